Context: an optimization exercise on an open-source flow, tuned for small area and a short achievable clock period. The choices shown serve that exercise and are no tape-out recipe.
Where RTL was checked, it was by simulation tests only, not by an equivalence proof against the original.
Runs are listed by start time; runs that overlapped did not see each other's results, and the first one shown may already differ from the original design.
Some runs may be left out. An edit can pass the tests and still lose a function that they never use.
No functional check of the RTL was part of runs 2 to 6, 15, 16, 18, 20, 21, 27, 28, 30, 35, 36 and 38 to 43.

===== constraint.sdc =====
create_clock -name core_clock -period 36.0 [get_ports {clk}]
set_input_delay 7.2000 -clock core_clock [delete_from_list [all_inputs] [get_ports {clk}]]
set_output_delay 7.2000 -clock core_clock [all_outputs]
set_load 0.01 [all_outputs]

===== config.mk =====
export PLATFORM = sky130hd
export DESIGN_NAME = Pipeline_1
export DESIGN_NICKNAME = Pipeline_1
export VERILOG_FILES = /design/flow/design.v
export SDC_FILE = /design/flow/constraint.sdc
export NUM_CORES = 4
export LEC_CHECK = 0
export CAP_MARGIN = 20
export CORE_MARGIN = 2
export CORE_UTILIZATION = 40
export SLEW_MARGIN = 20

===== design.v =====
`timescale 1ns / 1ps
module Pipeline_1(
input clk,rst,
input [7:0]a,b,c,d,
output [7:0]out
    );
    reg [7:0]L12_x1, L12_x2, L12_d1;
    reg [15:0]L23_x3;
    reg  [7:0]L23_d2;
    reg [15:0]L3_result;
    always@(posedge clk)begin
      if(rst)begin 
        L12_x1 <= 0;
        L12_x2 <= 0;
        L12_d1 <= 0;
      end else begin
        L12_x1 <= a + b;
        L12_x2 <= c-d;
        L12_d1 <= d;  
      end    
    end
    always@(posedge clk)begin
      if(rst)begin
        L23_x3 <= 0;
      end else begin
        L23_x3 <= L12_x1 * L12_x2;
        L23_d2 <= L12_d1;
      end
    end 
    always@(posedge clk)begin
      if(rst)begin
        L3_result <= 0;
      end else begin
      if(L23_d2 != 0)
        L3_result <= L23_x3 / L23_d2;
      else 
        L3_result <= 0;
      end   
    end
    assign out = L3_result;
endmodule

===== run.sh =====
#!/bin/bash
# synth_recipe.tcl (not shown) runs the flow's synth.tcl, then flattens the netlist and writes it again
# the make line also repeats each setting of config.mk as NAME=value (left out here)
make -C /OpenROAD-flow-scripts/flow DESIGN_CONFIG=/design/flow/config.mk WORK_HOME=/design/flow/orfs CLKGATE_MAP_FILE= SYNTH_SCRIPT=/design/flow/synth_recipe.tcl finish

==> metrics.md, run 1 <==
| Metric | Value |
|---|---|
| Result of the run | `complete, no violations` |
| Synthesis-stage register bit count | `56` |
| Hold buffers post-CTS | `0` |
| Final net count | `1380` |
| MaxCap Viol Count | `0` |
| Maximum net fanout on the critical path | `17` |
| Required time at the worst-slack endpoint | `36210 ps` |
| Synth Instances | `1131` |
| Worst r2r src | `L23_d2[7]` |
| Overall via count from detail_route | `8075` |
| Area growth syn-to-layout | `9.58%` |
| Mean instance size in the synthesized netlist | `8.12 sq um` |
| Setup Buffers After CTS | `0` |
| Async set-or-reset flop fraction in the synthesized netlist | `0` |
| XOR/XNOR share of the synthesized area | `0.0563` |
| Dominant combinational cell family by area after synthesis | `adder cells` |
| Largest stage delay on the critical path | `760 ps` |
| Adder and majority cell fraction of the synthesized area | `0.289` |
| Share of synthesized area occupied by flip-flops and latches | `0.131` |
| Starting density of the core | `0.407` |
| Chip Width | `155 um` |
| Clock root buffer master | `sky130_fd_sc_hd__clkbuf_16` |
| Insertion delay of the later-clocked pin in the worst-skew pair | `310 ps` |
| Yosys warning count | `1` |
| Final min period | `32910 ps` |
| Clock sink count | `56` |
| Multi-input gate area in the final layout | `7540 sq um` |
| Most frequent cells in the layout | `151 x sky130_fd_sc_hd__ha_1, 95 x sky130_fd_sc_hd__nand2_1, 94 x sky130_fd_sc_hd__nor2_1` |
| Critical Path Source Type | `flip-flop` |
| Most used DFF post-synth | `sky130_fd_sc_hd__dfxtp_1` |
| Length of the first detailed-routing pass in iterations | `4` |
| Cts bufs inserted | `5` |
| Average vias per placed instance | `5.60` |
| Total die area | `24200 sq um` |
| Uppermost layer routed | `met4` |
| Min-Delay Path Class | `reg2reg` |
| Max-slew headroom | `0.415` |
| Detailed-routing wirelength on met1 | `10600 um` |
| Number of antenna cells inserted | `0` |
| Buffering stage count on the worst path with inverters included | `2` |
| Number of gates given a new drive strength after cts | `0` |
| Max clock buf depth | `2` |
| Crit path max-delay family | `compound AO/OA/AOI/OAI gates` |
| Overall die height | `155 um` |
| Commonest non-fill, non-tap cell in the layout | `sky130_fd_sc_hd__ha_1` |
| Remaining Overflow, GRT | `0` |
| Met2 Wirelength | `10700 um` |
| Placed wire-length estimate after detailed placement | `18200 um` |
| Number of filler instances in the final layout | `2266` |
| Placer's final routability congestion estimate | `0.868` |
| Proportion of synthesized area in mux cells | `0.0369` |
| Most frequent cell on the critical path | `sky130_fd_sc_hd__o21a_1` |
| Post-detailed-route count of antenna-violating nets | `0` |
| Via count of the first global-routing pass | `7870` |
| Top Ports | `42` |
| Max Clk Rate | `30.4 MHz` |
| Crit Path Class | `reg2reg` |
| Final count of negative-setup-slack endpoints | `0` |
| Number of enable flip-flop cells after synthesis | `8` |
| Port Buf Inserts | `41` |
| Total detailed-routing wirelength | `22500 um` |
| TritonCTS clock tree | `yes` |
| Average wire per cell in the routed design | `15.6 um` |
| Worst setup EP type | `flip-flop` |
| Final TNS setup | `0 ps` |
| Post-synth cell types | `86` |
| Antenna violations before repair | `0` |
| Compound-Gate Fraction of Synth Area | `0.223` |
| Post-Synth Simple-Gate Area | `0.216` |
| Hold Path Origin | `L12_d1[1]` |
| Synth Cell Area | `9180 sq um` |
| Num rows | `55` |
| Data arrival time of the critical path | `33120 ps` |
| Met3 WL | `761 um` |
| Clock Skew | `11.9 ps` |
| Final Cycle Share | `0.914` |
| Clock transition at the registers of the reported paths | `90 ps` |
| Master of the slowest instance on the critical path | `sky130_fd_sc_hd__nor4b_4` |
| Number of DRC violations after detailed-routing iteration 0 | `312` |
| Global-route wire length before repair | `38000 um` |
| Fraction of final layout cells with drive strength greater than 1 | `0.0492` |
| Largest net degree at the start of global routing | `42` |
| Least-Margin Pin Slew | `874 ps` |
| H-tree levels | `2` |
| RSZ-0062 raised after global routing | `no` |
| Final Slew Violations | `0` |
| Core Area | `22600 sq um` |
| Crit path from | `L23_d2[7]` |
| Post-Syn Nets | `1354` |
| FF+latch area | `1200 sq um` |
| GRT Util Overall | `0.193` |
| Endpoints failing hold | `0` |
| DRC violations left | `0` |
==> path summary, 6_finish.rpt <==
check	cells after the start	endpoint	slack, ps
max	132	L3_result[0]	3090
min reg2reg	0	L23_d2[1]	400
min	0	L23_d2[1]	400
max reg2reg	132	L3_result[0]	3090
==> cell usage after synthesis, types with 22 or more instances <==
cell type | n | area (sq um)
sky130_fd_sc_hd__ha_1 | 151 | 1890
sky130_fd_sc_hd__a21o_1 | 29 | 218
sky130_fd_sc_hd__nor3_1 | 59 | 295
sky130_fd_sc_hd__o21ai_0 | 42 | 210
sky130_fd_sc_hd__dfxtp_1 | 48 | 961
sky130_fd_sc_hd__and2_1 | 41 | 257
sky130_fd_sc_hd__xnor2_1 | 43 | 377
sky130_fd_sc_hd__inv_1 | 89 | 334
sky130_fd_sc_hd__nor2_1 | 94 | 353
sky130_fd_sc_hd__a21oi_1 | 59 | 295
sky130_fd_sc_hd__nand2_1 | 95 | 357
sky130_fd_sc_hd__o21a_1 | 47 | 353
sky130_fd_sc_hd__o31ai_1 | 22 | 165
sky130_fd_sc_hd__fa_1 | 38 | 761
sky130_fd_sc_hd__clkbuf_1 | 23 | 86.3
==> flip-flops by register name (all words and copies together), names as in the netlist <==
signal and flops:
L23_d2 8, L3_result 8, L12_x2 8, L12_d1 8
L12_x1 8, L23_x3 16
==> cells by family (layout without fill, tap and decap cells) <==
logic type | after synthesis | count (layout)
AOI/OAI and AO/OA | 288 | 288
xor gates and xnor gates | 59 | 59
adders and majority gates | 189 | 189
and+or+nand+nor | 392 | 392
buffers and inverters | 116 | 143
DFF | 56 | 56
muxes | 31 | 31
==> worst register-to-register path: cells and delay by family (launching register included) <==
family / cells / cell delay [ps]
adders and majority gates: 15 / 4640
and+or+nand+nor: 37 / 9260
muxes: 6 / 2190
DFF: 1 / 500
AOI/OAI and AO/OA: 72 / 15950
buffers and inverters: 2 / 300
==> stage by stage <==
step | area [sq um] | std cells | utilization | worst slack [ps] | hold slack, ps
finish | 10100 | 1443 | 0.446 | 3090 | 401
global route | 10100 | 1443 | 0.446 | 681 | 411
CTS | 10100 | 1443 | 0.446 | 3400 | 407
detailed placement | 9880 | 1435 | 0.438 | 3570 | 389
global placement | 9880 | 1435 | 0.438 | 4210 | 390
floorplan | 9180 | 1131 | - | 6730 | 386
==> cell type report <==
type	instances	share of cell area
Clock buffer	7	0.0152
Clock inverter	1	0.00299
Inverter	89	0.0332
Multi-Input combinational cell	959	0.749
Sequential cell	56	0.119
Tap cell	285	0.0354
Timing Repair Buffer	46	0.0445
==> routing by layer <==
| metal | global-route usage | up-vias |
|---|---|---|
| met5 | 0 | - |
| met4 | 0.0594 | 0 |
| met3 | 0.0209 | 35 |
| met2 | 0.337 | 178 |
| met1 | 0.249 | 3744 |
| li1 | - | 4118 |
Power of run 1 is not shown: default switching activity piles up to over one toggle a cycle in this logic, so the estimate is an artifact.
==> inputs of run 2 (changes only) <==
==> design.v (replaced) <==
`timescale 1ns / 1ps
module Pipeline_1(
input clk,rst,
input [7:0]a,b,c,d,
output [7:0]out
    );
  wire s1 = a[0] ^ b[0];
  wire c2 = a[0] & b[0];
  wire s3 = a[1] ^ b[1] ^ c2;
  wire c4 = (a[1] & b[1]) | (c2 & (a[1] ^ b[1]));
  wire s5 = a[2] ^ b[2] ^ c4;
  wire c6 = (a[2] & b[2]) | (c4 & (a[2] ^ b[2]));
  wire s7 = a[3] ^ b[3] ^ c6;
  wire c8 = (a[3] & b[3]) | (c6 & (a[3] ^ b[3]));
  wire s9 = a[4] ^ b[4] ^ c8;
  wire c10 = (a[4] & b[4]) | (c8 & (a[4] ^ b[4]));
  wire s11 = a[5] ^ b[5] ^ c10;
  wire c12 = (a[5] & b[5]) | (c10 & (a[5] ^ b[5]));
  wire s13 = a[6] ^ b[6] ^ c12;
  wire c14 = (a[6] & b[6]) | (c12 & (a[6] ^ b[6]));
  wire s15 = a[7] ^ b[7] ^ c14;
  wire s16 = c[0] ^ d[0];
  wire c17 = c[0] | ~d[0];
  wire nd18 = ~d[1];
  wire s19 = c[1] ^ nd18 ^ c17;
  wire c20 = (c[1] & nd18) | (c17 & (c[1] ^ nd18));
  wire nd21 = ~d[2];
  wire s22 = c[2] ^ nd21 ^ c20;
  wire c23 = (c[2] & nd21) | (c20 & (c[2] ^ nd21));
  wire nd24 = ~d[3];
  wire s25 = c[3] ^ nd24 ^ c23;
  wire c26 = (c[3] & nd24) | (c23 & (c[3] ^ nd24));
  wire nd27 = ~d[4];
  wire s28 = c[4] ^ nd27 ^ c26;
  wire c29 = (c[4] & nd27) | (c26 & (c[4] ^ nd27));
  wire nd30 = ~d[5];
  wire s31 = c[5] ^ nd30 ^ c29;
  wire c32 = (c[5] & nd30) | (c29 & (c[5] ^ nd30));
  wire nd33 = ~d[6];
  wire s34 = c[6] ^ nd33 ^ c32;
  wire c35 = (c[6] & nd33) | (c32 & (c[6] ^ nd33));
  wire s36 = ~(c[7] ^ d[7] ^ c35);
  reg [7:0] R1_s, R1_t, R1_d;
  reg R1_v;
  always @(posedge clk) begin
    R1_s <= {s15, s13, s11, s9, s7, s5, s3, s1};
    R1_t <= {s36, s34, s31, s28, s25, s22, s19, s16};
    R1_d <= d;
    R1_v <= ~rst & (|d);
  end
  wire pp37 = R1_s[0] & R1_t[0];
  wire pp38 = R1_s[1] & R1_t[0];
  wire pp39 = R1_s[2] & R1_t[0];
  wire pp40 = R1_s[3] & R1_t[0];
  wire pp41 = R1_s[4] & R1_t[0];
  wire pp42 = R1_s[5] & R1_t[0];
  wire pp43 = R1_s[6] & R1_t[0];
  wire pp44 = R1_s[7] & R1_t[0];
  wire pp45 = R1_s[0] & R1_t[1];
  wire pp46 = R1_s[1] & R1_t[1];
  wire pp47 = R1_s[2] & R1_t[1];
  wire pp48 = R1_s[3] & R1_t[1];
  wire pp49 = R1_s[4] & R1_t[1];
  wire pp50 = R1_s[5] & R1_t[1];
  wire pp51 = R1_s[6] & R1_t[1];
  wire pp52 = R1_s[7] & R1_t[1];
  wire pp53 = R1_s[0] & R1_t[2];
  wire pp54 = R1_s[1] & R1_t[2];
  wire pp55 = R1_s[2] & R1_t[2];
  wire pp56 = R1_s[3] & R1_t[2];
  wire pp57 = R1_s[4] & R1_t[2];
  wire pp58 = R1_s[5] & R1_t[2];
  wire pp59 = R1_s[6] & R1_t[2];
  wire pp60 = R1_s[7] & R1_t[2];
  wire pp61 = R1_s[0] & R1_t[3];
  wire pp62 = R1_s[1] & R1_t[3];
  wire pp63 = R1_s[2] & R1_t[3];
  wire pp64 = R1_s[3] & R1_t[3];
  wire pp65 = R1_s[4] & R1_t[3];
  wire pp66 = R1_s[5] & R1_t[3];
  wire pp67 = R1_s[6] & R1_t[3];
  wire pp68 = R1_s[7] & R1_t[3];
  wire pp69 = R1_s[0] & R1_t[4];
  wire pp70 = R1_s[1] & R1_t[4];
  wire pp71 = R1_s[2] & R1_t[4];
  wire pp72 = R1_s[3] & R1_t[4];
  wire pp73 = R1_s[4] & R1_t[4];
  wire pp74 = R1_s[5] & R1_t[4];
  wire pp75 = R1_s[6] & R1_t[4];
  wire pp76 = R1_s[7] & R1_t[4];
  wire pp77 = R1_s[0] & R1_t[5];
  wire pp78 = R1_s[1] & R1_t[5];
  wire pp79 = R1_s[2] & R1_t[5];
  wire pp80 = R1_s[3] & R1_t[5];
  wire pp81 = R1_s[4] & R1_t[5];
  wire pp82 = R1_s[5] & R1_t[5];
  wire pp83 = R1_s[6] & R1_t[5];
  wire pp84 = R1_s[7] & R1_t[5];
  wire pp85 = R1_s[0] & R1_t[6];
  wire pp86 = R1_s[1] & R1_t[6];
  wire pp87 = R1_s[2] & R1_t[6];
  wire pp88 = R1_s[3] & R1_t[6];
  wire pp89 = R1_s[4] & R1_t[6];
  wire pp90 = R1_s[5] & R1_t[6];
  wire pp91 = R1_s[6] & R1_t[6];
  wire pp92 = R1_s[7] & R1_t[6];
  wire pp93 = R1_s[0] & R1_t[7];
  wire pp94 = R1_s[1] & R1_t[7];
  wire pp95 = R1_s[2] & R1_t[7];
  wire pp96 = R1_s[3] & R1_t[7];
  wire pp97 = R1_s[4] & R1_t[7];
  wire pp98 = R1_s[5] & R1_t[7];
  wire pp99 = R1_s[6] & R1_t[7];
  wire pp100 = R1_s[7] & R1_t[7];
  wire s101 = pp45 ^ pp38;
  wire c102 = pp45 & pp38;
  wire s103 = pp46 ^ pp39;
  wire c104 = pp46 & pp39;
  wire s105 = pp47 ^ pp40;
  wire c106 = pp47 & pp40;
  wire s107 = pp48 ^ pp41;
  wire c108 = pp48 & pp41;
  wire s109 = pp49 ^ pp42;
  wire c110 = pp49 & pp42;
  wire s111 = pp50 ^ pp43;
  wire c112 = pp50 & pp43;
  wire s113 = pp51 ^ pp44;
  wire c114 = pp51 & pp44;
  wire s115 = pp53 ^ s103 ^ c102;
  wire c116 = (pp53 & s103) | (c102 & (pp53 ^ s103));
  wire s117 = pp54 ^ s105 ^ c104;
  wire c118 = (pp54 & s105) | (c104 & (pp54 ^ s105));
  wire s119 = pp55 ^ s107 ^ c106;
  wire c120 = (pp55 & s107) | (c106 & (pp55 ^ s107));
  wire s121 = pp56 ^ s109 ^ c108;
  wire c122 = (pp56 & s109) | (c108 & (pp56 ^ s109));
  wire s123 = pp57 ^ s111 ^ c110;
  wire c124 = (pp57 & s111) | (c110 & (pp57 ^ s111));
  wire s125 = pp58 ^ s113 ^ c112;
  wire c126 = (pp58 & s113) | (c112 & (pp58 ^ s113));
  wire s127 = pp59 ^ pp52 ^ c114;
  wire c128 = (pp59 & pp52) | (c114 & (pp59 ^ pp52));
  wire s129 = pp61 ^ s117 ^ c116;
  wire c130 = (pp61 & s117) | (c116 & (pp61 ^ s117));
  wire s131 = pp62 ^ s119 ^ c118;
  wire c132 = (pp62 & s119) | (c118 & (pp62 ^ s119));
  wire s133 = pp63 ^ s121 ^ c120;
  wire c134 = (pp63 & s121) | (c120 & (pp63 ^ s121));
  wire s135 = pp64 ^ s123 ^ c122;
  wire c136 = (pp64 & s123) | (c122 & (pp64 ^ s123));
  wire s137 = pp65 ^ s125 ^ c124;
  wire c138 = (pp65 & s125) | (c124 & (pp65 ^ s125));
  wire s139 = pp66 ^ s127 ^ c126;
  wire c140 = (pp66 & s127) | (c126 & (pp66 ^ s127));
  wire s141 = pp67 ^ pp60 ^ c128;
  wire c142 = (pp67 & pp60) | (c128 & (pp67 ^ pp60));
  wire s143 = pp69 ^ s131 ^ c130;
  wire c144 = (pp69 & s131) | (c130 & (pp69 ^ s131));
  wire s145 = pp70 ^ s133 ^ c132;
  wire c146 = (pp70 & s133) | (c132 & (pp70 ^ s133));
  wire s147 = pp71 ^ s135 ^ c134;
  wire c148 = (pp71 & s135) | (c134 & (pp71 ^ s135));
  wire s149 = pp72 ^ s137 ^ c136;
  wire c150 = (pp72 & s137) | (c136 & (pp72 ^ s137));
  wire s151 = pp73 ^ s139 ^ c138;
  wire c152 = (pp73 & s139) | (c138 & (pp73 ^ s139));
  wire s153 = pp74 ^ s141 ^ c140;
  wire c154 = (pp74 & s141) | (c140 & (pp74 ^ s141));
  wire s155 = pp75 ^ pp68 ^ c142;
  wire c156 = (pp75 & pp68) | (c142 & (pp75 ^ pp68));
  wire s157 = pp77 ^ s145 ^ c144;
  wire c158 = (pp77 & s145) | (c144 & (pp77 ^ s145));
  wire s159 = pp78 ^ s147 ^ c146;
  wire c160 = (pp78 & s147) | (c146 & (pp78 ^ s147));
  wire s161 = pp79 ^ s149 ^ c148;
  wire c162 = (pp79 & s149) | (c148 & (pp79 ^ s149));
  wire s163 = pp80 ^ s151 ^ c150;
  wire c164 = (pp80 & s151) | (c150 & (pp80 ^ s151));
  wire s165 = pp81 ^ s153 ^ c152;
  wire c166 = (pp81 & s153) | (c152 & (pp81 ^ s153));
  wire s167 = pp82 ^ s155 ^ c154;
  wire c168 = (pp82 & s155) | (c154 & (pp82 ^ s155));
  wire s169 = pp83 ^ pp76 ^ c156;
  wire c170 = (pp83 & pp76) | (c156 & (pp83 ^ pp76));
  wire s171 = pp85 ^ s159 ^ c158;
  wire c172 = (pp85 & s159) | (c158 & (pp85 ^ s159));
  wire s173 = pp86 ^ s161 ^ c160;
  wire c174 = (pp86 & s161) | (c160 & (pp86 ^ s161));
  wire s175 = pp87 ^ s163 ^ c162;
  wire c176 = (pp87 & s163) | (c162 & (pp87 ^ s163));
  wire s177 = pp88 ^ s165 ^ c164;
  wire c178 = (pp88 & s165) | (c164 & (pp88 ^ s165));
  wire s179 = pp89 ^ s167 ^ c166;
  wire c180 = (pp89 & s167) | (c166 & (pp89 ^ s167));
  wire s181 = pp90 ^ s169 ^ c168;
  wire c182 = (pp90 & s169) | (c168 & (pp90 ^ s169));
  wire s183 = pp91 ^ pp84 ^ c170;
  wire c184 = (pp91 & pp84) | (c170 & (pp91 ^ pp84));
  wire s185 = pp93 ^ s173 ^ c172;
  wire c186 = (pp93 & s173) | (c172 & (pp93 ^ s173));
  wire s187 = pp94 ^ s175 ^ c174;
  wire c188 = (pp94 & s175) | (c174 & (pp94 ^ s175));
  wire s189 = pp95 ^ s177 ^ c176;
  wire c190 = (pp95 & s177) | (c176 & (pp95 ^ s177));
  wire s191 = pp96 ^ s179 ^ c178;
  wire c192 = (pp96 & s179) | (c178 & (pp96 ^ s179));
  wire s193 = pp97 ^ s181 ^ c180;
  wire c194 = (pp97 & s181) | (c180 & (pp97 ^ s181));
  wire s195 = pp98 ^ s183 ^ c182;
  wire c196 = (pp98 & s183) | (c182 & (pp98 ^ s183));
  wire s197 = pp99 ^ pp92 ^ c184;
  wire c198 = (pp99 & pp92) | (c184 & (pp99 ^ pp92));
  wire s199 = s187 ^ c186;
  wire c200 = s187 & c186;
  wire s201 = s189 ^ c188 ^ c200;
  wire c202 = (s189 & c188) | (c200 & (s189 ^ c188));
  wire s203 = s191 ^ c190 ^ c202;
  wire c204 = (s191 & c190) | (c202 & (s191 ^ c190));
  wire s205 = s193 ^ c192 ^ c204;
  wire c206 = (s193 & c192) | (c204 & (s193 ^ c192));
  wire s207 = s195 ^ c194 ^ c206;
  wire c208 = (s195 & c194) | (c206 & (s195 ^ c194));
  wire s209 = s197 ^ c196 ^ c208;
  wire c210 = (s197 & c196) | (c208 & (s197 ^ c196));
  wire s211 = pp100 ^ c198 ^ c210;
  wire c212 = (pp100 & c198) | (c210 & (pp100 ^ c198));
  wire nd213 = ~R1_d[0];
  wire nd214 = ~R1_d[1];
  wire nd215 = ~R1_d[2];
  wire nd216 = ~R1_d[3];
  wire nd217 = ~R1_d[4];
  wire nd218 = ~R1_d[5];
  wire nd219 = ~R1_d[6];
  wire nd220 = ~R1_d[7];
  wire hz221 = ~R1_d[7];
  wire hz222 = hz221 & ~R1_d[6];
  wire hz223 = hz222 & ~R1_d[5];
  wire hz224 = hz223 & ~R1_d[4];
  wire hz225 = hz224 & ~R1_d[3];
  wire hz226 = hz225 & ~R1_d[2];
  wire hz227 = hz226 & ~R1_d[1];
  wire b228 = ~c212 & R1_d[0];
  wire ge229 = ~b228 & hz227;
  wire r230 = c212 ^ (ge229 & R1_d[0]);
  wire b231 = ~s211 & R1_d[0];
  wire b232 = (~r230 & R1_d[1]) | (~(r230 ^ R1_d[1]) & b231);
  wire ge233 = ~b232 & hz226;
  wire r234 = s211 ^ (ge233 & R1_d[0]);
  wire r235 = r230 ^ (ge233 & (R1_d[1] ^ b231));
  wire b236 = ~s209 & R1_d[0];
  wire b237 = (~r234 & R1_d[1]) | (~(r234 ^ R1_d[1]) & b236);
  wire b238 = (~r235 & R1_d[2]) | (~(r235 ^ R1_d[2]) & b237);
  wire ge239 = ~b238 & hz225;
  wire r240 = s209 ^ (ge239 & R1_d[0]);
  wire r241 = r234 ^ (ge239 & (R1_d[1] ^ b236));
  wire r242 = r235 ^ (ge239 & (R1_d[2] ^ b237));
  wire b243 = ~s207 & R1_d[0];
  wire b244 = (~r240 & R1_d[1]) | (~(r240 ^ R1_d[1]) & b243);
  wire b245 = (~r241 & R1_d[2]) | (~(r241 ^ R1_d[2]) & b244);
  wire b246 = (~r242 & R1_d[3]) | (~(r242 ^ R1_d[3]) & b245);
  wire ge247 = ~b246 & hz224;
  wire r248 = s207 ^ (ge247 & R1_d[0]);
  wire r249 = r240 ^ (ge247 & (R1_d[1] ^ b243));
  wire r250 = r241 ^ (ge247 & (R1_d[2] ^ b244));
  wire r251 = r242 ^ (ge247 & (R1_d[3] ^ b245));
  wire b252 = ~s205 & R1_d[0];
  wire b253 = (~r248 & R1_d[1]) | (~(r248 ^ R1_d[1]) & b252);
  wire b254 = (~r249 & R1_d[2]) | (~(r249 ^ R1_d[2]) & b253);
  wire b255 = (~r250 & R1_d[3]) | (~(r250 ^ R1_d[3]) & b254);
  wire b256 = (~r251 & R1_d[4]) | (~(r251 ^ R1_d[4]) & b255);
  wire ge257 = ~b256 & hz223;
  wire r258 = s205 ^ (ge257 & R1_d[0]);
  wire r259 = r248 ^ (ge257 & (R1_d[1] ^ b252));
  wire r260 = r249 ^ (ge257 & (R1_d[2] ^ b253));
  wire r261 = r250 ^ (ge257 & (R1_d[3] ^ b254));
  wire r262 = r251 ^ (ge257 & (R1_d[4] ^ b255));
  reg [10:0] R2_p;
  reg [4:0] R2_r;
  reg [7:0] R2_d;
  reg R2_v;
  always @(posedge clk) begin
    R2_p <= {s203, s201, s199, s185, s171, s157, s143, s129, s115, s101, pp37};
    R2_r <= {r262, r261, r260, r259, r258};
    R2_d <= R1_d;
    R2_v <= ~rst & R1_v;
  end
  wire nd263 = ~R2_d[0];
  wire nd264 = ~R2_d[1];
  wire nd265 = ~R2_d[2];
  wire nd266 = ~R2_d[3];
  wire nd267 = ~R2_d[4];
  wire nd268 = ~R2_d[5];
  wire nd269 = ~R2_d[6];
  wire nd270 = ~R2_d[7];
  wire hz271 = ~R2_d[7];
  wire hz272 = hz271 & ~R2_d[6];
  wire hz273 = hz272 & ~R2_d[5];
  wire hz274 = hz273 & ~R2_d[4];
  wire hz275 = hz274 & ~R2_d[3];
  wire hz276 = hz275 & ~R2_d[2];
  wire hz277 = hz276 & ~R2_d[1];
  wire b278 = ~R2_p[10] & R2_d[0];
  wire b279 = (~R2_r[0] & R2_d[1]) | (~(R2_r[0] ^ R2_d[1]) & b278);
  wire b280 = (~R2_r[1] & R2_d[2]) | (~(R2_r[1] ^ R2_d[2]) & b279);
  wire b281 = (~R2_r[2] & R2_d[3]) | (~(R2_r[2] ^ R2_d[3]) & b280);
  wire b282 = (~R2_r[3] & R2_d[4]) | (~(R2_r[3] ^ R2_d[4]) & b281);
  wire b283 = (~R2_r[4] & R2_d[5]) | (~(R2_r[4] ^ R2_d[5]) & b282);
  wire ge284 = ~b283 & hz272;
  wire r285 = R2_p[10] ^ (ge284 & R2_d[0]);
  wire r286 = R2_r[0] ^ (ge284 & (R2_d[1] ^ b278));
  wire r287 = R2_r[1] ^ (ge284 & (R2_d[2] ^ b279));
  wire r288 = R2_r[2] ^ (ge284 & (R2_d[3] ^ b280));
  wire r289 = R2_r[3] ^ (ge284 & (R2_d[4] ^ b281));
  wire r290 = R2_r[4] ^ (ge284 & (R2_d[5] ^ b282));
  wire b291 = ~R2_p[9] & R2_d[0];
  wire b292 = (~r285 & R2_d[1]) | (~(r285 ^ R2_d[1]) & b291);
  wire b293 = (~r286 & R2_d[2]) | (~(r286 ^ R2_d[2]) & b292);
  wire b294 = (~r287 & R2_d[3]) | (~(r287 ^ R2_d[3]) & b293);
  wire b295 = (~r288 & R2_d[4]) | (~(r288 ^ R2_d[4]) & b294);
  wire b296 = (~r289 & R2_d[5]) | (~(r289 ^ R2_d[5]) & b295);
  wire b297 = (~r290 & R2_d[6]) | (~(r290 ^ R2_d[6]) & b296);
  wire ge298 = ~b297 & hz271;
  wire r299 = R2_p[9] ^ (ge298 & R2_d[0]);
  wire r300 = r285 ^ (ge298 & (R2_d[1] ^ b291));
  wire r301 = r286 ^ (ge298 & (R2_d[2] ^ b292));
  wire r302 = r287 ^ (ge298 & (R2_d[3] ^ b293));
  wire r303 = r288 ^ (ge298 & (R2_d[4] ^ b294));
  wire r304 = r289 ^ (ge298 & (R2_d[5] ^ b295));
  wire r305 = r290 ^ (ge298 & (R2_d[6] ^ b296));
  wire b306 = ~R2_p[8] & R2_d[0];
  wire b307 = (~r299 & R2_d[1]) | (~(r299 ^ R2_d[1]) & b306);
  wire b308 = (~r300 & R2_d[2]) | (~(r300 ^ R2_d[2]) & b307);
  wire b309 = (~r301 & R2_d[3]) | (~(r301 ^ R2_d[3]) & b308);
  wire b310 = (~r302 & R2_d[4]) | (~(r302 ^ R2_d[4]) & b309);
  wire b311 = (~r303 & R2_d[5]) | (~(r303 ^ R2_d[5]) & b310);
  wire b312 = (~r304 & R2_d[6]) | (~(r304 ^ R2_d[6]) & b311);
  wire b313 = (~r305 & R2_d[7]) | (~(r305 ^ R2_d[7]) & b312);
  wire ge314 = ~b313;
  wire r315 = R2_p[8] ^ (ge314 & R2_d[0]);
  wire r316 = r299 ^ (ge314 & (R2_d[1] ^ b306));
  wire r317 = r300 ^ (ge314 & (R2_d[2] ^ b307));
  wire r318 = r301 ^ (ge314 & (R2_d[3] ^ b308));
  wire r319 = r302 ^ (ge314 & (R2_d[4] ^ b309));
  wire r320 = r303 ^ (ge314 & (R2_d[5] ^ b310));
  wire r321 = r304 ^ (ge314 & (R2_d[6] ^ b311));
  wire r322 = r305 ^ (ge314 & (R2_d[7] ^ b312));
  wire b323 = ~R2_p[7] & R2_d[0];
  wire b324 = (~r315 & R2_d[1]) | (~(r315 ^ R2_d[1]) & b323);
  wire b325 = (~r316 & R2_d[2]) | (~(r316 ^ R2_d[2]) & b324);
  wire b326 = (~r317 & R2_d[3]) | (~(r317 ^ R2_d[3]) & b325);
  wire b327 = (~r318 & R2_d[4]) | (~(r318 ^ R2_d[4]) & b326);
  wire b328 = (~r319 & R2_d[5]) | (~(r319 ^ R2_d[5]) & b327);
  wire b329 = (~r320 & R2_d[6]) | (~(r320 ^ R2_d[6]) & b328);
  wire b330 = (~r321 & R2_d[7]) | (~(r321 ^ R2_d[7]) & b329);
  wire ge331 = r322 | ~b330;
  wire r332 = R2_p[7] ^ (ge331 & R2_d[0]);
  wire r333 = r315 ^ (ge331 & (R2_d[1] ^ b323));
  wire r334 = r316 ^ (ge331 & (R2_d[2] ^ b324));
  wire r335 = r317 ^ (ge331 & (R2_d[3] ^ b325));
  wire r336 = r318 ^ (ge331 & (R2_d[4] ^ b326));
  wire r337 = r319 ^ (ge331 & (R2_d[5] ^ b327));
  wire r338 = r320 ^ (ge331 & (R2_d[6] ^ b328));
  wire r339 = r321 ^ (ge331 & (R2_d[7] ^ b329));
  wire b340 = ~R2_p[6] & R2_d[0];
  wire b341 = (~r332 & R2_d[1]) | (~(r332 ^ R2_d[1]) & b340);
  wire b342 = (~r333 & R2_d[2]) | (~(r333 ^ R2_d[2]) & b341);
  wire b343 = (~r334 & R2_d[3]) | (~(r334 ^ R2_d[3]) & b342);
  wire b344 = (~r335 & R2_d[4]) | (~(r335 ^ R2_d[4]) & b343);
  wire b345 = (~r336 & R2_d[5]) | (~(r336 ^ R2_d[5]) & b344);
  wire b346 = (~r337 & R2_d[6]) | (~(r337 ^ R2_d[6]) & b345);
  wire b347 = (~r338 & R2_d[7]) | (~(r338 ^ R2_d[7]) & b346);
  wire ge348 = r339 | ~b347;
  wire r349 = R2_p[6] ^ (ge348 & R2_d[0]);
  wire r350 = r332 ^ (ge348 & (R2_d[1] ^ b340));
  wire r351 = r333 ^ (ge348 & (R2_d[2] ^ b341));
  wire r352 = r334 ^ (ge348 & (R2_d[3] ^ b342));
  wire r353 = r335 ^ (ge348 & (R2_d[4] ^ b343));
  wire r354 = r336 ^ (ge348 & (R2_d[5] ^ b344));
  wire r355 = r337 ^ (ge348 & (R2_d[6] ^ b345));
  wire r356 = r338 ^ (ge348 & (R2_d[7] ^ b346));
  wire b357 = ~R2_p[5] & R2_d[0];
  wire b358 = (~r349 & R2_d[1]) | (~(r349 ^ R2_d[1]) & b357);
  wire b359 = (~r350 & R2_d[2]) | (~(r350 ^ R2_d[2]) & b358);
  wire b360 = (~r351 & R2_d[3]) | (~(r351 ^ R2_d[3]) & b359);
  wire b361 = (~r352 & R2_d[4]) | (~(r352 ^ R2_d[4]) & b360);
  wire b362 = (~r353 & R2_d[5]) | (~(r353 ^ R2_d[5]) & b361);
  wire b363 = (~r354 & R2_d[6]) | (~(r354 ^ R2_d[6]) & b362);
  wire b364 = (~r355 & R2_d[7]) | (~(r355 ^ R2_d[7]) & b363);
  wire ge365 = r356 | ~b364;
  wire r366 = R2_p[5] ^ (ge365 & R2_d[0]);
  wire r367 = r349 ^ (ge365 & (R2_d[1] ^ b357));
  wire r368 = r350 ^ (ge365 & (R2_d[2] ^ b358));
  wire r369 = r351 ^ (ge365 & (R2_d[3] ^ b359));
  wire r370 = r352 ^ (ge365 & (R2_d[4] ^ b360));
  wire r371 = r353 ^ (ge365 & (R2_d[5] ^ b361));
  wire r372 = r354 ^ (ge365 & (R2_d[6] ^ b362));
  wire r373 = r355 ^ (ge365 & (R2_d[7] ^ b363));
  wire b374 = ~R2_p[4] & R2_d[0];
  wire b375 = (~r366 & R2_d[1]) | (~(r366 ^ R2_d[1]) & b374);
  wire b376 = (~r367 & R2_d[2]) | (~(r367 ^ R2_d[2]) & b375);
  wire b377 = (~r368 & R2_d[3]) | (~(r368 ^ R2_d[3]) & b376);
  wire b378 = (~r369 & R2_d[4]) | (~(r369 ^ R2_d[4]) & b377);
  wire b379 = (~r370 & R2_d[5]) | (~(r370 ^ R2_d[5]) & b378);
  wire b380 = (~r371 & R2_d[6]) | (~(r371 ^ R2_d[6]) & b379);
  wire b381 = (~r372 & R2_d[7]) | (~(r372 ^ R2_d[7]) & b380);
  wire ge382 = r373 | ~b381;
  wire r383 = R2_p[4] ^ (ge382 & R2_d[0]);
  wire r384 = r366 ^ (ge382 & (R2_d[1] ^ b374));
  wire r385 = r367 ^ (ge382 & (R2_d[2] ^ b375));
  wire r386 = r368 ^ (ge382 & (R2_d[3] ^ b376));
  wire r387 = r369 ^ (ge382 & (R2_d[4] ^ b377));
  wire r388 = r370 ^ (ge382 & (R2_d[5] ^ b378));
  wire r389 = r371 ^ (ge382 & (R2_d[6] ^ b379));
  wire r390 = r372 ^ (ge382 & (R2_d[7] ^ b380));
  reg [3:0] R3_p;
  reg [7:0] R3_r;
  reg [3:0] R3_q;
  reg [7:0] R3_d;
  reg R3_v;
  always @(posedge clk) begin
    R3_p <= {R2_p[3], R2_p[2], R2_p[1], R2_p[0]};
    R3_r <= {r390, r389, r388, r387, r386, r385, r384, r383};
    R3_q <= {ge331, ge348, ge365, ge382};
    R3_d <= R2_d;
    R3_v <= ~rst & R2_v;
  end
  wire nd391 = ~R3_d[0];
  wire nd392 = ~R3_d[1];
  wire nd393 = ~R3_d[2];
  wire nd394 = ~R3_d[3];
  wire nd395 = ~R3_d[4];
  wire nd396 = ~R3_d[5];
  wire nd397 = ~R3_d[6];
  wire nd398 = ~R3_d[7];
  wire hz399 = ~R3_d[7];
  wire hz400 = hz399 & ~R3_d[6];
  wire hz401 = hz400 & ~R3_d[5];
  wire hz402 = hz401 & ~R3_d[4];
  wire hz403 = hz402 & ~R3_d[3];
  wire hz404 = hz403 & ~R3_d[2];
  wire hz405 = hz404 & ~R3_d[1];
  wire b406 = ~R3_p[3] & R3_d[0];
  wire b407 = (~R3_r[0] & R3_d[1]) | (~(R3_r[0] ^ R3_d[1]) & b406);
  wire b408 = (~R3_r[1] & R3_d[2]) | (~(R3_r[1] ^ R3_d[2]) & b407);
  wire b409 = (~R3_r[2] & R3_d[3]) | (~(R3_r[2] ^ R3_d[3]) & b408);
  wire b410 = (~R3_r[3] & R3_d[4]) | (~(R3_r[3] ^ R3_d[4]) & b409);
  wire b411 = (~R3_r[4] & R3_d[5]) | (~(R3_r[4] ^ R3_d[5]) & b410);
  wire b412 = (~R3_r[5] & R3_d[6]) | (~(R3_r[5] ^ R3_d[6]) & b411);
  wire b413 = (~R3_r[6] & R3_d[7]) | (~(R3_r[6] ^ R3_d[7]) & b412);
  wire ge414 = R3_r[7] | ~b413;
  wire r415 = R3_p[3] ^ (ge414 & R3_d[0]);
  wire r416 = R3_r[0] ^ (ge414 & (R3_d[1] ^ b406));
  wire r417 = R3_r[1] ^ (ge414 & (R3_d[2] ^ b407));
  wire r418 = R3_r[2] ^ (ge414 & (R3_d[3] ^ b408));
  wire r419 = R3_r[3] ^ (ge414 & (R3_d[4] ^ b409));
  wire r420 = R3_r[4] ^ (ge414 & (R3_d[5] ^ b410));
  wire r421 = R3_r[5] ^ (ge414 & (R3_d[6] ^ b411));
  wire r422 = R3_r[6] ^ (ge414 & (R3_d[7] ^ b412));
  wire b423 = ~R3_p[2] & R3_d[0];
  wire b424 = (~r415 & R3_d[1]) | (~(r415 ^ R3_d[1]) & b423);
  wire b425 = (~r416 & R3_d[2]) | (~(r416 ^ R3_d[2]) & b424);
  wire b426 = (~r417 & R3_d[3]) | (~(r417 ^ R3_d[3]) & b425);
  wire b427 = (~r418 & R3_d[4]) | (~(r418 ^ R3_d[4]) & b426);
  wire b428 = (~r419 & R3_d[5]) | (~(r419 ^ R3_d[5]) & b427);
  wire b429 = (~r420 & R3_d[6]) | (~(r420 ^ R3_d[6]) & b428);
  wire b430 = (~r421 & R3_d[7]) | (~(r421 ^ R3_d[7]) & b429);
  wire ge431 = r422 | ~b430;
  wire r432 = R3_p[2] ^ (ge431 & R3_d[0]);
  wire r433 = r415 ^ (ge431 & (R3_d[1] ^ b423));
  wire r434 = r416 ^ (ge431 & (R3_d[2] ^ b424));
  wire r435 = r417 ^ (ge431 & (R3_d[3] ^ b425));
  wire r436 = r418 ^ (ge431 & (R3_d[4] ^ b426));
  wire r437 = r419 ^ (ge431 & (R3_d[5] ^ b427));
  wire r438 = r420 ^ (ge431 & (R3_d[6] ^ b428));
  wire r439 = r421 ^ (ge431 & (R3_d[7] ^ b429));
  wire b440 = ~R3_p[1] & R3_d[0];
  wire b441 = (~r432 & R3_d[1]) | (~(r432 ^ R3_d[1]) & b440);
  wire b442 = (~r433 & R3_d[2]) | (~(r433 ^ R3_d[2]) & b441);
  wire b443 = (~r434 & R3_d[3]) | (~(r434 ^ R3_d[3]) & b442);
  wire b444 = (~r435 & R3_d[4]) | (~(r435 ^ R3_d[4]) & b443);
  wire b445 = (~r436 & R3_d[5]) | (~(r436 ^ R3_d[5]) & b444);
  wire b446 = (~r437 & R3_d[6]) | (~(r437 ^ R3_d[6]) & b445);
  wire b447 = (~r438 & R3_d[7]) | (~(r438 ^ R3_d[7]) & b446);
  wire ge448 = r439 | ~b447;
  wire r449 = R3_p[1] ^ (ge448 & R3_d[0]);
  wire r450 = r432 ^ (ge448 & (R3_d[1] ^ b440));
  wire r451 = r433 ^ (ge448 & (R3_d[2] ^ b441));
  wire r452 = r434 ^ (ge448 & (R3_d[3] ^ b442));
  wire r453 = r435 ^ (ge448 & (R3_d[4] ^ b443));
  wire r454 = r436 ^ (ge448 & (R3_d[5] ^ b444));
  wire r455 = r437 ^ (ge448 & (R3_d[6] ^ b445));
  wire r456 = r438 ^ (ge448 & (R3_d[7] ^ b446));
  wire b457 = ~R3_p[0] & R3_d[0];
  wire b458 = (~r449 & R3_d[1]) | (~(r449 ^ R3_d[1]) & b457);
  wire b459 = (~r450 & R3_d[2]) | (~(r450 ^ R3_d[2]) & b458);
  wire b460 = (~r451 & R3_d[3]) | (~(r451 ^ R3_d[3]) & b459);
  wire b461 = (~r452 & R3_d[4]) | (~(r452 ^ R3_d[4]) & b460);
  wire b462 = (~r453 & R3_d[5]) | (~(r453 ^ R3_d[5]) & b461);
  wire b463 = (~r454 & R3_d[6]) | (~(r454 ^ R3_d[6]) & b462);
  wire b464 = (~r455 & R3_d[7]) | (~(r455 ^ R3_d[7]) & b463);
  wire ge465 = r456 | ~b464;
  assign out = {R3_q[3], R3_q[2], R3_q[1], R3_q[0], ge414, ge431, ge448, ge465} & {8{R3_v}};
endmodule
==> run 2 against run 1 <==
  * Still clean on timing, DRC and antenna
  * Worst setup slack improved by 16000 ps
  * Flip-flop and latch count rose by 19
  * Register-to-register slack improved by 17000 ps
  * Synthesized cell count fell by 17%
  * Clock skew fell by 3.2 ps
  * Synthesized area fell by 11%
  * Clock-buffer cell count rose by 2
  * Routed wire length fell by 23%
  * Cell count fell by 14%
  * Via count fell by 24%
  * Critical endpoint is now out[0]
==> metrics.md, run 2 <==
| Metric | Value |
|---|---|
| H-tree levels | `3 (+1)` |
| Core utilization of the finished layout | `0.457 (+0.0111)` |
| Hold Path Origin | `R2_p[2]` |
| Commonest non-fill, non-tap cell in the layout | `sky130_fd_sc_hd__nand2_1` |
| Post-detailed-route count of antenna-violating nets | `0 (unchanged)` |
| Total die area | `21700 sq um (-10%)` |
| Async set-or-reset flop fraction in the synthesized netlist | `0 (unchanged)` |
| Crit Path Class | `reg2out` |
| Number of enable flip-flop cells after synthesis | `0 (-8)` |
| Insertion delay of the later-clocked pin in the worst-skew pair | `340 ps (+30 ps)` |
| Global-route wire length before repair | `29700 um (-22%)` |
| Placer's final routability congestion estimate | `0.833 (-4.0%)` |
| GR Layer Usage met1 | `0.207 (-0.0424)` |
| Endpoints failing hold | `0 (unchanged)` |
| Final net count | `1147 (-17%)` |
| Worst setup EP type | `output port` |
| Multi-input gate area in the final layout | `6220 sq um (-17%)` |
| Standard cell area after detailed placement | `8840 sq um (-11%)` |
| Area growth syn-to-layout | `12.3%` |
| Largest stage delay on the critical path | `530 ps (-230 ps)` |
| Hold buffers post-CTS | `0 (unchanged)` |
| Num rows | `52 (-5.5%)` |
| Most frequent cell on the critical path | `sky130_fd_sc_hd__a21o_1` |
| Required time at the worst-slack endpoint | `28800 ps (-7410 ps)` |
| Cts bufs inserted | `9 (+4)` |
| Length of the first detailed-routing pass in iterations | `4 (unchanged)` |
| Leading area contributor after synthesis | `sky130_fd_sc_hd__dfxtp_1` |
| Data arrival time of the critical path | `9460 ps (-23660 ps)` |
| Final count of negative-setup-slack endpoints | `0 (unchanged)` |
| MaxCap Viol Count | `0 (unchanged)` |
| Count of cells along the worst hold path | `0 (unchanged)` |
| Largest register FFs | `11 (-5)` |
| Largest net degree at the start of global routing | `23 (-45%)` |
| Synth Instances | `939 (-17%)` |
| Chip Width | `147 um (-5.3%)` |
| Number of filler instances in the final layout | `2000 (-12%)` |
| Top Ports | `42 (unchanged)` |
| DRC violations left | `0 (unchanged)` |
| Largest Register | `R2_p` |
| Number of DRC violations after detailed-routing iteration 0 | `173 (-45%)` |
| Depth of the worst register-to-register path | `80 (-39%)` |
| Via count of the first global-routing pass | `6195 (-21%)` |
| Number of antenna cells inserted | `0 (unchanged)` |
| Average wire per cell in the routed design | `14.0 um (-10%)` |
| Yosys warning count | `1 (unchanged)` |
| Starting density of the core | `0.407 (about the same)` |
| Final Slew Violations | `0 (unchanged)` |
| Top area cells in the synthesized netlist | `sky130_fd_sc_hd__dfxtp_1 18%, sky130_fd_sc_hd__fa_1 15%, sky130_fd_sc_hd__ha_1 14%` |
| Area share of the leading cell type in the synthesized netlist | `0.183 (-0.0228)` |
| Mean instance size in the synthesized netlist | `8.74 sq um (+7.6%)` |
| Clock sink count | `75 (+34%)` |
| Busiest layer in global routing | `met2` |
| Fraction of final layout cells with drive strength greater than 1 | `0.0454 (-0.00382)` |
| Most used DFF post-synth | `sky130_fd_sc_hd__dfxtp_1` |
| Port Buf Inserts | `41 (unchanged)` |
| Post-Syn Nets | `1122 (-17%)` |
| Number of gates given a new drive strength after cts | `0 (unchanged)` |
| Placed wire-length estimate after detailed placement | `13600 um (-26%)` |
| TritonCTS clock tree | `yes` |
| Cell area after layout | `9210 sq um (-8.4%)` |
| Master of the slowest instance on the critical path | `sky130_fd_sc_hd__clkdlybuf4s50_1` |
| GRT Util Overall | `0.167 (-0.0254)` |
| Max clock buf depth | `2 (unchanged)` |
| Average vias per placed instance | `4.98 (-11%)` |
| Antenna violations before repair | `0 (unchanged)` |
| Max Clk Rate | `60.0 MHz (+98%)` |
| Worst r2r src | `R2_d[2]` |
| Final instance count without filler cells | `1239 (-14%)` |
| Result of the run | `complete, no violations` |
| Least-Margin Pin Slew | `974 ps (+100 ps)` |
| Min-Delay Path Class | `reg2reg` |
| FF+latch area | `1500 sq um (+25%)` |
| Final Cycle Share | `0.463 (-0.451)` |
| Overall via count from detail_route | `6165 (-24%)` |
| Overall die height | `147 um (-5.3%)` |
| Setup Buffers After CTS | `0 (unchanged)` |
| Worst flop-to-flop path endpoint | `R3_r[1]` |
| Synthesis-stage register bit count | `75 (+34%)` |
| Setup slack of the most critical reg-to-reg path | `19740 ps (+16650 ps)` |
| Total placed cells including tap cells | `1223 (-15%)` |
| Maximum net fanout on the critical path | `10 (-7)` |
| Synth Cell Area | `8200 sq um (-11%)` |
| RSZ-0062 raised after global routing | `no` |
| Commonest cells in the netlist | `141 x sky130_fd_sc_hd__nand2_1, 89 x sky130_fd_sc_hd__ha_1, 88 x sky130_fd_sc_hd__inv_1` |
| Sink of the worst hold path | `R3_p[2]` |
| Clock root buffer master | `sky130_fd_sc_hd__clkbuf_16` |
| Final TNS setup | `0 ps (unchanged)` |
| Most frequent cells in the layout | `141 x sky130_fd_sc_hd__nand2_1, 89 x sky130_fd_sc_hd__ha_1, 88 x sky130_fd_sc_hd__inv_1` |
| Remaining Overflow, GRT | `0 (unchanged)` |
| Clock transition at the registers of the reported paths | `60 ps (-30 ps)` |
| Max-slew headroom | `0.350 (-0.0653)` |
| Met2 usage in global routing | `0.303 (-0.0334)` |
| Post-synth cell types | `74 (-14%)` |
| Final min period | `16660 ps (-16250 ps)` |
| Met3 layer usage reported by global route | `0.0230 (+0.00209)` |
| Library cell with the highest instance count after synthesis | `sky130_fd_sc_hd__nand2_1` |
| Critical Path Source Type | `flip-flop` |
| Clock Skew | `8.70 ps (-3.21 ps)` |
| Core Area | `20200 sq um (-11%)` |
| Share of synthesized area occupied by flip-flops and latches | `0.183 (+0.0522)` |
| Total detailed-routing wirelength | `17300 um (-23%)` |
-- run 2: cell types whose count changed after synthesis, moves of 22 or more --
| cell | before | now |
|---|---|---|
| sky130_fd_sc_hd__xor2_1 | 16 | 65 |
| sky130_fd_sc_hd__o21a_1 | 47 | 6 |
| sky130_fd_sc_hd__ha_1 | 151 | 89 |
| sky130_fd_sc_hd__nand2_1 | 95 | 141 |
| sky130_fd_sc_hd__dfxtp_1 | 48 | 75 |
| sky130_fd_sc_hd__fa_1 | 38 | 60 |
| sky130_fd_sc_hd__a21oi_1 | 59 | 31 |
| sky130_fd_sc_hd__o21ai_0 | 42 | 14 |
| sky130_fd_sc_hd__nor3_1 | 59 | 13 |
| sky130_fd_sc_hd__nor2_1 | 94 | 22 |
| sky130_fd_sc_hd__xnor2_1 | 43 | 84 |
-- run 2: area by class of cell --
class,count,share of cell area
multi-input cells,744,0.675
well taps,270,0.0367
clock buffers,9,0.0244
repair buffers,45,0.0478
flip-flops and latches,75,0.163
inverters,89,0.0368
clock inverters,7,0.0162
-- run 2: how the worst max path moves through the flow --
stage,startpoint,end,slack [ps],cells past startpoint
after floorplan,R3_d[1],out[0],20770,47
after global placement,R3_d[1],out[0],19630,46
after detailed placement,R3_d[1],out[0],19660,46
after CTS,R3_d[1],out[0],19200,46
after global routing,R2_d[2],R3_r[1],18230,80
final,R3_d[1],out[0],19340,46
-- run 2: per-layer routing --
metal,vias up,share of wire,routed length [um]
li1,3165,-,-
met1,2878,0.45,7830
met2,100,0.50,8720
met3,22,0.031,532
met4,0,0.015,259
met5,-,0,0
-- run 2: stage by stage --
step / setup WS (ps) / hold slack [ps]
floorplan: 20770 / 310
global placement: 19630 / 311
detailed placement: 19660 / 316
CTS: 19200 / 329
global route: 18230 / 331
finish: 19340 / 326
-- run 2: logic make-up after synthesis --
logic type | after synthesis | share of synthesized area
muxes | 8 | 0.0102
adders and majority gates | 150 | 0.284
and+or+nand+nor | 279 | 0.163
DFF | 75 | 0.183
xor gates and xnor gates | 149 | 0.159
AOI/OAI and AO/OA | 158 | 0.142
buffers and inverters | 120 | 0.0586
-- run 2: critical path, delay by kind of cell, from the launching register on --
kind	cells	cell delay (ps)
AOI/OAI and AO/OA	27	5000
xor gates and xnor gates	3	600
adders and majority gates	4	1110
buffers and inverters	1	530
DFF	1	510
and+or+nand+nor	11	1400
Power of run 2 is left out for the same reason.
==> inputs of run 3 (changes only) <==
--- a/design.v
+++ b/design.v
@@ -275,57 +275,57 @@
   wire r261 = r250 ^ (ge257 & (R1_d[3] ^ b254));
   wire r262 = r251 ^ (ge257 & (R1_d[4] ^ b255));
-  reg [10:0] R2_p;
-  reg [4:0] R2_r;
+  wire b263 = ~s203 & R1_d[0];
+  wire b264 = (~r258 & R1_d[1]) | (~(r258 ^ R1_d[1]) & b263);
+  wire b265 = (~r259 & R1_d[2]) | (~(r259 ^ R1_d[2]) & b264);
+  wire b266 = (~r260 & R1_d[3]) | (~(r260 ^ R1_d[3]) & b265);
+  wire b267 = (~r261 & R1_d[4]) | (~(r261 ^ R1_d[4]) & b266);
+  wire b268 = (~r262 & R1_d[5]) | (~(r262 ^ R1_d[5]) & b267);
+  wire ge269 = ~b268 & hz222;
+  wire r270 = s203 ^ (ge269 & R1_d[0]);
+  wire r271 = r258 ^ (ge269 & (R1_d[1] ^ b263));
+  wire r272 = r259 ^ (ge269 & (R1_d[2] ^ b264));
+  wire r273 = r260 ^ (ge269 & (R1_d[3] ^ b265));
+  wire r274 = r261 ^ (ge269 & (R1_d[4] ^ b266));
+  wire r275 = r262 ^ (ge269 & (R1_d[5] ^ b267));
+  reg [9:0] R2_p;
+  reg [5:0] R2_r;
   reg [7:0] R2_d;
   reg R2_v;
   always @(posedge clk) begin
-    R2_p <= {s203, s201, s199, s185, s171, s157, s143, s129, s115, s101, pp37};
-    R2_r <= {r262, r261, r260, r259, r258};
+    R2_p <= {s201, s199, s185, s171, s157, s143, s129, s115, s101, pp37};
+    R2_r <= {r275, r274, r273, r272, r271, r270};
     R2_d <= R1_d;
     R2_v <= ~rst & R1_v;
   end
-  wire nd263 = ~R2_d[0];
-  wire nd264 = ~R2_d[1];
-  wire nd265 = ~R2_d[2];
-  wire nd266 = ~R2_d[3];
-  wire nd267 = ~R2_d[4];
-  wire nd268 = ~R2_d[5];
-  wire nd269 = ~R2_d[6];
-  wire nd270 = ~R2_d[7];
-  wire hz271 = ~R2_d[7];
-  wire hz272 = hz271 & ~R2_d[6];
-  wire hz273 = hz272 & ~R2_d[5];
-  wire hz274 = hz273 & ~R2_d[4];
-  wire hz275 = hz274 & ~R2_d[3];
-  wire hz276 = hz275 & ~R2_d[2];
-  wire hz277 = hz276 & ~R2_d[1];
-  wire b278 = ~R2_p[10] & R2_d[0];
-  wire b279 = (~R2_r[0] & R2_d[1]) | (~(R2_r[0] ^ R2_d[1]) & b278);
-  wire b280 = (~R2_r[1] & R2_d[2]) | (~(R2_r[1] ^ R2_d[2]) & b279);
-  wire b281 = (~R2_r[2] & R2_d[3]) | (~(R2_r[2] ^ R2_d[3]) & b280);
-  wire b282 = (~R2_r[3] & R2_d[4]) | (~(R2_r[3] ^ R2_d[4]) & b281);
-  wire b283 = (~R2_r[4] & R2_d[5]) | (~(R2_r[4] ^ R2_d[5]) & b282);
-  wire ge284 = ~b283 & hz272;
-  wire r285 = R2_p[10] ^ (ge284 & R2_d[0]);
-  wire r286 = R2_r[0] ^ (ge284 & (R2_d[1] ^ b278));
-  wire r287 = R2_r[1] ^ (ge284 & (R2_d[2] ^ b279));
-  wire r288 = R2_r[2] ^ (ge284 & (R2_d[3] ^ b280));
-  wire r289 = R2_r[3] ^ (ge284 & (R2_d[4] ^ b281));
-  wire r290 = R2_r[4] ^ (ge284 & (R2_d[5] ^ b282));
+  wire nd276 = ~R2_d[0];
+  wire nd277 = ~R2_d[1];
+  wire nd278 = ~R2_d[2];
+  wire nd279 = ~R2_d[3];
+  wire nd280 = ~R2_d[4];
+  wire nd281 = ~R2_d[5];
+  wire nd282 = ~R2_d[6];
+  wire nd283 = ~R2_d[7];
+  wire hz284 = ~R2_d[7];
+  wire hz285 = hz284 & ~R2_d[6];
+  wire hz286 = hz285 & ~R2_d[5];
+  wire hz287 = hz286 & ~R2_d[4];
+  wire hz288 = hz287 & ~R2_d[3];
+  wire hz289 = hz288 & ~R2_d[2];
+  wire hz290 = hz289 & ~R2_d[1];
   wire b291 = ~R2_p[9] & R2_d[0];
-  wire b292 = (~r285 & R2_d[1]) | (~(r285 ^ R2_d[1]) & b291);
-  wire b293 = (~r286 & R2_d[2]) | (~(r286 ^ R2_d[2]) & b292);
-  wire b294 = (~r287 & R2_d[3]) | (~(r287 ^ R2_d[3]) & b293);
-  wire b295 = (~r288 & R2_d[4]) | (~(r288 ^ R2_d[4]) & b294);
-  wire b296 = (~r289 & R2_d[5]) | (~(r289 ^ R2_d[5]) & b295);
-  wire b297 = (~r290 & R2_d[6]) | (~(r290 ^ R2_d[6]) & b296);
-  wire ge298 = ~b297 & hz271;
+  wire b292 = (~R2_r[0] & R2_d[1]) | (~(R2_r[0] ^ R2_d[1]) & b291);
+  wire b293 = (~R2_r[1] & R2_d[2]) | (~(R2_r[1] ^ R2_d[2]) & b292);
+  wire b294 = (~R2_r[2] & R2_d[3]) | (~(R2_r[2] ^ R2_d[3]) & b293);
+  wire b295 = (~R2_r[3] & R2_d[4]) | (~(R2_r[3] ^ R2_d[4]) & b294);
+  wire b296 = (~R2_r[4] & R2_d[5]) | (~(R2_r[4] ^ R2_d[5]) & b295);
+  wire b297 = (~R2_r[5] & R2_d[6]) | (~(R2_r[5] ^ R2_d[6]) & b296);
+  wire ge298 = ~b297 & hz284;
   wire r299 = R2_p[9] ^ (ge298 & R2_d[0]);
-  wire r300 = r285 ^ (ge298 & (R2_d[1] ^ b291));
-  wire r301 = r286 ^ (ge298 & (R2_d[2] ^ b292));
-  wire r302 = r287 ^ (ge298 & (R2_d[3] ^ b293));
-  wire r303 = r288 ^ (ge298 & (R2_d[4] ^ b294));
-  wire r304 = r289 ^ (ge298 & (R2_d[5] ^ b295));
-  wire r305 = r290 ^ (ge298 & (R2_d[6] ^ b296));
+  wire r300 = R2_r[0] ^ (ge298 & (R2_d[1] ^ b291));
+  wire r301 = R2_r[1] ^ (ge298 & (R2_d[2] ^ b292));
+  wire r302 = R2_r[2] ^ (ge298 & (R2_d[3] ^ b293));
+  wire r303 = R2_r[3] ^ (ge298 & (R2_d[4] ^ b294));
+  wire r304 = R2_r[4] ^ (ge298 & (R2_d[5] ^ b295));
+  wire r305 = R2_r[5] ^ (ge298 & (R2_d[6] ^ b296));
   wire b306 = ~R2_p[8] & R2_d[0];
   wire b307 = (~r299 & R2_d[1]) | (~(r299 ^ R2_d[1]) & b306);
==> run 3 against run 2 <==
  * Critical path type unchanged
  * Flip-flop and latch count unchanged
  * Hold slack is essentially flat
  * Global-route usage fell by 0.68 points
  * Clock skew is 2.2 ps lower
  * Synthesized area about the same
  * Utilization shrank 0.062 points
  * Design area shrank 0.14%
  * Die area about the same
  * Cell count decreased by 0.65%
  * Still clean on timing, DRC and antenna
==> metrics.md, run 3 <==
| Metric | Value |
|---|---|
| Placed wire-length estimate after detailed placement | `12900 um (-5.1%)` |
| Final TNS setup | `0 ps (unchanged)` |
| Largest stage delay on the critical path | `660 ps (+130 ps)` |
| Placer's final routability congestion estimate | `0.787 (-5.5%)` |
| Clock sink count | `75 (unchanged)` |
| Port Buf Inserts | `41 (unchanged)` |
| Standard cell area after detailed placement | `8870 sq um (+0.38%)` |
| Synth Instances | `924 (-1.6%)` |
| Synth Cell Area | `8200 sq um (about the same)` |
| Remaining Overflow, GRT | `0 (unchanged)` |
| Top area cells in the synthesized netlist | `sky130_fd_sc_hd__dfxtp_1 18%, sky130_fd_sc_hd__fa_1 15%, sky130_fd_sc_hd__ha_1 14%` |
| Final net count | `1140 (-0.61%)` |
| Average vias per placed instance | `4.96 (-0.35%)` |
| Most used DFF post-synth | `sky130_fd_sc_hd__dfxtp_1` |
| MaxCap Viol Count | `0 (unchanged)` |
| Sink of the worst hold path | `R3_p[1]` |
| Largest register FFs | `10 (-1)` |
| RSZ-0062 raised after global routing | `no` |
| Number of antenna cells inserted | `0 (unchanged)` |
| Min-Delay Path Class | `reg2reg` |
| H-tree levels | `3 (unchanged)` |
| Antenna violations before repair | `0 (unchanged)` |
| Cell area after layout | `9200 sq um (-0.14%)` |
| Final min period | `16530 ps (-135 ps)` |
| Fraction of final layout cells with drive strength greater than 1 | `0.0552 (+0.00974)` |
| Max-slew headroom | `0.382 (+0.0327)` |
| Data arrival time of the critical path | `9330 ps (-130 ps)` |
| Largest net degree at the start of global routing | `24 (+4.3%)` |
| Library cell with the highest instance count after synthesis | `sky130_fd_sc_hd__nand2_1` |
| Chip Width | `147 um (about the same)` |
| Worst r2r src | `R2_d[4]` |
| Most frequent cells in the layout | `113 x sky130_fd_sc_hd__nand2_1, 91 x sky130_fd_sc_hd__inv_1, 90 x sky130_fd_sc_hd__ha_1` |
| Most frequent cell on the critical path | `sky130_fd_sc_hd__a21o_1` |
| Area growth syn-to-layout | `12.2% (about the same)` |
| Async set-or-reset flop fraction in the synthesized netlist | `0 (unchanged)` |
| Crit Path Class | `reg2out` |
| Buffering stage count on the worst path with inverters included | `1 (unchanged)` |
| Master of the slowest instance on the critical path | `sky130_fd_sc_hd__nor3_1` |
| Least-Margin Pin Slew | `925 ps (-49.0 ps)` |
| Top Ports | `42 (unchanged)` |
| Cts bufs inserted | `9 (unchanged)` |
| Area share of the leading cell type in the synthesized netlist | `0.183 (about the same)` |
| Commonest non-fill, non-tap cell in the layout | `sky130_fd_sc_hd__nand2_1` |
| Max Clk Rate | `60.5 MHz (+0.81%)` |
| Clock root buffer master | `sky130_fd_sc_hd__clkbuf_16` |
| Core Area | `20200 sq um (unchanged)` |
| Worst flop-to-flop path endpoint | `R3_r[4]` |
| Hold buffers post-CTS | `0 (unchanged)` |
| Final count of negative-setup-slack endpoints | `0 (unchanged)` |
| Overall die height | `147 um (about the same)` |
| Number of DRC violations after detailed-routing iteration 0 | `172 (-0.58%)` |
| Number of enable flip-flop cells after synthesis | `0 (unchanged)` |
| Num rows | `52 (unchanged)` |
| GRT Util Overall | `0.160 (-0.00682)` |
| Global-route wire length before repair | `28900 um (-2.8%)` |
| Maximum net fanout on the critical path | `10 (unchanged)` |
| Number of gates given a new drive strength after cts | `0 (unchanged)` |
| Post-synth cell types | `66 (-11%)` |
| Worst setup EP type | `output port` |
| Max clock buf depth | `2 (unchanged)` |
| Commonest cells in the netlist | `113 x sky130_fd_sc_hd__nand2_1, 91 x sky130_fd_sc_hd__inv_1, 90 x sky130_fd_sc_hd__ha_1` |
| Share of synthesized area occupied by flip-flops and latches | `0.183 (about the same)` |
| Result of the run | `complete, no violations` |
| TritonCTS clock tree | `yes` |
| Clock Skew | `6.45 ps (-2.25 ps)` |
| Via count of the first global-routing pass | `6364 (+2.7%)` |
| Yosys warning count | `1 (unchanged)` |
| Critical Path Source Type | `flip-flop` |
| Final Cycle Share | `0.459 (-0.00374)` |
| Insertion delay of the later-clocked pin in the worst-skew pair | `340 ps (about the same)` |
| Leading area contributor after synthesis | `sky130_fd_sc_hd__dfxtp_1` |
| Total die area | `21700 sq um (about the same)` |
| Count of cells along the worst hold path | `0 (unchanged)` |
| Clock transition at the registers of the reported paths | `60 ps (about the same)` |
| Hold Path Origin | `R2_p[1]` |
| Endpoints failing hold | `0 (unchanged)` |
| Depth of the worst register-to-register path | `63 (-21%)` |
| Largest Register | `R2_p` |
| Post-detailed-route count of antenna-violating nets | `0 (unchanged)` |
| Overall via count from detail_route | `6104 (-0.99%)` |
| Synthesis-stage register bit count | `75 (unchanged)` |
| Setup slack of the most critical reg-to-reg path | `20420 ps (+680 ps)` |
| Mean instance size in the synthesized netlist | `8.87 sq um (+1.6%)` |
| Length of the first detailed-routing pass in iterations | `4 (unchanged)` |
| Total detailed-routing wirelength | `15700 um (-9.6%)` |
| Average wire per cell in the routed design | `12.7 um (-9.0%)` |
| Setup Buffers After CTS | `0 (unchanged)` |
| Required time at the worst-slack endpoint | `28800 ps (about the same)` |
| Final Slew Violations | `0 (unchanged)` |
| DRC violations left | `0 (unchanged)` |
| Starting density of the core | `0.407 (about the same)` |
| Post-Syn Nets | `1108 (-1.2%)` |
| Crit path max-delay family | `compound AO/OA/AOI/OAI gates` |
run 3: changes by cell type after synthesis, sizes merged, moves of 4 or more:
cell    before  now
and2        42   38
a21o        45   39
o21a         6   11
a21oi       34   29
mux2i        8    3
nor2b        9   13
buf         11    6
nand2      141  113
inv         88   93
nor2        22   36
or2          3    8
o21bai       0    5
run 3: cells by family after synthesis:
group / share of synthesized area
xor+xnor: 0.171
buf+inv: 0.0543
flops: 0.183
fa+ha+maj: 0.286
mux: 0.00549
compound gates: 0.132
simple gates: 0.167
run 3: how the worst max path moves through the flow:
stage	to	slack (ps)	depth (start not counted)	from
after CTS	out[0]	19310	46	R3_d[1]
after detailed placement	out[0]	19700	46	R3_d[1]
after global placement	out[0]	19880	46	R3_d[1]
after floorplan	out[0]	20860	47	R3_d[1]
final	out[0]	19470	46	R3_d[1]
after global routing	out[0]	18550	46	R3_d[1]
run 3: through the flow:
| stage | hold WS (ps) | setup WS (ps) | utilization | instances |
|---|---|---|---|---|
| after CTS | 326 | 19310 | 0.456 | 1231 |
| after detailed placement | 312 | 19700 | 0.440 | 1215 |
| final | 326 | 19470 | 0.456 | 1231 |
| after floorplan | 310 | 20860 | - | 924 |
| after global placement | 313 | 19880 | 0.440 | 1215 |
| after global routing | 336 | 18550 | 0.456 | 1231 |
run 3: area by class of cell:
class | instances | area, sq um
clock inverter | 6 | 87.6
clock buffer | 10 | 239
fill | 1970 | 11000
tap | 270 | 338
inverter | 93 | 349
timing repair buffer | 44 | 433
sequential | 75 | 1500
multi-input combinational | 733 | 6250
run 3: metal layers:
metal | GRT usage | vias up | share of wire
met5 | 0 | - | 0
met4 | 0.0505 | 0 | 0.017
met3 | 0.0258 | 18 | 0.028
met2 | 0.285 | 70 | 0.49
met1 | 0.199 | 2897 | 0.47
li1 | - | 3119 | -
Power of run 3 is left out for the same reason.
## Run 4: large edit since run 3, in outline
design.v: 503 -> 473 lines; modules unchanged: 0
  Pipeline_1: edited, 502 -> 472 lines, not shown
--- a/config.mk
+++ b/config.mk
@@ -6,4 +6,5 @@
 export NUM_CORES = 4
 export LEC_CHECK = 0
+export ABC_AREA = 1
 export CAP_MARGIN = 20
 export CORE_MARGIN = 2
==> run 4 against run 3 <==
  * Via count shrank 2.2%
  * Highest routed layer unchanged
  * Register-to-register slack gained 2200 ps
  * Clock skew shrank 2.1 ps
  * Global-route usage shrank 2.2 points
  * Critical endpoint unchanged
==> metrics.md, run 4 <==
| Metric | Value |
|---|---|
| Result of the run | `complete, no violations` |
| DRC violations left | `0 (unchanged)` |
| Synth Instances | `1042 (+13%)` |
| Worst r2r src | `R1_t[1]` |
| Area growth syn-to-layout | `11.4%` |
| Total detailed-routing wirelength | `14000 um (-11%)` |
| Data arrival time of the critical path | `6970 ps (-2360 ps)` |
| Synthesis-stage register bit count | `75 (unchanged)` |
| Antenna violations before repair | `0 (unchanged)` |
| Post-detailed-route count of antenna-violating nets | `0 (unchanged)` |
| Leading area contributor after synthesis | `sky130_fd_sc_hd__dfxtp_1` |
| Required time at the worst-slack endpoint | `28800 ps (about the same)` |
| Placer's final routability congestion estimate | `0.794 (+0.80%)` |
| Library cell with the highest instance count after synthesis | `sky130_fd_sc_hd__inv_1` |
| Largest net degree at the start of global routing | `22 (-8.3%)` |
| Largest stage delay on the critical path | `560 ps (-100 ps)` |
| Endpoints failing hold | `0 (unchanged)` |
| Length of the first detailed-routing pass in iterations | `4 (unchanged)` |
| Clock sink count | `75 (unchanged)` |
| Final net count | `1251 (+9.7%)` |
| Least-Margin Pin Slew | `728 ps (-198 ps)` |
| Fraction of final layout cells with drive strength greater than 1 | `0.0792 (+0.0241)` |
| Top area cells in the synthesized netlist | `sky130_fd_sc_hd__dfxtp_1 19%, sky130_fd_sc_hd__fa_1 15%, sky130_fd_sc_hd__ha_1 14%` |
| Commonest non-fill, non-tap cell in the layout | `sky130_fd_sc_hd__inv_1` |
| Max clock buf depth | `2 (unchanged)` |
| Mean instance size in the synthesized netlist | `7.63 sq um (-14%)` |
| Master of the slowest instance on the critical path | `sky130_fd_sc_hd__clkdlybuf4s50_1` |
| Final Slew Violations | `0 (unchanged)` |
| Async set-or-reset flop fraction in the synthesized netlist | `0 (unchanged)` |
| Compound-Gate Fraction of Synth Area | `0.0495 (-0.0828)` |
| Critical Path Source Type | `flip-flop` |
| Post-synth cell types | `32 (-52%)` |
| Synth Cell Area | `7960 sq um (-3.0%)` |
| Insertion delay of the later-clocked pin in the worst-skew pair | `340 ps (about the same)` |
| Final min period | `14170 ps (-2350 ps)` |
| Average wire per cell in the routed design | `10.5 um (-18%)` |
| Most used DFF post-synth | `sky130_fd_sc_hd__dfxtp_1` |
| H-tree levels | `3 (unchanged)` |
| Final Cycle Share | `0.394 (-0.0654)` |
| Global-route wire length before repair | `24700 um (-15%)` |
| Num rows | `51 (-1.9%)` |
| Overall die height | `145 um (-1.5%)` |
| Min-Delay Path Class | `reg2reg` |
| Clock transition at the registers of the reported paths | `50 ps (about the same)` |
| Post-Syn Nets | `1225 (+11%)` |
| Largest Register | `R2_p` |
| Overall via count from detail_route | `5972 (-2.2%)` |
| Area share of the leading cell type in the synthesized netlist | `0.189 (+0.00562)` |
| Number of DRC violations after detailed-routing iteration 0 | `130 (-24%)` |
| Chip Width | `145 um (-1.5%)` |
| Starting density of the core | `0.409 (+0.00223)` |
| Max Clk Rate | `70.6 MHz (+17%)` |
| Hold buffers post-CTS | `0 (unchanged)` |
| Crit Path Class | `reg2out` |
| Cts bufs inserted | `9 (unchanged)` |
| Post-Synth Simple-Gate Area | `0.215 (+0.0478)` |
| Via count of the first global-routing pass | `5674 (-11%)` |
| Yosys warning count | `1 (unchanged)` |
| Dominant combinational cell family by area after synthesis | `adder cells` |
| Final TNS setup | `0 ps (unchanged)` |
| Adder and majority cell fraction of the synthesized area | `0.291 (+0.00469)` |
| Maximum net fanout on the critical path | `7 (-3)` |
| MaxCap Viol Count | `0 (unchanged)` |
| Remaining Overflow, GRT | `0 (unchanged)` |
| RSZ-0062 raised after global routing | `no` |
| Commonest cells in the netlist | `227 x sky130_fd_sc_hd__inv_1, 207 x sky130_fd_sc_hd__nand2_1, 89 x sky130_fd_sc_hd__ha_1` |
| Proportion of synthesized area in mux cells | `0 (-0.00549)` |
| Core Area | `19500 sq um (-3.5%)` |
| Most frequent cell on the critical path | `sky130_fd_sc_hd__a21oi_1` |
| Average vias per placed instance | `4.46 (-10%)` |
| Setup Buffers After CTS | `0 (unchanged)` |
| Largest register FFs | `10 (unchanged)` |
| Number of antenna cells inserted | `0 (unchanged)` |
| Total die area | `21000 sq um (-2.9%)` |
| Final count of negative-setup-slack endpoints | `0 (unchanged)` |
| TritonCTS clock tree | `yes` |
| XOR/XNOR share of the synthesized area | `0.129 (-0.0423)` |
| Number of enable flip-flop cells after synthesis | `0 (unchanged)` |
| Hold Path Origin | `R2_p[0]` |
| Max-slew headroom | `0.514 (+0.132)` |
| Crit path from | `R3_r[0]` |
| Worst setup EP type | `output port` |
| Number of gates given a new drive strength after cts | `0 (unchanged)` |
| Most frequent cells in the layout | `227 x sky130_fd_sc_hd__inv_1, 207 x sky130_fd_sc_hd__nand2_1, 89 x sky130_fd_sc_hd__ha_1` |
| Top Ports | `42 (unchanged)` |
| Clock Skew | `4.38 ps (-2.07 ps)` |
| Port Buf Inserts | `41 (unchanged)` |
| Share of synthesized area occupied by flip-flops and latches | `0.189 (+0.00562)` |
| Placed wire-length estimate after detailed placement | `11900 um (-7.4%)` |
| GRT Util Overall | `0.139 (-0.0218)` |
| Clock root buffer master | `sky130_fd_sc_hd__clkbuf_16` |
==> run 4: cell types whose count changed in the layout (fill, tap and decap cells not counted), sizes merged, moves of 35 or more <==
| cell | previous run | this run |
|---|---|---|
| a21o | 39 | 4 |
| inv | 94 | 228 |
| nand3 | 10 | 67 |
| xnor2 | 87 | 39 |
| nand2 | 113 | 265 |
| and2 | 38 | 0 |
==> run 4: critical path: cells and delay by family, from the launching register on <==
family                     cells  cell delay [ps]
and+or+nand+nor                4              430
adders and majority gates      3              840
buffers and inverters         15             1590
AOI/OAI and AO/OA             21             3060
xor gates and xnor gates       2              330
DFF                            1              340
==> run 4: worst paths after layout <==
kind	endpoint	slack (ps)	cells past startpoint
min	R3_p[0]	320	0
min reg2reg	R3_p[0]	320	0
max reg2reg	R2_r[4]	22640	66
max	out[0]	21830	45
==> run 4: cells by family (layout without fill, tap and decap cells) <==
family / after synthesis / count (layout)
simple gates: 376 / 376
buf+inv: 256 / 287
fa+ha+maj: 149 / 149
xor+xnor: 117 / 117
flops: 75 / 75
compound gates: 69 / 69
==> run 4: final cells by class <==
class,count,area [sq um]
repair buffers,41,410
well taps,265,332
flip-flops and latches,75,1500
inverters,230,863
multi-input cells,711,5450
clock inverters,5,60.1
fillers,1963,10600
clock buffers,11,253
==> run 4: per-stage QoR <==
step | utilization | cells | area, sq um | setup slack (ps) | hold slack, ps
after CTS | 0.455 | 1338 | 8860 | 21850 | 325
final | 0.455 | 1338 | 8860 | 21830 | 325
after detailed placement | 0.439 | 1322 | 8550 | 22250 | 312
after global placement | 0.439 | 1322 | 8550 | 22320 | 318
after global routing | 0.455 | 1338 | 8860 | 21140 | 338
after floorplan | - | 1042 | 7960 | 23390 | 310
==> run 4: routing by layer <==
layer	vias up	track usage	wire [um]
li1	3181	-	-
met1	2720	0.167	6530
met2	55	0.253	6990
met3	16	0.0236	290
met4	0	0.0396	190
met5	-	0	0
Power of run 4 is left out for the same reason.
==> inputs of run 5 (changes only) <==
--- a/config.mk
+++ b/config.mk
@@ -9,4 +9,5 @@
 export CAP_MARGIN = 20
 export CORE_MARGIN = 2
-export CORE_UTILIZATION = 40
+export CORE_UTILIZATION = 60
+export CTS_BUF_LIST = sky130_fd_sc_hd__clkbuf_8
 export SLEW_MARGIN = 20
==> run 5 against run 4 <==
  * First-iteration DRC count rose by 28%
  * Non-clock buffer count increased by 1
  * Synthesized area unchanged
  * Register-to-register slack worse by 220 ps
  * Critical path depth fell by 1
  * Clock skew is 6.8 ps higher
  * Hold slack improved by 5.6 ps
  * Routed wire length is 5.3% lower
  * Flip-flop and latch count unchanged
  * Synthesized cell count stayed put
  * Cell count decreased by 6.6%
  * Critical endpoint unchanged
  * Highest routed layer unchanged
==> metrics.md, run 5 <==
| Metric | Value |
|---|---|
| Clock root buffer master | `sky130_fd_sc_hd__clkbuf_8` |
| Master of the slowest instance on the critical path | `sky130_fd_sc_hd__clkdlybuf4s50_1` |
| Final min period | `14120 ps (-47.9 ps)` |
| Num rows | `42 (-18%)` |
| Placed wire-length estimate after detailed placement | `11300 um (-4.9%)` |
| Async set-or-reset flop fraction in the synthesized netlist | `0 (unchanged)` |
| Detailed-routing wirelength on met1 | `6160 um (-5.6%)` |
| Antenna violations before repair | `0 (unchanged)` |
| Port Buf Inserts | `41 (unchanged)` |
| Setup Buffers After CTS | `0 (unchanged)` |
| Worst r2r src | `R1_s[6]` |
| Synth Instances | `1042 (unchanged)` |
| Critical Path Source Type | `flip-flop` |
| Share of synthesized area occupied by flip-flops and latches | `0.189 (unchanged)` |
| Yosys warning count | `1 (unchanged)` |
| Required time at the worst-slack endpoint | `28800 ps (about the same)` |
| H-tree levels | `3 (unchanged)` |
| Average wire per cell in the routed design | `10.6 um (+1.4%)` |
| Library cell with the highest instance count after synthesis | `sky130_fd_sc_hd__inv_1` |
| Length of the first detailed-routing pass in iterations | `4 (unchanged)` |
| Count of cells along the worst hold path | `0 (unchanged)` |
| Largest stage delay on the critical path | `540 ps (-20 ps)` |
| Clock transition at the registers of the reported paths | `80 ps (+30 ps)` |
| Number of antenna cells inserted | `0 (unchanged)` |
| Leading area contributor after synthesis | `sky130_fd_sc_hd__dfxtp_1` |
| Final TNS setup | `0 ps (unchanged)` |
| Largest net degree at the start of global routing | `22 (unchanged)` |
| Synthesis-stage register bit count | `75 (unchanged)` |
| Depth of the worst register-to-register path | `64 (-3.0%)` |
| Commonest non-fill, non-tap cell in the layout | `sky130_fd_sc_hd__inv_1` |
| Sink of the worst hold path | `R3_p[2]` |
| Remaining Overflow, GRT | `0 (unchanged)` |
| Min-Delay Path Class | `reg2reg` |
| Clock Skew | `11.2 ps (+6.81 ps)` |
| Via count of the first global-routing pass | `5860 (+3.3%)` |
| Top Ports | `42 (unchanged)` |
| Max Clk Rate | `70.8 MHz (+0.34%)` |
| Result of the run | `complete, no violations` |
| Final net count | `1252 (+0.080%)` |
| Uppermost layer routed | `met4` |
| Number of gates given a new drive strength after cts | `0 (unchanged)` |
| Final count of negative-setup-slack endpoints | `0 (unchanged)` |
| Largest Register | `R2_p` |
| Met3 WL | `244 um (-16%)` |
| Final Cycle Share | `0.392 (-0.00133)` |
| Fraction of final layout cells with drive strength greater than 1 | `0.0801 (+0.000857)` |
| Data arrival time of the critical path | `6920 ps (-50 ps)` |
| Setup slack of the most critical reg-to-reg path | `22420 ps (-220 ps)` |
| Area share of the leading cell type in the synthesized netlist | `0.189 (unchanged)` |
| Post-Syn Nets | `1225 (unchanged)` |
| Total detailed-routing wirelength | `13300 um (-5.3%)` |
| Insertion delay of the later-clocked pin in the worst-skew pair | `370 ps (+30 ps)` |
| Core Area | `13100 sq um (-33%)` |
| Endpoints failing hold | `0 (unchanged)` |
| Maximum net fanout on the critical path | `4 (-3)` |
| Average vias per placed instance | `4.71 (+5.6%)` |
| Least-Margin Pin Slew | `718 ps (-9.68 ps)` |
| Synth Cell Area | `7960 sq um (unchanged)` |
| RSZ-0062 raised after global routing | `no` |
| Largest register FFs | `10 (unchanged)` |
| Mean instance size in the synthesized netlist | `7.63 sq um (unchanged)` |
| TritonCTS clock tree | `yes` |
| Commonest cells in the netlist | `227 x sky130_fd_sc_hd__inv_1, 207 x sky130_fd_sc_hd__nand2_1, 89 x sky130_fd_sc_hd__ha_1` |
| Crit Path Class | `reg2out` |
| Met2 Wirelength | `6700 um (-4.1%)` |
| Max-slew headroom | `0.521 (+0.00646)` |
| Area growth syn-to-layout | `8.43%` |
| Number of enable flip-flop cells after synthesis | `0 (unchanged)` |
| Placer's final routability congestion estimate | `0.786 (-1.0%)` |
| Most used DFF post-synth | `sky130_fd_sc_hd__dfxtp_1` |
| GRT Util Overall | `0.210 (+0.0717)` |
| Overall via count from detail_route | `5891 (-1.4%)` |
| DRC violations left | `0 (unchanged)` |
| Global-route wire length before repair | `24800 um (+0.47%)` |
| MaxCap Viol Count | `0 (unchanged)` |
| Number of filler instances in the final layout | `1213 (-38%)` |
| Clock sink count | `75 (unchanged)` |
| Hold buffers post-CTS | `0 (unchanged)` |
| Starting density of the core | `0.608 (+0.199)` |
| Cts bufs inserted | `9 (unchanged)` |
| Top area cells in the synthesized netlist | `sky130_fd_sc_hd__dfxtp_1 19%, sky130_fd_sc_hd__fa_1 15%, sky130_fd_sc_hd__ha_1 14%` |
| Max clock buf depth | `2 (unchanged)` |
| Worst setup EP type | `output port` |
| Worst flop-to-flop path endpoint | `R2_r[4]` |
| Chip Width | `119 um (-18%)` |
| Overall die height | `119 um (-18%)` |
| Total die area | `14200 sq um (-33%)` |
| Most frequent cell on the critical path | `sky130_fd_sc_hd__a21oi_1` |
| Hold Path Origin | `R2_p[2]` |
| Post-synth cell types | `32 (unchanged)` |
| Post-detailed-route count of antenna-violating nets | `0 (unchanged)` |
| Final Slew Violations | `0 (unchanged)` |
| Most frequent cells in the layout | `227 x sky130_fd_sc_hd__inv_1, 207 x sky130_fd_sc_hd__nand2_1, 89 x sky130_fd_sc_hd__ha_1` |
| Number of DRC violations after detailed-routing iteration 0 | `167 (+28%)` |
==> run 5: worst max path at each step <==
stage          endpoint  slack (ps)     from  cells after the start
2_1_floorplan    out[0]       23390  R3_r[0]                     43
3_3_place_gp     out[0]       22330  R3_d[1]                     44
3_5_place_dp     out[0]       22300  R3_r[0]                     45
4_1_cts          out[0]       21850  R3_d[1]                     44
5_1_grt          out[0]       21060  R3_d[1]                     44
6_report         out[0]       21880  R3_d[1]                     44
==> run 5: worst max-delay path: cells and delay by family, from the launching register on <==
family                   cells  cell delay (ps)
AO/OA/AOI/OAI               22             3150
XOR/XNOR                     2              340
adder cells (fa/ha/maj)      3              800
buffers and inverters       13             1310
flip-flops                   1              410
AND/OR/NAND/NOR              4              500
==> run 5: layer usage <==
metal	vias to the layer above	GRT usage
met2	43	0.387
met3	14	0.0354
li1	3179	-
met5	-	0
met4	0	0.0543
met1	2655	0.253
==> run 5: cell families after synthesis <==
group	count (synthesis)	synth area share
AOI/OAI and AO/OA	69	0.0495
xor gates and xnor gates	117	0.129
adders and majority gates	149	0.291
buffers and inverters	256	0.127
DFF	75	0.189
and+or+nand+nor	376	0.215
==> run 5: layout make-up <==
cell class / count / area [sq um] / share of cell area
multi-input combinational: 711 / 5450 / 0.631
tap: 176 / 220 / 0.0255
clock inverter: 6 / 40.0 / 0.00464
timing repair buffer: 42 / 418 / 0.0484
inverter: 230 / 863 / 0.100
sequential: 75 / 1500 / 0.174
clock buffer: 10 / 138 / 0.0160
==> run 5: through the flow <==
stage                     utilization  area (sq um)  cells  hold slack [ps]  setup WS (ps)
after global routing            0.659          8630   1250              338          21060
after detailed placement        0.646          8450   1234              312          22300
after global placement          0.646          8450   1234              312          22330
final                           0.659          8630   1250              330          21880
after CTS                       0.659          8630   1250              332          21850
after floorplan                     -          7960   1042              310          23390
Power of run 5 is left out for the same reason.
## Run 6: large edit since run 5, in outline
design.v: 473 -> 500 lines; modules unchanged: 0
  Pipeline_1: edited, 472 -> 447 lines, not shown
  Pipeline_1_seg3: new, 52 lines, not shown
--- a/config.mk
+++ b/config.mk
@@ -12,2 +12,4 @@
 export CTS_BUF_LIST = sky130_fd_sc_hd__clkbuf_8
 export SLEW_MARGIN = 20
+export SYNTH_HIERARCHICAL = 1
+export SYNTH_MINIMUM_KEEP_SIZE = 0
==> run 6 against run 5 <==
  * Maximum frequency rose by 29%
  * Routed wire length grew 30%
  * Highest routed layer unchanged
  * Critical path type is now reg2reg
  * Critical endpoint is now R3_r[3]
  * Still clean
  * Hold slack better by 1.2 ps
==> metrics.md, run 6 <==
| Metric | Value |
|---|---|
| Result of the run | `complete, no violations` |
| Clock root buffer master | `sky130_fd_sc_hd__clkbuf_8` |
| Placer's final routability congestion estimate | `0.914 (+16%)` |
| Post-detailed-route count of antenna-violating nets | `0 (unchanged)` |
| Global-route wire length before repair | `30200 um (+22%)` |
| Cell area after layout | `9000 sq um (+4.3%)` |
| Largest Register | `R2_p` |
| Final worst setup slack | `25020 ps (+3140 ps)` |
| Chip Width | `123 um (+3.5%)` |
| Yosys warning count | `7 (+6)` |
| Hold buffers post-CTS | `0 (unchanged)` |
| Master of the slowest instance on the critical path | `sky130_fd_sc_hd__dfxtp_1` |
| Clock Skew | `9.14 ps (-2.05 ps)` |
| Final count of negative-setup-slack endpoints | `0 (unchanged)` |
| Synthesis-stage register bit count | `75 (unchanged)` |
| FF+latch area | `1500 sq um (unchanged)` |
| Share of synthesized area occupied by flip-flops and latches | `0.176 (-0.0131)` |
| Maximum net fanout on the critical path | `24 (+20)` |
| Most frequent cells in the layout | `351 x sky130_fd_sc_hd__nand2_1, 235 x sky130_fd_sc_hd__inv_1, 113 x sky130_fd_sc_hd__nand3_1` |
| Mean instance size in the synthesized netlist | `7.07 sq um (-7.4%)` |
| Most used DFF post-synth | `sky130_fd_sc_hd__dfxtp_1` |
| Via count of the first global-routing pass | `6631 (+13%)` |
| Area growth syn-to-layout | `5.24%` |
| Crit Path Class | `reg2reg` |
| Number of DRC violations after detailed-routing iteration 0 | `316 (+89%)` |
| Area share of the leading cell type in the synthesized netlist | `0.176 (-0.0131)` |
| Final min period | `10980 ps (-3140 ps)` |
| Num rows | `43 (+2.4%)` |
| Post-synth cell types | `49 (+53%)` |
| Number of enable flip-flop cells after synthesis | `0 (unchanged)` |
| Antenna violations before repair | `0 (unchanged)` |
| DRC violations left | `0 (unchanged)` |
| Least-Margin Pin Slew | `975 ps (+257 ps)` |
| Final TNS setup | `0 ps (unchanged)` |
| Most frequent cell on the critical path | `sky130_fd_sc_hd__nand2_2` |
| Final Cycle Share | `0.305 (-0.0872)` |
| H-tree levels | `3 (unchanged)` |
| Standard cell area after detailed placement | `8790 sq um (+4.1%)` |
| Max Clk Rate | `91.0 MHz (+29%)` |
| GRT Util Overall | `0.250 (+0.0401)` |
| Critical Path Source Type | `flip-flop` |
| Average vias per placed instance | `4.90 (+3.9%)` |
| Number of antenna cells inserted | `0 (unchanged)` |
| Library cell with the highest instance count after synthesis | `sky130_fd_sc_hd__nand2_1` |
| Clock transition at the registers of the reported paths | `80 ps (about the same)` |
| Post-Syn Nets | `1313 (+7.2%)` |
| Remaining Overflow, GRT | `0 (unchanged)` |
| Largest register FFs | `11 (+1)` |
| Number of gates given a new drive strength after cts | `0 (unchanged)` |
| Synth Instances | `1209 (+16%)` |
| Commonest cells in the netlist | `351 x sky130_fd_sc_hd__nand2_1, 234 x sky130_fd_sc_hd__inv_1, 113 x sky130_fd_sc_hd__nand3_1` |
| Commonest non-fill, non-tap cell in the layout | `sky130_fd_sc_hd__nand2_1` |
| Clock sink count | `75 (unchanged)` |
| Overall via count from detail_route | `6862 (+16%)` |
| Data arrival time of the critical path | `11230 ps (+4310 ps)` |
| Synth Cell Area | `8550 sq um (+7.5%)` |
| Required time at the worst-slack endpoint | `36250 ps (+7450 ps)` |
| Final net count | `1321 (+5.5%)` |
| Leading area contributor after synthesis | `sky130_fd_sc_hd__dfxtp_1` |
| Top area cells in the synthesized netlist | `sky130_fd_sc_hd__dfxtp_1 18%, sky130_fd_sc_hd__nand2_1 15%, sky130_fd_sc_hd__fa_1 14%` |
| Setup slack at placement | `25060 ps (+2760 ps)` |
| Core Area | `13900 sq um (+6.1%)` |
| Final Slew Violations | `0 (unchanged)` |
| Insertion delay of the later-clocked pin in the worst-skew pair | `360 ps (about the same)` |
| Max-slew headroom | `0.349 (-0.171)` |
| Top Ports | `42 (unchanged)` |
| RSZ-0062 raised after global routing | `no` |
| Async set-or-reset flop fraction in the synthesized netlist | `0 (unchanged)` |
| Fraction of final layout cells with drive strength greater than 1 | `0.137 (+0.0567)` |
| Length of the first detailed-routing pass in iterations | `5 (+1)` |
| TritonCTS clock tree | `yes` |
| Max clock buf depth | `2 (unchanged)` |
| Largest stage delay on the critical path | `960 ps (+420 ps)` |
| Setup Buffers After CTS | `0 (unchanged)` |
| Endpoints failing hold | `0 (unchanged)` |
| Min-Delay Path Class | `reg2reg` |
| Multi-input gate area in the final layout | `5680 sq um (+4.3%)` |
| Cts bufs inserted | `9 (unchanged)` |
| Total detailed-routing wirelength | `17300 um (+30%)` |
| Overall die height | `123 um (+3.5%)` |
| Number of filler instances in the final layout | `1359 (+12%)` |
| Largest net degree at the start of global routing | `25 (+14%)` |
| Worst setup EP type | `flip-flop` |
| Placed wire-length estimate after detailed placement | `14000 um (+23%)` |
| Average wire per cell in the routed design | `12.3 um (+16%)` |
| Total die area | `15200 sq um (+7.2%)` |
| Port Buf Inserts | `41 (unchanged)` |
| Starting density of the core | `0.616 (+0.00796)` |
| MaxCap Viol Count | `0 (unchanged)` |
-- run 6: changes by cell type after synthesis, moves of 9 or more --
cell                       before  now
sky130_fd_sc_hd__xor2_1        78   62
sky130_fd_sc_hd__nand3_1       63  113
sky130_fd_sc_hd__xnor2_1       39   15
sky130_fd_sc_hd__a21oi_1       38   11
sky130_fd_sc_hd__o21bai_1      12    0
sky130_fd_sc_hd__xor2_2         0   10
sky130_fd_sc_hd__nand3_2        3   44
sky130_fd_sc_hd__nand2_4        2   11
sky130_fd_sc_hd__ha_1          89   10
sky130_fd_sc_hd__nand2_1      207  351
sky130_fd_sc_hd__clkbuf_8       2   11
-- run 6: per-module statistics from Yosys (local to each module, per instance) --
module	flops+latches	cell area, sq um
Pipeline_1	75	7840
Pipeline_1_seg3	0	708
-- run 6: path summary, 6_finish.rpt --
path / from / to / slack, ps / cells after the start
worst max-delay path: R2_d[0] / R3_r[3] / 25020 / 110
worst min-delay path: R2_p[1] / R3_p[1] / 330 / 0
worst max register to register: R2_d[0] / R3_r[3] / 25020 / 110
worst min register to register: R2_p[1] / R3_p[1] / 330 / 0
-- run 6: area by class of cell --
cell class	instances	area share
inverter	244	0.105
tap	180	0.0250
multi-input combinational	842	0.631
clock inverter	6	0.00918
timing repair buffer	45	0.0490
clock buffer	9	0.0138
sequential	75	0.167
-- run 6: worst max-delay path: cells and delay by family, from the launching register on --
family / cells / cell delay (ps)
AND/OR/NAND/NOR: 107 / 9460
buffers and inverters: 2 / 220
XOR/XNOR: 1 / 190
flip-flops: 1 / 960
-- run 6: cells by family (layout without fill, tap and decap cells) --
kind of cell	after synthesis	in the layout	synth area share
flops	75	75	0.176
fa+ha+maj	70	70	0.155
buf+inv	292	304	0.160
xor+xnor	91	91	0.109
compound gates	43	43	0.0304
simple gates	638	638	0.370
-- run 6: stage by stage --
| step | utilization | std cells | hold slack (ps) |
|---|---|---|---|
| after global routing | 0.648 | 1401 | 338 |
| after global placement | 0.633 | 1386 | 313 |
| after CTS | 0.648 | 1401 | 334 |
| final | 0.648 | 1401 | 331 |
| after detailed placement | 0.633 | 1386 | 315 |
| after floorplan | - | 1209 | 310 |
-- run 6: metal layers --
metal | part of all wire | wire, um | vias up | global-route usage
met5 | 0 | 0 | - | 0
li1 | - | - | 3605 | -
met1 | 0.43 | 7510 | 3140 | 0.304
met2 | 0.52 | 9050 | 96 | 0.466
met4 | 0.013 | 231 | 0 | 0.0611
met3 | 0.028 | 486 | 21 | 0.0318
Power of run 6 is left out for the same reason.
==> inputs of run 7 (changes only) <==
--- a/design.v
+++ b/design.v
@@ -265,44 +265,44 @@
   wire r251 = r239 ^ (ge247 & (R1_d[3] ^ b244));
   wire r252 = r240 ^ (ge247 & (R1_d[4] ^ b245));
-  reg [10:0] R2_p;
-  reg [4:0] R2_r;
+  wire hz253 = ~(R1_d[6] | R1_d[7]);
+  wire b254 = ~s203 & R1_d[0];
+  wire b255 = (r248 ^ R1_d[1]) ? ~r248 : b254;
+  wire b256 = (r249 ^ R1_d[2]) ? ~r249 : b255;
+  wire b257 = (r250 ^ R1_d[3]) ? ~r250 : b256;
+  wire b258 = (r251 ^ R1_d[4]) ? ~r251 : b257;
+  wire b259 = (r252 ^ R1_d[5]) ? ~r252 : b258;
+  wire ge260 = ~b259 & hz253;
+  wire r261 = s203 ^ (ge260 & R1_d[0]);
+  wire r262 = r248 ^ (ge260 & (R1_d[1] ^ b254));
+  wire r263 = r249 ^ (ge260 & (R1_d[2] ^ b255));
+  wire r264 = r250 ^ (ge260 & (R1_d[3] ^ b256));
+  wire r265 = r251 ^ (ge260 & (R1_d[4] ^ b257));
+  wire r266 = r252 ^ (ge260 & (R1_d[5] ^ b258));
+  reg [9:0] R2_p;
+  reg [5:0] R2_r;
   reg [7:0] R2_d;
   reg R2_v;
   always @(posedge clk) begin
-    R2_p <= {s203, s201, s199, s197, s195, s193, s191, s189, s187, s185, pp37};
-    R2_r <= {r252, r251, r250, r249, r248};
+    R2_p <= {s201, s199, s197, s195, s193, s191, s189, s187, s185, pp37};
+    R2_r <= {r266, r265, r264, r263, r262, r261};
     R2_d <= {R1_d[7], R1_d[6], R1_d[5], R1_d[4], R1_d[3], R1_d[2], R1_d[1], R1_d[0]};
     R2_v <= ~rst & R1_v;
   end
-  wire hz253 = ~(R2_d[6] | R2_d[7]);
-  wire b254 = ~R2_p[10] & R2_d[0];
-  wire b255 = (R2_r[0] ^ R2_d[1]) ? ~R2_r[0] : b254;
-  wire b256 = (R2_r[1] ^ R2_d[2]) ? ~R2_r[1] : b255;
-  wire b257 = (R2_r[2] ^ R2_d[3]) ? ~R2_r[2] : b256;
-  wire b258 = (R2_r[3] ^ R2_d[4]) ? ~R2_r[3] : b257;
-  wire b259 = (R2_r[4] ^ R2_d[5]) ? ~R2_r[4] : b258;
-  wire ge260 = ~b259 & hz253;
-  wire r261 = R2_p[10] ^ (ge260 & R2_d[0]);
-  wire r262 = R2_r[0] ^ (ge260 & (R2_d[1] ^ b254));
-  wire r263 = R2_r[1] ^ (ge260 & (R2_d[2] ^ b255));
-  wire r264 = R2_r[2] ^ (ge260 & (R2_d[3] ^ b256));
-  wire r265 = R2_r[3] ^ (ge260 & (R2_d[4] ^ b257));
-  wire r266 = R2_r[4] ^ (ge260 & (R2_d[5] ^ b258));
   wire hz267 = ~(R2_d[7]);
   wire b268 = ~R2_p[9] & R2_d[0];
-  wire b269 = (r261 ^ R2_d[1]) ? ~r261 : b268;
-  wire b270 = (r262 ^ R2_d[2]) ? ~r262 : b269;
-  wire b271 = (r263 ^ R2_d[3]) ? ~r263 : b270;
-  wire b272 = (r264 ^ R2_d[4]) ? ~r264 : b271;
-  wire b273 = (r265 ^ R2_d[5]) ? ~r265 : b272;
-  wire b274 = (r266 ^ R2_d[6]) ? ~r266 : b273;
+  wire b269 = (R2_r[0] ^ R2_d[1]) ? ~R2_r[0] : b268;
+  wire b270 = (R2_r[1] ^ R2_d[2]) ? ~R2_r[1] : b269;
+  wire b271 = (R2_r[2] ^ R2_d[3]) ? ~R2_r[2] : b270;
+  wire b272 = (R2_r[3] ^ R2_d[4]) ? ~R2_r[3] : b271;
+  wire b273 = (R2_r[4] ^ R2_d[5]) ? ~R2_r[4] : b272;
+  wire b274 = (R2_r[5] ^ R2_d[6]) ? ~R2_r[5] : b273;
   wire ge275 = ~b274 & hz267;
   wire r276 = R2_p[9] ^ (ge275 & R2_d[0]);
-  wire r277 = r261 ^ (ge275 & (R2_d[1] ^ b268));
-  wire r278 = r262 ^ (ge275 & (R2_d[2] ^ b269));
-  wire r279 = r263 ^ (ge275 & (R2_d[3] ^ b270));
-  wire r280 = r264 ^ (ge275 & (R2_d[4] ^ b271));
-  wire r281 = r265 ^ (ge275 & (R2_d[5] ^ b272));
-  wire r282 = r266 ^ (ge275 & (R2_d[6] ^ b273));
+  wire r277 = R2_r[0] ^ (ge275 & (R2_d[1] ^ b268));
+  wire r278 = R2_r[1] ^ (ge275 & (R2_d[2] ^ b269));
+  wire r279 = R2_r[2] ^ (ge275 & (R2_d[3] ^ b270));
+  wire r280 = R2_r[3] ^ (ge275 & (R2_d[4] ^ b271));
+  wire r281 = R2_r[4] ^ (ge275 & (R2_d[5] ^ b272));
+  wire r282 = R2_r[5] ^ (ge275 & (R2_d[6] ^ b273));
   wire b283 = ~R2_p[8] & R2_d[0];
   wire b284 = (r276 ^ R2_d[1]) ? ~r276 : b283;
@@ -407,30 +407,13 @@
   wire r383 = r365 ^ (ge376 & (R2_d[6] ^ b373));
   wire r384 = r366 ^ (ge376 & (R2_d[7] ^ b374));
-  wire b385 = ~R2_p[2] & R2_d[0];
-  wire b386 = (r377 ^ R2_d[1]) ? ~r377 : b385;
-  wire b387 = (r378 ^ R2_d[2]) ? ~r378 : b386;
-  wire b388 = (r379 ^ R2_d[3]) ? ~r379 : b387;
-  wire b389 = (r380 ^ R2_d[4]) ? ~r380 : b388;
-  wire b390 = (r381 ^ R2_d[5]) ? ~r381 : b389;
-  wire b391 = (r382 ^ R2_d[6]) ? ~r382 : b390;
-  wire b392 = (r383 ^ R2_d[7]) ? ~r383 : b391;
-  wire ge393 = r384 | ~b392;
-  wire r394 = R2_p[2] ^ (ge393 & R2_d[0]);
-  wire r395 = r377 ^ (ge393 & (R2_d[1] ^ b385));
-  wire r396 = r378 ^ (ge393 & (R2_d[2] ^ b386));
-  wire r397 = r379 ^ (ge393 & (R2_d[3] ^ b387));
-  wire r398 = r380 ^ (ge393 & (R2_d[4] ^ b388));
-  wire r399 = r381 ^ (ge393 & (R2_d[5] ^ b389));
-  wire r400 = r382 ^ (ge393 & (R2_d[6] ^ b390));
-  wire r401 = r383 ^ (ge393 & (R2_d[7] ^ b391));
-  reg [1:0] R3_p;
+  reg [2:0] R3_p;
   reg [7:0] R3_r;
-  reg [5:0] R3_q;
+  reg [4:0] R3_q;
   reg [7:0] R3_d;
   reg R3_v;
   always @(posedge clk) begin
-    R3_p <= {R2_p[1], R2_p[0]};
-    R3_r <= {r401, r400, r399, r398, r397, r396, r395, r394};
-    R3_q <= {ge308, ge325, ge342, ge359, ge376, ge393};
+    R3_p <= {R2_p[2], R2_p[1], R2_p[0]};
+    R3_r <= {r384, r383, r382, r381, r380, r379, r378, r377};
+    R3_q <= {ge308, ge325, ge342, ge359, ge376};
     R3_d <= {R2_d[7], R2_d[6], R2_d[5], R2_d[4], R2_d[3], R2_d[2], R2_d[1], R2_d[0]};
     R3_v <= ~rst & R2_v;
@@ -438,7 +421,7 @@
   wire [7:0] seg3_out;
   Pipeline_1_seg3 u_seg3 (
-    .p({R3_p[1], R3_p[0]}),
+    .p({R3_p[2], R3_p[1], R3_p[0]}),
     .r({R3_r[7], R3_r[6], R3_r[5], R3_r[4], R3_r[3], R3_r[2], R3_r[1], R3_r[0]}),
-    .q({R3_q[5], R3_q[4], R3_q[3], R3_q[2], R3_q[1], R3_q[0]}),
+    .q({R3_q[4], R3_q[3], R3_q[2], R3_q[1], R3_q[0]}),
     .d({R3_d[7], R3_d[6], R3_d[5], R3_d[4], R3_d[3], R3_d[2], R3_d[1], R3_d[0]}),
     .v({R3_v}),
@@ -448,12 +431,12 @@
 endmodule
 module Pipeline_1_seg3(
-  input [1:0] p,
+  input [2:0] p,
   input [7:0] r,
-  input [5:0] q,
+  input [4:0] q,
   input [7:0] d,
   input [0:0] v,
   output [7:0] o_out
 );
-  wire b1 = ~p[1] & d[0];
+  wire b1 = ~p[2] & d[0];
   wire b2 = (r[0] ^ d[1]) ? ~r[0] : b1;
   wire b3 = (r[1] ^ d[2]) ? ~r[1] : b2;
@@ -464,5 +447,5 @@
   wire b8 = (r[6] ^ d[7]) ? ~r[6] : b7;
   wire ge9 = r[7] | ~b8;
-  wire r10 = p[1] ^ (ge9 & d[0]);
+  wire r10 = p[2] ^ (ge9 & d[0]);
   wire r11 = r[0] ^ (ge9 & (d[1] ^ b1));
   wire r12 = r[1] ^ (ge9 & (d[2] ^ b2));
@@ -472,5 +455,5 @@
   wire r16 = r[5] ^ (ge9 & (d[6] ^ b6));
   wire r17 = r[6] ^ (ge9 & (d[7] ^ b7));
-  wire b18 = ~p[0] & d[0];
+  wire b18 = ~p[1] & d[0];
   wire b19 = (r10 ^ d[1]) ? ~r10 : b18;
   wire b20 = (r11 ^ d[2]) ? ~r11 : b19;
@@ -481,5 +464,5 @@
   wire b25 = (r16 ^ d[7]) ? ~r16 : b24;
   wire ge26 = r17 | ~b25;
-  wire r27 = p[0] ^ (ge26 & d[0]);
+  wire r27 = p[1] ^ (ge26 & d[0]);
   wire r28 = r10 ^ (ge26 & (d[1] ^ b18));
   wire r29 = r11 ^ (ge26 & (d[2] ^ b19));
@@ -489,12 +472,29 @@
   wire r33 = r15 ^ (ge26 & (d[6] ^ b23));
   wire r34 = r16 ^ (ge26 & (d[7] ^ b24));
-  wire o35 = ge26 & v[0];
-  wire o36 = ge9 & v[0];
-  wire o37 = q[0] & v[0];
-  wire o38 = q[1] & v[0];
-  wire o39 = q[2] & v[0];
-  wire o40 = q[3] & v[0];
-  wire o41 = q[4] & v[0];
-  wire o42 = q[5] & v[0];
-  assign o_out = {o42, o41, o40, o39, o38, o37, o36, o35};
+  wire b35 = ~p[0] & d[0];
+  wire b36 = (r27 ^ d[1]) ? ~r27 : b35;
+  wire b37 = (r28 ^ d[2]) ? ~r28 : b36;
+  wire b38 = (r29 ^ d[3]) ? ~r29 : b37;
+  wire b39 = (r30 ^ d[4]) ? ~r30 : b38;
+  wire b40 = (r31 ^ d[5]) ? ~r31 : b39;
+  wire b41 = (r32 ^ d[6]) ? ~r32 : b40;
+  wire b42 = (r33 ^ d[7]) ? ~r33 : b41;
+  wire ge43 = r34 | ~b42;
+  wire r44 = p[0] ^ (ge43 & d[0]);
+  wire r45 = r27 ^ (ge43 & (d[1] ^ b35));
+  wire r46 = r28 ^ (ge43 & (d[2] ^ b36));
+  wire r47 = r29 ^ (ge43 & (d[3] ^ b37));
+  wire r48 = r30 ^ (ge43 & (d[4] ^ b38));
+  wire r49 = r31 ^ (ge43 & (d[5] ^ b39));
+  wire r50 = r32 ^ (ge43 & (d[6] ^ b40));
+  wire r51 = r33 ^ (ge43 & (d[7] ^ b41));
+  wire o52 = ge43 & v[0];
+  wire o53 = ge26 & v[0];
+  wire o54 = ge9 & v[0];
+  wire o55 = q[0] & v[0];
+  wire o56 = q[1] & v[0];
+  wire o57 = q[2] & v[0];
+  wire o58 = q[3] & v[0];
+  wire o59 = q[4] & v[0];
+  assign o_out = {o59, o58, o57, o56, o55, o54, o53, o52};
 endmodule
==> run 7 against run 6 <==
  * Synthesized area shrank 4.8%
  * Global-route usage shrank 2.6 points
  * Clock skew shrank 2.1 ps
  * Via count shrank 3.6%
  * Hold slack lost 2.4 ps
==> metrics.md, run 7 <==
| Metric | Value |
|---|---|
| Required time at the worst-slack endpoint | `28800 ps (-7450 ps)` |
| Post-detailed-route count of antenna-violating nets | `0 (unchanged)` |
| Insertion delay of the later-clocked pin in the worst-skew pair | `370 ps (about the same)` |
| Clock Skew | `7.00 ps (-2.14 ps)` |
| Number of antenna cells inserted | `0 (unchanged)` |
| Num rows | `42 (-2.3%)` |
| Post-Syn Nets | `1293 (-1.5%)` |
| Overall die height | `120 um (-2.3%)` |
| Max Clk Rate | `89.8 MHz (-1.3%)` |
| Largest Register | `R2_p` |
| Endpoints failing hold | `0 (unchanged)` |
| Average vias per placed instance | `4.80 (-2.0%)` |
| Average wire per cell in the routed design | `10.8 um (-12%)` |
| Global-route wire length before repair | `26800 um (-11%)` |
| Total detailed-routing wirelength | `14900 um (-14%)` |
| MaxCap Viol Count | `0 (unchanged)` |
| Master of the slowest instance on the critical path | `sky130_fd_sc_hd__clkdlybuf4s50_1` |
| Mean instance size in the synthesized netlist | `6.85 sq um (-3.2%)` |
| Number of enable flip-flop cells after synthesis | `0 (unchanged)` |
| Largest register FFs | `10 (-1)` |
| Worst setup EP type | `output port` |
| Total die area | `14500 sq um (-4.6%)` |
| Post-synth cell types | `45 (-8.2%)` |
| Synthesis-stage register bit count | `75 (unchanged)` |
| Maximum net fanout on the critical path | `10 (-58%)` |
| Placer's final routability congestion estimate | `0.851 (-6.8%)` |
| Least-Margin Pin Slew | `812 ps (-163 ps)` |
| Core Area | `13200 sq um (-4.6%)` |
| Top Ports | `42 (unchanged)` |
| Length of the first detailed-routing pass in iterations | `5 (unchanged)` |
| Async set-or-reset flop fraction in the synthesized netlist | `0 (unchanged)` |
| Fraction of final layout cells with drive strength greater than 1 | `0.109 (-0.0278)` |
| Data arrival time of the critical path | `3930 ps (-7300 ps)` |
| Antenna violations before repair | `0 (unchanged)` |
| Most used DFF post-synth | `sky130_fd_sc_hd__dfxtp_1` |
| Number of DRC violations after detailed-routing iteration 0 | `236 (-25%)` |
| Area growth syn-to-layout | `6.56%` |
| Synth Cell Area | `8140 sq um (-4.8%)` |
| Final min period | `11130 ps (+146 ps)` |
| Hold buffers post-CTS | `0 (unchanged)` |
| Port Buf Inserts | `41 (unchanged)` |
| Final net count | `1301 (-1.5%)` |
| Crit path max-delay family | `simple AND/OR/NAND/NOR gates` |
| Cts bufs inserted | `9 (unchanged)` |
| Largest net degree at the start of global routing | `23 (-8.0%)` |
| Clock transition at the registers of the reported paths | `70 ps (about the same)` |
| Final Cycle Share | `0.309 (+0.00406)` |
| Starting density of the core | `0.615 (-0.00122)` |
| Final TNS setup | `0 ps (unchanged)` |
| Placed wire-length estimate after detailed placement | `12500 um (-10%)` |
| Overall via count from detail_route | `6614 (-3.6%)` |
| Synth Instances | `1189 (-1.7%)` |
| Crit Path Class | `reg2out` |
| Library cell with the highest instance count after synthesis | `sky130_fd_sc_hd__nand2_1` |
| Most frequent cell on the critical path | `sky130_fd_sc_hd__nand3_2` |
| Max-slew headroom | `0.458 (+0.109)` |
| GRT Util Overall | `0.225 (-0.0256)` |
| Clock root buffer master | `sky130_fd_sc_hd__clkbuf_8` |
| Remaining Overflow, GRT | `0 (unchanged)` |
| TritonCTS clock tree | `yes` |
| Min-Delay Path Class | `reg2reg` |
| Result of the run | `complete, no violations` |
| DRC violations left | `0 (unchanged)` |
| Via count of the first global-routing pass | `6291 (-5.1%)` |
| Setup Buffers After CTS | `0 (unchanged)` |
| Yosys warning count | `7 (unchanged)` |
| Number of gates given a new drive strength after cts | `0 (unchanged)` |
| Max clock buf depth | `2 (unchanged)` |
| H-tree levels | `3 (unchanged)` |
| Largest stage delay on the critical path | `540 ps (-420 ps)` |
| Commonest cells in the netlist | `355 x sky130_fd_sc_hd__nand2_1, 235 x sky130_fd_sc_hd__inv_1, 106 x sky130_fd_sc_hd__nand3_1` |
| Buffering stage count on the worst path with inverters included | `4 (+2)` |
| Most frequent cells in the layout | `355 x sky130_fd_sc_hd__nand2_1, 236 x sky130_fd_sc_hd__inv_1, 106 x sky130_fd_sc_hd__nand3_1` |
| Clock sink count | `75 (unchanged)` |
| Final Slew Violations | `0 (unchanged)` |
| Area share of the leading cell type in the synthesized netlist | `0.184 (+0.00883)` |
| Leading area contributor after synthesis | `sky130_fd_sc_hd__dfxtp_1` |
| Critical Path Source Type | `flip-flop` |
| Commonest non-fill, non-tap cell in the layout | `sky130_fd_sc_hd__nand2_1` |
| Chip Width | `120 um (-2.3%)` |
| Share of synthesized area occupied by flip-flops and latches | `0.184 (+0.00883)` |
| Top area cells in the synthesized netlist | `sky130_fd_sc_hd__dfxtp_1 18%, sky130_fd_sc_hd__nand2_1 16%, sky130_fd_sc_hd__fa_1 15%` |
| Final count of negative-setup-slack endpoints | `0 (unchanged)` |
| RSZ-0062 raised after global routing | `no` |
[run 7: cell types whose count changed after synthesis, moves of 4 or more]
cell,change
sky130_fd_sc_hd__xor2_1,+6
sky130_fd_sc_hd__nand2_2,-11
sky130_fd_sc_hd__xor2_2,-7
sky130_fd_sc_hd__nand3_1,-7
sky130_fd_sc_hd__nand3_4,-4
sky130_fd_sc_hd__nand2_1,+4
sky130_fd_sc_hd__buf_2,+4
sky130_fd_sc_hd__nand3_2,-6
sky130_fd_sc_hd__clkbuf_1,+8
sky130_fd_sc_hd__clkbuf_8,-11
sky130_fd_sc_hd__buf_6,-5
sky130_fd_sc_hd__nand3b_1,+6
sky130_fd_sc_hd__o21ai_0,+4
sky130_fd_sc_hd__a21oi_1,+8
[run 7: per-module statistics from Yosys (local to each module, per instance)]
module | cell area (sq um) | cells | times used | flip-flops and latches
Pipeline_1 | 7060 | 981 | 1 | 75
Pipeline_1_seg3 | 1080 | 208 | 1 | 0
[run 7: kinds of logic after synthesis]
family	Yosys count	synth area share
compound gates	55	0.0389
xor+xnor	89	0.104
fa+ha+maj	71	0.164
buf+inv	287	0.146
flops	75	0.184
simple gates	612	0.362
[run 7: metal layers]
metal	vias to the layer above	track usage	share of wire
li1	3550	-	-
met1	2957	0.267	0.45
met2	86	0.419	0.51
met3	21	0.0354	0.026
met4	0	0.0596	0.017
met5	-	0	0
[run 7: metrics by stage]
step	instances	util	cell area, sq um	setup WS [ps]	hold WS, ps
2_1_floorplan	1189	-	8140	25770	310
3_3_place_gp	1362	0.642	8500	25250	311
3_5_place_dp	1362	0.642	8500	25070	312
4_1_cts	1378	0.655	8670	24830	330
5_1_grt	1378	0.655	8670	23880	346
6_report	1378	0.655	8670	24870	329
[run 7: cell type report]
| cell class | count | area, sq um |
|---|---|---|
| Multi-Input combinational cell | 827 | 5450 |
| Tap cell | 176 | 220 |
| Fill cell | 1212 | 4570 |
| Inverter | 242 | 913 |
| Clock buffer | 10 | 138 |
| Sequential cell | 75 | 1500 |
| Timing Repair Buffer | 42 | 418 |
| Clock inverter | 6 | 32.5 |
[run 7: worst paths after layout]
path | startpoint | endpoint | slack [ps] | depth (start not counted)
setup / recovery | R3_d[1] | out[0] | 24870 | 31
hold / removal | R2_p[1] | R3_p[1] | 330 | 0
setup reg to reg | R1_s[4] | R2_r[3] | 25020 | 59
hold reg to reg | R2_p[1] | R3_p[1] | 330 | 0
[run 7: worst reg2reg max path, delay by kind of cell (launching register included)]
| kind | cells | cell delay, ps |
|---|---|---|
| XOR/XNOR | 4 | 690 |
| buffers and inverters | 11 | 720 |
| AND/OR/NAND/NOR | 18 | 1740 |
| flip-flops | 1 | 480 |
| AO/OA/AOI/OAI | 12 | 2100 |
| adder cells (fa/ha/maj) | 14 | 5140 |
Power of run 7 is left out for the same reason.
--- run 8: outline of the changes from run 7 ---
design.v: 500 -> 647 lines; modules unchanged: 0
  Pipeline_1: edited, 430 -> 594 lines, not shown
  Pipeline_1_seg3: edited, 69 -> 52 lines, not shown
==> run 8 against run 7 <==
  * Synthesized area rose by 2.7%
  * Via count rose by 7.3%
  * Design area rose by 3.3%
  * Clock skew rose by 8.5 ps
  * Utilization fell by 0.42 points
  * Non-clock buffer count rose by 4
  * Cell count rose by 4.9%
  * Die area rose by 2.6%
  * Global-route usage rose by 0.66 points
  * Largest cell class unchanged
==> metrics.md, run 8 <==
| Metric | Value |
|---|---|
| Mean instance size in the synthesized netlist | `6.68 sq um (-2.4%)` |
| Largest net degree at the start of global routing | `25 (+8.7%)` |
| Clock Skew | `15.5 ps (+8.48 ps)` |
| Leading area contributor after synthesis | `sky130_fd_sc_hd__dfxtp_1` |
| Antenna violations before repair | `0 (unchanged)` |
| Endpoints failing hold | `0 (unchanged)` |
| Area growth syn-to-layout | `7.18%` |
| Most used DFF post-synth | `sky130_fd_sc_hd__dfxtp_1` |
| Overall die height | `122 um (+1.3%)` |
| Final Slew Violations | `0 (unchanged)` |
| Result of the run | `complete, no violations` |
| Top area cells in the synthesized netlist | `sky130_fd_sc_hd__dfxtp_1 18%, sky130_fd_sc_hd__nand2_1 16%, sky130_fd_sc_hd__inv_1 11%` |
| Data arrival time of the critical path | `10780 ps (+6850 ps)` |
| Most frequent cells in the layout | `357 x sky130_fd_sc_hd__nand2_1, 245 x sky130_fd_sc_hd__inv_1, 120 x sky130_fd_sc_hd__nand3_1` |
| Remaining Overflow, GRT | `0 (unchanged)` |
| Overall via count from detail_route | `7098 (+7.3%)` |
| Average vias per placed instance | `4.91 (+2.3%)` |
| Least-Margin Pin Slew | `831 ps (+19.0 ps)` |
| Average wire per cell in the routed design | `11.1 um (+2.2%)` |
| Synth Cell Area | `8360 sq um (+2.7%)` |
| Hold buffers post-CTS | `0 (unchanged)` |
| Chip Width | `122 um (+1.3%)` |
| Most frequent cell on the critical path | `sky130_fd_sc_hd__nand2_2` |
| Synth Instances | `1252 (+5.3%)` |
| Share of synthesized area occupied by flip-flops and latches | `0.180 (-0.00491)` |
| Final count of negative-setup-slack endpoints | `0 (unchanged)` |
| Placer's final routability congestion estimate | `0.874 (+2.6%)` |
| Length of the first detailed-routing pass in iterations | `5 (unchanged)` |
| Area share of the leading cell type in the synthesized netlist | `0.180 (-0.00491)` |
| Clock sink count | `75 (unchanged)` |
| Fraction of final layout cells with drive strength greater than 1 | `0.111 (+0.00239)` |
| Worst setup EP type | `flip-flop` |
| Number of DRC violations after detailed-routing iteration 0 | `262 (+11%)` |
| Post-detailed-route count of antenna-violating nets | `0 (unchanged)` |
| Final Cycle Share | `0.292 (-0.0171)` |
| Critical Path Source Type | `flip-flop` |
| Max-slew headroom | `0.445 (-0.0127)` |
| Max Clk Rate | `95.1 MHz (+5.8%)` |
| Top Ports | `42 (unchanged)` |
| Number of filler instances in the final layout | `1313 (+8.3%)` |
| Number of enable flip-flop cells after synthesis | `0 (unchanged)` |
| Final TNS setup | `0 ps (unchanged)` |
| Clock transition at the registers of the reported paths | `90 ps (+20 ps)` |
| RSZ-0062 raised after global routing | `no` |
| Num rows | `43 (+2.4%)` |
| Placed wire-length estimate after detailed placement | `13200 um (+5.6%)` |
| Global-route wire length before repair | `28000 um (+4.6%)` |
| Cts bufs inserted | `9 (unchanged)` |
| Number of gates given a new drive strength after cts | `0 (unchanged)` |
| Crit Path Class | `reg2reg` |
| Async set-or-reset flop fraction in the synthesized netlist | `0 (unchanged)` |
| Min-Delay Path Class | `reg2reg` |
| Clock root buffer master | `sky130_fd_sc_hd__clkbuf_8` |
| GRT Util Overall | `0.231 (+0.00662)` |
| Multi-input gate area in the final layout | `5640 sq um (+3.5%)` |
| Yosys warning count | `7 (unchanged)` |
| Synthesis-stage register bit count | `75 (unchanged)` |
| Commonest cells in the netlist | `357 x sky130_fd_sc_hd__nand2_1, 245 x sky130_fd_sc_hd__inv_1, 120 x sky130_fd_sc_hd__nand3_1` |
| Library cell with the highest instance count after synthesis | `sky130_fd_sc_hd__nand2_1` |
| FF+latch area | `1500 sq um (unchanged)` |
| Via count of the first global-routing pass | `6490 (+3.2%)` |
| Master of the slowest instance on the critical path | `sky130_fd_sc_hd__dfxtp_1` |
| Maximum net fanout on the critical path | `20 (+10)` |
| Largest register FFs | `10 (unchanged)` |
| Largest stage delay on the critical path | `690 ps (+150 ps)` |
| DRC violations left | `0 (unchanged)` |
| Number of antenna cells inserted | `0 (unchanged)` |
| Final net count | `1372 (+5.5%)` |
| Final min period | `10520 ps (-614 ps)` |
| Starting density of the core | `0.607 (-0.00751)` |
| H-tree levels | `3 (unchanged)` |
| Setup Buffers After CTS | `0 (unchanged)` |
| Post-synth cell types | `41 (-8.9%)` |
| Max clock buf depth | `2 (unchanged)` |
| MaxCap Viol Count | `0 (unchanged)` |
| Commonest non-fill, non-tap cell in the layout | `sky130_fd_sc_hd__nand2_1` |
| Post-Syn Nets | `1363 (+5.4%)` |
| TritonCTS clock tree | `yes` |
| Insertion delay of the later-clocked pin in the worst-skew pair | `380 ps (about the same)` |
| Largest Register | `R2_p` |
| Total die area | `14900 sq um (+2.6%)` |
| Core Area | `13800 sq um (+4.0%)` |
| Port Buf Inserts | `41 (unchanged)` |
| Total detailed-routing wirelength | `16000 um (+7.2%)` |
| Required time at the worst-slack endpoint | `36270 ps (+7470 ps)` |
-- run 8: cell count changes after synthesis, moves of 4 or more --
cell / previous run / this run
sky130_fd_sc_hd__fa_1: 60 / 44
sky130_fd_sc_hd__nand3_2: 38 / 34
sky130_fd_sc_hd__inv_1: 235 / 245
sky130_fd_sc_hd__or2_2: 3 / 7
sky130_fd_sc_hd__xor2_1: 68 / 86
sky130_fd_sc_hd__nand3b_1: 9 / 5
sky130_fd_sc_hd__a21oi_1: 19 / 23
sky130_fd_sc_hd__nand2_2: 45 / 62
sky130_fd_sc_hd__nand3_1: 106 / 120
sky130_fd_sc_hd__ha_1: 10 / 33
sky130_fd_sc_hd__nand2_4: 10 / 4
sky130_fd_sc_hd__buf_2: 7 / 12
-- run 8: cell type report --
type,count,area share
inverters,249,0.104
clock buffers,11,0.0169
repair buffers,46,0.0500
well taps,180,0.0251
clock inverters,5,0.00670
multi-input cells,880,0.630
flip-flops and latches,75,0.168
-- run 8: metal layers --
metal  up-vias  global-route usage  share of wire
met2        76               0.439           0.51
li1       3768                   -              -
met4         0              0.0510         0.0093
met3        11              0.0393          0.024
met5         -                   0              0
met1      3243               0.270           0.45
-- run 8: worst paths after layout --
check               start      end  slack (ps)  cells after the start
setup / recovery  R2_d[3]  R3_r[0]       25480                    102
hold / removal    R2_p[0]  R3_p[0]         330                      0
setup reg to reg  R2_d[3]  R3_r[0]       25480                    102
hold reg to reg   R2_p[0]  R3_p[0]         330                      0
-- run 8: per-module statistics from Yosys (local to each module, per instance) --
module	cell area, sq um	times used
Pipeline_1	7650	1
Pipeline_1_seg3	708	1
-- run 8: critical path: cells and delay by family (launching register included) --
family	cells	cell delay, ps
xor gates and xnor gates	3	740
buffers and inverters	2	540
and+or+nand+nor	97	8410
DFF	1	690
-- run 8: through the flow --
step                area [sq um]  instances   util  setup WS [ps]  hold slack [ps]
finish                      8960       1446  0.651          25480              332
global route                8960       1446  0.651          24100              340
CTS                         8960       1446  0.651          25460              335
detailed placement          8750       1430  0.635          25480              315
global placement            8750       1430  0.635          25740              314
floorplan                   8360       1252      -          26890              310
-- run 8: cells by family (layout without fill, tap and decap cells) --
logic type / after synthesis / after routing / synth area share
and+or+nand+nor: 632 / 632 / 0.356
AOI/OAI and AO/OA: 62 / 62 / 0.0414
adders and majority gates: 78 / 78 / 0.156
DFF: 75 / 75 / 0.180
buffers and inverters: 297 / 311 / 0.146
xor gates and xnor gates: 108 / 108 / 0.122
Power of run 8 is left out for the same reason.
==> inputs of run 9 (changes only) <==
==> flow/run.sh (new file) <==
#!/bin/bash
# Own flow: the standard layout (standard.sh, unchanged synthesis, floorplan,
# power grid, placement, CTS and routing), except that the port buffers that
# global placement inserts are plain sky130_fd_sc_hd__buf_2 cells instead of the
# default delay-cell buffers. make's full output goes to standard.log here; ORFS
# also keeps each step's own log under orfs/logs/.
set -euo pipefail
export BUFFER_PORTS_ARGS="-buffer_cell sky130_fd_sc_hd__buf_2"
bash standard.sh > standard.log 2>&1
==> standard.sh (new file) <==
#!/bin/bash
# synth_recipe.tcl (not shown) runs the flow's synth.tcl, then flattens the netlist and writes it again
# the make line also repeats each setting of config.mk as NAME=value (left out here)
make -C /OpenROAD-flow-scripts/flow DESIGN_CONFIG=/design/flow/config.mk WORK_HOME=/design/flow/orfs CLKGATE_MAP_FILE= SYNTH_SCRIPT=/design/flow/synth_recipe.tcl "${@:-finish}"
removed: run.sh
==> run 9 against run 8 <==
  * Register-to-register slack better by 30 ps
  * Global-route usage hardly changed
  * Design area is 2.8% lower
  * Critical path depth is 2 higher
  * Cell count stayed put
  * Die area stayed put
  * Hold slack worse by 2.2 ps
  * Clock-buffer cell count is 2 lower
  * Sequential share of layout area is 0.49 points higher
  * Critical path type unchanged
  * First-iteration DRC count is 5.0% lower
  * Routed wire length is 0.68% lower
  * Synthesized cell count stayed put
==> metrics.md, run 9 <==
| Metric | Value |
|---|---|
| Result of the run | `complete, no violations` |
| Largest Register | `R2_p` |
| Final Cycle Share | `0.291 (-0.000800)` |
| Yosys warning count | `7 (unchanged)` |
| Share of synthesized area occupied by flip-flops and latches | `0.180 (unchanged)` |
| Crit Path Class | `reg2reg` |
| Dominant combinational cell family by area after synthesis | `simple AND/OR/NAND/NOR gates` |
| Placer's final routability congestion estimate | `0.834 (-4.6%)` |
| MaxCap Viol Count | `0 (unchanged)` |
| Placed wire-length estimate after detailed placement | `13200 um (-0.58%)` |
| Chip Width | `122 um (unchanged)` |
| Largest register FFs | `10 (unchanged)` |
| Critical Path Source Type | `flip-flop` |
| Synth Cell Area | `8360 sq um (unchanged)` |
| Final count of negative-setup-slack endpoints | `0 (unchanged)` |
| Synth Instances | `1252 (unchanged)` |
| Count of cells along the worst hold path | `0 (unchanged)` |
| Total die area | `14900 sq um (unchanged)` |
| Final Slew Violations | `0 (unchanged)` |
| Least-Margin Pin Slew | `836 ps (+5.38 ps)` |
| GRT Util Overall | `0.231 (-0.000335)` |
| Max Clk Rate | `95.3 MHz (+0.28%)` |
| Remaining Overflow, GRT | `0 (unchanged)` |
| Overall via count from detail_route | `6979 (-1.7%)` |
| Antenna violations before repair | `0 (unchanged)` |
| DRC violations left | `0 (unchanged)` |
| Leading area contributor after synthesis | `sky130_fd_sc_hd__dfxtp_1` |
| Clock sink count | `75 (unchanged)` |
| Top Ports | `42 (unchanged)` |
| Max-slew headroom | `0.442 (-0.00359)` |
| Depth of the worst register-to-register path | `104 (+2.0%)` |
| Number of DRC violations after detailed-routing iteration 0 | `249 (-5.0%)` |
| Starting density of the core | `0.607 (unchanged)` |
| Largest net degree at the start of global routing | `25 (unchanged)` |
| Fraction of final layout cells with drive strength greater than 1 | `0.141 (+0.0300)` |
| Via count of the first global-routing pass | `6498 (+0.12%)` |
| Endpoints failing hold | `0 (unchanged)` |
| H-tree levels | `3 (unchanged)` |
| Num rows | `43 (unchanged)` |
| Total detailed-routing wirelength | `15900 um (-0.68%)` |
| Final TNS setup | `0 ps (unchanged)` |
| Commonest non-fill, non-tap cell in the layout | `sky130_fd_sc_hd__nand2_1` |
| Synthesis-stage register bit count | `75 (unchanged)` |
| Number of gates given a new drive strength after cts | `0 (unchanged)` |
| Clock root buffer master | `sky130_fd_sc_hd__clkbuf_8` |
| Library cell with the highest instance count after synthesis | `sky130_fd_sc_hd__nand2_1` |
| Post-synth cell types | `41 (unchanged)` |
| Maximum net fanout on the critical path | `20 (unchanged)` |
| Data arrival time of the critical path | `10760 ps (-20 ps)` |
| Min-Delay Path Class | `reg2reg` |
| Most frequent cell on the critical path | `sky130_fd_sc_hd__nand2_2` |
| Adder and majority cell fraction of the synthesized area | `0.156 (unchanged)` |
| Required time at the worst-slack endpoint | `36270 ps (about the same)` |
| Most used DFF post-synth | `sky130_fd_sc_hd__dfxtp_1` |
| Compound-Gate Fraction of Synth Area | `0.0414 (unchanged)` |
| Length of the first detailed-routing pass in iterations | `4 (-1)` |
| Final net count | `1372 (unchanged)` |
| Core Area | `13800 sq um (unchanged)` |
| Largest stage delay on the critical path | `700 ps (about the same)` |
| Overall die height | `122 um (unchanged)` |
| Most frequent cells in the layout | `357 x sky130_fd_sc_hd__nand2_1, 248 x sky130_fd_sc_hd__inv_1, 120 x sky130_fd_sc_hd__nand3_1` |
| Global-route wire length before repair | `28000 um (+0.17%)` |
| Post-Syn Nets | `1363 (unchanged)` |
| XOR/XNOR share of the synthesized area | `0.122 (unchanged)` |
| Post-Synth Simple-Gate Area | `0.356 (unchanged)` |
| Area share of the leading cell type in the synthesized netlist | `0.180 (unchanged)` |
| Post-detailed-route count of antenna-violating nets | `0 (unchanged)` |
| TritonCTS clock tree | `yes` |
| Proportion of synthesized area in mux cells | `0 (unchanged)` |
| Worst Hold Slack | `330 ps (-2.24 ps)` |
| Top area cells in the synthesized netlist | `sky130_fd_sc_hd__dfxtp_1 18%, sky130_fd_sc_hd__nand2_1 16%, sky130_fd_sc_hd__inv_1 11%` |
| Number of filler instances in the final layout | `1343 (+2.3%)` |
| Final min period | `10490 ps (-28.8 ps)` |
| Hold buffers post-CTS | `0 (unchanged)` |
| Number of antenna cells inserted | `0 (unchanged)` |
| Max clock buf depth | `2 (unchanged)` |
| RSZ-0062 raised after global routing | `no` |
| Port Buf Inserts | `41 (unchanged)` |
| Area growth syn-to-layout | `4.14%` |
| Average wire per cell in the routed design | `11.0 um (-0.68%)` |
| Insertion delay of the later-clocked pin in the worst-skew pair | `370 ps (about the same)` |
| Cts bufs inserted | `9 (unchanged)` |
| Number of enable flip-flop cells after synthesis | `0 (unchanged)` |
| Commonest cells in the netlist | `357 x sky130_fd_sc_hd__nand2_1, 245 x sky130_fd_sc_hd__inv_1, 120 x sky130_fd_sc_hd__nand3_1` |
| Worst setup EP type | `flip-flop` |
| Average vias per placed instance | `4.83 (-1.7%)` |
| Clock Skew | `16.9 ps (+1.41 ps)` |
| Clock transition at the registers of the reported paths | `90 ps (about the same)` |
| Setup Buffers After CTS | `0 (unchanged)` |
| Master of the slowest instance on the critical path | `sky130_fd_sc_hd__dfxtp_1` |
| Async set-or-reset flop fraction in the synthesized netlist | `0 (unchanged)` |
| Mean instance size in the synthesized netlist | `6.68 sq um (unchanged)` |
run 9: cell counts after synthesis:
No cell type changed its count.
run 9: layer usage:
layer	global-route usage	vias up	part of all wire
li1	-	3766	-
met1	0.283	3126	0.46
met2	0.422	75	0.51
met3	0.0365	12	0.022
met4	0.0575	0	0.011
met5	0	-	0
run 9: final cells by class:
type | count | area [sq um] | share of cell area
flip-flops and latches | 75 | 1500 | 0.172
inverters | 249 | 935 | 0.107
well taps | 180 | 225 | 0.0259
repair buffers | 46 | 243 | 0.0279
clock buffers | 9 | 124 | 0.0142
clock inverters | 7 | 38.8 | 0.00445
multi-input cells | 880 | 5640 | 0.648
run 9: final timing paths:
kind | startpoint | end | slack (ps)
worst max-delay path | R2_d[3] | R3_r[4] | 25510
worst min-delay path | R2_p[0] | R3_p[0] | 330
worst max register to register | R2_d[3] | R3_r[4] | 25510
worst min register to register | R2_p[0] | R3_p[0] | 330
run 9: critical path: cells and delay by family (launching register included):
kind | cells | cell delay (ps)
buffers and inverters | 1 | 440
and+or+nand+nor | 101 | 8780
DFF | 1 | 700
xor gates and xnor gates | 2 | 480
run 9: per-stage QoR:
stage	area, sq um	std cells	setup WS, ps	util
after CTS	8710	1446	25450	0.632
after global routing	8710	1446	24040	0.632
after global placement	8550	1430	25720	0.621
after detailed placement	8550	1430	25500	0.621
final	8710	1446	25510	0.632
after floorplan	8360	1252	26890	-
run 9: per-module statistics from Yosys (local to each module, per instance):
| module | cell area [sq um] | flip-flops and latches | times used |
|---|---|---|---|
| Pipeline_1 | 7650 | 75 | 1 |
| Pipeline_1_seg3 | 708 | 0 | 1 |
run 9: logic make-up (layout without fill, tap and decap cells):
kind of cell,count (synthesis),count (layout)
adders and majority gates,78,78
buffers and inverters,297,311
and+or+nand+nor,632,632
xor gates and xnor gates,108,108
AOI/OAI and AO/OA,62,62
DFF,75,75
Power of run 9 is left out for the same reason.
==> inputs of run 10 (changes only) <==
--- a/flow/run.sh
+++ b/flow/run.sh
@@ -7,3 +7,4 @@
 set -euo pipefail
 export BUFFER_PORTS_ARGS="-buffer_cell sky130_fd_sc_hd__buf_2"
+export SETUP_SLACK_MARGIN=26.5
 bash standard.sh > standard.log 2>&1
==> run 10 against run 9 <==
  * Clock-buffer cell count is the same
  * Cell count grew 6.4%
  * Global-route usage grew 1.3 points
  * Die area is the same
  * Design area grew 19%
  * Routed wire length grew 28%
  * Register-to-register slack gained 690 ps
  * Hold slack is essentially flat
  * Synthesized area is the same
  * Critical path depth shrank 2
  * Highest routed layer unchanged
==> metrics.md, run 10 <==
| Metric | Value |
|---|---|
| Result of the run | `complete, no violations` |
| Port Buf Inserts | `41 (unchanged)` |
| Yosys warning count | `7 (unchanged)` |
| Top area cells in the synthesized netlist | `sky130_fd_sc_hd__dfxtp_1 18%, sky130_fd_sc_hd__nand2_1 16%, sky130_fd_sc_hd__inv_1 11%` |
| Average vias per placed instance | `5.09 (+5.5%)` |
| Library cell with the highest instance count after synthesis | `sky130_fd_sc_hd__nand2_1` |
| Min-Delay Path Class | `reg2reg` |
| Synthesis-stage register bit count | `75 (unchanged)` |
| Num rows | `43 (unchanged)` |
| Commonest cells in the netlist | `357 x sky130_fd_sc_hd__nand2_1, 245 x sky130_fd_sc_hd__inv_1, 120 x sky130_fd_sc_hd__nand3_1` |
| Maximum net fanout on the critical path | `9 (-55%)` |
| Average wire per cell in the routed design | `13.3 um (+21%)` |
| Post-detailed-route count of antenna-violating nets | `0 (unchanged)` |
| Most frequent cell on the critical path | `sky130_fd_sc_hd__nand2_2` |
| Fraction of final layout cells with drive strength greater than 1 | `0.319 (+0.177)` |
| Count of cells along the worst hold path | `0 (unchanged)` |
| Overall die height | `122 um (unchanged)` |
| Most frequent cells in the layout | `286 x sky130_fd_sc_hd__nand2_1, 235 x sky130_fd_sc_hd__inv_1, 108 x sky130_fd_sc_hd__nand2_2` |
| Buffering stage count on the worst path with inverters included | `2 (+1)` |
| Critical Path Source Type | `flip-flop` |
| Number of enable flip-flop cells after synthesis | `0 (unchanged)` |
| Number of DRC violations after detailed-routing iteration 0 | `360 (+45%)` |
| Final net count | `1465 (+6.8%)` |
| Depth of the worst register-to-register path | `102 (-1.9%)` |
| Top Ports | `42 (unchanged)` |
| TritonCTS clock tree | `yes` |
| Overall via count from detail_route | `7838 (+12%)` |
| Clock Skew | `22.8 ps (+5.92 ps)` |
| Async set-or-reset flop fraction in the synthesized netlist | `0 (unchanged)` |
| Most used DFF post-synth | `sky130_fd_sc_hd__dfxtp_1` |
| Area growth syn-to-layout | `24.1%` |
| Synth Instances | `1252 (unchanged)` |
| Number of antenna cells inserted | `0 (unchanged)` |
| Worst r2r src | `R2_d[3]` |
| Largest register FFs | `10 (unchanged)` |
| Sink of the worst hold path | `R3_p[0]` |
| Total detailed-routing wirelength | `20400 um (+28%)` |
| Leading area contributor after synthesis | `sky130_fd_sc_hd__dfxtp_1` |
| Max clock buf depth | `2 (unchanged)` |
| Hold Path Origin | `R2_p[0]` |
| Max-slew headroom | `0.410 (-0.0320)` |
| Master of the slowest instance on the critical path | `sky130_fd_sc_hd__dfxtp_4` |
| Setup slack of the most critical reg-to-reg path | `26200 ps (+690 ps)` |
| Core Area | `13800 sq um (unchanged)` |
| Largest net degree at the start of global routing | `25 (unchanged)` |
| Least-Margin Pin Slew | `884 ps (+47.9 ps)` |
| Final count of negative-setup-slack endpoints | `0 (unchanged)` |
| Commonest non-fill, non-tap cell in the layout | `sky130_fd_sc_hd__nand2_1` |
| Worst setup EP type | `flip-flop` |
| Clock transition at the registers of the reported paths | `90 ps (about the same)` |
| Final min period | `9800 ps (-689 ps)` |
| H-tree levels | `3 (unchanged)` |
| MaxCap Viol Count | `0 (unchanged)` |
| GRT Util Overall | `0.244 (+0.0130)` |
| Synth Cell Area | `8360 sq um (unchanged)` |
| Antenna violations before repair | `0 (unchanged)` |
| Remaining Overflow, GRT | `0 (unchanged)` |
| Final worst setup slack | `26200 ps (+689 ps)` |
| Worst flop-to-flop path endpoint | `R3_r[1]` |
| DRC violations left | `0 (unchanged)` |
| Global-route wire length before repair | `29500 um (+5.1%)` |
| Mean instance size in the synthesized netlist | `6.68 sq um (unchanged)` |
| Endpoints failing hold | `0 (unchanged)` |
| Clock sink count | `75 (unchanged)` |
| FF+latch area | `1560 sq um (+3.6%)` |
| Placed wire-length estimate after detailed placement | `13200 um (unchanged)` |
| Setup slack at placement | `25500 ps (unchanged)` |
| Final Cycle Share | `0.272 (-0.0192)` |
| Largest stage delay on the critical path | `440 ps (-260 ps)` |
| Length of the first detailed-routing pass in iterations | `5 (+1)` |
| Insertion delay of the later-clocked pin in the worst-skew pair | `380 ps (about the same)` |
| Crit path max-delay family | `simple AND/OR/NAND/NOR gates` |
| Total die area | `14900 sq um (unchanged)` |
| Clock root buffer master | `sky130_fd_sc_hd__clkbuf_8` |
| Number of filler instances in the final layout | `1071 (-20%)` |
| Area share of the leading cell type in the synthesized netlist | `0.180 (unchanged)` |
| RSZ-0062 raised after global routing | `yes` |
| Post-Syn Nets | `1363 (unchanged)` |
| Chip Width | `122 um (unchanged)` |
| Share of synthesized area occupied by flip-flops and latches | `0.180 (unchanged)` |
| Multi-input gate area in the final layout | `6520 sq um (+16%)` |
| Final Slew Violations | `0 (unchanged)` |
| Final TNS setup | `0 ps (unchanged)` |
| Starting density of the core | `0.607 (unchanged)` |
| Post-synth cell types | `41 (unchanged)` |
| Placer's final routability congestion estimate | `0.834 (unchanged)` |
| Largest Register | `R2_p` |
| Cts bufs inserted | `9 (unchanged)` |
| Max Clk Rate | `102 MHz (+7.0%)` |
| Required time at the worst-slack endpoint | `36280 ps (about the same)` |
| Crit Path Class | `reg2reg` |
| Via count of the first global-routing pass | `6732 (+3.6%)` |
| Data arrival time of the critical path | `10080 ps (-680 ps)` |
[run 10: worst max path at each step]
stage / cells past startpoint / slack (ps) / to / startpoint
floorplan: 18 / 26890 / out[0] / R3_d[1]
global placement: 97 / 25720 / R3_r[0] / R2_d[3]
detailed placement: 102 / 25500 / R3_r[5] / R2_d[3]
CTS: 20 / 26320 / out[0] / R3_d[1]
global route: 104 / 25500 / R3_r[1] / R2_d[3]
finish: 102 / 26200 / R3_r[1] / R2_d[3]
[run 10: kinds of logic (layout without fill, tap and decap cells)]
logic type	after synthesis	in the layout	synth area share
fa+ha+maj	78	78	0.156
compound gates	62	62	0.0414
xor+xnor	108	108	0.122
simple gates	632	638	0.356
buf+inv	297	398	0.146
flops	75	75	0.180
[run 10: modules after synthesis, one instance, submodules excluded]
| module | copies in the design | cell area (sq um) | flip-flops and latches | cells inside |
|---|---|---|---|---|
| Pipeline_1 | 1 | 7650 | 75 | 1111 |
| Pipeline_1_seg3 | 1 | 708 | 0 | 141 |
[run 10: metrics by stage]
step,util,hold slack [ps],cell area (sq um),cells
after floorplan,-,310,8360,1252
final,0.753,330,10400,1539
after detailed placement,0.621,316,8550,1430
after global placement,0.621,312,8550,1430
after global routing,0.753,340,10400,1539
after CTS,0.655,333,9020,1467
[run 10: per-layer routing]
| layer | part of all wire | wire length (um) | GRT usage |
|---|---|---|---|
| met5 | 0 | 0 | 0 |
| met1 | 0.41 | 8330 | 0.298 |
| met3 | 0.037 | 751 | 0.0370 |
| met2 | 0.53 | 10800 | 0.445 |
| met4 | 0.024 | 484 | 0.0654 |
[run 10: repair_timing]
action / 4_1_cts / 5_1_grt
gates cloned: 4 / 4
pin swaps: 11 / 79
gates resized for setup: 37 / 211
setup buffers: 17 / 68
hold buffers: 0 / 0
endpoints found under the setup margin: 14 / 16
[run 10: final cells by class]
cell class | instances | area share
multi-input cells | 886 | 0.629
flip-flops and latches | 75 | 0.150
repair buffers | 132 | 0.0919
inverters | 249 | 0.0917
well taps | 180 | 0.0217
clock buffers | 9 | 0.0119
clock inverters | 7 | 0.00374
repair inverters | 1 | 0.000482
Power of run 10 is left out for the same reason.
==> inputs of run 11 (changes only) <==
--- a/flow/run.sh
+++ b/flow/run.sh
@@ -7,4 +7,4 @@
 set -euo pipefail
 export BUFFER_PORTS_ARGS="-buffer_cell sky130_fd_sc_hd__buf_2"
-export SETUP_SLACK_MARGIN=26.5
+export SETUP_SLACK_MARGIN=25.5
 bash standard.sh > standard.log 2>&1
--- a/config.mk
+++ b/config.mk
@@ -9,6 +9,7 @@
 export CAP_MARGIN = 20
 export CORE_MARGIN = 2
-export CORE_UTILIZATION = 60
+export CORE_UTILIZATION = 75
 export CTS_BUF_LIST = sky130_fd_sc_hd__clkbuf_8
+export PLACE_DENSITY = 0.85
 export SLEW_MARGIN = 20
 export SYNTH_HIERARCHICAL = 1
==> run 11 against run 10 <==
  * Cell count down 5.7%
  * Critical path type unchanged
  * Synthesized cell count unchanged
  * First-iteration DRC count rose by 46%
  * Design area fell by 10%
  * Critical path depth up 8
  * Non-clock buffer count shrank 46
==> metrics.md, run 11 <==
| Metric | Value |
|---|---|
| Worst flop-to-flop path endpoint | `R3_r[2]` |
| Mean instance size in the synthesized netlist | `6.68 sq um (unchanged)` |
| Crit path from | `R2_d[0]` |
| GRT Util Overall | `0.296 (+0.0515)` |
| Number of filler instances in the final layout | `657 (-39%)` |
| Length of the first detailed-routing pass in iterations | `8 (+3)` |
| Clock sink count | `75 (unchanged)` |
| Via count of the first global-routing pass | `6911 (+2.7%)` |
| Share of synthesized area occupied by flip-flops and latches | `0.180 (unchanged)` |
| Final count of negative-setup-slack endpoints | `0 (unchanged)` |
| Min-Delay Path Class | `reg2reg` |
| Final TNS setup | `0 ps (unchanged)` |
| Clock transition at the registers of the reported paths | `90 ps (about the same)` |
| RSZ-0062 raised after global routing | `no` |
| Starting density of the core | `0.771 (+0.164)` |
| Overall via count from detail_route | `7826 (-0.15%)` |
| Max Clk Rate | `97.1 MHz (-4.9%)` |
| Worst r2r src | `R2_d[0]` |
| Average vias per placed instance | `5.39 (+5.9%)` |
| GR Layer Usage met1 | `0.318 (+0.0193)` |
| Largest Register | `R2_p` |
| Most frequent cell on the critical path | `sky130_fd_sc_hd__nand2_2` |
| Total placed cells including tap cells | `1391 (-2.7%)` |
| DRC violations left | `0 (unchanged)` |
| Port Buf Inserts | `41 (unchanged)` |
| Antenna violations before repair | `0 (unchanged)` |
| Overall die height | `110 um (-10%)` |
| Clock root buffer master | `sky130_fd_sc_hd__clkbuf_8` |
| Number of antenna cells inserted | `0 (unchanged)` |
| Num rows | `38 (-12%)` |
| Met2 usage in global routing | `0.568 (+0.123)` |
| Required time at the worst-slack endpoint | `36280 ps (about the same)` |
| Maximum net fanout on the critical path | `12 (+3)` |
| Top Ports | `42 (unchanged)` |
| Setup slack of the most critical reg-to-reg path | `25700 ps (-500 ps)` |
| Core Area | `10800 sq um (-21%)` |
| Leading area contributor after synthesis | `sky130_fd_sc_hd__dfxtp_1` |
| Result of the run | `complete, no violations` |
| H-tree levels | `3 (unchanged)` |
| Average wire per cell in the routed design | `13.7 um (+3.7%)` |
| Final min period | `10300 ps (+500 ps)` |
| Critical Path Source Type | `flip-flop` |
| Max clock buf depth | `2 (unchanged)` |
| Insertion delay of the later-clocked pin in the worst-skew pair | `380 ps (about the same)` |
| Yosys warning count | `7 (unchanged)` |
| Number of enable flip-flop cells after synthesis | `0 (unchanged)` |
| Largest stage delay on the critical path | `360 ps (-80 ps)` |
| Worst Hold Slack | `331 ps (+1.41 ps)` |
| Largest net degree at the start of global routing | `25 (unchanged)` |
| Final Cycle Share | `0.286 (+0.0139)` |
| End of the critical path | `R3_r[2]` |
| Commonest non-fill, non-tap cell in the layout | `sky130_fd_sc_hd__nand2_1` |
| Busiest layer in global routing | `met2` |
| Post-synth cell types | `41 (unchanged)` |
| TritonCTS clock tree | `yes` |
| Least-Margin Pin Slew | `847 ps (-36.9 ps)` |
| Post-detailed-route count of antenna-violating nets | `0 (unchanged)` |
| Post-Syn Nets | `1363 (unchanged)` |
| Synth Cell Area | `8360 sq um (unchanged)` |
| Top area cells in the synthesized netlist | `sky130_fd_sc_hd__dfxtp_1 18%, sky130_fd_sc_hd__nand2_1 16%, sky130_fd_sc_hd__inv_1 11%` |
| Cts bufs inserted | `9 (unchanged)` |
| Total detailed-routing wirelength | `19900 um (-2.2%)` |
| Data arrival time of the critical path | `10570 ps (+490 ps)` |
| Master of the slowest instance on the critical path | `sky130_fd_sc_hd__dfxtp_4` |
| Placer's final routability congestion estimate | `0.874 (+4.9%)` |
| Synth Instances | `1252 (unchanged)` |
| Total die area | `12000 sq um (-19%)` |
| Most used DFF post-synth | `sky130_fd_sc_hd__dfxtp_1` |
| Fraction of final layout cells with drive strength greater than 1 | `0.197 (-0.122)` |
| Final net count | `1417 (-3.3%)` |
| Number of DRC violations after detailed-routing iteration 0 | `524 (+46%)` |
| Chip Width | `110 um (-10%)` |
| Global-route wire length before repair | `28200 um (-4.4%)` |
| Max-slew headroom | `0.434 (+0.0247)` |
| Final instance count without filler cells | `1451 (-5.7%)` |
| Placed wire-length estimate after detailed placement | `13200 um (+0.16%)` |
| Commonest cells in the netlist | `357 x sky130_fd_sc_hd__nand2_1, 245 x sky130_fd_sc_hd__inv_1, 120 x sky130_fd_sc_hd__nand3_1` |
| Synthesis-stage register bit count | `75 (unchanged)` |
| Async set-or-reset flop fraction in the synthesized netlist | `0 (unchanged)` |
| Endpoints failing hold | `0 (unchanged)` |
| Final Slew Violations | `0 (unchanged)` |
| Remaining Overflow, GRT | `0 (unchanged)` |
| Clock Skew | `12.6 ps (-10.2 ps)` |
| Met3 layer usage reported by global route | `0.0462 (+0.00925)` |
| Area growth syn-to-layout | `11.2%` |
| Library cell with the highest instance count after synthesis | `sky130_fd_sc_hd__nand2_1` |
| Area share of the leading cell type in the synthesized netlist | `0.180 (unchanged)` |
| Crit Path Class | `reg2reg` |
| Depth of the worst register-to-register path | `110 (+7.8%)` |
| Worst setup EP type | `flip-flop` |
| Most frequent cells in the layout | `345 x sky130_fd_sc_hd__nand2_1, 243 x sky130_fd_sc_hd__inv_1, 117 x sky130_fd_sc_hd__nand3_1` |
| MaxCap Viol Count | `0 (unchanged)` |
| Largest register FFs | `10 (unchanged)` |
[run 11: cell counts after synthesis]
No cell type changed its count.
[run 11: modules after synthesis (local to each module, per instance)]
module | flops+latches | area [sq um]
Pipeline_1 | 75 | 7650
Pipeline_1_seg3 | 0 | 708
[run 11: kinds of logic after synthesis]
kind of cell             Yosys count  synth area share
AO/OA/AOI/OAI                     62            0.0414
XOR/XNOR                         108             0.122
adder cells (fa/ha/maj)           78             0.156
buffers and inverters            297             0.146
flip-flops                        75             0.180
AND/OR/NAND/NOR                  632             0.356
[run 11: cell type report]
cell class / instances / area, sq um / share of cell area
multi-input cells: 883 / 5840 / 0.628
clock inverters: 5 / 60.1 / 0.00646
flip-flops and latches: 75 / 1520 / 0.164
clock buffers: 11 / 151 / 0.0163
inverters: 249 / 942 / 0.101
repair buffers: 86 / 602 / 0.0647
well taps: 140 / 175 / 0.0188
repair inverters: 2 / 10.0 / 0.00108
[run 11: stage by stage]
stage          area [sq um]   util  setup slack, ps
2_1_floorplan          8360      -            26890
3_3_place_gp           8500  0.785            25880
3_5_place_dp           8500  0.785            25390
4_1_cts                8730  0.805            25760
5_1_grt                9300  0.858            24810
6_report               9300  0.858            25700
[run 11: per-layer routing]
metal	up-vias	part of all wire	wire, um
li1	3858	-	-
met3	74	0.053	1060
met1	3592	0.37	7460
met2	302	0.53	10600
met5	-	0	0
met4	0	0.039	783
[run 11: repair_timing]
action / in CTS / in global routing
gates cloned: 1 / 5
hold buffers: 0 / 0
setup buffers: 0 / 38
endpoints found under the setup margin: 7 / 15
resized for setup: 2 / 58
pin swaps: 0 / 14
[run 11: how the worst min path moves through the flow]
| stage | from | endpoint | depth (start not counted) |
|---|---|---|---|
| after detailed placement | R2_p[0] | R3_p[0] | 0 |
| after global routing | R2_p[0] | R3_p[0] | 0 |
| after floorplan | R2_p[0] | R3_p[0] | 0 |
| after CTS | R2_p[0] | R3_p[0] | 0 |
| final | R2_p[0] | R3_p[0] | 0 |
| after global placement | R2_p[1] | R3_p[1] | 0 |
[run 11: worst max-delay path: cells and delay by family (launching register included)]
kind | cells | cell delay [ps]
AND/OR/NAND/NOR | 105 | 8920
XOR/XNOR | 2 | 510
flip-flops | 1 | 360
buffers and inverters | 2 | 200
AO/OA/AOI/OAI | 1 | 170
Power of run 11 is left out for the same reason.
==> inputs of run 12 (changes only) <==
--- a/flow/run.sh
+++ b/flow/run.sh
@@ -7,4 +7,4 @@
 set -euo pipefail
 export BUFFER_PORTS_ARGS="-buffer_cell sky130_fd_sc_hd__buf_2"
-export SETUP_SLACK_MARGIN=25.5
+export SETUP_SLACK_MARGIN=26
 bash standard.sh > standard.log 2>&1
--- a/config.mk
+++ b/config.mk
@@ -9,7 +9,6 @@
 export CAP_MARGIN = 20
 export CORE_MARGIN = 2
-export CORE_UTILIZATION = 75
+export CORE_UTILIZATION = 60
 export CTS_BUF_LIST = sky130_fd_sc_hd__clkbuf_8
-export PLACE_DENSITY = 0.85
 export SLEW_MARGIN = 20
 export SYNTH_HIERARCHICAL = 1
==> run 12 against run 11 <==
  * Via count fell by 3.9%
  * Still clean
  * Hold slack got worse by 1.2 ps
  * First-iteration DRC count fell by 35%
  * Design area rose by 6.4%
  * Die area rose by 24%
  * Clock skew rose by 7.3 ps
  * Sequential share of layout area fell by 0.88 points
  * Clock-buffer cell count fell by 2
==> metrics.md, run 12 <==
| Metric | Value |
|---|---|
| Hold buffers post-CTS | `0 (unchanged)` |
| Core utilization of the finished layout | `0.718 (-0.140)` |
| Area growth syn-to-layout | `18.3%` |
| Least-Margin Pin Slew | `858 ps (+10.6 ps)` |
| Master of the slowest instance on the critical path | `sky130_fd_sc_hd__dfxtp_2` |
| Buffering stage count on the worst path with inverters included | `3 (+1)` |
| Final worst setup slack | `26250 ps (+549 ps)` |
| Antenna violations before repair | `0 (unchanged)` |
| Area share of the leading cell type in the synthesized netlist | `0.180 (unchanged)` |
| Most frequent cell on the critical path | `sky130_fd_sc_hd__nand3_2` |
| Placed wire-length estimate after detailed placement | `13200 um (-0.15%)` |
| Min-Delay Path Class | `reg2reg` |
| Setup slack at placement | `25500 ps (+103 ps)` |
| Final count of negative-setup-slack endpoints | `0 (unchanged)` |
| Port Buf Inserts | `41 (unchanged)` |
| Required time at the worst-slack endpoint | `28800 ps (-7480 ps)` |
| Average vias per placed instance | `5.00 (-7.3%)` |
| Post-Syn Nets | `1363 (unchanged)` |
| Critical Path Source Type | `flip-flop` |
| Top area cells in the synthesized netlist | `sky130_fd_sc_hd__dfxtp_1 18%, sky130_fd_sc_hd__nand2_1 16%, sky130_fd_sc_hd__inv_1 11%` |
| Most used DFF post-synth | `sky130_fd_sc_hd__dfxtp_1` |
| Chip Width | `122 um (+11%)` |
| Worst setup EP type | `output port` |
| Via count of the first global-routing pass | `6539 (-5.4%)` |
| Length of the first detailed-routing pass in iterations | `5 (-3)` |
| Max Clk Rate | `103 MHz (+5.6%)` |
| Worst Hold Slack | `330 ps (-1.23 ps)` |
| Clock root buffer master | `sky130_fd_sc_hd__clkbuf_8` |
| Post-synth cell types | `41 (unchanged)` |
| Result of the run | `complete, no violations` |
| Number of antenna cells inserted | `0 (unchanged)` |
| Final min period | `9750 ps (-549 ps)` |
| Overall die height | `122 um (+11%)` |
| Yosys warning count | `7 (unchanged)` |
| H-tree levels | `3 (unchanged)` |
| Endpoints failing hold | `0 (unchanged)` |
| Starting density of the core | `0.607 (-0.164)` |
| RSZ-0062 raised after global routing | `yes` |
| Synth Cell Area | `8360 sq um (unchanged)` |
| GRT Util Overall | `0.232 (-0.0633)` |
| Crit path max-delay family | `simple AND/OR/NAND/NOR gates` |
| Commonest cells in the netlist | `357 x sky130_fd_sc_hd__nand2_1, 245 x sky130_fd_sc_hd__inv_1, 120 x sky130_fd_sc_hd__nand3_1` |
| Async set-or-reset flop fraction in the synthesized netlist | `0 (unchanged)` |
| Depth of the worst register-to-register path | `103 (-6.4%)` |
| Synth Instances | `1252 (unchanged)` |
| Final Cycle Share | `0.271 (-0.0152)` |
| Total detailed-routing wirelength | `18800 um (-6.0%)` |
| Top Ports | `42 (unchanged)` |
| Mean instance size in the synthesized netlist | `6.68 sq um (unchanged)` |
| Library cell with the highest instance count after synthesis | `sky130_fd_sc_hd__nand2_1` |
| Clock transition at the registers of the reported paths | `70 ps (-20 ps)` |
| CP Cell Sequence | `inv_1 > nand2_2 > nand3_2 > nand3_2 > nand3_2 > nand3_2 > nand3_2 > nand3_2 > nand3_2 > nand2_4 > nand2_1 > xor2_2 > nand2_1 > o21ai_0 > inv_1 > nand2_1 > nand2_1 > nand2_1 > a21oi_2 > buf_2` |
| Remaining Overflow, GRT | `0 (unchanged)` |
| Count of cells along the worst hold path | `0 (unchanged)` |
| Final TNS setup | `0 ps (unchanged)` |
| Clock Skew | `20.0 ps (+7.33 ps)` |
| Overall via count from detail_route | `7524 (-3.9%)` |
| Largest net degree at the start of global routing | `25 (unchanged)` |
| Total die area | `14900 sq um (+24%)` |
| Max clock buf depth | `2 (unchanged)` |
| Max-slew headroom | `0.427 (-0.00709)` |
| Num rows | `43 (+13%)` |
| Stages on the worst setup path | `20 (-82%)` |
| Clock sink count | `75 (unchanged)` |
| Placer's final routability congestion estimate | `0.834 (-4.7%)` |
| Final Slew Violations | `0 (unchanged)` |
| Number of enable flip-flop cells after synthesis | `0 (unchanged)` |
| Largest register FFs | `10 (unchanged)` |
| Core Area | `13800 sq um (+27%)` |
| Share of synthesized area occupied by flip-flops and latches | `0.180 (unchanged)` |
| Final net count | `1431 (+0.99%)` |
| Commonest non-fill, non-tap cell in the layout | `sky130_fd_sc_hd__nand2_1` |
| Most frequent cells in the layout | `314 x sky130_fd_sc_hd__nand2_1, 239 x sky130_fd_sc_hd__inv_1, 101 x sky130_fd_sc_hd__nand3_1` |
| DRC violations left | `0 (unchanged)` |
| Cts bufs inserted | `9 (unchanged)` |
| MaxCap Viol Count | `0 (unchanged)` |
| TritonCTS clock tree | `yes` |
| Fraction of final layout cells with drive strength greater than 1 | `0.263 (+0.0666)` |
| Maximum net fanout on the critical path | `6 (-6)` |
| Insertion delay of the later-clocked pin in the worst-skew pair | `370 ps (about the same)` |
| Synthesis-stage register bit count | `75 (unchanged)` |
| Crit Path Class | `reg2out` |
| Global-route wire length before repair | `28100 um (about the same)` |
| Largest stage delay on the critical path | `360 ps (about the same)` |
| Number of DRC violations after detailed-routing iteration 0 | `342 (-35%)` |
| Data arrival time of the critical path | `2550 ps (-8020 ps)` |
| Post-detailed-route count of antenna-violating nets | `0 (unchanged)` |
| Average wire per cell in the routed design | `12.5 um (-9.4%)` |
| Largest Register | `R2_p` |
| Leading area contributor after synthesis | `sky130_fd_sc_hd__dfxtp_1` |
[run 12: cell count changes in the layout (fill, tap and decap cells not counted), sizes merged]
| cell | previous run | this run |
|---|---|---|
| inv | 246 | 248 |
| bufinv | 1 | 0 |
| buf | 85 | 96 |
| clkbuf | 12 | 10 |
| clkinvlp | 5 | 4 |
| clkinv | 4 | 5 |
| nand2 | 426 | 430 |
[run 12: worst register-to-register path: cells and delay by family, from the launching register on]
family | cells | cell delay, ps
AND/OR/NAND/NOR | 94 | 7770
XOR/XNOR | 5 | 970
buffers and inverters | 4 | 370
flip-flops | 1 | 420
[run 12: timing repair]
action	CTS	global route
pin swaps	0	61
setup endpoints to repair	9	16
gates cloned	1	8
buffers inserted	0	50
gates resized for setup	4	171
[run 12: cells by family (layout without fill, tap and decap cells)]
group                    after synthesis  in the layout  share of synthesized area
XOR/XNOR                             108            108                      0.122
adder cells (fa/ha/maj)               78             78                      0.156
buffers and inverters                297            363                      0.146
AO/OA/AOI/OAI                         62             62                     0.0414
AND/OR/NAND/NOR                      632            639                      0.356
flip-flops                            75             75                      0.180
[run 12: cell type report]
type	instances	area (sq um)
Multi-Input combinational cell	887	6350
Inverter	249	948
Timing Repair Buffer	97	672
Clock inverter	7	38.8
Fill cell	1177	3880
Clock buffer	9	124
Tap cell	180	225
Timing Repair inverter	1	5.00
Sequential cell	75	1530
[run 12: final timing paths]
check             startpoint      end  slack [ps]
setup reg to reg     R2_d[3]  R3_r[4]       26450
hold / removal       R2_p[0]  R3_p[0]         330
setup / recovery     R3_d[1]   out[0]       26250
hold reg to reg      R2_p[0]  R3_p[0]         330
[run 12: per-layer routing]
metal	track usage	up-vias	share of wire
met1	0.282	3446	0.43
met2	0.423	154	0.52
li1	-	3891	-
met3	0.0375	33	0.031
met5	0	-	0
met4	0.0654	0	0.020
[run 12: Yosys stat by module (local to each module, per instance)]
module / cells / cell area [sq um]
Pipeline_1_seg3: 141 / 708
Pipeline_1: 1111 / 7650
[run 12: stage by stage]
stage               area, sq um  cells
CTS                        8730   1447
detailed placement         8550   1430
floorplan                  8360   1252
finish                     9890   1505
global route               9890   1505
global placement           8550   1430
Power of run 12 is left out for the same reason.
==> inputs of run 13 (changes only) <==
--- a/flow/run.sh
+++ b/flow/run.sh
@@ -7,4 +7,4 @@
 set -euo pipefail
 export BUFFER_PORTS_ARGS="-buffer_cell sky130_fd_sc_hd__buf_2"
-export SETUP_SLACK_MARGIN=26
+export SETUP_SLACK_MARGIN=25.5
 bash standard.sh > standard.log 2>&1
==> run 13 against run 12 <==
  * Die area unchanged
  * Still clean on timing, DRC and antenna
  * First-iteration DRC count down 27%
  * Largest cell class unchanged
  * Global-route usage down 0.12 points
  * Critical endpoint unchanged
  * Flip-flop and latch count unchanged
  * Synthesized cell count unchanged
==> metrics.md, run 13 <==
| Metric | Value |
|---|---|
| Antenna violations before repair | `0 (unchanged)` |
| Max clock buf depth | `2 (unchanged)` |
| Required time at the worst-slack endpoint | `28800 ps (about the same)` |
| Clock sink count | `75 (unchanged)` |
| Synth Instances | `1252 (unchanged)` |
| Most frequent cells in the layout | `351 x sky130_fd_sc_hd__nand2_1, 245 x sky130_fd_sc_hd__inv_1, 118 x sky130_fd_sc_hd__nand3_1` |
| Multi-input gate area in the final layout | `5790 sq um (-8.7%)` |
| Mean instance size in the synthesized netlist | `6.68 sq um (unchanged)` |
| Clock transition at the registers of the reported paths | `70 ps (about the same)` |
| DRC violations left | `0 (unchanged)` |
| Number of DRC violations after detailed-routing iteration 0 | `249 (-27%)` |
| Async set-or-reset flop fraction in the synthesized netlist | `0 (unchanged)` |
| Final net count | `1401 (-2.1%)` |
| Leading area contributor after synthesis | `sky130_fd_sc_hd__dfxtp_1` |
| Top Ports | `42 (unchanged)` |
| Commonest cells in the netlist | `357 x sky130_fd_sc_hd__nand2_1, 245 x sky130_fd_sc_hd__inv_1, 120 x sky130_fd_sc_hd__nand3_1` |
| Max Clk Rate | `102 MHz (-0.84%)` |
| Length of the first detailed-routing pass in iterations | `4 (-1)` |
| Worst setup EP type | `output port` |
| FF+latch area | `1520 sq um (-0.82%)` |
| Yosys warning count | `7 (unchanged)` |
| Final count of negative-setup-slack endpoints | `0 (unchanged)` |
| Endpoints failing hold | `0 (unchanged)` |
| Largest net degree at the start of global routing | `25 (unchanged)` |
| Num rows | `43 (unchanged)` |
| Remaining Overflow, GRT | `0 (unchanged)` |
| Final TNS setup | `0 ps (unchanged)` |
| Top area cells in the synthesized netlist | `sky130_fd_sc_hd__dfxtp_1 18%, sky130_fd_sc_hd__nand2_1 16%, sky130_fd_sc_hd__inv_1 11%` |
| Chip Width | `122 um (unchanged)` |
| Commonest non-fill, non-tap cell in the layout | `sky130_fd_sc_hd__nand2_1` |
| Largest register FFs | `10 (unchanged)` |
| Cts bufs inserted | `9 (unchanged)` |
| Number of filler instances in the final layout | `1308 (+11%)` |
| Placer's final routability congestion estimate | `0.834 (unchanged)` |
| Most used DFF post-synth | `sky130_fd_sc_hd__dfxtp_1` |
| Clock Skew | `15.8 ps (-4.19 ps)` |
| Placed wire-length estimate after detailed placement | `13200 um (unchanged)` |
| Post-detailed-route count of antenna-violating nets | `0 (unchanged)` |
| RSZ-0062 raised after global routing | `yes` |
| Synth Cell Area | `8360 sq um (unchanged)` |
| Global-route wire length before repair | `28000 um (-0.37%)` |
| Overall die height | `122 um (unchanged)` |
| Least-Margin Pin Slew | `866 ps (+7.55 ps)` |
| Final Slew Violations | `0 (unchanged)` |
| Standard cell area after detailed placement | `8550 sq um (unchanged)` |
| Area share of the leading cell type in the synthesized netlist | `0.180 (unchanged)` |
| Area growth syn-to-layout | `8.80%` |
| TritonCTS clock tree | `yes` |
| Maximum net fanout on the critical path | `12 (+6)` |
| Setup slack of the most critical reg-to-reg path | `26490 ps (+40 ps)` |
| Number of enable flip-flop cells after synthesis | `0 (unchanged)` |
| Critical Path Source Type | `flip-flop` |
| Fraction of final layout cells with drive strength greater than 1 | `0.178 (-0.0858)` |
| Average wire per cell in the routed design | `11.4 um (-8.3%)` |
| Final min period | `9830 ps (+83.1 ps)` |
| Via count of the first global-routing pass | `6498 (-0.63%)` |
| Share of synthesized area occupied by flip-flops and latches | `0.180 (unchanged)` |
| Data arrival time of the critical path | `2630 ps (+80 ps)` |
| MaxCap Viol Count | `0 (unchanged)` |
| Insertion delay of the later-clocked pin in the worst-skew pair | `370 ps (about the same)` |
| Total die area | `14900 sq um (unchanged)` |
| Clock root buffer master | `sky130_fd_sc_hd__clkbuf_8` |
| Max-slew headroom | `0.422 (-0.00504)` |
| Total detailed-routing wirelength | `16800 um (-10%)` |
| Synthesis-stage register bit count | `75 (unchanged)` |
| Starting density of the core | `0.607 (unchanged)` |
| Final Cycle Share | `0.273 (+0.00231)` |
| Hold buffers post-CTS | `0 (unchanged)` |
| Overall via count from detail_route | `7216 (-4.1%)` |
| Post-synth cell types | `41 (unchanged)` |
| GRT Util Overall | `0.231 (-0.00119)` |
| Average vias per placed instance | `4.89 (-2.1%)` |
| Core Area | `13800 sq um (unchanged)` |
| Port Buf Inserts | `41 (unchanged)` |
| Crit Path Class | `reg2out` |
| Cell area after layout | `9100 sq um (-8.0%)` |
| Largest Register | `R2_p` |
| Library cell with the highest instance count after synthesis | `sky130_fd_sc_hd__nand2_1` |
| Min-Delay Path Class | `reg2reg` |
| Post-Syn Nets | `1363 (unchanged)` |
| Result of the run | `complete, no violations` |
| H-tree levels | `3 (unchanged)` |
| Number of antenna cells inserted | `0 (unchanged)` |
==> run 13: changes by cell type in the layout (fill, tap and decap cells not counted), sizes merged <==
cell,delta
inv,-1
buf,-29
clkinv,+1
nand2,-1
==> run 13: per-module statistics from Yosys (local to each module, per instance) <==
module,area [sq um],cells,flops+latches
Pipeline_1,7650,1111,75
Pipeline_1_seg3,708,141,0
==> run 13: repair_timing <==
action	in CTS	in global routing
endpoints found under the setup margin	7	15
hold endpoints to repair	0	0
gates cloned	0	8
gates resized for setup	1	40
pin swaps	0	10
buffers inserted	0	21
==> run 13: worst paths after layout <==
path              cells after the start     from  endpoint
setup / recovery                     20  R3_d[1]    out[0]
hold / removal                        0  R2_p[0]   R3_p[0]
setup reg to reg                    105  R2_d[2]   R3_r[4]
hold reg to reg                       0  R2_p[0]   R3_p[0]
==> run 13: area by class of cell <==
cell class	instances	share of cell area
Sequential cell	75	0.167
Inverter	249	0.104
Clock buffer	9	0.0136
Clock inverter	7	0.00426
Timing Repair Buffer	68	0.0495
Tap cell	180	0.0248
Timing Repair inverter	1	0.000550
Multi-Input combinational cell	886	0.637
==> run 13: logic make-up (layout without fill, tap and decap cells) <==
family | Yosys count | after routing | synth area share
simple gates | 632 | 638 | 0.356
buf+inv | 297 | 334 | 0.146
xor+xnor | 108 | 108 | 0.122
fa+ha+maj | 78 | 78 | 0.156
flops | 75 | 75 | 0.180
compound gates | 62 | 62 | 0.0414
==> run 13: routing by layer <==
layer / share of wire / up-vias / track usage
met4: 0.015 / 0 / 0.0575
met5: 0 / - / 0
met2: 0.51 / 94 / 0.422
li1: - / 3828 / -
met1: 0.45 / 3275 / 0.283
met3: 0.027 / 19 / 0.0365
==> run 13: per-stage QoR <==
stage | std cells | setup WS (ps) | hold WS [ps] | utilization
CTS | 1446 | 25790 | 333 | 0.632
global route | 1475 | 25430 | 339 | 0.661
finish | 1475 | 26170 | 330 | 0.661
floorplan | 1252 | 26890 | 310 | -
global placement | 1430 | 25720 | 312 | 0.621
detailed placement | 1430 | 25500 | 316 | 0.621
==> run 13: worst max-delay path, stage by stage, from the launching register on <==
cell                      delay (ps)
sky130_fd_sc_hd__dfxtp_1         390
sky130_fd_sc_hd__inv_1            80
sky130_fd_sc_hd__nand2_2         100
sky130_fd_sc_hd__nand3_2         110
sky130_fd_sc_hd__nand3_2          90
sky130_fd_sc_hd__nand3_2          80
sky130_fd_sc_hd__nand3_2          90
sky130_fd_sc_hd__nand3_2          80
sky130_fd_sc_hd__nand3_2          80
sky130_fd_sc_hd__nand3_2          60
sky130_fd_sc_hd__nand2_2         230
sky130_fd_sc_hd__nand2_1         110
sky130_fd_sc_hd__xor2_1          190
sky130_fd_sc_hd__nand2_1          80
sky130_fd_sc_hd__o21ai_0          70
sky130_fd_sc_hd__inv_1            50
sky130_fd_sc_hd__nand2_1          80
sky130_fd_sc_hd__nand2_1          50
sky130_fd_sc_hd__nand2_1          70
sky130_fd_sc_hd__a21oi_2          50
sky130_fd_sc_hd__buf_2           130
Power of run 13 is left out for the same reason.
==> inputs of run 14 (changes only) <==
--- a/flow/run.sh
+++ b/flow/run.sh
@@ -7,4 +7,4 @@
 set -euo pipefail
 export BUFFER_PORTS_ARGS="-buffer_cell sky130_fd_sc_hd__buf_2"
-export SETUP_SLACK_MARGIN=25.5
+export SETUP_SLACK_MARGIN=24.5
 bash standard.sh > standard.log 2>&1
==> run 14 against run 13 <==
  * First-iteration DRC count increased by 12%
  * Synthesized cell count unchanged
  * Sequential share of layout area increased by 0.57 points
  * Cell count decreased by 1.9%
  * Design area decreased by 4.1%
  * Global-route usage unchanged
  * Critical path depth increased by 88
  * Die area unchanged
  * Synthesized area unchanged
  * Non-clock buffer count decreased by 22
  * Via count decreased by 3.2%
  * Largest cell class unchanged
  * Highest routed layer unchanged
==> metrics.md, run 14 <==
| Metric | Value |
|---|---|
| Worst setup EP type | `flip-flop` |
| Top Ports | `42 (unchanged)` |
| Leading area contributor after synthesis | `sky130_fd_sc_hd__dfxtp_1` |
| Commonest non-fill, non-tap cell in the layout | `sky130_fd_sc_hd__nand2_1` |
| Largest Register | `R2_p` |
| Largest net degree at the start of global routing | `25 (unchanged)` |
| Clock root buffer master | `sky130_fd_sc_hd__clkbuf_8` |
| Maximum net fanout on the critical path | `15 (+3)` |
| Total die area | `14900 sq um (unchanged)` |
| Num rows | `43 (unchanged)` |
| Overall via count from detail_route | `6988 (-3.2%)` |
| Clock Skew | `15.5 ps (-0.272 ps)` |
| Post-Syn Nets | `1363 (unchanged)` |
| Setup Buffers After CTS | `0 (unchanged)` |
| Max Clk Rate | `100 MHz (-1.6%)` |
| Async set-or-reset flop fraction in the synthesized netlist | `0 (unchanged)` |
| MaxCap Viol Count | `0 (unchanged)` |
| Final TNS setup | `0 ps (unchanged)` |
| Final net count | `1373 (-2.0%)` |
| Via count of the first global-routing pass | `6498 (unchanged)` |
| Placed wire-length estimate after detailed placement | `13200 um (unchanged)` |
| Largest stage delay on the critical path | `310 ps (-80 ps)` |
| Most used DFF post-synth | `sky130_fd_sc_hd__dfxtp_1` |
| Commonest cells in the netlist | `357 x sky130_fd_sc_hd__nand2_1, 245 x sky130_fd_sc_hd__inv_1, 120 x sky130_fd_sc_hd__nand3_1` |
| Mean instance size in the synthesized netlist | `6.68 sq um (unchanged)` |
| Number of gates given a new drive strength after cts | `0 (-1)` |
| Overall die height | `122 um (unchanged)` |
| Master of the slowest instance on the critical path | `sky130_fd_sc_hd__dfxtp_1` |
| Number of antenna cells inserted | `0 (unchanged)` |
| Remaining Overflow, GRT | `0 (unchanged)` |
| Clock sink count | `75 (unchanged)` |
| Port Buf Inserts | `41 (unchanged)` |
| H-tree levels | `3 (unchanged)` |
| Required time at the worst-slack endpoint | `36270 ps (+7470 ps)` |
| Placer's final routability congestion estimate | `0.834 (unchanged)` |
| Final count of negative-setup-slack endpoints | `0 (unchanged)` |
| Yosys warning count | `7 (unchanged)` |
| Final min period | `10000 ps (+164 ps)` |
| RSZ-0062 raised after global routing | `no` |
| Length of the first detailed-routing pass in iterations | `4 (unchanged)` |
| GRT Util Overall | `0.231 (unchanged)` |
| Core Area | `13800 sq um (unchanged)` |
| Area share of the leading cell type in the synthesized netlist | `0.180 (unchanged)` |
| Critical Path Source Type | `flip-flop` |
| Synthesis-stage register bit count | `75 (unchanged)` |
| Area growth syn-to-layout | `4.34%` |
| Min-Delay Path Class | `reg2reg` |
| Most frequent cell on the critical path | `sky130_fd_sc_hd__nand2_2` |
| DRC violations left | `0 (unchanged)` |
| Post-detailed-route count of antenna-violating nets | `0 (unchanged)` |
| Insertion delay of the later-clocked pin in the worst-skew pair | `370 ps (about the same)` |
| Library cell with the highest instance count after synthesis | `sky130_fd_sc_hd__nand2_1` |
| Total detailed-routing wirelength | `16000 um (-5.3%)` |
| Max-slew headroom | `0.436 (+0.0137)` |
| Number of DRC violations after detailed-routing iteration 0 | `280 (+12%)` |
| Least-Margin Pin Slew | `845 ps (-20.5 ps)` |
| Average vias per placed instance | `4.83 (-1.3%)` |
| Average wire per cell in the routed design | `11.0 um (-3.4%)` |
| Number of enable flip-flop cells after synthesis | `0 (unchanged)` |
| Most frequent cells in the layout | `357 x sky130_fd_sc_hd__nand2_1, 246 x sky130_fd_sc_hd__inv_1, 120 x sky130_fd_sc_hd__nand3_1` |
| Clock transition at the registers of the reported paths | `80 ps (about the same)` |
| Largest register FFs | `10 (unchanged)` |
| TritonCTS clock tree | `yes` |
| Starting density of the core | `0.607 (unchanged)` |
| Synth Cell Area | `8360 sq um (unchanged)` |
| Final Cycle Share | `0.278 (+0.00456)` |
| Fraction of final layout cells with drive strength greater than 1 | `0.144 (-0.0332)` |
| Crit Path Class | `reg2reg` |
| Chip Width | `122 um (unchanged)` |
| Final Slew Violations | `0 (unchanged)` |
| Hold buffers post-CTS | `0 (unchanged)` |
| Antenna violations before repair | `0 (unchanged)` |
| Synth Instances | `1252 (unchanged)` |
| Top area cells in the synthesized netlist | `sky130_fd_sc_hd__dfxtp_1 18%, sky130_fd_sc_hd__nand2_1 16%, sky130_fd_sc_hd__inv_1 11%` |
| Post-synth cell types | `41 (unchanged)` |
| Cts bufs inserted | `9 (unchanged)` |
| Share of synthesized area occupied by flip-flops and latches | `0.180 (unchanged)` |
| Data arrival time of the critical path | `10270 ps (+7640 ps)` |
| Result of the run | `complete, no violations` |
| Global-route wire length before repair | `28000 um (unchanged)` |
| Endpoints failing hold | `0 (unchanged)` |
| Max clock buf depth | `2 (unchanged)` |
[run 14: cell counts after synthesis]
No cell type changed its count.
[run 14: area by class of cell]
class	count	area, sq um
multi-input combinational	880	5640
fill	1337	5050
sequential	75	1510
inverter	249	942
timing repair buffer	46	243
tap	180	225
clock buffer	9	124
clock inverter	7	38.8
timing repair inverter	1	5.00
[run 14: modules after synthesis (local to each module, per instance)]
module           flops+latches  cells  area, sq um  copies in the design
Pipeline_1                  75   1111         7650                     1
Pipeline_1_seg3              0    141          708                     1
[run 14: critical path, delay by kind of cell, from the launching register on]
kind	cells	cell delay (ps)
flops	1	310
buf+inv	2	530
xor+xnor	3	720
simple gates	103	8360
[run 14: logic make-up after synthesis]
group                    synth area share
XOR/XNOR                            0.122
flip-flops                          0.180
AO/OA/AOI/OAI                      0.0414
adder cells (fa/ha/maj)             0.156
buffers and inverters               0.146
AND/OR/NAND/NOR                     0.356
[run 14: layer usage]
layer / wire, um / global-route usage / vias to the layer above
met5: 0 / 0 / -
met3: 444 / 0.0365 / 14
met4: 170 / 0.0575 / 0
li1: - / - / 3767
met1: 7240 / 0.283 / 3121
met2: 8110 / 0.422 / 86
[run 14: per-stage QoR]
stage                util  hold slack (ps)  std cells  cell area [sq um]  setup slack (ps)
finish              0.634              330       1447               8730             26000
global placement    0.621              312       1430               8550             25720
CTS                 0.632              333       1446               8710             25450
global route        0.634              339       1447               8730             24580
floorplan               -              310       1252               8360             26890
detailed placement  0.621              316       1430               8550             25500
[run 14: path summary, 6_finish.rpt]
path                               from      end  slack (ps)  cells past startpoint
worst max register to register  R2_d[2]  R3_r[4]       26000                    108
worst max-delay path            R2_d[2]  R3_r[4]       26000                    108
worst min-delay path            R2_p[0]  R3_p[0]         330                      0
worst min register to register  R2_p[0]  R3_p[0]         330                      0
Power of run 14 is left out for the same reason.
==> inputs of run 15 (changes only) <==
--- a/design.v
+++ b/design.v
@@ -571,13 +571,30 @@
   wire r547 = r529 ^ (ge540 & (R2_d[6] ^ b537));
   wire r548 = r530 ^ (ge540 & (R2_d[7] ^ b538));
-  reg [1:0] R3_p;
+  wire b549 = ~R2_p[1] & R2_d[0];
+  wire b550 = (r541 ^ R2_d[1]) ? ~r541 : b549;
+  wire b551 = (r542 ^ R2_d[2]) ? ~r542 : b550;
+  wire b552 = (r543 ^ R2_d[3]) ? ~r543 : b551;
+  wire b553 = (r544 ^ R2_d[4]) ? ~r544 : b552;
+  wire b554 = (r545 ^ R2_d[5]) ? ~r545 : b553;
+  wire b555 = (r546 ^ R2_d[6]) ? ~r546 : b554;
+  wire b556 = (r547 ^ R2_d[7]) ? ~r547 : b555;
+  wire ge557 = r548 | ~b556;
+  wire r558 = R2_p[1] ^ (ge557 & R2_d[0]);
+  wire r559 = r541 ^ (ge557 & (R2_d[1] ^ b549));
+  wire r560 = r542 ^ (ge557 & (R2_d[2] ^ b550));
+  wire r561 = r543 ^ (ge557 & (R2_d[3] ^ b551));
+  wire r562 = r544 ^ (ge557 & (R2_d[4] ^ b552));
+  wire r563 = r545 ^ (ge557 & (R2_d[5] ^ b553));
+  wire r564 = r546 ^ (ge557 & (R2_d[6] ^ b554));
+  wire r565 = r547 ^ (ge557 & (R2_d[7] ^ b555));
+  reg [0:0] R3_p;
   reg [7:0] R3_r;
-  reg [5:0] R3_q;
+  reg [6:0] R3_q;
   reg [7:0] R3_d;
   reg R3_v;
   always @(posedge clk) begin
-    R3_p <= {R2_p[1], R2_p[0]};
-    R3_r <= {r548, r547, r546, r545, r544, r543, r542, r541};
-    R3_q <= {ge455, ge472, ge489, ge506, ge523, ge540};
+    R3_p <= {R2_p[0]};
+    R3_r <= {r565, r564, r563, r562, r561, r560, r559, r558};
+    R3_q <= {ge455, ge472, ge489, ge506, ge523, ge540, ge557};
     R3_d <= {R2_d[7], R2_d[6], R2_d[5], R2_d[4], R2_d[3], R2_d[2], R2_d[1], R2_d[0]};
     R3_v <= ~rst & R2_v;
@@ -585,7 +602,7 @@
   wire [7:0] seg3_out;
   Pipeline_1_seg3 u_seg3 (
-    .p({R3_p[1], R3_p[0]}),
+    .p({R3_p[0]}),
     .r({R3_r[7], R3_r[6], R3_r[5], R3_r[4], R3_r[3], R3_r[2], R3_r[1], R3_r[0]}),
-    .q({R3_q[5], R3_q[4], R3_q[3], R3_q[2], R3_q[1], R3_q[0]}),
+    .q({R3_q[6], R3_q[5], R3_q[4], R3_q[3], R3_q[2], R3_q[1], R3_q[0]}),
     .d({R3_d[7], R3_d[6], R3_d[5], R3_d[4], R3_d[3], R3_d[2], R3_d[1], R3_d[0]}),
     .v({R3_v}),
@@ -595,12 +612,12 @@
 endmodule
 module Pipeline_1_seg3(
-  input [1:0] p,
+  input [0:0] p,
   input [7:0] r,
-  input [5:0] q,
+  input [6:0] q,
   input [7:0] d,
   input [0:0] v,
   output [7:0] o_out
 );
-  wire b1 = ~p[1] & d[0];
+  wire b1 = ~p[0] & d[0];
   wire b2 = (r[0] ^ d[1]) ? ~r[0] : b1;
   wire b3 = (r[1] ^ d[2]) ? ~r[1] : b2;
@@ -611,5 +628,5 @@
   wire b8 = (r[6] ^ d[7]) ? ~r[6] : b7;
   wire ge9 = r[7] | ~b8;
-  wire r10 = p[1] ^ (ge9 & d[0]);
+  wire r10 = p[0] ^ (ge9 & d[0]);
   wire r11 = r[0] ^ (ge9 & (d[1] ^ b1));
   wire r12 = r[1] ^ (ge9 & (d[2] ^ b2));
@@ -619,29 +636,12 @@
   wire r16 = r[5] ^ (ge9 & (d[6] ^ b6));
   wire r17 = r[6] ^ (ge9 & (d[7] ^ b7));
-  wire b18 = ~p[0] & d[0];
-  wire b19 = (r10 ^ d[1]) ? ~r10 : b18;
-  wire b20 = (r11 ^ d[2]) ? ~r11 : b19;
-  wire b21 = (r12 ^ d[3]) ? ~r12 : b20;
-  wire b22 = (r13 ^ d[4]) ? ~r13 : b21;
-  wire b23 = (r14 ^ d[5]) ? ~r14 : b22;
-  wire b24 = (r15 ^ d[6]) ? ~r15 : b23;
-  wire b25 = (r16 ^ d[7]) ? ~r16 : b24;
-  wire ge26 = r17 | ~b25;
-  wire r27 = p[0] ^ (ge26 & d[0]);
-  wire r28 = r10 ^ (ge26 & (d[1] ^ b18));
-  wire r29 = r11 ^ (ge26 & (d[2] ^ b19));
-  wire r30 = r12 ^ (ge26 & (d[3] ^ b20));
-  wire r31 = r13 ^ (ge26 & (d[4] ^ b21));
-  wire r32 = r14 ^ (ge26 & (d[5] ^ b22));
-  wire r33 = r15 ^ (ge26 & (d[6] ^ b23));
-  wire r34 = r16 ^ (ge26 & (d[7] ^ b24));
-  wire o35 = ge26 & v[0];
-  wire o36 = ge9 & v[0];
-  wire o37 = q[0] & v[0];
-  wire o38 = q[1] & v[0];
-  wire o39 = q[2] & v[0];
-  wire o40 = q[3] & v[0];
-  wire o41 = q[4] & v[0];
-  wire o42 = q[5] & v[0];
-  assign o_out = {o42, o41, o40, o39, o38, o37, o36, o35};
+  wire o18 = ge9 & v[0];
+  wire o19 = q[0] & v[0];
+  wire o20 = q[1] & v[0];
+  wire o21 = q[2] & v[0];
+  wire o22 = q[3] & v[0];
+  wire o23 = q[4] & v[0];
+  wire o24 = q[5] & v[0];
+  wire o25 = q[6] & v[0];
+  assign o_out = {o25, o24, o23, o22, o21, o20, o19, o18};
 endmodule
--- a/flow/run.sh
+++ b/flow/run.sh
@@ -7,4 +7,4 @@
 set -euo pipefail
 export BUFFER_PORTS_ARGS="-buffer_cell sky130_fd_sc_hd__buf_2"
-export SETUP_SLACK_MARGIN=24.5
+export SETUP_SLACK_MARGIN=25
 bash standard.sh > standard.log 2>&1
==> run 15 against run 14 <==
  * Flip-flop and latch count did not move
  * Cell count rose by 0.62%
  * Die area is 1.1% lower
  * Design area up 5.3%
  * Global-route usage grew 0.60 points
  * Register-to-register slack got worse by 70 ps
  * Clock-buffer cell count is the same
  * Utilization up 5.5 points
  * Synthesized cell count is 1.5% lower
  * Highest routed layer unchanged
==> metrics.md, run 15 <==
| Metric | Value |
|---|---|
| Largest register FFs | `10 (unchanged)` |
| Max Clk Rate | `99.3 MHz (-0.73%)` |
| Final Cycle Share | `0.280 (+0.00204)` |
| Average wire per cell in the routed design | `11.8 um (+7.3%)` |
| Standard cell area after detailed placement | `8460 sq um (-1.0%)` |
| Post-Syn Nets | `1344 (-1.4%)` |
| Insertion delay of the later-clocked pin in the worst-skew pair | `380 ps (about the same)` |
| Num rows | `42 (-2.3%)` |
| Commonest cells in the netlist | `355 x sky130_fd_sc_hd__nand2_1, 235 x sky130_fd_sc_hd__inv_1, 109 x sky130_fd_sc_hd__nand3_1` |
| Final count of negative-setup-slack endpoints | `0 (unchanged)` |
| Core Area | `13300 sq um (-3.1%)` |
| Max-slew headroom | `0.670 (+0.234)` |
| Most frequent cell on the critical path | `sky130_fd_sc_hd__nand2_2` |
| Proportion of synthesized area in mux cells | `0 (unchanged)` |
| Worst flop-to-flop path endpoint | `R3_r[5]` |
| Post-Synth Simple-Gate Area | `0.346 (-0.00953)` |
| Worst setup EP type | `flip-flop` |
| Number of enable flip-flop cells after synthesis | `0 (unchanged)` |
| Share of synthesized area occupied by flip-flops and latches | `0.182 (+0.00206)` |
| Max clock buf depth | `2 (unchanged)` |
| Clock Skew | `13.3 ps (-2.23 ps)` |
| GRT Util Overall | `0.237 (+0.00595)` |
| RSZ-0062 raised after global routing | `no` |
| Adder and majority cell fraction of the synthesized area | `0.159 (+0.00300)` |
| Antenna violations before repair | `0 (unchanged)` |
| MaxCap Viol Count | `0 (unchanged)` |
| Largest net degree at the start of global routing | `28 (+12%)` |
| Cts bufs inserted | `9 (unchanged)` |
| Overall via count from detail_route | `7164 (+2.5%)` |
| Largest stage delay on the critical path | `340 ps (+30 ps)` |
| Port Buf Inserts | `41 (unchanged)` |
| Clock transition at the registers of the reported paths | `80 ps (about the same)` |
| Global-route wire length before repair | `28200 um (+0.52%)` |
| Chip Width | `121 um (-0.55%)` |
| Maximum net fanout on the critical path | `9 (-6)` |
| Overall die height | `121 um (-0.55%)` |
| Async set-or-reset flop fraction in the synthesized netlist | `0 (unchanged)` |
| Total detailed-routing wirelength | `17200 um (+7.9%)` |
| Worst r2r src | `R2_d[2]` |
| Number of antenna cells inserted | `0 (unchanged)` |
| Area growth syn-to-layout | `11.1%` |
| Via count of the first global-routing pass | `6411 (-1.3%)` |
| Endpoints failing hold | `0 (unchanged)` |
| Data arrival time of the critical path | `10340 ps (+70 ps)` |
| Mean instance size in the synthesized netlist | `6.71 sq um (+0.39%)` |
| Fraction of final layout cells with drive strength greater than 1 | `0.191 (+0.0462)` |
| Length of the first detailed-routing pass in iterations | `5 (+1)` |
| Result of the run | `complete, no violations` |
| Final min period | `10070 ps (+73.6 ps)` |
| Synth Instances | `1233 (-1.5%)` |
| Remaining Overflow, GRT | `0 (unchanged)` |
| Library cell with the highest instance count after synthesis | `sky130_fd_sc_hd__nand2_1` |
| DRC violations left | `0 (unchanged)` |
| Least-Margin Pin Slew | `495 ps (-350 ps)` |
| Master of the slowest instance on the critical path | `sky130_fd_sc_hd__dfxtp_2` |
| Dominant combinational cell family by area after synthesis | `simple AND/OR/NAND/NOR gates` |
| Clock root buffer master | `sky130_fd_sc_hd__clkbuf_8` |
| Average vias per placed instance | `4.92 (+1.9%)` |
| Cell area after layout | `9190 sq um (+5.3%)` |
| Final TNS setup | `0 ps (unchanged)` |
| Area share of the leading cell type in the synthesized netlist | `0.182 (+0.00206)` |
| End of the critical path | `R3_r[5]` |
| Most frequent cells in the layout | `343 x sky130_fd_sc_hd__nand2_1, 232 x sky130_fd_sc_hd__inv_1, 98 x sky130_fd_sc_hd__nand3_1` |
| Top area cells in the synthesized netlist | `sky130_fd_sc_hd__dfxtp_1 18%, sky130_fd_sc_hd__nand2_1 16%, sky130_fd_sc_hd__inv_1 11%` |
| Yosys warning count | `7 (unchanged)` |
| Final net count | `1386 (+0.95%)` |
| Post-detailed-route count of antenna-violating nets | `0 (unchanged)` |
| Hold buffers post-CTS | `0 (unchanged)` |
| Min-Delay Path Class | `reg2reg` |
| XOR/XNOR share of the synthesized area | `0.125 (+0.00337)` |
| Crit path from | `R2_d[2]` |
| Placed wire-length estimate after detailed placement | `13300 um (+1.0%)` |
| Crit Path Class | `reg2reg` |
| Clock sink count | `75 (unchanged)` |
| TritonCTS clock tree | `yes` |
| Largest Register | `R2_p` |
| H-tree levels | `3 (unchanged)` |
| Final Slew Violations | `0 (unchanged)` |
| Placer's final routability congestion estimate | `0.832 (-0.14%)` |
| Number of DRC violations after detailed-routing iteration 0 | `291 (+3.9%)` |
| Total die area | `14700 sq um (-1.1%)` |
| Starting density of the core | `0.619 (+0.0122)` |
| Compound-Gate Fraction of Synth Area | `0.0468 (+0.00532)` |
| Setup slack of the most critical reg-to-reg path | `25930 ps (-70 ps)` |
| Post-synth cell types | `45 (+9.8%)` |
| Critical Path Source Type | `flip-flop` |
| Most used DFF post-synth | `sky130_fd_sc_hd__dfxtp_1` |
| Leading area contributor after synthesis | `sky130_fd_sc_hd__dfxtp_1` |
| Synthesis-stage register bit count | `75 (unchanged)` |
| Required time at the worst-slack endpoint | `36270 ps (about the same)` |
| Synth Cell Area | `8270 sq um (-1.1%)` |
| Top Ports | `42 (unchanged)` |
| Commonest non-fill, non-tap cell in the layout | `sky130_fd_sc_hd__nand2_1` |
| Depth of the worst register-to-register path | `104 (-3.7%)` |
==> run 15: changes by cell type after synthesis, moves of 5 or more <==
| cell | change |
|---|---|
| sky130_fd_sc_hd__inv_1 | -10 |
| sky130_fd_sc_hd__xor2_1 | +8 |
| sky130_fd_sc_hd__buf_2 | -5 |
| sky130_fd_sc_hd__xnor2_1 | -5 |
| sky130_fd_sc_hd__nand3_1 | -11 |
| sky130_fd_sc_hd__clkbuf_1 | +6 |
| sky130_fd_sc_hd__inv_2 | +7 |
| sky130_fd_sc_hd__nand2_2 | -25 |
==> run 15: final cells by class <==
cell class	count	area, sq um
clock buffers	9	124
clock inverters	7	70.1
fillers	1236	4160
inverters	245	937
multi-input cells	869	5840
flip-flops and latches	75	1520
well taps	176	220
repair buffers	74	462
repair inverters	1	5.00
==> run 15: cells by family (layout without fill, tap and decap cells) <==
logic type / count (synthesis) / in the layout
adder cells (fa/ha/maj): 79 / 79
AO/OA/AOI/OAI: 69 / 69
buffers and inverters: 293 / 336
XOR/XNOR: 110 / 110
AND/OR/NAND/NOR: 607 / 611
flip-flops: 75 / 75
==> run 15: worst max-delay path: cells and delay by family (launching register included) <==
kind                      cells  cell delay, ps
xor gates and xnor gates      5             880
and+or+nand+nor              92            7990
DFF                           1             340
buffers and inverters         7             680
==> run 15: what timing repair did <==
action / 4_1_cts / 5_1_grt
pin swaps: 0 / 16
hold endpoints to repair: 0 / 0
buffers inserted: 0 / 31
endpoints found under the setup margin: 9 / 9
cloned: 1 / 4
resized for setup: 5 / 58
==> run 15: worst min-delay path by stage <==
stage / start / to / cells past startpoint
global placement: R2_p[0] / R3_p / 0
global route: R2_p[0] / R3_p / 0
CTS: R2_p[0] / R3_p / 0
floorplan: R2_p[0] / R3_p / 0
detailed placement: R2_p[0] / R3_p / 0
finish: R2_p[0] / R3_p / 0
==> run 15: Yosys stat by module, one instance, submodules excluded <==
module           times used  cell area (sq um)
Pipeline_1_seg3           1                278
Pipeline_1                1               7990
==> run 15: metrics by stage <==
| stage | instances | setup slack, ps | utilization | hold slack (ps) |
|---|---|---|---|---|
| floorplan | 1233 | 27060 | - | 310 |
| global placement | 1404 | 25040 | 0.634 | 310 |
| detailed placement | 1404 | 24790 | 0.634 | 315 |
| CTS | 1421 | 25410 | 0.649 | 334 |
| global route | 1456 | 24880 | 0.688 | 337 |
| finish | 1456 | 25930 | 0.688 | 331 |
==> run 15: metal layers <==
layer	GRT usage	vias up	wire length (um)
met2	0.434	102	8600
met4	0.0718	0	241
met5	0	-	0
met1	0.287	3258	7900
li1	-	3787	-
met3	0.0329	17	487
Power of run 15 is left out for the same reason.
==> inputs of run 16 (changes only) <==
--- a/design.v
+++ b/design.v
@@ -426,47 +426,47 @@
   wire r412 = r398 ^ (ge407 & (R1_d[4] ^ b404));
   wire r413 = r399 ^ (ge407 & (R1_d[5] ^ b405));
-  reg [9:0] R2_p;
-  reg [5:0] R2_r;
+  wire hz414 = ~(R1_d[7]);
+  wire b415 = ~ps353 & R1_d[0];
+  wire b416 = (r408 ^ R1_d[1]) ? ~r408 : b415;
+  wire b417 = (r409 ^ R1_d[2]) ? ~r409 : b416;
+  wire b418 = (r410 ^ R1_d[3]) ? ~r410 : b417;
+  wire b419 = (r411 ^ R1_d[4]) ? ~r411 : b418;
+  wire b420 = (r412 ^ R1_d[5]) ? ~r412 : b419;
+  wire b421 = (r413 ^ R1_d[6]) ? ~r413 : b420;
+  wire ge422 = ~b421 & hz414;
+  wire r423 = ps353 ^ (ge422 & R1_d[0]);
+  wire r424 = r408 ^ (ge422 & (R1_d[1] ^ b415));
+  wire r425 = r409 ^ (ge422 & (R1_d[2] ^ b416));
+  wire r426 = r410 ^ (ge422 & (R1_d[3] ^ b417));
+  wire r427 = r411 ^ (ge422 & (R1_d[4] ^ b418));
+  wire r428 = r412 ^ (ge422 & (R1_d[5] ^ b419));
+  wire r429 = r413 ^ (ge422 & (R1_d[6] ^ b420));
+  reg [8:0] R2_p;
+  reg [6:0] R2_r;
   reg [7:0] R2_d;
   reg R2_v;
   always @(posedge clk) begin
-    R2_p <= {ps353, ps352, ps351, ps350, ps349, ps348, ps347, ps346, ps345, pp105};
-    R2_r <= {r413, r412, r411, r410, r409, r408};
+    R2_p <= {ps352, ps351, ps350, ps349, ps348, ps347, ps346, ps345, pp105};
+    R2_r <= {r429, r428, r427, r426, r425, r424, r423};
     R2_d <= {R1_d[7], R1_d[6], R1_d[5], R1_d[4], R1_d[3], R1_d[2], R1_d[1], R1_d[0]};
     R2_v <= ~rst & R1_v;
   end
-  wire hz414 = ~(R2_d[7]);
-  wire b415 = ~R2_p[9] & R2_d[0];
-  wire b416 = (R2_r[0] ^ R2_d[1]) ? ~R2_r[0] : b415;
-  wire b417 = (R2_r[1] ^ R2_d[2]) ? ~R2_r[1] : b416;
-  wire b418 = (R2_r[2] ^ R2_d[3]) ? ~R2_r[2] : b417;
-  wire b419 = (R2_r[3] ^ R2_d[4]) ? ~R2_r[3] : b418;
-  wire b420 = (R2_r[4] ^ R2_d[5]) ? ~R2_r[4] : b419;
-  wire b421 = (R2_r[5] ^ R2_d[6]) ? ~R2_r[5] : b420;
-  wire ge422 = ~b421 & hz414;
-  wire r423 = R2_p[9] ^ (ge422 & R2_d[0]);
-  wire r424 = R2_r[0] ^ (ge422 & (R2_d[1] ^ b415));
-  wire r425 = R2_r[1] ^ (ge422 & (R2_d[2] ^ b416));
-  wire r426 = R2_r[2] ^ (ge422 & (R2_d[3] ^ b417));
-  wire r427 = R2_r[3] ^ (ge422 & (R2_d[4] ^ b418));
-  wire r428 = R2_r[4] ^ (ge422 & (R2_d[5] ^ b419));
-  wire r429 = R2_r[5] ^ (ge422 & (R2_d[6] ^ b420));
   wire b430 = ~R2_p[8] & R2_d[0];
-  wire b431 = (r423 ^ R2_d[1]) ? ~r423 : b430;
-  wire b432 = (r424 ^ R2_d[2]) ? ~r424 : b431;
-  wire b433 = (r425 ^ R2_d[3]) ? ~r425 : b432;
-  wire b434 = (r426 ^ R2_d[4]) ? ~r426 : b433;
-  wire b435 = (r427 ^ R2_d[5]) ? ~r427 : b434;
-  wire b436 = (r428 ^ R2_d[6]) ? ~r428 : b435;
-  wire b437 = (r429 ^ R2_d[7]) ? ~r429 : b436;
+  wire b431 = (R2_r[0] ^ R2_d[1]) ? ~R2_r[0] : b430;
+  wire b432 = (R2_r[1] ^ R2_d[2]) ? ~R2_r[1] : b431;
+  wire b433 = (R2_r[2] ^ R2_d[3]) ? ~R2_r[2] : b432;
+  wire b434 = (R2_r[3] ^ R2_d[4]) ? ~R2_r[3] : b433;
+  wire b435 = (R2_r[4] ^ R2_d[5]) ? ~R2_r[4] : b434;
+  wire b436 = (R2_r[5] ^ R2_d[6]) ? ~R2_r[5] : b435;
+  wire b437 = (R2_r[6] ^ R2_d[7]) ? ~R2_r[6] : b436;
   wire ge438 = ~b437;
   wire r439 = R2_p[8] ^ (ge438 & R2_d[0]);
-  wire r440 = r423 ^ (ge438 & (R2_d[1] ^ b430));
-  wire r441 = r424 ^ (ge438 & (R2_d[2] ^ b431));
-  wire r442 = r425 ^ (ge438 & (R2_d[3] ^ b432));
-  wire r443 = r426 ^ (ge438 & (R2_d[4] ^ b433));
-  wire r444 = r427 ^ (ge438 & (R2_d[5] ^ b434));
-  wire r445 = r428 ^ (ge438 & (R2_d[6] ^ b435));
-  wire r446 = r429 ^ (ge438 & (R2_d[7] ^ b436));
+  wire r440 = R2_r[0] ^ (ge438 & (R2_d[1] ^ b430));
+  wire r441 = R2_r[1] ^ (ge438 & (R2_d[2] ^ b431));
+  wire r442 = R2_r[2] ^ (ge438 & (R2_d[3] ^ b432));
+  wire r443 = R2_r[3] ^ (ge438 & (R2_d[4] ^ b433));
+  wire r444 = R2_r[4] ^ (ge438 & (R2_d[5] ^ b434));
+  wire r445 = R2_r[5] ^ (ge438 & (R2_d[6] ^ b435));
+  wire r446 = R2_r[6] ^ (ge438 & (R2_d[7] ^ b436));
   wire b447 = ~R2_p[7] & R2_d[0];
   wire b448 = (r439 ^ R2_d[1]) ? ~r439 : b447;
@@ -571,30 +571,13 @@
   wire r547 = r529 ^ (ge540 & (R2_d[6] ^ b537));
   wire r548 = r530 ^ (ge540 & (R2_d[7] ^ b538));
-  wire b549 = ~R2_p[1] & R2_d[0];
-  wire b550 = (r541 ^ R2_d[1]) ? ~r541 : b549;
-  wire b551 = (r542 ^ R2_d[2]) ? ~r542 : b550;
-  wire b552 = (r543 ^ R2_d[3]) ? ~r543 : b551;
-  wire b553 = (r544 ^ R2_d[4]) ? ~r544 : b552;
-  wire b554 = (r545 ^ R2_d[5]) ? ~r545 : b553;
-  wire b555 = (r546 ^ R2_d[6]) ? ~r546 : b554;
-  wire b556 = (r547 ^ R2_d[7]) ? ~r547 : b555;
-  wire ge557 = r548 | ~b556;
-  wire r558 = R2_p[1] ^ (ge557 & R2_d[0]);
-  wire r559 = r541 ^ (ge557 & (R2_d[1] ^ b549));
-  wire r560 = r542 ^ (ge557 & (R2_d[2] ^ b550));
-  wire r561 = r543 ^ (ge557 & (R2_d[3] ^ b551));
-  wire r562 = r544 ^ (ge557 & (R2_d[4] ^ b552));
-  wire r563 = r545 ^ (ge557 & (R2_d[5] ^ b553));
-  wire r564 = r546 ^ (ge557 & (R2_d[6] ^ b554));
-  wire r565 = r547 ^ (ge557 & (R2_d[7] ^ b555));
-  reg [0:0] R3_p;
+  reg [1:0] R3_p;
   reg [7:0] R3_r;
-  reg [6:0] R3_q;
+  reg [5:0] R3_q;
   reg [7:0] R3_d;
   reg R3_v;
   always @(posedge clk) begin
-    R3_p <= {R2_p[0]};
-    R3_r <= {r565, r564, r563, r562, r561, r560, r559, r558};
-    R3_q <= {ge455, ge472, ge489, ge506, ge523, ge540, ge557};
+    R3_p <= {R2_p[1], R2_p[0]};
+    R3_r <= {r548, r547, r546, r545, r544, r543, r542, r541};
+    R3_q <= {ge455, ge472, ge489, ge506, ge523, ge540};
     R3_d <= {R2_d[7], R2_d[6], R2_d[5], R2_d[4], R2_d[3], R2_d[2], R2_d[1], R2_d[0]};
     R3_v <= ~rst & R2_v;
@@ -602,7 +585,7 @@
   wire [7:0] seg3_out;
   Pipeline_1_seg3 u_seg3 (
-    .p({R3_p[0]}),
+    .p({R3_p[1], R3_p[0]}),
     .r({R3_r[7], R3_r[6], R3_r[5], R3_r[4], R3_r[3], R3_r[2], R3_r[1], R3_r[0]}),
-    .q({R3_q[6], R3_q[5], R3_q[4], R3_q[3], R3_q[2], R3_q[1], R3_q[0]}),
+    .q({R3_q[5], R3_q[4], R3_q[3], R3_q[2], R3_q[1], R3_q[0]}),
     .d({R3_d[7], R3_d[6], R3_d[5], R3_d[4], R3_d[3], R3_d[2], R3_d[1], R3_d[0]}),
     .v({R3_v}),
@@ -612,12 +595,12 @@
 endmodule
 module Pipeline_1_seg3(
-  input [0:0] p,
+  input [1:0] p,
   input [7:0] r,
-  input [6:0] q,
+  input [5:0] q,
   input [7:0] d,
   input [0:0] v,
   output [7:0] o_out
 );
-  wire b1 = ~p[0] & d[0];
+  wire b1 = ~p[1] & d[0];
   wire b2 = (r[0] ^ d[1]) ? ~r[0] : b1;
   wire b3 = (r[1] ^ d[2]) ? ~r[1] : b2;
@@ -628,5 +611,5 @@
   wire b8 = (r[6] ^ d[7]) ? ~r[6] : b7;
   wire ge9 = r[7] | ~b8;
-  wire r10 = p[0] ^ (ge9 & d[0]);
+  wire r10 = p[1] ^ (ge9 & d[0]);
   wire r11 = r[0] ^ (ge9 & (d[1] ^ b1));
   wire r12 = r[1] ^ (ge9 & (d[2] ^ b2));
@@ -636,12 +619,29 @@
   wire r16 = r[5] ^ (ge9 & (d[6] ^ b6));
   wire r17 = r[6] ^ (ge9 & (d[7] ^ b7));
-  wire o18 = ge9 & v[0];
-  wire o19 = q[0] & v[0];
-  wire o20 = q[1] & v[0];
-  wire o21 = q[2] & v[0];
-  wire o22 = q[3] & v[0];
-  wire o23 = q[4] & v[0];
-  wire o24 = q[5] & v[0];
-  wire o25 = q[6] & v[0];
-  assign o_out = {o25, o24, o23, o22, o21, o20, o19, o18};
+  wire b18 = ~p[0] & d[0];
+  wire b19 = (r10 ^ d[1]) ? ~r10 : b18;
+  wire b20 = (r11 ^ d[2]) ? ~r11 : b19;
+  wire b21 = (r12 ^ d[3]) ? ~r12 : b20;
+  wire b22 = (r13 ^ d[4]) ? ~r13 : b21;
+  wire b23 = (r14 ^ d[5]) ? ~r14 : b22;
+  wire b24 = (r15 ^ d[6]) ? ~r15 : b23;
+  wire b25 = (r16 ^ d[7]) ? ~r16 : b24;
+  wire ge26 = r17 | ~b25;
+  wire r27 = p[0] ^ (ge26 & d[0]);
+  wire r28 = r10 ^ (ge26 & (d[1] ^ b18));
+  wire r29 = r11 ^ (ge26 & (d[2] ^ b19));
+  wire r30 = r12 ^ (ge26 & (d[3] ^ b20));
+  wire r31 = r13 ^ (ge26 & (d[4] ^ b21));
+  wire r32 = r14 ^ (ge26 & (d[5] ^ b22));
+  wire r33 = r15 ^ (ge26 & (d[6] ^ b23));
+  wire r34 = r16 ^ (ge26 & (d[7] ^ b24));
+  wire o35 = ge26 & v[0];
+  wire o36 = ge9 & v[0];
+  wire o37 = q[0] & v[0];
+  wire o38 = q[1] & v[0];
+  wire o39 = q[2] & v[0];
+  wire o40 = q[3] & v[0];
+  wire o41 = q[4] & v[0];
+  wire o42 = q[5] & v[0];
+  assign o_out = {o42, o41, o40, o39, o38, o37, o36, o35};
 endmodule
==> run 16 against run 15 <==
  * Still clean on timing, DRC and antenna
  * Routed wire length fell by 8.8%
  * Via count down 2.7%
  * Die area up 1.7%
  * Synthesized cell count up 1.9%
  * Flip-flop and latch count did not move
  * Clock skew down 2.2 ps
  * First-iteration DRC count decreased by 4.5%
  * Clock-buffer cell count is 1 higher
  * Synthesized area grew 1.8%
  * Non-clock buffer count decreased by 30
  * Utilization fell by 4.1 points
  * Worst setup slack better by 140 ps
  * Largest cell class unchanged
==> metrics.md, run 16 <==
| Metric | Value |
|---|---|
| Crit path max-delay family | `simple AND/OR/NAND/NOR gates` |
| Required time at the worst-slack endpoint | `36260 ps (about the same)` |
| Worst setup EP type | `flip-flop` |
| Worst Hold Slack | `331 ps (+0.139 ps)` |
| Endpoints failing hold | `0 (unchanged)` |
| Via count of the first global-routing pass | `6446 (+0.55%)` |
| TritonCTS clock tree | `yes` |
| Yosys warning count | `7 (unchanged)` |
| DRC violations left | `0 (unchanged)` |
| Worst flop-to-flop path endpoint | `R2_r[4]` |
| Crit Path Class | `reg2reg` |
| Length of the first detailed-routing pass in iterations | `4 (-1)` |
| Average vias per placed instance | `4.81 (-2.3%)` |
| Max-slew headroom | `0.547 (-0.123)` |
| Largest net degree at the start of global routing | `23 (-18%)` |
| Final instance count without filler cells | `1451 (-0.34%)` |
| Largest Register | `R2_p` |
| Antenna violations before repair | `0 (unchanged)` |
| Clock transition at the registers of the reported paths | `80 ps (about the same)` |
| Post-detailed-route count of antenna-violating nets | `0 (unchanged)` |
| Most used DFF post-synth | `sky130_fd_sc_hd__dfxtp_1` |
| Final net count | `1377 (-0.65%)` |
| Total die area | `15000 sq um (+1.7%)` |
| Hold buffers post-CTS | `0 (unchanged)` |
| Result of the run | `complete, no violations` |
| Area share of the leading cell type in the synthesized netlist | `0.178 (-0.00319)` |
| Most frequent cells in the layout | `364 x sky130_fd_sc_hd__nand2_1, 242 x sky130_fd_sc_hd__inv_1, 110 x sky130_fd_sc_hd__nand3_1` |
| RSZ-0062 raised after global routing | `no` |
| Final count of negative-setup-slack endpoints | `0 (unchanged)` |
| FF+latch area | `1520 sq um (-0.16%)` |
| Top Ports | `42 (unchanged)` |
| Overall via count from detail_route | `6974 (-2.7%)` |
| Total detailed-routing wirelength | `15700 um (-8.8%)` |
| Critical Path Source Type | `flip-flop` |
| Worst r2r src | `R1_s[7]` |
| Placer's final routability congestion estimate | `0.830 (-0.29%)` |
| Clock Skew | `11.1 ps (-2.19 ps)` |
| Fraction of final layout cells with drive strength greater than 1 | `0.151 (-0.0396)` |
| Count of cells along the worst hold path | `0 (unchanged)` |
| Maximum net fanout on the critical path | `8 (-1)` |
| Placed wire-length estimate after detailed placement | `13100 um (-1.8%)` |
| Hold Path Origin | `R2_p[1]` |
| Overall die height | `122 um (+0.86%)` |
| Global-route wire length before repair | `27700 um (-1.5%)` |
| Final Cycle Share | `0.276 (-0.00394)` |
| Mean instance size in the synthesized netlist | `6.69 sq um (-0.16%)` |
| Post-synth cell types | `44 (-2.2%)` |
| Most frequent cell on the critical path | `sky130_fd_sc_hd__nand2_1` |
| Max Clk Rate | `101 MHz (+1.4%)` |
| Core utilization of the finished layout | `0.647 (-0.0411)` |
| Top area cells in the synthesized netlist | `sky130_fd_sc_hd__dfxtp_1 18%, sky130_fd_sc_hd__nand2_1 16%, sky130_fd_sc_hd__inv_1 11%` |
| Remaining Overflow, GRT | `0 (unchanged)` |
| Final Slew Violations | `0 (unchanged)` |
| Share of synthesized area occupied by flip-flops and latches | `0.178 (-0.00319)` |
| Starting density of the core | `0.611 (-0.00841)` |
| Buffering stage count on the worst path with inverters included | `7 (unchanged)` |
| Min-Delay Path Class | `reg2reg` |
| Library cell with the highest instance count after synthesis | `sky130_fd_sc_hd__nand2_1` |
| Insertion delay of the later-clocked pin in the worst-skew pair | `380 ps (about the same)` |
| Num rows | `43 (+2.4%)` |
| Max clock buf depth | `2 (unchanged)` |
| Master of the slowest instance on the critical path | `sky130_fd_sc_hd__fa_1` |
| Depth of the worst register-to-register path | `75 (-28%)` |
| Area growth syn-to-layout | `5.89%` |
| Synth Cell Area | `8420 sq um (+1.8%)` |
| Clock root buffer master | `sky130_fd_sc_hd__clkbuf_8` |
| Largest stage delay on the critical path | `500 ps (+160 ps)` |
| Sink of the worst hold path | `R3_p[1]` |
| Synthesis-stage register bit count | `75 (unchanged)` |
| Number of antenna cells inserted | `0 (unchanged)` |
| Data arrival time of the critical path | `10190 ps (-150 ps)` |
| Commonest non-fill, non-tap cell in the layout | `sky130_fd_sc_hd__nand2_1` |
| Clock sink count | `75 (unchanged)` |
| Setup slack of the most critical reg-to-reg path | `26070 ps (+140 ps)` |
| Leading area contributor after synthesis | `sky130_fd_sc_hd__dfxtp_1` |
| Port Buf Inserts | `41 (unchanged)` |
| Number of filler instances in the final layout | `1352 (+9.4%)` |
| Core Area | `13800 sq um (+3.2%)` |
| Multi-input gate area in the final layout | `5750 sq um (-1.6%)` |
| Cts bufs inserted | `9 (unchanged)` |
| Total placed cells including tap cells | `1431 (+1.9%)` |
| GRT Util Overall | `0.227 (-0.0103)` |
| Chip Width | `122 um (+0.86%)` |
| MaxCap Viol Count | `0 (unchanged)` |
| Post-Syn Nets | `1368 (+1.8%)` |
| Average wire per cell in the routed design | `10.8 um (-8.5%)` |
| H-tree levels | `3 (unchanged)` |
| Final TNS setup | `0 ps (unchanged)` |
| Largest register FFs | `9 (-1)` |
| Synth Instances | `1257 (+1.9%)` |
| Least-Margin Pin Slew | `679 ps (+184 ps)` |
| Final min period | `9930 ps (-142 ps)` |
| Commonest cells in the netlist | `366 x sky130_fd_sc_hd__nand2_1, 241 x sky130_fd_sc_hd__inv_1, 111 x sky130_fd_sc_hd__nand3_1` |
| Async set-or-reset flop fraction in the synthesized netlist | `0 (unchanged)` |
| Number of enable flip-flop cells after synthesis | `0 (unchanged)` |
| Number of DRC violations after detailed-routing iteration 0 | `278 (-4.5%)` |
run 16: changes by cell type after synthesis, sizes merged, moves of 3 or more:
cell,delta
buf,+8
clkbuf,-10
clkinv,+4
inv,+13
nand2,+6
nand4,+6
nor2,+3
xnor2,+15
xor2,-17
run 16: per-layer routing:
metal,vias up,GRT usage,routed length (um),part of all wire
li1,3791,-,-,-
met1,3114,0.285,7460,0.47
met2,56,0.406,7770,0.49
met3,13,0.0321,281,0.018
met4,0,0.0596,195,0.012
met5,-,0,0,0
run 16: final cells by class:
| type | count | share of cell area |
|---|---|---|
| well taps | 180 | 0.0253 |
| clock inverters | 6 | 0.00730 |
| inverters | 262 | 0.111 |
| multi-input cells | 874 | 0.645 |
| flip-flops and latches | 75 | 0.171 |
| clock buffers | 10 | 0.0154 |
| repair buffers | 44 | 0.0256 |
run 16: worst max-delay path by stage:
| stage | cells past startpoint | endpoint | startpoint |
|---|---|---|---|
| finish | 75 | R2_r[4] | R1_s[7] |
| global placement | 73 | R2_r[1] | R1_s[6] |
| floorplan | 75 | R2_r[0] | R1_s[6] |
| CTS | 73 | R2_r[4] | R1_t[2] |
| global route | 79 | R2_r[0] | R1_s[5] |
| detailed placement | 73 | R2_r[4] | R1_t[2] |
run 16: stage by stage:
step	area (sq um)	worst slack [ps]
floorplan	8420	26710
global placement	8560	26060
detailed placement	8560	25800
CTS	8760	25750
global route	8910	24960
finish	8910	26070
run 16: worst register-to-register path, delay by kind of cell (launching register included):
family / cells / cell delay [ps]
compound gates: 17 / 2550
xor+xnor: 3 / 440
fa+ha+maj: 6 / 2470
buf+inv: 7 / 430
flops: 1 / 370
simple gates: 42 / 3500
run 16: timing repair:
item / CTS / global route
resized for setup: 0 / 30
setup buffers: 0 / 3
endpoints found under the setup margin: 0 / 7
run 16: cell families (layout without fill, tap and decap cells):
logic type / after synthesis / in the layout / share of synthesized area
compound gates: 67 / 68 / 0.0461
xor+xnor: 110 / 110 / 0.126
fa+ha+maj: 78 / 78 / 0.155
buf+inv: 309 / 322 / 0.151
flops: 75 / 75 / 0.178
mux: 1 / 1 / 0.00119
simple gates: 617 / 617 / 0.342
run 16: Yosys stat by module, one instance, submodules excluded:
module / times used / flip-flops and latches / cells
Pipeline_1: 1 / 75 / 1116
Pipeline_1_seg3: 1 / 0 / 141
Power of run 16 is left out for the same reason.
==> inputs of run 17 (changes only) <==
==> design.v: back to that of run 8 <==
==> run 17 against run 16 <==
  * Still clean
  * Utilization decreased by 0.84 points
  * Clock skew rose by 5.4 ps
  * Sequential share of layout area up 0.069 points
  * Critical path depth shrank 55
  * Clock-buffer cell count down 1
  * Non-clock buffer count up 8
  * Cell count up 0.14%
==> metrics.md, run 17 <==
| Metric | Value |
|---|---|
| Num rows | `43 (unchanged)` |
| Library cell with the highest instance count after synthesis | `sky130_fd_sc_hd__nand2_1` |
| Max-slew headroom | `0.422 (-0.125)` |
| Length of the first detailed-routing pass in iterations | `5 (+1)` |
| Final min period | `9830 ps (-99.4 ps)` |
| Placed wire-length estimate after detailed placement | `13200 um (+0.80%)` |
| Worst r2r src | `R2_d[0]` |
| Total die area | `14900 sq um (-0.60%)` |
| Synth Instances | `1252 (-0.40%)` |
| Number of enable flip-flop cells after synthesis | `0 (unchanged)` |
| Core Area | `13800 sq um (unchanged)` |
| Synthesis-stage register bit count | `75 (unchanged)` |
| TritonCTS clock tree | `yes` |
| Cts bufs inserted | `9 (unchanged)` |
| Commonest cells in the netlist | `357 x sky130_fd_sc_hd__nand2_1, 245 x sky130_fd_sc_hd__inv_1, 120 x sky130_fd_sc_hd__nand3_1` |
| Max Clk Rate | `102 MHz (+1.0%)` |
| Global-route wire length before repair | `28000 um (+1.0%)` |
| RSZ-0062 raised after global routing | `no` |
| Number of DRC violations after detailed-routing iteration 0 | `275 (-1.1%)` |
| Least-Margin Pin Slew | `865 ps (+187 ps)` |
| Port Buf Inserts | `41 (unchanged)` |
| Clock Skew | `16.5 ps (+5.36 ps)` |
| Hold Path Origin | `R2_p[0]` |
| Most used DFF post-synth | `sky130_fd_sc_hd__dfxtp_1` |
| Overall via count from detail_route | `7024 (+0.72%)` |
| Data arrival time of the critical path | `2630 ps (-7560 ps)` |
| Largest net degree at the start of global routing | `25 (+8.7%)` |
| Required time at the worst-slack endpoint | `28800 ps (-7460 ps)` |
| Critical Path Source Type | `flip-flop` |
| Commonest non-fill, non-tap cell in the layout | `sky130_fd_sc_hd__nand2_1` |
| Max clock buf depth | `2 (unchanged)` |
| Maximum net fanout on the critical path | `12 (+4)` |
| Number of filler instances in the final layout | `1325 (-2.0%)` |
| Endpoints failing hold | `0 (unchanged)` |
| Starting density of the core | `0.607 (-0.00382)` |
| Top Ports | `42 (unchanged)` |
| Final Slew Violations | `0 (unchanged)` |
| Yosys warning count | `7 (unchanged)` |
| Depth of the worst register-to-register path | `102 (+36%)` |
| Overall die height | `122 um (-0.30%)` |
| Via count of the first global-routing pass | `6498 (+0.81%)` |
| Met3 WL | `347 um (+23%)` |
| Sink of the worst hold path | `R3_p[0]` |
| Final Cycle Share | `0.273 (-0.00276)` |
| Standard cell area after detailed placement | `8550 sq um (-0.15%)` |
| Hold buffers post-CTS | `0 (unchanged)` |
| Crit Path Class | `reg2out` |
| H-tree levels | `3 (unchanged)` |
| Chip Width | `122 um (-0.30%)` |
| Average vias per placed instance | `4.83 (+0.58%)` |
| Placer's final routability congestion estimate | `0.834 (+0.43%)` |
| Largest stage delay on the critical path | `390 ps (-110 ps)` |
| Mean instance size in the synthesized netlist | `6.68 sq um (-0.23%)` |
| Fraction of final layout cells with drive strength greater than 1 | `0.150 (-0.00102)` |
| Remaining Overflow, GRT | `0 (unchanged)` |
| Worst flop-to-flop path endpoint | `R3_r[4]` |
| Most frequent cells in the layout | `357 x sky130_fd_sc_hd__nand2_1, 245 x sky130_fd_sc_hd__inv_1, 120 x sky130_fd_sc_hd__nand3_1` |
| Leading area contributor after synthesis | `sky130_fd_sc_hd__dfxtp_1` |
| Result of the run | `complete, no violations` |
| Cell area after layout | `8790 sq um (-1.3%)` |
| Crit path max-delay family | `simple AND/OR/NAND/NOR gates` |
| Synth Cell Area | `8360 sq um (-0.62%)` |
| Post-detailed-route count of antenna-violating nets | `0 (unchanged)` |
| Average wire per cell in the routed design | `11.0 um (+2.0%)` |
| Min-Delay Path Class | `reg2reg` |
| MaxCap Viol Count | `0 (unchanged)` |
| Total detailed-routing wirelength | `16000 um (+2.2%)` |
| Final net count | `1379 (+0.15%)` |
| Post-synth cell types | `41 (-6.8%)` |
| Antenna violations before repair | `0 (unchanged)` |
| Worst setup EP type | `output port` |
| Uppermost layer routed | `met4` |
| Insertion delay of the later-clocked pin in the worst-skew pair | `370 ps (about the same)` |
| Largest Register | `R2_p` |
| Final TNS setup | `0 ps (unchanged)` |
| Clock transition at the registers of the reported paths | `70 ps (about the same)` |
| DRC violations left | `0 (unchanged)` |
| Post-Syn Nets | `1363 (-0.37%)` |
| Area share of the leading cell type in the synthesized netlist | `0.180 (+0.00112)` |
| Setup slack of the most critical reg-to-reg path | `26350 ps (+280 ps)` |
| Area growth syn-to-layout | `5.16%` |
| Async set-or-reset flop fraction in the synthesized netlist | `0 (unchanged)` |
| Clock sink count | `75 (unchanged)` |
| Count of cells along the worst hold path | `0 (unchanged)` |
| Clock root buffer master | `sky130_fd_sc_hd__clkbuf_8` |
| Share of synthesized area occupied by flip-flops and latches | `0.180 (+0.00112)` |
| Master of the slowest instance on the critical path | `sky130_fd_sc_hd__dfxtp_1` |
| CP Cell Sequence | `inv_1 > nand2_2 > nand3_2 > nand3_2 > nand3_2 > nand3_2 > nand3_2 > nand3_2 > nand3_2 > nand2_2 > nand2_1 > xor2_1 > nand2_1 > o21ai_0 > inv_1 > nand2_1 > nand2_1 > nand2_1 > a21oi_2 > buf_2` |
| Buffering stage count on the worst path with inverters included | `3 (-4)` |
| Largest register FFs | `10 (+1)` |
| Final count of negative-setup-slack endpoints | `0 (unchanged)` |
| Detailed-routing wirelength on met1 | `7350 um (-1.4%)` |
| Top area cells in the synthesized netlist | `sky130_fd_sc_hd__dfxtp_1 18%, sky130_fd_sc_hd__nand2_1 16%, sky130_fd_sc_hd__inv_1 11%` |
| Met2 Wirelength | `8150 um (+4.9%)` |
| Most frequent cell on the critical path | `sky130_fd_sc_hd__nand3_2` |
| GRT Util Overall | `0.231 (+0.00433)` |
| Number of antenna cells inserted | `0 (unchanged)` |
-- run 17: cell types whose count changed in the layout (fill, tap and decap cells not counted), moves of 8 or more --
cell,previous run,this run
sky130_fd_sc_hd__nand2_2,35,59
sky130_fd_sc_hd__inv_2,15,2
sky130_fd_sc_hd__xnor2_1,23,14
sky130_fd_sc_hd__a21oi_1,15,23
sky130_fd_sc_hd__xor2_1,75,86
sky130_fd_sc_hd__nand3_1,110,120
-- run 17: routing by layer --
layer	GRT usage	vias up
met3	0.0365	14
met1	0.283	3156
met4	0.0575	0
met2	0.422	76
met5	0	-
li1	-	3778
-- run 17: worst max path at each step --
| stage | startpoint | end | slack (ps) | cells past startpoint |
|---|---|---|---|---|
| 2_1_floorplan | R3_d[1] | out[0] | 26890 | 18 |
| 3_3_place_gp | R2_d[3] | R3_r[0] | 25720 | 97 |
| 3_5_place_dp | R2_d[3] | R3_r[5] | 25500 | 102 |
| 4_1_cts | R2_d[3] | R3_r[4] | 25450 | 102 |
| 5_1_grt | R2_d[0] | R3_r[4] | 25010 | 114 |
| 6_report | R3_d[1] | out[0] | 26170 | 20 |
-- run 17: repair_timing --
item / 4_1_cts / 5_1_grt
gates resized for setup: 0 / 10
buffers inserted: 0 / 6
endpoints found under the setup margin: 0 / 9
-- run 17: logic make-up (layout without fill, tap and decap cells) --
kind of cell    after synthesis  in the layout  share of synthesized area
fa+ha+maj                    78             78                      0.156
xor+xnor                    108            108                      0.122
simple gates                632            632                      0.356
flops                        75             75                      0.180
buf+inv                     297            318                      0.146
compound gates               62             62                     0.0414
-- run 17: through the flow --
step / hold WS (ps) / cells / worst slack, ps / utilization
4_1_cts: 333 / 1446 / 25450 / 0.632
5_1_grt: 339 / 1453 / 25010 / 0.639
6_report: 330 / 1453 / 26170 / 0.639
2_1_floorplan: 310 / 1252 / 26890 / -
3_5_place_dp: 316 / 1430 / 25500 / 0.621
3_3_place_gp: 312 / 1430 / 25720 / 0.621
-- run 17: Yosys stat by module, one instance, submodules excluded --
module | area (sq um) | flops+latches
Pipeline_1 | 7650 | 75
Pipeline_1_seg3 | 708 | 0
-- run 17: cell type report --
class                      instances  area [sq um]  share of cell area
timing repair inverter             1          5.00            0.000569
inverter                         249           946               0.108
clock buffer                       9           124              0.0141
clock inverter                     7          38.8             0.00441
timing repair buffer              52           292              0.0331
sequential                        75          1510               0.171
tap                              180           225              0.0256
multi-input combinational        880          5660               0.643
Power of run 17 is left out for the same reason.
==> run 18: too many edits to list; what changed since run 17 <==
design.v: 647 -> 668 lines; modules unchanged: 1
  Pipeline_1: edited, 594 -> 500 lines, not shown
  Pipeline_1_seg0: new, 115 lines, not shown
==> run 18 against run 17 <==
  * Design area is 6.1% higher
  * Critical path depth is 77 higher
  * Worst setup slack worse by 19 ps
  * Utilization is 1.8 points lower
  * Critical path type is now reg2reg
==> metrics.md, run 18 <==
| Metric | Value |
|---|---|
| Largest stage delay on the critical path | `580 ps (+190 ps)` |
| Cts bufs inserted | `9 (unchanged)` |
| Result of the run | `complete, no violations` |
| Core Area | `15000 sq um (+9.1%)` |
| Worst setup EP type | `flip-flop` |
| Sink of the worst hold path | `R3_p[1]` |
| Number of antenna cells inserted | `0 (unchanged)` |
| Share of synthesized area occupied by flip-flops and latches | `0.164 (-0.0153)` |
| Crit Path Class | `reg2reg` |
| H-tree levels | `3 (unchanged)` |
| Clock Skew | `12.3 ps (-4.15 ps)` |
| Number of filler instances in the final layout | `1470 (+11%)` |
| Endpoints failing hold | `0 (unchanged)` |
| Synth Cell Area | `9140 sq um (+9.3%)` |
| Num rows | `45 (+4.7%)` |
| MaxCap Viol Count | `0 (unchanged)` |
| Synth Instances | `1308 (+4.5%)` |
| Most frequent cells in the layout | `355 x sky130_fd_sc_hd__nand2_1, 251 x sky130_fd_sc_hd__inv_1, 108 x sky130_fd_sc_hd__nand3_1` |
| Hold Path Origin | `R2_p[1]` |
| Synthesis-stage register bit count | `75 (unchanged)` |
| Fraction of final layout cells with drive strength greater than 1 | `0.188 (+0.0376)` |
| Busiest layer in global routing | `met2` |
| Final net count | `1418 (+2.8%)` |
| Final Slew Violations | `0 (unchanged)` |
| Final min period | `9850 ps (+18.7 ps)` |
| Starting density of the core | `0.608 (+0.00104)` |
| RSZ-0062 raised after global routing | `no` |
| Count of cells along the worst hold path | `0 (unchanged)` |
| Maximum net fanout on the critical path | `16 (+4)` |
| Async set-or-reset flop fraction in the synthesized netlist | `0 (unchanged)` |
| Chip Width | `127 um (+4.4%)` |
| Clock sink count | `75 (unchanged)` |
| Commonest cells in the netlist | `355 x sky130_fd_sc_hd__nand2_1, 250 x sky130_fd_sc_hd__inv_1, 108 x sky130_fd_sc_hd__nand3_1` |
| Largest net degree at the start of global routing | `23 (-8.0%)` |
| Top area cells in the synthesized netlist | `sky130_fd_sc_hd__dfxtp_1 16%, sky130_fd_sc_hd__nand2_1 15%, sky130_fd_sc_hd__inv_1 10%` |
| Met3 layer usage reported by global route | `0.0302 (-0.00637)` |
| Yosys warning count | `7 (unchanged)` |
| DRC violations left | `0 (unchanged)` |
| Worst flop-to-flop path endpoint | `R3_r[6]` |
| Overall via count from detail_route | `7231 (+2.9%)` |
| Mean instance size in the synthesized netlist | `6.99 sq um (+4.7%)` |
| Length of the first detailed-routing pass in iterations | `4 (-1)` |
| Max clock buf depth | `2 (unchanged)` |
| Buffering stage count on the worst path with inverters included | `4 (+1)` |
| Commonest non-fill, non-tap cell in the layout | `sky130_fd_sc_hd__nand2_1` |
| Largest Register | `R2_p` |
| Max-slew headroom | `0.485 (+0.0623)` |
| Post-Syn Nets | `1419 (+4.1%)` |
| Final TNS setup | `0 ps (unchanged)` |
| Min-Delay Path Class | `reg2reg` |
| Average wire per cell in the routed design | `11.2 um (+1.7%)` |
| Overall die height | `127 um (+4.4%)` |
| Largest register FFs | `10 (unchanged)` |
| Most used DFF post-synth | `sky130_fd_sc_hd__dfxtp_1` |
| Crit path max-delay family | `simple AND/OR/NAND/NOR gates` |
| Library cell with the highest instance count after synthesis | `sky130_fd_sc_hd__nand2_1` |
| Required time at the worst-slack endpoint | `36270 ps (+7470 ps)` |
| Hold buffers post-CTS | `0 (unchanged)` |
| Depth of the worst register-to-register path | `97 (-4.9%)` |
| Insertion delay of the later-clocked pin in the worst-skew pair | `370 ps (about the same)` |
| Data arrival time of the critical path | `10110 ps (+7480 ps)` |
| Met2 usage in global routing | `0.404 (-0.0182)` |
| TritonCTS clock tree | `yes` |
| Remaining Overflow, GRT | `0 (unchanged)` |
| Antenna violations before repair | `0 (unchanged)` |
| Area growth syn-to-layout | `2.01%` |
| Setup slack of the most critical reg-to-reg path | `26150 ps (-200 ps)` |
| GRT Util Overall | `0.220 (-0.0114)` |
| Clock root buffer master | `sky130_fd_sc_hd__clkbuf_8` |
| Area share of the leading cell type in the synthesized netlist | `0.164 (-0.0153)` |
| Top Ports | `42 (unchanged)` |
| Post-detailed-route count of antenna-violating nets | `0 (unchanged)` |
| Most frequent cell on the critical path | `sky130_fd_sc_hd__nand2_2` |
| Global-route wire length before repair | `29300 um (+4.4%)` |
| Post-synth cell types | `51 (+24%)` |
| Placer's final routability congestion estimate | `0.825 (-0.97%)` |
| Total detailed-routing wirelength | `16800 um (+4.9%)` |
| Port Buf Inserts | `41 (unchanged)` |
| Final Cycle Share | `0.274 (+0.000519)` |
| Number of enable flip-flop cells after synthesis | `0 (unchanged)` |
| Total die area | `16200 sq um (+9.0%)` |
| GR Layer Usage met1 | `0.269 (-0.0136)` |
| Number of DRC violations after detailed-routing iteration 0 | `281 (+2.2%)` |
| Placed wire-length estimate after detailed placement | `14100 um (+7.2%)` |
| Critical Path Source Type | `flip-flop` |
| Master of the slowest instance on the critical path | `sky130_fd_sc_hd__dfxtp_2` |
| Average vias per placed instance | `4.82 (-0.21%)` |
| Via count of the first global-routing pass | `6656 (+2.4%)` |
| Final count of negative-setup-slack endpoints | `0 (unchanged)` |
| Worst r2r src | `R2_d[4]` |
| Least-Margin Pin Slew | `772 ps (-93.4 ps)` |
| Max Clk Rate | `102 MHz (-0.19%)` |
| Leading area contributor after synthesis | `sky130_fd_sc_hd__dfxtp_1` |
| Clock transition at the registers of the reported paths | `80 ps (about the same)` |
run 18: cell families after synthesis:
logic type      after synthesis  share of synthesized area
compound gates               62                     0.0400
xor+xnor                    100                      0.114
fa+ha+maj                    78                      0.143
buf+inv                     321                      0.164
flops                        75                      0.164
simple gates                672                      0.376
run 18: layer usage:
| metal | part of all wire | routed length (um) | up-vias |
|---|---|---|---|
| li1 | - | - | 3908 |
| met2 | 0.51 | 8510 | 74 |
| met3 | 0.024 | 401 | 12 |
| met1 | 0.46 | 7750 | 3237 |
| met5 | 0 | 0 | - |
| met4 | 0.010 | 172 | 0 |
run 18: repair_timing:
item / 4_1_cts / 5_1_grt
buffers inserted: 0 / 6
resized for setup: 0 / 4
setup endpoints to repair: 0 / 9
hold endpoints to repair: 0 / 0
run 18: worst reg2reg max path, delay by kind of cell, from the launching register on:
family	cells	cell delay [ps]
AND/OR/NAND/NOR	90	7950
XOR/XNOR	3	700
flip-flops	1	580
buffers and inverters	4	520
run 18: area by class of cell:
cell class / count / area [sq um] / share of cell area
Multi-Input combinational cell: 912 / 6140 / 0.659
Clock buffer: 9 / 124 / 0.0133
Tap cell: 188 / 235 / 0.0252
Inverter: 258 / 981 / 0.105
Sequential cell: 75 / 1500 / 0.161
Clock inverter: 6 / 60.1 / 0.00644
Timing Repair Buffer: 51 / 280 / 0.0300
run 18: worst max-delay path by stage:
stage / start / endpoint / depth (start not counted)
global placement: R2_d[4] / R3_r[4] / 96
global route: R2_d[1] / R3_r[5] / 101
detailed placement: R2_d[4] / R3_r[6] / 96
floorplan: R3_d[1] / out[0] / 18
finish: R2_d[4] / R3_r[6] / 97
CTS: R2_d[4] / R3_r[6] / 96
run 18: per-stage QoR:
stage	worst slack, ps	utilization	cells	area, sq um	hold slack [ps]
finish	26150	0.620	1499	9330	331
global route	25000	0.620	1499	9330	346
CTS	25640	0.617	1493	9270	334
floorplan	26890	-	1308	9140	310
detailed placement	25680	0.605	1478	9090	316
global placement	25960	0.605	1478	9090	310
run 18: Yosys stat by module, one instance, submodules excluded:
module           cells  area (sq um)  flops+latches
Pipeline_1        1058          7700             75
Pipeline_1_seg0    109           738              0
Pipeline_1_seg3    141           708              0
Power of run 18 is left out for the same reason.
==> inputs of run 19 (changes only) <==
==> design.v: back to that of run 8 <==
--- a/config.mk
+++ b/config.mk
@@ -11,4 +11,6 @@
 export CORE_UTILIZATION = 60
 export CTS_BUF_LIST = sky130_fd_sc_hd__clkbuf_8
+export CTS_CLUSTER_DIAMETER = 100
+export CTS_CLUSTER_SIZE = 40
 export SLEW_MARGIN = 20
 export SYNTH_HIERARCHICAL = 1
==> run 19 against run 18 <==
  * Global-route usage rose by 1.1 points
  * Die area down 8.3%
  * Via count decreased by 2.9%
  * Critical path depth down 77
  * Critical path type is now reg2out
==> metrics.md, run 19 <==
| Metric | Value |
|---|---|
| Result of the run | `complete, no violations` |
| Mean instance size in the synthesized netlist | `6.68 sq um (-4.4%)` |
| Count of cells along the worst hold path | `0 (unchanged)` |
| Max clock buf depth | `2 (unchanged)` |
| Via count of the first global-routing pass | `6498 (-2.4%)` |
| Synth Instances | `1252 (-4.3%)` |
| Number of enable flip-flop cells after synthesis | `0 (unchanged)` |
| Commonest non-fill, non-tap cell in the layout | `sky130_fd_sc_hd__nand2_1` |
| Synthesis-stage register bit count | `75 (unchanged)` |
| Worst Hold Slack | `330 ps (-0.481 ps)` |
| Clock Skew | `16.5 ps (+4.15 ps)` |
| Largest net degree at the start of global routing | `25 (+8.7%)` |
| Fraction of final layout cells with drive strength greater than 1 | `0.150 (-0.0376)` |
| Data arrival time of the critical path | `2630 ps (-7480 ps)` |
| Clock transition at the registers of the reported paths | `70 ps (about the same)` |
| Top area cells in the synthesized netlist | `sky130_fd_sc_hd__dfxtp_1 18%, sky130_fd_sc_hd__nand2_1 16%, sky130_fd_sc_hd__inv_1 11%` |
| MaxCap Viol Count | `0 (unchanged)` |
| Post-Synth Simple-Gate Area | `0.356 (-0.0201)` |
| Placer's final routability congestion estimate | `0.834 (+0.98%)` |
| Max-slew headroom | `0.422 (-0.0623)` |
| Adder and majority cell fraction of the synthesized area | `0.156 (+0.0133)` |
| Final net count | `1379 (-2.8%)` |
| Insertion delay of the later-clocked pin in the worst-skew pair | `370 ps (about the same)` |
| Total detailed-routing wirelength | `16000 um (-4.7%)` |
| Least-Margin Pin Slew | `865 ps (+93.4 ps)` |
| Dominant combinational cell family by area after synthesis | `simple AND/OR/NAND/NOR gates` |
| Number of filler instances in the final layout | `1325 (-9.9%)` |
| Final min period | `9830 ps (-18.7 ps)` |
| Most used DFF post-synth | `sky130_fd_sc_hd__dfxtp_1` |
| Critical Path Source Type | `flip-flop` |
| Num rows | `43 (-4.4%)` |
| Number of DRC violations after detailed-routing iteration 0 | `275 (-2.1%)` |
| Standard cell area after detailed placement | `8550 sq um (-6.0%)` |
| Max Clk Rate | `102 MHz (+0.19%)` |
| Async set-or-reset flop fraction in the synthesized netlist | `0 (unchanged)` |
| Endpoints failing hold | `0 (unchanged)` |
| Average vias per placed instance | `4.83 (+0.21%)` |
| Maximum net fanout on the critical path | `12 (-4)` |
| Number of antenna cells inserted | `0 (unchanged)` |
| Core utilization of the finished layout | `0.639 (+0.0181)` |
| DRC violations left | `0 (unchanged)` |
| Required time at the worst-slack endpoint | `28800 ps (-7470 ps)` |
| Library cell with the highest instance count after synthesis | `sky130_fd_sc_hd__nand2_1` |
| Total die area | `14900 sq um (-8.3%)` |
| H-tree levels | `3 (unchanged)` |
| Largest Register | `R2_p` |
| Final Slew Violations | `0 (unchanged)` |
| Compound-Gate Fraction of Synth Area | `0.0414 (+0.00149)` |
| Worst setup EP type | `output port` |
| Clock root buffer master | `sky130_fd_sc_hd__clkbuf_8` |
| Clock sink count | `75 (unchanged)` |
| Chip Width | `122 um (-4.2%)` |
| Hold buffers post-CTS | `0 (unchanged)` |
| Starting density of the core | `0.607 (-0.00104)` |
| Share of synthesized area occupied by flip-flops and latches | `0.180 (+0.0153)` |
| Most frequent cells in the layout | `357 x sky130_fd_sc_hd__nand2_1, 245 x sky130_fd_sc_hd__inv_1, 120 x sky130_fd_sc_hd__nand3_1` |
| Min-Delay Path Class | `reg2reg` |
| Synth Cell Area | `8360 sq um (-8.5%)` |
| Crit Path Class | `reg2out` |
| Area growth syn-to-layout | `5.16%` |
| Proportion of synthesized area in mux cells | `0 (unchanged)` |
| Final TNS setup | `0 ps (unchanged)` |
| Commonest cells in the netlist | `357 x sky130_fd_sc_hd__nand2_1, 245 x sky130_fd_sc_hd__inv_1, 120 x sky130_fd_sc_hd__nand3_1` |
| Port Buf Inserts | `41 (unchanged)` |
| Top Ports | `42 (unchanged)` |
| Final count of negative-setup-slack endpoints | `0 (unchanged)` |
| Core Area | `13800 sq um (-8.4%)` |
| Post-Syn Nets | `1363 (-3.9%)` |
| Overall via count from detail_route | `7024 (-2.9%)` |
| GRT Util Overall | `0.231 (+0.0114)` |
| Depth of the worst register-to-register path | `102 (+5.2%)` |
| XOR/XNOR share of the synthesized area | `0.122 (+0.00821)` |
| Yosys warning count | `7 (unchanged)` |
| Remaining Overflow, GRT | `0 (unchanged)` |
| Post-synth cell types | `41 (-20%)` |
| Cell area after layout | `8790 sq um (-5.7%)` |
| Placed wire-length estimate after detailed placement | `13200 um (-6.7%)` |
| Overall die height | `122 um (-4.2%)` |
| Antenna violations before repair | `0 (unchanged)` |
| Post-detailed-route count of antenna-violating nets | `0 (unchanged)` |
| Area share of the leading cell type in the synthesized netlist | `0.180 (+0.0153)` |
| TritonCTS clock tree | `yes` |
| Average wire per cell in the routed design | `11.0 um (-1.7%)` |
| Cts bufs inserted | `9 (unchanged)` |
| Leading area contributor after synthesis | `sky130_fd_sc_hd__dfxtp_1` |
| Final Cycle Share | `0.273 (-0.000519)` |
| Length of the first detailed-routing pass in iterations | `5 (+1)` |
| RSZ-0062 raised after global routing | `no` |
| Global-route wire length before repair | `28000 um (-4.2%)` |
| Largest register FFs | `10 (unchanged)` |
[run 19: final timing paths]
| path | slack (ps) | end | startpoint |
|---|---|---|---|
| worst min-delay path | 330 | R3_p[0] | R2_p[0] |
| worst min register to register | 330 | R3_p[0] | R2_p[0] |
| worst max register to register | 26350 | R3_r[4] | R2_d[0] |
| worst max-delay path | 26170 | out[0] | R3_d[1] |
[run 19: area by class of cell]
class	instances	area [sq um]	share of cell area
clock buffers	9	124	0.0141
well taps	180	225	0.0256
repair buffers	52	292	0.0331
multi-input cells	880	5660	0.643
flip-flops and latches	75	1510	0.171
inverters	249	946	0.108
repair inverters	1	5.00	0.000569
clock inverters	7	38.8	0.00441
[run 19: routing by layer]
metal,GRT usage,up-vias,wire length (um)
met5,0,-,0
met4,0.0575,0,193
met3,0.0365,14,347
met2,0.422,76,8150
met1,0.283,3156,7350
li1,-,3778,-
[run 19: per-stage QoR]
step	setup slack [ps]	cells
CTS	25450	1446
global route	25010	1453
detailed placement	25500	1430
floorplan	26890	1252
global placement	25720	1430
finish	26170	1453
[run 19: worst max-delay path: stages (launching register included)]
cell and delay (ps):
sky130_fd_sc_hd__dfxtp_1 390, sky130_fd_sc_hd__inv_1 80, sky130_fd_sc_hd__nand2_2 100, sky130_fd_sc_hd__nand3_2 110
sky130_fd_sc_hd__nand3_2 90, sky130_fd_sc_hd__nand3_2 80, sky130_fd_sc_hd__nand3_2 90, sky130_fd_sc_hd__nand3_2 80
sky130_fd_sc_hd__nand3_2 80, sky130_fd_sc_hd__nand3_2 60, sky130_fd_sc_hd__nand2_2 230, sky130_fd_sc_hd__nand2_1 100
sky130_fd_sc_hd__xor2_1 190, sky130_fd_sc_hd__nand2_1 80, sky130_fd_sc_hd__o21ai_0 70, sky130_fd_sc_hd__inv_1 50
sky130_fd_sc_hd__nand2_1 80, sky130_fd_sc_hd__nand2_1 50, sky130_fd_sc_hd__nand2_1 70, sky130_fd_sc_hd__a21oi_2 50
sky130_fd_sc_hd__buf_2 130
[run 19: kinds of logic (layout without fill, tap and decap cells)]
logic type	after synthesis	in the layout
adder cells (fa/ha/maj)	78	78
flip-flops	75	75
XOR/XNOR	108	108
AO/OA/AOI/OAI	62	62
AND/OR/NAND/NOR	632	632
buffers and inverters	297	318
[run 19: modules after synthesis (local to each module, per instance)]
| module | area [sq um] | flip-flops and latches |
|---|---|---|
| Pipeline_1 | 7650 | 75 |
| Pipeline_1_seg3 | 708 | 0 |
[run 19: what timing repair did]
item	in CTS	in global routing
resized for setup	0	10
setup buffers	0	6
endpoints found under the setup margin	0	9
hold endpoints to repair	0	0
Power of run 19 is left out for the same reason.
## Run 20: large edit since run 19, in outline
design.v: 647 -> 668 lines; modules unchanged: 0
  Pipeline_1: edited, 594 -> 517 lines, not shown
  Pipeline_1_seg0: new, 115 lines, not shown
  Pipeline_1_seg3: edited, 52 -> 35 lines, not shown
==> flow/run.sh (replaced) <==
#!/bin/bash
# Own flow: the standard layout (standard.sh: ORFS synthesis with the standard flow's
# synthesis script, floorplan, power grid, placement, CTS, routing) with three
# settings changed:
#  - ADDER_MAP_FILE is empty, so synthesis does not extract full/half adder
#    cells and ABC maps the (bit-level) arithmetic like any other logic; the
#    registers are the same as in the standard synthesis;
#  - the port buffers that global placement inserts are sky130_fd_sc_hd__buf_2;
#  - timing repair aims for a setup slack of 25 ns at the design's 36 ns clock.
# make's full output goes to standard.log here; ORFS keeps each step's own log
# under orfs/logs/.
set -euo pipefail
export ADDER_MAP_FILE=
export BUFFER_PORTS_ARGS="-buffer_cell sky130_fd_sc_hd__buf_2"
export SETUP_SLACK_MARGIN=25
bash standard.sh > standard.log 2>&1
--- a/config.mk
+++ b/config.mk
@@ -11,6 +11,4 @@
 export CORE_UTILIZATION = 60
 export CTS_BUF_LIST = sky130_fd_sc_hd__clkbuf_8
-export CTS_CLUSTER_DIAMETER = 100
-export CTS_CLUSTER_SIZE = 40
 export SLEW_MARGIN = 20
 export SYNTH_HIERARCHICAL = 1
==> run 20 against run 19 <==
  * Synthesized area is 5.8% higher
  * Critical path depth rose by 80
  * Clock-buffer cell count unchanged
  * Routed wire length rose by 5.7%
  * Utilization fell by 1.4 points
  * Via count increased by 17%
  * Clock skew up 1.1 ps
  * Non-clock buffer count fell by 8
  * Die area is 5.6% higher
  * Register-to-register slack gained 30 ps
  * Critical endpoint is now R3_r[2]
  * Cell count is 14% higher
==> metrics.md, run 20 <==
| Metric | Value |
|---|---|
| Result of the run | `complete, no violations` |
| Final min period | `9620 ps (-207 ps)` |
| Port Buf Inserts | `41 (unchanged)` |
| Synth Instances | `1484 (+19%)` |
| Setup Buffers After CTS | `0 (unchanged)` |
| Number of filler instances in the final layout | `1452 (+9.6%)` |
| Library cell with the highest instance count after synthesis | `sky130_fd_sc_hd__nand2_1` |
| Synth Cell Area | `8850 sq um (+5.8%)` |
| Final net count | `1505 (+9.1%)` |
| Final Cycle Share | `0.267 (-0.00575)` |
| Master of the slowest instance on the critical path | `sky130_fd_sc_hd__inv_1` |
| Fraction of final layout cells with drive strength greater than 1 | `0.141 (-0.00902)` |
| Commonest non-fill, non-tap cell in the layout | `sky130_fd_sc_hd__nand2_1` |
| Total detailed-routing wirelength | `17000 um (+5.7%)` |
| Maximum net fanout on the critical path | `15 (+3)` |
| Post-synth cell types | `54 (+32%)` |
| Mean instance size in the synthesized netlist | `5.96 sq um (-11%)` |
| Largest stage delay on the critical path | `310 ps (-80 ps)` |
| Worst setup EP type | `flip-flop` |
| Final TNS setup | `0 ps (unchanged)` |
| Async set-or-reset flop fraction in the synthesized netlist | `0 (unchanged)` |
| Core Area | `14500 sq um (+5.1%)` |
| Top area cells in the synthesized netlist | `sky130_fd_sc_hd__nand2_1 21%, sky130_fd_sc_hd__dfxtp_1 17%, sky130_fd_sc_hd__xor2_1 10%` |
| Share of synthesized area occupied by flip-flops and latches | `0.170 (-0.00980)` |
| Global-route wire length before repair | `30700 um (+9.5%)` |
| Required time at the worst-slack endpoint | `36260 ps (+7460 ps)` |
| Most used DFF post-synth | `sky130_fd_sc_hd__dfxtp_1` |
| Crit Path Class | `reg2reg` |
| Leading area contributor after synthesis | `sky130_fd_sc_hd__nand2_1` |
| Commonest cells in the netlist | `502 x sky130_fd_sc_hd__nand2_1, 193 x sky130_fd_sc_hd__inv_1, 142 x sky130_fd_sc_hd__nand3_1` |
| Clock transition at the registers of the reported paths | `70 ps (about the same)` |
| Min-Delay Path Class | `reg2reg` |
| MaxCap Viol Count | `0 (unchanged)` |
| Number of DRC violations after detailed-routing iteration 0 | `307 (+12%)` |
| TritonCTS clock tree | `yes` |
| Length of the first detailed-routing pass in iterations | `5 (unchanged)` |
| DRC violations left | `0 (unchanged)` |
| Average vias per placed instance | `4.94 (+2.1%)` |
| Max clock buf depth | `2 (unchanged)` |
| Endpoints failing hold | `0 (unchanged)` |
| Number of antenna cells inserted | `0 (unchanged)` |
| Max Clk Rate | `104 MHz (+2.2%)` |
| Cts bufs inserted | `9 (unchanged)` |
| Remaining Overflow, GRT | `0 (unchanged)` |
| Clock Skew | `17.6 ps (+1.13 ps)` |
| Synthesis-stage register bit count | `75 (unchanged)` |
| Yosys warning count | `7 (unchanged)` |
| H-tree levels | `3 (unchanged)` |
| Via count of the first global-routing pass | `7447 (+15%)` |
| Final count of negative-setup-slack endpoints | `0 (unchanged)` |
| Largest net degree at the start of global routing | `28 (+12%)` |
| Most frequent cell on the critical path | `sky130_fd_sc_hd__nand2_2` |
| Insertion delay of the later-clocked pin in the worst-skew pair | `370 ps (about the same)` |
| Num rows | `44 (+2.3%)` |
| Area share of the leading cell type in the synthesized netlist | `0.213 (+0.0335)` |
| Overall die height | `125 um (+2.8%)` |
| Post-detailed-route count of antenna-violating nets | `0 (unchanged)` |
| Largest Register | `R2_p` |
| Chip Width | `125 um (+2.8%)` |
| Overall via count from detail_route | `8192 (+17%)` |
| Largest register FFs | `9 (-1)` |
| Total die area | `15700 sq um (+5.6%)` |
| Area growth syn-to-layout | `2.18%` |
| RSZ-0062 raised after global routing | `no` |
| Placer's final routability congestion estimate | `0.816 (-2.1%)` |
| Final Slew Violations | `0 (unchanged)` |
| Average wire per cell in the routed design | `10.2 um (-7.4%)` |
| Data arrival time of the critical path | `9880 ps (+7250 ps)` |
| Clock sink count | `75 (unchanged)` |
| Antenna violations before repair | `0 (unchanged)` |
| Starting density of the core | `0.611 (+0.00376)` |
| GRT Util Overall | `0.226 (-0.00508)` |
| Max-slew headroom | `0.565 (+0.142)` |
| Most frequent cells in the layout | `502 x sky130_fd_sc_hd__nand2_1, 194 x sky130_fd_sc_hd__inv_1, 142 x sky130_fd_sc_hd__nand3_1` |
| Placed wire-length estimate after detailed placement | `14400 um (+9.7%)` |
| Critical Path Source Type | `flip-flop` |
| Number of enable flip-flop cells after synthesis | `0 (unchanged)` |
| Clock root buffer master | `sky130_fd_sc_hd__clkbuf_8` |
| Post-Syn Nets | `1518 (+11%)` |
| Least-Margin Pin Slew | `652 ps (-213 ps)` |
| Top Ports | `42 (unchanged)` |
[run 20: cell count changes after synthesis, moves of 17 or more]
cell / before / now
sky130_fd_sc_hd__fa_1: 44 / 0
sky130_fd_sc_hd__nor2_1: 36 / 82
sky130_fd_sc_hd__nand2_1: 357 / 502
sky130_fd_sc_hd__xor2_1: 86 / 104
sky130_fd_sc_hd__o21ai_0: 25 / 42
sky130_fd_sc_hd__inv_1: 245 / 193
sky130_fd_sc_hd__buf_4: 8 / 35
sky130_fd_sc_hd__ha_1: 33 / 0
sky130_fd_sc_hd__nand3_1: 120 / 142
[run 20: layout make-up]
class	instances	area, sq um	share of cell area
Timing Repair Buffer	44	228	0.0252
Clock buffer	9	124	0.0137
Multi-Input combinational cell	1135	6110	0.676
Inverter	206	779	0.0862
Tap cell	184	230	0.0255
Clock inverter	6	58.8	0.00651
Sequential cell	75	1510	0.167
[run 20: cell families (layout without fill, tap and decap cells)]
group,count (synthesis),after routing,share of synthesized area
and+or+nand+nor,877,877,0.458
DFF,75,75,0.170
AOI/OAI and AO/OA,110,110,0.0738
buffers and inverters,274,265,0.140
xor gates and xnor gates,144,144,0.154
adders and majority gates,4,4,0.00467
[run 20: layer usage]
layer / wire length (um) / up-vias / part of all wire / track usage
li1: - / 4534 / - / -
met1: 7950 / 3538 / 0.47 / 0.265
met2: 8360 / 101 / 0.49 / 0.428
met3: 393 / 19 / 0.023 / 0.0278
met4: 254 / 0 / 0.015 / 0.0627
met5: 0 / - / 0 / 0
[run 20: per-stage QoR]
step	area, sq um	hold WS, ps	util	setup WS, ps	instances
after floorplan	8850	310	-	27560	1484
after global placement	8850	311	0.611	26160	1644
after detailed placement	8850	317	0.611	25830	1644
after CTS	9030	335	0.624	25830	1659
after global routing	9040	348	0.624	25000	1659
final	9040	335	0.624	26380	1659
[run 20: critical path, delay by kind of cell (launching register included)]
family	cells	cell delay [ps]
and+or+nand+nor	93	7740
xor gates and xnor gates	4	830
buffers and inverters	3	570
DFF	1	300
[run 20: modules after synthesis, one instance, submodules excluded]
module	flops+latches	times used	area, sq um
Pipeline_1	75	1	7810
Pipeline_1_seg0	0	1	754
Pipeline_1_seg3	0	1	278
[run 20: worst paths after layout]
path,cells past startpoint,end,slack (ps),startpoint
setup / recovery,100,R3_r[2],26380,R2_d[2]
hold / removal,0,R3_p,340,R2_p[0]
setup reg to reg,100,R3_r[2],26380,R2_d[2]
hold reg to reg,0,R3_p,340,R2_p[0]
[run 20: what timing repair did]
item	CTS	global route
gates resized for setup	0	6
hold buffers	0	0
endpoints found under the setup margin	0	16
Power of run 20 is left out for the same reason.
==> run 21: too many edits to list; what changed since run 20 <==
design.v: 668 -> 647 lines; modules unchanged: 1
  Pipeline_1: edited, 517 -> 611 lines, not shown
  removed: Pipeline_1_seg0
==> run 21 against run 20 <==
  * Worst setup slack improved by 13 ps
  * Hold slack got worse by 11 ps
  * Design area fell by 1.6%
  * Clock skew shrank 4.5 ps
  * Critical path depth fell by 18
  * Non-clock buffer count grew 3
  * Register-to-register slack barely moved
  * Clock-buffer cell count increased by 1
  * Maximum frequency grew 0.14%
  * Critical path type unchanged
  * Synthesized area down 3.2%
  * Highest routed layer unchanged
  * Cell count decreased by 3.6%
  * Largest cell class unchanged
==> metrics.md, run 21 <==
| Metric | Value |
|---|---|
| Proportion of synthesized area in mux cells | `0 (unchanged)` |
| Mean instance size in the synthesized netlist | `6.09 sq um (+2.1%)` |
| Clock Skew | `13.1 ps (-4.51 ps)` |
| Worst setup EP type | `flip-flop` |
| Maximum net fanout on the critical path | `13 (-2)` |
| Critical Path Source Type | `flip-flop` |
| Cts bufs inserted | `9 (unchanged)` |
| Overall die height | `123 um (-1.6%)` |
| Most used DFF post-synth | `sky130_fd_sc_hd__dfxtp_1` |
| Total detailed-routing wirelength | `17900 um (+5.5%)` |
| Max clock buf depth | `2 (unchanged)` |
| Placer's final routability congestion estimate | `0.880 (+7.8%)` |
| Least-Margin Pin Slew | `670 ps (+17.9 ps)` |
| Synth Instances | `1407 (-5.2%)` |
| Endpoints failing hold | `0 (unchanged)` |
| TritonCTS clock tree | `yes` |
| Number of enable flip-flop cells after synthesis | `0 (unchanged)` |
| Max-slew headroom | `0.553 (-0.0119)` |
| Final min period | `9610 ps (-13.0 ps)` |
| Total placed cells including tap cells | `1580 (-3.9%)` |
| Commonest non-fill, non-tap cell in the layout | `sky130_fd_sc_hd__nand2_1` |
| GRT Util Overall | `0.248 (+0.0224)` |
| Global-route wire length before repair | `30900 um (+0.67%)` |
| Final Cycle Share | `0.267 (-0.000361)` |
| Largest stage delay on the critical path | `540 ps (+230 ps)` |
| Post-Synth Simple-Gate Area | `0.443 (-0.0148)` |
| Core Area | `13900 sq um (-3.8%)` |
| Num rows | `43 (-2.3%)` |
| Leading area contributor after synthesis | `sky130_fd_sc_hd__nand2_1` |
| Async set-or-reset flop fraction in the synthesized netlist | `0 (unchanged)` |
| Top area cells in the synthesized netlist | `sky130_fd_sc_hd__nand2_1 20%, sky130_fd_sc_hd__dfxtp_1 18%, sky130_fd_sc_hd__xor2_1 11%` |
| Starting density of the core | `0.615 (+0.00357)` |
| Total die area | `15200 sq um (-3.1%)` |
| Final count of negative-setup-slack endpoints | `0 (unchanged)` |
| Average wire per cell in the routed design | `11.2 um (+9.5%)` |
| Hold buffers post-CTS | `0 (unchanged)` |
| Port Buf Inserts | `41 (unchanged)` |
| Number of antenna cells inserted | `0 (unchanged)` |
| Setup slack at placement | `26150 ps (+324 ps)` |
| Fraction of final layout cells with drive strength greater than 1 | `0.143 (+0.00204)` |
| MaxCap Viol Count | `0 (unchanged)` |
| Required time at the worst-slack endpoint | `36270 ps (about the same)` |
| Insertion delay of the later-clocked pin in the worst-skew pair | `380 ps (about the same)` |
| Synth Cell Area | `8560 sq um (-3.2%)` |
| Data arrival time of the critical path | `9880 ps (about the same)` |
| Yosys warning count | `7 (unchanged)` |
| Share of synthesized area occupied by flip-flops and latches | `0.175 (+0.00560)` |
| Overall via count from detail_route | `8061 (-1.6%)` |
| GR Layer Usage met1 | `0.286 (+0.0205)` |
| Clock root buffer master | `sky130_fd_sc_hd__clkbuf_8` |
| Largest net degree at the start of global routing | `26 (-7.1%)` |
| Remaining Overflow, GRT | `0 (unchanged)` |
| Number of DRC violations after detailed-routing iteration 0 | `436 (+42%)` |
| Max Clk Rate | `104 MHz (+0.14%)` |
| Length of the first detailed-routing pass in iterations | `5 (unchanged)` |
| Master of the slowest instance on the critical path | `sky130_fd_sc_hd__dfxtp_1` |
| Core utilization of the finished layout | `0.638 (+0.0137)` |
| Chip Width | `123 um (-1.6%)` |
| DRC violations left | `0 (unchanged)` |
| Post-synth cell types | `53 (-1.9%)` |
| Final Slew Violations | `0 (unchanged)` |
| Final instance count without filler cells | `1599 (-3.6%)` |
| Final net count | `1448 (-3.8%)` |
| Top Ports | `42 (unchanged)` |
| Crit Path Class | `reg2reg` |
| Compound-Gate Fraction of Synth Area | `0.0728 (-0.00107)` |
| Final worst setup slack | `26390 ps (+13.0 ps)` |
| Placed wire-length estimate after detailed placement | `14600 um (+1.1%)` |
| Synthesis-stage register bit count | `75 (unchanged)` |
| Average vias per placed instance | `5.04 (+2.1%)` |
| Via count of the first global-routing pass | `7361 (-1.2%)` |
| Library cell with the highest instance count after synthesis | `sky130_fd_sc_hd__nand2_1` |
| Busiest layer in global routing | `met2` |
| Met2 usage in global routing | `0.473 (+0.0446)` |
| Dominant combinational cell family by area after synthesis | `simple AND/OR/NAND/NOR gates` |
| Most frequent cell on the critical path | `sky130_fd_sc_hd__nand2_1` |
| H-tree levels | `3 (unchanged)` |
| Most frequent cells in the layout | `464 x sky130_fd_sc_hd__nand2_1, 179 x sky130_fd_sc_hd__inv_1, 133 x sky130_fd_sc_hd__nand3_1` |
| Clock sink count | `75 (unchanged)` |
| XOR/XNOR share of the synthesized area | `0.171 (+0.0165)` |
| Area share of the leading cell type in the synthesized netlist | `0.203 (-0.00962)` |
| Adder and majority cell fraction of the synthesized area | `0.00818 (+0.00351)` |
| Area growth syn-to-layout | `3.81%` |
| Clock transition at the registers of the reported paths | `90 ps (+20 ps)` |
| Min-Delay Path Class | `reg2reg` |
| Largest Register | `R2_p` |
| Largest register FFs | `9 (unchanged)` |
| Post-detailed-route count of antenna-violating nets | `0 (unchanged)` |
| Met3 layer usage reported by global route | `0.0360 (+0.00816)` |
| Antenna violations before repair | `0 (unchanged)` |
| Result of the run | `complete, no violations` |
| Final TNS setup | `0 ps (unchanged)` |
| RSZ-0062 raised after global routing | `no` |
| Post-Syn Nets | `1441 (-5.1%)` |
| Commonest cells in the netlist | `464 x sky130_fd_sc_hd__nand2_1, 179 x sky130_fd_sc_hd__inv_1, 133 x sky130_fd_sc_hd__nand3_1` |
-- run 21: layer usage --
layer | routed length, um | share of wire
met3 | 553 | 0.031
met2 | 9050 | 0.51
met5 | 0 | 0
met1 | 8080 | 0.45
met4 | 199 | 0.011
-- run 21: worst max-delay path: cells and delay by family (launching register included) --
family,cells,cell delay (ps)
adder cells (fa/ha/maj),2,720
flip-flops,1,540
XOR/XNOR,4,720
AND/OR/NAND/NOR,55,5120
AO/OA/AOI/OAI,14,1990
buffers and inverters,7,340
-- run 21: timing repair --
action / in CTS / in global routing
resized for setup: 0 / 15
endpoints found under the setup margin: 0 / 16
buffers inserted: 0 / 3
-- run 21: final cells by class --
type | count | area (sq um)
Timing Repair Buffer | 47 | 250
Inverter | 196 | 746
Sequential cell | 75 | 1520
Multi-Input combinational cell | 1085 | 5950
Fill cell | 1426 | 5040
Tap cell | 180 | 225
Clock inverter | 6 | 65.1
Clock buffer | 10 | 138
-- run 21: per-module statistics from Yosys, one instance, submodules excluded --
module	flops+latches	cell area (sq um)	cells inside
Pipeline_1	75	8290	1347
Pipeline_1_seg3	0	278	60
-- run 21: final timing paths --
check / slack (ps) / from / cells past startpoint / endpoint
worst max-delay path: 26390 / R1_s[2] / 82 / R2_r[0]
worst min-delay path: 320 / R2_p[0] / 0 / R3_p
worst max register to register: 26390 / R1_s[2] / 82 / R2_r[0]
worst min register to register: 320 / R2_p[0] / 0 / R3_p
-- run 21: kinds of logic (layout without fill, tap and decap cells) --
family,after synthesis,count (layout)
compound gates,108,108
xor+xnor,155,155
fa+ha+maj,7,7
buf+inv,247,259
flops,75,75
simple gates,815,815
-- run 21: per-stage QoR --
step                      cell area, sq um  hold slack, ps
final                                 8890             324
after global routing                  8890             344
after global placement                8640             310
after detailed placement              8640             315
after floorplan                       8560             310
after CTS                             8840             326
Power of run 21 is left out for the same reason.
==> inputs of run 22 (changes only) <==
==> design.v: back to that of run 8 <==
==> run 22 against run 21 <==
  * First-iteration DRC count fell by 27%
  * Register-to-register slack got worse by 80 ps
  * Global-route usage fell by 0.21 points
  * Critical endpoint is now out[0]
  * Design area fell by 1.1%
  * Critical path depth fell by 62
  * Via count fell by 2.4%
  * Still clean on timing, DRC and antenna
  * Worst setup slack got worse by 210 ps
==> metrics.md, run 22 <==
| Metric | Value |
|---|---|
| Least-Margin Pin Slew | `774 ps (+104 ps)` |
| GRT Util Overall | `0.246 (-0.00206)` |
| Total detailed-routing wirelength | `17100 um (-4.3%)` |
| Top Ports | `42 (unchanged)` |
| Data arrival time of the critical path | `2620 ps (-7260 ps)` |
| Crit Path Class | `reg2out` |
| Clock sink count | `75 (unchanged)` |
| Antenna violations before repair | `0 (unchanged)` |
| Average vias per placed instance | `5.01 (-0.68%)` |
| Number of filler instances in the final layout | `1356 (-4.9%)` |
| Average wire per cell in the routed design | `10.9 um (-2.6%)` |
| Number of antenna cells inserted | `0 (unchanged)` |
| Insertion delay of the later-clocked pin in the worst-skew pair | `370 ps (about the same)` |
| TritonCTS clock tree | `yes` |
| Hold buffers post-CTS | `0 (unchanged)` |
| Clock transition at the registers of the reported paths | `70 ps (-20 ps)` |
| H-tree levels | `3 (unchanged)` |
| Clock root buffer master | `sky130_fd_sc_hd__clkbuf_8` |
| Largest Register | `R2_p` |
| Critical Path Source Type | `flip-flop` |
| Chip Width | `122 um (-1.2%)` |
| Clock Skew | `14.5 ps (+1.47 ps)` |
| Core Area | `13700 sq um (-1.5%)` |
| Largest register FFs | `10 (+1)` |
| Via count of the first global-routing pass | `7148 (-2.9%)` |
| Synthesis-stage register bit count | `75 (unchanged)` |
| Final net count | `1420 (-1.9%)` |
| Port Buf Inserts | `41 (unchanged)` |
| Length of the first detailed-routing pass in iterations | `4 (-1)` |
| Area share of the leading cell type in the synthesized netlist | `0.206 (+0.00227)` |
| Most frequent cells in the layout | `458 x sky130_fd_sc_hd__nand2_1, 166 x sky130_fd_sc_hd__inv_1, 137 x sky130_fd_sc_hd__nand3_1` |
| Most frequent cell on the critical path | `sky130_fd_sc_hd__nand3_2` |
| Yosys warning count | `7 (unchanged)` |
| Top area cells in the synthesized netlist | `sky130_fd_sc_hd__nand2_1 21%, sky130_fd_sc_hd__dfxtp_1 18%, sky130_fd_sc_hd__xor2_1 12%` |
| Synth Instances | `1373 (-2.4%)` |
| DRC violations left | `0 (unchanged)` |
| Master of the slowest instance on the critical path | `sky130_fd_sc_hd__dfxtp_1` |
| Worst Hold Slack | `330 ps (+6.37 ps)` |
| Result of the run | `complete, no violations` |
| CP Cell Sequence | `inv_1 > nand2_2 > nand3_2 > nand3_2 > nand3_2 > nand3_2 > nand3_2 > nand3_2 > nand3_2 > nand2_2 > nand2_1 > xor2_1 > nand2_1 > o21ai_0 > inv_1 > nand2_1 > nand2_1 > nand2_1 > a21oi_2 > buf_2` |
| Total die area | `14900 sq um (-2.3%)` |
| Final Cycle Share | `0.273 (+0.00577)` |
| Final Slew Violations | `0 (unchanged)` |
| Global-route wire length before repair | `30400 um (-1.8%)` |
| Post-synth cell types | `52 (-1.9%)` |
| Async set-or-reset flop fraction in the synthesized netlist | `0 (unchanged)` |
| Leading area contributor after synthesis | `sky130_fd_sc_hd__nand2_1` |
| Commonest non-fill, non-tap cell in the layout | `sky130_fd_sc_hd__nand2_1` |
| RSZ-0062 raised after global routing | `no` |
| Number of enable flip-flop cells after synthesis | `0 (unchanged)` |
| Required time at the worst-slack endpoint | `28800 ps (-7470 ps)` |
| Number of DRC violations after detailed-routing iteration 0 | `320 (-27%)` |
| Synth Cell Area | `8360 sq um (-2.4%)` |
| Remaining Overflow, GRT | `0 (unchanged)` |
| Final TNS setup | `0 ps (unchanged)` |
| Placer's final routability congestion estimate | `0.854 (-2.9%)` |
| Overall via count from detail_route | `7866 (-2.4%)` |
| Final min period | `9820 ps (+208 ps)` |
| Worst setup EP type | `output port` |
| Post-detailed-route count of antenna-violating nets | `0 (unchanged)` |
| Final count of negative-setup-slack endpoints | `0 (unchanged)` |
| Max-slew headroom | `0.483 (-0.0695)` |
| Max Clk Rate | `102 MHz (-2.1%)` |
| Overall die height | `122 um (-1.2%)` |
| Fraction of final layout cells with drive strength greater than 1 | `0.139 (-0.00359)` |
| Largest stage delay on the critical path | `390 ps (-150 ps)` |
| Maximum net fanout on the critical path | `12 (-1)` |
| Min-Delay Path Class | `reg2reg` |
| Library cell with the highest instance count after synthesis | `sky130_fd_sc_hd__nand2_1` |
| Num rows | `43 (unchanged)` |
| MaxCap Viol Count | `0 (unchanged)` |
| Mean instance size in the synthesized netlist | `6.09 sq um (about the same)` |
| Starting density of the core | `0.609 (-0.00523)` |
| Share of synthesized area occupied by flip-flops and latches | `0.180 (+0.00428)` |
| Commonest cells in the netlist | `458 x sky130_fd_sc_hd__nand2_1, 166 x sky130_fd_sc_hd__inv_1, 137 x sky130_fd_sc_hd__nand3_1` |
| Area growth syn-to-layout | `5.18%` |
| Largest net degree at the start of global routing | `26 (unchanged)` |
| Cts bufs inserted | `9 (unchanged)` |
| Placed wire-length estimate after detailed placement | `14100 um (-3.3%)` |
| Max clock buf depth | `2 (unchanged)` |
| Post-Syn Nets | `1407 (-2.4%)` |
| Most used DFF post-synth | `sky130_fd_sc_hd__dfxtp_1` |
| Endpoints failing hold | `0 (unchanged)` |
-- run 22: cell types whose count changed after synthesis, moves of 9 or more --
cell / previous run / this run
sky130_fd_sc_hd__inv_1: 179 / 166
sky130_fd_sc_hd__or2_1: 14 / 5
sky130_fd_sc_hd__nand2_2: 36 / 45
sky130_fd_sc_hd__buf_6: 14 / 4
sky130_fd_sc_hd__or2_2: 4 / 16
-- run 22: worst max-delay path, delay by kind of cell, from the launching register on --
family	cells	cell delay (ps)
AND/OR/NAND/NOR	14	1220
flip-flops	1	390
AO/OA/AOI/OAI	2	180
buffers and inverters	3	260
XOR/XNOR	1	170
-- run 22: what timing repair did --
action / 4_1_cts / 5_1_grt
hold endpoints to repair: 0 / 0
gates resized for setup: 0 / 1
endpoints found under the setup margin: 0 / 7
setup buffers: 0 / 0
-- run 22: final timing paths --
path,startpoint,end,slack (ps),cells past startpoint
max,R3_d[1],out[0],26180,20
min reg2reg,R2_p[1],R3_p[1],330,0
max reg2reg,R2_d[5],R3_r[4],26310,93
min,R2_p[1],R3_p[1],330,0
-- run 22: layer usage --
layer	vias up	routed length (um)	track usage	part of all wire
li1	4298	-	-	-
met1	3439	7930	0.298	0.46
met2	115	8450	0.453	0.49
met3	14	552	0.0403	0.032
met4	0	183	0.0568	0.011
met5	-	0	0	0
-- run 22: metrics by stage --
| step | cell area (sq um) | util | worst slack [ps] | cells |
|---|---|---|---|---|
| after global placement | 8530 | 0.622 | 26440 | 1555 |
| after floorplan | 8360 | - | 26690 | 1373 |
| after detailed placement | 8530 | 0.622 | 26210 | 1555 |
| after global routing | 8790 | 0.641 | 25030 | 1571 |
| final | 8790 | 0.641 | 26180 | 1571 |
| after CTS | 8790 | 0.641 | 26130 | 1571 |
-- run 22: layout make-up --
| class | count | area [sq um] | area share |
|---|---|---|---|
| inverters | 174 | 653 | 0.0743 |
| clock inverters | 4 | 95.1 | 0.0108 |
| clock buffers | 12 | 165 | 0.0188 |
| well taps | 180 | 225 | 0.0256 |
| flip-flops and latches | 75 | 1500 | 0.171 |
| multi-input cells | 1080 | 5910 | 0.672 |
| repair buffers | 46 | 243 | 0.0276 |
-- run 22: Yosys stat by module, one instance, submodules excluded --
| module | flip-flops and latches | cell area, sq um | cells |
|---|---|---|---|
| Pipeline_1_seg3 | 0 | 708 | 141 |
| Pipeline_1 | 75 | 7650 | 1232 |
-- run 22: logic make-up after synthesis --
group | Yosys count | share of synthesized area
xor gates and xnor gates | 152 | 0.167
DFF | 75 | 0.180
adders and majority gates | 9 | 0.0108
AOI/OAI and AO/OA | 106 | 0.0750
and+or+nand+nor | 813 | 0.454
buffers and inverters | 218 | 0.114
Power of run 22 is left out for the same reason.
==> inputs of run 23 (changes only) <==
==> flow/run.sh (replaced) <==
#!/bin/bash
# Own flow: the standard layout (standard.sh, unchanged synthesis, floorplan,
# power grid, placement, CTS and routing), except that the port buffers that
# global placement inserts are plain sky130_fd_sc_hd__buf_1 cells instead of the
# default delay-cell buffers. make's full output goes to standard.log here; ORFS
# also keeps each step's own log under orfs/logs/.
set -euo pipefail
export BUFFER_PORTS_ARGS="-buffer_cell sky130_fd_sc_hd__buf_1"
export SETUP_SLACK_MARGIN=25
bash standard.sh > standard.log 2>&1
==> run 23 against run 22 <==
  * Still clean
  * Maximum frequency decreased by 0.39%
  * Global-route usage decreased by 1.7 points
  * Synthesized area about the same
  * Non-clock buffer count up 6
  * Die area about the same
  * Register-to-register slack improved by 30 ps
  * Routed wire length down 7.9%
  * First-iteration DRC count fell by 41%
  * Hold slack worse by 1.8 ps
  * Clock skew decreased by 3.5 ps
  * Sequential share of layout area barely moved
  * Critical path depth unchanged
  * Critical endpoint unchanged
  * Largest cell class unchanged
  * Highest routed layer unchanged
==> metrics.md, run 23 <==
| Metric | Value |
|---|---|
| DRC violations left | `0 (unchanged)` |
| Commonest non-fill, non-tap cell in the layout | `sky130_fd_sc_hd__nand2_1` |
| Required time at the worst-slack endpoint | `28800 ps (about the same)` |
| Number of antenna cells inserted | `0 (unchanged)` |
| Met3 layer usage reported by global route | `0.0384 (-0.00187)` |
| Post-detailed-route count of antenna-violating nets | `0 (unchanged)` |
| Compound-Gate Fraction of Synth Area | `0.0414 (-0.0335)` |
| Via count of the first global-routing pass | `6496 (-9.1%)` |
| Busiest layer in global routing | `met2` |
| Setup slack at placement | `25450 ps (-763 ps)` |
| Leading area contributor after synthesis | `sky130_fd_sc_hd__dfxtp_1` |
| Overall die height | `122 um (about the same)` |
| Most frequent cell on the critical path | `sky130_fd_sc_hd__nand3_2` |
| Fraction of final layout cells with drive strength greater than 1 | `0.119 (-0.0201)` |
| Final Slew Violations | `0 (unchanged)` |
| Top area cells in the synthesized netlist | `sky130_fd_sc_hd__dfxtp_1 18%, sky130_fd_sc_hd__nand2_1 16%, sky130_fd_sc_hd__inv_1 11%` |
| Synth Instances | `1252 (-8.8%)` |
| Dominant combinational cell family by area after synthesis | `simple AND/OR/NAND/NOR gates` |
| Standard cell area after detailed placement | `8500 sq um (-0.32%)` |
| Yosys warning count | `7 (unchanged)` |
| MaxCap Viol Count | `0 (unchanged)` |
| Length of the first detailed-routing pass in iterations | `4 (unchanged)` |
| Average vias per placed instance | `4.86 (-3.0%)` |
| Endpoints failing hold | `0 (unchanged)` |
| Final worst setup slack | `26140 ps (-38.9 ps)` |
| Post-Synth Simple-Gate Area | `0.356 (-0.0982)` |
| Total detailed-routing wirelength | `15800 um (-7.9%)` |
| Top Ports | `42 (unchanged)` |
| Num rows | `43 (unchanged)` |
| Area share of the leading cell type in the synthesized netlist | `0.180 (-0.0261)` |
| Most frequent cells in the layout | `357 x sky130_fd_sc_hd__nand2_1, 244 x sky130_fd_sc_hd__inv_1, 120 x sky130_fd_sc_hd__nand3_1` |
| Remaining Overflow, GRT | `0 (unchanged)` |
| Max Clk Rate | `101 MHz (-0.39%)` |
| Area growth syn-to-layout | `5.30%` |
| XOR/XNOR share of the synthesized area | `0.122 (-0.0454)` |
| RSZ-0062 raised after global routing | `no` |
| Total die area | `14900 sq um (about the same)` |
| CP Cell Sequence | `inv_1 > nand2_2 > nand3_2 > nand3_2 > nand3_2 > nand3_2 > nand3_2 > nand3_2 > nand3_2 > nand2_2 > nand2_1 > xor2_1 > nand2_1 > o21ai_0 > inv_1 > nand2_1 > nand2_1 > nand2_1 > a21oi_2 > buf_1` |
| Result of the run | `complete, no violations` |
| Worst setup EP type | `output port` |
| Least-Margin Pin Slew | `834 ps (+59.7 ps)` |
| Mean instance size in the synthesized netlist | `6.68 sq um (+9.7%)` |
| Clock transition at the registers of the reported paths | `80 ps (about the same)` |
| Post-synth cell types | `41 (-21%)` |
| Clock sink count | `75 (unchanged)` |
| Core utilization of the finished layout | `0.639 (-0.00150)` |
| Final TNS setup | `0 ps (unchanged)` |
| Largest net degree at the start of global routing | `25 (-3.8%)` |
| Share of synthesized area occupied by flip-flops and latches | `0.180 (about the same)` |
| Cell area after layout | `8810 sq um (+0.16%)` |
| Met2 usage in global routing | `0.434 (-0.0189)` |
| Final Cycle Share | `0.274 (+0.00108)` |
| Largest register FFs | `10 (unchanged)` |
| Clock root buffer master | `sky130_fd_sc_hd__clkbuf_8` |
| Data arrival time of the critical path | `2660 ps (+40 ps)` |
| Overall via count from detail_route | `7056 (-10%)` |
| Maximum net fanout on the critical path | `12 (unchanged)` |
| Placed wire-length estimate after detailed placement | `13000 um (-7.9%)` |
| Library cell with the highest instance count after synthesis | `sky130_fd_sc_hd__nand2_1` |
| Antenna violations before repair | `0 (unchanged)` |
| Placer's final routability congestion estimate | `0.854 (about the same)` |
| Average wire per cell in the routed design | `10.9 um (-0.38%)` |
| Max-slew headroom | `0.443 (-0.0399)` |
| Proportion of synthesized area in mux cells | `0 (unchanged)` |
| Adder and majority cell fraction of the synthesized area | `0.156 (+0.145)` |
| Synth Cell Area | `8360 sq um (about the same)` |
| Largest stage delay on the critical path | `400 ps (about the same)` |
| Min-Delay Path Class | `reg2reg` |
| H-tree levels | `3 (unchanged)` |
| Cts bufs inserted | `9 (unchanged)` |
| Port Buf Inserts | `41 (unchanged)` |
| Max clock buf depth | `2 (unchanged)` |
| GRT Util Overall | `0.229 (-0.0173)` |
| Most used DFF post-synth | `sky130_fd_sc_hd__dfxtp_1` |
| Global-route wire length before repair | `27600 um (-9.0%)` |
| TritonCTS clock tree | `yes` |
| Chip Width | `122 um (about the same)` |
| Final net count | `1379 (-2.9%)` |
| Crit Path Class | `reg2out` |
| Core Area | `13800 sq um (+0.39%)` |
| Commonest cells in the netlist | `357 x sky130_fd_sc_hd__nand2_1, 245 x sky130_fd_sc_hd__inv_1, 120 x sky130_fd_sc_hd__nand3_1` |
| Largest Register | `R2_p` |
| Number of DRC violations after detailed-routing iteration 0 | `189 (-41%)` |
| Critical Path Source Type | `flip-flop` |
| Synthesis-stage register bit count | `75 (unchanged)` |
| Master of the slowest instance on the critical path | `sky130_fd_sc_hd__dfxtp_1` |
| GR Layer Usage met1 | `0.267 (-0.0313)` |
| Post-Syn Nets | `1363 (-3.1%)` |
| Async set-or-reset flop fraction in the synthesized netlist | `0 (unchanged)` |
| Final min period | `9860 ps (+38.9 ps)` |
| Number of enable flip-flop cells after synthesis | `0 (unchanged)` |
| Final count of negative-setup-slack endpoints | `0 (unchanged)` |
| Number of filler instances in the final layout | `1343 (-0.96%)` |
| Insertion delay of the later-clocked pin in the worst-skew pair | `360 ps (about the same)` |
| Clock Skew | `11.1 ps (-3.50 ps)` |
| Starting density of the core | `0.607 (-0.00211)` |
-- run 23: cell families (layout without fill, tap and decap cells) --
family	after synthesis	count (layout)
adders and majority gates	78	78
xor gates and xnor gates	108	108
buffers and inverters	297	318
and+or+nand+nor	632	632
AOI/OAI and AO/OA	62	62
DFF	75	75
-- run 23: metal layers --
metal | wire length (um) | vias up
li1 | - | 3773
met1 | 6980 | 3196
met2 | 8290 | 76
met3 | 367 | 11
met4 | 140 | 0
met5 | 0 | -
-- run 23: cell type report --
| class | instances | area (sq um) | area share |
|---|---|---|---|
| Clock buffer | 11 | 151 | 0.0172 |
| Timing Repair Buffer | 52 | 240 | 0.0273 |
| Sequential cell | 75 | 1510 | 0.171 |
| Tap cell | 180 | 225 | 0.0256 |
| Inverter | 249 | 942 | 0.107 |
| Timing Repair inverter | 1 | 5.00 | 0.000568 |
| Clock inverter | 5 | 52.6 | 0.00597 |
| Multi-Input combinational cell | 880 | 5680 | 0.645 |
-- run 23: worst max-delay path: cells and delay by family, from the launching register on --
family                    cells  cell delay (ps)
DFF                           1              400
AOI/OAI and AO/OA             2              180
xor gates and xnor gates      1              170
and+or+nand+nor              14             1230
buffers and inverters         3              280
-- run 23: worst paths after layout --
check	to	slack [ps]	start	cells past startpoint
setup / recovery	out[0]	26140	R3_d[1]	20
hold / removal	R3_p[0]	330	R2_p[0]	0
setup reg to reg	R3_r[4]	26340	R2_d[0]	113
hold reg to reg	R3_p[0]	330	R2_p[0]	0
-- run 23: timing repair --
item                       4_1_cts  5_1_grt
buffers inserted                 0        5
hold buffers                     0        0
setup endpoints to repair        0        9
resized for setup                0       11
-- run 23: stage by stage --
| step | hold WS [ps] | std cells |
|---|---|---|
| after floorplan | 310 | 1252 |
| after global placement | 311 | 1431 |
| after detailed placement | 312 | 1431 |
| after CTS | 330 | 1447 |
| after global routing | 341 | 1453 |
| final | 329 | 1453 |
-- run 23: Yosys stat by module (local to each module, per instance) --
module           cells inside  flip-flops and latches  cell area [sq um]
Pipeline_1_seg3           141                       0                708
Pipeline_1               1111                      75               7650
Power of run 23 is left out for the same reason.
==> inputs of run 24 (changes only) <==
==> flow/run.sh (replaced) <==
#!/bin/bash
# Own flow: the standard layout (standard.sh, unchanged synthesis, floorplan,
# power grid, placement, CTS and routing), except that the port buffers that
# global placement inserts are plain sky130_fd_sc_hd__buf_2 cells instead of the
# default delay-cell buffers. make's full output goes to standard.log here; ORFS
# also keeps each step's own log under orfs/logs/.
set -euo pipefail
export BUFFER_PORTS_ARGS="-buffer_cell sky130_fd_sc_hd__buf_2"
export SETUP_SLACK_MARGIN=25
bash standard.sh > standard.log 2>&1
--- a/config.mk
+++ b/config.mk
@@ -9,5 +9,5 @@
 export CAP_MARGIN = 20
 export CORE_MARGIN = 2
-export CORE_UTILIZATION = 60
+export CORE_UTILIZATION = 50
 export CTS_BUF_LIST = sky130_fd_sc_hd__clkbuf_8
 export SLEW_MARGIN = 20
==> run 24 against run 23 <==
  * Still clean on timing, DRC and antenna
  * Routed wire length up 6.7%
  * Non-clock buffer count increased by 3
  * Via count fell by 1.2%
  * Cell count increased by 2.9%
  * Design area grew 1.5%
  * Critical path depth unchanged
  * Critical endpoint unchanged
  * Highest routed layer unchanged
==> metrics.md, run 24 <==
| Metric | Value |
|---|---|
| Result of the run | `complete, no violations` |
| Most frequent cells in the layout | `357 x sky130_fd_sc_hd__nand2_1, 242 x sky130_fd_sc_hd__inv_1, 120 x sky130_fd_sc_hd__nand3_1` |
| Core utilization of the finished layout | `0.543 (-0.0965)` |
| Clock sink count | `75 (unchanged)` |
| GRT Util Overall | `0.203 (-0.0265)` |
| Port Buf Inserts | `41 (unchanged)` |
| Area growth syn-to-layout | `6.88%` |
| Cts bufs inserted | `9 (unchanged)` |
| Final min period | `9760 ps (-95.9 ps)` |
| DRC violations left | `0 (unchanged)` |
| Critical Path Source Type | `flip-flop` |
| Most used DFF post-synth | `sky130_fd_sc_hd__dfxtp_1` |
| Clock root buffer master | `sky130_fd_sc_hd__clkbuf_8` |
| Synth Instances | `1252 (unchanged)` |
| Synth Cell Area | `8360 sq um (unchanged)` |
| Worst setup EP type | `output port` |
| Required time at the worst-slack endpoint | `28800 ps (about the same)` |
| Antenna violations before repair | `0 (unchanged)` |
| Overall die height | `133 um (+9.2%)` |
| Min-Delay Path Class | `reg2reg` |
| Clock transition at the registers of the reported paths | `70 ps (about the same)` |
| Area share of the leading cell type in the synthesized netlist | `0.180 (unchanged)` |
| Number of antenna cells inserted | `0 (unchanged)` |
| Global-route wire length before repair | `29600 um (+7.0%)` |
| Number of DRC violations after detailed-routing iteration 0 | `254 (+34%)` |
| Length of the first detailed-routing pass in iterations | `6 (+2)` |
| MaxCap Viol Count | `0 (unchanged)` |
| H-tree levels | `3 (unchanged)` |
| Chip Width | `133 um (+9.2%)` |
| RSZ-0062 raised after global routing | `no` |
| Core Area | `16500 sq um (+20%)` |
| Final count of negative-setup-slack endpoints | `0 (unchanged)` |
| Max-slew headroom | `0.564 (+0.121)` |
| Final TNS setup | `0 ps (unchanged)` |
| Post-detailed-route count of antenna-violating nets | `0 (unchanged)` |
| Mean instance size in the synthesized netlist | `6.68 sq um (unchanged)` |
| Data arrival time of the critical path | `2560 ps (-100 ps)` |
| Number of enable flip-flop cells after synthesis | `0 (unchanged)` |
| Endpoints failing hold | `0 (unchanged)` |
| Largest net degree at the start of global routing | `25 (unchanged)` |
| Final Slew Violations | `0 (unchanged)` |
| Max clock buf depth | `2 (unchanged)` |
| Largest Register | `R2_p` |
| Largest register FFs | `10 (unchanged)` |
| Leading area contributor after synthesis | `sky130_fd_sc_hd__dfxtp_1` |
| Synthesis-stage register bit count | `75 (unchanged)` |
| Placed wire-length estimate after detailed placement | `13500 um (+4.2%)` |
| Commonest non-fill, non-tap cell in the layout | `sky130_fd_sc_hd__nand2_1` |
| Starting density of the core | `0.508 (-0.0993)` |
| Placer's final routability congestion estimate | `0.803 (-5.9%)` |
| Max Clk Rate | `102 MHz (+0.98%)` |
| Yosys warning count | `7 (unchanged)` |
| Top Ports | `42 (unchanged)` |
| Total die area | `17800 sq um (+19%)` |
| Top area cells in the synthesized netlist | `sky130_fd_sc_hd__dfxtp_1 18%, sky130_fd_sc_hd__nand2_1 16%, sky130_fd_sc_hd__inv_1 11%` |
| Maximum net fanout on the critical path | `12 (unchanged)` |
| Average wire per cell in the routed design | `11.3 um (+3.7%)` |
| Commonest cells in the netlist | `357 x sky130_fd_sc_hd__nand2_1, 245 x sky130_fd_sc_hd__inv_1, 120 x sky130_fd_sc_hd__nand3_1` |
| Average vias per placed instance | `4.66 (-3.9%)` |
| TritonCTS clock tree | `yes` |
| Clock Skew | `13.8 ps (+2.76 ps)` |
| Via count of the first global-routing pass | `6716 (+3.4%)` |
| Async set-or-reset flop fraction in the synthesized netlist | `0 (unchanged)` |
| Share of synthesized area occupied by flip-flops and latches | `0.180 (unchanged)` |
| Post-synth cell types | `41 (unchanged)` |
| Post-Syn Nets | `1363 (unchanged)` |
| Num rows | `47 (+9.3%)` |
| Crit Path Class | `reg2out` |
| Final net count | `1381 (+0.15%)` |
| Total detailed-routing wirelength | `16800 um (+6.7%)` |
| Overall via count from detail_route | `6974 (-1.2%)` |
| Insertion delay of the later-clocked pin in the worst-skew pair | `370 ps (about the same)` |
| Least-Margin Pin Slew | `653 ps (-181 ps)` |
| Remaining Overflow, GRT | `0 (unchanged)` |
| Library cell with the highest instance count after synthesis | `sky130_fd_sc_hd__nand2_1` |
| Final Cycle Share | `0.271 (-0.00266)` |
| Fraction of final layout cells with drive strength greater than 1 | `0.157 (+0.0375)` |
| Hold buffers post-CTS | `0 (unchanged)` |
[run 24: logic make-up after synthesis]
kind of cell               Yosys count  share of synthesized area
adders and majority gates           78                      0.156
DFF                                 75                      0.180
buffers and inverters              297                      0.146
AOI/OAI and AO/OA                   62                     0.0414
and+or+nand+nor                    632                      0.356
xor gates and xnor gates           108                      0.122
[run 24: worst paths after layout]
path / end / cells after the start / start / slack, ps
setup / recovery: out[0] / 20 / R3_d[1] / 26240
hold / removal: R3_p[0] / 0 / R2_p[0] / 330
hold reg to reg: R3_p[0] / 0 / R2_p[0] / 330
setup reg to reg: R3_r[4] / 96 / R2_d[6] / 26370
[run 24: what timing repair did]
item | in CTS | in global routing
setup buffers | 0 | 11
endpoints found under the setup margin | 0 | 9
gates resized for setup | 0 | 20
[run 24: per-module statistics from Yosys, one instance, submodules excluded]
module | flops+latches | copies in the design | area [sq um] | cells inside
Pipeline_1_seg3 | 0 | 1 | 708 | 141
Pipeline_1 | 75 | 1 | 7650 | 1111
[run 24: per-stage QoR]
stage | cell area (sq um) | setup slack (ps) | cells | hold WS (ps)
final | 8940 | 26240 | 1495 | 332
after global routing | 8940 | 25000 | 1495 | 344
after CTS | 8780 | 25220 | 1484 | 338
after detailed placement | 8580 | 25260 | 1468 | 317
after global placement | 8580 | 25510 | 1468 | 313
after floorplan | 8360 | 26890 | 1252 | 310
[run 24: layout make-up]
class                           instances  area, sq um
Fill cell                            1652         7530
Timing Repair Buffer                   55          323
Inverter                              249          946
Clock buffer                            9          124
Clock inverter                          7         76.3
Tap cell                              220          275
Multi-Input combinational cell        880         5680
Sequential cell                        75         1520
[run 24: worst max-delay path, stage by stage, from the launching register on]
cell and delay (ps):
sky130_fd_sc_hd__dfxtp_1 400, sky130_fd_sc_hd__inv_1 90, sky130_fd_sc_hd__nand2_2 90, sky130_fd_sc_hd__nand3_2 90
sky130_fd_sc_hd__nand3_2 80, sky130_fd_sc_hd__nand3_2 70, sky130_fd_sc_hd__nand3_2 90, sky130_fd_sc_hd__nand3_2 80
sky130_fd_sc_hd__nand3_2 80, sky130_fd_sc_hd__nand3_2 60, sky130_fd_sc_hd__nand2_2 210, sky130_fd_sc_hd__nand2_1 100
sky130_fd_sc_hd__xor2_1 170, sky130_fd_sc_hd__nand2_1 60, sky130_fd_sc_hd__o21ai_0 70, sky130_fd_sc_hd__inv_1 50
sky130_fd_sc_hd__nand2_1 40, sky130_fd_sc_hd__nand2_1 50, sky130_fd_sc_hd__nand2_1 70, sky130_fd_sc_hd__a21oi_2 100
sky130_fd_sc_hd__buf_2 130
[run 24: layer usage]
layer,up-vias,GRT usage,share of wire
met5,-,0,0
met4,0,0.0591,0.018
met3,24,0.0301,0.024
met2,83,0.375,0.51
met1,3086,0.243,0.45
li1,3781,-,-
Power of run 24 is left out for the same reason.
==> inputs of run 25 (changes only) <==
--- a/config.mk
+++ b/config.mk
@@ -9,5 +9,5 @@
 export CAP_MARGIN = 20
 export CORE_MARGIN = 2
-export CORE_UTILIZATION = 50
+export CORE_UTILIZATION = 65
 export CTS_BUF_LIST = sky130_fd_sc_hd__clkbuf_8
 export SLEW_MARGIN = 20
==> run 25 against run 24 <==
  * Utilization grew 16 points
  * Sequential share of layout area barely moved
  * Maximum frequency is 1.1% lower
  * Via count grew 2.4%
  * Synthesized cell count is the same
  * Worst setup slack got worse by 110 ps
  * Critical path depth stayed put
  * Synthesized area stayed put
  * Still clean
  * Highest routed layer unchanged
  * First-iteration DRC count up 7.5%
  * Global-route usage up 4.4 points
  * Routed wire length down 4.6%
  * Non-clock buffer count up 1
==> metrics.md, run 25 <==
| Metric | Value |
|---|---|
| Total placed cells including tap cells | `1423 (-3.1%)` |
| Leading area contributor after synthesis | `sky130_fd_sc_hd__dfxtp_1` |
| CP Cell Sequence | `inv_1 > nand2_2 > nand3_2 > nand3_2 > nand3_2 > nand3_2 > nand3_2 > nand3_2 > nand3_2 > nand2_2 > nand2_1 > xor2_1 > nand2_1 > o21ai_0 > inv_1 > nand2_1 > nand2_1 > nand2_1 > a21oi_2 > buf_2` |
| Via count of the first global-routing pass | `6778 (+0.92%)` |
| Master of the slowest instance on the critical path | `sky130_fd_sc_hd__dfxtp_1` |
| Endpoints failing hold | `0 (unchanged)` |
| Largest net degree at the start of global routing | `25 (unchanged)` |
| Worst setup EP type | `output port` |
| Clock root buffer master | `sky130_fd_sc_hd__clkbuf_8` |
| Synthesis-stage register bit count | `75 (unchanged)` |
| Starting density of the core | `0.665 (+0.158)` |
| Max-slew headroom | `0.416 (-0.148)` |
| Most used DFF post-synth | `sky130_fd_sc_hd__dfxtp_1` |
| Clock Skew | `13.5 ps (-0.286 ps)` |
| Area share of the leading cell type in the synthesized netlist | `0.180 (unchanged)` |
| Num rows | `41 (-13%)` |
| Total detailed-routing wirelength | `16000 um (-4.6%)` |
| GRT Util Overall | `0.247 (+0.0441)` |
| Most frequent cell on the critical path | `sky130_fd_sc_hd__nand3_2` |
| Overall die height | `117 um (-12%)` |
| Final count of negative-setup-slack endpoints | `0 (unchanged)` |
| Core utilization of the finished layout | `0.705 (+0.163)` |
| Buffering stage count on the worst path with inverters included | `3 (unchanged)` |
| Total die area | `13800 sq um (-22%)` |
| Yosys warning count | `7 (unchanged)` |
| Final Slew Violations | `0 (unchanged)` |
| Crit Path Class | `reg2out` |
| TritonCTS clock tree | `yes` |
| Overall via count from detail_route | `7144 (+2.4%)` |
| Final net count | `1383 (+0.14%)` |
| Maximum net fanout on the critical path | `12 (unchanged)` |
| DRC violations left | `0 (unchanged)` |
| Share of synthesized area occupied by flip-flops and latches | `0.180 (unchanged)` |
| MaxCap Viol Count | `0 (unchanged)` |
| Final TNS setup | `0 ps (unchanged)` |
| Synth Cell Area | `8360 sq um (unchanged)` |
| Chip Width | `117 um (-12%)` |
| Crit path max-delay family | `simple AND/OR/NAND/NOR gates` |
| Placed wire-length estimate after detailed placement | `12900 um (-4.6%)` |
| Length of the first detailed-routing pass in iterations | `5 (-1)` |
| Number of enable flip-flop cells after synthesis | `0 (unchanged)` |
| H-tree levels | `3 (unchanged)` |
| Number of DRC violations after detailed-routing iteration 0 | `273 (+7.5%)` |
| Antenna violations before repair | `0 (unchanged)` |
| Library cell with the highest instance count after synthesis | `sky130_fd_sc_hd__nand2_1` |
| Largest register FFs | `10 (unchanged)` |
| Top area cells in the synthesized netlist | `sky130_fd_sc_hd__dfxtp_1 18%, sky130_fd_sc_hd__nand2_1 16%, sky130_fd_sc_hd__inv_1 11%` |
| Post-detailed-route count of antenna-violating nets | `0 (unchanged)` |
| Mean instance size in the synthesized netlist | `6.68 sq um (unchanged)` |
| Number of filler instances in the final layout | `1162 (-30%)` |
| Average vias per placed instance | `4.93 (+5.7%)` |
| Clock transition at the registers of the reported paths | `80 ps (about the same)` |
| Global-route wire length before repair | `28600 um (-3.5%)` |
| Number of antenna cells inserted | `0 (unchanged)` |
| Cts bufs inserted | `9 (unchanged)` |
| Required time at the worst-slack endpoint | `28800 ps (about the same)` |
| Async set-or-reset flop fraction in the synthesized netlist | `0 (unchanged)` |
| Core Area | `12600 sq um (-24%)` |
| Critical Path Source Type | `flip-flop` |
| Port Buf Inserts | `41 (unchanged)` |
| Synth Instances | `1252 (unchanged)` |
| Min-Delay Path Class | `reg2reg` |
| Commonest cells in the netlist | `357 x sky130_fd_sc_hd__nand2_1, 245 x sky130_fd_sc_hd__inv_1, 120 x sky130_fd_sc_hd__nand3_1` |
| Fraction of final layout cells with drive strength greater than 1 | `0.153 (-0.00338)` |
| Result of the run | `complete, no violations` |
| Post-synth cell types | `41 (unchanged)` |
| Commonest non-fill, non-tap cell in the layout | `sky130_fd_sc_hd__nand2_1` |
| Least-Margin Pin Slew | `874 ps (+221 ps)` |
| Final min period | `9870 ps (+111 ps)` |
| Most frequent cells in the layout | `357 x sky130_fd_sc_hd__nand2_1, 244 x sky130_fd_sc_hd__inv_1, 120 x sky130_fd_sc_hd__nand3_1` |
| Clock sink count | `75 (unchanged)` |
| Max clock buf depth | `2 (unchanged)` |
| Max Clk Rate | `101 MHz (-1.1%)` |
| Final instance count without filler cells | `1449 (-3.1%)` |
| Top Ports | `42 (unchanged)` |
| Area growth syn-to-layout | `6.01%` |
| Remaining Overflow, GRT | `0 (unchanged)` |
| Data arrival time of the critical path | `2670 ps (+110 ps)` |
| Post-Syn Nets | `1363 (unchanged)` |
| Setup slack of the most critical reg-to-reg path | `26270 ps (-100 ps)` |
| Placer's final routability congestion estimate | `0.870 (+8.4%)` |
| Largest stage delay on the critical path | `390 ps (about the same)` |
| Final Cycle Share | `0.274 (+0.00309)` |
| Insertion delay of the later-clocked pin in the worst-skew pair | `380 ps (about the same)` |
| Largest Register | `R2_p` |
| RSZ-0062 raised after global routing | `no` |
| Average wire per cell in the routed design | `11.1 um (-1.6%)` |
[run 25: cell counts after synthesis]
No cell type changed its count.
[run 25: logic make-up (layout without fill, tap and decap cells)]
group                    after synthesis  count (layout)  synth area share
flip-flops                            75              75             0.180
XOR/XNOR                             108             108             0.122
adder cells (fa/ha/maj)               78              78             0.156
AO/OA/AOI/OAI                         62              62            0.0414
AND/OR/NAND/NOR                      632             632             0.356
buffers and inverters                297             322             0.146
[run 25: final cells by class]
class / instances / area [sq um] / area share
clock inverter: 5 / 60.1 / 0.00677
timing repair buffer: 56 / 322 / 0.0363
sequential: 75 / 1510 / 0.170
clock buffer: 11 / 151 / 0.0171
tap: 172 / 215 / 0.0243
multi-input combinational: 880 / 5660 / 0.639
timing repair inverter: 1 / 5.00 / 0.000564
inverter: 249 / 942 / 0.106
[run 25: worst paths after layout]
kind / end / cells after the start / from
max: out[0] / 20 / R3_d[1]
min: R3_p[1] / 0 / R2_p[1]
max reg2reg: R3_r[3] / 103 / R2_d[2]
min reg2reg: R3_p[1] / 0 / R2_p[1]
[run 25: modules after synthesis, one instance, submodules excluded]
| module | cells inside | flops+latches | copies in the design | cell area, sq um |
|---|---|---|---|---|
| Pipeline_1_seg3 | 141 | 0 | 1 | 708 |
| Pipeline_1 | 1111 | 75 | 1 | 7650 |
[run 25: metrics by stage]
| step | worst slack [ps] | cell area (sq um) | hold slack (ps) |
|---|---|---|---|
| 2_1_floorplan | 26890 | 8360 | 310 |
| 3_3_place_gp | 25750 | 8540 | 313 |
| 3_5_place_dp | 25540 | 8540 | 318 |
| 4_1_cts | 25500 | 8760 | 338 |
| 5_1_grt | 24980 | 8870 | 349 |
| 6_report | 26130 | 8870 | 333 |
[run 25: metal layers]
metal  vias to the layer above  wire (um)  global-route usage
li1                       3785          -                   -
met1                      3234       6950               0.288
met2                        95       8180               0.454
met3                        30        541              0.0413
met4                         0        369              0.0873
met5                         -          0                   0
[run 25: repair_timing]
item                       in CTS  in global routing
gates resized for setup         0                  9
setup endpoints to repair       0                  9
setup buffers                   0                  9
hold buffers                    0                  0
Power of run 25 is left out for the same reason.
==> inputs of run 26 (changes only) <==
--- a/flow/run.sh
+++ b/flow/run.sh
@@ -7,4 +7,4 @@
 set -euo pipefail
 export BUFFER_PORTS_ARGS="-buffer_cell sky130_fd_sc_hd__buf_2"
-export SETUP_SLACK_MARGIN=25
+export SETUP_SLACK_MARGIN=25.25
 bash standard.sh > standard.log 2>&1
--- a/config.mk
+++ b/config.mk
@@ -9,5 +9,5 @@
 export CAP_MARGIN = 20
 export CORE_MARGIN = 2
-export CORE_UTILIZATION = 65
+export CORE_UTILIZATION = 60
 export CTS_BUF_LIST = sky130_fd_sc_hd__clkbuf_8
 export SLEW_MARGIN = 20
==> run 26 against run 25 <==
  * Synthesized area unchanged
  * Non-clock buffer count up 2
  * Cell count up 0.69%
  * Maximum frequency up 0.47%
  * Flip-flop and latch count did not move
  * Design area rose by 0.41%
  * Clock-buffer cell count down 2
  * Via count decreased by 1.1%
  * Die area increased by 8.0%
  * Hold slack worse by 2.6 ps
  * Sequential share of layout area hardly changed
  * Highest routed layer unchanged
==> metrics.md, run 26 <==
| Metric | Value |
|---|---|
| Result of the run | `complete, no violations` |
| Final net count | `1385 (+0.14%)` |
| Post-Synth Simple-Gate Area | `0.356 (unchanged)` |
| Synth Instances | `1252 (unchanged)` |
| Master of the slowest instance on the critical path | `sky130_fd_sc_hd__dfxtp_1` |
| Port Buf Inserts | `41 (unchanged)` |
| Total placed cells including tap cells | `1430 (+0.49%)` |
| Most used DFF post-synth | `sky130_fd_sc_hd__dfxtp_1` |
| Core utilization of the finished layout | `0.646 (-0.0591)` |
| Fraction of final layout cells with drive strength greater than 1 | `0.159 (+0.00523)` |
| Most frequent cells in the layout | `355 x sky130_fd_sc_hd__nand2_1, 245 x sky130_fd_sc_hd__inv_1, 118 x sky130_fd_sc_hd__nand3_1` |
| Number of enable flip-flop cells after synthesis | `0 (unchanged)` |
| Starting density of the core | `0.607 (-0.0582)` |
| Leading area contributor after synthesis | `sky130_fd_sc_hd__dfxtp_1` |
| Largest stage delay on the critical path | `390 ps (about the same)` |
| Largest Register | `R2_p` |
| Synth Cell Area | `8360 sq um (unchanged)` |
| Final min period | `9830 ps (-46.7 ps)` |
| Final instance count without filler cells | `1459 (+0.69%)` |
| Min-Delay Path Class | `reg2reg` |
| Cts bufs inserted | `9 (unchanged)` |
| CP Cell Sequence | `inv_1 > nand2_2 > nand3_2 > nand3_2 > nand3_2 > nand3_2 > nand3_2 > nand3_2 > nand3_2 > nand2_2 > nand2_1 > xor2_1 > nand2_1 > o21ai_0 > inv_1 > nand2_1 > nand2_1 > nand2_1 > a21oi_2 > buf_2` |
| Clock transition at the registers of the reported paths | `70 ps (about the same)` |
| DRC violations left | `0 (unchanged)` |
| Final Slew Violations | `0 (unchanged)` |
| Yosys warning count | `7 (unchanged)` |
| Commonest non-fill, non-tap cell in the layout | `sky130_fd_sc_hd__nand2_1` |
| Placer's final routability congestion estimate | `0.834 (-4.2%)` |
| Data arrival time of the critical path | `2630 ps (-40 ps)` |
| Overall via count from detail_route | `7065 (-1.1%)` |
| Length of the first detailed-routing pass in iterations | `4 (-1)` |
| Worst setup EP type | `output port` |
| Final count of negative-setup-slack endpoints | `0 (unchanged)` |
| Insertion delay of the later-clocked pin in the worst-skew pair | `370 ps (about the same)` |
| Mean instance size in the synthesized netlist | `6.68 sq um (unchanged)` |
| Most frequent cell on the critical path | `sky130_fd_sc_hd__nand3_2` |
| Critical Path Source Type | `flip-flop` |
| H-tree levels | `3 (unchanged)` |
| Top area cells in the synthesized netlist | `sky130_fd_sc_hd__dfxtp_1 18%, sky130_fd_sc_hd__nand2_1 16%, sky130_fd_sc_hd__inv_1 11%` |
| XOR/XNOR share of the synthesized area | `0.122 (unchanged)` |
| Overall die height | `122 um (+3.9%)` |
| Clock Skew | `15.3 ps (+1.73 ps)` |
| Max-slew headroom | `0.435 (+0.0189)` |
| Placed wire-length estimate after detailed placement | `13200 um (+1.9%)` |
| MaxCap Viol Count | `0 (unchanged)` |
| Commonest cells in the netlist | `357 x sky130_fd_sc_hd__nand2_1, 245 x sky130_fd_sc_hd__inv_1, 120 x sky130_fd_sc_hd__nand3_1` |
| Largest register FFs | `10 (unchanged)` |
| Area share of the leading cell type in the synthesized netlist | `0.180 (unchanged)` |
| Average vias per placed instance | `4.84 (-1.8%)` |
| Adder and majority cell fraction of the synthesized area | `0.156 (unchanged)` |
| RSZ-0062 raised after global routing | `no` |
| Max clock buf depth | `2 (unchanged)` |
| Required time at the worst-slack endpoint | `28800 ps (about the same)` |
| Final TNS setup | `0 ps (unchanged)` |
| Clock sink count | `75 (unchanged)` |
| Async set-or-reset flop fraction in the synthesized netlist | `0 (unchanged)` |
| Library cell with the highest instance count after synthesis | `sky130_fd_sc_hd__nand2_1` |
| Total detailed-routing wirelength | `16200 um (+1.1%)` |
| Synthesis-stage register bit count | `75 (unchanged)` |
| Area growth syn-to-layout | `6.45%` |
| Compound-Gate Fraction of Synth Area | `0.0414 (unchanged)` |
| Post-synth cell types | `41 (unchanged)` |
| Crit Path Class | `reg2out` |
| Final Cycle Share | `0.273 (-0.00130)` |
| Global-route wire length before repair | `28000 um (-1.8%)` |
| TritonCTS clock tree | `yes` |
| Post-detailed-route count of antenna-violating nets | `0 (unchanged)` |
| Total die area | `14900 sq um (+8.0%)` |
| GRT Util Overall | `0.231 (-0.0155)` |
| Average wire per cell in the routed design | `11.1 um (+0.37%)` |
| Number of DRC violations after detailed-routing iteration 0 | `269 (-1.5%)` |
| Num rows | `43 (+4.9%)` |
| Endpoints failing hold | `0 (unchanged)` |
| Proportion of synthesized area in mux cells | `0 (unchanged)` |
| Post-Syn Nets | `1363 (unchanged)` |
| Largest net degree at the start of global routing | `25 (unchanged)` |
| Number of antenna cells inserted | `0 (unchanged)` |
| Max Clk Rate | `102 MHz (+0.47%)` |
| Least-Margin Pin Slew | `846 ps (-28.3 ps)` |
| Remaining Overflow, GRT | `0 (unchanged)` |
| Clock root buffer master | `sky130_fd_sc_hd__clkbuf_8` |
| Top Ports | `42 (unchanged)` |
| Share of synthesized area occupied by flip-flops and latches | `0.180 (unchanged)` |
| Maximum net fanout on the critical path | `12 (unchanged)` |
| Core Area | `13800 sq um (+9.6%)` |
| Antenna violations before repair | `0 (unchanged)` |
| Chip Width | `122 um (+3.9%)` |
| Via count of the first global-routing pass | `6498 (-4.1%)` |
| Dominant combinational cell family by area after synthesis | `simple AND/OR/NAND/NOR gates` |
==> run 26: cell counts after synthesis <==
Identical to the previous run, type by type.
==> run 26: metal layers <==
metal,global-route usage,share of wire,vias up
met5,0,0,-
met4,0.0575,0.011,0
met3,0.0365,0.028,14
met2,0.422,0.51,91
met1,0.283,0.45,3170
li1,-,-,3790
==> run 26: Yosys stat by module, one instance, submodules excluded <==
module / flip-flops and latches / cells inside / area, sq um
Pipeline_1: 75 / 1111 / 7650
Pipeline_1_seg3: 0 / 141 / 708
==> run 26: area by class of cell <==
cell class | instances | area (sq um)
multi-input combinational | 880 | 5690
fill | 1313 | 4870
sequential | 75 | 1510
inverter | 249 | 946
timing repair buffer | 58 | 367
tap | 180 | 225
clock buffer | 9 | 124
clock inverter | 7 | 38.8
timing repair inverter | 1 | 5.00
==> run 26: worst paths after layout <==
check / start / to / slack, ps / cells past startpoint
worst max register to register: R2_d[0] / R3_r[4] / 26430 / 104
worst max-delay path: R3_d[1] / out[0] / 26170 / 20
worst min register to register: R2_p[0] / R3_p[0] / 330 / 0
worst min-delay path: R2_p[0] / R3_p[0] / 330 / 0
==> run 26: cell families after synthesis <==
logic type	Yosys count
fa+ha+maj	78
flops	75
buf+inv	297
compound gates	62
xor+xnor	108
simple gates	632
==> run 26: timing repair <==
action | in CTS | in global routing
hold buffers | 0 | 0
endpoints found under the setup margin | 0 | 14
buffers inserted | 0 | 11
gates resized for setup | 0 | 22
==> run 26: critical path: cells and delay by family, from the launching register on <==
| kind | cells | cell delay [ps] |
|---|---|---|
| compound gates | 2 | 120 |
| xor+xnor | 1 | 190 |
| buf+inv | 3 | 260 |
| flops | 1 | 390 |
| simple gates | 14 | 1290 |
==> run 26: stage by stage <==
stage	area [sq um]	setup WS [ps]	hold slack (ps)
after detailed placement	8550	25500	316
after CTS	8710	25450	333
after global placement	8550	25720	312
after floorplan	8360	26890	310
final	8900	26170	330
after global routing	8900	25230	339
Power of run 26 is left out for the same reason.
==> run 27: too many edits to list; what changed since run 26 <==
design.v: 647 -> 620 lines; modules unchanged: 0
  Pipeline_1: edited, 594 -> 619 lines, not shown
  removed: Pipeline_1_seg3
--- a/flow/run.sh
+++ b/flow/run.sh
@@ -7,4 +7,4 @@
 set -euo pipefail
 export BUFFER_PORTS_ARGS="-buffer_cell sky130_fd_sc_hd__buf_2"
-export SETUP_SLACK_MARGIN=25.25
+export SETUP_SLACK_MARGIN=25
 bash standard.sh > standard.log 2>&1
--- a/config.mk
+++ b/config.mk
@@ -12,4 +12,2 @@
 export CTS_BUF_LIST = sky130_fd_sc_hd__clkbuf_8
 export SLEW_MARGIN = 20
-export SYNTH_HIERARCHICAL = 1
-export SYNTH_MINIMUM_KEEP_SIZE = 0
==> run 27 against run 26 <==
  * Still clean on timing, DRC and antenna
  * Worst setup slack worse by 800 ps
  * Synthesized cell count decreased by 5.0%
  * Via count down 1.2%
  * Flip-flop and latch count did not move
  * Critical path depth up 51
  * Register-to-register slack got worse by 1100 ps
  * Design area increased by 3.5%
  * Clock skew fell by 2.6 ps
  * Global-route usage grew 0.32 points
  * Synthesized area down 0.21%
  * Critical path type is now reg2reg
  * Critical endpoint is now R2_r[0]
  * Highest routed layer unchanged
==> metrics.md, run 27 <==
| Metric | Value |
|---|---|
| Post-detailed-route count of antenna-violating nets | `0 (unchanged)` |
| Fraction of final layout cells with drive strength greater than 1 | `0.228 (+0.0689)` |
| Overall via count from detail_route | `6980 (-1.2%)` |
| Data arrival time of the critical path | `10890 ps (+8260 ps)` |
| Largest Register | `R2_p` |
| Global-route wire length before repair | `28400 um (+1.5%)` |
| Mean instance size in the synthesized netlist | `7.02 sq um (+5.1%)` |
| Most frequent cells in the layout | `295 x sky130_fd_sc_hd__nand2_1, 226 x sky130_fd_sc_hd__inv_1, 96 x sky130_fd_sc_hd__nand3_1` |
| Leading area contributor after synthesis | `sky130_fd_sc_hd__dfxtp_1` |
| Worst setup EP type | `flip-flop` |
| GRT Util Overall | `0.234 (+0.00321)` |
| Adder and majority cell fraction of the synthesized area | `0.160 (+0.00393)` |
| Starting density of the core | `0.608 (+0.00110)` |
| Critical Path Source Type | `flip-flop` |
| Result of the run | `complete, no violations` |
| Length of the first detailed-routing pass in iterations | `5 (+1)` |
| Multi-input gate area in the final layout | `5970 sq um (+5.1%)` |
| Largest stage delay on the critical path | `540 ps (+150 ps)` |
| Remaining Overflow, GRT | `0 (unchanged)` |
| Clock sink count | `75 (unchanged)` |
| Master of the slowest instance on the critical path | `sky130_fd_sc_hd__fa_1` |
| Most frequent cell on the critical path | `sky130_fd_sc_hd__nand2_2` |
| TritonCTS clock tree | `yes` |
| Library cell with the highest instance count after synthesis | `sky130_fd_sc_hd__nand2_1` |
| Clock transition at the registers of the reported paths | `90 ps (+20 ps)` |
| Max clock buf depth | `2 (unchanged)` |
| RSZ-0062 raised after global routing | `yes` |
| Proportion of synthesized area in mux cells | `0 (unchanged)` |
| Max Clk Rate | `94.1 MHz (-7.5%)` |
| Total detailed-routing wirelength | `16200 um (about the same)` |
| Yosys warning count | `1 (-6)` |
| Number of DRC violations after detailed-routing iteration 0 | `242 (-10%)` |
| Endpoints failing hold | `0 (unchanged)` |
| Placed wire-length estimate after detailed placement | `12900 um (-2.2%)` |
| Largest net degree at the start of global routing | `28 (+12%)` |
| Number of antenna cells inserted | `0 (unchanged)` |
| Final count of negative-setup-slack endpoints | `0 (unchanged)` |
| Maximum net fanout on the critical path | `6 (-6)` |
| Most used DFF post-synth | `sky130_fd_sc_hd__dfxtp_1` |
| Average wire per cell in the routed design | `11.5 um (+3.5%)` |
| Commonest cells in the netlist | `320 x sky130_fd_sc_hd__nand2_1, 230 x sky130_fd_sc_hd__inv_1, 99 x sky130_fd_sc_hd__nand3_1` |
| Average vias per placed instance | `4.95 (+2.2%)` |
| Share of synthesized area occupied by flip-flops and latches | `0.180 (+0.000377)` |
| Total die area | `14900 sq um (-0.20%)` |
| Clock Skew | `12.7 ps (-2.59 ps)` |
| Final Slew Violations | `0 (unchanged)` |
| Insertion delay of the later-clocked pin in the worst-skew pair | `380 ps (about the same)` |
| Port Buf Inserts | `41 (unchanged)` |
| H-tree levels | `3 (unchanged)` |
| XOR/XNOR share of the synthesized area | `0.137 (+0.0155)` |
| Cts bufs inserted | `9 (unchanged)` |
| Final Cycle Share | `0.295 (+0.0222)` |
| Top Ports | `42 (unchanged)` |
| Dominant combinational cell family by area after synthesis | `simple AND/OR/NAND/NOR gates` |
| Synthesis-stage register bit count | `75 (unchanged)` |
| Top area cells in the synthesized netlist | `sky130_fd_sc_hd__dfxtp_1 18%, sky130_fd_sc_hd__nand2_1 14%, sky130_fd_sc_hd__fa_1 11%` |
| Antenna violations before repair | `0 (unchanged)` |
| Area growth syn-to-layout | `10.4%` |
| Compound-Gate Fraction of Synth Area | `0.0472 (+0.00578)` |
| Clock root buffer master | `sky130_fd_sc_hd__clkbuf_8` |
| Async set-or-reset flop fraction in the synthesized netlist | `0 (unchanged)` |
| Commonest non-fill, non-tap cell in the layout | `sky130_fd_sc_hd__nand2_1` |
| Placer's final routability congestion estimate | `0.835 (+0.22%)` |
| Crit Path Class | `reg2reg` |
| Number of filler instances in the final layout | `1267 (-3.5%)` |
| Min-Delay Path Class | `reg2reg` |
| Post-synth cell types | `46 (+12%)` |
| Required time at the worst-slack endpoint | `36270 ps (+7470 ps)` |
| Final TNS setup | `0 ps (unchanged)` |
| Overall die height | `122 um (-0.10%)` |
| Via count of the first global-routing pass | `6712 (+3.3%)` |
| MaxCap Viol Count | `0 (unchanged)` |
| Core Area | `13700 sq um (-0.39%)` |
| Chip Width | `122 um (-0.10%)` |
| Final net count | `1336 (-3.5%)` |
| Max-slew headroom | `0.601 (+0.166)` |
| Num rows | `43 (unchanged)` |
| Final min period | `10620 ps (+798 ps)` |
| Post-Synth Simple-Gate Area | `0.340 (-0.0159)` |
| Number of enable flip-flop cells after synthesis | `0 (unchanged)` |
| Post-Syn Nets | `1300 (-4.6%)` |
| Area share of the leading cell type in the synthesized netlist | `0.180 (+0.000377)` |
| FF+latch area | `1540 sq um (+1.7%)` |
| Least-Margin Pin Slew | `598 ps (-248 ps)` |
| Synth Cell Area | `8350 sq um (-0.21%)` |
| Largest register FFs | `9 (-1)` |
| DRC violations left | `0 (unchanged)` |
| Synth Instances | `1189 (-5.0%)` |
[run 27: changes by cell type in the layout (fill, tap and decap cells not counted), moves of 8 or more]
cell	previous run	this run
sky130_fd_sc_hd__nand2_1	355	295
sky130_fd_sc_hd__nand2_2	61	86
sky130_fd_sc_hd__nand3_1	118	96
sky130_fd_sc_hd__inv_1	245	226
sky130_fd_sc_hd__xor2_1	86	74
sky130_fd_sc_hd__dfxtp_1	72	62
sky130_fd_sc_hd__buf_4	14	23
sky130_fd_sc_hd__nor2_1	36	28
sky130_fd_sc_hd__xnor2_1	14	22
[run 27: repair_timing]
item	CTS	global route
gates resized for setup	6	88
hold buffers	0	0
pin swaps	0	37
setup endpoints to repair	6	16
buffers inserted	0	19
[run 27: layout make-up]
cell class	count	share of cell area
clock buffers	10	0.0149
repair buffers	64	0.0410
multi-input cells	838	0.649
flip-flops and latches	75	0.167
well taps	180	0.0245
clock inverters	6	0.00693
inverters	237	0.0973
[run 27: stage by stage]
step                      std cells  utilization  worst slack [ps]  cell area [sq um]  hold WS (ps)
final                          1410        0.671             25380               9210           333
after global routing           1410        0.671             24710               9210           337
after CTS                      1391        0.640             25030               8790           334
after detailed placement       1375        0.624             24870               8560           313
after global placement         1375        0.624             25260               8560           311
after floorplan                1189            -             25890               8350           310
[run 27: path summary, 6_finish.rpt]
kind	from	to	slack, ps	cells after the start
max	R1_s[5]	R2_r[0]	25380	71
min	R2_p[0]	R3_p	330	0
max reg2reg	R1_s[5]	R2_r[0]	25380	71
min reg2reg	R2_p[0]	R3_p	330	0
[run 27: critical path: cells and delay by family (launching register included)]
kind | cells | cell delay [ps]
flip-flops | 1 | 370
XOR/XNOR | 6 | 1090
AO/OA/AOI/OAI | 16 | 2900
buffers and inverters | 5 | 270
adder cells (fa/ha/maj) | 8 | 3030
AND/OR/NAND/NOR | 36 | 2850
[run 27: cell families after synthesis]
logic type,Yosys count
simple gates,575
buf+inv,276
xor+xnor,113
fa+ha+maj,81
flops,75
compound gates,69
[run 27: per-layer routing]
layer | vias up | share of wire | track usage
met4 | 0 | 0.023 | 0.0647
met3 | 33 | 0.033 | 0.0384
met2 | 108 | 0.52 | 0.434
met5 | - | 0 | 0
li1 | 3659 | - | -
met1 | 3180 | 0.43 | 0.278
Power of run 27 is left out for the same reason.
--- run 28: outline of the changes from run 27 ---
design.v: 620 -> 620 lines; modules unchanged: 0
  Pipeline_1: edited, 619 -> 619 lines, not shown
==> run 28 against run 27 <==
  * Synthesized cell count decreased by 3.0%
  * Sequential share of layout area is 0.66 points higher
  * Non-clock buffer count rose by 12
  * Die area down 5.3%
  * First-iteration DRC count is 20% higher
  * Register-to-register slack gained 1600 ps
  * Clock-buffer cell count is 1 lower
  * Utilization up 1.3 points
  * Cell count down 2.0%
  * Hold slack worse by 3.6 ps
  * Critical endpoint is now out[0]
  * Highest routed layer unchanged
==> metrics.md, run 28 <==
| Metric | Value |
|---|---|
| Average vias per placed instance | `4.98 (+0.65%)` |
| Crit path max-delay family | `simple AND/OR/NAND/NOR gates` |
| GRT Util Overall | `0.238 (+0.00396)` |
| Max Clk Rate | `74.4 MHz (-21%)` |
| Clock sink count | `75 (unchanged)` |
| Yosys warning count | `1 (unchanged)` |
| RSZ-0062 raised after global routing | `yes` |
| Worst r2r src | `R2_d[3]` |
| Core Area | `12700 sq um (-7.3%)` |
| Endpoints failing hold | `0 (unchanged)` |
| Antenna violations before repair | `0 (unchanged)` |
| Total placed cells including tap cells | `1332 (-3.1%)` |
| Library cell with the highest instance count after synthesis | `sky130_fd_sc_hd__nand2_1` |
| Largest register FFs | `10 (+1)` |
| Most frequent cells in the layout | `323 x sky130_fd_sc_hd__nand2_1, 219 x sky130_fd_sc_hd__inv_1, 98 x sky130_fd_sc_hd__nand3_1` |
| Final instance count without filler cells | `1382 (-2.0%)` |
| Post-Syn Nets | `1264 (-2.8%)` |
| TritonCTS clock tree | `yes` |
| Number of DRC violations after detailed-routing iteration 0 | `291 (+20%)` |
| Master of the slowest instance on the critical path | `sky130_fd_sc_hd__dfxtp_2` |
| Crit path from | `R3_p[2]` |
| Commonest non-fill, non-tap cell in the layout | `sky130_fd_sc_hd__nand2_1` |
| Top area cells in the synthesized netlist | `sky130_fd_sc_hd__dfxtp_1 19%, sky130_fd_sc_hd__nand2_1 16%, sky130_fd_sc_hd__fa_1 11%` |
| Critical Path Source Type | `flip-flop` |
| Final count of negative-setup-slack endpoints | `0 (unchanged)` |
| Insertion delay of the later-clocked pin in the worst-skew pair | `370 ps (about the same)` |
| Port Buf Inserts | `41 (unchanged)` |
| Mean instance size in the synthesized netlist | `6.84 sq um (-2.6%)` |
| Final Cycle Share | `0.373 (+0.0784)` |
| Number of enable flip-flop cells after synthesis | `0 (unchanged)` |
| Number of antenna cells inserted | `0 (unchanged)` |
| Largest stage delay on the critical path | `330 ps (-210 ps)` |
| MaxCap Viol Count | `0 (unchanged)` |
| Clock transition at the registers of the reported paths | `80 ps (about the same)` |
| Largest net degree at the start of global routing | `21 (-25%)` |
| Most frequent cell on the critical path | `sky130_fd_sc_hd__buf_4` |
| Maximum net fanout on the critical path | `2 (-4)` |
| Total die area | `14100 sq um (-5.3%)` |
| Placed wire-length estimate after detailed placement | `12400 um (-3.8%)` |
| Placer's final routability congestion estimate | `0.839 (+0.42%)` |
| Final net count | `1316 (-1.5%)` |
| Length of the first detailed-routing pass in iterations | `5 (unchanged)` |
| Clock Skew | `10.4 ps (-2.24 ps)` |
| Final TNS setup | `0 ps (unchanged)` |
| Synth Instances | `1153 (-3.0%)` |
| Chip Width | `119 um (-2.7%)` |
| Min-Delay Path Class | `reg2reg` |
| Top Ports | `42 (unchanged)` |
| Share of synthesized area occupied by flip-flops and latches | `0.190 (+0.0105)` |
| Most used DFF post-synth | `sky130_fd_sc_hd__dfxtp_1` |
| Area growth syn-to-layout | `10.3% (about the same)` |
| DRC violations left | `0 (unchanged)` |
| Starting density of the core | `0.620 (+0.0116)` |
| Max-slew headroom | `0.504 (-0.0963)` |
| Global-route wire length before repair | `27700 um (-2.4%)` |
| Max clock buf depth | `2 (unchanged)` |
| Data arrival time of the critical path | `6240 ps (-4650 ps)` |
| Required time at the worst-slack endpoint | `28800 ps (-7470 ps)` |
| Clock root buffer master | `sky130_fd_sc_hd__clkbuf_8` |
| Crit Path Class | `reg2out` |
| Overall die height | `119 um (-2.7%)` |
| Average wire per cell in the routed design | `11.4 um (-0.57%)` |
| Leading area contributor after synthesis | `sky130_fd_sc_hd__dfxtp_1` |
| Total detailed-routing wirelength | `15800 um (-2.5%)` |
| Via count of the first global-routing pass | `6542 (-2.5%)` |
| Overall via count from detail_route | `6886 (-1.3%)` |
| Num rows | `41 (-4.7%)` |
| Largest Register | `R2_p` |
| Final Slew Violations | `0 (unchanged)` |
| Remaining Overflow, GRT | `0 (unchanged)` |
| Async set-or-reset flop fraction in the synthesized netlist | `0 (unchanged)` |
| Synth Cell Area | `7890 sq um (-5.5%)` |
| H-tree levels | `3 (unchanged)` |
| Commonest cells in the netlist | `331 x sky130_fd_sc_hd__nand2_1, 221 x sky130_fd_sc_hd__inv_1, 99 x sky130_fd_sc_hd__nand3_1` |
| Worst setup EP type | `output port` |
| Fraction of final layout cells with drive strength greater than 1 | `0.165 (-0.0624)` |
| Synthesis-stage register bit count | `75 (unchanged)` |
| Area share of the leading cell type in the synthesized netlist | `0.190 (+0.0105)` |
| Post-detailed-route count of antenna-violating nets | `0 (unchanged)` |
| Least-Margin Pin Slew | `742 ps (+144 ps)` |
| Hold Path Origin | `R2_p[2]` |
| Cts bufs inserted | `9 (unchanged)` |
| Result of the run | `complete, no violations` |
| Final min period | `13450 ps (+2820 ps)` |
| Buffering stage count on the worst path with inverters included | `13 (+8)` |
| Post-synth cell types | `45 (-2.2%)` |
-- run 28: cell count changes in the layout (fill, tap and decap cells not counted), moves of 9 or more --
| cell | before | now |
|---|---|---|
| sky130_fd_sc_hd__nand2_1 | 295 | 323 |
| sky130_fd_sc_hd__nand3b_1 | 4 | 18 |
| sky130_fd_sc_hd__buf_4 | 23 | 33 |
| sky130_fd_sc_hd__xnor2_1 | 22 | 13 |
| sky130_fd_sc_hd__dfxtp_1 | 62 | 72 |
| sky130_fd_sc_hd__nand2_2 | 86 | 34 |
-- run 28: cell type report --
class                   instances  area (sq um)
multi-input cells             819          5460
fillers                      1186          4020
flip-flops and latches         75          1510
inverters                     224           843
repair buffers                 76           482
well taps                     172           215
clock buffers                   9           124
clock inverters                 7          70.1
-- run 28: metrics by stage --
stage	worst slack, ps	utilization	area, sq um	hold WS, ps
3_5_place_dp	22880	0.642	8170	313
5_1_grt	22060	0.684	8700	335
4_1_cts	22930	0.676	8600	332
2_1_floorplan	23620	-	7930	310
3_3_place_gp	23040	0.642	8170	310
6_report	22560	0.684	8700	329
-- run 28: worst paths after layout --
kind | depth (start not counted) | to | slack (ps)
max | 47 | out[0] | 22560
min | 0 | R3_p[2] | 330
max reg2reg | 75 | R3_r[0] | 26950
min reg2reg | 0 | R3_p[2] | 330
-- run 28: what timing repair did --
| action | CTS | global route |
|---|---|---|
| gates resized for setup | 5 | 19 |
| hold buffers | 0 | 0 |
| setup endpoints to repair | 2 | 2 |
| pin swaps | 2 | 22 |
| setup buffers | 30 | 4 |
-- run 28: cells by family after synthesis --
kind of cell	count (synthesis)	share of synthesized area
XOR/XNOR	102	0.120
buffers and inverters	259	0.131
AND/OR/NAND/NOR	564	0.336
AO/OA/AOI/OAI	73	0.0552
adder cells (fa/ha/maj)	80	0.168
flip-flops	75	0.190
-- run 28: layer usage --
metal / GRT usage / vias up / routed length (um)
met5: 0 / - / 0
met4: 0.0826 / 0 / 335
met3: 0.0430 / 31 / 538
met2: 0.445 / 119 / 8170
met1: 0.269 / 3122 / 6770
li1: - / 3614 / -
Power of run 28 is left out for the same reason.
==> inputs of run 29 (changes only) <==
==> design.v: back to that of run 8 <==
==> flow/run.sh (replaced) <==
#!/bin/bash
# Own flow: the standard layout (standard.sh: ORFS synthesis with the standard flow's
# synthesis script, floorplan, power grid, placement, CTS, routing) with three
# settings changed:
#  - ADDER_MAP_FILE is empty, so synthesis does not extract full/half adder
#    cells and ABC maps the (bit-level) arithmetic like any other logic; the
#    registers are the same as in the standard synthesis;
#  - the port buffers that global placement inserts are sky130_fd_sc_hd__buf_2;
#  - timing repair aims for a setup slack of 25.6 ns at the design's 36 ns clock.
# make's full output goes to standard.log here; ORFS keeps each step's own log
# under orfs/logs/.
set -euo pipefail
export ADDER_MAP_FILE=
export BUFFER_PORTS_ARGS="-buffer_cell sky130_fd_sc_hd__buf_2"
export SETUP_SLACK_MARGIN=25.6
bash standard.sh > standard.log 2>&1
--- a/config.mk
+++ b/config.mk
@@ -12,2 +12,4 @@
 export CTS_BUF_LIST = sky130_fd_sc_hd__clkbuf_8
 export SLEW_MARGIN = 20
+export SYNTH_HIERARCHICAL = 1
+export SYNTH_MINIMUM_KEEP_SIZE = 0
==> run 29 against run 28 <==
  * Routed wire length grew 10%
  * Synthesized area grew 6.0%
  * Maximum frequency grew 37%
  * Utilization shrank 3.2 points
  * Clock-buffer cell count grew 3
  * Clock skew grew 3.8 ps
  * Via count grew 15%
  * Still clean on timing, DRC and antenna
==> metrics.md, run 29 <==
| Metric | Value |
|---|---|
| Share of synthesized area occupied by flip-flops and latches | `0.180 (-0.0108)` |
| Core Area | `13700 sq um (+7.8%)` |
| Overall die height | `122 um (+2.9%)` |
| Final Cycle Share | `0.273 (-0.101)` |
| Overall via count from detail_route | `7915 (+15%)` |
| Post-detailed-route count of antenna-violating nets | `0 (unchanged)` |
| Commonest cells in the netlist | `458 x sky130_fd_sc_hd__nand2_1, 166 x sky130_fd_sc_hd__inv_1, 137 x sky130_fd_sc_hd__nand3_1` |
| Largest register FFs | `10 (unchanged)` |
| Top Ports | `42 (unchanged)` |
| Total die area | `14900 sq um (+5.8%)` |
| Final min period | `9820 ps (-3620 ps)` |
| Average wire per cell in the routed design | `11.0 um (-3.5%)` |
| Synthesis-stage register bit count | `75 (unchanged)` |
| Fraction of final layout cells with drive strength greater than 1 | `0.153 (-0.0123)` |
| Result of the run | `complete, no violations` |
| Number of antenna cells inserted | `0 (unchanged)` |
| Placed wire-length estimate after detailed placement | `14100 um (+14%)` |
| Chip Width | `122 um (+2.9%)` |
| Yosys warning count | `7 (+6)` |
| Synth Cell Area | `8360 sq um (+6.0%)` |
| Antenna violations before repair | `0 (unchanged)` |
| DRC violations left | `0 (unchanged)` |
| Worst setup EP type | `output port` |
| Largest Register | `R2_p` |
| Number of enable flip-flop cells after synthesis | `0 (unchanged)` |
| Post-Syn Nets | `1407 (+11%)` |
| Final count of negative-setup-slack endpoints | `0 (unchanged)` |
| Largest stage delay on the critical path | `390 ps (+60 ps)` |
| Via count of the first global-routing pass | `7148 (+9.3%)` |
| Final Slew Violations | `0 (unchanged)` |
| Endpoints failing hold | `0 (unchanged)` |
| Clock sink count | `75 (unchanged)` |
| Library cell with the highest instance count after synthesis | `sky130_fd_sc_hd__nand2_1` |
| TritonCTS clock tree | `yes` |
| Placer's final routability congestion estimate | `0.854 (+1.8%)` |
| Final net count | `1428 (+8.5%)` |
| Average vias per placed instance | `5.01 (+0.60%)` |
| Clock transition at the registers of the reported paths | `70 ps (about the same)` |
| Post-synth cell types | `52 (+16%)` |
| Clock root buffer master | `sky130_fd_sc_hd__clkbuf_8` |
| GRT Util Overall | `0.246 (+0.00807)` |
| Length of the first detailed-routing pass in iterations | `5 (unchanged)` |
| Max Clk Rate | `102 MHz (+37%)` |
| Global-route wire length before repair | `30400 um (+9.4%)` |
| CP Cell Sequence | `inv_1 > nand2_2 > nand3_2 > nand3_2 > nand3_2 > nand3_2 > nand3_2 > nand3_2 > nand3_2 > nand2_2 > nand2_1 > xor2_1 > nand2_1 > o21ai_0 > inv_1 > nand2_1 > nand2_1 > nand2_1 > a21oi_2 > buf_2` |
| Area share of the leading cell type in the synthesized netlist | `0.206 (+0.0153)` |
| Synth Instances | `1373 (+19%)` |
| Async set-or-reset flop fraction in the synthesized netlist | `0 (unchanged)` |
| Port Buf Inserts | `41 (unchanged)` |
| Remaining Overflow, GRT | `0 (unchanged)` |
| Maximum net fanout on the critical path | `12 (+10)` |
| Master of the slowest instance on the critical path | `sky130_fd_sc_hd__dfxtp_1` |
| Most frequent cell on the critical path | `sky130_fd_sc_hd__nand3_2` |
| Total detailed-routing wirelength | `17400 um (+10%)` |
| Largest net degree at the start of global routing | `26 (+24%)` |
| Starting density of the core | `0.609 (-0.0106)` |
| Mean instance size in the synthesized netlist | `6.09 sq um (-11%)` |
| MaxCap Viol Count | `0 (unchanged)` |
| Leading area contributor after synthesis | `sky130_fd_sc_hd__nand2_1` |
| Most used DFF post-synth | `sky130_fd_sc_hd__dfxtp_1` |
| Critical Path Source Type | `flip-flop` |
| Top area cells in the synthesized netlist | `sky130_fd_sc_hd__nand2_1 21%, sky130_fd_sc_hd__dfxtp_1 18%, sky130_fd_sc_hd__xor2_1 12%` |
| Commonest non-fill, non-tap cell in the layout | `sky130_fd_sc_hd__nand2_1` |
| Crit Path Class | `reg2out` |
| Area growth syn-to-layout | `7.05%` |
| Most frequent cells in the layout | `456 x sky130_fd_sc_hd__nand2_1, 164 x sky130_fd_sc_hd__inv_1, 137 x sky130_fd_sc_hd__nand3_1` |
| Number of DRC violations after detailed-routing iteration 0 | `302 (+3.8%)` |
| H-tree levels | `3 (unchanged)` |
| Num rows | `43 (+4.9%)` |
| RSZ-0062 raised after global routing | `yes` |
| Max-slew headroom | `0.670 (+0.166)` |
| Final TNS setup | `0 ps (unchanged)` |
| Required time at the worst-slack endpoint | `28800 ps (about the same)` |
| Least-Margin Pin Slew | `494 ps (-248 ps)` |
| Cts bufs inserted | `9 (unchanged)` |
| Data arrival time of the critical path | `2620 ps (-3620 ps)` |
| Insertion delay of the later-clocked pin in the worst-skew pair | `370 ps (about the same)` |
| Max clock buf depth | `2 (unchanged)` |
| Number of filler instances in the final layout | `1340 (+13%)` |
| Min-Delay Path Class | `reg2reg` |
| Clock Skew | `14.2 ps (+3.75 ps)` |
==> run 29: path summary, 6_finish.rpt <==
check / startpoint / end / slack (ps) / depth (start not counted)
worst max-delay path: R3_d[1] / out[0] / 26180 / 20
worst min register to register: R2_p[1] / R3_p[1] / 330 / 0
worst max register to register: R2_d[3] / R3_r[4] / 26600 / 91
worst min-delay path: R2_p[1] / R3_p[1] / 330 / 0
==> run 29: critical path: cells and delay by family, from the launching register on <==
| family | cells | cell delay, ps |
|---|---|---|
| AOI/OAI and AO/OA | 2 | 180 |
| xor gates and xnor gates | 1 | 170 |
| buffers and inverters | 3 | 260 |
| DFF | 1 | 390 |
| and+or+nand+nor | 14 | 1250 |
==> run 29: cells by family after synthesis <==
group / share of synthesized area
AND/OR/NAND/NOR: 0.454
AO/OA/AOI/OAI: 0.0750
flip-flops: 0.180
XOR/XNOR: 0.167
buffers and inverters: 0.114
adder cells (fa/ha/maj): 0.0108
==> run 29: what timing repair did <==
| action | 4_1_cts | 5_1_grt |
|---|---|---|
| buffers inserted | 0 | 7 |
| setup endpoints to repair | 0 | 11 |
| hold buffers | 0 | 0 |
| resized for setup | 0 | 24 |
==> run 29: Yosys stat by module, one instance, submodules excluded <==
| module | cell area, sq um | flip-flops and latches | cells inside | times used |
|---|---|---|---|---|
| Pipeline_1 | 7650 | 75 | 1232 | 1 |
| Pipeline_1_seg3 | 708 | 0 | 141 | 1 |
==> run 29: stage by stage <==
| stage | cells | setup WS, ps | utilization | instance area (sq um) | hold slack [ps] |
|---|---|---|---|---|---|
| after floorplan | 1373 | 26690 | - | 8360 | 310 |
| after global placement | 1555 | 26440 | 0.622 | 8530 | 311 |
| after detailed placement | 1555 | 26210 | 0.622 | 8530 | 315 |
| after CTS | 1571 | 26130 | 0.641 | 8790 | 333 |
| after global routing | 1579 | 25540 | 0.652 | 8950 | 348 |
| final | 1579 | 26180 | 0.652 | 8950 | 330 |
==> run 29: cell type report <==
cell class / instances / area (sq um) / share of cell area
Clock buffer: 12 / 165 / 0.0185
Clock inverter: 4 / 95.1 / 0.0106
Inverter: 174 / 666 / 0.0744
Multi-Input combinational cell: 1081 / 5960 / 0.667
Sequential cell: 75 / 1510 / 0.169
Tap cell: 180 / 225 / 0.0252
Timing Repair Buffer: 53 / 324 / 0.0362
==> run 29: per-layer routing <==
metal	global-route usage	vias to the layer above	part of all wire
met5	0	-	0
met4	0.0568	0	0.012
met3	0.0403	14	0.033
met2	0.453	120	0.50
met1	0.298	3468	0.46
li1	-	4313	-
Power of run 29 is left out for the same reason.
==> inputs of run 30 (changes only) <==
==> design.v: back to that of run 21 <==
==> run 30 against run 29 <==
  * First-iteration DRC count rose by 39%
  * Synthesized cell count rose by 2.5%
  * Highest routed layer unchanged
  * Clock-buffer cell count shrank 2
  * Design area increased by 5.6%
==> metrics.md, run 30 <==
| Metric | Value |
|---|---|
| Library cell with the highest instance count after synthesis | `sky130_fd_sc_hd__nand2_1` |
| Final Cycle Share | `0.265 (-0.00769)` |
| Final min period | `9550 ps (-277 ps)` |
| Area share of the leading cell type in the synthesized netlist | `0.203 (-0.00227)` |
| Endpoints failing hold | `0 (unchanged)` |
| Final net count | `1480 (+3.6%)` |
| Area growth syn-to-layout | `10.3%` |
| Cts bufs inserted | `9 (unchanged)` |
| Most used DFF post-synth | `sky130_fd_sc_hd__dfxtp_1` |
| Crit Path Class | `reg2reg` |
| Insertion delay of the later-clocked pin in the worst-skew pair | `380 ps (about the same)` |
| Port Buf Inserts | `41 (unchanged)` |
| Top area cells in the synthesized netlist | `sky130_fd_sc_hd__nand2_1 20%, sky130_fd_sc_hd__dfxtp_1 18%, sky130_fd_sc_hd__xor2_1 11%` |
| Starting density of the core | `0.615 (+0.00523)` |
| Length of the first detailed-routing pass in iterations | `5 (unchanged)` |
| Synthesis-stage register bit count | `75 (unchanged)` |
| Core Area | `13900 sq um (+1.6%)` |
| Largest Register | `R2_p` |
| Least-Margin Pin Slew | `572 ps (+77.7 ps)` |
| Crit path max-delay family | `simple AND/OR/NAND/NOR gates` |
| Antenna violations before repair | `0 (unchanged)` |
| Async set-or-reset flop fraction in the synthesized netlist | `0 (unchanged)` |
| Largest stage delay on the critical path | `380 ps (about the same)` |
| Placer's final routability congestion estimate | `0.880 (+3.0%)` |
| Critical Path Source Type | `flip-flop` |
| Commonest cells in the netlist | `464 x sky130_fd_sc_hd__nand2_1, 179 x sky130_fd_sc_hd__inv_1, 133 x sky130_fd_sc_hd__nand3_1` |
| Placed wire-length estimate after detailed placement | `14600 um (+3.5%)` |
| Synth Instances | `1407 (+2.5%)` |
| Average vias per placed instance | `5.11 (+2.0%)` |
| Num rows | `43 (unchanged)` |
| Master of the slowest instance on the critical path | `sky130_fd_sc_hd__dfxtp_4` |
| Most frequent cell on the critical path | `sky130_fd_sc_hd__nand3_2` |
| Final count of negative-setup-slack endpoints | `0 (unchanged)` |
| Average wire per cell in the routed design | `11.9 um (+7.9%)` |
| GRT Util Overall | `0.248 (+0.00206)` |
| MaxCap Viol Count | `0 (unchanged)` |
| Total detailed-routing wirelength | `19400 um (+11%)` |
| Yosys warning count | `7 (unchanged)` |
| Global-route wire length before repair | `30900 um (+1.8%)` |
| Post-detailed-route count of antenna-violating nets | `0 (unchanged)` |
| Share of synthesized area occupied by flip-flops and latches | `0.175 (-0.00428)` |
| Mean instance size in the synthesized netlist | `6.09 sq um (about the same)` |
| Overall via count from detail_route | `8338 (+5.3%)` |
| Max clock buf depth | `2 (unchanged)` |
| Min-Delay Path Class | `reg2reg` |
| Fraction of final layout cells with drive strength greater than 1 | `0.196 (+0.0434)` |
| Most frequent cells in the layout | `447 x sky130_fd_sc_hd__nand2_1, 177 x sky130_fd_sc_hd__inv_1, 127 x sky130_fd_sc_hd__nand3_1` |
| Clock root buffer master | `sky130_fd_sc_hd__clkbuf_8` |
| Overall die height | `123 um (+1.2%)` |
| Max Clk Rate | `105 MHz (+2.9%)` |
| Via count of the first global-routing pass | `7361 (+3.0%)` |
| TritonCTS clock tree | `yes` |
| Result of the run | `complete, no violations` |
| Top Ports | `42 (unchanged)` |
| Clock transition at the registers of the reported paths | `90 ps (+20 ps)` |
| Total die area | `15200 sq um (+2.4%)` |
| Final TNS setup | `0 ps (unchanged)` |
| Remaining Overflow, GRT | `0 (unchanged)` |
| Required time at the worst-slack endpoint | `36280 ps (+7480 ps)` |
| Maximum net fanout on the critical path | `13 (+1)` |
| Commonest non-fill, non-tap cell in the layout | `sky130_fd_sc_hd__nand2_1` |
| Largest register FFs | `9 (-1)` |
| Number of enable flip-flop cells after synthesis | `0 (unchanged)` |
| Synth Cell Area | `8560 sq um (+2.4%)` |
| Buffering stage count on the worst path with inverters included | `4 (+1)` |
| DRC violations left | `0 (unchanged)` |
| Clock Skew | `8.99 ps (-5.19 ps)` |
| Hold buffers post-CTS | `0 (unchanged)` |
| Post-synth cell types | `53 (+1.9%)` |
| Number of DRC violations after detailed-routing iteration 0 | `419 (+39%)` |
| Number of antenna cells inserted | `0 (unchanged)` |
| Chip Width | `123 um (+1.2%)` |
| RSZ-0062 raised after global routing | `no` |
| H-tree levels | `3 (unchanged)` |
| Final Slew Violations | `0 (unchanged)` |
| Clock sink count | `75 (unchanged)` |
| Max-slew headroom | `0.618 (-0.0519)` |
| Leading area contributor after synthesis | `sky130_fd_sc_hd__nand2_1` |
| Worst setup EP type | `flip-flop` |
| Number of filler instances in the final layout | `1349 (+0.67%)` |
| Post-Syn Nets | `1441 (+2.4%)` |
| Data arrival time of the critical path | `9820 ps (+7200 ps)` |
| Largest net degree at the start of global routing | `26 (unchanged)` |
[run 30: cell types whose count changed in the layout (fill, tap and decap cells not counted), sizes merged, moves of 3 or more]
| cell | change |
|---|---|
| a21o | -4 |
| a21oi | +5 |
| and2 | +3 |
| buf | +20 |
| clkinvlp | +5 |
| inv | +19 |
| nand2 | -4 |
| nand4 | +3 |
| nor2 | +3 |
| o21ai | +4 |
| or2 | -3 |
| xor2 | +4 |
[run 30: cell families after synthesis]
| logic type | count (synthesis) | share of synthesized area |
|---|---|---|
| and+or+nand+nor | 815 | 0.443 |
| buffers and inverters | 247 | 0.130 |
| xor gates and xnor gates | 155 | 0.171 |
| AOI/OAI and AO/OA | 108 | 0.0728 |
| DFF | 75 | 0.175 |
| adders and majority gates | 7 | 0.00818 |
[run 30: final timing paths]
| kind | start | to | slack (ps) | cells past startpoint |
|---|---|---|---|---|
| worst max-delay path | R2_d[0] | R3_r[0] | 26450 | 89 |
| worst max register to register | R2_d[0] | R3_r[0] | 26450 | 89 |
| worst min register to register | R2_p[0] | R3_p | 330 | 0 |
| worst min-delay path | R2_p[0] | R3_p | 330 | 0 |
[run 30: area by class of cell]
class | count | area (sq um) | share of cell area
well taps | 180 | 225 | 0.0238
inverters | 196 | 756 | 0.0800
clock buffers | 10 | 138 | 0.0146
clock inverters | 6 | 65.1 | 0.00689
repair buffers | 75 | 490 | 0.0519
flip-flops and latches | 75 | 1560 | 0.165
multi-input cells | 1089 | 6220 | 0.658
[run 30: timing repair]
item | in CTS | in global routing
setup endpoints to repair | 0 | 16
buffers inserted | 0 | 30
resized for setup | 0 | 101
[run 30: per-layer routing]
metal	wire length, um	track usage	vias up
li1	-	-	4432
met1	8320	0.286	3748
met2	10300	0.473	133
met3	570	0.0360	25
met4	260	0.0675	0
met5	0	0	-
[run 30: Yosys stat by module (local to each module, per instance)]
module / copies in the design / cell area (sq um)
Pipeline_1: 1 / 8290
Pipeline_1_seg3: 1 / 278
[run 30: stage by stage]
stage          setup WS, ps  hold slack, ps  cell area (sq um)  utilization  instances
2_1_floorplan         26690             310               8560            -       1407
3_3_place_gp          26360             310               8640        0.620       1580
3_5_place_dp          26150             315               8640        0.620       1580
4_1_cts               26080             326               8840        0.635       1596
5_1_grt               25430             344               9450        0.678       1631
6_report              26450             327               9450        0.678       1631
Power of run 30 is left out for the same reason.
==> inputs of run 31 (changes only) <==
==> design.v: back to that of run 8 <==
==> flow/run.sh (replaced) <==
#!/bin/bash
# Own flow: the standard layout (standard.sh, unchanged synthesis, floorplan,
# power grid, placement, CTS and routing), except that the port buffers that
# global placement inserts are plain sky130_fd_sc_hd__buf_2 cells instead of the
# default delay-cell buffers. make's full output goes to standard.log here; ORFS
# also keeps each step's own log under orfs/logs/.
set -euo pipefail
export BUFFER_PORTS_ARGS="-buffer_cell sky130_fd_sc_hd__buf_2"
export SETUP_SLACK_MARGIN=25
bash standard.sh > standard.log 2>&1
--- a/config.mk
+++ b/config.mk
@@ -10,5 +10,5 @@
 export CORE_MARGIN = 2
 export CORE_UTILIZATION = 60
-export CTS_BUF_LIST = sky130_fd_sc_hd__clkbuf_8
+export CTS_BUF_LIST = sky130_fd_sc_hd__clkbuf_16
 export SLEW_MARGIN = 20
 export SYNTH_HIERARCHICAL = 1
==> run 31 against run 30 <==
  * Hold slack lost 1.2 ps
  * Via count shrank 16%
  * Global-route usage shrank 1.6 points
  * Clock skew is essentially flat
  * Non-clock buffer count shrank 23
  * Design area shrank 5.6%
  * Still clean
  * Critical path depth shrank 69
  * Sequential share of layout area grew 0.41 points
  * Worst setup slack lost 250 ps
==> metrics.md, run 31 <==
| Metric | Value |
|---|---|
| Starting density of the core | `0.607 (-0.00733)` |
| Final count of negative-setup-slack endpoints | `0 (unchanged)` |
| Depth of the worst register-to-register path | `102 (+15%)` |
| Leading area contributor after synthesis | `sky130_fd_sc_hd__dfxtp_1` |
| Compound-Gate Fraction of Synth Area | `0.0414 (-0.0313)` |
| TritonCTS clock tree | `yes` |
| Port Buf Inserts | `41 (unchanged)` |
| Insertion delay of the later-clocked pin in the worst-skew pair | `340 ps (-40 ps)` |
| Share of synthesized area occupied by flip-flops and latches | `0.180 (+0.00420)` |
| Endpoints failing hold | `0 (unchanged)` |
| Synth Instances | `1252 (-11%)` |
| Dominant combinational cell family by area after synthesis | `simple AND/OR/NAND/NOR gates` |
| Clock root buffer master | `sky130_fd_sc_hd__clkbuf_16` |
| Post-detailed-route count of antenna-violating nets | `0 (unchanged)` |
| Standard cell area after detailed placement | `8550 sq um (-1.1%)` |
| Count of cells along the worst hold path | `0 (unchanged)` |
| Area growth syn-to-layout | `6.60%` |
| Final min period | `9800 ps (+253 ps)` |
| Final net count | `1379 (-6.8%)` |
| Area share of the leading cell type in the synthesized netlist | `0.180 (-0.0239)` |
| Sink of the worst hold path | `R3_p[0]` |
| Crit path max-delay family | `simple AND/OR/NAND/NOR gates` |
| Post-Synth Simple-Gate Area | `0.356 (-0.0871)` |
| Number of enable flip-flop cells after synthesis | `0 (unchanged)` |
| Clock Skew | `9.23 ps (+0.234 ps)` |
| Fraction of final layout cells with drive strength greater than 1 | `0.151 (-0.0456)` |
| Library cell with the highest instance count after synthesis | `sky130_fd_sc_hd__nand2_1` |
| Critical Path Source Type | `flip-flop` |
| Post-synth cell types | `41 (-23%)` |
| Max clock buf depth | `2 (unchanged)` |
| Post-Syn Nets | `1363 (-5.4%)` |
| Worst r2r src | `R2_d[2]` |
| Async set-or-reset flop fraction in the synthesized netlist | `0 (unchanged)` |
| Result of the run | `complete, no violations` |
| Least-Margin Pin Slew | `861 ps (+289 ps)` |
| Min-Delay Path Class | `reg2reg` |
| Clock sink count | `75 (unchanged)` |
| Overall via count from detail_route | `7014 (-16%)` |
| Maximum net fanout on the critical path | `12 (-1)` |
| Largest register FFs | `10 (+1)` |
| Average wire per cell in the routed design | `11.1 um (-7.1%)` |
| Commonest non-fill, non-tap cell in the layout | `sky130_fd_sc_hd__nand2_1` |
| RSZ-0062 raised after global routing | `no` |
| Number of antenna cells inserted | `0 (unchanged)` |
| Number of filler instances in the final layout | `1314 (-2.6%)` |
| Largest net degree at the start of global routing | `25 (-3.8%)` |
| Final TNS setup | `0 ps (unchanged)` |
| Num rows | `43 (unchanged)` |
| Global-route wire length before repair | `28200 um (-8.8%)` |
| Top Ports | `42 (unchanged)` |
| Master of the slowest instance on the critical path | `sky130_fd_sc_hd__dfxtp_1` |
| Proportion of synthesized area in mux cells | `0 (unchanged)` |
| Crit Path Class | `reg2out` |
| Largest Register | `R2_p` |
| FF+latch area | `1510 sq um (-3.3%)` |
| Number of DRC violations after detailed-routing iteration 0 | `285 (-32%)` |
| Most frequent cells in the layout | `357 x sky130_fd_sc_hd__nand2_1, 245 x sky130_fd_sc_hd__inv_1, 120 x sky130_fd_sc_hd__nand3_1` |
| Overall die height | `122 um (-1.1%)` |
| Final Cycle Share | `0.272 (+0.00704)` |
| Core Area | `13800 sq um (-1.2%)` |
| Max-slew headroom | `0.425 (-0.193)` |
| Yosys warning count | `7 (unchanged)` |
| Via count of the first global-routing pass | `6528 (-11%)` |
| GRT Util Overall | `0.232 (-0.0162)` |
| Most used DFF post-synth | `sky130_fd_sc_hd__dfxtp_1` |
| Adder and majority cell fraction of the synthesized area | `0.156 (+0.148)` |
| Placer's final routability congestion estimate | `0.834 (-5.3%)` |
| Hold buffers post-CTS | `0 (unchanged)` |
| Cell area after layout | `8910 sq um (-5.6%)` |
| Total die area | `14900 sq um (-2.3%)` |
| Max Clk Rate | `102 MHz (-2.6%)` |
| Buffering stage count on the worst path with inverters included | `3 (-1)` |
| H-tree levels | `3 (unchanged)` |
| Synth Cell Area | `8360 sq um (-2.3%)` |
| XOR/XNOR share of the synthesized area | `0.122 (-0.0492)` |
| MaxCap Viol Count | `0 (unchanged)` |
| Worst flop-to-flop path endpoint | `R3_r[4]` |
| Placed wire-length estimate after detailed placement | `13200 um (-9.8%)` |
| Mean instance size in the synthesized netlist | `6.68 sq um (+9.8%)` |
| Setup slack of the most critical reg-to-reg path | `26340 ps (-110 ps)` |
| Cts bufs inserted | `9 (unchanged)` |
| Average vias per placed instance | `4.83 (-5.6%)` |
| Multi-input gate area in the final layout | `5680 sq um (-8.7%)` |
| CP Cell Sequence | `inv_1 > nand2_2 > nand3_2 > nand3_2 > nand3_2 > nand3_2 > nand3_2 > nand3_2 > nand3_2 > nand2_2 > nand2_1 > xor2_1 > nand2_1 > o21ai_0 > inv_1 > nand2_1 > nand2_1 > nand2_1 > a21oi_2 > buf_2` |
| Total detailed-routing wirelength | `16100 um (-17%)` |
| Top area cells in the synthesized netlist | `sky130_fd_sc_hd__dfxtp_1 18%, sky130_fd_sc_hd__nand2_1 16%, sky130_fd_sc_hd__inv_1 11%` |
| Worst setup EP type | `output port` |
| Synthesis-stage register bit count | `75 (unchanged)` |
| Required time at the worst-slack endpoint | `28800 ps (-7480 ps)` |
| Largest stage delay on the critical path | `380 ps (about the same)` |
| Hold Path Origin | `R2_p[0]` |
| Length of the first detailed-routing pass in iterations | `6 (+1)` |
| Remaining Overflow, GRT | `0 (unchanged)` |
| Commonest cells in the netlist | `357 x sky130_fd_sc_hd__nand2_1, 245 x sky130_fd_sc_hd__inv_1, 120 x sky130_fd_sc_hd__nand3_1` |
| Chip Width | `122 um (-1.1%)` |
| Antenna violations before repair | `0 (unchanged)` |
| Most frequent cell on the critical path | `sky130_fd_sc_hd__nand3_2` |
| Data arrival time of the critical path | `2600 ps (-7220 ps)` |
| Final Slew Violations | `0 (unchanged)` |
| DRC violations left | `0 (unchanged)` |
| Clock transition at the registers of the reported paths | `50 ps (-40 ps)` |
## run 31: how the worst max path moves through the flow
stage	slack (ps)	startpoint	to	cells after the start
2_1_floorplan	26890	R3_d[1]	out[0]	18
3_3_place_gp	25720	R2_d[3]	R3_r[0]	97
3_5_place_dp	25500	R2_d[3]	R3_r[5]	102
4_1_cts	25450	R2_d[3]	R3_r[4]	102
5_1_grt	25010	R2_d[0]	R3_r[0]	114
6_report	26200	R3_d[1]	out[0]	20
## run 31: routing by layer
layer,share of wire,vias up,global-route usage
met5,0,-,0
met3,0.025,17,0.0351
met2,0.51,87,0.426
met4,0.014,0,0.0575
met1,0.45,3135,0.284
li1,-,3775,-
## run 31: cell type report
| cell class | instances | area share |
|---|---|---|
| Timing Repair Buffer | 52 | 0.0327 |
| Clock buffer | 9 | 0.0253 |
| Tap cell | 180 | 0.0253 |
| Timing Repair inverter | 1 | 0.000561 |
| Clock inverter | 7 | 0.00435 |
| Sequential cell | 75 | 0.169 |
| Inverter | 249 | 0.106 |
| Multi-Input combinational cell | 880 | 0.637 |
## run 31: through the flow
step | std cells | setup WS, ps | hold slack [ps] | util
finish | 1453 | 26200 | 326 | 0.647
global placement | 1430 | 25720 | 312 | 0.621
CTS | 1446 | 25450 | 329 | 0.640
global route | 1453 | 25010 | 333 | 0.647
floorplan | 1252 | 26890 | 310 | -
detailed placement | 1430 | 25500 | 316 | 0.621
## run 31: Yosys stat by module (local to each module, per instance)
module / cells inside / area [sq um]
Pipeline_1: 1111 / 7650
Pipeline_1_seg3: 141 / 708
## run 31: kinds of logic after synthesis
family / count (synthesis)
buffers and inverters: 297
XOR/XNOR: 108
AO/OA/AOI/OAI: 62
AND/OR/NAND/NOR: 632
adder cells (fa/ha/maj): 78
flip-flops: 75
## run 31: what timing repair did
item                       in CTS  in global routing
gates resized for setup         0                 12
buffers inserted                0                  6
setup endpoints to repair       0                  9
## run 31: worst reg2reg max path, delay by kind of cell, from the launching register on
kind | cells | cell delay (ps)
simple gates | 93 | 7440
flops | 1 | 290
compound gates | 1 | 210
xor+xnor | 5 | 1200
buf+inv | 3 | 440
Power of run 31 is left out for the same reason.
==> inputs of run 32 (changes only) <==
--- a/config.mk
+++ b/config.mk
@@ -10,5 +10,5 @@
 export CORE_MARGIN = 2
 export CORE_UTILIZATION = 60
-export CTS_BUF_LIST = sky130_fd_sc_hd__clkbuf_16
+export CTS_BUF_LIST = sky130_fd_sc_hd__clkbuf_4 sky130_fd_sc_hd__clkbuf_8
 export SLEW_MARGIN = 20
 export SYNTH_HIERARCHICAL = 1
==> run 32 against run 31 <==
  * Still clean on timing, DRC and antenna
  * First-iteration DRC count down 14%
  * Worst setup slack worse by 26 ps
  * Global-route usage is 0.099 points lower
  * Non-clock buffer count unchanged
  * Clock-buffer cell count up 3
  * Routed wire length decreased by 0.16%
  * Synthesized area is the same
  * Design area decreased by 1.2%
  * Critical endpoint unchanged
  * Highest routed layer unchanged
==> metrics.md, run 32 <==
| Metric | Value |
|---|---|
| Met2 usage in global routing | `0.422 (-0.00349)` |
| Top area cells in the synthesized netlist | `sky130_fd_sc_hd__dfxtp_1 18%, sky130_fd_sc_hd__nand2_1 16%, sky130_fd_sc_hd__inv_1 11%` |
| Synth Instances | `1252 (unchanged)` |
| XOR/XNOR share of the synthesized area | `0.122 (unchanged)` |
| Met3 layer usage reported by global route | `0.0365 (+0.00140)` |
| Synthesis-stage register bit count | `75 (unchanged)` |
| Worst setup EP type | `output port` |
| Post-Synth Simple-Gate Area | `0.356 (unchanged)` |
| Chip Width | `122 um (unchanged)` |
| Final min period | `9830 ps (+25.8 ps)` |
| Overall die height | `122 um (unchanged)` |
| Area share of the leading cell type in the synthesized netlist | `0.180 (unchanged)` |
| Proportion of synthesized area in mux cells | `0 (unchanged)` |
| Largest Register | `R2_p` |
| Number of DRC violations after detailed-routing iteration 0 | `246 (-14%)` |
| Num rows | `43 (unchanged)` |
| Port Buf Inserts | `41 (unchanged)` |
| Number of antenna cells inserted | `0 (unchanged)` |
| Library cell with the highest instance count after synthesis | `sky130_fd_sc_hd__nand2_1` |
| Post-detailed-route count of antenna-violating nets | `0 (unchanged)` |
| Busiest layer in global routing | `met2` |
| Placer's final routability congestion estimate | `0.834 (unchanged)` |
| Clock root buffer master | `sky130_fd_sc_hd__clkbuf_8` |
| Final Cycle Share | `0.273 (+0.000717)` |
| Yosys warning count | `7 (unchanged)` |
| Global-route wire length before repair | `28000 um (-0.61%)` |
| Depth of the worst register-to-register path | `102 (unchanged)` |
| Total detailed-routing wirelength | `16100 um (-0.16%)` |
| CP Cell Sequence | `inv_1 > nand2_2 > nand3_2 > nand3_2 > nand3_2 > nand3_2 > nand3_2 > nand3_2 > nand3_2 > nand2_2 > nand2_1 > xor2_1 > nand2_1 > o21ai_0 > inv_1 > nand2_1 > nand2_1 > nand2_1 > a21oi_2 > buf_2` |
| Mean instance size in the synthesized netlist | `6.68 sq um (unchanged)` |
| Least-Margin Pin Slew | `842 ps (-19.2 ps)` |
| Placed wire-length estimate after detailed placement | `13200 um (unchanged)` |
| Critical Path Source Type | `flip-flop` |
| Final TNS setup | `0 ps (unchanged)` |
| Remaining Overflow, GRT | `0 (unchanged)` |
| Standard cell area after detailed placement | `8550 sq um (unchanged)` |
| Final Slew Violations | `0 (unchanged)` |
| Clock transition at the registers of the reported paths | `70 ps (+20 ps)` |
| Largest stage delay on the critical path | `390 ps (about the same)` |
| Average vias per placed instance | `4.83 (about the same)` |
| Largest net degree at the start of global routing | `25 (unchanged)` |
| Final count of negative-setup-slack endpoints | `0 (unchanged)` |
| Hold buffers post-CTS | `0 (unchanged)` |
| Leading area contributor after synthesis | `sky130_fd_sc_hd__dfxtp_1` |
| Final net count | `1379 (unchanged)` |
| Share of synthesized area occupied by flip-flops and latches | `0.180 (unchanged)` |
| GR Layer Usage met1 | `0.283 (-0.000881)` |
| Antenna violations before repair | `0 (unchanged)` |
| Insertion delay of the later-clocked pin in the worst-skew pair | `370 ps (+30 ps)` |
| Number of enable flip-flop cells after synthesis | `0 (unchanged)` |
| Worst Hold Slack | `330 ps (+4.22 ps)` |
| Length of the first detailed-routing pass in iterations | `4 (-2)` |
| Min-Delay Path Class | `reg2reg` |
| Required time at the worst-slack endpoint | `28800 ps (about the same)` |
| Overall via count from detail_route | `7011 (-0.043%)` |
| Compound-Gate Fraction of Synth Area | `0.0414 (unchanged)` |
| Adder and majority cell fraction of the synthesized area | `0.156 (unchanged)` |
| Most frequent cells in the layout | `357 x sky130_fd_sc_hd__nand2_1, 242 x sky130_fd_sc_hd__inv_1, 120 x sky130_fd_sc_hd__nand3_1` |
| RSZ-0062 raised after global routing | `no` |
| Count of cells along the worst hold path | `0 (unchanged)` |
| Total die area | `14900 sq um (unchanged)` |
| Most frequent cell on the critical path | `sky130_fd_sc_hd__nand3_2` |
| Cts bufs inserted | `9 (unchanged)` |
| Starting density of the core | `0.607 (unchanged)` |
| DRC violations left | `0 (unchanged)` |
| Max Clk Rate | `102 MHz (-0.26%)` |
| Synth Cell Area | `8360 sq um (unchanged)` |
| H-tree levels | `3 (unchanged)` |
| Average wire per cell in the routed design | `11.1 um (-0.16%)` |
| Endpoints failing hold | `0 (unchanged)` |
| GRT Util Overall | `0.231 (-0.000992)` |
| Max clock buf depth | `2 (unchanged)` |
| Data arrival time of the critical path | `2630 ps (+30 ps)` |
| Clock sink count | `75 (unchanged)` |
| Most used DFF post-synth | `sky130_fd_sc_hd__dfxtp_1` |
| TritonCTS clock tree | `yes` |
| Async set-or-reset flop fraction in the synthesized netlist | `0 (unchanged)` |
| Top Ports | `42 (unchanged)` |
| MaxCap Viol Count | `0 (unchanged)` |
| Crit Path Class | `reg2out` |
| Commonest cells in the netlist | `357 x sky130_fd_sc_hd__nand2_1, 245 x sky130_fd_sc_hd__inv_1, 120 x sky130_fd_sc_hd__nand3_1` |
| Core Area | `13800 sq um (unchanged)` |
| Fraction of final layout cells with drive strength greater than 1 | `0.152 (+0.00157)` |
| Area growth syn-to-layout | `5.30%` |
| Commonest non-fill, non-tap cell in the layout | `sky130_fd_sc_hd__nand2_1` |
| Cell area after layout | `8810 sq um (-1.2%)` |
| Via count of the first global-routing pass | `6499 (-0.44%)` |
| Dominant combinational cell family by area after synthesis | `simple AND/OR/NAND/NOR gates` |
| Clock Skew | `15.7 ps (+6.50 ps)` |
| Post-Syn Nets | `1363 (unchanged)` |
| Post-synth cell types | `41 (unchanged)` |
| Maximum net fanout on the critical path | `12 (unchanged)` |
| Largest register FFs | `10 (unchanged)` |
| Master of the slowest instance on the critical path | `sky130_fd_sc_hd__dfxtp_1` |
| Result of the run | `complete, no violations` |
| Max-slew headroom | `0.438 (+0.0128)` |
-- run 32: cell counts after synthesis --
Identical to the previous run, type by type.
-- run 32: layout make-up --
class                           count  area [sq um]
Multi-Input combinational cell    880          5660
Fill cell                        1328          4970
Sequential cell                    75          1510
Timing Repair inverter              1          5.00
Timing Repair Buffer               52           292
Clock inverter                      4          27.5
Inverter                          249           946
Tap cell                          180           225
Clock buffer                       12           146
-- run 32: per-stage QoR --
| stage | util | cells | worst slack, ps |
|---|---|---|---|
| finish | 0.639 | 1453 | 26170 |
| floorplan | - | 1252 | 26890 |
| detailed placement | 0.621 | 1430 | 25500 |
| CTS | 0.633 | 1446 | 25470 |
| global placement | 0.621 | 1430 | 25720 |
| global route | 0.639 | 1453 | 25010 |
-- run 32: cells by family (layout without fill, tap and decap cells) --
family                   count (synthesis)  in the layout
flip-flops                              75             75
adder cells (fa/ha/maj)                 78             78
AO/OA/AOI/OAI                           62             62
buffers and inverters                  297            318
XOR/XNOR                               108            108
AND/OR/NAND/NOR                        632            632
-- run 32: repair_timing --
item,CTS,global route
buffers inserted,0,6
gates resized for setup,0,10
hold endpoints to repair,0,0
endpoints found under the setup margin,0,9
-- run 32: path summary, 6_finish.rpt --
path	slack, ps	startpoint	endpoint
min reg2reg	330	R2_p[0]	R3_p[0]
min	330	R2_p[0]	R3_p[0]
max	26170	R3_d[1]	out[0]
max reg2reg	26360	R2_d[2]	R3_r[5]
-- run 32: worst max-delay path, delay by kind of cell, from the launching register on --
family / cells / cell delay [ps]
buffers and inverters: 3 / 260
AOI/OAI and AO/OA: 2 / 120
and+or+nand+nor: 14 / 1290
DFF: 1 / 390
xor gates and xnor gates: 1 / 190
-- run 32: per-layer routing --
layer | wire, um | share of wire
met4 | 197 | 0.012
met5 | 0 | 0
met2 | 8140 | 0.51
met1 | 7290 | 0.45
met3 | 430 | 0.027
-- run 32: Yosys stat by module (local to each module, per instance) --
module           flops+latches  cells inside  cell area [sq um]
Pipeline_1                  75          1111               7650
Pipeline_1_seg3              0           141                708
Power of run 32 is left out for the same reason.
==> inputs of run 33 (changes only) <==
==> flow/run.sh (replaced) <==
#!/bin/bash
# Own flow: the standard layout (standard.sh, run whole and unchanged:
# synthesis with the standard flow's synthesis script, floorplan, power grid, tap cells,
# placement, CTS and routing) with two settings passed through the environment:
#  - the port buffers that global placement inserts on every input and output
#    are sky130_fd_sc_hd__buf_2 cells instead of the default delay-cell buffers;
#  - timing repair (repair_timing in floorplan, CTS and global route) aims for a
#    setup slack of 25 ns at the design's 36 ns clock, so it sizes up the
#    slowest paths; the clock period and constraints are the design's.
# make's full output goes to standard.log here; ORFS also keeps each step's own
# log under orfs/logs/.
set -euo pipefail
export BUFFER_PORTS_ARGS="-buffer_cell sky130_fd_sc_hd__buf_2"
export SETUP_SLACK_MARGIN=25
bash standard.sh > standard.log 2>&1
--- a/config.mk
+++ b/config.mk
@@ -10,5 +10,5 @@
 export CORE_MARGIN = 2
 export CORE_UTILIZATION = 60
-export CTS_BUF_LIST = sky130_fd_sc_hd__clkbuf_4 sky130_fd_sc_hd__clkbuf_8
+export CTS_BUF_LIST = sky130_fd_sc_hd__clkbuf_8
 export SLEW_MARGIN = 20
 export SYNTH_HIERARCHICAL = 1
==> run 33 against run 32 <==
  * Still clean on timing, DRC and antenna
  * Flip-flop and latch count stayed put
  * Cell count stayed put
  * Utilization is 0.082 points lower
  * Critical path depth stayed put
  * Clock-buffer cell count is 3 lower
  * Die area stayed put
  * First-iteration DRC count is 12% higher
  * Maximum frequency hardly changed
==> metrics.md, run 33 <==
| Metric | Value |
|---|---|
| Num rows | `43 (unchanged)` |
| Insertion delay of the later-clocked pin in the worst-skew pair | `370 ps (about the same)` |
| Final net count | `1379 (unchanged)` |
| Async set-or-reset flop fraction in the synthesized netlist | `0 (unchanged)` |
| Final Cycle Share | `0.273 (about the same)` |
| Least-Margin Pin Slew | `865 ps (+23.1 ps)` |
| Data arrival time of the critical path | `2630 ps (about the same)` |
| Worst r2r src | `R2_d[0]` |
| Largest net degree at the start of global routing | `25 (unchanged)` |
| Commonest cells in the netlist | `357 x sky130_fd_sc_hd__nand2_1, 245 x sky130_fd_sc_hd__inv_1, 120 x sky130_fd_sc_hd__nand3_1` |
| Top Ports | `42 (unchanged)` |
| Required time at the worst-slack endpoint | `28800 ps (about the same)` |
| Synth Instances | `1252 (unchanged)` |
| Min-Delay Path Class | `reg2reg` |
| Length of the first detailed-routing pass in iterations | `5 (+1)` |
| Max Clk Rate | `102 MHz (about the same)` |
| Master of the slowest instance on the critical path | `sky130_fd_sc_hd__dfxtp_1` |
| Sink of the worst hold path | `R3_p[0]` |
| TritonCTS clock tree | `yes` |
| Dominant combinational cell family by area after synthesis | `simple AND/OR/NAND/NOR gates` |
| Proportion of synthesized area in mux cells | `0 (unchanged)` |
| Remaining Overflow, GRT | `0 (unchanged)` |
| Leading area contributor after synthesis | `sky130_fd_sc_hd__dfxtp_1` |
| GR Layer Usage met1 | `0.283 (unchanged)` |
| Average wire per cell in the routed design | `11.0 um (about the same)` |
| Mean instance size in the synthesized netlist | `6.68 sq um (unchanged)` |
| DRC violations left | `0 (unchanged)` |
| Library cell with the highest instance count after synthesis | `sky130_fd_sc_hd__nand2_1` |
| Fraction of final layout cells with drive strength greater than 1 | `0.150 (-0.00236)` |
| Critical Path Source Type | `flip-flop` |
| Synthesis-stage register bit count | `75 (unchanged)` |
| Clock transition at the registers of the reported paths | `70 ps (about the same)` |
| Clock sink count | `75 (unchanged)` |
| Final min period | `9830 ps (+3.10 ps)` |
| Port Buf Inserts | `41 (unchanged)` |
| XOR/XNOR share of the synthesized area | `0.122 (unchanged)` |
| Via count of the first global-routing pass | `6498 (-0.015%)` |
| Depth of the worst register-to-register path | `102 (unchanged)` |
| Result of the run | `complete, no violations` |
| Average vias per placed instance | `4.83 (+0.19%)` |
| Total detailed-routing wirelength | `16000 um (about the same)` |
| Clock Skew | `16.5 ps (+0.725 ps)` |
| Placed wire-length estimate after detailed placement | `13200 um (unchanged)` |
| Max clock buf depth | `2 (unchanged)` |
| Share of synthesized area occupied by flip-flops and latches | `0.180 (unchanged)` |
| CP Cell Sequence | `inv_1 > nand2_2 > nand3_2 > nand3_2 > nand3_2 > nand3_2 > nand3_2 > nand3_2 > nand3_2 > nand2_2 > nand2_1 > xor2_1 > nand2_1 > o21ai_0 > inv_1 > nand2_1 > nand2_1 > nand2_1 > a21oi_2 > buf_2` |
| Maximum net fanout on the critical path | `12 (unchanged)` |
| Largest stage delay on the critical path | `390 ps (about the same)` |
| Number of enable flip-flop cells after synthesis | `0 (unchanged)` |
| Post-synth cell types | `41 (unchanged)` |
| Core Area | `13800 sq um (unchanged)` |
| Post-Syn Nets | `1363 (unchanged)` |
| Crit path max-delay family | `simple AND/OR/NAND/NOR gates` |
| Overall die height | `122 um (unchanged)` |
| Buffering stage count on the worst path with inverters included | `3 (unchanged)` |
| Met2 usage in global routing | `0.422 (about the same)` |
| Worst setup EP type | `output port` |
| Final TNS setup | `0 ps (unchanged)` |
| Max-slew headroom | `0.422 (-0.0154)` |
| Number of antenna cells inserted | `0 (unchanged)` |
| Starting density of the core | `0.607 (unchanged)` |
| Worst flop-to-flop path endpoint | `R3_r[4]` |
| GRT Util Overall | `0.231 (about the same)` |
| Post-detailed-route count of antenna-violating nets | `0 (unchanged)` |
| Compound-Gate Fraction of Synth Area | `0.0414 (unchanged)` |
| Synth Cell Area | `8360 sq um (unchanged)` |
| Placer's final routability congestion estimate | `0.834 (unchanged)` |
| Total die area | `14900 sq um (unchanged)` |
| Antenna violations before repair | `0 (unchanged)` |
| RSZ-0062 raised after global routing | `no` |
| Top area cells in the synthesized netlist | `sky130_fd_sc_hd__dfxtp_1 18%, sky130_fd_sc_hd__nand2_1 16%, sky130_fd_sc_hd__inv_1 11%` |
| Crit Path Class | `reg2out` |
| Hold Path Origin | `R2_p[0]` |
| Clock root buffer master | `sky130_fd_sc_hd__clkbuf_8` |
| Final count of negative-setup-slack endpoints | `0 (unchanged)` |
| Endpoints failing hold | `0 (unchanged)` |
| Area growth syn-to-layout | `5.16%` |
| Global-route wire length before repair | `28000 um (unchanged)` |
| H-tree levels | `3 (unchanged)` |
| Area share of the leading cell type in the synthesized netlist | `0.180 (unchanged)` |
| Setup slack of the most critical reg-to-reg path | `26350 ps (about the same)` |
| Largest register FFs | `10 (unchanged)` |
| Most used DFF post-synth | `sky130_fd_sc_hd__dfxtp_1` |
| Adder and majority cell fraction of the synthesized area | `0.156 (unchanged)` |
| Most frequent cell on the critical path | `sky130_fd_sc_hd__nand3_2` |
| Chip Width | `122 um (unchanged)` |
| Commonest non-fill, non-tap cell in the layout | `sky130_fd_sc_hd__nand2_1` |
| MaxCap Viol Count | `0 (unchanged)` |
| Post-Synth Simple-Gate Area | `0.356 (unchanged)` |
| Number of DRC violations after detailed-routing iteration 0 | `275 (+12%)` |
| Yosys warning count | `7 (unchanged)` |
| Busiest layer in global routing | `met2` |
| Largest Register | `R2_p` |
| Cts bufs inserted | `9 (unchanged)` |
| Overall via count from detail_route | `7024 (+0.19%)` |
| Count of cells along the worst hold path | `0 (unchanged)` |
| Met3 layer usage reported by global route | `0.0365 (unchanged)` |
| Most frequent cells in the layout | `357 x sky130_fd_sc_hd__nand2_1, 245 x sky130_fd_sc_hd__inv_1, 120 x sky130_fd_sc_hd__nand3_1` |
| Final Slew Violations | `0 (unchanged)` |
| Worst Hold Slack | `330 ps (+0.0660 ps)` |
==> run 33: cell counts after synthesis <==
Identical to the previous run, type by type.
==> run 33: final cells by class <==
cell class                 count  area [sq um]
tap                          180           225
fill                        1325          4980
clock buffer                   9           124
multi-input combinational    880          5660
clock inverter                 7          38.8
inverter                     249           946
sequential                    75          1510
timing repair inverter         1          5.00
timing repair buffer          52           292
==> run 33: worst max path at each step <==
stage / from / end / slack [ps] / depth (start not counted)
global route: R2_d[0] / R3_r[4] / 25010 / 114
floorplan: R3_d[1] / out[0] / 26890 / 18
finish: R3_d[1] / out[0] / 26170 / 20
detailed placement: R2_d[3] / R3_r[5] / 25500 / 102
CTS: R2_d[3] / R3_r[4] / 25450 / 102
global placement: R2_d[3] / R3_r[0] / 25720 / 97
==> run 33: timing repair <==
item                       4_1_cts  5_1_grt
resized for setup                0       10
hold buffers                     0        0
setup endpoints to repair        0        9
setup buffers                    0        6
==> run 33: cells by family after synthesis <==
family | Yosys count
XOR/XNOR | 108
flip-flops | 75
adder cells (fa/ha/maj) | 78
buffers and inverters | 297
AO/OA/AOI/OAI | 62
AND/OR/NAND/NOR | 632
==> run 33: worst reg2reg max path, delay by kind of cell (launching register included) <==
kind	cells	cell delay, ps
flip-flops	1	330
XOR/XNOR	5	1210
AND/OR/NAND/NOR	93	7490
AO/OA/AOI/OAI	2	260
buffers and inverters	2	300
==> run 33: Yosys stat by module (local to each module, per instance) <==
module           cells  times used
Pipeline_1        1111           1
Pipeline_1_seg3    141           1
==> run 33: layer usage <==
layer / up-vias / part of all wire
li1: 3778 / -
met1: 3156 / 0.46
met2: 76 / 0.51
met3: 14 / 0.022
met4: 0 / 0.012
met5: - / 0
==> run 33: per-stage QoR <==
step	std cells	cell area [sq um]	util	setup slack, ps
2_1_floorplan	1252	8360	-	26890
3_3_place_gp	1430	8550	0.621	25720
3_5_place_dp	1430	8550	0.621	25500
4_1_cts	1446	8710	0.632	25450
5_1_grt	1453	8790	0.639	25010
6_report	1453	8790	0.639	26170
Power of run 33 is left out for the same reason.
==> inputs of run 34 (changes only) <==
==> flow/run.sh (replaced) <==
#!/bin/bash
# Own flow: the standard layout (standard.sh) with these changes:
#  - synthesis is the standard flow's synthesis script (synth_recipe.tcl) unchanged, except
#    that the abc step maps each module separately with ORFS's area script
#    plus a delay target (flow/abc_map.script, flow/abc_override.tcl); the
#    registers are exactly those of the standard synthesis;
#  - the port buffers that global placement inserts on every input and output
#    are sky130_fd_sc_hd__buf_2 cells instead of the default delay-cell buffers;
#  - timing repair aims for a setup slack of 25 ns at the design's 36 ns clock.
# The rest (floorplan, power grid, tap cells, placement, CTS, routing) is
# standard.sh unchanged. Logs: synth.log (synthesis make run), standard.log
# (the rest); ORFS also keeps each step's log under orfs/logs/.
set -euo pipefail
W=$PWD
export BUFFER_PORTS_ARGS="-buffer_cell sky130_fd_sc_hd__buf_2"
export SETUP_SLACK_MARGIN=25
export ABC_SCRIPT_FILE=$W/flow/abc_map.script
export ABC_DMAP="Pipeline_1=9000 Pipeline_1_seg3=1500"
printf 'source %s\nsource %s\n' "$W/flow/abc_override.tcl" "$W/synth_recipe.tcl" > "$W/own_synth.tcl"
sed "s#SYNTH_SCRIPT=[^ ]*#SYNTH_SCRIPT=$W/own_synth.tcl#" standard.sh > own_standard.sh
bash own_standard.sh synth > synth.log 2>&1
bash standard.sh > standard.log 2>&1
==> flow/abc_map.script (new file) <==
strash
dch
map -B 0.9 {D}
topo
stime -c
buffer -c
upsize -c {D}
dnsize -c {D}
==> flow/abc_override.tcl (new file) <==
# Sourced before synth_recipe.tcl: replaces Yosys's abc command so that each
# module is mapped on its own, with the script in ABC_SCRIPT_FILE (where {D}
# stands for the delay target) and the per-module delay target in ps from
# ABC_DMAP ("module=ps ..."). Registers are not touched by abc.
proc abc {args} {
  set i [lsearch $args -D]
  if {$i >= 0} { set args [lreplace $args $i [expr {$i+1}]] }
  set fh [open $::env(ABC_SCRIPT_FILE) r]; set tmpl [read $fh]; close $fh
  foreach kv $::env(ABC_DMAP) {
    lassign [split $kv =] mod d
    set sf $::env(OBJECTS_DIR)/abc_$mod.script
    set fh [open $sf w]; puts -nonewline $fh [string map [list "{D}" "-D $d"] $tmpl]; close $fh
    set j [lsearch $args -script]
    set a [lreplace $args $j [expr {$j+1}] -script $sf]
    puts "abc for module $mod with delay target $d ps"
    yosys abc {*}$a $mod
  }
}
==> run 34 against run 33 <==
  * Global-route usage fell by 0.062 points
  * Die area fell by 2.7%
  * Clock-buffer cell count rose by 2
  * Worst setup slack got worse by 63 ps
  * Synthesized area fell by 2.8%
  * Critical endpoint is now R3_r[5]
  * Largest cell class unchanged
  * Non-clock buffer count rose by 18
  * Via count rose by 3.1%
  * Cell count rose by 1.4%
  * Maximum frequency fell by 0.64%
  * Clock skew fell by 10 ps
==> metrics.md, run 34 <==
| Metric | Value |
|---|---|
| Synthesis-stage register bit count | `75 (unchanged)` |
| Data arrival time of the critical path | `10210 ps (+7580 ps)` |
| Hold buffers post-CTS | `0 (unchanged)` |
| Required time at the worst-slack endpoint | `36310 ps (+7510 ps)` |
| Result of the run | `complete, no violations` |
| Clock root buffer master | `sky130_fd_sc_hd__clkbuf_8` |
| Leading area contributor after synthesis | `sky130_fd_sc_hd__nand2_1` |
| Number of filler instances in the final layout | `1222 (-7.8%)` |
| Average wire per cell in the routed design | `11.2 um (+1.6%)` |
| Length of the first detailed-routing pass in iterations | `7 (+2)` |
| TritonCTS clock tree | `yes` |
| Average vias per placed instance | `4.92 (+1.7%)` |
| Antenna violations before repair | `0 (unchanged)` |
| Post-synth cell types | `39 (-4.9%)` |
| Total placed cells including tap cells | `1425 (-0.35%)` |
| Remaining Overflow, GRT | `0 (unchanged)` |
| Area growth syn-to-layout | `10.8%` |
| DRC violations left | `0 (unchanged)` |
| Top Ports | `42 (unchanged)` |
| Mean instance size in the synthesized netlist | `6.49 sq um (-2.8%)` |
| Master of the slowest instance on the critical path | `sky130_fd_sc_hd__dfxtp_4` |
| Critical Path Source Type | `flip-flop` |
| Insertion delay of the later-clocked pin in the worst-skew pair | `370 ps (about the same)` |
| Number of enable flip-flop cells after synthesis | `0 (unchanged)` |
| Proportion of synthesized area in mux cells | `0 (unchanged)` |
| Async set-or-reset flop fraction in the synthesized netlist | `0 (unchanged)` |
| Post-Synth Simple-Gate Area | `0.343 (-0.0125)` |
| Max Clk Rate | `101 MHz (-0.64%)` |
| Dominant combinational cell family by area after synthesis | `simple AND/OR/NAND/NOR gates` |
| Core Area | `13200 sq um (-3.9%)` |
| Total detailed-routing wirelength | `16500 um (+3.0%)` |
| Min-Delay Path Class | `reg2reg` |
| Chip Width | `120 um (-1.4%)` |
| Post-detailed-route count of antenna-violating nets | `0 (unchanged)` |
| Most frequent cell on the critical path | `sky130_fd_sc_hd__nand2_1` |
| Count of cells along the worst hold path | `0 (unchanged)` |
| Endpoints failing hold | `0 (unchanged)` |
| Least-Margin Pin Slew | `853 ps (-12.7 ps)` |
| Overall via count from detail_route | `7242 (+3.1%)` |
| Largest net degree at the start of global routing | `25 (unchanged)` |
| Library cell with the highest instance count after synthesis | `sky130_fd_sc_hd__nand2_1` |
| Compound-Gate Fraction of Synth Area | `0.0422 (+0.000738)` |
| Total die area | `14500 sq um (-2.7%)` |
| Largest stage delay on the critical path | `490 ps (+100 ps)` |
| XOR/XNOR share of the synthesized area | `0.122 (-0.000170)` |
| Port Buf Inserts | `41 (unchanged)` |
| Max-slew headroom | `0.431 (+0.00849)` |
| Worst r2r src | `R2_d[3]` |
| Final net count | `1403 (+1.7%)` |
| Clock transition at the registers of the reported paths | `80 ps (about the same)` |
| Overall die height | `120 um (-1.4%)` |
| Number of antenna cells inserted | `0 (unchanged)` |
| Placer's final routability congestion estimate | `0.823 (-1.3%)` |
| Setup slack of the most critical reg-to-reg path | `26110 ps (-240 ps)` |
| MaxCap Viol Count | `0 (unchanged)` |
| Yosys warning count | `7 (unchanged)` |
| Clock Skew | `6.40 ps (-10.1 ps)` |
| Fraction of final layout cells with drive strength greater than 1 | `0.150 (-0.000463)` |
| Maximum net fanout on the critical path | `16 (+4)` |
| Largest register FFs | `10 (unchanged)` |
| Final instance count without filler cells | `1473 (+1.4%)` |
| Final min period | `9890 ps (+63.0 ps)` |
| Post-Syn Nets | `1363 (unchanged)` |
| Final Cycle Share | `0.275 (+0.00175)` |
| Number of DRC violations after detailed-routing iteration 0 | `295 (+7.3%)` |
| Clock sink count | `75 (unchanged)` |
| Most used DFF post-synth | `sky130_fd_sc_hd__dfxtp_1` |
| Via count of the first global-routing pass | `6541 (+0.66%)` |
| Starting density of the core | `0.614 (+0.00656)` |
| GRT Util Overall | `0.230 (-0.000623)` |
| RSZ-0062 raised after global routing | `no` |
| Placed wire-length estimate after detailed placement | `12800 um (-2.6%)` |
| Sink of the worst hold path | `R3_p[1]` |
| Final count of negative-setup-slack endpoints | `0 (unchanged)` |
| Commonest non-fill, non-tap cell in the layout | `sky130_fd_sc_hd__nand2_1` |
| Top area cells in the synthesized netlist | `sky130_fd_sc_hd__nand2_1 19%, sky130_fd_sc_hd__dfxtp_1 18%, sky130_fd_sc_hd__inv_1 11%` |
| Hold Path Origin | `R2_p[1]` |
| Depth of the worst register-to-register path | `104 (+2.0%)` |
| Worst flop-to-flop path endpoint | `R3_r[5]` |
| Commonest cells in the netlist | `402 x sky130_fd_sc_hd__nand2_1, 246 x sky130_fd_sc_hd__inv_1, 131 x sky130_fd_sc_hd__nand3_1` |
| Final Slew Violations | `0 (unchanged)` |
| Cts bufs inserted | `9 (unchanged)` |
| Crit Path Class | `reg2reg` |
| Max clock buf depth | `2 (unchanged)` |
| Share of synthesized area occupied by flip-flops and latches | `0.185 (+0.00520)` |
| H-tree levels | `3 (unchanged)` |
| Final TNS setup | `0 ps (unchanged)` |
| Synth Instances | `1252 (unchanged)` |
| Synth Cell Area | `8130 sq um (-2.8%)` |
| Worst setup EP type | `flip-flop` |
| Area share of the leading cell type in the synthesized netlist | `0.186 (+0.00612)` |
| Largest Register | `R2_p` |
| Most frequent cells in the layout | `383 x sky130_fd_sc_hd__nand2_1, 244 x sky130_fd_sc_hd__inv_1, 121 x sky130_fd_sc_hd__nand3_1` |
| Global-route wire length before repair | `27600 um (-1.5%)` |
| Num rows | `42 (-2.3%)` |
| Adder and majority cell fraction of the synthesized area | `0.160 (+0.00451)` |
[run 34: changes by cell type after synthesis, moves of 2 or more]
cell	before	now
sky130_fd_sc_hd__nand2_1	357	402
sky130_fd_sc_hd__nand2_2	62	20
sky130_fd_sc_hd__nand3_1	120	131
sky130_fd_sc_hd__nand3_2	34	23
sky130_fd_sc_hd__xor2_1	86	90
sky130_fd_sc_hd__xor2_2	5	1
sky130_fd_sc_hd__nand2_4	4	1
sky130_fd_sc_hd__buf_2	12	10
sky130_fd_sc_hd__clkbuf_1	21	23
[run 34: final cells by class]
type | instances | area [sq um] | share of cell area
repair inverters | 1 | 5.00 | 0.000556
flip-flops and latches | 75 | 1520 | 0.168
multi-input cells | 886 | 5660 | 0.628
inverters | 249 | 946 | 0.105
repair buffers | 70 | 457 | 0.0507
clock inverters | 5 | 52.6 | 0.00583
clock buffers | 11 | 151 | 0.0168
well taps | 176 | 220 | 0.0244
[run 34: cells by family after synthesis]
family                     count (synthesis)
and+or+nand+nor                          632
adders and majority gates                 78
AOI/OAI and AO/OA                         62
xor gates and xnor gates                 108
buffers and inverters                    297
DFF                                       75
[run 34: critical path, delay by kind of cell, from the launching register on]
family	cells	cell delay (ps)
and+or+nand+nor	94	8010
buffers and inverters	7	780
DFF	1	490
xor gates and xnor gates	3	570
[run 34: what timing repair did]
| item | in CTS | in global routing |
|---|---|---|
| endpoints found under the setup margin | 9 | 9 |
| setup buffers | 0 | 24 |
| pin swaps | 0 | 16 |
| gates cloned | 1 | 7 |
| gates resized for setup | 3 | 57 |
[run 34: metal layers]
layer  up-vias  track usage  wire length [um]
met5         -            0                 0
met4         0       0.0567               184
met3        17       0.0368               572
met2       104        0.429              8490
met1      3293        0.275              7270
li1       3828            -                 -
[run 34: worst max path at each step]
stage	startpoint	endpoint	slack [ps]	depth (start not counted)
final	R2_d[3]	R3_r[5]	26110	104
after global routing	R2_d[0]	R3_r[6]	24870	112
after CTS	R2_d[3]	R3_r[6]	25150	102
after detailed placement	R2_d[3]	R3_r[6]	24780	99
after global placement	R2_d[3]	R3_r[3]	25050	102
after floorplan	R3_d[1]	out[0]	26890	18
[run 34: stage by stage]
| stage | instance area (sq um) | util | setup WS, ps | hold slack (ps) |
|---|---|---|---|---|
| after floorplan | 8130 | - | 26890 | 310 |
| after global placement | 8320 | 0.628 | 25050 | 311 |
| after detailed placement | 8320 | 0.628 | 24780 | 312 |
| after CTS | 8530 | 0.644 | 25150 | 330 |
| after global routing | 9010 | 0.680 | 24870 | 335 |
| final | 9010 | 0.680 | 26110 | 328 |
[run 34: modules after synthesis, one instance, submodules excluded]
module	cells inside	flip-flops and latches
Pipeline_1	1111	75
Pipeline_1_seg3	141	0
Power of run 34 is left out for the same reason.
==> inputs of run 35 (changes only) <==
--- a/design.v
+++ b/design.v
@@ -554,30 +554,13 @@
   wire r530 = r512 ^ (ge523 & (R2_d[6] ^ b520));
   wire r531 = r513 ^ (ge523 & (R2_d[7] ^ b521));
-  wire b532 = ~R2_p[2] & R2_d[0];
-  wire b533 = (r524 ^ R2_d[1]) ? ~r524 : b532;
-  wire b534 = (r525 ^ R2_d[2]) ? ~r525 : b533;
-  wire b535 = (r526 ^ R2_d[3]) ? ~r526 : b534;
-  wire b536 = (r527 ^ R2_d[4]) ? ~r527 : b535;
-  wire b537 = (r528 ^ R2_d[5]) ? ~r528 : b536;
-  wire b538 = (r529 ^ R2_d[6]) ? ~r529 : b537;
-  wire b539 = (r530 ^ R2_d[7]) ? ~r530 : b538;
-  wire ge540 = r531 | ~b539;
-  wire r541 = R2_p[2] ^ (ge540 & R2_d[0]);
-  wire r542 = r524 ^ (ge540 & (R2_d[1] ^ b532));
-  wire r543 = r525 ^ (ge540 & (R2_d[2] ^ b533));
-  wire r544 = r526 ^ (ge540 & (R2_d[3] ^ b534));
-  wire r545 = r527 ^ (ge540 & (R2_d[4] ^ b535));
-  wire r546 = r528 ^ (ge540 & (R2_d[5] ^ b536));
-  wire r547 = r529 ^ (ge540 & (R2_d[6] ^ b537));
-  wire r548 = r530 ^ (ge540 & (R2_d[7] ^ b538));
-  reg [1:0] R3_p;
+  reg [2:0] R3_p;
   reg [7:0] R3_r;
-  reg [5:0] R3_q;
+  reg [4:0] R3_q;
   reg [7:0] R3_d;
   reg R3_v;
   always @(posedge clk) begin
-    R3_p <= {R2_p[1], R2_p[0]};
-    R3_r <= {r548, r547, r546, r545, r544, r543, r542, r541};
-    R3_q <= {ge455, ge472, ge489, ge506, ge523, ge540};
+    R3_p <= {R2_p[2], R2_p[1], R2_p[0]};
+    R3_r <= {r531, r530, r529, r528, r527, r526, r525, r524};
+    R3_q <= {ge455, ge472, ge489, ge506, ge523};
     R3_d <= {R2_d[7], R2_d[6], R2_d[5], R2_d[4], R2_d[3], R2_d[2], R2_d[1], R2_d[0]};
     R3_v <= ~rst & R2_v;
@@ -585,7 +568,7 @@
   wire [7:0] seg3_out;
   Pipeline_1_seg3 u_seg3 (
-    .p({R3_p[1], R3_p[0]}),
+    .p({R3_p[2], R3_p[1], R3_p[0]}),
     .r({R3_r[7], R3_r[6], R3_r[5], R3_r[4], R3_r[3], R3_r[2], R3_r[1], R3_r[0]}),
-    .q({R3_q[5], R3_q[4], R3_q[3], R3_q[2], R3_q[1], R3_q[0]}),
+    .q({R3_q[4], R3_q[3], R3_q[2], R3_q[1], R3_q[0]}),
     .d({R3_d[7], R3_d[6], R3_d[5], R3_d[4], R3_d[3], R3_d[2], R3_d[1], R3_d[0]}),
     .v({R3_v}),
@@ -595,12 +578,12 @@
 endmodule
 module Pipeline_1_seg3(
-  input [1:0] p,
+  input [2:0] p,
   input [7:0] r,
-  input [5:0] q,
+  input [4:0] q,
   input [7:0] d,
   input [0:0] v,
   output [7:0] o_out
 );
-  wire b1 = ~p[1] & d[0];
+  wire b1 = ~p[2] & d[0];
   wire b2 = (r[0] ^ d[1]) ? ~r[0] : b1;
   wire b3 = (r[1] ^ d[2]) ? ~r[1] : b2;
@@ -611,5 +594,5 @@
   wire b8 = (r[6] ^ d[7]) ? ~r[6] : b7;
   wire ge9 = r[7] | ~b8;
-  wire r10 = p[1] ^ (ge9 & d[0]);
+  wire r10 = p[2] ^ (ge9 & d[0]);
   wire r11 = r[0] ^ (ge9 & (d[1] ^ b1));
   wire r12 = r[1] ^ (ge9 & (d[2] ^ b2));
@@ -619,5 +602,5 @@
   wire r16 = r[5] ^ (ge9 & (d[6] ^ b6));
   wire r17 = r[6] ^ (ge9 & (d[7] ^ b7));
-  wire b18 = ~p[0] & d[0];
+  wire b18 = ~p[1] & d[0];
   wire b19 = (r10 ^ d[1]) ? ~r10 : b18;
   wire b20 = (r11 ^ d[2]) ? ~r11 : b19;
@@ -628,5 +611,5 @@
   wire b25 = (r16 ^ d[7]) ? ~r16 : b24;
   wire ge26 = r17 | ~b25;
-  wire r27 = p[0] ^ (ge26 & d[0]);
+  wire r27 = p[1] ^ (ge26 & d[0]);
   wire r28 = r10 ^ (ge26 & (d[1] ^ b18));
   wire r29 = r11 ^ (ge26 & (d[2] ^ b19));
@@ -636,12 +619,29 @@
   wire r33 = r15 ^ (ge26 & (d[6] ^ b23));
   wire r34 = r16 ^ (ge26 & (d[7] ^ b24));
-  wire o35 = ge26 & v[0];
-  wire o36 = ge9 & v[0];
-  wire o37 = q[0] & v[0];
-  wire o38 = q[1] & v[0];
-  wire o39 = q[2] & v[0];
-  wire o40 = q[3] & v[0];
-  wire o41 = q[4] & v[0];
-  wire o42 = q[5] & v[0];
-  assign o_out = {o42, o41, o40, o39, o38, o37, o36, o35};
+  wire b35 = ~p[0] & d[0];
+  wire b36 = (r27 ^ d[1]) ? ~r27 : b35;
+  wire b37 = (r28 ^ d[2]) ? ~r28 : b36;
+  wire b38 = (r29 ^ d[3]) ? ~r29 : b37;
+  wire b39 = (r30 ^ d[4]) ? ~r30 : b38;
+  wire b40 = (r31 ^ d[5]) ? ~r31 : b39;
+  wire b41 = (r32 ^ d[6]) ? ~r32 : b40;
+  wire b42 = (r33 ^ d[7]) ? ~r33 : b41;
+  wire ge43 = r34 | ~b42;
+  wire r44 = p[0] ^ (ge43 & d[0]);
+  wire r45 = r27 ^ (ge43 & (d[1] ^ b35));
+  wire r46 = r28 ^ (ge43 & (d[2] ^ b36));
+  wire r47 = r29 ^ (ge43 & (d[3] ^ b37));
+  wire r48 = r30 ^ (ge43 & (d[4] ^ b38));
+  wire r49 = r31 ^ (ge43 & (d[5] ^ b39));
+  wire r50 = r32 ^ (ge43 & (d[6] ^ b40));
+  wire r51 = r33 ^ (ge43 & (d[7] ^ b41));
+  wire o52 = ge43 & v[0];
+  wire o53 = ge26 & v[0];
+  wire o54 = ge9 & v[0];
+  wire o55 = q[0] & v[0];
+  wire o56 = q[1] & v[0];
+  wire o57 = q[2] & v[0];
+  wire o58 = q[3] & v[0];
+  wire o59 = q[4] & v[0];
+  assign o_out = {o59, o58, o57, o56, o55, o54, o53, o52};
 endmodule
==> flow/run.sh (replaced) <==
#!/bin/bash
# Own flow: the standard layout (standard.sh, run whole and unchanged:
# synthesis with the standard flow's synthesis script, floorplan, power grid, tap cells,
# placement, CTS and routing) with two settings passed through the environment:
#  - the port buffers that global placement inserts on every input and output
#    are sky130_fd_sc_hd__buf_2 cells instead of the default delay-cell buffers;
#  - timing repair (repair_timing in floorplan, CTS and global route) aims for a
#    setup slack of 25 ns at the design's 36 ns clock, so it sizes up the
#    slowest paths; the clock period and constraints are the design's.
# make's full output goes to standard.log here; ORFS also keeps each step's own
# log under orfs/logs/.
set -euo pipefail
export BUFFER_PORTS_ARGS="-buffer_cell sky130_fd_sc_hd__buf_2"
export SETUP_SLACK_MARGIN=25
bash standard.sh > standard.log 2>&1
removed: flow/abc_map.script
removed: flow/abc_override.tcl
==> run 35 against run 34 <==
  * Still clean on timing, DRC and antenna
  * Critical path depth shrank 74
  * Routed wire length shrank 7.8%
  * Cell count shrank 1.5%
  * Synthesized area grew 5.1%
  * Clock skew grew 5.5 ps
  * Maximum frequency shrank 6.5%
  * Flip-flop and latch count is the same
  * Worst setup slack lost 680 ps
  * Critical endpoint is now out[0]
  * Largest cell class unchanged
==> metrics.md, run 35 <==
| Metric | Value |
|---|---|
| Result of the run | `complete, no violations` |
| Largest net degree at the start of global routing | `24 (-4.0%)` |
| Average vias per placed instance | `4.80 (-2.4%)` |
| Leading area contributor after synthesis | `sky130_fd_sc_hd__dfxtp_1` |
| Insertion delay of the later-clocked pin in the worst-skew pair | `370 ps (about the same)` |
| Hold buffers post-CTS | `0 (unchanged)` |
| H-tree levels | `3 (unchanged)` |
| Placed wire-length estimate after detailed placement | `12800 um (-0.18%)` |
| Largest Register | `R2_p` |
| Commonest cells in the netlist | `367 x sky130_fd_sc_hd__nand2_1, 242 x sky130_fd_sc_hd__inv_1, 108 x sky130_fd_sc_hd__nand3_1` |
| Number of antenna cells inserted | `0 (unchanged)` |
| Crit path max-delay family | `simple AND/OR/NAND/NOR gates` |
| Post-Syn Nets | `1367 (+0.29%)` |
| Max-slew headroom | `0.555 (+0.124)` |
| Top area cells in the synthesized netlist | `sky130_fd_sc_hd__dfxtp_1 18%, sky130_fd_sc_hd__nand2_1 16%, sky130_fd_sc_hd__inv_1 11%` |
| Length of the first detailed-routing pass in iterations | `5 (-2)` |
| Maximum net fanout on the critical path | `6 (-10)` |
| Core Area | `13900 sq um (+4.8%)` |
| GRT Util Overall | `0.216 (-0.0140)` |
| Clock transition at the registers of the reported paths | `80 ps (about the same)` |
| Final net count | `1377 (-1.9%)` |
| Critical Path Source Type | `flip-flop` |
| Async set-or-reset flop fraction in the synthesized netlist | `0 (unchanged)` |
| Buffering stage count on the worst path with inverters included | `6 (-1)` |
| Worst setup EP type | `output port` |
| Chip Width | `123 um (+2.4%)` |
| Port Buf Inserts | `41 (unchanged)` |
| Global-route wire length before repair | `26900 um (-2.7%)` |
| Num rows | `43 (+2.4%)` |
| Remaining Overflow, GRT | `0 (unchanged)` |
| Placer's final routability congestion estimate | `0.828 (+0.67%)` |
| Starting density of the core | `0.615 (+0.00171)` |
| Worst Hold Slack | `333 ps (+4.96 ps)` |
| Mean instance size in the synthesized netlist | `6.80 sq um (+4.8%)` |
| Area share of the leading cell type in the synthesized netlist | `0.176 (-0.00991)` |
| Clock Skew | `11.9 ps (+5.51 ps)` |
| Most used DFF post-synth | `sky130_fd_sc_hd__dfxtp_1` |
| TritonCTS clock tree | `yes` |
| Min-Delay Path Class | `reg2reg` |
| Overall die height | `123 um (+2.4%)` |
| DRC violations left | `0 (unchanged)` |
| Fraction of final layout cells with drive strength greater than 1 | `0.152 (+0.00227)` |
| Final Cycle Share | `0.294 (+0.0190)` |
| Cell area after layout | `8930 sq um (-0.89%)` |
| Final min period | `10580 ps (+685 ps)` |
| Final Slew Violations | `0 (unchanged)` |
| Master of the slowest instance on the critical path | `sky130_fd_sc_hd__dfxtp_2` |
| Top Ports | `42 (unchanged)` |
| MaxCap Viol Count | `0 (unchanged)` |
| Synth Cell Area | `8540 sq um (+5.1%)` |
| Data arrival time of the critical path | `3380 ps (-6830 ps)` |
| Crit Path Class | `reg2out` |
| Overall via count from detail_route | `6963 (-3.9%)` |
| Number of DRC violations after detailed-routing iteration 0 | `210 (-29%)` |
| Clock sink count | `75 (unchanged)` |
| Total die area | `15200 sq um (+4.9%)` |
| Max Clk Rate | `94.5 MHz (-6.5%)` |
| Total detailed-routing wirelength | `15200 um (-7.8%)` |
| Commonest non-fill, non-tap cell in the layout | `sky130_fd_sc_hd__nand2_1` |
| RSZ-0062 raised after global routing | `no` |
| Endpoints failing hold | `0 (unchanged)` |
| Largest stage delay on the critical path | `340 ps (-150 ps)` |
| Most frequent cells in the layout | `365 x sky130_fd_sc_hd__nand2_1, 242 x sky130_fd_sc_hd__inv_1, 106 x sky130_fd_sc_hd__nand3_1` |
| Standard cell area after detailed placement | `8640 sq um (+3.9%)` |
| Via count of the first global-routing pass | `6467 (-1.1%)` |
| Clock root buffer master | `sky130_fd_sc_hd__clkbuf_8` |
| Number of enable flip-flop cells after synthesis | `0 (unchanged)` |
| Post-synth cell types | `48 (+23%)` |
| Largest register FFs | `10 (unchanged)` |
| Most frequent cell on the critical path | `sky130_fd_sc_hd__nand3_2` |
| Average wire per cell in the routed design | `10.5 um (-6.4%)` |
| Share of synthesized area occupied by flip-flops and latches | `0.176 (-0.00898)` |
| Post-detailed-route count of antenna-violating nets | `0 (unchanged)` |
| Synthesis-stage register bit count | `75 (unchanged)` |
| Synth Instances | `1256 (+0.32%)` |
| Yosys warning count | `7 (unchanged)` |
| Library cell with the highest instance count after synthesis | `sky130_fd_sc_hd__nand2_1` |
| Max clock buf depth | `2 (unchanged)` |
| Least-Margin Pin Slew | `666 ps (-186 ps)` |
| Antenna violations before repair | `0 (unchanged)` |
| Area growth syn-to-layout | `4.50%` |
| Final count of negative-setup-slack endpoints | `0 (unchanged)` |
| Cts bufs inserted | `9 (unchanged)` |
| Final TNS setup | `0 ps (unchanged)` |
| Required time at the worst-slack endpoint | `28800 ps (-7510 ps)` |
[run 35: what timing repair did]
action                     in CTS  in global routing
setup endpoints to repair       0                  1
gates resized for setup         0                 13
setup buffers                   0                  1
[run 35: layer usage]
| metal | wire length (um) | vias to the layer above | part of all wire | global-route usage |
|---|---|---|---|---|
| met4 | 141 | 0 | 0.0093 | 0.0447 |
| met3 | 359 | 10 | 0.024 | 0.0383 |
| met2 | 7670 | 68 | 0.50 | 0.413 |
| met5 | 0 | - | 0 | 0 |
| met1 | 7060 | 3093 | 0.46 | 0.250 |
| li1 | - | 3792 | - | - |
[run 35: final timing paths]
check          start  endpoint  slack [ps]  depth (start not counted)
max reg2reg  R1_t[2]   R2_r[2]       26400                         70
max          R3_d[1]    out[0]       25420                         30
min          R2_p[2]   R3_p[2]         330                          0
min reg2reg  R2_p[2]   R3_p[2]         330                          0
[run 35: per-module statistics from Yosys, one instance, submodules excluded]
module,cell area (sq um),flip-flops and latches
Pipeline_1_seg3,1080,0
Pipeline_1,7470,75
[run 35: cell families (layout without fill, tap and decap cells)]
logic type,after synthesis,after routing,synth area share
simple gates,631,633,0.353
fa+ha+maj,77,77,0.151
buf+inv,297,310,0.151
xor+xnor,108,108,0.123
compound gates,68,68,0.0460
flops,75,75,0.176
[run 35: metrics by stage]
step,std cells,worst slack (ps),util
global route,1451,25010,0.643
CTS,1448,25310,0.638
global placement,1432,25780,0.623
floorplan,1256,26040,-
detailed placement,1432,25730,0.623
finish,1451,25420,0.643
[run 35: cell type report]
class / count / area, sq um
multi-input cells: 886 / 5810
fillers: 1391 / 4950
flip-flops and latches: 75 / 1510
inverters: 250 / 941
repair buffers: 44 / 228
well taps: 180 / 225
clock buffers: 11 / 151
clock inverters: 5 / 60.1
Power of run 35 is left out for the same reason.
==> inputs of run 36 (changes only) <==
--- a/design.v
+++ b/design.v
@@ -412,44 +412,44 @@
   wire r398 = r386 ^ (ge394 & (R1_d[3] ^ b391));
   wire r399 = r387 ^ (ge394 & (R1_d[4] ^ b392));
-  wire hz400 = ~(R1_d[6] | R1_d[7]);
-  wire b401 = ~ps354 & R1_d[0];
-  wire b402 = (r395 ^ R1_d[1]) ? ~r395 : b401;
-  wire b403 = (r396 ^ R1_d[2]) ? ~r396 : b402;
-  wire b404 = (r397 ^ R1_d[3]) ? ~r397 : b403;
-  wire b405 = (r398 ^ R1_d[4]) ? ~r398 : b404;
-  wire b406 = (r399 ^ R1_d[5]) ? ~r399 : b405;
-  wire ge407 = ~b406 & hz400;
-  wire r408 = ps354 ^ (ge407 & R1_d[0]);
-  wire r409 = r395 ^ (ge407 & (R1_d[1] ^ b401));
-  wire r410 = r396 ^ (ge407 & (R1_d[2] ^ b402));
-  wire r411 = r397 ^ (ge407 & (R1_d[3] ^ b403));
-  wire r412 = r398 ^ (ge407 & (R1_d[4] ^ b404));
-  wire r413 = r399 ^ (ge407 & (R1_d[5] ^ b405));
-  reg [9:0] R2_p;
-  reg [5:0] R2_r;
+  reg [10:0] R2_p;
+  reg [4:0] R2_r;
   reg [7:0] R2_d;
   reg R2_v;
   always @(posedge clk) begin
-    R2_p <= {ps353, ps352, ps351, ps350, ps349, ps348, ps347, ps346, ps345, pp105};
-    R2_r <= {r413, r412, r411, r410, r409, r408};
+    R2_p <= {ps354, ps353, ps352, ps351, ps350, ps349, ps348, ps347, ps346, ps345, pp105};
+    R2_r <= {r399, r398, r397, r396, r395};
     R2_d <= {R1_d[7], R1_d[6], R1_d[5], R1_d[4], R1_d[3], R1_d[2], R1_d[1], R1_d[0]};
     R2_v <= ~rst & R1_v;
   end
+  wire hz400 = ~(R2_d[6] | R2_d[7]);
+  wire b401 = ~R2_p[10] & R2_d[0];
+  wire b402 = (R2_r[0] ^ R2_d[1]) ? ~R2_r[0] : b401;
+  wire b403 = (R2_r[1] ^ R2_d[2]) ? ~R2_r[1] : b402;
+  wire b404 = (R2_r[2] ^ R2_d[3]) ? ~R2_r[2] : b403;
+  wire b405 = (R2_r[3] ^ R2_d[4]) ? ~R2_r[3] : b404;
+  wire b406 = (R2_r[4] ^ R2_d[5]) ? ~R2_r[4] : b405;
+  wire ge407 = ~b406 & hz400;
+  wire r408 = R2_p[10] ^ (ge407 & R2_d[0]);
+  wire r409 = R2_r[0] ^ (ge407 & (R2_d[1] ^ b401));
+  wire r410 = R2_r[1] ^ (ge407 & (R2_d[2] ^ b402));
+  wire r411 = R2_r[2] ^ (ge407 & (R2_d[3] ^ b403));
+  wire r412 = R2_r[3] ^ (ge407 & (R2_d[4] ^ b404));
+  wire r413 = R2_r[4] ^ (ge407 & (R2_d[5] ^ b405));
   wire hz414 = ~(R2_d[7]);
   wire b415 = ~R2_p[9] & R2_d[0];
-  wire b416 = (R2_r[0] ^ R2_d[1]) ? ~R2_r[0] : b415;
-  wire b417 = (R2_r[1] ^ R2_d[2]) ? ~R2_r[1] : b416;
-  wire b418 = (R2_r[2] ^ R2_d[3]) ? ~R2_r[2] : b417;
-  wire b419 = (R2_r[3] ^ R2_d[4]) ? ~R2_r[3] : b418;
-  wire b420 = (R2_r[4] ^ R2_d[5]) ? ~R2_r[4] : b419;
-  wire b421 = (R2_r[5] ^ R2_d[6]) ? ~R2_r[5] : b420;
+  wire b416 = (r408 ^ R2_d[1]) ? ~r408 : b415;
+  wire b417 = (r409 ^ R2_d[2]) ? ~r409 : b416;
+  wire b418 = (r410 ^ R2_d[3]) ? ~r410 : b417;
+  wire b419 = (r411 ^ R2_d[4]) ? ~r411 : b418;
+  wire b420 = (r412 ^ R2_d[5]) ? ~r412 : b419;
+  wire b421 = (r413 ^ R2_d[6]) ? ~r413 : b420;
   wire ge422 = ~b421 & hz414;
   wire r423 = R2_p[9] ^ (ge422 & R2_d[0]);
-  wire r424 = R2_r[0] ^ (ge422 & (R2_d[1] ^ b415));
-  wire r425 = R2_r[1] ^ (ge422 & (R2_d[2] ^ b416));
-  wire r426 = R2_r[2] ^ (ge422 & (R2_d[3] ^ b417));
-  wire r427 = R2_r[3] ^ (ge422 & (R2_d[4] ^ b418));
-  wire r428 = R2_r[4] ^ (ge422 & (R2_d[5] ^ b419));
-  wire r429 = R2_r[5] ^ (ge422 & (R2_d[6] ^ b420));
+  wire r424 = r408 ^ (ge422 & (R2_d[1] ^ b415));
+  wire r425 = r409 ^ (ge422 & (R2_d[2] ^ b416));
+  wire r426 = r410 ^ (ge422 & (R2_d[3] ^ b417));
+  wire r427 = r411 ^ (ge422 & (R2_d[4] ^ b418));
+  wire r428 = r412 ^ (ge422 & (R2_d[5] ^ b419));
+  wire r429 = r413 ^ (ge422 & (R2_d[6] ^ b420));
   wire b430 = ~R2_p[8] & R2_d[0];
   wire b431 = (r423 ^ R2_d[1]) ? ~r423 : b430;
@@ -554,13 +554,30 @@
   wire r530 = r512 ^ (ge523 & (R2_d[6] ^ b520));
   wire r531 = r513 ^ (ge523 & (R2_d[7] ^ b521));
-  reg [2:0] R3_p;
+  wire b532 = ~R2_p[2] & R2_d[0];
+  wire b533 = (r524 ^ R2_d[1]) ? ~r524 : b532;
+  wire b534 = (r525 ^ R2_d[2]) ? ~r525 : b533;
+  wire b535 = (r526 ^ R2_d[3]) ? ~r526 : b534;
+  wire b536 = (r527 ^ R2_d[4]) ? ~r527 : b535;
+  wire b537 = (r528 ^ R2_d[5]) ? ~r528 : b536;
+  wire b538 = (r529 ^ R2_d[6]) ? ~r529 : b537;
+  wire b539 = (r530 ^ R2_d[7]) ? ~r530 : b538;
+  wire ge540 = r531 | ~b539;
+  wire r541 = R2_p[2] ^ (ge540 & R2_d[0]);
+  wire r542 = r524 ^ (ge540 & (R2_d[1] ^ b532));
+  wire r543 = r525 ^ (ge540 & (R2_d[2] ^ b533));
+  wire r544 = r526 ^ (ge540 & (R2_d[3] ^ b534));
+  wire r545 = r527 ^ (ge540 & (R2_d[4] ^ b535));
+  wire r546 = r528 ^ (ge540 & (R2_d[5] ^ b536));
+  wire r547 = r529 ^ (ge540 & (R2_d[6] ^ b537));
+  wire r548 = r530 ^ (ge540 & (R2_d[7] ^ b538));
+  reg [1:0] R3_p;
   reg [7:0] R3_r;
-  reg [4:0] R3_q;
+  reg [5:0] R3_q;
   reg [7:0] R3_d;
   reg R3_v;
   always @(posedge clk) begin
-    R3_p <= {R2_p[2], R2_p[1], R2_p[0]};
-    R3_r <= {r531, r530, r529, r528, r527, r526, r525, r524};
-    R3_q <= {ge455, ge472, ge489, ge506, ge523};
+    R3_p <= {R2_p[1], R2_p[0]};
+    R3_r <= {r548, r547, r546, r545, r544, r543, r542, r541};
+    R3_q <= {ge455, ge472, ge489, ge506, ge523, ge540};
     R3_d <= {R2_d[7], R2_d[6], R2_d[5], R2_d[4], R2_d[3], R2_d[2], R2_d[1], R2_d[0]};
     R3_v <= ~rst & R2_v;
@@ -568,7 +585,7 @@
   wire [7:0] seg3_out;
   Pipeline_1_seg3 u_seg3 (
-    .p({R3_p[2], R3_p[1], R3_p[0]}),
+    .p({R3_p[1], R3_p[0]}),
     .r({R3_r[7], R3_r[6], R3_r[5], R3_r[4], R3_r[3], R3_r[2], R3_r[1], R3_r[0]}),
-    .q({R3_q[4], R3_q[3], R3_q[2], R3_q[1], R3_q[0]}),
+    .q({R3_q[5], R3_q[4], R3_q[3], R3_q[2], R3_q[1], R3_q[0]}),
     .d({R3_d[7], R3_d[6], R3_d[5], R3_d[4], R3_d[3], R3_d[2], R3_d[1], R3_d[0]}),
     .v({R3_v}),
@@ -578,12 +595,12 @@
 endmodule
 module Pipeline_1_seg3(
-  input [2:0] p,
+  input [1:0] p,
   input [7:0] r,
-  input [4:0] q,
+  input [5:0] q,
   input [7:0] d,
   input [0:0] v,
   output [7:0] o_out
 );
-  wire b1 = ~p[2] & d[0];
+  wire b1 = ~p[1] & d[0];
   wire b2 = (r[0] ^ d[1]) ? ~r[0] : b1;
   wire b3 = (r[1] ^ d[2]) ? ~r[1] : b2;
@@ -594,5 +611,5 @@
   wire b8 = (r[6] ^ d[7]) ? ~r[6] : b7;
   wire ge9 = r[7] | ~b8;
-  wire r10 = p[2] ^ (ge9 & d[0]);
+  wire r10 = p[1] ^ (ge9 & d[0]);
   wire r11 = r[0] ^ (ge9 & (d[1] ^ b1));
   wire r12 = r[1] ^ (ge9 & (d[2] ^ b2));
@@ -602,5 +619,5 @@
   wire r16 = r[5] ^ (ge9 & (d[6] ^ b6));
   wire r17 = r[6] ^ (ge9 & (d[7] ^ b7));
-  wire b18 = ~p[1] & d[0];
+  wire b18 = ~p[0] & d[0];
   wire b19 = (r10 ^ d[1]) ? ~r10 : b18;
   wire b20 = (r11 ^ d[2]) ? ~r11 : b19;
@@ -611,5 +628,5 @@
   wire b25 = (r16 ^ d[7]) ? ~r16 : b24;
   wire ge26 = r17 | ~b25;
-  wire r27 = p[1] ^ (ge26 & d[0]);
+  wire r27 = p[0] ^ (ge26 & d[0]);
   wire r28 = r10 ^ (ge26 & (d[1] ^ b18));
   wire r29 = r11 ^ (ge26 & (d[2] ^ b19));
@@ -619,29 +636,12 @@
   wire r33 = r15 ^ (ge26 & (d[6] ^ b23));
   wire r34 = r16 ^ (ge26 & (d[7] ^ b24));
-  wire b35 = ~p[0] & d[0];
-  wire b36 = (r27 ^ d[1]) ? ~r27 : b35;
-  wire b37 = (r28 ^ d[2]) ? ~r28 : b36;
-  wire b38 = (r29 ^ d[3]) ? ~r29 : b37;
-  wire b39 = (r30 ^ d[4]) ? ~r30 : b38;
-  wire b40 = (r31 ^ d[5]) ? ~r31 : b39;
-  wire b41 = (r32 ^ d[6]) ? ~r32 : b40;
-  wire b42 = (r33 ^ d[7]) ? ~r33 : b41;
-  wire ge43 = r34 | ~b42;
-  wire r44 = p[0] ^ (ge43 & d[0]);
-  wire r45 = r27 ^ (ge43 & (d[1] ^ b35));
-  wire r46 = r28 ^ (ge43 & (d[2] ^ b36));
-  wire r47 = r29 ^ (ge43 & (d[3] ^ b37));
-  wire r48 = r30 ^ (ge43 & (d[4] ^ b38));
-  wire r49 = r31 ^ (ge43 & (d[5] ^ b39));
-  wire r50 = r32 ^ (ge43 & (d[6] ^ b40));
-  wire r51 = r33 ^ (ge43 & (d[7] ^ b41));
-  wire o52 = ge43 & v[0];
-  wire o53 = ge26 & v[0];
-  wire o54 = ge9 & v[0];
-  wire o55 = q[0] & v[0];
-  wire o56 = q[1] & v[0];
-  wire o57 = q[2] & v[0];
-  wire o58 = q[3] & v[0];
-  wire o59 = q[4] & v[0];
-  assign o_out = {o59, o58, o57, o56, o55, o54, o53, o52};
+  wire o35 = ge26 & v[0];
+  wire o36 = ge9 & v[0];
+  wire o37 = q[0] & v[0];
+  wire o38 = q[1] & v[0];
+  wire o39 = q[2] & v[0];
+  wire o40 = q[3] & v[0];
+  wire o41 = q[4] & v[0];
+  wire o42 = q[5] & v[0];
+  assign o_out = {o42, o41, o40, o39, o38, o37, o36, o35};
 endmodule
==> run 36 against run 35 <==
  * Still clean
  * Clock-buffer cell count rose by 1
  * Worst setup slack improved by 380 ps
  * Utilization rose by 3.6 points
  * Clock skew rose by 4.2 ps
  * Synthesized area rose by 4.9%
  * Register-to-register slack got worse by 600 ps
  * Via count rose by 9.1%
  * Non-clock buffer count rose by 46
  * Global-route usage rose by 2.4 points
  * Synthesized cell count rose by 2.2%
  * Flip-flop and latch count did not move
  * Critical endpoint is now R3_r[3]
  * Largest cell class unchanged
  * Highest routed layer unchanged
==> metrics.md, run 36 <==
| Metric | Value |
|---|---|
| Overall via count from detail_route | `7594 (+9.1%)` |
| Num rows | `44 (+2.3%)` |
| Sink of the worst hold path | `R3_p[1]` |
| Master of the slowest instance on the critical path | `sky130_fd_sc_hd__dfxtp_4` |
| Number of DRC violations after detailed-routing iteration 0 | `395 (+88%)` |
| Most frequent cell on the critical path | `sky130_fd_sc_hd__nand2_2` |
| Total detailed-routing wirelength | `19400 um (+27%)` |
| DRC violations left | `0 (unchanged)` |
| Port Buf Inserts | `41 (unchanged)` |
| Count of cells along the worst hold path | `0 (unchanged)` |
| Maximum net fanout on the critical path | `12 (+6)` |
| Largest net degree at the start of global routing | `25 (+4.2%)` |
| Global-route wire length before repair | `31800 um (+18%)` |
| Most frequent cells in the layout | `342 x sky130_fd_sc_hd__nand2_1, 234 x sky130_fd_sc_hd__inv_1, 109 x sky130_fd_sc_hd__nand3_1` |
| Data arrival time of the critical path | `10430 ps (+7050 ps)` |
| Post-synth cell types | `53 (+10%)` |
| Leading area contributor after synthesis | `sky130_fd_sc_hd__dfxtp_1` |
| Clock Skew | `16.1 ps (+4.18 ps)` |
| Largest stage delay on the critical path | `360 ps (+20 ps)` |
| Synth Cell Area | `8960 sq um (+4.9%)` |
| Commonest non-fill, non-tap cell in the layout | `sky130_fd_sc_hd__nand2_1` |
| Share of synthesized area occupied by flip-flops and latches | `0.168 (-0.00822)` |
| Worst Hold Slack | `337 ps (+3.97 ps)` |
| Worst flop-to-flop path endpoint | `R3_r[3]` |
| Length of the first detailed-routing pass in iterations | `5 (unchanged)` |
| Max Clk Rate | `98.0 MHz (+3.7%)` |
| Library cell with the highest instance count after synthesis | `sky130_fd_sc_hd__nand2_1` |
| Synthesis-stage register bit count | `75 (unchanged)` |
| TritonCTS clock tree | `yes` |
| Synth Instances | `1284 (+2.2%)` |
| Hold Path Origin | `R2_p[1]` |
| RSZ-0062 raised after global routing | `no` |
| Clock sink count | `75 (unchanged)` |
| Largest register FFs | `11 (+1)` |
| Required time at the worst-slack endpoint | `36230 ps (+7430 ps)` |
| H-tree levels | `3 (unchanged)` |
| Depth of the worst register-to-register path | `109 (+56%)` |
| Post-detailed-route count of antenna-violating nets | `0 (unchanged)` |
| Async set-or-reset flop fraction in the synthesized netlist | `0 (unchanged)` |
| Cts bufs inserted | `9 (unchanged)` |
| Final Slew Violations | `0 (unchanged)` |
| Core Area | `14600 sq um (+5.1%)` |
| Placed wire-length estimate after detailed placement | `14500 um (+13%)` |
| Via count of the first global-routing pass | `6913 (+6.9%)` |
| Most used DFF post-synth | `sky130_fd_sc_hd__dfxtp_1` |
| Final Cycle Share | `0.283 (-0.0105)` |
| Top area cells in the synthesized netlist | `sky130_fd_sc_hd__dfxtp_1 17%, sky130_fd_sc_hd__nand2_1 15%, sky130_fd_sc_hd__inv_1 10%` |
| Fraction of final layout cells with drive strength greater than 1 | `0.237 (+0.0848)` |
| Average vias per placed instance | `4.97 (+3.6%)` |
| Overall die height | `126 um (+2.3%)` |
| Antenna violations before repair | `0 (unchanged)` |
| Final TNS setup | `0 ps (unchanged)` |
| Mean instance size in the synthesized netlist | `6.98 sq um (+2.6%)` |
| Yosys warning count | `7 (unchanged)` |
| Crit path max-delay family | `simple AND/OR/NAND/NOR gates` |
| Commonest cells in the netlist | `365 x sky130_fd_sc_hd__nand2_1, 238 x sky130_fd_sc_hd__inv_1, 120 x sky130_fd_sc_hd__nand3_1` |
| Max-slew headroom | `0.554 (-0.00127)` |
| Final min period | `10200 ps (-378 ps)` |
| Clock transition at the registers of the reported paths | `90 ps (about the same)` |
| Top Ports | `42 (unchanged)` |
| Worst r2r src | `R2_d[0]` |
| Area growth syn-to-layout | `10.6%` |
| GRT Util Overall | `0.241 (+0.0242)` |
| Min-Delay Path Class | `reg2reg` |
| Chip Width | `126 um (+2.3%)` |
| Insertion delay of the later-clocked pin in the worst-skew pair | `350 ps (-20 ps)` |
| Endpoints failing hold | `0 (unchanged)` |
| Placer's final routability congestion estimate | `0.835 (+0.82%)` |
| Average wire per cell in the routed design | `12.7 um (+21%)` |
| Setup slack of the most critical reg-to-reg path | `25800 ps (-600 ps)` |
| Total die area | `15900 sq um (+4.7%)` |
| Core utilization of the finished layout | `0.679 (+0.0363)` |
| Starting density of the core | `0.614 (-0.00115)` |
| Number of enable flip-flop cells after synthesis | `0 (unchanged)` |
| Clock root buffer master | `sky130_fd_sc_hd__clkbuf_8` |
| Critical Path Source Type | `flip-flop` |
| Buffering stage count on the worst path with inverters included | `4 (-2)` |
| Max clock buf depth | `2 (unchanged)` |
| Post-Syn Nets | `1395 (+2.0%)` |
| Least-Margin Pin Slew | `669 ps (+2.08 ps)` |
| MaxCap Viol Count | `0 (unchanged)` |
| Worst setup EP type | `flip-flop` |
| Remaining Overflow, GRT | `0 (unchanged)` |
| Largest Register | `R2_p` |
| Area share of the leading cell type in the synthesized netlist | `0.168 (-0.00822)` |
| Hold buffers post-CTS | `0 (unchanged)` |
| Crit Path Class | `reg2reg` |
| Final count of negative-setup-slack endpoints | `0 (unchanged)` |
| Result of the run | `complete, no violations` |
| Final net count | `1450 (+5.3%)` |
| Number of antenna cells inserted | `0 (unchanged)` |
==> run 36: cell types whose count changed in the layout (fill, tap and decap cells not counted), moves of 6 or more <==
cell                      change
sky130_fd_sc_hd__xor2_1      -15
sky130_fd_sc_hd__inv_1        -8
sky130_fd_sc_hd__nand3_2      +9
sky130_fd_sc_hd__nand2_1     -23
sky130_fd_sc_hd__nand3_4     +13
sky130_fd_sc_hd__o21ai_0      -6
sky130_fd_sc_hd__nand2_4     +14
sky130_fd_sc_hd__nand2_2     +24
sky130_fd_sc_hd__xor2_2       +7
sky130_fd_sc_hd__buf_4       +43
==> run 36: worst max path at each step <==
| stage | start | to | slack [ps] | cells after the start |
|---|---|---|---|---|
| detailed placement | R2_d[2] | R3_r[4] | 24940 | 106 |
| floorplan | R3_d[1] | out[0] | 26890 | 18 |
| CTS | R2_d[2] | R3_r[4] | 25250 | 104 |
| finish | R2_d[0] | R3_r[3] | 25800 | 109 |
| global route | R2_d[0] | R3_r[4] | 24850 | 109 |
| global placement | R2_d[2] | R3_r[4] | 25220 | 106 |
==> run 36: routing by layer <==
metal,vias up,part of all wire,GRT usage
li1,3971,-,-
met2,134,0.49,0.420
met1,3468,0.46,0.321
met5,-,0,0
met4,0,0.010,0.0465
met3,21,0.037,0.0327
==> run 36: Yosys stat by module, one instance, submodules excluded <==
module,flip-flops and latches,copies in the design
Pipeline_1_seg3,0,1
Pipeline_1,75,1
==> run 36: stage by stage <==
| step | area [sq um] | worst slack [ps] | instances |
|---|---|---|---|
| global route | 9910 | 24850 | 1528 |
| floorplan | 8960 | 26890 | 1284 |
| detailed placement | 8960 | 24940 | 1464 |
| finish | 9910 | 25800 | 1528 |
| global placement | 8960 | 25220 | 1464 |
| CTS | 9190 | 25250 | 1480 |
==> run 36: layout make-up <==
class | count | area [sq um]
clock inverter | 4 | 56.3
tap | 184 | 230
inverter | 250 | 976
timing repair buffer | 90 | 607
sequential | 75 | 1510
clock buffer | 12 | 165
fill | 1311 | 4680
timing repair inverter | 1 | 5.00
multi-input combinational | 912 | 6360
==> run 36: kinds of logic (layout without fill, tap and decap cells) <==
| group | after synthesis | in the layout | share of synthesized area |
|---|---|---|---|
| AO/OA/AOI/OAI | 54 | 54 | 0.0353 |
| XOR/XNOR | 102 | 102 | 0.113 |
| adder cells (fa/ha/maj) | 78 | 78 | 0.145 |
| buffers and inverters | 301 | 357 | 0.161 |
| flip-flops | 75 | 75 | 0.168 |
| AND/OR/NAND/NOR | 674 | 678 | 0.378 |
==> run 36: repair_timing <==
action | 4_1_cts | 5_1_grt
setup buffers | 0 | 42
endpoints found under the setup margin | 7 | 9
gates cloned | 0 | 6
gates resized for setup | 1 | 82
pin swaps | 0 | 33
hold endpoints to repair | 0 | 0
Power of run 36 is left out for the same reason.
==> inputs of run 37 (changes only) <==
==> design.v: back to that of run 8 <==
--- a/config.mk
+++ b/config.mk
@@ -11,4 +11,6 @@
 export CORE_UTILIZATION = 60
 export CTS_BUF_LIST = sky130_fd_sc_hd__clkbuf_8
+export GPL_TIMING_DRIVEN = 1
+export PLACE_DENSITY = 0.75
 export SLEW_MARGIN = 20
 export SYNTH_HIERARCHICAL = 1
==> run 37 against run 36 <==
  * Sequential share of layout area grew 1.7 points
  * Critical path depth shrank 5
  * Cell count shrank 4.6%
  * Flip-flop and latch count is the same
  * Highest routed layer unchanged
  * Clock-buffer cell count shrank 3
  * Still clean
  * Die area shrank 6.5%
  * First-iteration DRC count shrank 16%
==> metrics.md, run 37 <==
| Metric | Value |
|---|---|
| Result of the run | `complete, no violations` |
| Core utilization of the finished layout | `0.650 (-0.0290)` |
| Global-route wire length before repair | `28600 um (-10%)` |
| DRC violations left | `0 (unchanged)` |
| Antenna violations before repair | `0 (unchanged)` |
| Most frequent cells in the layout | `357 x sky130_fd_sc_hd__nand2_1, 243 x sky130_fd_sc_hd__inv_1, 119 x sky130_fd_sc_hd__nand3_1` |
| Clock transition at the registers of the reported paths | `80 ps (about the same)` |
| Most frequent cell on the critical path | `sky130_fd_sc_hd__nand2_2` |
| RSZ-0062 raised after global routing | `no` |
| Num rows | `43 (-2.3%)` |
| Most used DFF post-synth | `sky130_fd_sc_hd__dfxtp_1` |
| Total die area | `14900 sq um (-6.5%)` |
| Average vias per placed instance | `4.94 (-0.59%)` |
| Least-Margin Pin Slew | `556 ps (-112 ps)` |
| Clock Skew | `8.77 ps (-7.33 ps)` |
| Worst setup EP type | `flip-flop` |
| Fraction of final layout cells with drive strength greater than 1 | `0.160 (-0.0770)` |
| Starting density of the core | `0.607 (-0.00713)` |
| Cts bufs inserted | `9 (unchanged)` |
| Placed wire-length estimate after detailed placement | `13300 um (-8.0%)` |
| Final TNS setup | `0 ps (unchanged)` |
| Final Cycle Share | `0.274 (-0.00917)` |
| Post-Syn Nets | `1363 (-2.3%)` |
| Leading area contributor after synthesis | `sky130_fd_sc_hd__dfxtp_1` |
| Area share of the leading cell type in the synthesized netlist | `0.180 (+0.0120)` |
| Max clock buf depth | `2 (unchanged)` |
| Final min period | `9870 ps (-330 ps)` |
| Via count of the first global-routing pass | `6833 (-1.2%)` |
| H-tree levels | `3 (unchanged)` |
| Commonest non-fill, non-tap cell in the layout | `sky130_fd_sc_hd__nand2_1` |
| Top area cells in the synthesized netlist | `sky130_fd_sc_hd__dfxtp_1 18%, sky130_fd_sc_hd__nand2_1 16%, sky130_fd_sc_hd__inv_1 11%` |
| Overall via count from detail_route | `7203 (-5.1%)` |
| Crit path from | `R2_d[2]` |
| Yosys warning count | `7 (unchanged)` |
| Top Ports | `42 (unchanged)` |
| Library cell with the highest instance count after synthesis | `sky130_fd_sc_hd__nand2_1` |
| Number of enable flip-flop cells after synthesis | `0 (unchanged)` |
| Final count of negative-setup-slack endpoints | `0 (unchanged)` |
| Largest Register | `R2_p` |
| Insertion delay of the later-clocked pin in the worst-skew pair | `360 ps (about the same)` |
| Min-Delay Path Class | `reg2reg` |
| Post-detailed-route count of antenna-violating nets | `0 (unchanged)` |
| Largest register FFs | `10 (-1)` |
| Chip Width | `122 um (-3.3%)` |
| Final net count | `1384 (-4.6%)` |
| Commonest cells in the netlist | `357 x sky130_fd_sc_hd__nand2_1, 245 x sky130_fd_sc_hd__inv_1, 120 x sky130_fd_sc_hd__nand3_1` |
| Length of the first detailed-routing pass in iterations | `4 (-1)` |
| Placer's final routability congestion estimate | `0.863 (+3.3%)` |
| Largest net degree at the start of global routing | `25 (unchanged)` |
| Data arrival time of the critical path | `10110 ps (-320 ps)` |
| Maximum net fanout on the critical path | `14 (+2)` |
| Max-slew headroom | `0.629 (+0.0748)` |
| Final Slew Violations | `0 (unchanged)` |
| Clock root buffer master | `sky130_fd_sc_hd__clkbuf_8` |
| TritonCTS clock tree | `yes` |
| Core Area | `13800 sq um (-5.6%)` |
| GRT Util Overall | `0.233 (-0.00717)` |
| Synth Instances | `1252 (-2.5%)` |
| Share of synthesized area occupied by flip-flops and latches | `0.180 (+0.0120)` |
| Master of the slowest instance on the critical path | `sky130_fd_sc_hd__dfxtp_1` |
| Async set-or-reset flop fraction in the synthesized netlist | `0 (unchanged)` |
| Number of DRC violations after detailed-routing iteration 0 | `333 (-16%)` |
| Post-synth cell types | `41 (-23%)` |
| Average wire per cell in the routed design | `11.3 um (-11%)` |
| Required time at the worst-slack endpoint | `36240 ps (about the same)` |
| Synthesis-stage register bit count | `75 (unchanged)` |
| Critical Path Source Type | `flip-flop` |
| Synth Cell Area | `8360 sq um (-6.7%)` |
| MaxCap Viol Count | `0 (unchanged)` |
| Overall die height | `122 um (-3.3%)` |
| Clock sink count | `75 (unchanged)` |
| Hold Path Origin | `R2_p[1]` |
| Area growth syn-to-layout | `7.12%` |
| Number of antenna cells inserted | `0 (unchanged)` |
| Port Buf Inserts | `41 (unchanged)` |
| Max Clk Rate | `101 MHz (+3.3%)` |
| Total detailed-routing wirelength | `16500 um (-15%)` |
| Endpoints failing hold | `0 (unchanged)` |
| Remaining Overflow, GRT | `0 (unchanged)` |
| Largest stage delay on the critical path | `330 ps (-30 ps)` |
| Worst r2r src | `R2_d[2]` |
| Mean instance size in the synthesized netlist | `6.68 sq um (-4.3%)` |
| Crit Path Class | `reg2reg` |
-- run 37: cell count changes after synthesis, sizes merged, moves of 3 or more --
cell    before  now
clkbuf      28   21
o21ai       24   29
nor2        41   37
a21oi       19   24
xor2        81   91
buf         23   26
nand2      437  423
nand3      174  154
xnor2       19   15
-- run 37: stage by stage --
stage               hold WS, ps  std cells  area [sq um]  setup WS, ps
finish                      333       1458          8960         26130
global route                337       1458          8960         24930
global placement            310       1428          8530         25490
CTS                         331       1444          8720         25150
floorplan                   310       1252          8360         26890
detailed placement          313       1428          8530         25170
-- run 37: logic make-up (layout without fill, tap and decap cells) --
| group | count (synthesis) | after routing | synth area share |
|---|---|---|---|
| fa+ha+maj | 78 | 78 | 0.156 |
| flops | 75 | 75 | 0.180 |
| simple gates | 632 | 633 | 0.356 |
| xor+xnor | 108 | 108 | 0.122 |
| compound gates | 62 | 62 | 0.0414 |
| buf+inv | 297 | 322 | 0.146 |
-- run 37: modules after synthesis, one instance, submodules excluded --
module	area, sq um	copies in the design	flip-flops and latches	cells inside
Pipeline_1	7650	1	75	1111
Pipeline_1_seg3	708	1	0	141
-- run 37: layout make-up --
type,count,area (sq um)
Inverter,249,946
Tap cell,180,225
Sequential cell,75,1520
Timing Repair Buffer,56,360
Clock buffer,9,124
Timing Repair inverter,1,5.00
Fill cell,1296,4810
Clock inverter,7,67.6
Multi-Input combinational cell,881,5710
-- run 37: worst max-delay path: cells and delay by family (launching register included) --
kind / cells / cell delay, ps
AOI/OAI and AO/OA: 1 / 200
and+or+nand+nor: 95 / 7790
DFF: 1 / 330
xor gates and xnor gates: 4 / 970
buffers and inverters: 4 / 440
-- run 37: path summary, 6_finish.rpt --
kind | end | slack [ps] | cells past startpoint
max | R3_r[4] | 26130 | 104
min | R3_p[1] | 330 | 0
max reg2reg | R3_r[4] | 26130 | 104
min reg2reg | R3_p[1] | 330 | 0
-- run 37: metal layers --
metal	global-route usage	share of wire	routed length (um)
met1	0.270	0.44	7230
met5	0	0	0
met2	0.447	0.53	8690
met3	0.0356	0.025	410
met4	0.0568	0.012	190
-- run 37: timing repair --
item / 4_1_cts / 5_1_grt
endpoints found under the setup margin: 0 / 9
gates resized for setup: 0 / 27
hold buffers: 0 / 0
setup buffers: 0 / 11
Power of run 37 is left out for the same reason.
--- run 38: outline of the changes from run 37 ---
design.v: 647 -> 681 lines; modules unchanged: 1
  Pipeline_1: edited, 594 -> 628 lines, not shown
--- a/config.mk
+++ b/config.mk
@@ -11,6 +11,4 @@
 export CORE_UTILIZATION = 60
 export CTS_BUF_LIST = sky130_fd_sc_hd__clkbuf_8
-export GPL_TIMING_DRIVEN = 1
-export PLACE_DENSITY = 0.75
 export SLEW_MARGIN = 20
 export SYNTH_HIERARCHICAL = 1
==> run 38 against run 37 <==
  * Hold slack worse by 2.5 ps
  * Worst setup slack better by 63 ps
  * Still clean
  * Sequential share of layout area down 0.19 points
  * Routed wire length up 2.8%
  * Critical path depth down 84
  * Die area up 2.6%
==> metrics.md, run 38 <==
| Metric | Value |
|---|---|
| Leading area contributor after synthesis | `sky130_fd_sc_hd__dfxtp_1` |
| Final TNS setup | `0 ps (unchanged)` |
| Buffering stage count on the worst path with inverters included | `3 (-1)` |
| Master of the slowest instance on the critical path | `sky130_fd_sc_hd__dfxtp_1` |
| Met2 usage in global routing | `0.421 (-0.0259)` |
| Global-route wire length before repair | `28700 um (+0.39%)` |
| Max clock buf depth | `2 (unchanged)` |
| Port Buf Inserts | `41 (unchanged)` |
| Stages on the worst setup path | `20 (-81%)` |
| Number of DRC violations after detailed-routing iteration 0 | `343 (+3.0%)` |
| Average wire per cell in the routed design | `11.6 um (+2.5%)` |
| FF+latch area | `1510 sq um (-0.41%)` |
| Overall die height | `124 um (+1.3%)` |
| Antenna violations before repair | `0 (unchanged)` |
| Largest Register | `R2_p` |
| Most frequent cell on the critical path | `sky130_fd_sc_hd__nand3_2` |
| Crit path from | `R3_d[1]` |
| Share of synthesized area occupied by flip-flops and latches | `0.175 (-0.00478)` |
| Commonest cells in the netlist | `371 x sky130_fd_sc_hd__nand2_1, 237 x sky130_fd_sc_hd__inv_1, 108 x sky130_fd_sc_hd__nand3_1` |
| Clock Skew | `19.9 ps (+11.1 ps)` |
| GRT Util Overall | `0.235 (+0.00136)` |
| Max-slew headroom | `0.409 (-0.219)` |
| Mean instance size in the synthesized netlist | `6.77 sq um (+1.4%)` |
| Number of antenna cells inserted | `0 (unchanged)` |
| Post-synth cell types | `50 (+22%)` |
| Max Clk Rate | `102 MHz (+0.64%)` |
| Total detailed-routing wirelength | `17000 um (+2.8%)` |
| Final Cycle Share | `0.272 (-0.00175)` |
| Top Ports | `42 (unchanged)` |
| Worst r2r src | `R2_d[5]` |
| Clock sink count | `75 (unchanged)` |
| MaxCap Viol Count | `0 (unchanged)` |
| Fraction of final layout cells with drive strength greater than 1 | `0.151 (-0.00830)` |
| Least-Margin Pin Slew | `885 ps (+329 ps)` |
| Core utilization of the finished layout | `0.648 (-0.00287)` |
| Critical Path Source Type | `flip-flop` |
| Post-Syn Nets | `1387 (+1.8%)` |
| Post-detailed-route count of antenna-violating nets | `0 (unchanged)` |
| Starting density of the core | `0.617 (+0.00940)` |
| Largest net degree at the start of global routing | `23 (-8.0%)` |
| Most frequent cells in the layout | `371 x sky130_fd_sc_hd__nand2_1, 236 x sky130_fd_sc_hd__inv_1, 108 x sky130_fd_sc_hd__nand3_1` |
| Final Slew Violations | `0 (unchanged)` |
| Number of enable flip-flop cells after synthesis | `0 (unchanged)` |
| Via count of the first global-routing pass | `6531 (-4.4%)` |
| Final net count | `1395 (+0.79%)` |
| Multi-input gate area in the final layout | `5910 sq um (+3.4%)` |
| Area share of the leading cell type in the synthesized netlist | `0.175 (-0.00478)` |
| RSZ-0062 raised after global routing | `no` |
| Commonest non-fill, non-tap cell in the layout | `sky130_fd_sc_hd__nand2_1` |
| Min-Delay Path Class | `reg2reg` |
| Most used DFF post-synth | `sky130_fd_sc_hd__dfxtp_1` |
| Number of filler instances in the final layout | `1283 (-1.0%)` |
| Synth Cell Area | `8590 sq um (+2.7%)` |
| Average vias per placed instance | `4.98 (+0.89%)` |
| Async set-or-reset flop fraction in the synthesized netlist | `0 (unchanged)` |
| H-tree levels | `3 (unchanged)` |
| Synthesis-stage register bit count | `75 (unchanged)` |
| Final count of negative-setup-slack endpoints | `0 (unchanged)` |
| Placed wire-length estimate after detailed placement | `13600 um (+2.7%)` |
| Maximum net fanout on the critical path | `12 (-2)` |
| Largest register FFs | `10 (unchanged)` |
| Final min period | `9810 ps (-63.1 ps)` |
| End of the critical path | `out[0]` |
| Insertion delay of the later-clocked pin in the worst-skew pair | `370 ps (about the same)` |
| Total die area | `15300 sq um (+2.6%)` |
| DRC violations left | `0 (unchanged)` |
| Busiest layer in global routing | `met2` |
| Crit Path Class | `reg2out` |
| Num rows | `43 (unchanged)` |
| Library cell with the highest instance count after synthesis | `sky130_fd_sc_hd__nand2_1` |
| Yosys warning count | `7 (unchanged)` |
| Endpoints failing hold | `0 (unchanged)` |
| Depth of the worst register-to-register path | `93 (-11%)` |
| CP Cell Sequence | `inv_1 > nand2_2 > nand3_2 > nand3_2 > nand3_2 > nand3_2 > nand3_2 > nand3_2 > nand3_2 > nand2_2 > nand2_1 > xor2_1 > nand2_1 > o21ai_0 > inv_1 > nand2_1 > nand2_1 > nand2_1 > a21oi_2 > buf_2` |
| Worst setup EP type | `output port` |
| Result of the run | `complete, no violations` |
| Overall via count from detail_route | `7287 (+1.2%)` |
| Synth Instances | `1269 (+1.4%)` |
| Area growth syn-to-layout | `5.02%` |
| TritonCTS clock tree | `yes` |
| Length of the first detailed-routing pass in iterations | `5 (+1)` |
| Remaining Overflow, GRT | `0 (unchanged)` |
| Met3 layer usage reported by global route | `0.0375 (+0.00197)` |
| Core Area | `13900 sq um (+1.2%)` |
| Cts bufs inserted | `9 (unchanged)` |
| GR Layer Usage met1 | `0.288 (+0.0178)` |
| Hold buffers post-CTS | `0 (unchanged)` |
| Setup slack of the most critical reg-to-reg path | `26280 ps (+150 ps)` |
| Largest stage delay on the critical path | `390 ps (+60 ps)` |
| Clock transition at the registers of the reported paths | `80 ps (about the same)` |
| Required time at the worst-slack endpoint | `28800 ps (-7440 ps)` |
| Placer's final routability congestion estimate | `0.885 (+2.6%)` |
| Clock root buffer master | `sky130_fd_sc_hd__clkbuf_8` |
| Chip Width | `124 um (+1.3%)` |
| Data arrival time of the critical path | `2610 ps (-7500 ps)` |
| Crit path max-delay family | `simple AND/OR/NAND/NOR gates` |
| Worst Hold Slack | `330 ps (-2.49 ps)` |
| Top area cells in the synthesized netlist | `sky130_fd_sc_hd__dfxtp_1 17%, sky130_fd_sc_hd__nand2_1 16%, sky130_fd_sc_hd__inv_1 10%` |
| Worst flop-to-flop path endpoint | `R3_r[2]` |
-- run 38: layout make-up --
cell class,count,area share
Timing Repair Buffer,45,0.0261
Clock inverter,7,0.0111
Inverter,243,0.102
Clock buffer,9,0.0137
Tap cell,180,0.0250
Sequential cell,75,0.167
Multi-Input combinational cell,903,0.655
-- run 38: layer usage --
| layer | share of wire | wire length (um) |
|---|---|---|
| met5 | 0 | 0 |
| met4 | 0.016 | 268 |
| met3 | 0.036 | 615 |
| met2 | 0.50 | 8440 |
| met1 | 0.45 | 7650 |
-- run 38: worst min path at each step --
stage             from  depth (start not counted)  slack, ps  endpoint
2_1_floorplan  R2_p[0]                          0        310   R3_p[0]
4_1_cts        R2_p[1]                          0        330   R3_p[1]
3_3_place_gp   R2_p[1]                          0        310   R3_p[1]
3_5_place_dp   R2_p[1]                          0        310   R3_p[1]
5_1_grt        R2_p[1]                          0        340   R3_p[1]
6_report       R2_p[1]                          0        330   R3_p[1]
-- run 38: modules after synthesis, one instance, submodules excluded --
module           cells inside  copies in the design  flops+latches  cell area [sq um]
Pipeline_1               1128                     1             75               7880
Pipeline_1_seg3           141                     1              0                708
-- run 38: logic make-up (layout without fill, tap and decap cells) --
group                      after synthesis  after routing  share of synthesized area
AOI/OAI and AO/OA                       76             76                     0.0524
adders and majority gates               85             85                      0.162
buffers and inverters                  291            304                      0.140
and+or+nand+nor                        642            642                      0.362
xor gates and xnor gates               100            100                      0.109
DFF                                     75             75                      0.175
-- run 38: stage by stage --
| stage | std cells | instance area (sq um) | worst slack, ps |
|---|---|---|---|
| 2_1_floorplan | 1269 | 8590 | 26890 |
| 3_3_place_gp | 1444 | 8750 | 26080 |
| 3_5_place_dp | 1444 | 8750 | 25820 |
| 4_1_cts | 1460 | 8980 | 25840 |
| 5_1_grt | 1462 | 9020 | 25050 |
| 6_report | 1462 | 9020 | 26190 |
-- run 38: what timing repair did --
action	CTS	global route
setup buffers	0	2
gates resized for setup	0	10
setup endpoints to repair	0	9
Power of run 38 is left out for the same reason.
==> inputs of run 39 (changes only) <==
--- a/design.v
+++ b/design.v
@@ -460,64 +460,64 @@
   wire r398 = r384 ^ (ge393 & (R1_d[4] ^ b390));
   wire r399 = r385 ^ (ge393 & (R1_d[5] ^ b391));
-  reg [9:0] R2_p;
-  reg [5:0] R2_r;
+  wire hz400 = ~(R1_d[7]);
+  wire b401 = ~ps353 & R1_d[0];
+  wire b402 = (r394 ^ R1_d[1]) ? ~r394 : b401;
+  wire b403 = (r395 ^ R1_d[2]) ? ~r395 : b402;
+  wire b404 = (r396 ^ R1_d[3]) ? ~r396 : b403;
+  wire b405 = (r397 ^ R1_d[4]) ? ~r397 : b404;
+  wire b406 = (r398 ^ R1_d[5]) ? ~r398 : b405;
+  wire b407 = (r399 ^ R1_d[6]) ? ~r399 : b406;
+  wire ge408 = ~b407 & hz400;
+  wire r409 = ps353 ^ (ge408 & R1_d[0]);
+  wire r410 = r394 ^ (ge408 & (R1_d[1] ^ b401));
+  wire r411 = r395 ^ (ge408 & (R1_d[2] ^ b402));
+  wire r412 = r396 ^ (ge408 & (R1_d[3] ^ b403));
+  wire r413 = r397 ^ (ge408 & (R1_d[4] ^ b404));
+  wire r414 = r398 ^ (ge408 & (R1_d[5] ^ b405));
+  wire r415 = r399 ^ (ge408 & (R1_d[6] ^ b406));
+  wire b416 = ~ps352 & R1_d[0];
+  wire b417 = (r409 ^ R1_d[1]) ? ~r409 : b416;
+  wire b418 = (r410 ^ R1_d[2]) ? ~r410 : b417;
+  wire b419 = (r411 ^ R1_d[3]) ? ~r411 : b418;
+  wire b420 = (r412 ^ R1_d[4]) ? ~r412 : b419;
+  wire b421 = (r413 ^ R1_d[5]) ? ~r413 : b420;
+  wire b422 = (r414 ^ R1_d[6]) ? ~r414 : b421;
+  wire b423 = (r415 ^ R1_d[7]) ? ~r415 : b422;
+  wire ge424 = ~b423;
+  wire r425 = ps352 ^ (ge424 & R1_d[0]);
+  wire r426 = r409 ^ (ge424 & (R1_d[1] ^ b416));
+  wire r427 = r410 ^ (ge424 & (R1_d[2] ^ b417));
+  wire r428 = r411 ^ (ge424 & (R1_d[3] ^ b418));
+  wire r429 = r412 ^ (ge424 & (R1_d[4] ^ b419));
+  wire r430 = r413 ^ (ge424 & (R1_d[5] ^ b420));
+  wire r431 = r414 ^ (ge424 & (R1_d[6] ^ b421));
+  wire r432 = r415 ^ (ge424 & (R1_d[7] ^ b422));
+  reg [7:0] R2_p;
+  reg [7:0] R2_r;
   reg [7:0] R2_d;
   reg R2_v;
   always @(posedge clk) begin
-    R2_p <= {ps353, ps352, ps351, ps350, ps349, ps348, ps347, ps346, ps345, pp105};
-    R2_r <= {r399, r398, r397, r396, r395, r394};
+    R2_p <= {ps351, ps350, ps349, ps348, ps347, ps346, ps345, pp105};
+    R2_r <= {r432, r431, r430, r429, r428, r427, r426, r425};
     R2_d <= {R1_d[7], R1_d[6], R1_d[5], R1_d[4], R1_d[3], R1_d[2], R1_d[1], R1_d[0]};
     R2_v <= ~rst & R1_v;
   end
-  wire hz400 = ~(R2_d[7]);
-  wire b401 = ~R2_p[9] & R2_d[0];
-  wire b402 = (R2_r[0] ^ R2_d[1]) ? ~R2_r[0] : b401;
-  wire b403 = (R2_r[1] ^ R2_d[2]) ? ~R2_r[1] : b402;
-  wire b404 = (R2_r[2] ^ R2_d[3]) ? ~R2_r[2] : b403;
-  wire b405 = (R2_r[3] ^ R2_d[4]) ? ~R2_r[3] : b404;
-  wire b406 = (R2_r[4] ^ R2_d[5]) ? ~R2_r[4] : b405;
-  wire b407 = (R2_r[5] ^ R2_d[6]) ? ~R2_r[5] : b406;
-  wire ge408 = ~b407 & hz400;
-  wire r409 = R2_p[9] ^ (ge408 & R2_d[0]);
-  wire r410 = R2_r[0] ^ (ge408 & (R2_d[1] ^ b401));
-  wire r411 = R2_r[1] ^ (ge408 & (R2_d[2] ^ b402));
-  wire r412 = R2_r[2] ^ (ge408 & (R2_d[3] ^ b403));
-  wire r413 = R2_r[3] ^ (ge408 & (R2_d[4] ^ b404));
-  wire r414 = R2_r[4] ^ (ge408 & (R2_d[5] ^ b405));
-  wire r415 = R2_r[5] ^ (ge408 & (R2_d[6] ^ b406));
-  wire b416 = ~R2_p[8] & R2_d[0];
-  wire b417 = (r409 ^ R2_d[1]) ? ~r409 : b416;
-  wire b418 = (r410 ^ R2_d[2]) ? ~r410 : b417;
-  wire b419 = (r411 ^ R2_d[3]) ? ~r411 : b418;
-  wire b420 = (r412 ^ R2_d[4]) ? ~r412 : b419;
-  wire b421 = (r413 ^ R2_d[5]) ? ~r413 : b420;
-  wire b422 = (r414 ^ R2_d[6]) ? ~r414 : b421;
-  wire b423 = (r415 ^ R2_d[7]) ? ~r415 : b422;
-  wire ge424 = ~b423;
-  wire r425 = R2_p[8] ^ (ge424 & R2_d[0]);
-  wire r426 = r409 ^ (ge424 & (R2_d[1] ^ b416));
-  wire r427 = r410 ^ (ge424 & (R2_d[2] ^ b417));
-  wire r428 = r411 ^ (ge424 & (R2_d[3] ^ b418));
-  wire r429 = r412 ^ (ge424 & (R2_d[4] ^ b419));
-  wire r430 = r413 ^ (ge424 & (R2_d[5] ^ b420));
-  wire r431 = r414 ^ (ge424 & (R2_d[6] ^ b421));
-  wire r432 = r415 ^ (ge424 & (R2_d[7] ^ b422));
   wire b433 = ~R2_p[7] & R2_d[0];
-  wire b434 = (r425 ^ R2_d[1]) ? ~r425 : b433;
-  wire b435 = (r426 ^ R2_d[2]) ? ~r426 : b434;
-  wire b436 = (r427 ^ R2_d[3]) ? ~r427 : b435;
-  wire b437 = (r428 ^ R2_d[4]) ? ~r428 : b436;
-  wire b438 = (r429 ^ R2_d[5]) ? ~r429 : b437;
-  wire b439 = (r430 ^ R2_d[6]) ? ~r430 : b438;
-  wire b440 = (r431 ^ R2_d[7]) ? ~r431 : b439;
-  wire ge441 = r432 | ~b440;
+  wire b434 = (R2_r[0] ^ R2_d[1]) ? ~R2_r[0] : b433;
+  wire b435 = (R2_r[1] ^ R2_d[2]) ? ~R2_r[1] : b434;
+  wire b436 = (R2_r[2] ^ R2_d[3]) ? ~R2_r[2] : b435;
+  wire b437 = (R2_r[3] ^ R2_d[4]) ? ~R2_r[3] : b436;
+  wire b438 = (R2_r[4] ^ R2_d[5]) ? ~R2_r[4] : b437;
+  wire b439 = (R2_r[5] ^ R2_d[6]) ? ~R2_r[5] : b438;
+  wire b440 = (R2_r[6] ^ R2_d[7]) ? ~R2_r[6] : b439;
+  wire ge441 = R2_r[7] | ~b440;
   wire r442 = R2_p[7] ^ (ge441 & R2_d[0]);
-  wire r443 = r425 ^ (ge441 & (R2_d[1] ^ b433));
-  wire r444 = r426 ^ (ge441 & (R2_d[2] ^ b434));
-  wire r445 = r427 ^ (ge441 & (R2_d[3] ^ b435));
-  wire r446 = r428 ^ (ge441 & (R2_d[4] ^ b436));
-  wire r447 = r429 ^ (ge441 & (R2_d[5] ^ b437));
-  wire r448 = r430 ^ (ge441 & (R2_d[6] ^ b438));
-  wire r449 = r431 ^ (ge441 & (R2_d[7] ^ b439));
+  wire r443 = R2_r[0] ^ (ge441 & (R2_d[1] ^ b433));
+  wire r444 = R2_r[1] ^ (ge441 & (R2_d[2] ^ b434));
+  wire r445 = R2_r[2] ^ (ge441 & (R2_d[3] ^ b435));
+  wire r446 = R2_r[3] ^ (ge441 & (R2_d[4] ^ b436));
+  wire r447 = R2_r[4] ^ (ge441 & (R2_d[5] ^ b437));
+  wire r448 = R2_r[5] ^ (ge441 & (R2_d[6] ^ b438));
+  wire r449 = R2_r[6] ^ (ge441 & (R2_d[7] ^ b439));
   wire b450 = ~R2_p[6] & R2_d[0];
   wire b451 = (r442 ^ R2_d[1]) ? ~r442 : b450;
==> run 39 against run 38 <==
  * Critical path depth stayed put
  * Highest routed layer unchanged
  * Die area up 1.7%
  * Register-to-register slack about the same
  * Worst setup slack got worse by 14 ps
  * Hold slack gained 2.1 ps
  * Clock-buffer cell count increased by 1
  * Still clean
  * Cell count increased by 3.6%
  * Global-route usage is 0.092 points higher
  * Synthesized cell count grew 4.2%
  * Via count is 3.3% higher
  * Design area up 0.36%
  * Non-clock buffer count decreased by 4
==> metrics.md, run 39 <==
| Metric | Value |
|---|---|
| Placed wire-length estimate after detailed placement | `14100 um (+3.2%)` |
| Setup Buffers After CTS | `0 (unchanged)` |
| Number of enable flip-flop cells after synthesis | `0 (unchanged)` |
| Max Clk Rate | `102 MHz (-0.14%)` |
| Data arrival time of the critical path | `2620 ps (about the same)` |
| Post-Syn Nets | `1440 (+3.8%)` |
| Dominant combinational cell family by area after synthesis | `simple AND/OR/NAND/NOR gates` |
| Final Slew Violations | `0 (unchanged)` |
| Post-synth cell types | `46 (-8.0%)` |
| Cts bufs inserted | `9 (unchanged)` |
| Final count of negative-setup-slack endpoints | `0 (unchanged)` |
| Clock transition at the registers of the reported paths | `80 ps (about the same)` |
| Port Buf Inserts | `41 (unchanged)` |
| Leading area contributor after synthesis | `sky130_fd_sc_hd__nand2_1` |
| Number of antenna cells inserted | `0 (unchanged)` |
| Remaining Overflow, GRT | `0 (unchanged)` |
| Commonest non-fill, non-tap cell in the layout | `sky130_fd_sc_hd__nand2_1` |
| Area share of the leading cell type in the synthesized netlist | `0.178 (+0.00304)` |
| Fraction of final layout cells with drive strength greater than 1 | `0.140 (-0.0116)` |
| Yosys warning count | `7 (unchanged)` |
| Average wire per cell in the routed design | `11.2 um (-3.2%)` |
| DRC violations left | `0 (unchanged)` |
| Share of synthesized area occupied by flip-flops and latches | `0.172 (-0.00298)` |
| Maximum net fanout on the critical path | `12 (unchanged)` |
| Required time at the worst-slack endpoint | `28800 ps (about the same)` |
| Top area cells in the synthesized netlist | `sky130_fd_sc_hd__nand2_1 18%, sky130_fd_sc_hd__dfxtp_1 17%, sky130_fd_sc_hd__fa_1 10%` |
| Final min period | `9820 ps (+14.1 ps)` |
| Commonest cells in the netlist | `414 x sky130_fd_sc_hd__nand2_1, 231 x sky130_fd_sc_hd__inv_1, 134 x sky130_fd_sc_hd__nand3_1` |
| GRT Util Overall | `0.236 (+0.000916)` |
| Top Ports | `42 (unchanged)` |
| Placer's final routability congestion estimate | `0.889 (+0.45%)` |
| Insertion delay of the later-clocked pin in the worst-skew pair | `380 ps (about the same)` |
| Final Cycle Share | `0.273 (+0.000392)` |
| Total detailed-routing wirelength | `17000 um (+0.26%)` |
| Clock sink count | `75 (unchanged)` |
| Adder and majority cell fraction of the synthesized area | `0.158 (-0.00390)` |
| Synth Instances | `1322 (+4.2%)` |
| Antenna violations before repair | `0 (unchanged)` |
| Starting density of the core | `0.608 (-0.00827)` |
| Via count of the first global-routing pass | `7401 (+13%)` |
| MaxCap Viol Count | `0 (unchanged)` |
| Final TNS setup | `0 ps (unchanged)` |
| Chip Width | `125 um (+0.84%)` |
| Average vias per placed instance | `4.97 (-0.27%)` |
| Most frequent cells in the layout | `414 x sky130_fd_sc_hd__nand2_1, 231 x sky130_fd_sc_hd__inv_1, 134 x sky130_fd_sc_hd__nand3_1` |
| Crit Path Class | `reg2out` |
| Max clock buf depth | `2 (unchanged)` |
| Clock Skew | `14.4 ps (-5.47 ps)` |
| Async set-or-reset flop fraction in the synthesized netlist | `0 (unchanged)` |
| Compound-Gate Fraction of Synth Area | `0.0386 (-0.0138)` |
| Final net count | `1444 (+3.5%)` |
| Overall via count from detail_route | `7531 (+3.3%)` |
| Number of gates given a new drive strength after cts | `0 (unchanged)` |
| RSZ-0062 raised after global routing | `no` |
| Num rows | `44 (+2.3%)` |
| Hold buffers post-CTS | `0 (unchanged)` |
| Multi-input gate area in the final layout | `5990 sq um (+1.4%)` |
| Final worst setup slack | `26180 ps (-14.1 ps)` |
| Result of the run | `complete, no violations` |
| Setup slack at placement | `26310 ps (+494 ps)` |
| Length of the first detailed-routing pass in iterations | `5 (unchanged)` |
| Area growth syn-to-layout | `3.61%` |
| Number of DRC violations after detailed-routing iteration 0 | `290 (-15%)` |
| Critical Path Source Type | `flip-flop` |
| Post-Synth Simple-Gate Area | `0.375 (+0.0126)` |
| Worst setup EP type | `output port` |
| Min-Delay Path Class | `reg2reg` |
| Core Area | `14400 sq um (+3.1%)` |
| H-tree levels | `3 (unchanged)` |
| Global-route wire length before repair | `31000 um (+8.0%)` |
| Synth Cell Area | `8740 sq um (+1.7%)` |
| Total die area | `15600 sq um (+1.7%)` |
| FF+latch area | `1500 sq um (-0.58%)` |
| Post-detailed-route count of antenna-violating nets | `0 (unchanged)` |
| Endpoints failing hold | `0 (unchanged)` |
| Worst Hold Slack | `332 ps (+2.06 ps)` |
| Least-Margin Pin Slew | `728 ps (-157 ps)` |
| Max-slew headroom | `0.514 (+0.105)` |
| TritonCTS clock tree | `yes` |
| Synthesis-stage register bit count | `75 (unchanged)` |
| Overall die height | `125 um (+0.84%)` |
| Mean instance size in the synthesized netlist | `6.61 sq um (-2.3%)` |
| Clock root buffer master | `sky130_fd_sc_hd__clkbuf_8` |
| Library cell with the highest instance count after synthesis | `sky130_fd_sc_hd__nand2_1` |
| Largest net degree at the start of global routing | `25 (+8.7%)` |
| Most used DFF post-synth | `sky130_fd_sc_hd__dfxtp_1` |
| XOR/XNOR share of the synthesized area | `0.114 (+0.00516)` |
| Number of filler instances in the final layout | `1420 (+11%)` |
| Proportion of synthesized area in mux cells | `0 (unchanged)` |
[run 39: routing by layer]
metal / track usage / routed length [um]
met4: 0.0793 / 333
met2: 0.451 / 8860
met1: 0.266 / 7270
met5: 0 / 0
met3: 0.0326 / 550
[run 39: area by class of cell]
cell class | instances | area share
clock buffers | 10 | 0.0152
flip-flops and latches | 75 | 0.166
clock inverters | 6 | 0.00788
multi-input cells | 955 | 0.662
well taps | 184 | 0.0254
repair buffers | 41 | 0.0227
inverters | 244 | 0.101
[run 39: per-module statistics from Yosys (local to each module, per instance)]
module | area [sq um] | cells
Pipeline_1_seg3 | 708 | 141
Pipeline_1 | 8030 | 1181
[run 39: final timing paths]
path / cells past startpoint / slack, ps / end / startpoint
max: 20 / 26180 / out[0] / R3_d[1]
min: 0 / 330 / R3_p[1] / R2_p[1]
max reg2reg: 76 / 26280 / R2_r[0] / R1_s[5]
min reg2reg: 0 / 330 / R3_p[1] / R2_p[1]
[run 39: kinds of logic after synthesis]
family          count (synthesis)
buf+inv                       292
fa+ha+maj                      84
xor+xnor                      107
simple gates                  707
compound gates                 57
flops                          75
[run 39: worst max-delay path, cell delays in order (launching register included)]
cell                      delay [ps]
sky130_fd_sc_hd__dfxtp_1         390
sky130_fd_sc_hd__inv_1            80
sky130_fd_sc_hd__nand2_2          90
sky130_fd_sc_hd__nand3_2          90
sky130_fd_sc_hd__nand3_2          90
sky130_fd_sc_hd__nand3_2          80
sky130_fd_sc_hd__nand3_2          90
sky130_fd_sc_hd__nand3_2          80
sky130_fd_sc_hd__nand3_2          80
sky130_fd_sc_hd__nand3_2          70
sky130_fd_sc_hd__nand2_2         240
sky130_fd_sc_hd__nand2_1         110
sky130_fd_sc_hd__xor2_1          160
sky130_fd_sc_hd__nand2_1          60
sky130_fd_sc_hd__o21ai_0          70
sky130_fd_sc_hd__inv_1            50
sky130_fd_sc_hd__nand2_1          50
sky130_fd_sc_hd__nand2_1          50
sky130_fd_sc_hd__nand2_1          50
sky130_fd_sc_hd__a21oi_2         100
sky130_fd_sc_hd__buf_2           130
[run 39: stage by stage]
stage	instances	utilization	instance area, sq um
floorplan	1322	-	8740
global placement	1499	0.616	8850
detailed placement	1499	0.616	8850
CTS	1515	0.630	9060
global route	1515	0.630	9060
finish	1515	0.630	9060
Power of run 39 is left out for the same reason.
==> inputs of run 40 (changes only) <==
--- a/design.v
+++ b/design.v
@@ -476,48 +476,48 @@
   wire r414 = r398 ^ (ge408 & (R1_d[5] ^ b405));
   wire r415 = r399 ^ (ge408 & (R1_d[6] ^ b406));
-  wire b416 = ~ps352 & R1_d[0];
-  wire b417 = (r409 ^ R1_d[1]) ? ~r409 : b416;
-  wire b418 = (r410 ^ R1_d[2]) ? ~r410 : b417;
-  wire b419 = (r411 ^ R1_d[3]) ? ~r411 : b418;
-  wire b420 = (r412 ^ R1_d[4]) ? ~r412 : b419;
-  wire b421 = (r413 ^ R1_d[5]) ? ~r413 : b420;
-  wire b422 = (r414 ^ R1_d[6]) ? ~r414 : b421;
-  wire b423 = (r415 ^ R1_d[7]) ? ~r415 : b422;
-  wire ge424 = ~b423;
-  wire r425 = ps352 ^ (ge424 & R1_d[0]);
-  wire r426 = r409 ^ (ge424 & (R1_d[1] ^ b416));
-  wire r427 = r410 ^ (ge424 & (R1_d[2] ^ b417));
-  wire r428 = r411 ^ (ge424 & (R1_d[3] ^ b418));
-  wire r429 = r412 ^ (ge424 & (R1_d[4] ^ b419));
-  wire r430 = r413 ^ (ge424 & (R1_d[5] ^ b420));
-  wire r431 = r414 ^ (ge424 & (R1_d[6] ^ b421));
-  wire r432 = r415 ^ (ge424 & (R1_d[7] ^ b422));
-  reg [7:0] R2_p;
-  reg [7:0] R2_r;
+  reg [8:0] R2_p;
+  reg [6:0] R2_r;
   reg [7:0] R2_d;
   reg R2_v;
   always @(posedge clk) begin
-    R2_p <= {ps351, ps350, ps349, ps348, ps347, ps346, ps345, pp105};
-    R2_r <= {r432, r431, r430, r429, r428, r427, r426, r425};
+    R2_p <= {ps352, ps351, ps350, ps349, ps348, ps347, ps346, ps345, pp105};
+    R2_r <= {r415, r414, r413, r412, r411, r410, r409};
     R2_d <= {R1_d[7], R1_d[6], R1_d[5], R1_d[4], R1_d[3], R1_d[2], R1_d[1], R1_d[0]};
     R2_v <= ~rst & R1_v;
   end
+  wire b416 = ~R2_p[8] & R2_d[0];
+  wire b417 = (R2_r[0] ^ R2_d[1]) ? ~R2_r[0] : b416;
+  wire b418 = (R2_r[1] ^ R2_d[2]) ? ~R2_r[1] : b417;
+  wire b419 = (R2_r[2] ^ R2_d[3]) ? ~R2_r[2] : b418;
+  wire b420 = (R2_r[3] ^ R2_d[4]) ? ~R2_r[3] : b419;
+  wire b421 = (R2_r[4] ^ R2_d[5]) ? ~R2_r[4] : b420;
+  wire b422 = (R2_r[5] ^ R2_d[6]) ? ~R2_r[5] : b421;
+  wire b423 = (R2_r[6] ^ R2_d[7]) ? ~R2_r[6] : b422;
+  wire ge424 = ~b423;
+  wire r425 = R2_p[8] ^ (ge424 & R2_d[0]);
+  wire r426 = R2_r[0] ^ (ge424 & (R2_d[1] ^ b416));
+  wire r427 = R2_r[1] ^ (ge424 & (R2_d[2] ^ b417));
+  wire r428 = R2_r[2] ^ (ge424 & (R2_d[3] ^ b418));
+  wire r429 = R2_r[3] ^ (ge424 & (R2_d[4] ^ b419));
+  wire r430 = R2_r[4] ^ (ge424 & (R2_d[5] ^ b420));
+  wire r431 = R2_r[5] ^ (ge424 & (R2_d[6] ^ b421));
+  wire r432 = R2_r[6] ^ (ge424 & (R2_d[7] ^ b422));
   wire b433 = ~R2_p[7] & R2_d[0];
-  wire b434 = (R2_r[0] ^ R2_d[1]) ? ~R2_r[0] : b433;
-  wire b435 = (R2_r[1] ^ R2_d[2]) ? ~R2_r[1] : b434;
-  wire b436 = (R2_r[2] ^ R2_d[3]) ? ~R2_r[2] : b435;
-  wire b437 = (R2_r[3] ^ R2_d[4]) ? ~R2_r[3] : b436;
-  wire b438 = (R2_r[4] ^ R2_d[5]) ? ~R2_r[4] : b437;
-  wire b439 = (R2_r[5] ^ R2_d[6]) ? ~R2_r[5] : b438;
-  wire b440 = (R2_r[6] ^ R2_d[7]) ? ~R2_r[6] : b439;
-  wire ge441 = R2_r[7] | ~b440;
+  wire b434 = (r425 ^ R2_d[1]) ? ~r425 : b433;
+  wire b435 = (r426 ^ R2_d[2]) ? ~r426 : b434;
+  wire b436 = (r427 ^ R2_d[3]) ? ~r427 : b435;
+  wire b437 = (r428 ^ R2_d[4]) ? ~r428 : b436;
+  wire b438 = (r429 ^ R2_d[5]) ? ~r429 : b437;
+  wire b439 = (r430 ^ R2_d[6]) ? ~r430 : b438;
+  wire b440 = (r431 ^ R2_d[7]) ? ~r431 : b439;
+  wire ge441 = r432 | ~b440;
   wire r442 = R2_p[7] ^ (ge441 & R2_d[0]);
-  wire r443 = R2_r[0] ^ (ge441 & (R2_d[1] ^ b433));
-  wire r444 = R2_r[1] ^ (ge441 & (R2_d[2] ^ b434));
-  wire r445 = R2_r[2] ^ (ge441 & (R2_d[3] ^ b435));
-  wire r446 = R2_r[3] ^ (ge441 & (R2_d[4] ^ b436));
-  wire r447 = R2_r[4] ^ (ge441 & (R2_d[5] ^ b437));
-  wire r448 = R2_r[5] ^ (ge441 & (R2_d[6] ^ b438));
-  wire r449 = R2_r[6] ^ (ge441 & (R2_d[7] ^ b439));
+  wire r443 = r425 ^ (ge441 & (R2_d[1] ^ b433));
+  wire r444 = r426 ^ (ge441 & (R2_d[2] ^ b434));
+  wire r445 = r427 ^ (ge441 & (R2_d[3] ^ b435));
+  wire r446 = r428 ^ (ge441 & (R2_d[4] ^ b436));
+  wire r447 = r429 ^ (ge441 & (R2_d[5] ^ b437));
+  wire r448 = r430 ^ (ge441 & (R2_d[6] ^ b438));
+  wire r449 = r431 ^ (ge441 & (R2_d[7] ^ b439));
   wire b450 = ~R2_p[6] & R2_d[0];
   wire b451 = (r442 ^ R2_d[1]) ? ~r442 : b450;
==> run 40 against run 39 <==
  * Synthesized area down 2.4%
  * Clock-buffer cell count down 1
  * Global-route usage decreased by 0.28 points
  * Design area down 1.3%
  * Synthesized cell count decreased by 3.1%
  * First-iteration DRC count increased by 0.69%
  * Critical path type is now reg2reg
==> metrics.md, run 40 <==
| Metric | Value |
|---|---|
| Worst r2r src | `R1_s[4]` |
| Commonest cells in the netlist | `378 x sky130_fd_sc_hd__nand2_1, 248 x sky130_fd_sc_hd__inv_1, 112 x sky130_fd_sc_hd__nand3_1` |
| Final count of negative-setup-slack endpoints | `0 (unchanged)` |
| RSZ-0062 raised after global routing | `no` |
| Final instance count without filler cells | `1472 (-2.8%)` |
| Starting density of the core | `0.614 (+0.00597)` |
| Final min period | `9990 ps (+168 ps)` |
| Min-Delay Path Class | `reg2reg` |
| Average vias per placed instance | `4.87 (-2.0%)` |
| Data arrival time of the critical path | `10250 ps (+7630 ps)` |
| Async set-or-reset flop fraction in the synthesized netlist | `0 (unchanged)` |
| Placer's final routability congestion estimate | `0.872 (-2.0%)` |
| Length of the first detailed-routing pass in iterations | `5 (unchanged)` |
| H-tree levels | `3 (unchanged)` |
| Leading area contributor after synthesis | `sky130_fd_sc_hd__dfxtp_1` |
| Critical Path Source Type | `flip-flop` |
| Clock sink count | `75 (unchanged)` |
| Number of filler instances in the final layout | `1331 (-6.3%)` |
| Largest register FFs | `9` |
| Synth Cell Area | `8530 sq um (-2.4%)` |
| Max clock buf depth | `2 (unchanged)` |
| Final Cycle Share | `0.277 (+0.00466)` |
| Required time at the worst-slack endpoint | `36260 ps (+7460 ps)` |
| Crit path from | `R1_s[4]` |
| Overall via count from detail_route | `7170 (-4.8%)` |
| Number of antenna cells inserted | `0 (unchanged)` |
| Setup slack of the most critical reg-to-reg path | `26010 ps (-270 ps)` |
| Remaining Overflow, GRT | `0 (unchanged)` |
| Port Buf Inserts | `41 (unchanged)` |
| Crit Path Class | `reg2reg` |
| Clock Skew | `10.5 ps (-3.93 ps)` |
| Crit path max-delay family | `simple AND/OR/NAND/NOR gates` |
| Endpoints failing hold | `0 (unchanged)` |
| Final Slew Violations | `0 (unchanged)` |
| Largest net degree at the start of global routing | `25 (unchanged)` |
| Antenna violations before repair | `0 (unchanged)` |
| Placed wire-length estimate after detailed placement | `13200 um (-6.2%)` |
| Least-Margin Pin Slew | `767 ps (+38.4 ps)` |
| Clock root buffer master | `sky130_fd_sc_hd__clkbuf_8` |
| Post-detailed-route count of antenna-violating nets | `0 (unchanged)` |
| TritonCTS clock tree | `yes` |
| Share of synthesized area occupied by flip-flops and latches | `0.176 (+0.00431)` |
| Post-Syn Nets | `1399 (-2.8%)` |
| Buffering stage count on the worst path with inverters included | `7 (+4)` |
| GRT Util Overall | `0.233 (-0.00280)` |
| Total placed cells including tap cells | `1456 (-2.9%)` |
| Num rows | `43 (-2.3%)` |
| Max Clk Rate | `100 MHz (-1.7%)` |
| Mean instance size in the synthesized netlist | `6.66 sq um (+0.67%)` |
| Final net count | `1405 (-2.7%)` |
| Largest stage delay on the critical path | `490 ps (+100 ps)` |
| Final TNS setup | `0 ps (unchanged)` |
| Area share of the leading cell type in the synthesized netlist | `0.176 (-0.00170)` |
| Master of the slowest instance on the critical path | `sky130_fd_sc_hd__fa_1` |
| Yosys warning count | `7 (unchanged)` |
| Hold Path Origin | `R2_p[1]` |
| Most frequent cells in the layout | `378 x sky130_fd_sc_hd__nand2_1, 248 x sky130_fd_sc_hd__inv_1, 112 x sky130_fd_sc_hd__nand3_1` |
| Total die area | `15200 sq um (-2.4%)` |
| Average wire per cell in the routed design | `10.9 um (-2.9%)` |
| Post-synth cell types | `45 (-2.2%)` |
| MaxCap Viol Count | `0 (unchanged)` |
| Commonest non-fill, non-tap cell in the layout | `sky130_fd_sc_hd__nand2_1` |
| Setup Buffers After CTS | `0 (unchanged)` |
| Core Area | `13900 sq um (-3.4%)` |
| DRC violations left | `0 (unchanged)` |
| Maximum net fanout on the critical path | `8 (-4)` |
| Total detailed-routing wirelength | `16100 um (-5.7%)` |
| Fraction of final layout cells with drive strength greater than 1 | `0.133 (-0.00662)` |
| Top Ports | `42 (unchanged)` |
| Synth Instances | `1281 (-3.1%)` |
| Insertion delay of the later-clocked pin in the worst-skew pair | `380 ps (about the same)` |
| Global-route wire length before repair | `28500 um (-8.0%)` |
| Result of the run | `complete, no violations` |
| Synthesis-stage register bit count | `75 (unchanged)` |
| Top area cells in the synthesized netlist | `sky130_fd_sc_hd__dfxtp_1 18%, sky130_fd_sc_hd__nand2_1 17%, sky130_fd_sc_hd__inv_1 11%` |
| Most used DFF post-synth | `sky130_fd_sc_hd__dfxtp_1` |
| Largest Register | `R2_p` |
| Overall die height | `123 um (-1.2%)` |
| Area growth syn-to-layout | `4.87%` |
| Number of DRC violations after detailed-routing iteration 0 | `292 (+0.69%)` |
| Cts bufs inserted | `9 (unchanged)` |
| Chip Width | `123 um (-1.2%)` |
| Clock transition at the registers of the reported paths | `80 ps (about the same)` |
| Worst setup EP type | `flip-flop` |
| Library cell with the highest instance count after synthesis | `sky130_fd_sc_hd__nand2_1` |
| Max-slew headroom | `0.488 (-0.0256)` |
| Most frequent cell on the critical path | `sky130_fd_sc_hd__nand2_1` |
| Hold buffers post-CTS | `0 (unchanged)` |
| Via count of the first global-routing pass | `6758 (-8.7%)` |
| Number of enable flip-flop cells after synthesis | `0 (unchanged)` |
## run 40: cell count changes in the layout (fill, tap and decap cells not counted), sizes merged, moves of 2 or more
cell,before,now
a21oi,22,19
a31oi,1,3
inv,243,257
maj3,0,3
nand2,475,425
nand3,169,153
nand3b,1,3
nor3,3,1
o211ai,1,3
o21ai,24,38
o221ai,2,0
or2,7,4
xnor2,14,20
xor2,91,81
## run 40: per-module statistics from Yosys, one instance, submodules excluded
module	times used	area, sq um	cells	flops+latches
Pipeline_1	1	7820	1140	75
Pipeline_1_seg3	1	708	141	0
## run 40: worst paths after layout
kind	to	depth (start not counted)
max reg2reg	R2_r[0]	72
min	R3_p[1]	0
max	R2_r[0]	72
min reg2reg	R3_p[1]	0
## run 40: cells by family (layout without fill, tap and decap cells)
kind of cell / count (synthesis) / count (layout) / share of synthesized area
DFF: 75 / 75 / 0.176
and+or+nand+nor: 640 / 640 / 0.355
AOI/OAI and AO/OA: 73 / 73 / 0.0477
xor gates and xnor gates: 102 / 102 / 0.109
buffers and inverters: 304 / 315 / 0.147
adders and majority gates: 87 / 87 / 0.166
## run 40: worst register-to-register path: cells and delay by family (launching register included)
family	cells	cell delay [ps]
xor gates and xnor gates	4	690
buffers and inverters	7	560
AOI/OAI and AO/OA	16	2270
adders and majority gates	7	2720
DFF	1	470
and+or+nand+nor	38	3160
## run 40: per-layer routing
metal | track usage | wire [um] | vias to the layer above | share of wire
met4 | 0.0717 | 250 | 0 | 0.016
met3 | 0.0447 | 573 | 20 | 0.036
met2 | 0.428 | 8050 | 106 | 0.50
met5 | 0 | 0 | - | 0
met1 | 0.272 | 7180 | 3178 | 0.45
li1 | - | - | 3866 | -
## run 40: timing repair
item,4_1_cts,5_1_grt
setup endpoints to repair,0,6
resized for setup,0,13
endpoints found under the hold margin,0,0
## run 40: area by class of cell
class	count	area, sq um	share of cell area
Multi-Input combinational cell	902	5810	0.649
Sequential cell	75	1510	0.169
Inverter	257	967	0.108
Tap cell	180	225	0.0252
Timing Repair Buffer	42	213	0.0238
Clock buffer	9	124	0.0139
Clock inverter	7	98.8	0.0111
## run 40: stage by stage
stage                     area, sq um  hold WS, ps   util  setup WS (ps)
after global routing             8940          339  0.644          25000
after detailed placement         8680          315  0.625          25810
after CTS                        8900          334  0.642          25780
after floorplan                  8530          310      -          26730
final                            8940          332  0.644          26010
after global placement           8680          311  0.625          26060
Power of run 40 is left out for the same reason.
--- run 41: outline of the changes from run 40 ---
design.v: 681 -> 683 lines; modules unchanged: 0
  Pipeline_1: edited, 628 -> 647 lines, not shown
  Pipeline_1_seg3: edited, 52 -> 35 lines, not shown
==> run 41 against run 40 <==
  * Sequential share of layout area down 0.61 points
  * Clock skew up 0.82 ps
  * Global-route usage rose by 0.72 points
  * Still clean on timing, DRC and antenna
  * Design area is 3.2% higher
  * Largest cell class unchanged
  * Non-clock buffer count stayed put
  * Critical path type unchanged
  * Synthesized area increased by 4.6%
==> metrics.md, run 41 <==
| Metric | Value |
|---|---|
| Result of the run | `complete, no violations` |
| Clock transition at the registers of the reported paths | `100 ps (+20 ps)` |
| Top area cells in the synthesized netlist | `sky130_fd_sc_hd__nand2_1 18%, sky130_fd_sc_hd__dfxtp_1 17%, sky130_fd_sc_hd__fa_1 9.9%` |
| Via count of the first global-routing pass | `7431 (+10%)` |
| Total detailed-routing wirelength | `17500 um (+9.0%)` |
| Most frequent cells in the layout | `417 x sky130_fd_sc_hd__nand2_1, 233 x sky130_fd_sc_hd__inv_1, 133 x sky130_fd_sc_hd__nand3_1` |
| Most used DFF post-synth | `sky130_fd_sc_hd__dfxtp_1` |
| Overall via count from detail_route | `7607 (+6.1%)` |
| Chip Width | `126 um (+2.2%)` |
| Synthesis-stage register bit count | `75 (unchanged)` |
| Area share of the leading cell type in the synthesized netlist | `0.176 (-0.000528)` |
| Number of enable flip-flop cells after synthesis | `0 (unchanged)` |
| TritonCTS clock tree | `yes` |
| Library cell with the highest instance count after synthesis | `sky130_fd_sc_hd__nand2_1` |
| Buffering stage count on the worst path with inverters included | `5 (-2)` |
| RSZ-0062 raised after global routing | `no` |
| Largest net degree at the start of global routing | `26 (+4.0%)` |
| Setup Buffers After CTS | `0 (unchanged)` |
| Num rows | `44 (+2.3%)` |
| Global-route wire length before repair | `31800 um (+11%)` |
| Post-detailed-route count of antenna-violating nets | `0 (unchanged)` |
| Data arrival time of the critical path | `9950 ps (-300 ps)` |
| Master of the slowest instance on the critical path | `sky130_fd_sc_hd__fa_1` |
| Hold buffers post-CTS | `0 (unchanged)` |
| Core utilization of the finished layout | `0.635 (-0.00906)` |
| Port Buf Inserts | `41 (unchanged)` |
| Starting density of the core | `0.613 (-0.000832)` |
| Met2 usage in global routing | `0.460 (+0.0326)` |
| Placer's final routability congestion estimate | `0.902 (+3.5%)` |
| Clock root buffer master | `sky130_fd_sc_hd__clkbuf_8` |
| Fraction of final layout cells with drive strength greater than 1 | `0.133 (+0.000206)` |
| Required time at the worst-slack endpoint | `36290 ps (+30 ps)` |
| Max clock buf depth | `2 (unchanged)` |
| Cts bufs inserted | `9 (unchanged)` |
| Commonest cells in the netlist | `417 x sky130_fd_sc_hd__nand2_1, 233 x sky130_fd_sc_hd__inv_1, 133 x sky130_fd_sc_hd__nand3_1` |
| GRT Util Overall | `0.240 (+0.00716)` |
| H-tree levels | `3 (unchanged)` |
| Commonest non-fill, non-tap cell in the layout | `sky130_fd_sc_hd__nand2_1` |
| Total die area | `15900 sq um (+4.4%)` |
| Busiest layer in global routing | `met2` |
| Placed wire-length estimate after detailed placement | `14200 um (+7.4%)` |
| Synth Instances | `1326 (+3.5%)` |
| Critical Path Source Type | `flip-flop` |
| Max Clk Rate | `103 MHz (+3.4%)` |
| Top Ports | `42 (unchanged)` |
| Largest stage delay on the critical path | `550 ps (+60 ps)` |
| Number of antenna cells inserted | `0 (unchanged)` |
| Post-Syn Nets | `1444 (+3.2%)` |
| Maximum net fanout on the critical path | `15 (+7)` |
| Number of DRC violations after detailed-routing iteration 0 | `263 (-9.9%)` |
| Endpoints failing hold | `0 (unchanged)` |
| Yosys warning count | `7 (unchanged)` |
| GR Layer Usage met1 | `0.278 (+0.00580)` |
| Met3 layer usage reported by global route | `0.0336 (-0.0112)` |
| Synth Cell Area | `8920 sq um (+4.6%)` |
| Share of synthesized area occupied by flip-flops and latches | `0.168 (-0.00768)` |
| Clock sink count | `75 (unchanged)` |
| Final net count | `1448 (+3.1%)` |
| Leading area contributor after synthesis | `sky130_fd_sc_hd__nand2_1` |
| Antenna violations before repair | `0 (unchanged)` |
| Clock Skew | `11.3 ps (+0.824 ps)` |
| Post-synth cell types | `48 (+6.7%)` |
| Number of gates given a new drive strength after cts | `0 (unchanged)` |
| Mean instance size in the synthesized netlist | `6.72 sq um (+1.0%)` |
| Average wire per cell in the routed design | `11.5 um (+5.7%)` |
| Max-slew headroom | `0.491 (+0.00309)` |
| Final Cycle Share | `0.268 (-0.00902)` |
| Final Slew Violations | `0 (unchanged)` |
| Average vias per placed instance | `5.01 (+2.8%)` |
| DRC violations left | `0 (unchanged)` |
| Length of the first detailed-routing pass in iterations | `5 (unchanged)` |
| Area growth syn-to-layout | `3.54%` |
| Async set-or-reset flop fraction in the synthesized netlist | `0 (unchanged)` |
| Final min period | `9660 ps (-325 ps)` |
| Crit path max-delay family | `simple AND/OR/NAND/NOR gates` |
| Final TNS setup | `0 ps (unchanged)` |
| Core Area | `14500 sq um (+4.7%)` |
| Worst setup EP type | `flip-flop` |
| Most frequent cell on the critical path | `sky130_fd_sc_hd__nand2_1` |
| Insertion delay of the later-clocked pin in the worst-skew pair | `380 ps (about the same)` |
| Min-Delay Path Class | `reg2reg` |
| Least-Margin Pin Slew | `756 ps (-10.6 ps)` |
| Overall die height | `126 um (+2.2%)` |
| Final count of negative-setup-slack endpoints | `0 (unchanged)` |
| Crit Path Class | `reg2reg` |
| Remaining Overflow, GRT | `0 (unchanged)` |
| MaxCap Viol Count | `0 (unchanged)` |
run 41: path summary, 6_finish.rpt:
kind              startpoint      end  slack (ps)  cells after the start
setup / recovery     R1_t[3]  R2_r[0]       26340                     73
hold / removal          R2_q  R3_q[6]         330                      0
setup reg to reg     R1_t[3]  R2_r[0]       26340                     73
hold reg to reg         R2_q  R3_q[6]         330                      0
run 41: per-module statistics from Yosys, one instance, submodules excluded:
module	times used	flops+latches	area, sq um	cells inside
Pipeline_1	1	75	8640	1266
Pipeline_1_seg3	1	0	278	60
run 41: cell families (layout without fill, tap and decap cells):
logic type | count (synthesis) | in the layout | share of synthesized area
flops | 75 | 75 | 0.168
fa+ha+maj | 84 | 84 | 0.155
compound gates | 66 | 66 | 0.0428
simple gates | 714 | 714 | 0.385
xor+xnor | 94 | 94 | 0.109
buf+inv | 293 | 302 | 0.140
run 41: cell type report:
cell class	instances	area, sq um
inverters	244	916
repair buffers	42	213
fillers	1451	5300
clock inverters	7	83.8
clock buffers	9	124
well taps	184	230
multi-input cells	958	6160
flip-flops and latches	75	1500
run 41: per-stage QoR:
stage	setup slack, ps	std cells	hold WS [ps]	instance area, sq um
after floorplan	27250	1326	310	8920
after global placement	26540	1503	311	9020
after detailed placement	26350	1503	312	9020
after CTS	26300	1519	333	9230
after global routing	25110	1519	344	9230
final	26340	1519	332	9230
run 41: routing by layer:
layer  share of wire  up-vias
met4           0.015        0
met1            0.45     3473
met2            0.51       69
met5               0        -
li1                -     4049
met3           0.024       16
run 41: worst register-to-register path: cells and delay by family (launching register included):
family	cells	cell delay (ps)
DFF	1	510
AOI/OAI and AO/OA	3	650
and+or+nand+nor	59	5570
xor gates and xnor gates	1	250
buffers and inverters	5	280
adders and majority gates	5	2330
Power of run 41 is left out for the same reason.
==> inputs of run 42 (changes only) <==
==> design.v: back to that of run 39 <==
--- a/flow/run.sh
+++ b/flow/run.sh
@@ -6,5 +6,5 @@
 #    are sky130_fd_sc_hd__buf_2 cells instead of the default delay-cell buffers;
 #  - timing repair (repair_timing in floorplan, CTS and global route) aims for a
-#    setup slack of 25 ns at the design's 36 ns clock, so it sizes up the
+#    setup slack of 25.5 ns at the design's 36 ns clock, so it sizes up the
 #    slowest paths; the clock period and constraints are the design's.
 # make's full output goes to standard.log here; ORFS also keeps each step's own
@@ -12,4 +12,4 @@
 set -euo pipefail
 export BUFFER_PORTS_ARGS="-buffer_cell sky130_fd_sc_hd__buf_2"
-export SETUP_SLACK_MARGIN=25
+export SETUP_SLACK_MARGIN=25.5
 bash standard.sh > standard.log 2>&1
==> run 42 against run 41 <==
  * Routed wire length is 2.8% lower
  * Flip-flop and latch count stayed put
  * Synthesized area is 2.0% lower
  * Global-route usage is 0.44 points lower
  * Critical path depth is 53 lower
  * Non-clock buffer count is 1 lower
  * Hold slack hardly changed
  * Cell count is 0.26% lower
  * Utilization is 0.28 points lower
  * Via count is 0.76% lower
==> metrics.md, run 42 <==
| Metric | Value |
|---|---|
| Result of the run | `complete, no violations` |
| Largest net degree at the start of global routing | `25 (-3.8%)` |
| GRT Util Overall | `0.236 (-0.00435)` |
| Most used DFF post-synth | `sky130_fd_sc_hd__dfxtp_1` |
| Area share of the leading cell type in the synthesized netlist | `0.178 (+0.00223)` |
| Top area cells in the synthesized netlist | `sky130_fd_sc_hd__nand2_1 18%, sky130_fd_sc_hd__dfxtp_1 17%, sky130_fd_sc_hd__fa_1 10%` |
| Clock transition at the registers of the reported paths | `80 ps (-20 ps)` |
| Total die area | `15600 sq um (-1.9%)` |
| Clock root buffer master | `sky130_fd_sc_hd__clkbuf_8` |
| Least-Margin Pin Slew | `728 ps (-28.1 ps)` |
| Top Ports | `42 (unchanged)` |
| Overall die height | `125 um (-0.95%)` |
| Data arrival time of the critical path | `2620 ps (-7330 ps)` |
| Fraction of final layout cells with drive strength greater than 1 | `0.149 (+0.0154)` |
| Post-Syn Nets | `1440 (-0.28%)` |
| Clock Skew | `14.4 ps (+3.10 ps)` |
| Endpoints failing hold | `0 (unchanged)` |
| Starting density of the core | `0.608 (-0.00514)` |
| Max-slew headroom | `0.514 (+0.0227)` |
| Overall via count from detail_route | `7549 (-0.76%)` |
| Post-detailed-route count of antenna-violating nets | `0 (unchanged)` |
| DRC violations left | `0 (unchanged)` |
| Share of synthesized area occupied by flip-flops and latches | `0.172 (+0.00337)` |
| Number of filler instances in the final layout | `1417 (-2.3%)` |
| Core Area | `14400 sq um (-1.1%)` |
| Average vias per placed instance | `4.98 (-0.50%)` |
| Post-synth cell types | `46 (-4.2%)` |
| Depth of the worst register-to-register path | `76 (+4.1%)` |
| Most frequent cells in the layout | `414 x sky130_fd_sc_hd__nand2_1, 231 x sky130_fd_sc_hd__inv_1, 134 x sky130_fd_sc_hd__nand3_1` |
| Number of DRC violations after detailed-routing iteration 0 | `295 (+12%)` |
| Crit path from | `R3_d[1]` |
| Final count of negative-setup-slack endpoints | `0 (unchanged)` |
| Synth Instances | `1322 (-0.30%)` |
| Commonest cells in the netlist | `414 x sky130_fd_sc_hd__nand2_1, 231 x sky130_fd_sc_hd__inv_1, 134 x sky130_fd_sc_hd__nand3_1` |
| H-tree levels | `3 (unchanged)` |
| End of the critical path | `out[0]` |
| Global-route wire length before repair | `31000 um (-2.5%)` |
| Worst flop-to-flop path endpoint | `R2_r[0]` |
| Cts bufs inserted | `9 (unchanged)` |
| Worst setup EP type | `output port` |
| Placed wire-length estimate after detailed placement | `14100 um (-0.76%)` |
| Library cell with the highest instance count after synthesis | `sky130_fd_sc_hd__nand2_1` |
| Yosys warning count | `7 (unchanged)` |
| Hold buffers post-CTS | `0 (unchanged)` |
| Multi-input gate area in the final layout | `6010 sq um (-2.5%)` |
| Num rows | `44 (unchanged)` |
| Async set-or-reset flop fraction in the synthesized netlist | `0 (unchanged)` |
| Commonest non-fill, non-tap cell in the layout | `sky130_fd_sc_hd__nand2_1` |
| Maximum net fanout on the critical path | `12 (-3)` |
| Mean instance size in the synthesized netlist | `6.61 sq um (-1.7%)` |
| Max clock buf depth | `2 (unchanged)` |
| Average wire per cell in the routed design | `11.2 um (-2.5%)` |
| MaxCap Viol Count | `0 (unchanged)` |
| Final TNS setup | `0 ps (unchanged)` |
| FF+latch area | `1510 sq um (+0.75%)` |
| Required time at the worst-slack endpoint | `28800 ps (-7490 ps)` |
| Port Buf Inserts | `41 (unchanged)` |
| Chip Width | `125 um (-0.95%)` |
| Final min period | `9820 ps (+158 ps)` |
| Area growth syn-to-layout | `3.95%` |
| Length of the first detailed-routing pass in iterations | `5 (unchanged)` |
| Final Cycle Share | `0.273 (+0.00440)` |
| TritonCTS clock tree | `yes` |
| Via count of the first global-routing pass | `7401 (-0.40%)` |
| Clock sink count | `75 (unchanged)` |
| Number of antenna cells inserted | `0 (unchanged)` |
| Critical Path Source Type | `flip-flop` |
| Final Slew Violations | `0 (unchanged)` |
| Placer's final routability congestion estimate | `0.889 (-1.5%)` |
| Crit Path Class | `reg2out` |
| Total detailed-routing wirelength | `17000 um (-2.8%)` |
| Antenna violations before repair | `0 (unchanged)` |
| Remaining Overflow, GRT | `0 (unchanged)` |
| Synthesis-stage register bit count | `75 (unchanged)` |
| Max Clk Rate | `102 MHz (-1.6%)` |
| Setup Buffers After CTS | `0 (unchanged)` |
| Min-Delay Path Class | `reg2reg` |
| Insertion delay of the later-clocked pin in the worst-skew pair | `380 ps (about the same)` |
| RSZ-0062 raised after global routing | `no` |
| Number of gates given a new drive strength after cts | `0 (unchanged)` |
| Synth Cell Area | `8740 sq um (-2.0%)` |
| Final net count | `1444 (-0.28%)` |
| Worst r2r src | `R1_s[5]` |
| Number of enable flip-flop cells after synthesis | `0 (unchanged)` |
| Leading area contributor after synthesis | `sky130_fd_sc_hd__nand2_1` |
| Setup slack of the most critical reg-to-reg path | `26570 ps (+230 ps)` |
==> run 42: changes by cell type after synthesis, sizes merged, moves of 3 or more <==
cell,before,now
xnor2,6,14
nand3b,7,1
nand4,9,5
a21oi,30,22
xor2,82,91
nand2,451,475
nand3,183,169
xnor3,6,2
clkbuf,25,28
==> run 42: per-stage QoR <==
| stage | hold WS (ps) | setup WS, ps | util | area, sq um | std cells |
|---|---|---|---|---|---|
| 3_5_place_dp | 312 | 26310 | 0.616 | 8850 | 1499 |
| 2_1_floorplan | 310 | 26890 | - | 8740 | 1322 |
| 6_report | 332 | 26180 | 0.632 | 9090 | 1515 |
| 5_1_grt | 341 | 25520 | 0.632 | 9090 | 1515 |
| 4_1_cts | 334 | 26140 | 0.630 | 9060 | 1515 |
| 3_3_place_gp | 311 | 26590 | 0.616 | 8850 | 1499 |
==> run 42: kinds of logic after synthesis <==
family / Yosys count / share of synthesized area
flops: 75 / 0.172
xor+xnor: 107 / 0.114
fa+ha+maj: 84 / 0.158
compound gates: 57 / 0.0387
buf+inv: 292 / 0.143
simple gates: 707 / 0.375
==> run 42: worst min path at each step <==
stage | from | to | slack, ps | cells after the start
after floorplan | R2_p[0] | R3_p[0] | 310 | 0
after global placement | R2_p[0] | R3_p[0] | 310 | 0
after detailed placement | R2_p[1] | R3_p[1] | 310 | 0
after CTS | R2_p[1] | R3_p[1] | 330 | 0
after global routing | R2_p[0] | R3_p[0] | 340 | 0
final | R2_p[1] | R3_p[1] | 330 | 0
==> run 42: per-module statistics from Yosys, one instance, submodules excluded <==
module,copies in the design,cells,flip-flops and latches
Pipeline_1,1,1181,75
Pipeline_1_seg3,1,141,0
==> run 42: layout make-up <==
| class | instances | area share |
|---|---|---|
| Multi-Input combinational cell | 955 | 0.662 |
| Sequential cell | 75 | 0.166 |
| Inverter | 244 | 0.101 |
| Tap cell | 184 | 0.0253 |
| Timing Repair Buffer | 41 | 0.0226 |
| Clock buffer | 10 | 0.0151 |
| Clock inverter | 6 | 0.00785 |
==> run 42: worst max-delay path, cell delays in order, from the launching register on <==
cell	delay (ps)
sky130_fd_sc_hd__dfxtp_1	390
sky130_fd_sc_hd__inv_1	80
sky130_fd_sc_hd__nand2_2	90
sky130_fd_sc_hd__nand3_2	90
sky130_fd_sc_hd__nand3_2	90
sky130_fd_sc_hd__nand3_2	80
sky130_fd_sc_hd__nand3_2	90
sky130_fd_sc_hd__nand3_2	80
sky130_fd_sc_hd__nand3_2	80
sky130_fd_sc_hd__nand3_2	70
sky130_fd_sc_hd__nand2_2	240
sky130_fd_sc_hd__nand2_1	110
sky130_fd_sc_hd__xor2_1	160
sky130_fd_sc_hd__nand2_1	60
sky130_fd_sc_hd__o21ai_0	70
sky130_fd_sc_hd__inv_1	50
sky130_fd_sc_hd__nand2_1	50
sky130_fd_sc_hd__nand2_1	50
sky130_fd_sc_hd__nand2_1	50
sky130_fd_sc_hd__a21oi_2	100
sky130_fd_sc_hd__buf_2	130
==> run 42: routing by layer <==
metal,share of wire,track usage
met5,0,0
met4,0.020,0.0793
met3,0.032,0.0326
met2,0.52,0.451
met1,0.43,0.266
Power of run 42 is left out for the same reason.
==> inputs of run 43 (changes only) <==
--- a/flow/run.sh
+++ b/flow/run.sh
@@ -6,5 +6,5 @@
 #    are sky130_fd_sc_hd__buf_2 cells instead of the default delay-cell buffers;
 #  - timing repair (repair_timing in floorplan, CTS and global route) aims for a
-#    setup slack of 25.5 ns at the design's 36 ns clock, so it sizes up the
+#    setup slack of 26 ns at the design's 36 ns clock, so it sizes up the
 #    slowest paths; the clock period and constraints are the design's.
 # make's full output goes to standard.log here; ORFS also keeps each step's own
@@ -12,4 +12,4 @@
 set -euo pipefail
 export BUFFER_PORTS_ARGS="-buffer_cell sky130_fd_sc_hd__buf_2"
-export SETUP_SLACK_MARGIN=25.5
+export SETUP_SLACK_MARGIN=26
 bash standard.sh > standard.log 2>&1
==> run 43 against run 42 <==
  * Design area rose by 2.7%
  * Utilization rose by 1.7 points
  * Synthesized cell count did not move
  * Non-clock buffer count rose by 12
  * Worst setup slack improved by 85 ps
  * Highest routed layer unchanged
==> metrics.md, run 43 <==
| Metric | Value |
|---|---|
| Number of DRC violations after detailed-routing iteration 0 | `375 (+27%)` |
| Proportion of synthesized area in mux cells | `0 (unchanged)` |
| Final min period | `9740 ps (-85.2 ps)` |
| Worst setup EP type | `output port` |
| Synth Instances | `1322 (unchanged)` |
| Synth Cell Area | `8740 sq um (unchanged)` |
| TritonCTS clock tree | `yes` |
| Crit path max-delay family | `simple AND/OR/NAND/NOR gates` |
| GRT Util Overall | `0.236 (unchanged)` |
| Final TNS setup | `0 ps (unchanged)` |
| Result of the run | `complete, no violations` |
| Critical Path Source Type | `flip-flop` |
| Post-detailed-route count of antenna-violating nets | `0 (unchanged)` |
| Num rows | `44 (unchanged)` |
| Core Area | `14400 sq um (unchanged)` |
| Async set-or-reset flop fraction in the synthesized netlist | `0 (unchanged)` |
| Final net count | `1457 (+0.90%)` |
| Remaining Overflow, GRT | `0 (unchanged)` |
| Average vias per placed instance | `5.00 (+0.25%)` |
| Placed wire-length estimate after detailed placement | `14100 um (unchanged)` |
| RSZ-0062 raised after global routing | `no` |
| Total detailed-routing wirelength | `17500 um (+2.9%)` |
| Cell area after layout | `9340 sq um (+2.7%)` |
| Largest stage delay on the critical path | `390 ps (about the same)` |
| Antenna violations before repair | `0 (unchanged)` |
| Max clock buf depth | `2 (unchanged)` |
| Leading area contributor after synthesis | `sky130_fd_sc_hd__nand2_1` |
| Fraction of final layout cells with drive strength greater than 1 | `0.170 (+0.0216)` |
| Post-synth cell types | `46 (unchanged)` |
| Required time at the worst-slack endpoint | `28800 ps (about the same)` |
| Post-Syn Nets | `1440 (unchanged)` |
| Worst Hold Slack | `333 ps (+0.231 ps)` |
| Endpoints failing hold | `0 (unchanged)` |
| Worst r2r src | `R1_s[5]` |
| Area growth syn-to-layout | `6.80%` |
| Final Slew Violations | `0 (unchanged)` |
| DRC violations left | `0 (unchanged)` |
| Most frequent cells in the layout | `409 x sky130_fd_sc_hd__nand2_1, 231 x sky130_fd_sc_hd__inv_1, 133 x sky130_fd_sc_hd__nand3_1` |
| Crit path from | `R3_d[1]` |
| Buffering stage count on the worst path with inverters included | `3 (unchanged)` |
| Most used DFF post-synth | `sky130_fd_sc_hd__dfxtp_1` |
| Largest net degree at the start of global routing | `25 (unchanged)` |
| Hold Path Origin | `R2_p[1]` |
| MaxCap Viol Count | `0 (unchanged)` |
| Port Buf Inserts | `41 (unchanged)` |
| Insertion delay of the later-clocked pin in the worst-skew pair | `380 ps (about the same)` |
| Max-slew headroom | `0.513 (-0.00126)` |
| Standard cell area after detailed placement | `8850 sq um (unchanged)` |
| Length of the first detailed-routing pass in iterations | `4 (-1)` |
| Top area cells in the synthesized netlist | `sky130_fd_sc_hd__nand2_1 18%, sky130_fd_sc_hd__dfxtp_1 17%, sky130_fd_sc_hd__fa_1 10%` |
| Hold buffers post-CTS | `0 (unchanged)` |
| XOR/XNOR share of the synthesized area | `0.114 (unchanged)` |
| Crit Path Class | `reg2out` |
| H-tree levels | `3 (unchanged)` |
| Overall die height | `125 um (unchanged)` |
| Most frequent cell on the critical path | `sky130_fd_sc_hd__nand3_2` |
| Number of filler instances in the final layout | `1379 (-2.7%)` |
| Clock root buffer master | `sky130_fd_sc_hd__clkbuf_8` |
| Number of enable flip-flop cells after synthesis | `0 (unchanged)` |
| Cts bufs inserted | `9 (unchanged)` |
| Compound-Gate Fraction of Synth Area | `0.0386 (unchanged)` |
| Placer's final routability congestion estimate | `0.889 (unchanged)` |
| Top Ports | `42 (unchanged)` |
| Library cell with the highest instance count after synthesis | `sky130_fd_sc_hd__nand2_1` |
| Via count of the first global-routing pass | `7401 (unchanged)` |
| Clock Skew | `16.3 ps (+1.91 ps)` |
| Maximum net fanout on the critical path | `12 (unchanged)` |
| Total die area | `15600 sq um (unchanged)` |
| Final Cycle Share | `0.270 (-0.00237)` |
| Dominant combinational cell family by area after synthesis | `simple AND/OR/NAND/NOR gates` |
| Post-Synth Simple-Gate Area | `0.375 (unchanged)` |
| Clock transition at the registers of the reported paths | `90 ps (about the same)` |
| Area share of the leading cell type in the synthesized netlist | `0.178 (unchanged)` |
| Mean instance size in the synthesized netlist | `6.61 sq um (unchanged)` |
| Data arrival time of the critical path | `2540 ps (-80 ps)` |
| Global-route wire length before repair | `31000 um (unchanged)` |
| Commonest cells in the netlist | `414 x sky130_fd_sc_hd__nand2_1, 231 x sky130_fd_sc_hd__inv_1, 134 x sky130_fd_sc_hd__nand3_1` |
| Final count of negative-setup-slack endpoints | `0 (unchanged)` |
| Share of synthesized area occupied by flip-flops and latches | `0.172 (unchanged)` |
| Clock sink count | `75 (unchanged)` |
| Yosys warning count | `7 (unchanged)` |
| Average wire per cell in the routed design | `11.5 um (+2.0%)` |
| CP Cell Sequence | `inv_1 > nand2_2 > nand3_2 > nand3_2 > nand3_2 > nand3_2 > nand3_2 > nand3_2 > nand3_2 > nand2_4 > nand2_1 > xor2_1 > nand2_1 > o21ai_0 > inv_1 > nand2_1 > nand2_1 > nand2_1 > a21oi_2 > buf_2` |
| Min-Delay Path Class | `reg2reg` |
| Overall via count from detail_route | `7633 (+1.1%)` |
| Adder and majority cell fraction of the synthesized area | `0.158 (unchanged)` |
| Chip Width | `125 um (unchanged)` |
| Max Clk Rate | `103 MHz (+0.88%)` |
| Number of antenna cells inserted | `0 (unchanged)` |
| Commonest non-fill, non-tap cell in the layout | `sky130_fd_sc_hd__nand2_1` |
| Starting density of the core | `0.608 (unchanged)` |
| Synthesis-stage register bit count | `75 (unchanged)` |
| Least-Margin Pin Slew | `730 ps (+1.89 ps)` |
| Master of the slowest instance on the critical path | `sky130_fd_sc_hd__dfxtp_1` |
run 43: cell types whose count changed in the layout (fill, tap and decap cells not counted), sizes merged:
cell	change
buf	+12
nand2	+1
run 43: cell type report:
class / instances / area [sq um] / area share
clock buffer: 10 / 138 / 0.0147
inverter: 244 / 917 / 0.0982
multi-input combinational: 956 / 6150 / 0.659
timing repair buffer: 53 / 295 / 0.0316
tap: 184 / 230 / 0.0247
sequential: 75 / 1530 / 0.164
clock inverter: 6 / 71.3 / 0.00764
run 43: metrics by stage:
| step | instances | setup WS, ps | utilization |
|---|---|---|---|
| floorplan | 1322 | 26890 | - |
| global placement | 1499 | 26590 | 0.616 |
| detailed placement | 1499 | 26310 | 0.616 |
| CTS | 1515 | 26140 | 0.630 |
| global route | 1528 | 25920 | 0.650 |
| finish | 1528 | 26260 | 0.650 |
run 43: per-layer routing:
layer  up-vias  share of wire  wire, um  global-route usage
met5         -              0         0                   0
met4         0          0.019       331              0.0793
li1       4022              -         -                   -
met1      3497           0.42      7420               0.266
met3        21          0.027       475              0.0326
met2        93           0.53      9280               0.451
run 43: kinds of logic (layout without fill, tap and decap cells):
| logic type | Yosys count | count (layout) |
|---|---|---|
| xor gates and xnor gates | 107 | 107 |
| AOI/OAI and AO/OA | 57 | 57 |
| DFF | 75 | 75 |
| buffers and inverters | 292 | 313 |
| and+or+nand+nor | 707 | 708 |
| adders and majority gates | 84 | 84 |
run 43: per-module statistics from Yosys (local to each module, per instance):
module,flip-flops and latches,copies in the design
Pipeline_1,75,1
Pipeline_1_seg3,0,1
run 43: path summary, 6_finish.rpt:
check	slack, ps	endpoint	cells after the start
worst max-delay path	26260	out[0]	20
worst min-delay path	330	R3_p[1]	0
worst max register to register	26800	R2_r[0]	78
worst min register to register	330	R3_p[1]	0
run 43: what timing repair did:
action                     CTS  global route
hold endpoints to repair     0             0
gates resized for setup      0            47
setup buffers                0            12
setup endpoints to repair    0             9
run 43: worst register-to-register path, delay by kind of cell, from the launching register on:
kind / cells / cell delay [ps]
fa+ha+maj: 4 / 1720
xor+xnor: 3 / 570
compound gates: 7 / 950
flops: 1 / 390
buf+inv: 4 / 290
simple gates: 60 / 5220
Power of run 43 is left out for the same reason.

[re-timing with driven ports]
The flow's constraints put no driver on any port. The routed layouts listed below were extracted and timed again, unchanged, in two steps. Step 1: set_driving_cell puts a clkbuf_16 on clk and a buf_2 on each other input, an assumption about the parent block. Step 2 adds t to the input delays and takes it off the output delays; t is the mean of the earliest and latest rising clock arrival at the registers after step 1. Input paths then give back, and output paths get back, about the clock's delay inside the block. Three values: ideal ports, drivers, drivers and shift; two values: the first two.
run | shift t [ns] | setup slack, ns | latest minus earliest clock arrival (ns)
run 1 | 0.352 | 3.093 / 3.093 / 3.093 | 0.012 / 0.012
run 2 | 0.376 | 19.339 / 19.300 / 19.676 | 0.009 / 0.009
run 3 | 0.384 | 19.474 / 19.431 / 19.815 | 0.006 / 0.007
run 4 | 0.380 | 21.828 / 21.787 / 22.167 | 0.005 / 0.005
run 5 | 0.395 | 21.875 / 21.842 / 22.237 | 0.011 / 0.012
run 6 | 0.392 | 25.015 / 25.015 / 25.015 | 0.009 / 0.009
run 7 | 0.402 | 24.869 / 24.832 / 25.024 | 0.008 / 0.008
run 8 | 0.402 | 25.483 / 25.483 / 25.483 | 0.015 / 0.016
run 9 | 0.395 | 25.512 / 25.512 / 25.512 | 0.017 / 0.017
run 10 | 0.408 | 26.201 / 26.201 / 26.201 | 0.025 / 0.025
run 11 | 0.409 | 25.701 / 25.701 / 25.701 | 0.013 / 0.012
run 12 | 0.398 | 26.250 / 26.215 / 26.452 | 0.020 / 0.020
run 13 | 0.396 | 26.167 / 26.133 / 26.487 | 0.016 / 0.016
run 14 | 0.393 | 26.003 / 26.003 / 26.003 | 0.016 / 0.016
run 15 | 0.408 | 25.929 / 25.929 / 25.929 | 0.014 / 0.014
run 16 | 0.412 | 26.071 / 26.071 / 26.071 | 0.011 / 0.012
run 17 | 0.395 | 26.170 / 26.135 / 26.352 | 0.017 / 0.017
run 18 | 0.403 | 26.152 / 26.135 / 26.152 | 0.013 / 0.012
run 19 | 0.395 | 26.170 / 26.135 / 26.352 | 0.017 / 0.017
run 20 | 0.401 | 26.377 / 26.377 / 26.377 | 0.018 / 0.018
run 21 | 0.406 | 26.390 / 26.390 / 26.390 | 0.013 / 0.013
run 22 | 0.401 | 26.182 / 26.146 / 26.313 | 0.015 / 0.014
run 23 | 0.396 | 26.143 / 26.107 / 26.338 | 0.012 / 0.012
run 24 | 0.400 | 26.239 / 26.203 / 26.366 | 0.015 / 0.015
run 25 | 0.405 | 26.128 / 26.091 / 26.272 | 0.013 / 0.013
run 26 | 0.395 | 26.175 / 26.140 / 26.430 | 0.015 / 0.015
run 27 | 0.417 | 25.376 / 25.376 / 25.376 | 0.014 / 0.014
run 28 | 0.403 | 22.555 / 22.519 / 22.923 | 0.013 / 0.013
run 29 | 0.401 | 26.176 / 26.139 / 26.470 | 0.015 / 0.014
run 30 | 0.407 | 26.453 / 26.453 / 26.444 | 0.009 / 0.009
run 31 | 0.376 | 26.199 / 26.160 / 26.344 | 0.009 / 0.010
run 32 | 0.396 | 26.173 / 26.138 / 26.363 | 0.016 / 0.016
run 33 | 0.395 | 26.170 / 26.135 / 26.352 | 0.017 / 0.017
run 34 | 0.397 | 26.107 / 26.107 / 26.107 | 0.006 / 0.006
run 35 | 0.395 | 25.422 / 25.388 / 25.783 | 0.013 / 0.012
run 36 | 0.378 | 25.801 / 25.801 / 25.801 | 0.016 / 0.017
run 37 | 0.393 | 26.131 / 26.131 / 26.131 | 0.009 / 0.009
run 38 | 0.396 | 26.194 / 26.158 / 26.283 | 0.021 / 0.021
run 39 | 0.413 | 26.180 / 26.141 / 26.280 | 0.018 / 0.017
run 40 | 0.409 | 26.012 / 26.012 / 26.012 | 0.014 / 0.014
run 41 | 0.414 | 26.337 / 26.337 / 26.337 | 0.011 / 0.011
run 42 | 0.413 | 26.179 / 26.140 / 26.553 | 0.016 / 0.016
run 43 | 0.414 | 26.264 / 26.225 / 26.639 | 0.019 / 0.020
After both steps every run listed still meets setup and hold. The setup slack of run 30, which loses most, moves by 0.000 ns with the drivers and by -0.009 ns with both steps.
